Background: an optimization exercise with open tools, aiming at small area and a short achievable clock period. Do not read the settings as production practice. RTL that was checked went through simulation tests only; none was proved equivalent to the original. Runs are listed by start time; runs that overlapped did not see each other's results, and the first one shown may already differ from the original design. Some runs may be left out. An edit can pass the tests and still lose a function that they never use. The RTL of runs 2 to 18, 21, 26 to 28, 34 and 40 to 42 was laid out without a check of its function.

===== flow/run.sh =====
#!/bin/bash
# synth_recipe.tcl (not shown) runs the flow's synth.tcl, then flattens the netlist and writes it again
# the make line also repeats each setting of config.mk as NAME=value (left out here)
make -C /OpenROAD-flow-scripts/flow DESIGN_CONFIG=/design/flow/config.mk WORK_HOME=/design/flow/orfs CLKGATE_MAP_FILE= SYNTH_SCRIPT=/design/flow/synth_recipe.tcl finish

===== flow/config.mk =====
export PLATFORM = sky130hd
export DESIGN_NAME = Microprocessor
export DESIGN_NICKNAME = Microprocessor
export VERILOG_FILES = /design/flow/design.v
export SDC_FILE = /design/flow/constraint.sdc
export NUM_CORES = 4
export LEC_CHECK = 0
export CAP_MARGIN = 20
export CORE_MARGIN = 2
export CORE_UTILIZATION = 40
export SLEW_MARGIN = 20

===== flow/constraint.sdc =====
create_clock -name core_clock -period 5.5 [get_ports {clk}]
set_input_delay 1.1000 -clock core_clock [delete_from_list [all_inputs] [get_ports {clk}]]
set_output_delay 1.1000 -clock core_clock [all_outputs]
set_load 0.01 [all_outputs]

===== flow/design.v =====
`timescale 1ns / 1ps
module ALU(
		input [7:0] operand1,
		input [7:0] operand2,
		output [7:0] result
	);
	assign result = operand1 + operand2;
endmodule
`timescale 1ns / 1ps
module Control(
		input [1:0] op,
		output reg_dst,
		output reg_write,
		output alu_src,
		output branch,
		output mem_read,
		output mem_write,
		output mem_to_reg,
		output alu_op
	);
	wire [7:0] out;
	assign {reg_dst, reg_write, alu_src, branch, mem_read, mem_write, mem_to_reg, alu_op} = out;
	assign out = op == 2'b00 ? 8'b11000001 :  
		op == 2'b01 ? 8'b01101010 :  
		op == 2'b10 ? 8'b00100100 :  
		8'b00010000;  
endmodule
`timescale 1ns / 1ps
module OpDecoder(
		input [1:0] op,
		output reg [6:0] seg
	);
	always @(op) begin
		case (op)
			2'd0: seg <= 7'b1110111;  
			2'd1: seg <= 7'b0111000;  
			2'd2: seg <= 7'b1101101;  
			2'd3: seg <= 7'b0001110;  
		endcase
	end
endmodule
`timescale 1ns / 1ps
module HexDecoder(
		input [3:0] bcd,
		output [6:0] seg
	);
	assign seg = bcd == 4'd0 ? 7'b0111111 :
		bcd == 4'd1 ? 7'b0000110 :
		bcd == 4'd2 ? 7'b1011011 :
		bcd == 4'd3 ? 7'b1001111 :
		bcd == 4'd4 ? 7'b1100110 :
		bcd == 4'd5 ? 7'b1101101 :
		bcd == 4'd6 ? 7'b1111101 :
		bcd == 4'd7 ? 7'b0000111 :
		bcd == 4'd8 ? 7'b1111111 :
		bcd == 4'd9 ? 7'b1101111 :
		bcd == 4'd10 ? 7'b1110111 :
		bcd == 4'd11 ? 7'b1111100 :
		bcd == 4'd12 ? 7'b0111001 :
		bcd == 4'd13 ? 7'b1011110 :
		bcd == 4'd14 ? 7'b1111001 :
		7'b1110001;
endmodule
`timescale 1ns / 1ps
module Registers(
		input clk,
		input reset,
		input [1:0] read_reg1,
		input [1:0] read_reg2,
		input write,
		input [1:0] write_reg,
		input [7:0] write_data,
		output [7:0] read_data1,
		output [7:0] read_data2
	);
	reg [7:0] registers[3:0];
	integer i;
	assign read_data1 = registers[read_reg1];
	assign read_data2 = registers[read_reg2];
	always @(posedge reset or posedge clk) begin
		if (reset) begin
			for (i = 0; i < 4; i = i + 1)
				registers[i] <= 0;
		end else begin
			if (write)
				registers[write_reg] <= write_data;
		end
	end
endmodule
`timescale 1ns / 1ps
module DataMemory(
		input clk,
		input reset,
		input [7:0] address,
		input write,
		input [7:0] data_inputs,
		output [7:0] data_outputs
	);
	reg [7:0] registers[31:0];
	integer i;
	assign data_outputs = registers[address[4:0]];
	always @(posedge reset or posedge clk) begin
		if (reset) begin
			for (i = 0; i < 16; i = i + 1) begin
				registers[i] <= i;
			end
			for (i = 0; i < 16; i = i + 1) begin
				registers[i + 16] <= -i;
			end
		end else begin
			if (write)
				registers[address[4:0]] <= data_inputs;
		end
	end
endmodule
`timescale 1ns / 1ps
module Microprocessor(
		input clk,
		input reset,
		input [7:0] instruction,
		output reg [7:0] pc,
		output [6:0] display_low,
		output [6:0] display_high,
		output [6:0] display_op,
		output [6:0] display_rs,
		output [6:0] display_rt,
		output [6:0] display_rd,
		output [4:0] display_pc
	);
	wire [1:0] op = instruction[7:6];
	wire [1:0] rs = instruction[5:4];
	wire [1:0] rt = instruction[3:2];
	wire [1:0] rd = instruction[1:0];
	wire [7:0] imm = {
			instruction[1],
			instruction[1],
			instruction[1],
			instruction[1],
			instruction[1],
			instruction[1],
			instruction[1],
			instruction[0]
		};
	wire reg_dst;
	wire reg_write;
	wire alu_src;
	wire branch;
	wire mem_read;
	wire mem_write;
	wire mem_to_reg;
	wire alu_op;
	wire [7:0] reg_data1;
	wire [7:0] reg_data2;
	wire [7:0] alu_result;
	wire [7:0] alu_operand2 =
		alu_src == 0
		? reg_data2
		: imm;
	wire [7:0] memory_output;
	wire [1:0] reg_write_reg =
		reg_dst == 0
		? rt
		: rd;
	wire [7:0] reg_write_data =
		mem_to_reg == 0
		? alu_result
		: memory_output;
	reg [7:0] display_write_data;
	assign display_pc = pc;
	Control control(
			.op(op),
			.reg_dst(reg_dst),
			.reg_write(reg_write),
			.alu_src(alu_src),
			.branch(branch),
			.mem_read(mem_read),
			.mem_write(mem_write),
			.mem_to_reg(mem_to_reg),
			.alu_op(alu_op)
		);
	Registers registers(
			.clk(clk),
			.reset(reset),
			.read_reg1(rs),
			.read_reg2(rt),
			.write(reg_write),
			.write_reg(reg_write_reg),
			.write_data(reg_write_data),
			.read_data1(reg_data1),
			.read_data2(reg_data2)
		);
	HexDecoder ssdecoder_high(
			.bcd(display_write_data[3:0]),
			.seg(display_low)
		);
	HexDecoder ssdecoder_low(
			.bcd(display_write_data[7:4]),
			.seg(display_high)
		);
	OpDecoder ssdecoder_op(
			.op(op),
			.seg(display_op)
		);
	HexDecoder ssdecoder_rs(
			.bcd(rs),
			.seg(display_rs)
		);
	HexDecoder ssdecoder_rt(
			.bcd(rt),
			.seg(display_rt)
		);
	HexDecoder ssdecoder_rd(
			.bcd(rd),
			.seg(display_rd)
		);
	ALU alu(
			.operand1(reg_data1),
			.operand2(alu_operand2),
			.result(alu_result)
		);
	DataMemory memory(
			.clk(clk),
			.reset(reset),
			.address(alu_result),
			.write(mem_write),
			.data_inputs(reg_data2),
			.data_outputs(memory_output)
		);
	always @(posedge reset or posedge clk) begin
		if (reset)
			pc <= 0;
		else
			pc <=
				branch == 0
				? pc + 1
				: pc + 1 + imm;
	end
	always @(posedge reset or posedge clk) begin
		if (reset)
			display_write_data <= 0;
		else
			display_write_data <= reg_write_data;
	end
endmodule

==> results.tsv, run 1 <==
stage	metric	value	unit
critical_path	worst reg2reg path endpoint	registers.registers[0][2]	
critical_path	Crit Path Category	input port to flop	
finish	Antenna Cells	0	
synth	number of synthesized flops with an enable pin	0	
detailed_routing	DR pass1 iterations	5	
finish	layout cell share with drive strength beyond 1	36.00	%
critical_path	launching element type of the critical path	input port	
finish	post-route cell area	20110	um2
sta	RSZ-0062 raised after global routing	false	
sta	share of the clock period used by the worst path	97.05	%
die	Die X-Extent	206.7	um
hold_path	number of cells on the worst hold path	2	
die	height of the chip	206.7	um
synth	Post-synth top flop	sky130_fd_sc_hd__dfrtp_1	
synth	register bit count reported by yosys	304	
global_routing	global router's overall resource usage	26.69	%
critical_path	Worst Reg2Reg Path Length in Cells	18	
critical_path	critical path fanouts, max	17	
placement	HPWL Detailed	40060	um
global_routing	maximum number of pins on one net before global-route repair	168	
critical_path	ordered cell list for the critical path	clkdlybuf4s50_1, buf_6, mux2_2, o21a_1, a21boi_0, buf_4, inv_1, ha_1, a21o_1, a211o_1, buf_4, a21oi_1, buf_4, a311oi_1, o22ai_1, nor4_2, buf_4, o41ai_1	
finish	leading cell type in the layout, fill and taps excluded	sky130_fd_sc_hd__buf_4	
critical_path	CP top delay family	compound AO/OA/AOI/OAI gates	
global_routing	vias in the first global route	13560	
global_routing	antenna violations before repair	1	
critical_path	WP buf/inv	7	
clock_network	clock network latency to the later pin of the worst-skew pair	0.57	ns
synth	Syn Std Cell Area	16440	um2
placement	area post-placement	18920	um2
sta	number of endpoints with negative hold slack in the final report	0	
synth	syn_area_per_cell	10.42	um2
global_routing	first-pass GRT wire length	85100	um
sta	setup violation total in the final timing report	0	
synth	number of instances in the synthesized netlist	1578	
sta	Max-slew headroom	24.33	%
synth	count of cell types in the netlist	86	
finish	synth-to-layout area growth	22.31	%
die	Core Rows	74	
critical_path	launch instance of the worst register-to-register path	registers.registers[3][0]	
critical_path	CP Launch Point	instruction[2]	
detailed_routing	remaining antenna violation count	0	
clock_network	number of buffers created by CTS	36	
finish	area used by multi-input combinational logic	7958	um2
finish	number of nets in the finished design	1792	
hold_path	launch instance of the worst min-delay path	memory.registers[17][0]	
critical_path	arrival time reported for the critical path endpoint	5.77	ns
die	effective utilization at floorplan	40.36	%
clock_network	cts hold-fix bufs	0	
clock_network	CTS root buffer	sky130_fd_sc_hd__clkbuf_16	
detailed_routing	Starting DRT DRC Count	1103	
critical_path	reg2reg setup slack	1.08	ns
sta	worst clock skew on the final layout	0.03128	ns
sta	Tmin final	5.338	ns
die	Top Ports	65	
die	Die Footprint	42740	um2
global_routing	total global routing overflow	0	
die	area of the core region	40740	um2
critical_path	highest-delay cell along the critical path	sky130_fd_sc_hd__clkdlybuf4s50_1	
finish	fill cell instance count of the final layout	3782	
synth	share of the yosys chip area belonging to registers	47.21	%
detailed_routing	vias per cell	5.819	
critical_path	Worst setup EP type	flop	
detailed_routing	detailed-route wire length per cell	24.07	um
critical_path	highest cell delay on the worst timing path	0.59	ns
clock_network	clock edge transition at the registers on the reported setup and hold paths	0.06	ns
synth	FFs w/ async S/R, synth	100.0	%
clock_network	maximum clock path buffer count	3	
critical_path	crit-path most repeated cell	sky130_fd_sc_hd__buf_4	
synth	number of warnings reported in the yosys synthesis log	9	
clock_network	clock tree from TritonCTS	yes	
hold_path	hold endpoint	memory.registers[17][0]	
sta	transition time at the pin with the least slew margin	1.135	ns
finish	Sequential cell area	7762	um2
placement	input/output buffers	61	
detailed_routing	final routed DRC violation total	0	
clock_network	sinks on the clock net	304	
run	reported max-cap violation count	0	
finish	highest-count cells in the layout ignoring fill and taps	sky130_fd_sc_hd__buf_4 (212), sky130_fd_sc_hd__nand2_1 (202), sky130_fd_sc_hd__mux2_2 (183)	
critical_path	data required time at the worst endpoint	5.93	ns
sta	FMAX	0.1874	GHz
detailed_routing	via count	13490	
clock_network	number of H-tree levels	2	
sta	total count of max-transition violations in the final report	0	
hold_path	Min-Delay Path Class	flop to flop	
detailed_routing	total wirelength of the detailed-routed design	55810	um
placement	Placer Congestion	0.9866	
run_status	result of the run	complete, no violations	
[area by class of cell]
type                    count  share of cell area (%)
multi-input cells        1102                   39.57
well taps                 532                   3.310
clock inverters            14                  0.6969
repair buffers            286                   12.20
inverters                  29                  0.5600
flip-flops and latches    304                   38.60
clock buffers              51                   5.059
[worst register-to-register path: stages, from the launching register on]
cell and delay, ns:
sky130_fd_sc_hd__dfrtp_1 0.39, sky130_fd_sc_hd__mux2i_1 0.10, sky130_fd_sc_hd__nand2_1 0.09, sky130_fd_sc_hd__o21ai_0 0.09
sky130_fd_sc_hd__buf_4 0.15, sky130_fd_sc_hd__o21ai_0 0.15, sky130_fd_sc_hd__ha_2 0.23, sky130_fd_sc_hd__inv_1 0.07
sky130_fd_sc_hd__fa_2 0.69, sky130_fd_sc_hd__buf_4 0.19, sky130_fd_sc_hd__nor2_1 0.06, sky130_fd_sc_hd__buf_4 0.18
sky130_fd_sc_hd__a22oi_1 0.24, sky130_fd_sc_hd__buf_4 0.15, sky130_fd_sc_hd__nor4_1 0.03, sky130_fd_sc_hd__a311o_1 0.33
sky130_fd_sc_hd__or4_1 0.46, sky130_fd_sc_hd__o31a_1 0.41, sky130_fd_sc_hd__mux2_2 0.30
[state kept, by name, summed over array words and instances (netlist names)]
signal               flops
display_write_data       8
memory.registers       256
pc                       8
registers.registers     32
[stage by stage]
stage / TNS, ns / setup WS, ns / hold WS, ns / utilization, % / std cells
6_report: 0 / 0.1624 / 0.4762 / 49.36 / 2318
4_1_cts: 0 / 0.1127 / 0.4806 / 49.28 / 2318
5_1_grt: 0 / 0.04448 / 0.4986 / 49.36 / 2318
3_5_place_dp: -12.73 / -0.4535 / 0.4700 / 46.44 / 2253
2_1_floorplan: 0 / 0.05001 / 0.4418 / - / 1580
3_3_place_gp: -12.29 / -0.3925 / 0.4595 / 46.44 / 2253
[cells in the mapped netlist, drive strengths merged, types with 10 or more instances]
| cell type | n | share of area [%] |
|---|---|---|
| nand2 | 203 | 4.7 |
| mux2 | 183 | 13 |
| dfrtp | 180 | 27 |
| o21ai | 152 | 4.6 |
| dfstp | 124 | 20 |
| nor2 | 88 | 2.1 |
| clkbuf | 81 | 1.8 |
| buf | 64 | 2.3 |
| a21oi | 48 | 1.5 |
| mux2i | 44 | 2.7 |
| nand3 | 34 | 1.0 |
| inv | 29 | 0.66 |
| nor3 | 29 | 1.1 |
| a22oi | 25 | 1.1 |
| ha | 21 | 1.6 |
| mux4 | 18 | 2.5 |
| nand4 | 17 | 0.65 |
| xnor2 | 13 | 0.69 |
| nand2b | 12 | 0.50 |
| o31ai | 12 | 0.55 |
| a211oi | 11 | 0.56 |
| a31oi | 11 | 0.42 |
| o21a | 11 | 0.50 |
| o22ai | 10 | 0.38 |
[how the worst max path moves through the flow]
| stage | endpoint | slack, ns | depth (start not counted) |
|---|---|---|---|
| global route | registers.registers[3][1] | 0.04 | 18 |
| finish | registers.registers[2][6] | 0.16 | 18 |
| global placement | registers.registers[1][2] | -0.39 | 16 |
| floorplan | registers.registers[2][2] | 0.05 | 21 |
| CTS | registers.registers[0][2] | 0.11 | 16 |
| detailed placement | registers.registers[0][2] | -0.45 | 16 |
[cell families after synthesis]
family                     share of synthesized area [%]
and+or+nand+nor                                    12.19
AOI/OAI and AO/OA                                  15.23
DFF                                                47.21
muxes                                              17.68
buffers and inverters                              4.764
adders and majority gates                          1.842
xor gates and xnor gates                           1.058
other                                            0.02281
[per-layer routing]
| layer | track usage (%) | part of all wire [%] | vias up |
|---|---|---|---|
| li1 | - | - | 6062 |
| met1 | 36.05 | 43 | 6772 |
| met2 | 42.12 | 46 | 506 |
| met3 | 3.234 | 5.5 | 149 |
| met4 | 14.29 | 5.3 | 0 |
| met5 | 0 | 0 | - |
[timing repair]
item                                    CTS  global route
endpoints found under the setup margin    0            17
gates resized for setup                   0             7
setup buffers                             0             0
Power of run 1 is not shown: the default activity estimate is doubtful for this run.
==> run 2, diff against run 1 <==
==> flow/design.v (replaced) <==
`timescale 1ns / 1ps
`timescale 1ns / 1ps
`timescale 1ns / 1ps
module OpDecoder(
		input [1:0] op,
		output reg [6:0] seg
	);
	always @(op) begin
		case (op)
			2'd0: seg <= 7'b1110111;  
			2'd1: seg <= 7'b0111000;  
			2'd2: seg <= 7'b1101101;  
			2'd3: seg <= 7'b0001110;  
		endcase
	end
endmodule
`timescale 1ns / 1ps
module HexDecoder(
		input [3:0] bcd,
		output [6:0] seg
	);
	assign seg = bcd == 4'd0 ? 7'b0111111 :
		bcd == 4'd1 ? 7'b0000110 :
		bcd == 4'd2 ? 7'b1011011 :
		bcd == 4'd3 ? 7'b1001111 :
		bcd == 4'd4 ? 7'b1100110 :
		bcd == 4'd5 ? 7'b1101101 :
		bcd == 4'd6 ? 7'b1111101 :
		bcd == 4'd7 ? 7'b0000111 :
		bcd == 4'd8 ? 7'b1111111 :
		bcd == 4'd9 ? 7'b1101111 :
		bcd == 4'd10 ? 7'b1110111 :
		bcd == 4'd11 ? 7'b1111100 :
		bcd == 4'd12 ? 7'b0111001 :
		bcd == 4'd13 ? 7'b1011110 :
		bcd == 4'd14 ? 7'b1111001 :
		7'b1110001;
endmodule
`timescale 1ns / 1ps
`timescale 1ns / 1ps
`timescale 1ns / 1ps
module Microprocessor(
		input clk,
		input reset,
		input [7:0] instruction,
		output reg [7:0] pc,
		output [6:0] display_low,
		output [6:0] display_high,
		output [6:0] display_op,
		output [6:0] display_rs,
		output [6:0] display_rt,
		output [6:0] display_rd,
		output [4:0] display_pc
	);
	wire [1:0] op = instruction[7:6];
	wire [1:0] rs = instruction[5:4];
	wire [1:0] rt = instruction[3:2];
	wire [1:0] rd = instruction[1:0];
	wire [7:0] imm = {{7{instruction[1]}}, instruction[0]};
	wire is_add   = op == 2'b00;
	wire is_load  = op == 2'b01;
	wire is_store = op == 2'b10;
	wire is_jump  = op == 2'b11;
	reg [7:0] R [0:3];
	reg [7:0] M [0:31];
	reg [7:0] disp;
	integer i;
	wire [7:0] a = R[rs];
	wire [7:0] b = R[rt];
	wire [7:0] sum = a + b;
	wire [7:0] ea = a + imm;
	wire [4:0] addr = ea[4:0];
	reg [31:0] valid;
	wire [7:0] init = addr[4] ? -{4'd0, addr[3:0]} : {4'd0, addr[3:0]};
	wire [7:0] mdata = valid[addr] ? M[addr] : init;
	wire [7:0] result = is_load ? mdata : is_store ? ea : sum;
	always @(posedge reset or posedge clk) begin
		if (reset) begin
			for (i = 0; i < 4; i = i + 1)
				R[i] <= 8'd0;
		end else if (is_add) begin
			R[rd] <= sum;
		end else if (is_load) begin
			R[rt] <= mdata;
		end
	end
	always @(posedge clk) begin
		if (is_store)
			M[addr] <= b;
	end
	always @(posedge reset or posedge clk) begin
		if (reset)
			valid <= 32'd0;
		else if (is_store)
			valid[addr] <= 1'b1;
	end
	always @(posedge reset or posedge clk) begin
		if (reset) begin
			pc <= 8'd0;
			disp <= 8'd0;
		end else begin
			pc <= pc + 8'd1 + (is_jump ? imm : 8'd0);
			disp <= result;
		end
	end
	assign display_pc = pc[4:0];
	HexDecoder d_low(.bcd(disp[3:0]), .seg(display_low));
	HexDecoder d_high(.bcd(disp[7:4]), .seg(display_high));
	HexDecoder d_rs(.bcd({2'b00, rs}), .seg(display_rs));
	HexDecoder d_rt(.bcd({2'b00, rt}), .seg(display_rt));
	HexDecoder d_rd(.bcd({2'b00, rd}), .seg(display_rd));
	OpDecoder d_op(.op(op), .seg(display_op));
endmodule
--- a/flow/config.mk
+++ b/flow/config.mk
@@ -5,7 +5,9 @@
 export SDC_FILE = /design/flow/constraint.sdc
 export NUM_CORES = 4
 export LEC_CHECK = 0
+export ABC_CLOCK_PERIOD_IN_PS = 3000
 export CAP_MARGIN = 20
 export CORE_MARGIN = 2
 export CORE_UTILIZATION = 40
+export SETUP_SLACK_MARGIN = 2.5
 export SLEW_MARGIN = 20
==> results.tsv, run 2 <==
stage	metric	value	unit	change
clock_network	clock tree from TritonCTS	yes		unchanged
synth	number of synthesized flops with an enable pin	256		was 0
critical_path	critical path fanouts, max	8		was 17
finish	highest-count cells in the layout ignoring fill and taps	sky130_fd_sc_hd__edfxtp_1 (256), sky130_fd_sc_hd__buf_4 (93), sky130_fd_sc_hd__mux4_2 (88)		was sky130_fd_sc_hd__buf_4 (212), sky130_fd_sc_hd__nand2_1 (202), sky130_fd_sc_hd__mux2_2 (183)
sta	post-route setup slack	1.472	ns	was 0.1624 ns
global_routing	first-pass GRT wire length	61890	um	was 85100 um
global_routing	antenna violations before repair	0		was 1
die	Die X-Extent	201.6	um	was 206.7 um
clock_network	sinks on the clock net	336		was 304
critical_path	Crit Path Category	input port to flop		unchanged
placement	area post-placement	17270	um2	was 18920 um2
critical_path	CP top delay family	multiplexers		was compound AO/OA/AOI/OAI gates
detailed_routing	Starting DRT DRC Count	855		was 1103
sta	RSZ-0062 raised after global routing	true		was false
finish	synth-to-layout area growth	33.21	%	was 22.31%
finish	biggest registers after layout	M: 256 flops, R: 32 flops, valid: 32 flops		was memory.registers: 256 flops, registers.registers: 32 flops
global_routing	maximum number of pins on one net before global-route repair	52		was 168
clock_network	number of buffers created by CTS	36		unchanged
synth	synth cell count leaders	sky130_fd_sc_hd__edfxtp_1 (256), sky130_fd_sc_hd__mux4_2 (87), sky130_fd_sc_hd__dfrtp_1 (80)		was sky130_fd_sc_hd__nand2_1 (202), sky130_fd_sc_hd__mux2_2 (183), sky130_fd_sc_hd__dfrtp_1 (180)
critical_path	ordered cell list for the critical path	buf_8, buf_6, mux4_2, fa_2, xor2_4, buf_12, buf_6, buf_16, buf_12, mux4_2, mux2i_1, o22a_1, o221ai_4, a21oi_4, o221ai_1		was clkdlybuf4s50_1, buf_6, mux2_2, o21a_1, a21boi_0, buf_4, inv_1, ha_1, a21o_1, a211o_1, buf_4, a21oi_1, buf_4, a311oi_1, o22ai_1, nor4_2, buf_4, o41ai_1
die	height of the chip	201.6	um	was 206.7 um
critical_path	WP buf/inv	6		was 7
sta	transition time at the pin with the least slew margin	0.9860	ns	was 1.135 ns
die	Core Rows	72		was 74
die	effective utilization at floorplan	40.50	%	was 40.36%
sta	share of the clock period used by the worst path	73.24	%	was 97.05%
detailed_routing	final routed DRC violation total	0		unchanged
global_routing	total global routing overflow	0		unchanged
synth	Yosys top cell area share	49.23	%	was 27.40%
run_status	result of the run	complete, no violations		unchanged
placement	HPWL Detailed	24480	um	was 40060 um
placement	input/output buffers	61		unchanged
clock_network	clock network latency to the later pin of the worst-skew pair	0.52	ns	was 0.57 ns
sta	worst clock skew on the final layout	0.01749	ns	was 0.03128 ns
synth	Post-synth top flop	sky130_fd_sc_hd__edfxtp_1		was sky130_fd_sc_hd__dfrtp_1
synth	library cell with the highest instance count after synthesis	sky130_fd_sc_hd__edfxtp_1		was sky130_fd_sc_hd__nand2_1
synth	number of warnings reported in the yosys synthesis log	3		was 9
finish	Largest register FFs	256		unchanged
synth	number of instances in the synthesized netlist	1021		was 1578
finish	number of nets in the finished design	1274		was 1792
global_routing	global router's overall resource usage	20.16	%	was 26.69%
finish	utilization of the core after routing	53.95	%	was 49.36%
finish	register name with the most flops	M		was memory.registers
sta	number of endpoints with negative hold slack in the final report	0		unchanged
synth	share of the yosys chip area belonging to registers	62.05	%	was 47.21%
finish	Antenna Cells	0		unchanged
sta	Total Negative Setup Slacks	0	ns	unchanged
sta	Tmin final	4.028	ns	was 5.338 ns
sta	Max-slew headroom	33.76	%	was 24.33%
critical_path	launching element type of the critical path	input port		unchanged
finish	post-route cell area	20800	um2	was 20110 um2
synth	most area-hungry cell type in the Yosys netlist	sky130_fd_sc_hd__edfxtp_1		was sky130_fd_sc_hd__dfrtp_1
critical_path	arrival time reported for the critical path endpoint	4.40	ns	was 5.77 ns
run	reported max-cap violation count	0		unchanged
placement	Placer Congestion	0.8651		was 0.9866
synth	FFs w/ async S/R, synth	23.81	%	was 100.0%
hold_path	Min-Delay Path Class	flop to flop		unchanged
clock_network	number of H-tree levels	2		unchanged
die	Top Ports	65		unchanged
finish	leading cell type in the layout, fill and taps excluded	sky130_fd_sc_hd__edfxtp_1		was sky130_fd_sc_hd__buf_4
sta	FMAX	0.2482	GHz	was 0.1874 GHz
finish	layout cell share with drive strength beyond 1	40.80	%	was 36.00%
detailed_routing	remaining antenna violation count	0		unchanged
detailed_routing	via count	9902		was 13490
clock_network	clock edge transition at the registers on the reported setup and hold paths	0.06	ns	about the same
detailed_routing	DR pass1 iterations	5		unchanged
critical_path	Worst setup EP type	flop		unchanged
sta	total count of max-transition violations in the final report	0		unchanged
detailed_routing	total wirelength of the detailed-routed design	41390	um	was 55810 um
synth	register bit count reported by yosys	336		was 304
clock_network	CTS root buffer	sky130_fd_sc_hd__clkbuf_16		unchanged
clock_network	cts hold-fix bufs	0		unchanged
global_routing	vias in the first global route	9796		was 13560
die	Die Footprint	40630	um2	was 42740 um2
detailed_routing	vias per cell	5.601		was 5.819
clock_network	maximum clock path buffer count	3		unchanged
synth	syn_area_per_cell	15.29	um2	was 10.42 um2
synth	Area contributors post-synth	sky130_fd_sc_hd__edfxtp_1 (49%), sky130_fd_sc_hd__dfrtp_1 (13%), sky130_fd_sc_hd__mux4_2 (13%), sky130_fd_sc_hd__mux2i_1 (3.0%), sky130_fd_sc_hd__ha_1 (2.6%)		was sky130_fd_sc_hd__dfrtp_1 (27%), sky130_fd_sc_hd__dfstp_2 (20%), sky130_fd_sc_hd__mux2_2 (13%), sky130_fd_sc_hd__nand2_1 (4.6%), sky130_fd_sc_hd__o21ai_0 (4.4%)
synth	Syn Std Cell Area	15610	um2	was 16440 um2
sta	setup violation total in the final timing report	0		unchanged
synth	count of cell types in the netlist	68		was 86
detailed_routing	detailed-route wire length per cell	23.41	um	was 24.07 um
critical_path	highest cell delay on the worst timing path	0.54	ns	was 0.59 ns
die	area of the core region	38560	um2	was 40740 um2
placement	dpl ws	0.09674	ns	was -0.4535 ns
critical_path	highest-delay cell along the critical path	sky130_fd_sc_hd__mux4_2		was sky130_fd_sc_hd__clkdlybuf4s50_1
critical_path	data required time at the worst endpoint	5.87	ns	was 5.93 ns
==> run 2: changes by cell type in the layout (fill, tap and decap cells not counted), moves of 54 or more <==
cell                       before  now
sky130_fd_sc_hd__dfrtp_1      180   72
sky130_fd_sc_hd__o21ai_0      142   17
sky130_fd_sc_hd__edfxtp_1       0  256
sky130_fd_sc_hd__nor2_1        85   31
sky130_fd_sc_hd__nand2_1      202   57
sky130_fd_sc_hd__dfstp_2      124    0
sky130_fd_sc_hd__mux2_2       183    1
sky130_fd_sc_hd__buf_4        212   93
sky130_fd_sc_hd__mux4_2        18   88
==> run 2: final timing paths <==
check	slack, ns	to	from	cells after the start
hold reg to reg	0.45	valid[10]	valid[10]	1
setup / recovery	1.47	R[0][7]	instruction[5]	15
setup reg to reg	1.74	R[0][7]	R[3][0]	14
hold / removal	0.45	valid[10]	valid[10]	1
max in group asynchronous	3.44	disp[3]	reset	3
min in group asynchronous	1.07	pc[4]	reset	2
==> run 2: worst reg2reg max path, stage by stage, from the launching register on <==
cell and delay, ns:
sky130_fd_sc_hd__dfrtp_1 0.40, sky130_fd_sc_hd__mux4_2 0.52, sky130_fd_sc_hd__ha_4 0.19, sky130_fd_sc_hd__fa_2 0.39, sky130_fd_sc_hd__xor2_4 0.18, sky130_fd_sc_hd__buf_12 0.17
sky130_fd_sc_hd__buf_6 0.13, sky130_fd_sc_hd__buf_16 0.14, sky130_fd_sc_hd__buf_12 0.14, sky130_fd_sc_hd__mux4_2 0.30, sky130_fd_sc_hd__mux2i_1 0.17, sky130_fd_sc_hd__o22a_1 0.31
sky130_fd_sc_hd__o221ai_4 0.17, sky130_fd_sc_hd__a21oi_4 0.25, sky130_fd_sc_hd__o221ai_1 0.14
==> run 2: kinds of logic after synthesis <==
group,after synthesis,synth area share (%)
buf+inv,101,3.261
xor+xnor,20,1.218
flops,336,62.05
compound gates,176,7.869
simple gates,208,6.138
other cells,1,0.02402
fa+ha+maj,36,3.029
mux,143,16.41
==> run 2: layout make-up <==
| class | instances | area (um2) |
|---|---|---|
| Fill cell | 3069 | 17760 |
| Clock inverter | 11 | 85.08 |
| Timing Repair Buffer | 238 | 2648 |
| Multi-Input combinational cell | 587 | 6585 |
| Sequential cell | 336 | 9699 |
| Tap cell | 518 | 648.1 |
| Clock buffer | 49 | 980.9 |
| Inverter | 29 | 155.1 |
==> run 2: routing by layer <==
layer / vias up / global-route usage, % / share of wire (%)
li1: 4392 / - / -
met1: 5164 / 27.75 / 44
met2: 281 / 33.20 / 49
met3: 65 / 3.142 / 4.6
met4: 0 / 6.119 / 2.9
met5: - / 0 / 0
==> run 2: metrics by stage <==
stage | hold WS [ns] | instances
global route | 0.4870 | 1768
floorplan | 0.4205 | 1023
global placement | 0.4382 | 1585
CTS | 0.4594 | 1731
detailed placement | 0.4456 | 1585
finish | 0.4546 | 1768
==> run 2: what timing repair did <==
action | in CTS | in global routing
resized for setup | 307 | 82
endpoints found under the setup margin | 370 | 339
pin swaps | 48 | 23
cloned | 6 | 2
buffers inserted | 80 | 35
Power of run 2 is not shown: the default activity estimate is doubtful for this run.
==> run 3, diff against run 2 <==
--- a/flow/config.mk
+++ b/flow/config.mk
@@ -5,9 +5,7 @@
 export SDC_FILE = /design/flow/constraint.sdc
 export NUM_CORES = 4
 export LEC_CHECK = 0
-export ABC_CLOCK_PERIOD_IN_PS = 3000
 export CAP_MARGIN = 20
 export CORE_MARGIN = 2
 export CORE_UTILIZATION = 40
-export SETUP_SLACK_MARGIN = 2.5
 export SLEW_MARGIN = 20
==> results.tsv, run 3 <==
stage	metric	value	unit	change
clock_network	CTS resizes	0		was 307
die	Top Ports	65		unchanged
critical_path	data required time at the worst endpoint	5.86	ns	was 5.87 ns
clock_network	maximum clock path buffer count	3		unchanged
global_routing	maximum number of pins on one net before global-route repair	46		was 52
synth	syn_area_per_cell	15.29	um2	unchanged
finish	layout cell share with drive strength beyond 1	21.10	%	was 40.80%
placement	input/output buffers	61		unchanged
clock_network	sinks on the clock net	336		unchanged
synth	fraction of the mapped netlist area in compound gates	7.869	%	unchanged
finish	Largest register FFs	256		unchanged
sta	share of the clock period used by the worst path	88.27	%	was 73.24%
sta	Total Negative Setup Slacks	0	ns	unchanged
placement	Placer Congestion	0.8660		was 0.8651
sta	RSZ-0062 raised after global routing	false		was true
sta	Max-slew headroom	40.19	%	was 33.76%
synth	Syn Std Cell Area	15610	um2	unchanged
die	height of the chip	201.6	um	unchanged
run_status	result of the run	complete, no violations		unchanged
clock_network	clock edge transition at the registers on the reported setup and hold paths	0.06	ns	about the same
finish	synth-to-layout area growth	17.07	%	was 33.21%
detailed_routing	Starting DRT DRC Count	825		was 855
clock_network	number of buffers created by CTS	37		was 36
synth	number of instances in the synthesized netlist	1021		unchanged
critical_path	Worst setup EP type	flop		unchanged
synth	Post-synth top flop	sky130_fd_sc_hd__edfxtp_1		unchanged
sta	Tmin final	4.855	ns	was 4.028 ns
synth	fraction of synthesized area in multiplexers	16.41	%	unchanged
sta	number of endpoints with negative hold slack in the final report	0		unchanged
finish	number of nets in the finished design	1161		was 1274
synth	Area contributors post-synth	sky130_fd_sc_hd__edfxtp_1 (49%), sky130_fd_sc_hd__dfrtp_1 (13%), sky130_fd_sc_hd__mux4_2 (13%), sky130_fd_sc_hd__mux2i_1 (3.0%), sky130_fd_sc_hd__ha_1 (2.6%)		unchanged
clock_network	clock network latency to the later pin of the worst-skew pair	0.52	ns	about the same
hold_path	hold endpoint	valid[18]		was valid[10]
critical_path	launching element type of the critical path	input port		unchanged
detailed_routing	DR pass1 iterations	5		unchanged
synth	Yosys top cell area share	49.23	%	unchanged
synth	most area-hungry cell type in the Yosys netlist	sky130_fd_sc_hd__edfxtp_1		unchanged
clock_network	CTS root buffer	sky130_fd_sc_hd__clkbuf_16		unchanged
synth	area fraction in and, or, nand and nor cells after synthesis	6.138	%	unchanged
finish	biggest registers after layout	M: 256 flops, R: 32 flops, valid: 32 flops		unchanged
synth	synth cell count leaders	sky130_fd_sc_hd__edfxtp_1 (256), sky130_fd_sc_hd__mux4_2 (87), sky130_fd_sc_hd__dfrtp_1 (80)		unchanged
synth	area share of fa/ha/maj cells after synthesis	3.029	%	unchanged
detailed_routing	vias per cell	5.534		was 5.601
finish	highest-count cells in the layout ignoring fill and taps	sky130_fd_sc_hd__edfxtp_1 (256), sky130_fd_sc_hd__mux4_2 (87), sky130_fd_sc_hd__dfrtp_1 (80)		was sky130_fd_sc_hd__edfxtp_1 (256), sky130_fd_sc_hd__buf_4 (93), sky130_fd_sc_hd__mux4_2 (88)
detailed_routing	detailed-route wire length per cell	22.59	um	was 23.41 um
clock_network	cts hold-fix bufs	0		unchanged
run	reported max-cap violation count	0		unchanged
sta	FMAX	0.2060	GHz	was 0.2482 GHz
global_routing	global router's overall resource usage	18.86	%	was 20.16%
die	Die X-Extent	201.6	um	unchanged
finish	leading cell type in the layout, fill and taps excluded	sky130_fd_sc_hd__edfxtp_1		unchanged
die	Core Rows	72		unchanged
sta	worst clock skew on the final layout	0.02055	ns	was 0.01749 ns
synth	number of synthesized flops with an enable pin	256		unchanged
synth	library cell with the highest instance count after synthesis	sky130_fd_sc_hd__edfxtp_1		unchanged
global_routing	antenna violations before repair	1		was 0
clock_network	number of buffers inserted to repair setup after CTS	0		was 80
global_routing	vias in the first global route	9296		was 9796
detailed_routing	remaining antenna violation count	0		unchanged
synth	Synth Area in XOR/XNOR	1.218	%	unchanged
hold_path	Min-Delay Path Class	flop to flop		unchanged
critical_path	arrival time reported for the critical path endpoint	5.22	ns	was 4.40 ns
finish	Antenna Cells	0		unchanged
global_routing	total global routing overflow	0		unchanged
critical_path	Worst Reg2Reg Path Length in Cells	10		was 14
die	Die Footprint	40630	um2	unchanged
synth	share of the yosys chip area belonging to registers	62.05	%	unchanged
global_routing	first-pass GRT wire length	57840	um	was 61890 um
critical_path	reg2reg setup slack	1.47	ns	was 1.74 ns
hold_path	number of cells on the worst hold path	1		unchanged
clock_network	clock tree from TritonCTS	yes		unchanged
die	effective utilization at floorplan	40.50	%	unchanged
sta	setup violation total in the final timing report	0		unchanged
critical_path	critical path fanouts, max	12		was 8
synth	count of cell types in the netlist	68		unchanged
detailed_routing	final routed DRC violation total	0		unchanged
detailed_routing	total wirelength of the detailed-routed design	37500	um	was 41390 um
sta	total count of max-transition violations in the final report	0		unchanged
sta	transition time at the pin with the least slew margin	0.8895	ns	was 0.9860 ns
critical_path	launch instance of the worst register-to-register path	R[3][0]		unchanged
synth	register bit count reported by yosys	336		unchanged
synth	number of warnings reported in the yosys synthesis log	3		unchanged
synth	combinational family with the most area after synthesis	multiplexers		unchanged
placement	HPWL Detailed	25490	um	was 24480 um
hold_path	launch instance of the worst min-delay path	valid[18]		was valid[10]
critical_path	worst reg2reg path endpoint	disp[4]		was R[0][7]
die	area of the core region	38560	um2	unchanged
finish	register name with the most flops	M		unchanged
critical_path	CP Launch Point	instruction[5]		unchanged
synth	FFs w/ async S/R, synth	23.81	%	unchanged
clock_network	number of H-tree levels	2		unchanged
detailed_routing	via count	9187		was 9902
critical_path	Crit Path Category	input port to flop		unchanged
==> run 3: routing by layer <==
metal	global-route usage [%]	vias to the layer above	wire (um)
met5	0	-	0
met4	6.329	0	986
met3	4.001	67	2347
met2	28.68	263	17360
met1	27.10	4716	16810
li1	-	4141	-
==> run 3: logic make-up after synthesis <==
logic type,Yosys count
other,1
multiplexers,143
AO/OA/AOI/OAI,176
buffers and inverters,101
XOR/XNOR,20
adder cells (fa/ha/maj),36
AND/OR/NAND/NOR,208
flip-flops,336
==> run 3: layout make-up <==
cell class                 count  area (um2)
clock buffer                  45        1008
fill                        3376       20280
clock inverter                21       210.2
inverter                      29       110.1
sequential                   336        9689
multi-input combinational    586        5473
tap                          518       648.1
timing repair buffer         125        1141
==> run 3: worst max path at each step <==
stage	endpoint	slack (ns)	cells past startpoint
2_1_floorplan	valid[0]	0.009	15
3_3_place_gp	disp[6]	0.10	11
3_5_place_dp	disp[6]	0.05	11
4_1_cts	disp[6]	0.59	11
5_1_grt	disp[6]	0.39	11
6_report	disp[4]	0.65	11
==> run 3: stage by stage <==
step,setup slack (ns),hold slack (ns),instances,instance area (um2),utilization [%]
global placement,0.1003,0.4312,1594,17060,44.25
CTS,0.5910,0.4498,1660,18280,47.41
global route,0.3852,0.4598,1660,18280,47.41
floorplan,0.009274,0.4205,1023,15630,-
detailed placement,0.05315,0.4374,1594,17060,44.25
finish,0.6453,0.4500,1660,18280,47.41
==> run 3: critical path, stage by stage <==
cell and delay [ns]:
sky130_fd_sc_hd__clkdlybuf4s50_1 0.55, sky130_fd_sc_hd__buf_4 0.23, sky130_fd_sc_hd__mux4_2 0.59, sky130_fd_sc_hd__fa_1 0.54, sky130_fd_sc_hd__xor2_4 0.38, sky130_fd_sc_hd__buf_4 0.30
sky130_fd_sc_hd__mux4_2 0.32, sky130_fd_sc_hd__mux2i_1 0.46, sky130_fd_sc_hd__o22ai_1 0.19, sky130_fd_sc_hd__nor3b_2 0.41, sky130_fd_sc_hd__a211oi_1 0.13
Power of run 3 is not shown: the default activity estimate is doubtful for this run.
==> run 4, diff against run 3 <==
--- a/flow/config.mk
+++ b/flow/config.mk
@@ -8,4 +8,6 @@
 export CAP_MARGIN = 20
 export CORE_MARGIN = 2
 export CORE_UTILIZATION = 40
+export SETUP_SLACK_MARGIN = 2.0
 export SLEW_MARGIN = 20
+export TNS_END_PERCENT = 0
==> results.tsv, run 4 <==
stage	metric	value	unit	change
synth	library cell with the highest instance count after synthesis	sky130_fd_sc_hd__edfxtp_1		unchanged
sta	worst clock skew on the final layout	0.01521	ns	was 0.02055 ns
critical_path	data required time at the worst endpoint	5.86	ns	about the same
synth	count of cell types in the netlist	68		unchanged
run	reported max-cap violation count	0		unchanged
sta	post-route setup slack	1.604	ns	was 0.6453 ns
sta	share of the clock period used by the worst path	70.84	%	was 88.27%
critical_path	launching element type of the critical path	input port		unchanged
synth	register bit count reported by yosys	336		unchanged
die	Die Footprint	40630	um2	unchanged
critical_path	Crit Path Category	input port to flop		unchanged
global_routing	maximum number of pins on one net before global-route repair	48		was 46
clock_network	clock edge transition at the registers on the reported setup and hold paths	0.06	ns	about the same
finish	layout cell share with drive strength beyond 1	25.11	%	was 21.10%
clock_network	CTS root buffer	sky130_fd_sc_hd__clkbuf_16		unchanged
finish	Sequential cell area	9689	um2	unchanged
finish	utilization of the core after routing	48.63	%	was 47.41%
placement	dpl ws	0.2747	ns	was 0.05315 ns
sta	Total Negative Setup Slacks	0	ns	unchanged
finish	fill cell instance count of the final layout	3355		was 3376
clock_network	number of H-tree levels	2		unchanged
clock_network	sinks on the clock net	336		unchanged
critical_path	Worst setup EP type	flop		unchanged
clock_network	clock network latency to the later pin of the worst-skew pair	0.53	ns	was 0.52 ns
critical_path	reg2reg setup slack	1.88	ns	was 1.47 ns
synth	share of the yosys chip area belonging to registers	62.05	%	unchanged
global_routing	total global routing overflow	0		unchanged
placement	input/output buffers	61		unchanged
sta	FMAX	0.2567	GHz	was 0.2060 GHz
finish	highest-count cells in the layout ignoring fill and taps	sky130_fd_sc_hd__edfxtp_1 (256), sky130_fd_sc_hd__mux4_2 (87), sky130_fd_sc_hd__dfrtp_1 (80)		unchanged
finish	leading cell type in the layout, fill and taps excluded	sky130_fd_sc_hd__edfxtp_1		unchanged
detailed_routing	vias per cell	5.606		was 5.534
finish	Antenna Cells	0		unchanged
detailed_routing	DR pass1 iterations	5		unchanged
clock_network	number of buffers created by CTS	38		was 37
synth	synth cell count leaders	sky130_fd_sc_hd__edfxtp_1 (256), sky130_fd_sc_hd__mux4_2 (87), sky130_fd_sc_hd__dfrtp_1 (80)		unchanged
die	Top Ports	65		unchanged
clock_network	cts hold-fix bufs	0		unchanged
sta	setup violation total in the final timing report	0		unchanged
finish	area used by multi-input combinational logic	5694	um2	was 5473 um2
die	height of the chip	201.6	um	unchanged
finish	synth-to-layout area growth	20.09	%	was 17.07%
finish	register name with the most flops	M		unchanged
global_routing	vias in the first global route	9595		was 9296
detailed_routing	total wirelength of the detailed-routed design	38620	um	was 37500 um
synth	number of instances in the synthesized netlist	1021		unchanged
clock_network	clock tree from TritonCTS	yes		unchanged
finish	Largest register FFs	256		unchanged
global_routing	antenna violations before repair	1		unchanged
synth	Yosys top cell area share	49.23	%	unchanged
detailed_routing	detailed-route wire length per cell	22.98	um	was 22.59 um
synth	Syn Std Cell Area	15610	um2	unchanged
die	Core Rows	72		unchanged
sta	total count of max-transition violations in the final report	0		unchanged
synth	number of warnings reported in the yosys synthesis log	3		unchanged
global_routing	first-pass GRT wire length	59600	um	was 57840 um
synth	syn_area_per_cell	15.29	um2	unchanged
synth	most area-hungry cell type in the Yosys netlist	sky130_fd_sc_hd__edfxtp_1		unchanged
sta	number of endpoints with negative hold slack in the final report	0		unchanged
critical_path	critical path fanouts, max	22		was 12
die	effective utilization at floorplan	40.50	%	unchanged
synth	Post-synth top flop	sky130_fd_sc_hd__edfxtp_1		unchanged
sta	Tmin final	3.896	ns	was 4.855 ns
hold_path	Min-Delay Path Class	flop to flop		unchanged
sta	Max-slew headroom	22.02	%	was 40.19%
synth	number of synthesized flops with an enable pin	256		unchanged
clock_network	maximum clock path buffer count	3		unchanged
detailed_routing	Starting DRT DRC Count	861		was 825
synth	FFs w/ async S/R, synth	23.81	%	unchanged
placement	HPWL Detailed	24870	um	was 25490 um
finish	number of nets in the finished design	1179		was 1161
die	area of the core region	38560	um2	unchanged
detailed_routing	remaining antenna violation count	0		unchanged
finish	biggest registers after layout	M: 256 flops, R: 32 flops, valid: 32 flops		unchanged
sta	transition time at the pin with the least slew margin	1.161	ns	was 0.8895 ns
critical_path	arrival time reported for the critical path endpoint	4.26	ns	was 5.22 ns
sta	RSZ-0062 raised after global routing	true		was false
global_routing	global router's overall resource usage	19.25	%	was 18.86%
detailed_routing	via count	9423		was 9187
detailed_routing	final routed DRC violation total	0		unchanged
placement	Placer Congestion	0.8574		was 0.8660
run_status	result of the run	complete, no violations		unchanged
synth	Area contributors post-synth	sky130_fd_sc_hd__edfxtp_1 (49%), sky130_fd_sc_hd__dfrtp_1 (13%), sky130_fd_sc_hd__mux4_2 (13%), sky130_fd_sc_hd__mux2i_1 (3.0%), sky130_fd_sc_hd__ha_1 (2.6%)		unchanged
die	Die X-Extent	201.6	um	unchanged
run 4: cell counts after synthesis:
Identical to the previous run, type by type.
run 4: routing by layer:
layer	GRT usage [%]	vias up	wire [um]	share of wire, %
met5	0	-	0	0
met4	6.014	0	882	2.3
met3	3.094	59	2115	5.5
met2	31.13	294	18730	48
met1	26.84	4865	16900	44
li1	-	4205	-	-
run 4: cell type report:
class | count | share of cell area, %
inverter | 29 | 0.6672
tap | 518 | 3.456
timing repair buffer | 141 | 7.466
clock buffer | 49 | 5.405
sequential | 336 | 51.67
multi-input combinational | 587 | 30.37
clock inverter | 21 | 0.9675
run 4: per-stage QoR:
| step | hold WS [ns] | instances | instance area (um2) |
|---|---|---|---|
| after floorplan | 0.4205 | 1023 | 15780 |
| after global placement | 0.4318 | 1595 | 17130 |
| after detailed placement | 0.4389 | 1595 | 17130 |
| after CTS | 0.4518 | 1678 | 18640 |
| after global routing | 0.4714 | 1681 | 18750 |
| final | 0.4517 | 1681 | 18750 |
run 4: repair_timing:
item	CTS	global route
setup endpoints to repair	353	318
setup buffers	10	3
gates resized for setup	46	17
pin swaps	8	2
cloned	3	0
run 4: path summary, 6_finish.rpt:
| check | start | endpoint | depth (start not counted) |
|---|---|---|---|
| worst max-delay path | instruction[5] | R[3][5] | 15 |
| worst min-delay path | valid[18] | valid[18] | 1 |
| worst max register to register | R[3][0] | R[3][5] | 14 |
| worst min register to register | valid[18] | valid[18] | 1 |
| max in group asynchronous | reset | R[2][3] | 3 |
| min in group asynchronous | reset | pc[5] | 2 |
run 4: critical path, cell delays in order:
cell                       delay [ns]
sky130_fd_sc_hd__buf_8           0.08
sky130_fd_sc_hd__mux4_2          0.54
sky130_fd_sc_hd__ha_4            0.19
sky130_fd_sc_hd__fa_2            0.41
sky130_fd_sc_hd__xor2_4          0.18
sky130_fd_sc_hd__buf_12          0.15
sky130_fd_sc_hd__buf_12          0.11
sky130_fd_sc_hd__buf_16          0.19
sky130_fd_sc_hd__mux4_2          0.31
sky130_fd_sc_hd__mux2_2          0.31
sky130_fd_sc_hd__o22ai_1         0.16
sky130_fd_sc_hd__a221oi_2        0.08
sky130_fd_sc_hd__a21oi_2         0.16
sky130_fd_sc_hd__buf_4           0.18
sky130_fd_sc_hd__a221oi_1        0.09
run 4: kinds of logic (layout without fill, tap and decap cells):
family	after synthesis	in the layout	share of synthesized area (%)
multiplexers	143	143	16.41
adder cells (fa/ha/maj)	36	36	3.029
AO/OA/AOI/OAI	176	177	7.869
buffers and inverters	101	240	3.261
AND/OR/NAND/NOR	208	208	6.138
XOR/XNOR	20	20	1.218
flip-flops	336	336	62.05
other	1	3	0.02402
Power of run 4 is not shown: the default activity estimate is doubtful for this run.
==> run 5, diff against run 4 <==
--- a/flow/config.mk
+++ b/flow/config.mk
@@ -10,4 +10,4 @@
 export CORE_UTILIZATION = 40
 export SETUP_SLACK_MARGIN = 2.0
 export SLEW_MARGIN = 20
-export TNS_END_PERCENT = 0
+export TNS_END_PERCENT = 10
==> results.tsv, run 5 <==
stage	metric	value	unit	change
clock_network	clock tree from TritonCTS	yes		unchanged
placement	input/output buffers	61		unchanged
synth	register bit count reported by yosys	336		unchanged
global_routing	antenna violations before repair	1		unchanged
global_routing	global router's overall resource usage	19.02	%	was 19.25%
sta	FMAX	0.2502	GHz	was 0.2567 GHz
finish	Antenna Cells	0		unchanged
placement	Placer Congestion	0.8903		was 0.8574
critical_path	highest-delay cell along the critical path	sky130_fd_sc_hd__mux4_2		unchanged
critical_path	launching element type of the critical path	input port		unchanged
sta	Max-slew headroom	35.29	%	was 22.02%
finish	leading cell type in the layout, fill and taps excluded	sky130_fd_sc_hd__edfxtp_1		unchanged
global_routing	total global routing overflow	0		unchanged
synth	FFs w/ async S/R, synth	23.81	%	unchanged
sta	Total Negative Setup Slacks	0	ns	unchanged
synth	Post-synth top flop	sky130_fd_sc_hd__edfxtp_1		unchanged
die	Top Ports	65		unchanged
detailed_routing	Starting DRT DRC Count	756		was 861
finish	utilization of the core after routing	50.14	%	was 48.63%
clock_network	number of buffers created by CTS	37		was 38
sta	Tmin final	3.997	ns	was 3.896 ns
die	area of the core region	38560	um2	unchanged
die	height of the chip	201.6	um	unchanged
critical_path	arrival time reported for the critical path endpoint	4.38	ns	was 4.26 ns
critical_path	critical path fanouts, max	7		was 22
placement	Cells after DPL	1599		was 1595
sta	number of endpoints with negative hold slack in the final report	0		unchanged
detailed_routing	vias per cell	5.595		was 5.606
global_routing	first-pass GRT wire length	59020	um	was 59600 um
detailed_routing	final routed DRC violation total	0		unchanged
synth	number of warnings reported in the yosys synthesis log	3		unchanged
synth	most area-hungry cell type in the Yosys netlist	sky130_fd_sc_hd__edfxtp_1		unchanged
clock_network	CTS root buffer	sky130_fd_sc_hd__clkbuf_16		unchanged
finish	synth-to-layout area growth	23.80	%	was 20.09%
critical_path	data required time at the worst endpoint	5.89	ns	was 5.86 ns
run	reported max-cap violation count	0		unchanged
finish	Final Non-Filler Cells	1706		was 1681
sta	RSZ-0062 raised after global routing	true		unchanged
hold_path	Min-Delay Path Class	flop to flop		unchanged
detailed_routing	total wirelength of the detailed-routed design	39490	um	was 38620 um
finish	layout cell share with drive strength beyond 1	29.63	%	was 25.11%
critical_path	ordered cell list for the critical path	buf_8, mux4_2, ha_4, fa_2, xor2_4, buf_12, mux4_2, mux2_4, a221o_2, buf_12, nor3_1, a211oi_1		was buf_8, mux4_2, ha_4, fa_2, xor2_4, buf_12, buf_12, buf_16, mux4_2, mux2_2, o22ai_1, a221oi_2, a21oi_2, buf_4, a221oi_1
clock_network	number of H-tree levels	2		unchanged
finish	biggest registers after layout	M: 256 flops, R: 32 flops, valid: 32 flops		unchanged
detailed_routing	remaining antenna violation count	0		unchanged
synth	Area contributors post-synth	sky130_fd_sc_hd__edfxtp_1 (49%), sky130_fd_sc_hd__dfrtp_1 (13%), sky130_fd_sc_hd__mux4_2 (13%), sky130_fd_sc_hd__mux2i_1 (3.0%), sky130_fd_sc_hd__ha_1 (2.6%)		unchanged
finish	register name with the most flops	M		unchanged
clock_network	clock edge transition at the registers on the reported setup and hold paths	0.06	ns	about the same
finish	Largest register FFs	256		unchanged
finish	fill cell instance count of the final layout	3258		was 3355
critical_path	Crit Path Category	input port to flop		unchanged
placement	HPWL Detailed	24860	um	was 24870 um
die	Core Rows	72		unchanged
sta	worst clock skew on the final layout	0.01904	ns	was 0.01521 ns
sta	transition time at the pin with the least slew margin	0.9633	ns	was 1.161 ns
die	effective utilization at floorplan	40.50	%	unchanged
critical_path	highest cell delay on the worst timing path	0.53	ns	was 0.54 ns
clock_network	maximum clock path buffer count	3		unchanged
sta	total count of max-transition violations in the final report	0		unchanged
finish	highest-count cells in the layout ignoring fill and taps	sky130_fd_sc_hd__edfxtp_1 (256), sky130_fd_sc_hd__mux4_2 (88), sky130_fd_sc_hd__buf_4 (82)		was sky130_fd_sc_hd__edfxtp_1 (256), sky130_fd_sc_hd__mux4_2 (87), sky130_fd_sc_hd__dfrtp_1 (80)
run_status	result of the run	complete, no violations		unchanged
clock_network	clock network latency to the later pin of the worst-skew pair	0.53	ns	about the same
synth	count of cell types in the netlist	68		unchanged
sta	share of the clock period used by the worst path	72.67	%	was 70.84%
critical_path	Worst setup EP type	flop		unchanged
clock_network	cts hold-fix bufs	0		unchanged
detailed_routing	via count	9545		was 9423
die	Die X-Extent	201.6	um	unchanged
clock_network	sinks on the clock net	336		unchanged
synth	share of the yosys chip area belonging to registers	62.05	%	unchanged
synth	number of instances in the synthesized netlist	1021		unchanged
die	Die Footprint	40630	um2	unchanged
global_routing	maximum number of pins on one net before global-route repair	53		was 48
detailed_routing	detailed-route wire length per cell	23.15	um	was 22.98 um
synth	Syn Std Cell Area	15610	um2	unchanged
sta	setup violation total in the final timing report	0		unchanged
synth	syn_area_per_cell	15.29	um2	unchanged
synth	Yosys top cell area share	49.23	%	unchanged
synth	number of synthesized flops with an enable pin	256		unchanged
synth	library cell with the highest instance count after synthesis	sky130_fd_sc_hd__edfxtp_1		unchanged
finish	number of nets in the finished design	1206		was 1179
global_routing	vias in the first global route	9570		was 9595
sta	hold slack	0.4511	ns	was 0.4517 ns
synth	synth cell count leaders	sky130_fd_sc_hd__edfxtp_1 (256), sky130_fd_sc_hd__mux4_2 (87), sky130_fd_sc_hd__dfrtp_1 (80)		unchanged
detailed_routing	DR pass1 iterations	6		was 5
==> run 5: cell counts after synthesis <==
No cell type changed its count.
==> run 5: logic make-up after synthesis <==
| family | count (synthesis) | synth area share [%] |
|---|---|---|
| compound gates | 176 | 7.869 |
| xor+xnor | 20 | 1.218 |
| fa+ha+maj | 36 | 3.029 |
| buf+inv | 101 | 3.261 |
| flops | 336 | 62.05 |
| mux | 143 | 16.41 |
| other cells | 1 | 0.02402 |
| simple gates | 208 | 6.138 |
==> run 5: per-stage QoR <==
step,worst slack [ns],area [um2]
after detailed placement,0.03217,17200
final,1.503,19330
after CTS,1.550,18770
after floorplan,1.208,15860
after global routing,1.441,19330
after global placement,0.1089,17200
==> run 5: per-layer routing <==
metal	global-route usage, %	vias up	wire length (um)
li1	-	4227	-
met1	27.38	4914	17340
met2	29.69	334	18650
met3	2.818	70	2377
met4	6.565	0	1130
met5	0	-	0
==> run 5: final timing paths <==
path	from	endpoint	slack, ns	depth (start not counted)
hold / removal	valid[26]	valid[26]	0.45	1
setup / recovery	instruction[5]	R[2][4]	1.50	12
min in group asynchronous	reset	pc[6]	0.99	2
hold reg to reg	valid[26]	valid[26]	0.45	1
setup reg to reg	R[3][0]	R[2][4]	1.77	11
max in group asynchronous	reset	valid[23]	3.50	3
==> run 5: area by class of cell <==
class                   instances  area, um2  area share (%)
clock inverters                19      166.4          0.8608
repair buffers                170       1748           9.042
clock buffers                  48       1018           5.269
inverters                      29      128.9          0.6667
well taps                     518      648.1           3.353
flip-flops and latches        336       9689           50.12
multi-input cells             586       5932           30.69
==> run 5: critical path, delay by kind of cell <==
family                   cells  cell delay [ns]
multiplexers                 3             1.15
adder cells (fa/ha/maj)      2             0.64
XOR/XNOR                     1             0.18
AND/OR/NAND/NOR              1             0.39
buffers and inverters        3             0.40
AO/OA/AOI/OAI                2             0.50
==> run 5: timing repair <==
action / in CTS / in global routing
cloned: 1 / 5
pin swaps: 20 / 16
resized for setup: 55 / 59
setup endpoints to repair: 353 / 343
setup buffers: 19 / 15
Power of run 5 is not shown: the default activity estimate is doubtful for this run.
==> run 6, diff against run 5 <==
--- a/flow/design.v
+++ b/flow/design.v
@@ -68,7 +68,20 @@
 	wire [7:0] a = R[rs];
 	wire [7:0] b = R[rt];
 	wire [7:0] sum = a + b;
-	wire [7:0] ea = a + imm;
+	wire [1:0] ic = instruction[1:0];
+	reg [7:0] flip;
+	integer k;
+	always @(*) begin
+		for (k = 0; k < 8; k = k + 1) begin
+			case (ic)
+				2'd0: flip[k] = 1'b0;
+				2'd1: flip[k] = &(a | ~((8'd1 << k) - 8'd1));
+				2'd2: flip[k] = (k == 0) ? 1'b0 : ~|(a & ((8'd1 << k) - 8'd2));
+				default: flip[k] = ~|(a & ((8'd1 << k) - 8'd1));
+			endcase
+		end
+	end
+	wire [7:0] ea = a ^ flip;
 	wire [4:0] addr = ea[4:0];
 	reg [31:0] valid;
 	wire [7:0] init = addr[4] ? -{4'd0, addr[3:0]} : {4'd0, addr[3:0]};
@@ -99,7 +112,7 @@
 			pc <= 8'd0;
 			disp <= 8'd0;
 		end else begin
-			pc <= pc + 8'd1 + (is_jump ? imm : 8'd0);
+			pc <= pc + (is_jump ? imm + 8'd1 : 8'd1);
 			disp <= result;
 		end
 	end
--- a/flow/config.mk
+++ b/flow/config.mk
@@ -8,6 +8,6 @@
 export CAP_MARGIN = 20
 export CORE_MARGIN = 2
 export CORE_UTILIZATION = 40
-export SETUP_SLACK_MARGIN = 2.0
+export SETUP_SLACK_MARGIN = 3.0
 export SLEW_MARGIN = 20
-export TNS_END_PERCENT = 10
+export TNS_END_PERCENT = 0
==> results.tsv, run 6 <==
stage	metric	value	unit	change
finish	Antenna Cells	0		unchanged
finish	number of nets in the finished design	1375		was 1206
synth	syn_area_per_cell	13.50	um2	was 15.29 um2
detailed_routing	DR pass1 iterations	5		was 6
clock_network	CTS root buffer	sky130_fd_sc_hd__clkbuf_16		unchanged
finish	highest-count cells in the layout ignoring fill and taps	sky130_fd_sc_hd__edfxtp_1 (256), sky130_fd_sc_hd__nand2_1 (148), sky130_fd_sc_hd__buf_4 (106)		was sky130_fd_sc_hd__edfxtp_1 (256), sky130_fd_sc_hd__mux4_2 (88), sky130_fd_sc_hd__buf_4 (82)
clock_network	cts hold-fix bufs	0		unchanged
finish	post-route cell area	19720	um2	was 19330 um2
global_routing	global router's overall resource usage	21.02	%	was 19.02%
critical_path	reg2reg setup slack	1.72	ns	was 1.77 ns
clock_network	sinks on the clock net	336		unchanged
finish	layout cell share with drive strength beyond 1	25.84	%	was 29.63%
sta	share of the clock period used by the worst path	73.51	%	was 72.67%
hold_path	Min-Delay Path Class	flop to flop		unchanged
run	reported max-cap violation count	0		unchanged
synth	number of synthesized flops with an enable pin	256		unchanged
finish	synth-to-layout area growth	24.52	%	was 23.80%
placement	HPWL Detailed	26990	um	was 24860 um
sta	transition time at the pin with the least slew margin	0.8035	ns	was 0.9633 ns
synth	Syn Std Cell Area	15840	um2	was 15610 um2
synth	share of the yosys chip area belonging to registers	61.19	%	was 62.05%
finish	fill cell instance count of the final layout	3262		was 3258
critical_path	worst reg2reg path endpoint	R[0][2]		was R[2][4]
sta	Total Negative Setup Slacks	0	ns	unchanged
global_routing	vias in the first global route	10500		was 9570
die	Die Footprint	41190	um2	was 40630 um2
global_routing	first-pass GRT wire length	65470	um	was 59020 um
critical_path	CP Launch Point	instruction[4]		was instruction[5]
synth	Area contributors post-synth	sky130_fd_sc_hd__edfxtp_1 (49%), sky130_fd_sc_hd__dfrtp_1 (13%), sky130_fd_sc_hd__mux4_2 (8.2%), sky130_fd_sc_hd__nand2_1 (3.6%), sky130_fd_sc_hd__mux2i_1 (2.7%)		was sky130_fd_sc_hd__edfxtp_1 (49%), sky130_fd_sc_hd__dfrtp_1 (13%), sky130_fd_sc_hd__mux4_2 (13%), sky130_fd_sc_hd__mux2i_1 (3.0%), sky130_fd_sc_hd__ha_1 (2.6%)
die	area of the core region	38830	um2	was 38560 um2
critical_path	launching element type of the critical path	input port		unchanged
sta	number of endpoints with negative hold slack in the final report	0		unchanged
synth	count of cell types in the netlist	70		was 68
clock_network	number of H-tree levels	2		unchanged
detailed_routing	Starting DRT DRC Count	950		was 756
synth	number of instances in the synthesized netlist	1173		was 1021
sta	FMAX	0.2473	GHz	was 0.2502 GHz
clock_network	clock edge transition at the registers on the reported setup and hold paths	0.06	ns	about the same
placement	area post-placement	17590	um2	was 17200 um2
synth	most area-hungry cell type in the Yosys netlist	sky130_fd_sc_hd__edfxtp_1		unchanged
detailed_routing	final routed DRC violation total	0		unchanged
sta	Max-slew headroom	46.43	%	was 35.29%
synth	Yosys top cell area share	48.55	%	was 49.23%
critical_path	Worst setup EP type	flop		unchanged
global_routing	maximum number of pins on one net before global-route repair	42		was 53
die	Die X-Extent	203.0	um	was 201.6 um
detailed_routing	detailed-route wire length per cell	22.72	um	was 23.15 um
placement	input/output buffers	62		was 61
detailed_routing	via count	10700		was 9545
detailed_routing	remaining antenna violation count	0		unchanged
critical_path	Worst Reg2Reg Path Length in Cells	13		was 11
synth	FFs w/ async S/R, synth	23.81	%	unchanged
critical_path	data required time at the worst endpoint	5.94	ns	was 5.89 ns
sta	RSZ-0062 raised after global routing	true		unchanged
global_routing	antenna violations before repair	0		was 1
finish	Largest register FFs	256		unchanged
die	Top Ports	65		unchanged
critical_path	launch instance of the worst register-to-register path	R[3][0]		unchanged
detailed_routing	total wirelength of the detailed-routed design	42710	um	was 39490 um
die	height of the chip	203.0	um	was 201.6 um
die	effective utilization at floorplan	40.78	%	was 40.50%
synth	register bit count reported by yosys	336		unchanged
placement	Placer Congestion	0.8858		was 0.8903
synth	synth cell count leaders	sky130_fd_sc_hd__edfxtp_1 (256), sky130_fd_sc_hd__nand2_1 (151), sky130_fd_sc_hd__dfrtp_1 (80)		was sky130_fd_sc_hd__edfxtp_1 (256), sky130_fd_sc_hd__mux4_2 (87), sky130_fd_sc_hd__dfrtp_1 (80)
critical_path	Crit Path Category	input port to flop		unchanged
clock_network	maximum clock path buffer count	3		unchanged
synth	number of warnings reported in the yosys synthesis log	3		unchanged
clock_network	number of buffers created by CTS	37		unchanged
sta	worst clock skew on the final layout	0.01176	ns	was 0.01904 ns
clock_network	clock network latency to the later pin of the worst-skew pair	0.54	ns	was 0.53 ns
clock_network	clock tree from TritonCTS	yes		unchanged
critical_path	termination of the worst setup path	R[0][2]		was R[2][4]
finish	biggest registers after layout	M: 256 flops, R: 32 flops, valid: 32 flops		unchanged
sta	total count of max-transition violations in the final report	0		unchanged
critical_path	critical path fanouts, max	29		was 7
finish	leading cell type in the layout, fill and taps excluded	sky130_fd_sc_hd__edfxtp_1		unchanged
global_routing	total global routing overflow	0		unchanged
run_status	result of the run	complete, no violations		unchanged
die	Core Rows	72		unchanged
finish	register name with the most flops	M		unchanged
sta	setup violation total in the final timing report	0		unchanged
sta	Tmin final	4.043	ns	was 3.997 ns
detailed_routing	vias per cell	5.694		was 5.595
synth	Post-synth top flop	sky130_fd_sc_hd__edfxtp_1		unchanged
critical_path	arrival time reported for the critical path endpoint	4.48	ns	was 4.38 ns
synth	library cell with the highest instance count after synthesis	sky130_fd_sc_hd__edfxtp_1		unchanged
run 6: changes by cell type after synthesis, moves of 9 or more:
cell / before / now
sky130_fd_sc_hd__nand4_1: 1 / 10
sky130_fd_sc_hd__nor3_1: 13 / 25
sky130_fd_sc_hd__a31oi_1: 2 / 12
sky130_fd_sc_hd__and3_1: 1 / 19
sky130_fd_sc_hd__nor2_1: 63 / 73
sky130_fd_sc_hd__a211oi_1: 18 / 27
sky130_fd_sc_hd__nand2_1: 65 / 151
sky130_fd_sc_hd__a31o_2: 1 / 15
sky130_fd_sc_hd__mux4_2: 87 / 58
run 6: cell type report:
class,count,area (um2),area share (%)
Clock inverter,18,110.1,0.5584
Sequential cell,336,9689,49.14
Inverter,35,171.4,0.8693
Timing Repair Buffer,199,1997,10.13
Clock buffer,50,1006,5.102
Tap cell,518,648.1,3.287
Multi-Input combinational cell,724,6096,30.92
run 6: worst min-delay path by stage:
stage,to,from,slack [ns],cells past startpoint
floorplan,valid[22],valid[22],0.43,1
global placement,valid[30],valid[30],0.45,1
detailed placement,valid[6],valid[6],0.46,1
CTS,valid[22],valid[22],0.47,1
global route,valid[22],valid[22],0.49,1
finish,valid[22],valid[22],0.47,1
run 6: cells by family after synthesis:
logic type | Yosys count | synth area share [%]
AO/OA/AOI/OAI | 223 | 10.18
XOR/XNOR | 24 | 1.375
adder cells (fa/ha/maj) | 33 | 2.639
buffers and inverters | 115 | 3.603
flip-flops | 336 | 61.19
multiplexers | 112 | 11.78
other | 1 | 0.02368
AND/OR/NAND/NOR | 329 | 9.205
run 6: critical path: stages:
cell	delay [ns]
sky130_fd_sc_hd__buf_8	0.08
sky130_fd_sc_hd__mux4_2	0.59
sky130_fd_sc_hd__buf_6	0.17
sky130_fd_sc_hd__a211o_1	0.30
sky130_fd_sc_hd__nand3_4	0.12
sky130_fd_sc_hd__nand2_8	0.11
sky130_fd_sc_hd__bufbuf_16	0.31
sky130_fd_sc_hd__clkinv_8	0.15
sky130_fd_sc_hd__nand2_1	0.08
sky130_fd_sc_hd__a31o_2	0.24
sky130_fd_sc_hd__mux4_2	0.51
sky130_fd_sc_hd__nor4_2	0.22
sky130_fd_sc_hd__a41oi_1	0.16
sky130_fd_sc_hd__a41oi_1	0.31
run 6: timing repair:
| item | CTS | global route |
|---|---|---|
| gates cloned | 8 | 0 |
| setup endpoints to repair | 546 | 387 |
| buffers inserted | 49 | 2 |
| pin swaps | 25 | 9 |
| hold endpoints to repair | 0 | 0 |
| resized for setup | 86 | 21 |
run 6: routing by layer:
| metal | global-route usage [%] | wire length [um] | vias to the layer above | part of all wire, % |
|---|---|---|---|---|
| li1 | - | - | 4807 | - |
| met1 | 29.63 | 18460 | 5404 | 43 |
| met2 | 33.28 | 20060 | 424 | 47 |
| met3 | 3.596 | 3005 | 69 | 7.0 |
| met4 | 6.804 | 1181 | 0 | 2.8 |
| met5 | 0 | 0 | - | 0 |
run 6: stage by stage:
stage | utilization (%) | std cells | hold slack, ns | setup WS [ns]
floorplan | - | 1174 | 0.4312 | 1.375
global placement | 45.30 | 1753 | 0.4498 | 0.1586
detailed placement | 45.30 | 1753 | 0.4552 | 0.09670
CTS | 50.56 | 1878 | 0.4656 | 1.481
global route | 50.78 | 1880 | 0.4902 | 1.397
finish | 50.78 | 1880 | 0.4706 | 1.457
Power of run 6 is not shown: the default activity estimate is doubtful for this run.
==> run 7, diff against run 6 <==
--- a/flow/config.mk
+++ b/flow/config.mk
@@ -8,6 +8,6 @@
 export CAP_MARGIN = 20
 export CORE_MARGIN = 2
 export CORE_UTILIZATION = 40
-export SETUP_SLACK_MARGIN = 3.0
+export SETUP_SLACK_MARGIN = 2.0
 export SLEW_MARGIN = 20
 export TNS_END_PERCENT = 0
==> results.tsv, run 7 <==
stage	metric	value	unit	change
critical_path	Worst setup EP type	flop		unchanged
clock_network	clock network latency to the later pin of the worst-skew pair	0.54	ns	about the same
synth	Area contributors post-synth	sky130_fd_sc_hd__edfxtp_1 (49%), sky130_fd_sc_hd__dfrtp_1 (13%), sky130_fd_sc_hd__mux4_2 (8.2%), sky130_fd_sc_hd__nand2_1 (3.6%), sky130_fd_sc_hd__mux2i_1 (2.7%)		unchanged
clock_network	number of buffers created by CTS	37		unchanged
critical_path	arrival time reported for the critical path endpoint	4.48	ns	about the same
finish	highest-count cells in the layout ignoring fill and taps	sky130_fd_sc_hd__edfxtp_1 (256), sky130_fd_sc_hd__nand2_1 (148), sky130_fd_sc_hd__buf_4 (106)		unchanged
critical_path	highest cell delay on the worst timing path	0.59	ns	about the same
synth	most area-hungry cell type in the Yosys netlist	sky130_fd_sc_hd__edfxtp_1		unchanged
finish	Sequential cell area	9689	um2	unchanged
sta	share of the clock period used by the worst path	73.51	%	unchanged
synth	register bit count reported by yosys	336		unchanged
critical_path	data required time at the worst endpoint	5.94	ns	about the same
clock_network	sinks on the clock net	336		unchanged
synth	FFs w/ async S/R, synth	23.81	%	unchanged
synth	library cell with the highest instance count after synthesis	sky130_fd_sc_hd__edfxtp_1		unchanged
sta	transition time at the pin with the least slew margin	0.8035	ns	unchanged
die	effective utilization at floorplan	40.78	%	unchanged
global_routing	first-pass GRT wire length	65470	um	unchanged
sta	setup violation total in the final timing report	0		unchanged
run_status	result of the run	complete, no violations		unchanged
synth	number of warnings reported in the yosys synthesis log	3		unchanged
critical_path	WP buf/inv	4		unchanged
finish	biggest registers after layout	M: 256 flops, R: 32 flops, valid: 32 flops		unchanged
finish	layout cell share with drive strength beyond 1	25.84	%	unchanged
detailed_routing	via count	10700		unchanged
global_routing	antenna violations before repair	0		unchanged
sta	number of endpoints with negative hold slack in the final report	0		unchanged
detailed_routing	total wirelength of the detailed-routed design	42710	um	unchanged
synth	number of synthesized flops with an enable pin	256		unchanged
global_routing	total global routing overflow	0		unchanged
sta	total count of max-transition violations in the final report	0		unchanged
finish	fill cell instance count of the final layout	3262		unchanged
die	Die Footprint	41190	um2	unchanged
synth	synth cell count leaders	sky130_fd_sc_hd__edfxtp_1 (256), sky130_fd_sc_hd__nand2_1 (151), sky130_fd_sc_hd__dfrtp_1 (80)		unchanged
placement	HPWL Detailed	26990	um	unchanged
global_routing	maximum number of pins on one net before global-route repair	42		unchanged
critical_path	CP top delay family	multiplexers		unchanged
detailed_routing	remaining antenna violation count	0		unchanged
critical_path	launching element type of the critical path	input port		unchanged
finish	leading cell type in the layout, fill and taps excluded	sky130_fd_sc_hd__edfxtp_1		unchanged
detailed_routing	final routed DRC violation total	0		unchanged
finish	synth-to-layout area growth	24.52	%	unchanged
run	reported max-cap violation count	0		unchanged
clock_network	number of H-tree levels	2		unchanged
synth	count of cell types in the netlist	70		unchanged
critical_path	Crit Path Category	input port to flop		unchanged
sta	FMAX	0.2473	GHz	unchanged
global_routing	vias in the first global route	10500		unchanged
finish	area used by multi-input combinational logic	6096	um2	unchanged
synth	share of the yosys chip area belonging to registers	61.19	%	unchanged
sta	Total Negative Setup Slacks	0	ns	unchanged
clock_network	CTS root buffer	sky130_fd_sc_hd__clkbuf_16		unchanged
finish	Largest register FFs	256		unchanged
die	height of the chip	203.0	um	unchanged
sta	RSZ-0062 raised after global routing	true		unchanged
die	Core Rows	72		unchanged
global_routing	global router's overall resource usage	21.02	%	unchanged
placement	Placer Congestion	0.8858		unchanged
finish	Antenna Cells	0		unchanged
detailed_routing	vias per cell	5.694		unchanged
die	Die X-Extent	203.0	um	unchanged
critical_path	critical path fanouts, max	29		unchanged
finish	register name with the most flops	M		unchanged
synth	syn_area_per_cell	13.50	um2	unchanged
hold_path	Min-Delay Path Class	flop to flop		unchanged
synth	Yosys top cell area share	48.55	%	unchanged
finish	number of nets in the finished design	1375		unchanged
detailed_routing	DR pass1 iterations	5		unchanged
detailed_routing	Starting DRT DRC Count	950		unchanged
critical_path	ordered cell list for the critical path	buf_8, mux4_2, buf_6, a211o_1, nand3_4, nand2_8, bufbuf_16, clkinv_8, nand2_1, a31o_2, mux4_2, nor4_2, a41oi_1, a41oi_1		unchanged
sta	Max-slew headroom	46.43	%	unchanged
critical_path	highest-delay cell along the critical path	sky130_fd_sc_hd__mux4_2		unchanged
sta	Tmin final	4.043	ns	unchanged
die	area of the core region	38830	um2	unchanged
synth	Post-synth top flop	sky130_fd_sc_hd__edfxtp_1		unchanged
synth	number of instances in the synthesized netlist	1173		unchanged
clock_network	clock tree from TritonCTS	yes		unchanged
clock_network	clock edge transition at the registers on the reported setup and hold paths	0.06	ns	about the same
clock_network	maximum clock path buffer count	3		unchanged
placement	input/output buffers	62		unchanged
sta	worst clock skew on the final layout	0.01176	ns	unchanged
synth	Syn Std Cell Area	15840	um2	unchanged
die	Top Ports	65		unchanged
detailed_routing	detailed-route wire length per cell	22.72	um	unchanged
-- run 7: cell counts after synthesis --
No cell type changed its count.
-- run 7: cell families (layout without fill, tap and decap cells) --
group	count (synthesis)	count (layout)	synth area share, %
flip-flops	336	336	61.19
adder cells (fa/ha/maj)	33	33	2.639
multiplexers	112	112	11.78
AND/OR/NAND/NOR	329	330	9.205
other	1	2	0.02368
buffers and inverters	115	302	3.603
XOR/XNOR	24	24	1.375
AO/OA/AOI/OAI	223	223	10.18
-- run 7: stage by stage --
step	worst slack, ns	util, %	hold WS [ns]	area (um2)	instances
6_report	1.457	50.78	0.4706	19720	1880
5_1_grt	1.397	50.78	0.4902	19720	1880
4_1_cts	1.481	50.56	0.4656	19630	1878
3_5_place_dp	0.09670	45.30	0.4552	17590	1753
3_3_place_gp	0.1586	45.30	0.4498	17590	1753
2_1_floorplan	1.375	-	0.4312	16130	1174
-- run 7: cell type report --
class                      instances  share of cell area, %
clock buffer                      50                  5.102
clock inverter                    18                 0.5584
inverter                          35                 0.8693
multi-input combinational        724                  30.92
sequential                       336                  49.14
tap                              518                  3.287
timing repair buffer             199                  10.13
-- run 7: path summary, 6_finish.rpt --
kind | startpoint | end | slack (ns) | cells after the start
setup / recovery | instruction[4] | R[0][2] | 1.46 | 14
hold / removal | valid[22] | valid[22] | 0.47 | 1
setup reg to reg | R[3][0] | R[0][2] | 1.72 | 13
hold reg to reg | valid[22] | valid[22] | 0.47 | 1
max in group asynchronous | reset | valid[16] | 3.52 | 3
min in group asynchronous | reset | R[2][1] | 1.00 | 2
-- run 7: per-layer routing --
layer / vias up / routed length (um) / share of wire, % / GRT usage (%)
li1: 4807 / - / - / -
met4: 0 / 1181 / 2.8 / 6.804
met3: 69 / 3005 / 7.0 / 3.596
met2: 424 / 20060 / 47 / 33.28
met5: - / 0 / 0 / 0
met1: 5404 / 18460 / 43 / 29.63
-- run 7: worst register-to-register path: stages (launching register included) --
cell and delay, ns:
sky130_fd_sc_hd__dfrtp_1 0.39, sky130_fd_sc_hd__mux4_2 0.58, sky130_fd_sc_hd__buf_6 0.18, sky130_fd_sc_hd__a211o_1 0.30, sky130_fd_sc_hd__nand3_4 0.12, sky130_fd_sc_hd__nand2_8 0.12
sky130_fd_sc_hd__bufbuf_16 0.31, sky130_fd_sc_hd__clkinv_8 0.15, sky130_fd_sc_hd__nand2_1 0.09, sky130_fd_sc_hd__a31o_2 0.24, sky130_fd_sc_hd__mux4_2 0.51, sky130_fd_sc_hd__nor4_2 0.23
sky130_fd_sc_hd__a41oi_1 0.16, sky130_fd_sc_hd__a41oi_1 0.31
-- run 7: what timing repair did --
item	4_1_cts	5_1_grt
hold endpoints to repair	0	0
endpoints found under the setup margin	351	340
pin swaps	25	9
cloned	8	0
resized for setup	86	21
setup buffers	49	2
hold buffers	0	0
Power of run 7 is not shown: the default activity estimate is doubtful for this run.
==> run 8, diff against run 7 <==
--- a/flow/design.v
+++ b/flow/design.v
@@ -1,4 +1,46 @@
 `timescale 1ns / 1ps
+module AddrCand(
+		input [4:0] r,
+		output [4:0] c0,
+		output [4:0] c1,
+		output [4:0] c2,
+		output [4:0] c3
+	);
+	assign c0 = r;
+	assign c1 = {r[4] ^ (&r[3:0]), r[3] ^ (&r[2:0]), r[2] ^ (&r[1:0]), r[1] ^ r[0], ~r[0]};
+	assign c3 = {r[4] ^ ~(|r[3:0]), r[3] ^ ~(|r[2:0]), r[2] ^ ~(|r[1:0]), r[1] ^ ~r[0], ~r[0]};
+	assign c2 = {r[4] ^ ~(|r[3:1]), r[3] ^ ~(|r[2:1]), r[2] ^ ~r[1], ~r[1], r[0]};
+endmodule
+module AddrSel(
+		input [15:0] sel,
+		input [79:0] cand,
+		output [4:0] addr
+	);
+	genvar j, k;
+	generate
+		for (j = 0; j < 5; j = j + 1) begin : g_bit
+			wire [15:0] col;
+			for (k = 0; k < 16; k = k + 1) begin : g_col
+				assign col[k] = cand[k * 5 + j];
+			end
+			assign addr[j] = |(sel & col);
+		end
+	endgenerate
+endmodule
+module AddrDecode(
+		input [1:0] rs,
+		input [1:0] ic,
+		output [15:0] sel
+	);
+	genvar s, c;
+	generate
+		for (s = 0; s < 4; s = s + 1) begin : g_s
+			for (c = 0; c < 4; c = c + 1) begin : g_c
+				assign sel[s * 4 + c] = (rs == s) & (ic == c);
+			end
+		end
+	endgenerate
+endmodule
 `timescale 1ns / 1ps
 `timescale 1ns / 1ps
 module OpDecoder(
@@ -37,7 +79,118 @@
 		7'b1110001;
 endmodule
 `timescale 1ns / 1ps
-`timescale 1ns / 1ps
+module RegRead(
+		input [1:0] sel,
+		input [7:0] r0,
+		input [7:0] r1,
+		input [7:0] r2,
+		input [7:0] r3,
+		output reg [7:0] data
+	);
+	always @(*) begin
+		case (sel)
+			2'd0: data = r0;
+			2'd1: data = r1;
+			2'd2: data = r2;
+			default: data = r3;
+		endcase
+	end
+endmodule
+module NextVal(
+		input ld,
+		input [7:0] ldata,
+		input sel_alt,
+		input [7:0] alt,
+		input [7:0] hold,
+		output [7:0] next
+	);
+	assign next = ld ? ldata : sel_alt ? alt : hold;
+endmodule
+`timescale 1ns / 1ps
+module MemDecode(
+		input [4:0] addr,
+		input [31:0] valid,
+		input write,
+		output [31:0] rsel,
+		output [31:0] we
+	);
+	wire [3:0] lo = 4'b0001 << addr[1:0];
+	wire [7:0] hi = 8'b00000001 << addr[4:2];
+	genvar a;
+	generate
+		for (a = 0; a < 32; a = a + 1) begin : g_sel
+			assign rsel[a] = lo[a % 4] & hi[a / 4] & valid[a];
+			assign we[a] = lo[a % 4] & hi[a / 4] & write;
+		end
+	endgenerate
+endmodule
+module MemRead(
+		input [31:0] rsel,
+		input [255:0] mem,
+		output [7:0] data,
+		output hit
+	);
+	genvar a, j;
+	generate
+		for (j = 0; j < 8; j = j + 1) begin : g_bit
+			wire [31:0] col;
+			for (a = 0; a < 32; a = a + 1) begin : g_col
+				assign col[a] = mem[a * 8 + j];
+			end
+			assign data[j] = |(rsel & col);
+		end
+	endgenerate
+	assign hit = |rsel;
+endmodule
+module MemInit(
+		input [4:0] addr,
+		output reg [7:0] value
+	);
+	always @(*) begin
+		case (addr)
+			5'd0: value = 8'h00;
+			5'd1: value = 8'h01;
+			5'd2: value = 8'h02;
+			5'd3: value = 8'h03;
+			5'd4: value = 8'h04;
+			5'd5: value = 8'h05;
+			5'd6: value = 8'h06;
+			5'd7: value = 8'h07;
+			5'd8: value = 8'h08;
+			5'd9: value = 8'h09;
+			5'd10: value = 8'h0a;
+			5'd11: value = 8'h0b;
+			5'd12: value = 8'h0c;
+			5'd13: value = 8'h0d;
+			5'd14: value = 8'h0e;
+			5'd15: value = 8'h0f;
+			5'd16: value = 8'h00;
+			5'd17: value = 8'hff;
+			5'd18: value = 8'hfe;
+			5'd19: value = 8'hfd;
+			5'd20: value = 8'hfc;
+			5'd21: value = 8'hfb;
+			5'd22: value = 8'hfa;
+			5'd23: value = 8'hf9;
+			5'd24: value = 8'hf8;
+			5'd25: value = 8'hf7;
+			5'd26: value = 8'hf6;
+			5'd27: value = 8'hf5;
+			5'd28: value = 8'hf4;
+			5'd29: value = 8'hf3;
+			5'd30: value = 8'hf2;
+			default: value = 8'hf1;
+		endcase
+	end
+endmodule
+module LoadMerge(
+		input [7:0] raw,
+		input hit,
+		input [7:0] init,
+		output [7:0] data
+	);
+	assign data = raw | (init & {8{~hit}});
+endmodule
 `timescale 1ns / 1ps
 module Microprocessor(
 		input clk,
@@ -56,6 +209,7 @@
 	wire [1:0] rs = instruction[5:4];
 	wire [1:0] rt = instruction[3:2];
 	wire [1:0] rd = instruction[1:0];
+	wire [1:0] ic = instruction[1:0];
 	wire [7:0] imm = {{7{instruction[1]}}, instruction[0]};
 	wire is_add   = op == 2'b00;
 	wire is_load  = op == 2'b01;
@@ -63,12 +217,39 @@
 	wire is_jump  = op == 2'b11;
 	reg [7:0] R [0:3];
 	reg [7:0] M [0:31];
+	reg [31:0] valid;
 	reg [7:0] disp;
-	integer i;
-	wire [7:0] a = R[rs];
-	wire [7:0] b = R[rt];
+	wire [7:0] a, b;
+	RegRead read_a(.sel(rs), .r0(R[0]), .r1(R[1]), .r2(R[2]), .r3(R[3]), .data(a));
+	RegRead read_b(.sel(rt), .r0(R[0]), .r1(R[1]), .r2(R[2]), .r3(R[3]), .data(b));
+	wire [79:0] cand;
+	genvar g;
+	generate
+		for (g = 0; g < 4; g = g + 1) begin : g_cand
+			AddrCand addr_cand(.r(R[g][4:0]),
+				.c0(cand[(g * 4 + 0) * 5 +: 5]), .c1(cand[(g * 4 + 1) * 5 +: 5]),
+				.c2(cand[(g * 4 + 2) * 5 +: 5]), .c3(cand[(g * 4 + 3) * 5 +: 5]));
+		end
+	endgenerate
+	wire [15:0] asel;
+	AddrDecode addr_dec(.rs(rs), .ic(ic), .sel(asel));
+	wire [4:0] addr;
+	AddrSel addr_sel(.sel(asel), .cand(cand), .addr(addr));
+	wire [255:0] mem_flat;
+	generate
+		for (g = 0; g < 32; g = g + 1) begin : g_flat
+			assign mem_flat[g * 8 +: 8] = M[g];
+		end
+	endgenerate
+	wire [31:0] rsel, we;
+	MemDecode mem_dec(.addr(addr), .valid(valid), .write(is_store), .rsel(rsel), .we(we));
+	wire [7:0] mraw;
+	wire hit;
+	MemRead mem_read(.rsel(rsel), .mem(mem_flat), .data(mraw), .hit(hit));
+	wire [7:0] init, mdata;
+	MemInit mem_init(.addr(addr), .value(init));
+	LoadMerge load_merge(.raw(mraw), .hit(hit), .init(init), .data(mdata));
 	wire [7:0] sum = a + b;
-	wire [1:0] ic = instruction[1:0];
 	reg [7:0] flip;
 	integer k;
 	always @(*) begin
@@ -82,30 +263,39 @@
 		end
 	end
 	wire [7:0] ea = a ^ flip;
-	wire [4:0] addr = ea[4:0];
-	reg [31:0] valid;
-	wire [7:0] init = addr[4] ? -{4'd0, addr[3:0]} : {4'd0, addr[3:0]};
-	wire [7:0] mdata = valid[addr] ? M[addr] : init;
-	wire [7:0] result = is_load ? mdata : is_store ? ea : sum;
+	wire [7:0] rnext [0:3];
+	wire [7:0] dnext;
+	generate
+		for (g = 0; g < 4; g = g + 1) begin : g_rnext
+			NextVal next_r(.ld(is_load & (rt == g)), .ldata(mdata),
+				.sel_alt(is_add & (rd == g)), .alt(sum), .hold(R[g]), .next(rnext[g]));
+		end
+	endgenerate
+	NextVal next_d(.ld(is_load), .ldata(mdata), .sel_alt(is_store), .alt(ea), .hold(sum), .next(dnext));
 	always @(posedge reset or posedge clk) begin
 		if (reset) begin
-			for (i = 0; i < 4; i = i + 1)
-				R[i] <= 8'd0;
-		end else if (is_add) begin
-			R[rd] <= sum;
-		end else if (is_load) begin
-			R[rt] <= mdata;
-		end
-	end
+			R[0] <= 8'd0;
+			R[1] <= 8'd0;
+			R[2] <= 8'd0;
+			R[3] <= 8'd0;
+		end else begin
+			R[0] <= rnext[0];
+			R[1] <= rnext[1];
+			R[2] <= rnext[2];
+			R[3] <= rnext[3];
+		end
+	end
+	integer i;
 	always @(posedge clk) begin
-		if (is_store)
-			M[addr] <= b;
+		for (i = 0; i < 32; i = i + 1)
+			if (we[i])
+				M[i] <= b;
 	end
 	always @(posedge reset or posedge clk) begin
 		if (reset)
 			valid <= 32'd0;
-		else if (is_store)
-			valid[addr] <= 1'b1;
+		else
+			valid <= valid | we;
 	end
 	always @(posedge reset or posedge clk) begin
 		if (reset) begin
@@ -113,7 +303,7 @@
 			disp <= 8'd0;
 		end else begin
 			pc <= pc + (is_jump ? imm + 8'd1 : 8'd1);
-			disp <= result;
+			disp <= dnext;
 		end
 	end
 	assign display_pc = pc[4:0];
--- a/flow/config.mk
+++ b/flow/config.mk
@@ -8,6 +8,8 @@
 export CAP_MARGIN = 20
 export CORE_MARGIN = 2
 export CORE_UTILIZATION = 40
-export SETUP_SLACK_MARGIN = 2.0
+export SETUP_SLACK_MARGIN = 2.5
 export SLEW_MARGIN = 20
+export SYNTH_HIERARCHICAL = 1
+export SYNTH_MINIMUM_KEEP_SIZE = 0
 export TNS_END_PERCENT = 0
==> results.tsv, run 8 <==
stage	metric	value	unit	change
detailed_routing	remaining antenna violation count	0		unchanged
critical_path	launching element type of the critical path	input port		unchanged
die	area of the core region	41950	um2	was 38830 um2
critical_path	Crit Path Category	input port to flop		unchanged
critical_path	highest cell delay on the worst timing path	0.59	ns	about the same
placement	input/output buffers	61		was 62
global_routing	total global routing overflow	0		unchanged
clock_network	number of buffers created by CTS	36		was 37
critical_path	crit-path most repeated cell	sky130_fd_sc_hd__buf_6		
synth	library cell with the highest instance count after synthesis	sky130_fd_sc_hd__edfxtp_1		unchanged
detailed_routing	via count	11650		was 10700
sta	setup violation total in the final timing report	0		unchanged
sta	worst clock skew on the final layout	0.02431	ns	was 0.01176 ns
sta	total count of max-transition violations in the final report	0		unchanged
synth	Post-synth top flop	sky130_fd_sc_hd__edfxtp_1		unchanged
critical_path	critical path fanouts, max	7		was 29
sta	share of the clock period used by the worst path	75.27	%	was 73.51%
synth	number of instances in the synthesized netlist	1342		was 1173
synth	FFs w/ async S/R, synth	23.81	%	unchanged
synth	share of the yosys chip area belonging to registers	56.90	%	was 61.19%
global_routing	antenna violations before repair	0		unchanged
detailed_routing	Starting DRT DRC Count	999		was 950
clock_network	maximum clock path buffer count	3		unchanged
global_routing	maximum number of pins on one net before global-route repair	44		was 42
synth	syn_area_per_cell	12.69	um2	was 13.50 um2
run	reported max-cap violation count	0		unchanged
critical_path	data required time at the worst endpoint	5.88	ns	was 5.94 ns
run_status	result of the run	complete, no violations		unchanged
synth	count of cell types in the netlist	70		unchanged
die	Top Ports	65		unchanged
sta	number of endpoints with negative hold slack in the final report	0		unchanged
critical_path	ordered cell list for the critical path	buf_8, buf_6, and4b_2, buf_6, a22o_1, a221oi_2, nand4_1, buf_12, and3b_2, and3_4, buf_6, a22oi_2, nand4_1, or4_4, a21o_4, nand2_1, o21ai_1		was buf_8, mux4_2, buf_6, a211o_1, nand3_4, nand2_8, bufbuf_16, clkinv_8, nand2_1, a31o_2, mux4_2, nor4_2, a41oi_1, a41oi_1
finish	fill cell instance count of the final layout	3655		was 3262
synth	number of warnings reported in the yosys synthesis log	14		was 3
finish	Largest register FFs	256		unchanged
clock_network	cts hold-fix bufs	0		unchanged
finish	highest-count cells in the layout ignoring fill and taps	sky130_fd_sc_hd__edfxtp_1 (256), sky130_fd_sc_hd__buf_4 (86), sky130_fd_sc_hd__a22oi_1 (81)		was sky130_fd_sc_hd__edfxtp_1 (256), sky130_fd_sc_hd__nand2_1 (148), sky130_fd_sc_hd__buf_4 (106)
detailed_routing	uppermost routed layer	met4		unchanged
clock_network	CTS root buffer	sky130_fd_sc_hd__clkbuf_16		unchanged
global_routing	first-pass GRT wire length	71620	um	was 65470 um
placement	Placer Congestion	0.9118		was 0.8858
synth	Yosys top cell area share	45.14	%	was 48.55%
clock_network	number of H-tree levels	2		unchanged
sta	Total Negative Setup Slacks	0	ns	unchanged
finish	biggest registers after layout	M: 256 flops, R: 32 flops, valid: 32 flops		unchanged
die	Core Rows	75		was 72
finish	synth-to-layout area growth	19.16	%	was 24.52%
finish	register name with the most flops	M		unchanged
sta	RSZ-0062 raised after global routing	true		unchanged
critical_path	arrival time reported for the critical path endpoint	4.52	ns	was 4.48 ns
finish	layout cell share with drive strength beyond 1	27.90	%	was 25.84%
clock_network	clock tree from TritonCTS	yes		unchanged
detailed_routing	vias per cell	5.808		was 5.694
sta	FMAX	0.2415	GHz	was 0.2473 GHz
detailed_routing	total wirelength of the detailed-routed design	46980	um	was 42710 um
detailed_routing	routed wl met2	23110	um	was 20060 um
synth	most area-hungry cell type in the Yosys netlist	sky130_fd_sc_hd__edfxtp_1		unchanged
clock_network	clock edge transition at the registers on the reported setup and hold paths	0.06	ns	about the same
critical_path	highest-delay cell along the critical path	sky130_fd_sc_hd__or4_4		was sky130_fd_sc_hd__mux4_2
finish	leading cell type in the layout, fill and taps excluded	sky130_fd_sc_hd__edfxtp_1		unchanged
synth	Area contributors post-synth	sky130_fd_sc_hd__edfxtp_1 (45%), sky130_fd_sc_hd__dfrtp_1 (12%), sky130_fd_sc_hd__a22oi_1 (5.5%), sky130_fd_sc_hd__ha_1 (3.4%), sky130_fd_sc_hd__mux2i_1 (2.8%)		was sky130_fd_sc_hd__edfxtp_1 (49%), sky130_fd_sc_hd__dfrtp_1 (13%), sky130_fd_sc_hd__mux4_2 (8.2%), sky130_fd_sc_hd__nand2_1 (3.6%), sky130_fd_sc_hd__mux2i_1 (2.7%)
detailed_routing	post-route met1 wirelength	20480	um	was 18460 um
die	Die X-Extent	210.3	um	was 203.0 um
finish	number of nets in the finished design	1496		was 1375
synth	number of synthesized flops with an enable pin	256		unchanged
sta	Tmin final	4.140	ns	was 4.043 ns
die	Die Footprint	44240	um2	was 41190 um2
global_routing	global router's overall resource usage	21.21	%	was 21.02%
critical_path	Worst setup EP type	flop		unchanged
hold_path	Min-Delay Path Class	flop to flop		unchanged
sta	transition time at the pin with the least slew margin	1.196	ns	was 0.8035 ns
synth	Syn Std Cell Area	17030	um2	was 15840 um2
detailed_routing	final routed DRC violation total	0		unchanged
detailed_routing	detailed-route wire length per cell	23.43	um	was 22.72 um
clock_network	sinks on the clock net	336		unchanged
detailed_routing	DR pass1 iterations	5		unchanged
synth	register bit count reported by yosys	336		unchanged
placement	HPWL Detailed	31510	um	was 26990 um
detailed_routing	met3 WL post-DR	2284	um	was 3005 um
die	effective utilization at floorplan	40.60	%	was 40.78%
die	height of the chip	210.3	um	was 203.0 um
finish	Antenna Cells	0		unchanged
synth	synth cell count leaders	sky130_fd_sc_hd__edfxtp_1 (256), sky130_fd_sc_hd__a22oi_1 (124), sky130_fd_sc_hd__dfrtp_1 (80)		was sky130_fd_sc_hd__edfxtp_1 (256), sky130_fd_sc_hd__nand2_1 (151), sky130_fd_sc_hd__dfrtp_1 (80)
clock_network	clock network latency to the later pin of the worst-skew pair	0.53	ns	was 0.54 ns
sta	Max-slew headroom	19.95	%	was 46.43%
global_routing	vias in the first global route	11680		was 10500
==> run 8: changes by cell type after synthesis, moves of 20 or more <==
cell                       change
sky130_fd_sc_hd__buf_4        +31
sky130_fd_sc_hd__nor2_1       -20
sky130_fd_sc_hd__o21bai_1     -31
sky130_fd_sc_hd__nand4_1      +31
sky130_fd_sc_hd__xor2_1       +24
sky130_fd_sc_hd__a22oi_1     +119
sky130_fd_sc_hd__o21ai_1      +46
sky130_fd_sc_hd__nand2_1      -73
sky130_fd_sc_hd__buf_6        +27
sky130_fd_sc_hd__mux4_2       -42
sky130_fd_sc_hd__a211oi_1     -27
sky130_fd_sc_hd__or2_2        +32
==> run 8: repair_timing <==
item                       CTS  global route
cloned                       3             1
setup endpoints to repair  373           370
buffers inserted            35             8
resized for setup          132            57
pin swaps                   40            36
==> run 8: kinds of logic (layout without fill, tap and decap cells) <==
| logic type | Yosys count | in the layout | synth area share (%) |
|---|---|---|---|
| and+or+nand+nor | 384 | 385 | 13.45 |
| DFF | 336 | 336 | 56.90 |
| AOI/OAI and AO/OA | 295 | 295 | 12.23 |
| buffers and inverters | 167 | 284 | 6.443 |
| muxes | 64 | 65 | 4.937 |
| adders and majority gates | 48 | 48 | 3.615 |
| xor gates and xnor gates | 47 | 47 | 2.417 |
| other | 1 | 6 | 0.02202 |
==> run 8: layer usage <==
layer  vias to the layer above  global-route usage [%]
met2                       359                   35.85
li1                       5296                       -
met5                         -                       0
met3                        71                   2.533
met1                      5919                   28.90
met4                         0                   6.065
==> run 8: area by class of cell <==
cell class                      count  area, um2  share of cell area [%]
Multi-Input combinational cell    846       6947                   34.23
Timing Repair Buffer              167       1541                   7.596
Tap cell                          539      674.4                   3.323
Inverter                           51      195.2                  0.9618
Clock inverter                     18      235.2                   1.159
Sequential cell                   336       9703                   47.81
Clock buffer                       48      997.2                   4.914
==> run 8: modules after synthesis, one instance, submodules excluded, excerpt <==
module	times used	cells	flops+latches	cell area, um2
AddrCand	4	28	0	219.0
AddrSel	1	45	0	394.1
Microprocessor	1	480	336	10760
RegRead	2	10	0	196.4
MemRead	1	211	0	1531
MemDecode	1	100	0	564.3
LoadMerge	1	9	0	63.81
NextVal	5	26	0	172.7
OpDecoder	1	15	0	117.6
AddrDecode	1	20	0	226.5
==> run 8: path summary, 6_finish.rpt <==
kind                                 from         to  cells after the start  slack, ns
max                        instruction[5]    R[3][1]                     17       1.36
min                             valid[12]  valid[12]                      1       0.46
max reg2reg                       R[3][0]    R[3][1]                     16       1.37
min reg2reg                     valid[12]  valid[12]                      1       0.46
max in group asynchronous           reset    R[3][1]                      3       3.38
min in group asynchronous           reset      pc[7]                      2       1.00
==> run 8: per-stage QoR <==
step                instances  hold WS (ns)  cell area, um2  utilization (%)  setup WS, ns
floorplan                1347        0.4273           17340                -         1.448
global placement         1892        0.4411           18100            43.15       0.03132
detailed placement       1892        0.4440           18100            43.15       0.03231
CTS                      1996        0.4602           20040            47.77         1.412
global route             2005        0.4695           20290            48.38         1.313
finish                   2005        0.4615           20290            48.38         1.360
==> run 8: worst max-delay path: cells and delay by family <==
kind / cells / cell delay, ns
and+or+nand+nor: 7 / 1.90
AOI/OAI and AO/OA: 5 / 0.79
buffers and inverters: 5 / 0.73
Power of run 8 is not shown: the default activity estimate is doubtful for this run.
==> run 9, diff against run 8 <==
--- a/flow/config.mk
+++ b/flow/config.mk
@@ -10,6 +10,4 @@
 export CORE_UTILIZATION = 40
 export SETUP_SLACK_MARGIN = 2.5
 export SLEW_MARGIN = 20
-export SYNTH_HIERARCHICAL = 1
-export SYNTH_MINIMUM_KEEP_SIZE = 0
 export TNS_END_PERCENT = 0
==> results.tsv, run 9 <==
stage	metric	value	unit	change
sta	number of endpoints with negative hold slack in the final report	0		unchanged
detailed_routing	vias per cell	5.953		was 5.808
detailed_routing	DR pass1 iterations	5		unchanged
detailed_routing	detailed-route wire length per cell	26.39	um	was 23.43 um
finish	Largest register FFs	256		unchanged
global_routing	first-pass GRT wire length	88790	um	was 71620 um
detailed_routing	total wirelength of the detailed-routed design	60640	um	was 46980 um
critical_path	launching element type of the critical path	input port		unchanged
sta	FMAX	0.2363	GHz	was 0.2415 GHz
global_routing	antenna violations before repair	1		was 0
placement	dpl ws	-0.1455	ns	was 0.03231 ns
sta	share of the clock period used by the worst path	76.93	%	was 75.27%
synth	FFs w/ async S/R, synth	23.81	%	unchanged
global_routing	global router's overall resource usage	27.32	%	was 21.21%
synth	share of the yosys chip area belonging to registers	56.25	%	was 56.90%
global_routing	total global routing overflow	0		unchanged
synth	count of cell types in the netlist	86		was 70
global_routing	maximum number of pins on one net before global-route repair	44		unchanged
clock_network	number of buffers created by CTS	38		was 36
global_routing	GR met1 Demand/Resource	35.29	%	was 28.90%
sta	RSZ-0062 raised after global routing	true		unchanged
critical_path	data required time at the worst endpoint	5.91	ns	was 5.88 ns
clock_network	number of H-tree levels	2		unchanged
sta	hold slack	0.4615	ns	about the same
finish	Antenna Cells	0		unchanged
global_routing	GRT Max-Usage Layer	met2		unchanged
placement	input/output buffers	62		was 61
die	Core Rows	76		was 75
synth	Area contributors post-synth	sky130_fd_sc_hd__edfxtp_1 (45%), sky130_fd_sc_hd__dfrtp_1 (12%), sky130_fd_sc_hd__ha_1 (4.1%), sky130_fd_sc_hd__a21oi_1 (2.6%), sky130_fd_sc_hd__nand2_1 (2.5%)		was sky130_fd_sc_hd__edfxtp_1 (45%), sky130_fd_sc_hd__dfrtp_1 (12%), sky130_fd_sc_hd__a22oi_1 (5.5%), sky130_fd_sc_hd__ha_1 (3.4%), sky130_fd_sc_hd__mux2i_1 (2.8%)
sta	transition time at the pin with the least slew margin	0.9465	ns	was 1.196 ns
synth	syn_area_per_cell	11.57	um2	was 12.69 um2
sta	Max-slew headroom	36.90	%	was 19.95%
die	Die Footprint	44740	um2	was 44240 um2
global_routing	vias in the first global route	13440		was 11680
die	effective utilization at floorplan	40.25	%	was 40.60%
finish	leading cell type in the layout, fill and taps excluded	sky130_fd_sc_hd__edfxtp_1		unchanged
critical_path	critical path fanouts, max	6		was 7
clock_network	clock network latency to the later pin of the worst-skew pair	0.57	ns	was 0.53 ns
clock_network	maximum clock path buffer count	3		unchanged
clock_network	clock edge transition at the registers on the reported setup and hold paths	0.06	ns	about the same
global_routing	met2 track demand over resource in global routing	44.32	%	was 35.85%
finish	layout cell share with drive strength beyond 1	29.11	%	was 27.90%
synth	register bit count reported by yosys	336		unchanged
detailed_routing	Starting DRT DRC Count	1449		was 999
detailed_routing	final routed DRC violation total	0		unchanged
placement	HPWL Detailed	41590	um	was 31510 um
hold_path	Min-Delay Path Class	flop to flop		unchanged
clock_network	sinks on the clock net	336		unchanged
synth	number of warnings reported in the yosys synthesis log	8		was 14
sta	post-route setup slack	1.269	ns	was 1.360 ns
sta	worst clock skew on the final layout	0.03700	ns	was 0.02431 ns
synth	most area-hungry cell type in the Yosys netlist	sky130_fd_sc_hd__edfxtp_1		unchanged
finish	highest-count cells in the layout ignoring fill and taps	sky130_fd_sc_hd__edfxtp_1 (256), sky130_fd_sc_hd__buf_4 (223), sky130_fd_sc_hd__nand2_1 (115)		was sky130_fd_sc_hd__edfxtp_1 (256), sky130_fd_sc_hd__buf_4 (86), sky130_fd_sc_hd__a22oi_1 (81)
sta	setup violation total in the final timing report	0		unchanged
detailed_routing	via count	13680		was 11650
synth	library cell with the highest instance count after synthesis	sky130_fd_sc_hd__edfxtp_1		unchanged
placement	Placer Congestion	0.9857		was 0.9118
die	height of the chip	211.5	um	was 210.3 um
critical_path	Worst setup EP type	flop		unchanged
sta	Tmin final	4.231	ns	was 4.140 ns
die	area of the core region	42790	um2	was 41950 um2
synth	synth cell count leaders	sky130_fd_sc_hd__edfxtp_1 (256), sky130_fd_sc_hd__nand2_1 (116), sky130_fd_sc_hd__nor2_1 (101)		was sky130_fd_sc_hd__edfxtp_1 (256), sky130_fd_sc_hd__a22oi_1 (124), sky130_fd_sc_hd__dfrtp_1 (80)
run_status	result of the run	complete, no violations		unchanged
critical_path	arrival time reported for the critical path endpoint	4.64	ns	was 4.52 ns
clock_network	clock tree from TritonCTS	yes		unchanged
finish	register name with the most flops	M		unchanged
run	reported max-cap violation count	0		unchanged
sta	Total Negative Setup Slacks	0	ns	unchanged
synth	number of synthesized flops with an enable pin	256		unchanged
critical_path	Crit Path Category	input port to flop		unchanged
sta	total count of max-transition violations in the final report	0		unchanged
detailed_routing	remaining antenna violation count	0		unchanged
clock_network	CTS root buffer	sky130_fd_sc_hd__clkbuf_16		unchanged
synth	Post-synth top flop	sky130_fd_sc_hd__edfxtp_1		unchanged
die	Die X-Extent	211.5	um	was 210.3 um
die	Top Ports	65		unchanged
global_routing	GR Util met3	5.637	%	was 2.533%
synth	Yosys top cell area share	44.63	%	was 45.14%
synth	number of instances in the synthesized netlist	1489		was 1342
finish	number of nets in the finished design	1792		was 1496
synth	Syn Std Cell Area	17230	um2	was 17030 um2
finish	biggest registers after layout	M: 256 flops, R: 32 flops, valid: 32 flops		unchanged
finish	synth-to-layout area growth	28.46	%	was 19.16%
run 9: final timing paths:
check                                     from        end  slack, ns  cells past startpoint
min in group asynchronous                reset      pc[7]       0.99                      2
worst max register to register         R[2][1]    R[1][7]       1.32                     18
worst min-delay path                 valid[30]  valid[30]       0.46                      1
max in group asynchronous                reset    R[3][0]       3.40                      3
worst max-delay path            instruction[1]    R[1][7]       1.27                     19
worst min register to register       valid[30]  valid[30]       0.46                      1
run 9: cell type report:
class	count	area, um2
clock buffer	52	1065
clock inverter	16	244.0
fill	3749	20660
inverter	53	206.4
multi-input combinational	982	7421
sequential	336	9702
tap	546	683.2
timing repair buffer	313	2806
run 9: critical path: stages:
cell,delay [ns]
sky130_fd_sc_hd__buf_4,0.14
sky130_fd_sc_hd__ha_4,0.16
sky130_fd_sc_hd__buf_4,0.14
sky130_fd_sc_hd__buf_6,0.13
sky130_fd_sc_hd__nand2b_4,0.07
sky130_fd_sc_hd__o21ai_2,0.07
sky130_fd_sc_hd__a2111oi_4,0.46
sky130_fd_sc_hd__inv_2,0.13
sky130_fd_sc_hd__ha_4,0.25
sky130_fd_sc_hd__buf_8,0.15
sky130_fd_sc_hd__and2_4,0.16
sky130_fd_sc_hd__buf_4,0.14
sky130_fd_sc_hd__a22oi_1,0.25
sky130_fd_sc_hd__nor3_1,0.13
sky130_fd_sc_hd__o21ai_1,0.19
sky130_fd_sc_hd__nand4_1,0.28
sky130_fd_sc_hd__nor4_4,0.40
sky130_fd_sc_hd__buf_6,0.18
sky130_fd_sc_hd__a31oi_1,0.08
run 9: kinds of logic (layout without fill, tap and decap cells):
group           after synthesis  after routing  share of synthesized area (%)
compound gates              351            351                          14.18
other cells                   1              2                        0.02177
fa+ha+maj                    58             58                          4.300
mux                          56             56                          4.402
buf+inv                     172            434                          4.482
flops                       336            336                          56.25
xor+xnor                     41             41                          2.085
simple gates                474            474                          14.28
run 9: timing repair:
item                                    4_1_cts  5_1_grt
endpoints found under the setup margin      371      371
hold buffers                                  0        0
gates cloned                                  3        0
pin swaps                                    41       29
resized for setup                           117       50
setup buffers                                24       17
run 9: metal layers:
| layer | routed length (um) | share of wire [%] |
|---|---|---|
| met1 | 24090 | 40 |
| met2 | 28340 | 47 |
| met3 | 5037 | 8.3 |
| met4 | 3172 | 5.2 |
| met5 | 0 | 0 |
run 9: per-stage QoR:
stage	utilization (%)	instance area (um2)	std cells
final	51.71	22130	2298
after floorplan	-	17390	1490
after detailed placement	46.23	19780	2186
after CTS	50.82	21750	2281
after global placement	46.23	19780	2186
after global routing	51.71	22130	2298
Power of run 9 is not shown: the default activity estimate is doubtful for this run.
==> run 10, diff against run 9 <==
==> flow/design.v: back to that of run 2 <==
--- a/flow/config.mk
+++ b/flow/config.mk
@@ -8,6 +8,7 @@
 export CAP_MARGIN = 20
 export CORE_MARGIN = 2
 export CORE_UTILIZATION = 40
-export SETUP_SLACK_MARGIN = 2.5
+export CTS_BUF_LIST = sky130_fd_sc_hd__clkbuf_4 sky130_fd_sc_hd__clkbuf_8
+export SETUP_SLACK_MARGIN = 2.0
 export SLEW_MARGIN = 20
 export TNS_END_PERCENT = 0
==> results.tsv, run 10 <==
stage	metric	value	unit	change
clock_network	clock network latency to the later pin of the worst-skew pair	0.64	ns	was 0.57 ns
synth	fraction of the mapped netlist area in compound gates	7.869	%	was 14.18%
synth	FFs w/ async S/R, synth	23.81	%	unchanged
finish	synth-to-layout area growth	20.06	%	was 28.46%
synth	most area-hungry cell type in the Yosys netlist	sky130_fd_sc_hd__edfxtp_1		unchanged
die	Core Rows	72		was 76
critical_path	Worst Reg2Reg Path Length in Cells	12		was 18
finish	Largest register FFs	256		unchanged
detailed_routing	total wirelength of the detailed-routed design	39020	um	was 60640 um
synth	Syn Std Cell Area	15610	um2	was 17230 um2
clock_network	clock tree from TritonCTS	yes		unchanged
run	reported max-cap violation count	0		unchanged
placement	Placer Congestion	0.8574		was 0.9857
synth	Post-synth top flop	sky130_fd_sc_hd__edfxtp_1		unchanged
global_routing	maximum number of pins on one net before global-route repair	48		was 44
sta	worst clock skew on the final layout	0.03104	ns	was 0.03700 ns
clock_network	number of buffers created by CTS	55		was 38
sta	setup violation total in the final timing report	0		unchanged
placement	input/output buffers	61		was 62
die	area of the core region	38560	um2	was 42790 um2
die	effective utilization at floorplan	40.50	%	was 40.25%
critical_path	Worst setup EP type	flop		unchanged
synth	number of synthesized flops with an enable pin	256		unchanged
sta	transition time at the pin with the least slew margin	1.143	ns	was 0.9465 ns
sta	share of the clock period used by the worst path	70.49	%	was 76.93%
sta	FMAX	0.2579	GHz	was 0.2363 GHz
critical_path	Crit Path Category	input port to flop		unchanged
finish	register name with the most flops	M		unchanged
synth	Synth Area in XOR/XNOR	1.218	%	was 2.085%
global_routing	global router's overall resource usage	19.50	%	was 27.32%
sta	Tmin final	3.877	ns	was 4.231 ns
detailed_routing	detailed-route wire length per cell	22.74	um	was 26.39 um
critical_path	arrival time reported for the critical path endpoint	4.33	ns	was 4.64 ns
die	Die X-Extent	201.6	um	was 211.5 um
global_routing	antenna violations before repair	0		was 1
clock_network	CTS root buffer	sky130_fd_sc_hd__clkbuf_8		was sky130_fd_sc_hd__clkbuf_16
sta	RSZ-0062 raised after global routing	true		unchanged
finish	layout cell share with drive strength beyond 1	27.71	%	was 29.11%
clock_network	sinks on the clock net	336		unchanged
hold_path	Min-Delay Path Class	flop to flop		unchanged
detailed_routing	remaining antenna violation count	0		unchanged
detailed_routing	final routed DRC violation total	0		unchanged
hold_path	number of cells on the worst hold path	1		unchanged
clock_network	maximum clock path buffer count	3		unchanged
critical_path	launching element type of the critical path	input port		unchanged
synth	area fraction in and, or, nand and nor cells after synthesis	6.138	%	was 14.28%
synth	register bit count reported by yosys	336		unchanged
detailed_routing	via count	9601		was 13680
critical_path	data required time at the worst endpoint	5.95	ns	was 5.91 ns
clock_network	clock edge transition at the registers on the reported setup and hold paths	0.06	ns	about the same
run_status	result of the run	complete, no violations		unchanged
synth	library cell with the highest instance count after synthesis	sky130_fd_sc_hd__edfxtp_1		unchanged
finish	biggest registers after layout	M: 256 flops, R: 32 flops, valid: 32 flops		unchanged
critical_path	crit-path most repeated cell	sky130_fd_sc_hd__mux4_2		was sky130_fd_sc_hd__buf_4
synth	synth cell count leaders	sky130_fd_sc_hd__edfxtp_1 (256), sky130_fd_sc_hd__mux4_2 (87), sky130_fd_sc_hd__dfrtp_1 (80)		was sky130_fd_sc_hd__edfxtp_1 (256), sky130_fd_sc_hd__nand2_1 (116), sky130_fd_sc_hd__nor2_1 (101)
finish	leading cell type in the layout, fill and taps excluded	sky130_fd_sc_hd__edfxtp_1		unchanged
synth	combinational family with the most area after synthesis	multiplexers		was simple AND/OR/NAND/NOR gates
finish	highest-count cells in the layout ignoring fill and taps	sky130_fd_sc_hd__edfxtp_1 (256), sky130_fd_sc_hd__mux4_2 (87), sky130_fd_sc_hd__dfrtp_1 (80)		was sky130_fd_sc_hd__edfxtp_1 (256), sky130_fd_sc_hd__buf_4 (223), sky130_fd_sc_hd__nand2_1 (115)
die	height of the chip	201.6	um	was 211.5 um
placement	HPWL Detailed	24870	um	was 41590 um
global_routing	vias in the first global route	9674		was 13440
global_routing	first-pass GRT wire length	60150	um	was 88790 um
finish	Antenna Cells	0		unchanged
synth	share of the yosys chip area belonging to registers	62.05	%	was 56.25%
synth	count of cell types in the netlist	68		was 86
finish	number of nets in the finished design	1198		was 1792
synth	Yosys top cell area share	49.23	%	was 44.63%
global_routing	total global routing overflow	0		unchanged
sta	number of endpoints with negative hold slack in the final report	0		unchanged
critical_path	critical path fanouts, max	11		was 6
critical_path	ordered cell list for the critical path	clkdlybuf4s15_2, mux4_2, ha_4, fa_2, xor2_4, buf_12, bufbuf_16, mux4_2, mux2i_2, o22a_1, o221ai_2, mux2i_4, a21oi_1		was buf_4, ha_4, buf_4, buf_6, nand2b_4, o21ai_2, a2111oi_4, inv_2, ha_4, buf_8, and2_4, buf_4, a22oi_1, nor3_1, o21ai_1, nand4_1, nor4_4, buf_6, a31oi_1
detailed_routing	DR pass1 iterations	5		unchanged
synth	Area contributors post-synth	sky130_fd_sc_hd__edfxtp_1 (49%), sky130_fd_sc_hd__dfrtp_1 (13%), sky130_fd_sc_hd__mux4_2 (13%), sky130_fd_sc_hd__mux2i_1 (3.0%), sky130_fd_sc_hd__ha_1 (2.6%)		was sky130_fd_sc_hd__edfxtp_1 (45%), sky130_fd_sc_hd__dfrtp_1 (12%), sky130_fd_sc_hd__ha_1 (4.1%), sky130_fd_sc_hd__a21oi_1 (2.6%), sky130_fd_sc_hd__nand2_1 (2.5%)
synth	area share of fa/ha/maj cells after synthesis	3.029	%	was 4.300%
synth	syn_area_per_cell	15.29	um2	was 11.57 um2
critical_path	highest cell delay on the worst timing path	0.44	ns	was 0.46 ns
synth	number of instances in the synthesized netlist	1021		was 1489
sta	Max-slew headroom	23.25	%	was 36.90%
die	Die Footprint	40630	um2	was 44740 um2
sta	total count of max-transition violations in the final report	0		unchanged
detailed_routing	Starting DRT DRC Count	877		was 1449
sta	Total Negative Setup Slacks	0	ns	unchanged
synth	number of warnings reported in the yosys synthesis log	3		was 8
detailed_routing	vias per cell	5.595		was 5.953
die	Top Ports	65		unchanged
clock_network	number of H-tree levels	2		unchanged
critical_path	highest-delay cell along the critical path	sky130_fd_sc_hd__fa_2		was sky130_fd_sc_hd__a2111oi_4
synth	fraction of synthesized area in multiplexers	16.41	%	was 4.402%
run 10: cell types whose count changed after synthesis, sizes merged, moves of 30 or more:
cell | previous run | this run
mux4 | 15 | 88
nand2 | 116 | 66
or2 | 35 | 4
nand3 | 53 | 21
a22oi | 53 | 3
a211oi | 48 | 18
nor2 | 103 | 63
clkbuf | 69 | 33
and2 | 34 | 2
a21oi | 91 | 41
run 10: final timing paths:
check / from / to / slack (ns)
max: instruction[4] / R[2][1] / 1.62
min: valid[18] / valid[18] / 0.45
max reg2reg: R[3][0] / R[2][1] / 1.80
min reg2reg: valid[18] / valid[18] / 0.45
max in group asynchronous: reset / valid[24] / 3.57
min in group asynchronous: reset / pc[5] / 0.88
run 10: routing by layer:
metal	GRT usage, %	up-vias	share of wire [%]
met5	0	-	0
met4	6.119	0	2.8
met3	4.017	72	5.7
met2	30.97	298	48
met1	27.07	4988	44
li1	-	4243	-
run 10: through the flow:
| stage | utilization (%) | hold WS [ns] | instances | cell area, um2 | setup WS [ns] |
|---|---|---|---|---|---|
| finish | 48.62 | 0.4525 | 1716 | 18750 | 1.623 |
| CTS | 48.32 | 0.4525 | 1712 | 18630 | 1.737 |
| global placement | 44.42 | 0.4318 | 1595 | 17130 | 0.2572 |
| floorplan | - | 0.4205 | 1023 | 15780 | 1.208 |
| detailed placement | 44.42 | 0.4389 | 1595 | 17130 | 0.2747 |
| global route | 48.62 | 0.4740 | 1716 | 18750 | 1.608 |
run 10: what timing repair did:
action | CTS | global route
gates resized for setup | 52 | 16
endpoints found under the setup margin | 355 | 279
cloned | 4 | 0
setup buffers | 10 | 4
pin swaps | 9 | 4
hold buffers | 0 | 0
run 10: logic make-up after synthesis:
group / Yosys count
other: 1
AOI/OAI and AO/OA: 176
xor gates and xnor gates: 20
DFF: 336
muxes: 143
buffers and inverters: 101
and+or+nand+nor: 208
adders and majority gates: 36
run 10: cell type report:
type | instances | area (um2)
Clock buffer | 65 | 838.3
Clock inverter | 38 | 320.3
Fill cell | 3318 | 19810
Inverter | 29 | 125.1
Multi-Input combinational cell | 587 | 5695
Sequential cell | 336 | 9689
Tap cell | 518 | 648.1
Timing Repair Buffer | 143 | 1431
run 10: worst max-delay path, delay by kind of cell:
family | cells | cell delay (ns)
multiplexers | 4 | 1.15
XOR/XNOR | 1 | 0.17
AO/OA/AOI/OAI | 3 | 0.53
buffers and inverters | 3 | 0.73
adder cells (fa/ha/maj) | 2 | 0.63
Power of run 10 is not shown: the default activity estimate is doubtful for this run.
==> run 11, diff against run 10 <==
--- a/flow/config.mk
+++ b/flow/config.mk
@@ -7,8 +7,7 @@
 export LEC_CHECK = 0
 export CAP_MARGIN = 20
 export CORE_MARGIN = 2
-export CORE_UTILIZATION = 40
-export CTS_BUF_LIST = sky130_fd_sc_hd__clkbuf_4 sky130_fd_sc_hd__clkbuf_8
+export CORE_UTILIZATION = 60
 export SETUP_SLACK_MARGIN = 2.0
 export SLEW_MARGIN = 20
 export TNS_END_PERCENT = 0
==> results.tsv, run 11 <==
stage	metric	value	unit	change
finish	fill cell instance count of the final layout	1641		was 3318
synth	number of synthesized flops with an enable pin	256		unchanged
clock_network	clock tree from TritonCTS	yes		unchanged
synth	count of cell types in the netlist	68		unchanged
sta	Max-slew headroom	37.04	%	was 23.25%
sta	worst clock skew on the final layout	0.01729	ns	was 0.03104 ns
critical_path	data required time at the worst endpoint	5.92	ns	was 5.95 ns
hold_path	hold endpoint	valid[26]		was valid[18]
synth	number of instances in the synthesized netlist	1021		unchanged
critical_path	arrival time reported for the critical path endpoint	4.40	ns	was 4.33 ns
finish	synth-to-layout area growth	19.10	%	was 20.06%
clock_network	clock network latency to the later pin of the worst-skew pair	0.53	ns	was 0.64 ns
detailed_routing	DR pass1 iterations	5		unchanged
critical_path	Worst setup EP type	flop		unchanged
finish	highest-count cells in the layout ignoring fill and taps	sky130_fd_sc_hd__edfxtp_1 (256), sky130_fd_sc_hd__mux4_2 (87), sky130_fd_sc_hd__dfrtp_1 (80)		unchanged
finish	layout cell share with drive strength beyond 1	26.05	%	was 27.71%
synth	library cell with the highest instance count after synthesis	sky130_fd_sc_hd__edfxtp_1		unchanged
synth	Post-synth top flop	sky130_fd_sc_hd__edfxtp_1		unchanged
detailed_routing	total wirelength of the detailed-routed design	35970	um	was 39020 um
sta	Total Negative Setup Slacks	0	ns	unchanged
die	Core Rows	59		was 72
clock_network	clock edge transition at the registers on the reported setup and hold paths	0.06	ns	about the same
run_status	result of the run	complete, no violations		unchanged
die	area of the core region	25840	um2	was 38560 um2
run	reported max-cap violation count	0		unchanged
hold_path	launch instance of the worst min-delay path	valid[26]		was valid[18]
global_routing	antenna violations before repair	0		unchanged
sta	share of the clock period used by the worst path	72.47	%	was 70.49%
finish	leading cell type in the layout, fill and taps excluded	sky130_fd_sc_hd__edfxtp_1		unchanged
hold_path	number of cells on the worst hold path	1		unchanged
die	Die Footprint	27330	um2	was 40630 um2
clock_network	number of buffers created by CTS	35		was 55
sta	setup violation total in the final timing report	0		unchanged
die	Die X-Extent	165.3	um	was 201.6 um
detailed_routing	via count	9359		was 9601
finish	number of nets in the finished design	1183		was 1198
clock_network	CTS root buffer	sky130_fd_sc_hd__clkbuf_16		was sky130_fd_sc_hd__clkbuf_8
global_routing	global router's overall resource usage	27.09	%	was 19.50%
synth	number of warnings reported in the yosys synthesis log	3		unchanged
synth	Yosys top cell area share	49.23	%	unchanged
placement	Placer Congestion	0.8834		was 0.8574
hold_path	Min-Delay Path Class	flop to flop		unchanged
die	height of the chip	165.3	um	was 201.6 um
synth	Syn Std Cell Area	15610	um2	unchanged
critical_path	Worst Reg2Reg Path Length in Cells	11		was 12
placement	input/output buffers	61		unchanged
sta	total count of max-transition violations in the final report	0		unchanged
global_routing	maximum number of pins on one net before global-route repair	55		was 48
detailed_routing	Starting DRT DRC Count	822		was 877
finish	biggest registers after layout	M: 256 flops, R: 32 flops, valid: 32 flops		unchanged
clock_network	sinks on the clock net	336		unchanged
clock_network	cts hold-fix bufs	0		unchanged
sta	transition time at the pin with the least slew margin	0.9433	ns	was 1.143 ns
clock_network	maximum clock path buffer count	3		unchanged
global_routing	total global routing overflow	0		unchanged
detailed_routing	detailed-route wire length per cell	24.01	um	was 22.74 um
detailed_routing	final routed DRC violation total	0		unchanged
placement	HPWL Detailed	23310	um	was 24870 um
synth	register bit count reported by yosys	336		unchanged
placement	area post-placement	16920	um2	was 17130 um2
synth	Area contributors post-synth	sky130_fd_sc_hd__edfxtp_1 (49%), sky130_fd_sc_hd__dfrtp_1 (13%), sky130_fd_sc_hd__mux4_2 (13%), sky130_fd_sc_hd__mux2i_1 (3.0%), sky130_fd_sc_hd__ha_1 (2.6%)		unchanged
critical_path	critical path fanouts, max	7		was 11
synth	share of the yosys chip area belonging to registers	62.05	%	unchanged
finish	Antenna Cells	0		unchanged
die	effective utilization at floorplan	60.44	%	was 40.50%
critical_path	worst reg2reg path endpoint	R[2][4]		was R[2][1]
detailed_routing	vias per cell	6.248		was 5.595
clock_network	number of H-tree levels	2		unchanged
sta	number of endpoints with negative hold slack in the final report	0		unchanged
global_routing	first-pass GRT wire length	54370	um	was 60150 um
global_routing	vias in the first global route	9117		was 9674
finish	post-route cell area	18600	um2	was 18750 um2
die	Top Ports	65		unchanged
synth	syn_area_per_cell	15.29	um2	unchanged
critical_path	launching element type of the critical path	input port		unchanged
synth	most area-hungry cell type in the Yosys netlist	sky130_fd_sc_hd__edfxtp_1		unchanged
synth	FFs w/ async S/R, synth	23.81	%	unchanged
sta	RSZ-0062 raised after global routing	true		unchanged
sta	FMAX	0.2509	GHz	was 0.2579 GHz
critical_path	Crit Path Category	input port to flop		unchanged
sta	Tmin final	3.986	ns	was 3.877 ns
critical_path	launch instance of the worst register-to-register path	R[3][0]		unchanged
synth	synth cell count leaders	sky130_fd_sc_hd__edfxtp_1 (256), sky130_fd_sc_hd__mux4_2 (87), sky130_fd_sc_hd__dfrtp_1 (80)		unchanged
finish	register name with the most flops	M		unchanged
finish	Largest register FFs	256		unchanged
critical_path	reg2reg setup slack	1.78	ns	was 1.80 ns
detailed_routing	remaining antenna violation count	0		unchanged
[run 11: changes by cell type in the layout (fill, tap and decap cells not counted), sizes merged, moves of 3 or more]
cell,delta
bufinv,-4
clkbuf,-19
buf,+7
clkdlybuf4s50,+3
dlygate4sd2,-5
clkinv,-17
[run 11: repair_timing]
item | CTS | global route
cloned | 2 | 0
endpoints found under the setup margin | 352 | 328
endpoints found under the hold margin | 0 | 0
buffers inserted | 11 | 7
resized for setup | 56 | 36
pin swaps | 11 | 11
[run 11: worst max path at each step]
stage | start | end | slack, ns | cells past startpoint
2_1_floorplan | instruction[5] | R[3][3] | 1.21 | 10
3_3_place_gp | instruction[5] | disp[4] | 0.25 | 13
3_5_place_dp | instruction[5] | R[1][1] | 0.25 | 13
4_1_cts | instruction[5] | disp[5] | 1.54 | 12
5_1_grt | instruction[5] | R[3][3] | 1.45 | 14
6_report | instruction[5] | R[2][4] | 1.51 | 12
[run 11: layout make-up]
type	instances	area [um2]	share of cell area, %
clock buffer	45	934.6	5.026
clock inverter	18	156.4	0.8410
inverter	29	121.4	0.6526
multi-input combinational	586	5827	31.33
sequential	336	9689	52.10
tap	335	419.2	2.254
timing repair buffer	149	1450	7.797
[run 11: kinds of logic (layout without fill, tap and decap cells)]
| family | after synthesis | count (layout) | synth area share (%) |
|---|---|---|---|
| DFF | 336 | 336 | 62.05 |
| and+or+nand+nor | 208 | 208 | 6.138 |
| AOI/OAI and AO/OA | 176 | 176 | 7.869 |
| muxes | 143 | 143 | 16.41 |
| buffers and inverters | 101 | 241 | 3.261 |
| adders and majority gates | 36 | 36 | 3.029 |
| xor gates and xnor gates | 20 | 20 | 1.218 |
| other | 1 | 3 | 0.02402 |
[run 11: per-layer routing]
layer	GRT usage (%)	vias to the layer above	wire, um
li1	-	4193	-
met1	39.65	4715	14980
met2	42.99	385	17210
met3	3.971	66	2593
met4	8.307	0	1189
met5	0	-	0
[run 11: per-stage QoR]
step                      std cells  worst slack [ns]  hold WS [ns]  utilization, %
after floorplan                1023             1.208        0.4205               -
after global placement         1415            0.2503        0.4334           65.48
after detailed placement       1415            0.2489        0.4432           65.48
after CTS                      1491             1.543        0.4563           71.11
after global routing           1498             1.454        0.4732           71.98
final                          1498             1.514        0.4508           71.98
[run 11: critical path, cell delays in order]
cell and delay [ns]:
sky130_fd_sc_hd__buf_8 0.08, sky130_fd_sc_hd__mux4_2 0.56, sky130_fd_sc_hd__ha_4 0.20, sky130_fd_sc_hd__fa_2 0.44
sky130_fd_sc_hd__xor2_4 0.18, sky130_fd_sc_hd__buf_6 0.14, sky130_fd_sc_hd__mux4_2 0.31, sky130_fd_sc_hd__mux2_4 0.30
sky130_fd_sc_hd__a221o_4 0.48, sky130_fd_sc_hd__nor3b_2 0.18, sky130_fd_sc_hd__buf_4 0.18, sky130_fd_sc_hd__a211oi_1 0.24
Power of run 11 is not shown: the default activity estimate is doubtful for this run.
==> run 12, diff against run 11 <==
--- a/flow/config.mk
+++ b/flow/config.mk
@@ -7,7 +7,9 @@
 export LEC_CHECK = 0
 export CAP_MARGIN = 20
 export CORE_MARGIN = 2
-export CORE_UTILIZATION = 60
+export CORE_UTILIZATION = 40
+export CTS_CLUSTER_DIAMETER = 80
+export CTS_CLUSTER_SIZE = 40
 export SETUP_SLACK_MARGIN = 2.0
 export SLEW_MARGIN = 20
 export TNS_END_PERCENT = 0
==> results.tsv, run 12 <==
stage	metric	value	unit	change
critical_path	CP top delay family	multiplexers		unchanged
finish	leading cell type in the layout, fill and taps excluded	sky130_fd_sc_hd__edfxtp_1		unchanged
critical_path	reg2reg setup slack	1.78	ns	about the same
critical_path	Worst setup EP type	flop		unchanged
global_routing	first-pass GRT wire length	58410	um	was 54370 um
critical_path	launching element type of the critical path	input port		unchanged
finish	register name with the most flops	M		unchanged
critical_path	data required time at the worst endpoint	5.91	ns	was 5.92 ns
critical_path	highest cell delay on the worst timing path	0.54	ns	was 0.56 ns
detailed_routing	remaining antenna violation count	0		unchanged
clock_network	number of H-tree levels	1		was 2
sta	setup violation total in the final timing report	0		unchanged
clock_network	cts hold-fix bufs	0		unchanged
finish	utilization of the core after routing	47.13	%	was 71.98%
critical_path	CP Launch Point	instruction[5]		unchanged
die	area of the core region	38560	um2	was 25840 um2
clock_network	clock tree from TritonCTS	yes		unchanged
finish	layout cell share with drive strength beyond 1	24.02	%	was 26.05%
synth	most area-hungry cell type in the Yosys netlist	sky130_fd_sc_hd__edfxtp_1		unchanged
detailed_routing	routed wl met2	18100	um	was 17210 um
detailed_routing	met3 WL post-DR	1934	um	was 2593 um
synth	number of warnings reported in the yosys synthesis log	3		unchanged
synth	register bit count reported by yosys	336		unchanged
sta	share of the clock period used by the worst path	72.42	%	was 72.47%
finish	synth-to-layout area growth	16.38	%	was 19.10%
critical_path	termination of the worst setup path	R[2][3]		was R[2][4]
critical_path	arrival time reported for the critical path endpoint	4.40	ns	about the same
synth	Area contributors post-synth	sky130_fd_sc_hd__edfxtp_1 (49%), sky130_fd_sc_hd__dfrtp_1 (13%), sky130_fd_sc_hd__mux4_2 (13%), sky130_fd_sc_hd__mux2i_1 (3.0%), sky130_fd_sc_hd__ha_1 (2.6%)		unchanged
synth	share of the yosys chip area belonging to registers	62.05	%	unchanged
detailed_routing	total wirelength of the detailed-routed design	37700	um	was 35970 um
clock_network	clock edge transition at the registers on the reported setup and hold paths	0.08	ns	was 0.06 ns
sta	FMAX	0.2511	GHz	was 0.2509 GHz
synth	number of instances in the synthesized netlist	1021		unchanged
detailed_routing	post-route met1 wirelength	16640	um	was 14980 um
critical_path	highest-delay cell along the critical path	sky130_fd_sc_hd__mux4_2		unchanged
die	Top Ports	65		unchanged
critical_path	crit-path most repeated cell	sky130_fd_sc_hd__mux4_2		unchanged
global_routing	vias in the first global route	9383		was 9117
synth	Post-synth top flop	sky130_fd_sc_hd__edfxtp_1		unchanged
run	reported max-cap violation count	0		unchanged
placement	input/output buffers	61		unchanged
run_status	result of the run	complete, no violations		unchanged
finish	biggest registers after layout	M: 256 flops, R: 32 flops, valid: 32 flops		unchanged
detailed_routing	via count	9286		was 9359
detailed_routing	detailed-route wire length per cell	22.91	um	was 24.01 um
synth	synth cell count leaders	sky130_fd_sc_hd__edfxtp_1 (256), sky130_fd_sc_hd__mux4_2 (87), sky130_fd_sc_hd__dfrtp_1 (80)		unchanged
finish	fill cell instance count of the final layout	3372		was 1641
synth	syn_area_per_cell	15.29	um2	unchanged
hold_path	Min-Delay Path Class	flop to flop		unchanged
global_routing	antenna violations before repair	0		unchanged
critical_path	Crit Path Category	input port to flop		unchanged
sta	number of endpoints with negative hold slack in the final report	0		unchanged
die	Die X-Extent	201.6	um	was 165.3 um
detailed_routing	Starting DRT DRC Count	883		was 822
placement	HPWL Detailed	24870	um	was 23310 um
critical_path	critical path fanouts, max	7		unchanged
die	Die Footprint	40630	um2	was 27330 um2
sta	transition time at the pin with the least slew margin	0.9009	ns	was 0.9433 ns
synth	Syn Std Cell Area	15610	um2	unchanged
detailed_routing	uppermost routed layer	met4		unchanged
finish	Largest register FFs	256		unchanged
clock_network	number of buffers created by CTS	20		was 35
sta	Tmin final	3.983	ns	was 3.986 ns
finish	Antenna Cells	0		unchanged
sta	Total Negative Setup Slacks	0	ns	unchanged
synth	library cell with the highest instance count after synthesis	sky130_fd_sc_hd__edfxtp_1		unchanged
clock_network	maximum clock path buffer count	3		unchanged
detailed_routing	final routed DRC violation total	0		unchanged
global_routing	maximum number of pins on one net before global-route repair	48		was 55
critical_path	launch instance of the worst register-to-register path	R[3][0]		unchanged
critical_path	worst reg2reg path endpoint	R[2][3]		was R[2][4]
sta	Max-slew headroom	39.72	%	was 37.04%
global_routing	total global routing overflow	0		unchanged
clock_network	sinks on the clock net	336		unchanged
die	height of the chip	201.6	um	was 165.3 um
critical_path	Worst Reg2Reg Path Length in Cells	11		unchanged
sta	worst clock skew on the final layout	0.04322	ns	was 0.01729 ns
critical_path	critical path depth	12		unchanged
synth	Yosys top cell area share	49.23	%	unchanged
detailed_routing	DR pass1 iterations	5		unchanged
synth	count of cell types in the netlist	68		unchanged
critical_path	WP buf/inv	3		unchanged
finish	number of nets in the finished design	1160		was 1183
critical_path	ordered cell list for the critical path	buf_8, mux4_2, ha_4, fa_2, xor2_4, buf_12, mux4_2, mux2_4, a221o_2, buf_4, mux2i_4, o221a_2		was buf_8, mux4_2, ha_4, fa_2, xor2_4, buf_6, mux4_2, mux2_4, a221o_4, nor3b_2, buf_4, a211oi_1
synth	FFs w/ async S/R, synth	23.81	%	unchanged
clock_network	CTS root buffer	sky130_fd_sc_hd__clkbuf_16		unchanged
synth	number of synthesized flops with an enable pin	256		unchanged
detailed_routing	vias per cell	5.642		was 6.248
die	effective utilization at floorplan	40.50	%	was 60.44%
placement	Placer Congestion	0.8574		was 0.8834
sta	total count of max-transition violations in the final report	0		unchanged
clock_network	clock network latency to the later pin of the worst-skew pair	0.55	ns	was 0.53 ns
finish	highest-count cells in the layout ignoring fill and taps	sky130_fd_sc_hd__edfxtp_1 (256), sky130_fd_sc_hd__mux4_2 (87), sky130_fd_sc_hd__dfrtp_1 (80)		unchanged
sta	RSZ-0062 raised after global routing	true		unchanged
global_routing	global router's overall resource usage	18.71	%	was 27.09%
die	Core Rows	72		was 59
run 12: cell types whose count changed in the layout (fill, tap and decap cells not counted), sizes merged:
| cell | before | now |
|---|---|---|
| dlygate4sd2 | 2 | 6 |
| clkinvlp | 3 | 7 |
| clkdlybuf4s50 | 55 | 53 |
| inv | 29 | 31 |
| a221o | 1 | 2 |
| dlymetal6s2s | 1 | 0 |
| buf | 88 | 79 |
| clkbuf | 46 | 23 |
| clkinv | 14 | 4 |
| bufinv | 1 | 0 |
run 12: through the flow:
| stage | cell area, um2 | cells | hold WS, ns | worst slack, ns |
|---|---|---|---|---|
| floorplan | 15780 | 1023 | 0.4205 | 1.208 |
| CTS | 18130 | 1642 | 0.4562 | 1.638 |
| detailed placement | 17130 | 1595 | 0.4389 | 0.2747 |
| global route | 18170 | 1646 | 0.4783 | 1.453 |
| global placement | 17130 | 1595 | 0.4318 | 0.2572 |
| finish | 18170 | 1646 | 0.4559 | 1.517 |
run 12: worst reg2reg max path: stages, from the launching register on:
cell	delay, ns
sky130_fd_sc_hd__dfrtp_1	0.40
sky130_fd_sc_hd__mux4_2	0.53
sky130_fd_sc_hd__ha_4	0.19
sky130_fd_sc_hd__fa_2	0.41
sky130_fd_sc_hd__xor2_4	0.18
sky130_fd_sc_hd__buf_12	0.15
sky130_fd_sc_hd__mux4_2	0.29
sky130_fd_sc_hd__mux2_4	0.31
sky130_fd_sc_hd__a221o_2	0.48
sky130_fd_sc_hd__buf_4	0.18
sky130_fd_sc_hd__mux2i_4	0.20
sky130_fd_sc_hd__o221a_2	0.29
run 12: logic make-up after synthesis:
kind of cell	Yosys count	synth area share, %
flip-flops	336	62.05
AND/OR/NAND/NOR	208	6.138
AO/OA/AOI/OAI	176	7.869
multiplexers	143	16.41
buffers and inverters	101	3.261
adder cells (fa/ha/maj)	36	3.029
XOR/XNOR	20	1.218
other	1	0.02402
run 12: repair_timing:
item	4_1_cts	5_1_grt
gates resized for setup	56	2
endpoints found under the setup margin	353	316
setup buffers	9	4
pin swaps	12	1
cloned	2	0
run 12: routing by layer:
metal,global-route usage [%],vias up
met5,0,-
met4,5.200,0
met3,2.413,63
met2,30.48,262
met1,26.56,4830
li1,-,4131
run 12: cell type report:
type                    count  area, um2  area share, %
multi-input cells         587       5673          31.22
inverters                  29      125.1         0.6885
well taps                 518      648.1          3.567
flip-flops and latches    336       9689          53.32
clock inverters            13      156.4         0.8606
repair buffers            140       1338          7.360
clock buffers              23      543.0          2.988
run 12: worst min path at each step:
stage	endpoint	cells past startpoint	start	slack (ns)
2_1_floorplan	valid[18]	1	valid[18]	0.42
3_3_place_gp	valid[18]	1	valid[18]	0.43
3_5_place_dp	valid[18]	1	valid[18]	0.44
4_1_cts	valid[18]	1	valid[18]	0.46
5_1_grt	valid[10]	1	valid[10]	0.48
6_report	valid[18]	1	valid[18]	0.46
Power of run 12 is not shown: the default activity estimate is doubtful for this run.
==> run 13, diff against run 12 <==
--- a/flow/config.mk
+++ b/flow/config.mk
@@ -8,8 +8,6 @@
 export CAP_MARGIN = 20
 export CORE_MARGIN = 2
 export CORE_UTILIZATION = 40
-export CTS_CLUSTER_DIAMETER = 80
-export CTS_CLUSTER_SIZE = 40
-export SETUP_SLACK_MARGIN = 2.0
+export SETUP_SLACK_MARGIN = 1.5
 export SLEW_MARGIN = 20
 export TNS_END_PERCENT = 0
==> results.tsv, run 13 <==
stage	metric	value	unit	change
run_status	result of the run	complete, no violations		unchanged
sta	Max-slew headroom	23.05	%	was 39.72%
synth	fraction of the mapped netlist area in compound gates	7.869	%	unchanged
clock_network	clock tree from TritonCTS	yes		unchanged
sta	total count of max-transition violations in the final report	0		unchanged
critical_path	data required time at the worst endpoint	5.87	ns	was 5.91 ns
critical_path	critical path fanouts, max	7		unchanged
finish	number of nets in the finished design	1176		was 1160
detailed_routing	DR pass1 iterations	5		unchanged
global_routing	vias in the first global route	9556		was 9383
detailed_routing	detailed-route wire length per cell	23.00	um	was 22.91 um
finish	leading cell type in the layout, fill and taps excluded	sky130_fd_sc_hd__edfxtp_1		unchanged
finish	Antenna Cells	0		unchanged
die	height of the chip	201.6	um	unchanged
sta	number of endpoints with negative hold slack in the final report	0		unchanged
sta	setup violation total in the final timing report	0		unchanged
sta	FMAX	0.2511	GHz	about the same
finish	synth-to-layout area growth	20.02	%	was 16.38%
finish	highest-count cells in the layout ignoring fill and taps	sky130_fd_sc_hd__edfxtp_1 (256), sky130_fd_sc_hd__mux4_2 (87), sky130_fd_sc_hd__dfrtp_1 (80)		unchanged
placement	Placer Congestion	0.8574		unchanged
detailed_routing	final routed DRC violation total	0		unchanged
synth	share of the yosys chip area belonging to registers	62.05	%	unchanged
synth	number of synthesized flops with an enable pin	256		unchanged
hold_path	Min-Delay Path Class	flop to flop		unchanged
sta	Tmin final	3.983	ns	about the same
die	Core Rows	72		unchanged
synth	Yosys top cell area share	49.23	%	unchanged
sta	share of the clock period used by the worst path	72.41	%	was 72.42%
detailed_routing	via count	9421		was 9286
critical_path	arrival time reported for the critical path endpoint	4.35	ns	was 4.40 ns
synth	most area-hungry cell type in the Yosys netlist	sky130_fd_sc_hd__edfxtp_1		unchanged
critical_path	Crit Path Category	input port to flop		unchanged
synth	number of instances in the synthesized netlist	1021		unchanged
run	reported max-cap violation count	0		unchanged
placement	HPWL Detailed	24870	um	unchanged
finish	layout cell share with drive strength beyond 1	25.43	%	was 24.02%
clock_network	clock edge transition at the registers on the reported setup and hold paths	0.06	ns	was 0.08 ns
global_routing	maximum number of pins on one net before global-route repair	48		unchanged
clock_network	CTS root buffer	sky130_fd_sc_hd__clkbuf_16		unchanged
synth	number of warnings reported in the yosys synthesis log	3		unchanged
finish	Largest register FFs	256		unchanged
clock_network	number of H-tree levels	2		was 1
sta	RSZ-0062 raised after global routing	true		unchanged
synth	syn_area_per_cell	15.29	um2	unchanged
synth	synth cell count leaders	sky130_fd_sc_hd__edfxtp_1 (256), sky130_fd_sc_hd__mux4_2 (87), sky130_fd_sc_hd__dfrtp_1 (80)		unchanged
clock_network	number of buffers created by CTS	38		was 20
critical_path	launching element type of the critical path	input port		unchanged
sta	transition time at the pin with the least slew margin	1.145	ns	was 0.9009 ns
synth	Area contributors post-synth	sky130_fd_sc_hd__edfxtp_1 (49%), sky130_fd_sc_hd__dfrtp_1 (13%), sky130_fd_sc_hd__mux4_2 (13%), sky130_fd_sc_hd__mux2i_1 (3.0%), sky130_fd_sc_hd__ha_1 (2.6%)		unchanged
sta	worst clock skew on the final layout	0.01565	ns	was 0.04322 ns
die	Top Ports	65		unchanged
synth	library cell with the highest instance count after synthesis	sky130_fd_sc_hd__edfxtp_1		unchanged
global_routing	total global routing overflow	0		unchanged
synth	Synth Area in XOR/XNOR	1.218	%	unchanged
finish	register name with the most flops	M		unchanged
detailed_routing	Starting DRT DRC Count	888		was 883
die	area of the core region	38560	um2	unchanged
detailed_routing	vias per cell	5.614		was 5.642
synth	area share of fa/ha/maj cells after synthesis	3.029	%	unchanged
die	Die Footprint	40630	um2	unchanged
detailed_routing	total wirelength of the detailed-routed design	38590	um	was 37700 um
sta	Total Negative Setup Slacks	0	ns	unchanged
placement	input/output buffers	61		unchanged
synth	count of cell types in the netlist	68		unchanged
die	Die X-Extent	201.6	um	unchanged
clock_network	clock network latency to the later pin of the worst-skew pair	0.53	ns	was 0.55 ns
synth	combinational family with the most area after synthesis	multiplexers		unchanged
critical_path	Worst setup EP type	flop		unchanged
synth	register bit count reported by yosys	336		unchanged
synth	Post-synth top flop	sky130_fd_sc_hd__edfxtp_1		unchanged
clock_network	cts hold-fix bufs	0		unchanged
finish	biggest registers after layout	M: 256 flops, R: 32 flops, valid: 32 flops		unchanged
detailed_routing	remaining antenna violation count	0		unchanged
global_routing	global router's overall resource usage	19.23	%	was 18.71%
die	effective utilization at floorplan	40.50	%	unchanged
synth	area fraction in and, or, nand and nor cells after synthesis	6.138	%	unchanged
synth	Syn Std Cell Area	15610	um2	unchanged
global_routing	first-pass GRT wire length	59530	um	was 58410 um
synth	fraction of synthesized area in multiplexers	16.41	%	unchanged
global_routing	antenna violations before repair	1		was 0
synth	FFs w/ async S/R, synth	23.81	%	unchanged
clock_network	sinks on the clock net	336		unchanged
clock_network	maximum clock path buffer count	3		unchanged
## run 13: path summary, 6_finish.rpt
kind | from | to | slack [ns] | cells past startpoint
worst max-delay path | instruction[5] | R[0][7] | 1.52 | 12
worst min-delay path | valid[18] | valid[18] | 0.45 | 1
worst max register to register | R[3][0] | R[0][7] | 1.79 | 11
worst min register to register | valid[18] | valid[18] | 0.45 | 1
max in group asynchronous | reset | R[2][3] | 3.46 | 3
min in group asynchronous | reset | pc[5] | 0.97 | 2
## run 13: timing repair
item                                    CTS  global route
gates resized for setup                  25            40
pin swaps                                 7             7
cloned                                    3             0
setup buffers                             8             2
endpoints found under the setup margin  308           103
## run 13: cell type report
cell class	instances	area (um2)
Fill cell	3346	19820
Sequential cell	336	9689
Multi-Input combinational cell	587	5724
Timing Repair Buffer	138	1359
Clock buffer	49	1013
Tap cell	518	648.1
Clock inverter	21	181.4
Inverter	29	125.1
## run 13: through the flow
step,std cells,hold WS [ns],utilization (%),cell area (um2),setup slack (ns)
3_3_place_gp,1595,0.4318,44.42,17130,0.2572
3_5_place_dp,1595,0.4389,44.42,17130,0.2747
6_report,1678,0.4517,48.60,18740,1.517
5_1_grt,1678,0.4714,48.60,18740,1.439
2_1_floorplan,1023,0.4205,-,15780,1.208
4_1_cts,1676,0.4518,48.14,18560,1.460
## run 13: layer usage
| layer | global-route usage (%) | part of all wire (%) |
|---|---|---|
| met1 | 26.76 | 43 |
| met2 | 31.19 | 48 |
| met3 | 3.077 | 6.1 |
| met4 | 5.987 | 2.6 |
| met5 | 0 | 0 |
## run 13: critical path, cell delays in order
cell	delay (ns)
sky130_fd_sc_hd__buf_8	0.08
sky130_fd_sc_hd__mux4_2	0.54
sky130_fd_sc_hd__ha_4	0.20
sky130_fd_sc_hd__fa_2	0.45
sky130_fd_sc_hd__xor2_4	0.20
sky130_fd_sc_hd__buf_12	0.16
sky130_fd_sc_hd__mux4_2	0.29
sky130_fd_sc_hd__mux2_4	0.31
sky130_fd_sc_hd__a221o_2	0.45
sky130_fd_sc_hd__buf_12	0.18
sky130_fd_sc_hd__a21oi_4	0.25
sky130_fd_sc_hd__o221ai_2	0.14
## run 13: cells by family after synthesis
kind of cell,after synthesis
DFF,336
AOI/OAI and AO/OA,176
buffers and inverters,101
xor gates and xnor gates,20
and+or+nand+nor,208
adders and majority gates,36
muxes,143
other,1
Power of run 13 is not shown: the default activity estimate is doubtful for this run.
==> run 14, diff against run 13 <==
==> flow/flow/run.sh (new file) <==
#!/bin/bash
# Standard layout, with the port buffers made of buf_1 cells instead of the
# cell buffer_ports picks by itself.
set -euo pipefail
export BUFFER_PORTS_ARGS="-buffer_cell sky130_fd_sc_hd__buf_1"
bash standard.sh > standard_make.log 2>&1
==> flow/standard.sh (new file) <==
#!/bin/bash
# synth_recipe.tcl (not shown) runs the flow's synth.tcl, then flattens the netlist and writes it again
# the make line also repeats each setting of config.mk as NAME=value (left out here)
make -C /OpenROAD-flow-scripts/flow DESIGN_CONFIG=/design/flow/config.mk WORK_HOME=/design/flow/orfs CLKGATE_MAP_FILE= SYNTH_SCRIPT=/design/flow/synth_recipe.tcl "${@:-finish}"
--- a/flow/config.mk
+++ b/flow/config.mk
@@ -8,6 +8,6 @@
 export CAP_MARGIN = 20
 export CORE_MARGIN = 2
 export CORE_UTILIZATION = 40
-export SETUP_SLACK_MARGIN = 1.5
+export SETUP_SLACK_MARGIN = 2.0
 export SLEW_MARGIN = 20
 export TNS_END_PERCENT = 0
removed: flow/run.sh
==> results.tsv, run 14 <==
stage	metric	value	unit	change
run_status	result of the run	complete, no violations		unchanged
synth	area share of fa/ha/maj cells after synthesis	3.029	%	unchanged
detailed_routing	Starting DRT DRC Count	1022		was 888
die	Core Rows	72		unchanged
synth	synth cell count leaders	sky130_fd_sc_hd__edfxtp_1 (256), sky130_fd_sc_hd__mux4_2 (87), sky130_fd_sc_hd__dfrtp_1 (80)		unchanged
finish	layout cell share with drive strength beyond 1	26.42	%	was 25.43%
placement	Cells after DPL	1585		was 1595
placement	input/output buffers	61		unchanged
finish	Antenna Cells	0		unchanged
sta	share of the clock period used by the worst path	71.34	%	was 72.41%
critical_path	worst reg2reg path endpoint	R[3][0]		was R[0][7]
synth	Synth Area in XOR/XNOR	1.218	%	unchanged
sta	FMAX	0.2549	GHz	was 0.2511 GHz
synth	fraction of synthesized area in multiplexers	16.41	%	unchanged
die	area of the core region	38560	um2	unchanged
clock_network	sinks on the clock net	336		unchanged
finish	synth-to-layout area growth	18.87	%	was 20.02%
finish	register name with the most flops	M		unchanged
detailed_routing	vias per cell	5.721		was 5.614
synth	share of the yosys chip area belonging to registers	62.05	%	unchanged
hold_path	hold endpoint	valid[18]		unchanged
critical_path	reg2reg setup slack	1.79	ns	about the same
sta	number of endpoints with negative hold slack in the final report	0		unchanged
critical_path	Crit Path Category	input port to flop		unchanged
global_routing	global router's overall resource usage	19.00	%	was 19.23%
synth	register bit count reported by yosys	336		unchanged
sta	RSZ-0062 raised after global routing	true		unchanged
detailed_routing	DR pass1 iterations	5		unchanged
synth	library cell with the highest instance count after synthesis	sky130_fd_sc_hd__edfxtp_1		unchanged
finish	Final Non-Filler Cells	1676		was 1678
detailed_routing	remaining antenna violation count	0		unchanged
clock_network	clock tree from TritonCTS	yes		unchanged
critical_path	critical path fanouts, max	8		was 7
run	reported max-cap violation count	0		unchanged
die	Die X-Extent	201.6	um	unchanged
sta	transition time at the pin with the least slew margin	0.9201	ns	was 1.145 ns
sta	Max-slew headroom	38.19	%	was 23.05%
hold_path	number of cells on the worst hold path	1		unchanged
synth	number of instances in the synthesized netlist	1021		unchanged
detailed_routing	total wirelength of the detailed-routed design	39920	um	was 38590 um
sta	Total Negative Setup Slacks	0	ns	unchanged
clock_network	clock network latency to the later pin of the worst-skew pair	0.56	ns	was 0.53 ns
global_routing	vias in the first global route	9412		was 9556
clock_network	clock edge transition at the registers on the reported setup and hold paths	0.06	ns	about the same
die	height of the chip	201.6	um	unchanged
critical_path	launch instance of the worst register-to-register path	R[3][0]		unchanged
placement	HPWL Detailed	24590	um	was 24870 um
detailed_routing	final routed DRC violation total	0		unchanged
synth	count of cell types in the netlist	68		unchanged
critical_path	arrival time reported for the critical path endpoint	4.35	ns	about the same
detailed_routing	via count	9589		was 9421
hold_path	Min-Delay Path Class	flop to flop		unchanged
critical_path	Worst setup EP type	flop		unchanged
synth	number of warnings reported in the yosys synthesis log	3		unchanged
die	effective utilization at floorplan	40.50	%	unchanged
sta	Tmin final	3.924	ns	was 3.983 ns
synth	Post-synth top flop	sky130_fd_sc_hd__edfxtp_1		unchanged
critical_path	Worst Reg2Reg Path Length in Cells	11		unchanged
synth	Syn Std Cell Area	15610	um2	unchanged
clock_network	number of H-tree levels	2		unchanged
finish	Largest register FFs	256		unchanged
finish	number of nets in the finished design	1174		was 1176
global_routing	maximum number of pins on one net before global-route repair	47		was 48
die	Die Footprint	40630	um2	unchanged
synth	Yosys top cell area share	49.23	%	unchanged
placement	Placer Congestion	0.8451		was 0.8574
sta	setup violation total in the final timing report	0		unchanged
global_routing	first-pass GRT wire length	58350	um	was 59530 um
finish	highest-count cells in the layout ignoring fill and taps	sky130_fd_sc_hd__edfxtp_1 (256), sky130_fd_sc_hd__mux4_2 (87), sky130_fd_sc_hd__dfrtp_1 (80)		unchanged
global_routing	antenna violations before repair	2		was 1
critical_path	launching element type of the critical path	input port		unchanged
finish	utilization of the core after routing	48.14	%	was 48.60%
synth	number of synthesized flops with an enable pin	256		unchanged
die	Top Ports	65		unchanged
detailed_routing	detailed-route wire length per cell	23.82	um	was 23.00 um
sta	total count of max-transition violations in the final report	0		unchanged
synth	area fraction in and, or, nand and nor cells after synthesis	6.138	%	unchanged
critical_path	data required time at the worst endpoint	5.93	ns	was 5.87 ns
synth	combinational family with the most area after synthesis	multiplexers		unchanged
synth	syn_area_per_cell	15.29	um2	unchanged
finish	leading cell type in the layout, fill and taps excluded	sky130_fd_sc_hd__edfxtp_1		unchanged
synth	most area-hungry cell type in the Yosys netlist	sky130_fd_sc_hd__edfxtp_1		unchanged
synth	FFs w/ async S/R, synth	23.81	%	unchanged
hold_path	launch instance of the worst min-delay path	valid[18]		unchanged
clock_network	CTS root buffer	sky130_fd_sc_hd__clkbuf_16		unchanged
clock_network	maximum clock path buffer count	3		unchanged
clock_network	number of buffers created by CTS	38		unchanged
synth	fraction of the mapped netlist area in compound gates	7.869	%	unchanged
finish	fill cell instance count of the final layout	3302		was 3346
global_routing	total global routing overflow	0		unchanged
sta	worst clock skew on the final layout	0.01710	ns	was 0.01565 ns
finish	biggest registers after layout	M: 256 flops, R: 32 flops, valid: 32 flops		unchanged
synth	Area contributors post-synth	sky130_fd_sc_hd__edfxtp_1 (49%), sky130_fd_sc_hd__dfrtp_1 (13%), sky130_fd_sc_hd__mux4_2 (13%), sky130_fd_sc_hd__mux2i_1 (3.0%), sky130_fd_sc_hd__ha_1 (2.6%)		unchanged
## run 14: metal layers
metal  GRT usage [%]  vias up  part of all wire, %
met5               0        -                0.058
met1           26.26     4987                   43
li1                -     4204                    -
met4           6.539        4                  2.6
met2           30.79      320                   47
met3           2.964       74                  6.9
## run 14: layout make-up
| type | count | area [um2] | area share, % |
|---|---|---|---|
| sequential | 336 | 9689 | 52.20 |
| clock buffer | 44 | 983.4 | 5.298 |
| inverter | 29 | 112.6 | 0.6067 |
| timing repair buffer | 133 | 974.7 | 5.251 |
| tap | 518 | 648.1 | 3.492 |
| multi-input combinational | 590 | 5948 | 32.05 |
| clock inverter | 26 | 205.2 | 1.105 |
## run 14: metrics by stage
step / area, um2 / worst slack, ns / hold slack (ns)
final: 18560 / 1.576 / 0.4580
after global routing: 18560 / 1.510 / 0.4833
after CTS: 18300 / 1.680 / 0.4632
after detailed placement: 16660 / 0.3572 / 0.4463
after global placement: 16660 / 0.3574 / 0.4472
after floorplan: 15780 / 1.208 / 0.4205
## run 14: worst max path at each step
stage,start,end,cells past startpoint
floorplan,instruction[5],R[3][3],10
global placement,instruction[5],R[2][3],12
detailed placement,instruction[5],R[2][3],12
CTS,instruction[5],R[3][3],11
global route,instruction[5],R[0][6],12
finish,instruction[5],R[3][0],12
## run 14: cell families after synthesis
family          Yosys count
flops                   336
mux                     143
simple gates            208
fa+ha+maj                36
compound gates          176
other cells               1
xor+xnor                 20
buf+inv                 101
## run 14: repair_timing
item	in CTS	in global routing
buffers inserted	12	2
setup endpoints to repair	330	300
resized for setup	53	32
pin swaps	9	11
hold buffers	0	0
gates cloned	3	4
## run 14: critical path: stages
cell and delay (ns):
sky130_fd_sc_hd__buf_12 0.08, sky130_fd_sc_hd__mux4_2 0.53, sky130_fd_sc_hd__ha_4 0.20, sky130_fd_sc_hd__fa_2 0.44, sky130_fd_sc_hd__xor2_4 0.20, sky130_fd_sc_hd__buf_12 0.17, sky130_fd_sc_hd__mux4_2 0.29, sky130_fd_sc_hd__mux2_4 0.32
sky130_fd_sc_hd__a221o_4 0.46, sky130_fd_sc_hd__buf_6 0.16, sky130_fd_sc_hd__mux2i_4 0.28, sky130_fd_sc_hd__o21ai_1 0.11
Power of run 14 is not shown: the default activity estimate is doubtful for this run.
==> run 15, diff against run 14 <==
==> flow/flow/run.sh (replaced) <==
#!/bin/bash
# Standard layout, with the port buffers made of buf_2 cells instead of the
# cell buffer_ports picks by itself.
set -euo pipefail
export BUFFER_PORTS_ARGS="-buffer_cell sky130_fd_sc_hd__buf_2"
bash standard.sh > standard_make.log 2>&1
==> results.tsv, run 15 <==
stage	metric	value	unit	change
run_status	result of the run	complete, no violations		unchanged
clock_network	clock edge transition at the registers on the reported setup and hold paths	0.06	ns	about the same
run	reported max-cap violation count	0		unchanged
sta	transition time at the pin with the least slew margin	0.8235	ns	was 0.9201 ns
placement	Placer Congestion	0.8460		was 0.8451
clock_network	clock tree from TritonCTS	yes		unchanged
sta	FMAX	0.2486	GHz	was 0.2549 GHz
finish	synth-to-layout area growth	18.13	%	was 18.87%
sta	share of the clock period used by the worst path	73.13	%	was 71.34%
clock_network	cts hold-fix bufs	0		unchanged
die	area of the core region	38560	um2	unchanged
global_routing	vias in the first global route	9591		was 9412
sta	total count of max-transition violations in the final report	0		unchanged
synth	share of the yosys chip area belonging to registers	62.05	%	unchanged
critical_path	critical path fanouts, max	27		was 8
detailed_routing	via count	9363		was 9589
global_routing	global router's overall resource usage	19.49	%	was 19.00%
critical_path	arrival time reported for the critical path endpoint	4.40	ns	was 4.35 ns
die	Top Ports	65		unchanged
die	Die X-Extent	201.6	um	unchanged
detailed_routing	Starting DRT DRC Count	771		was 1022
clock_network	CTS root buffer	sky130_fd_sc_hd__clkbuf_16		unchanged
synth	Area contributors post-synth	sky130_fd_sc_hd__edfxtp_1 (49%), sky130_fd_sc_hd__dfrtp_1 (13%), sky130_fd_sc_hd__mux4_2 (13%), sky130_fd_sc_hd__mux2i_1 (3.0%), sky130_fd_sc_hd__ha_1 (2.6%)		unchanged
clock_network	sinks on the clock net	336		unchanged
sta	post-route setup slack	1.478	ns	was 1.576 ns
synth	Syn Std Cell Area	15610	um2	unchanged
global_routing	first-pass GRT wire length	59560	um	was 58350 um
synth	number of warnings reported in the yosys synthesis log	3		unchanged
finish	leading cell type in the layout, fill and taps excluded	sky130_fd_sc_hd__edfxtp_1		unchanged
die	Die Footprint	40630	um2	unchanged
sta	RSZ-0062 raised after global routing	true		unchanged
sta	setup violation total in the final timing report	0		unchanged
finish	register name with the most flops	M		unchanged
synth	register bit count reported by yosys	336		unchanged
detailed_routing	final routed DRC violation total	0		unchanged
global_routing	maximum number of pins on one net before global-route repair	42		was 47
clock_network	maximum clock path buffer count	3		unchanged
sta	Total Negative Setup Slacks	0	ns	unchanged
synth	Post-synth top flop	sky130_fd_sc_hd__edfxtp_1		unchanged
synth	syn_area_per_cell	15.29	um2	unchanged
sta	Tmin final	4.022	ns	was 3.924 ns
clock_network	clock network latency to the later pin of the worst-skew pair	0.56	ns	about the same
finish	layout cell share with drive strength beyond 1	28.82	%	was 26.42%
global_routing	antenna violations before repair	4		was 2
sta	number of endpoints with negative hold slack in the final report	0		unchanged
placement	dpl ws	0.4527	ns	was 0.3572 ns
sta	worst clock skew on the final layout	0.02503	ns	was 0.01710 ns
placement	input/output buffers	61		unchanged
clock_network	number of buffers created by CTS	38		unchanged
critical_path	launching element type of the critical path	input port		unchanged
hold_path	Min-Delay Path Class	flop to flop		unchanged
placement	HPWL Detailed	24030	um	was 24590 um
finish	fill cell instance count of the final layout	3337		was 3302
finish	biggest registers after layout	M: 256 flops, R: 32 flops, valid: 32 flops		unchanged
synth	FFs w/ async S/R, synth	23.81	%	unchanged
finish	Largest register FFs	256		unchanged
synth	library cell with the highest instance count after synthesis	sky130_fd_sc_hd__edfxtp_1		unchanged
synth	number of instances in the synthesized netlist	1021		unchanged
detailed_routing	detailed-route wire length per cell	23.82	um	about the same
synth	Yosys top cell area share	49.23	%	unchanged
finish	Antenna Cells	0		unchanged
detailed_routing	remaining antenna violation count	0		unchanged
clock_network	number of H-tree levels	2		unchanged
synth	most area-hungry cell type in the Yosys netlist	sky130_fd_sc_hd__edfxtp_1		unchanged
die	effective utilization at floorplan	40.50	%	unchanged
synth	number of synthesized flops with an enable pin	256		unchanged
detailed_routing	DR pass1 iterations	7		was 5
synth	count of cell types in the netlist	68		unchanged
critical_path	Crit Path Category	input port to flop		unchanged
die	height of the chip	201.6	um	unchanged
critical_path	data required time at the worst endpoint	5.88	ns	was 5.93 ns
die	Core Rows	72		unchanged
finish	highest-count cells in the layout ignoring fill and taps	sky130_fd_sc_hd__edfxtp_1 (256), sky130_fd_sc_hd__mux4_2 (87), sky130_fd_sc_hd__dfrtp_1 (80)		unchanged
global_routing	total global routing overflow	0		unchanged
sta	Max-slew headroom	44.90	%	was 38.19%
finish	number of nets in the finished design	1169		was 1174
detailed_routing	total wirelength of the detailed-routed design	39780	um	was 39920 um
synth	synth cell count leaders	sky130_fd_sc_hd__edfxtp_1 (256), sky130_fd_sc_hd__mux4_2 (87), sky130_fd_sc_hd__dfrtp_1 (80)		unchanged
critical_path	Worst setup EP type	flop		unchanged
detailed_routing	vias per cell	5.607		was 5.721
## run 15: cell count changes in the layout (fill, tap and decap cells not counted), moves of 5 or more
cell | previous run | this run
sky130_fd_sc_hd__a211oi_1 | 9 | 16
sky130_fd_sc_hd__a211oi_2 | 9 | 2
sky130_fd_sc_hd__buf_1 | 58 | 0
sky130_fd_sc_hd__buf_2 | 1 | 59
sky130_fd_sc_hd__clkbuf_1 | 5 | 10
sky130_fd_sc_hd__clkinv_2 | 10 | 4
sky130_fd_sc_hd__mux2i_1 | 35 | 42
## run 15: cell families after synthesis
kind of cell             synth area share, %
adder cells (fa/ha/maj)                3.029
other                                0.02402
AO/OA/AOI/OAI                          7.869
flip-flops                             62.05
AND/OR/NAND/NOR                        6.138
multiplexers                           16.41
XOR/XNOR                               1.218
buffers and inverters                  3.261
## run 15: path summary, 6_finish.rpt
check	from	end	slack (ns)	cells past startpoint
hold / removal	valid[18]	valid[18]	0.46	1
max in group asynchronous	reset	R[3][2]	3.82	3
setup / recovery	instruction[5]	R[0][2]	1.48	13
setup reg to reg	R[3][0]	R[0][2]	1.56	12
hold reg to reg	valid[18]	valid[18]	0.46	1
min in group asynchronous	reset	pc[5]	0.62	2
## run 15: area by class of cell
class,instances,area (um2),area share [%]
inverter,29,118.9,0.6444
sequential,336,9689,52.53
clock inverter,20,246.5,1.336
multi-input combinational,590,5768,31.27
tap,518,648.1,3.514
clock buffer,49,1002,5.433
timing repair buffer,128,973.4,5.277
## run 15: critical path: stages
cell and delay [ns]:
sky130_fd_sc_hd__buf_12 0.08, sky130_fd_sc_hd__mux4_2 0.56, sky130_fd_sc_hd__ha_4 0.20, sky130_fd_sc_hd__fa_2 0.46, sky130_fd_sc_hd__xor2_4 0.17, sky130_fd_sc_hd__buf_12 0.16, sky130_fd_sc_hd__buf_16 0.19, sky130_fd_sc_hd__mux4_2 0.33
sky130_fd_sc_hd__mux2i_2 0.26, sky130_fd_sc_hd__o22a_1 0.21, sky130_fd_sc_hd__o221ai_1 0.18, sky130_fd_sc_hd__mux2i_2 0.34, sky130_fd_sc_hd__a21oi_1 0.14
## run 15: what timing repair did
item                                    in CTS  in global routing
endpoints found under the setup margin     330                320
pin swaps                                    8                  7
gates resized for setup                     30                 15
buffers inserted                            15                  2
gates cloned                                 4                  2
## run 15: layer usage
layer | vias up | track usage [%] | share of wire (%)
met5 | - | 0 | 0.21
li1 | 4183 | - | -
met4 | 2 | 6.618 | 2.4
met3 | 73 | 3.013 | 6.2
met2 | 322 | 31.49 | 47
met1 | 4783 | 27.06 | 44
## run 15: through the flow
stage	hold WS (ns)	util, %	instance area, um2	instances
after floorplan	0.4205	-	15780	1023
after global placement	0.4335	43.23	16670	1578
after detailed placement	0.4411	43.23	16670	1578
after CTS	0.4542	47.49	18310	1666
after global routing	0.4688	47.84	18450	1670
final	0.4574	47.84	18450	1670
Power of run 15 is not shown: the default activity estimate is doubtful for this run.
==> run 16, diff against run 15 <==
==> flow/design.v (replaced) <==
`timescale 1ns / 1ps
module BankRows(
		input [4:0] x,
		output [2:0] row0,
		output [2:0] row1,
		output [2:0] row2,
		output [2:0] row3
	);
	assign row0 = x[4:2] + {2'b00, x[1:0] == 2'd3};
	assign row1 = x[4:2];
	assign row2 = x[4:2] - {2'b00, x[1:0] == 2'd0};
	assign row3 = x[4:2] - {2'b00, ~x[1]};
endmodule
module AddImm(
		input [7:0] a,
		input [1:0] ic,
		output [7:0] y
	);
	reg [7:0] flip;
	integer k;
	always @(*) begin
		for (k = 0; k < 8; k = k + 1) begin
			case (ic)
				2'd0: flip[k] = 1'b0;
				2'd1: flip[k] = &(a | ~((8'd1 << k) - 8'd1));
				2'd2: flip[k] = (k == 0) ? 1'b0 : ~|(a & ((8'd1 << k) - 8'd2));
				default: flip[k] = ~|(a & ((8'd1 << k) - 8'd1));
			endcase
		end
	end
	assign y = a ^ flip;
endmodule
module BankSel(
		input [1:0] x,
		input [1:0] ic,
		output [1:0] bank
	);
	assign bank = x + ic;
endmodule
`timescale 1ns / 1ps
`timescale 1ns / 1ps
module OpDecoder(
		input [1:0] op,
		output reg [6:0] seg
	);
	always @(op) begin
		case (op)
			2'd0: seg <= 7'b1110111;  
			2'd1: seg <= 7'b0111000;  
			2'd2: seg <= 7'b1101101;  
			2'd3: seg <= 7'b0001110;  
		endcase
	end
endmodule
`timescale 1ns / 1ps
module HexDecoder(
		input [3:0] bcd,
		output [6:0] seg
	);
	assign seg = bcd == 4'd0 ? 7'b0111111 :
		bcd == 4'd1 ? 7'b0000110 :
		bcd == 4'd2 ? 7'b1011011 :
		bcd == 4'd3 ? 7'b1001111 :
		bcd == 4'd4 ? 7'b1100110 :
		bcd == 4'd5 ? 7'b1101101 :
		bcd == 4'd6 ? 7'b1111101 :
		bcd == 4'd7 ? 7'b0000111 :
		bcd == 4'd8 ? 7'b1111111 :
		bcd == 4'd9 ? 7'b1101111 :
		bcd == 4'd10 ? 7'b1110111 :
		bcd == 4'd11 ? 7'b1111100 :
		bcd == 4'd12 ? 7'b0111001 :
		bcd == 4'd13 ? 7'b1011110 :
		bcd == 4'd14 ? 7'b1111001 :
		7'b1110001;
endmodule
module HexDecoder2(
		input [1:0] bcd,
		output reg [6:0] seg
	);
	always @(*) begin
		case (bcd)
			2'd0: seg = 7'b0111111;
			2'd1: seg = 7'b0000110;
			2'd2: seg = 7'b1011011;
			default: seg = 7'b1001111;
		endcase
	end
endmodule
`timescale 1ns / 1ps
module Mux4 #(parameter W = 8) (
		input [1:0] sel,
		input [W-1:0] d0,
		input [W-1:0] d1,
		input [W-1:0] d2,
		input [W-1:0] d3,
		output reg [W-1:0] y
	);
	always @(*) begin
		case (sel)
			2'd0: y = d0;
			2'd1: y = d1;
			2'd2: y = d2;
			default: y = d3;
		endcase
	end
endmodule
module Mux2 #(parameter W = 8) (
		input sel,
		input [W-1:0] d0,
		input [W-1:0] d1,
		output [W-1:0] y
	);
	assign y = sel ? d1 : d0;
endmodule
module NextVal(
		input ld,
		input [7:0] ldata,
		input sel_alt,
		input [7:0] alt,
		input [7:0] hold,
		output [7:0] next
	);
	assign next = ld ? ldata : sel_alt ? alt : hold;
endmodule
`timescale 1ns / 1ps
module BankRead(
		input [2:0] row,
		input [63:0] bytes,
		input [7:0] valid,
		output [7:0] data,
		output v
	);
	wire [8:0] w [0:7];
	genvar r;
	generate
		for (r = 0; r < 8; r = r + 1) begin : g_row
			assign w[r] = {valid[r], bytes[r * 8 +: 8]};
		end
	endgenerate
	wire [8:0] lo, hi;
	Mux4 #(9) mux_lo(.sel(row[1:0]), .d0(w[0]), .d1(w[1]), .d2(w[2]), .d3(w[3]), .y(lo));
	Mux4 #(9) mux_hi(.sel(row[1:0]), .d0(w[4]), .d1(w[5]), .d2(w[6]), .d3(w[7]), .y(hi));
	Mux2 #(9) mux_row(.sel(row[2]), .d0(lo), .d1(hi), .y({v, data}));
endmodule
module MemInit(
		input [4:0] addr,
		output [7:0] value
	);
	assign value = addr[4] ? 8'd0 - {4'd0, addr[3:0]} : {4'd0, addr[3:0]};
endmodule
module LoadMerge(
		input [7:0] data,
		input v,
		input [7:0] init,
		output [7:0] y
	);
	assign y = v ? data : init;
endmodule
module BankWriteDec(
		input [2:0] row,
		input write,
		output [7:0] we
	);
	assign we = {7'd0, write} << row;
endmodule
`timescale 1ns / 1ps
module Microprocessor(
		input clk,
		input reset,
		input [7:0] instruction,
		output reg [7:0] pc,
		output [6:0] display_low,
		output [6:0] display_high,
		output [6:0] display_op,
		output [6:0] display_rs,
		output [6:0] display_rt,
		output [6:0] display_rd,
		output [4:0] display_pc
	);
	wire [1:0] op = instruction[7:6];
	wire [1:0] rs = instruction[5:4];
	wire [1:0] rt = instruction[3:2];
	wire [1:0] rd = instruction[1:0];
	wire [1:0] ic = instruction[1:0];
	wire [7:0] imm = {{7{instruction[1]}}, instruction[0]};
	wire is_add   = op == 2'b00;
	wire is_load  = op == 2'b01;
	wire is_store = op == 2'b10;
	wire is_jump  = op == 2'b11;
	reg [7:0] R [0:3];
	reg [7:0] M [0:31];
	reg [31:0] valid;
	reg [7:0] disp;
	wire [7:0] a, b;
	Mux4 #(8) read_a(.sel(rs), .d0(R[0]), .d1(R[1]), .d2(R[2]), .d3(R[3]), .y(a));
	Mux4 #(8) read_b(.sel(rt), .d0(R[0]), .d1(R[1]), .d2(R[2]), .d3(R[3]), .y(b));
	wire [7:0] sum = a + b;
	wire [7:0] ea;
	AddImm add_imm(.a(a), .ic(ic), .y(ea));
	wire [2:0] rows [0:3][0:3];
	genvar g, h;
	generate
		for (g = 0; g < 4; g = g + 1) begin : g_rows
			BankRows bank_rows(.x(R[g][4:0]), .row0(rows[g][0]), .row1(rows[g][1]),
				.row2(rows[g][2]), .row3(rows[g][3]));
		end
	endgenerate
	wire [1:0] bank;
	BankSel bank_sel(.x(a[1:0]), .ic(ic), .bank(bank));
	wire [2:0] brow [0:3];
	wire [31:0] we;
	wire [7:0] bdata [0:3];
	wire [3:0] bvalid;
	generate
		for (h = 0; h < 4; h = h + 1) begin : g_bank
			wire [2:0] row;
			Mux4 #(3) row_sel(.sel(rs), .d0(rows[0][h]), .d1(rows[1][h]), .d2(rows[2][h]),
				.d3(rows[3][h]), .y(row));
			wire [63:0] bytes;
			wire [7:0] bval;
			for (g = 0; g < 8; g = g + 1) begin : g_byte
				assign bytes[g * 8 +: 8] = M[g * 4 + h];
				assign bval[g] = valid[g * 4 + h];
			end
			BankRead bank_read(.row(row), .bytes(bytes), .valid(bval), .data(bdata[h]), .v(bvalid[h]));
			assign brow[h] = row;
			wire [7:0] bwe;
			BankWriteDec bank_we(.row(row), .write(is_store & (bank == h)), .we(bwe));
			for (g = 0; g < 8; g = g + 1) begin : g_we
				assign we[g * 4 + h] = bwe[g];
			end
		end
	endgenerate
	wire [7:0] ldata;
	wire lvalid;
	Mux4 #(9) data_sel(.sel(bank), .d0({bvalid[0], bdata[0]}), .d1({bvalid[1], bdata[1]}),
		.d2({bvalid[2], bdata[2]}), .d3({bvalid[3], bdata[3]}), .y({lvalid, ldata}));
	wire [7:0] init, mdata;
	wire [2:0] lrow;
	Mux4 #(3) lrow_sel(.sel(bank), .d0(brow[0]), .d1(brow[1]), .d2(brow[2]), .d3(brow[3]), .y(lrow));
	MemInit mem_init(.addr({lrow, bank}), .value(init));
	LoadMerge load_merge(.data(ldata), .v(lvalid), .init(init), .y(mdata));
	wire [7:0] rnext [0:3];
	wire [7:0] dnext;
	generate
		for (g = 0; g < 4; g = g + 1) begin : g_rnext
			NextVal next_r(.ld(is_load & (rt == g)), .ldata(mdata),
				.sel_alt(is_add & (rd == g)), .alt(sum), .hold(R[g]), .next(rnext[g]));
		end
	endgenerate
	NextVal next_d(.ld(is_load), .ldata(mdata), .sel_alt(is_store), .alt(ea), .hold(sum), .next(dnext));
	always @(posedge reset or posedge clk) begin
		if (reset) begin
			R[0] <= 8'd0;
			R[1] <= 8'd0;
			R[2] <= 8'd0;
			R[3] <= 8'd0;
		end else begin
			R[0] <= rnext[0];
			R[1] <= rnext[1];
			R[2] <= rnext[2];
			R[3] <= rnext[3];
		end
	end
	integer i;
	always @(posedge clk) begin
		for (i = 0; i < 32; i = i + 1)
			if (we[i])
				M[i] <= b;
	end
	always @(posedge reset or posedge clk) begin
		if (reset)
			valid <= 32'd0;
		else
			valid <= valid | we;
	end
	always @(posedge reset or posedge clk) begin
		if (reset) begin
			pc <= 8'd0;
			disp <= 8'd0;
		end else begin
			pc <= pc + (is_jump ? imm + 8'd1 : 8'd1);
			disp <= dnext;
		end
	end
	assign display_pc = pc[4:0];
	HexDecoder d_low(.bcd(disp[3:0]), .seg(display_low));
	HexDecoder d_high(.bcd(disp[7:4]), .seg(display_high));
	HexDecoder2 d_rs(.bcd(rs), .seg(display_rs));
	HexDecoder2 d_rt(.bcd(rt), .seg(display_rt));
	HexDecoder2 d_rd(.bcd(rd), .seg(display_rd));
	OpDecoder d_op(.op(op), .seg(display_op));
endmodule
==> flow/flow/run.sh (replaced) <==
#!/bin/bash
# Standard layout, with the port buffers made of buf_1 cells instead of the
# cell buffer_ports picks by itself.
set -euo pipefail
export BUFFER_PORTS_ARGS="-buffer_cell sky130_fd_sc_hd__buf_1"
bash standard.sh > standard_make.log 2>&1
--- a/flow/config.mk
+++ b/flow/config.mk
@@ -8,6 +8,10 @@
 export CAP_MARGIN = 20
 export CORE_MARGIN = 2
 export CORE_UTILIZATION = 40
+export CTS_CLUSTER_DIAMETER = 80
+export CTS_CLUSTER_SIZE = 40
 export SETUP_SLACK_MARGIN = 2.0
 export SLEW_MARGIN = 20
+export SYNTH_HIERARCHICAL = 1
+export SYNTH_MINIMUM_KEEP_SIZE = 0
 export TNS_END_PERCENT = 0
==> results.tsv, run 16 <==
stage	metric	value	unit	change
run_status	result of the run	complete, no violations		unchanged
clock_network	maximum clock path buffer count	3		unchanged
sta	transition time at the pin with the least slew margin	0.9769	ns	was 0.8235 ns
critical_path	highest cell delay on the worst timing path	0.65	ns	was 0.56 ns
synth	syn_area_per_cell	16.15	um2	was 15.29 um2
global_routing	antenna violations before repair	3		was 4
global_routing	global router's overall resource usage	18.84	%	was 19.49%
synth	Post-synth top flop	sky130_fd_sc_hd__edfxtp_1		unchanged
die	Die Footprint	44420	um2	was 40630 um2
critical_path	highest-delay cell along the critical path	sky130_fd_sc_hd__mux4_2		unchanged
synth	share of the yosys chip area belonging to registers	56.66	%	was 62.05%
detailed_routing	met3 WL post-DR	2341	um	was 2465 um
sta	hold slack	0.4666	ns	was 0.4574 ns
placement	Placer Congestion	0.7966		was 0.8460
run	reported max-cap violation count	0		unchanged
detailed_routing	detailed-route wire length per cell	24.33	um	was 23.82 um
sta	FMAX	0.2708	GHz	was 0.2486 GHz
clock_network	cts hold-fix bufs	0		unchanged
synth	number of warnings reported in the yosys synthesis log	18		was 3
hold_path	Min-Delay Path Class	flop to flop		unchanged
clock_network	clock edge transition at the registers on the reported setup and hold paths	0.10	ns	was 0.06 ns
placement	input/output buffers	61		unchanged
clock_network	number of H-tree levels	1		was 2
detailed_routing	vias per cell	5.597		was 5.607
critical_path	critical path fanouts, max	8		was 27
critical_path	arrival time reported for the critical path endpoint	4.08	ns	was 4.40 ns
finish	highest-count cells in the layout ignoring fill and taps	sky130_fd_sc_hd__edfxtp_1 (256), sky130_fd_sc_hd__mux4_2 (107), sky130_fd_sc_hd__buf_4 (65)		was sky130_fd_sc_hd__edfxtp_1 (256), sky130_fd_sc_hd__mux4_2 (87), sky130_fd_sc_hd__dfrtp_1 (80)
synth	most area-hungry cell type in the Yosys netlist	sky130_fd_sc_hd__edfxtp_1		unchanged
detailed_routing	routed wl met2	19900	um	was 18820 um
finish	number of nets in the finished design	1200		was 1169
detailed_routing	uppermost routed layer	met5		unchanged
die	effective utilization at floorplan	40.68	%	was 40.50%
clock_network	clock tree from TritonCTS	yes		unchanged
critical_path	Worst setup EP type	flop		unchanged
synth	Area contributors post-synth	sky130_fd_sc_hd__edfxtp_1 (45%), sky130_fd_sc_hd__mux4_2 (13%), sky130_fd_sc_hd__dfrtp_1 (12%), sky130_fd_sc_hd__mux2_4 (3.9%), sky130_fd_sc_hd__ha_1 (3.4%)		was sky130_fd_sc_hd__edfxtp_1 (49%), sky130_fd_sc_hd__dfrtp_1 (13%), sky130_fd_sc_hd__mux4_2 (13%), sky130_fd_sc_hd__mux2i_1 (3.0%), sky130_fd_sc_hd__ha_1 (2.6%)
sta	RSZ-0062 raised after global routing	true		unchanged
sta	worst clock skew on the final layout	0.04375	ns	was 0.02503 ns
critical_path	crit-path most repeated cell	sky130_fd_sc_hd__mux4_2		
clock_network	number of buffers created by CTS	19		was 38
die	height of the chip	210.8	um	was 201.6 um
sta	share of the clock period used by the worst path	67.15	%	was 73.13%
finish	layout cell share with drive strength beyond 1	34.11	%	was 28.82%
placement	HPWL Detailed	24850	um	was 24030 um
detailed_routing	post-route met1 wirelength	17920	um	was 17430 um
critical_path	data required time at the worst endpoint	5.89	ns	was 5.88 ns
critical_path	ordered cell list for the critical path	and2_4, ha_4, ha_4, mux4_2, mux4_2, mux2_4, mux4_2, mux2_4, nand2_1, o21ai_1		was buf_12, mux4_2, ha_4, fa_2, xor2_4, buf_12, buf_16, mux4_2, mux2i_2, o22a_1, o221ai_1, mux2i_2, a21oi_1
clock_network	clock network latency to the later pin of the worst-skew pair	0.55	ns	was 0.56 ns
synth	number of synthesized flops with an enable pin	256		unchanged
detailed_routing	remaining antenna violation count	0		unchanged
global_routing	vias in the first global route	9586		was 9591
finish	synth-to-layout area growth	11.51	%	was 18.13%
synth	Syn Std Cell Area	17100	um2	was 15610 um2
synth	number of instances in the synthesized netlist	1059		was 1021
finish	biggest registers after layout	M: 256 flops, R: 32 flops, valid: 32 flops		unchanged
detailed_routing	final routed DRC violation total	0		unchanged
synth	library cell with the highest instance count after synthesis	sky130_fd_sc_hd__edfxtp_1		unchanged
detailed_routing	total wirelength of the detailed-routed design	41230	um	was 39780 um
synth	FFs w/ async S/R, synth	23.81	%	unchanged
detailed_routing	Starting DRT DRC Count	793		was 771
global_routing	total global routing overflow	0		unchanged
die	Top Ports	65		unchanged
finish	Largest register FFs	256		unchanged
finish	leading cell type in the layout, fill and taps excluded	sky130_fd_sc_hd__edfxtp_1		unchanged
sta	Tmin final	3.693	ns	was 4.022 ns
global_routing	maximum number of pins on one net before global-route repair	45		was 42
clock_network	CTS root buffer	sky130_fd_sc_hd__clkbuf_16		unchanged
sta	Total Negative Setup Slacks	0	ns	unchanged
sta	number of endpoints with negative hold slack in the final report	0		unchanged
sta	total count of max-transition violations in the final report	0		unchanged
detailed_routing	DR pass1 iterations	5		was 7
global_routing	first-pass GRT wire length	61710	um	was 59560 um
synth	count of cell types in the netlist	66		was 68
detailed_routing	via count	9487		was 9363
die	area of the core region	42040	um2	was 38560 um2
clock_network	sinks on the clock net	336		unchanged
synth	register bit count reported by yosys	336		unchanged
synth	Yosys top cell area share	44.96	%	was 49.23%
sta	setup violation total in the final timing report	0		unchanged
critical_path	launching element type of the critical path	flop		was input port
sta	Max-slew headroom	34.87	%	was 44.90%
finish	register name with the most flops	M		unchanged
critical_path	Crit Path Category	flop to flop		was input port to flop
die	Die X-Extent	210.8	um	was 201.6 um
synth	synth cell count leaders	sky130_fd_sc_hd__edfxtp_1 (256), sky130_fd_sc_hd__mux4_2 (97), sky130_fd_sc_hd__dfrtp_1 (80)		was sky130_fd_sc_hd__edfxtp_1 (256), sky130_fd_sc_hd__mux4_2 (87), sky130_fd_sc_hd__dfrtp_1 (80)
die	Core Rows	75		was 72
## run 16: cell types whose count changed after synthesis, sizes merged, moves of 22 or more
| cell | delta |
|---|---|
| nor2 | -43 |
| mux2 | +39 |
| or2 | +31 |
| o21bai | -28 |
| a21oi | -26 |
| inv | +25 |
| mux4 | +24 |
| buf | +22 |
| o21ai | +22 |
## run 16: metal layers
layer | global-route usage (%) | up-vias
met5 | 0 | -
met4 | 4.735 | 2
met3 | 3.033 | 61
met2 | 31.28 | 282
met1 | 26.06 | 4920
li1 | - | 4222
## run 16: final timing paths
kind / to / depth (start not counted) / start / slack (ns)
worst max-delay path: R[3][1] / 10 / R[3][0] / 1.81
worst max register to register: R[3][1] / 10 / R[3][0] / 1.81
worst min-delay path: valid[6] / 1 / valid[6] / 0.47
max in group asynchronous: R[3][2] / 3 / reset / 3.66
worst min register to register: valid[6] / 1 / valid[6] / 0.47
min in group asynchronous: valid[8] / 2 / reset / 0.66
## run 16: through the flow
step | util [%] | instances | setup WS (ns) | instance area (um2)
2_1_floorplan | - | 1059 | 1.767 | 17110
3_3_place_gp | 41.74 | 1606 | 0.7031 | 17550
3_5_place_dp | 41.74 | 1606 | 0.6624 | 17550
4_1_cts | 45.06 | 1688 | 1.848 | 18940
5_1_grt | 45.35 | 1694 | 1.774 | 19070
6_report | 45.36 | 1695 | 1.807 | 19070
## run 16: what timing repair did
| action | 4_1_cts | 5_1_grt |
|---|---|---|
| setup endpoints to repair | 328 | 211 |
| gates resized for setup | 60 | 17 |
| gates cloned | 4 | 0 |
| buffers inserted | 44 | 6 |
| pin swaps | 9 | 4 |
## run 16: layout make-up
| class | instances | area, um2 |
|---|---|---|
| fillers | 3665 | 22970 |
| flip-flops and latches | 336 | 9709 |
| multi-input cells | 595 | 6843 |
| repair buffers | 136 | 892.1 |
| well taps | 539 | 674.4 |
| clock buffers | 20 | 489.2 |
| clock inverters | 14 | 254.0 |
| inverters | 54 | 203.9 |
| diodes | 1 | 2.502 |
## run 16: worst max-delay path, delay by kind of cell (launching register included)
kind,cells,cell delay [ns]
AOI/OAI and AO/OA,1,0.08
adders and majority gates,2,0.39
DFF,1,0.46
muxes,5,2.36
and+or+nand+nor,2,0.25
## run 16: cells by family (layout without fill, tap and decap cells)
| logic type | after synthesis | after routing | synth area share (%) |
|---|---|---|---|
| flip-flops | 336 | 336 | 56.66 |
| buffers and inverters | 132 | 224 | 5.041 |
| adder cells (fa/ha/maj) | 48 | 48 | 3.600 |
| other | 3 | 4 | 0.06585 |
| AO/OA/AOI/OAI | 85 | 85 | 3.000 |
| XOR/XNOR | 39 | 39 | 2.085 |
| AND/OR/NAND/NOR | 217 | 217 | 8.085 |
| multiplexers | 199 | 203 | 21.46 |
## run 16: modules after synthesis (local to each module, per instance), a selection
module	cells inside	cell area, um2
AddImm	35	247.7
Microprocessor	467	10650
HexDecoder	36	224.0
HexDecoder2	8	42.54
BankRows	21	160.2
LoadMerge	9	131.4
BankWriteDec	8	96.34
BankSel	2	36.28
OpDecoder	15	117.6
MemInit	15	106.4
NextVal	26	172.7
Power of run 16 is not shown: the default activity estimate is doubtful for this run.
==> run 17, diff against run 16 <==
--- a/flow/design.v
+++ b/flow/design.v
@@ -31,11 +31,17 @@
 	assign y = a ^ flip;
 endmodule
 module BankSel(
-		input [1:0] x,
-		input [1:0] ic,
-		output [1:0] bank
-	);
-	assign bank = x + ic;
+		input [3:0] xh,
+		input [3:0] ich,
+		output [3:0] bank
+	);
+	genvar k;
+	generate
+		for (k = 0; k < 4; k = k + 1) begin : g_k
+			assign bank[k] = (ich[0] & xh[k]) | (ich[1] & xh[(k + 3) % 4]) |
+				(ich[2] & xh[(k + 2) % 4]) | (ich[3] & xh[(k + 1) % 4]);
+		end
+	endgenerate
 endmodule
 `timescale 1ns / 1ps
 `timescale 1ns / 1ps
@@ -88,30 +94,21 @@
 	end
 endmodule
 `timescale 1ns / 1ps
-module Mux4 #(parameter W = 8) (
-		input [1:0] sel,
+module Sel4 #(parameter W = 8) (
+		input [3:0] sel,
 		input [W-1:0] d0,
 		input [W-1:0] d1,
 		input [W-1:0] d2,
 		input [W-1:0] d3,
-		output reg [W-1:0] y
-	);
-	always @(*) begin
-		case (sel)
-			2'd0: y = d0;
-			2'd1: y = d1;
-			2'd2: y = d2;
-			default: y = d3;
-		endcase
-	end
-endmodule
-module Mux2 #(parameter W = 8) (
-		input sel,
-		input [W-1:0] d0,
-		input [W-1:0] d1,
 		output [W-1:0] y
 	);
-	assign y = sel ? d1 : d0;
+	assign y = ({W{sel[0]}} & d0) | ({W{sel[1]}} & d1) | ({W{sel[2]}} & d2) | ({W{sel[3]}} & d3);
+endmodule
+module Dec2(
+		input [1:0] x,
+		output [3:0] y
+	);
+	assign y = 4'b0001 << x;
 endmodule
 module NextVal(
 		input ld,
@@ -124,29 +121,33 @@
 	assign next = ld ? ldata : sel_alt ? alt : hold;
 endmodule
 `timescale 1ns / 1ps
+module RowDec(
+		input [2:0] row,
+		output [7:0] y
+	);
+	assign y = 8'b00000001 << row;
+endmodule
 module BankRead(
-		input [2:0] row,
+		input [7:0] rsel,
 		input [63:0] bytes,
 		input [7:0] valid,
 		output [7:0] data,
 		output v
 	);
-	wire [8:0] w [0:7];
-	genvar r;
-	generate
-		for (r = 0; r < 8; r = r + 1) begin : g_row
-			assign w[r] = {valid[r], bytes[r * 8 +: 8]};
-		end
-	endgenerate
-	wire [8:0] lo, hi;
-	Mux4 #(9) mux_lo(.sel(row[1:0]), .d0(w[0]), .d1(w[1]), .d2(w[2]), .d3(w[3]), .y(lo));
-	Mux4 #(9) mux_hi(.sel(row[1:0]), .d0(w[4]), .d1(w[5]), .d2(w[6]), .d3(w[7]), .y(hi));
-	Mux2 #(9) mux_row(.sel(row[2]), .d0(lo), .d1(hi), .y({v, data}));
-endmodule
-module MemInit(
-		input [4:0] addr,
+	reg [8:0] y;
+	integer r;
+	always @(*) begin
+		y = 9'd0;
+		for (r = 0; r < 8; r = r + 1)
+			y = y | ({9{rsel[r]}} & {valid[r], bytes[r * 8 +: 8]});
+	end
+	assign {v, data} = y;
+endmodule
+module MemInit #(parameter BANK = 0) (
+		input [2:0] row,
 		output [7:0] value
 	);
+	wire [4:0] addr = {row, BANK[1:0]};
 	assign value = addr[4] ? 8'd0 - {4'd0, addr[3:0]} : {4'd0, addr[3:0]};
 endmodule
 module LoadMerge(
@@ -156,13 +157,6 @@
 		output [7:0] y
 	);
 	assign y = v ? data : init;
-endmodule
-module BankWriteDec(
-		input [2:0] row,
-		input write,
-		output [7:0] we
-	);
-	assign we = {7'd0, write} << row;
 endmodule
 `timescale 1ns / 1ps
 module Microprocessor(
@@ -192,9 +186,12 @@
 	reg [7:0] M [0:31];
 	reg [31:0] valid;
 	reg [7:0] disp;
+	wire [3:0] rs_oh, rt_oh;
+	Dec2 dec_rs(.x(rs), .y(rs_oh));
+	Dec2 dec_rt(.x(rt), .y(rt_oh));
 	wire [7:0] a, b;
-	Mux4 #(8) read_a(.sel(rs), .d0(R[0]), .d1(R[1]), .d2(R[2]), .d3(R[3]), .y(a));
-	Mux4 #(8) read_b(.sel(rt), .d0(R[0]), .d1(R[1]), .d2(R[2]), .d3(R[3]), .y(b));
+	Sel4 #(8) read_a(.sel(rs_oh), .d0(R[0]), .d1(R[1]), .d2(R[2]), .d3(R[3]), .y(a));
+	Sel4 #(8) read_b(.sel(rt_oh), .d0(R[0]), .d1(R[1]), .d2(R[2]), .d3(R[3]), .y(b));
 	wire [7:0] sum = a + b;
 	wire [7:0] ea;
 	AddImm add_imm(.a(a), .ic(ic), .y(ea));
@@ -206,46 +203,49 @@
 				.row2(rows[g][2]), .row3(rows[g][3]));
 		end
 	endgenerate
-	wire [1:0] bank;
-	BankSel bank_sel(.x(a[1:0]), .ic(ic), .bank(bank));
-	wire [2:0] brow [0:3];
+	wire [3:0] ic_oh;
+	Dec2 dec_ic(.x(ic), .y(ic_oh));
+	wire [3:0] banks [0:3];
+	generate
+		for (g = 0; g < 4; g = g + 1) begin : g_banks
+			wire [3:0] xh;
+			Dec2 dec_x(.x(R[g][1:0]), .y(xh));
+			BankSel bank_sel(.xh(xh), .ich(ic_oh), .bank(banks[g]));
+		end
+	endgenerate
+	wire [3:0] bank;
+	Sel4 #(4) bank_pick(.sel(rs_oh), .d0(banks[0]), .d1(banks[1]), .d2(banks[2]), .d3(banks[3]), .y(bank));
 	wire [31:0] we;
-	wire [7:0] bdata [0:3];
-	wire [3:0] bvalid;
+	wire [7:0] bword [0:3];
 	generate
 		for (h = 0; h < 4; h = h + 1) begin : g_bank
 			wire [2:0] row;
-			Mux4 #(3) row_sel(.sel(rs), .d0(rows[0][h]), .d1(rows[1][h]), .d2(rows[2][h]),
+			Sel4 #(3) row_sel(.sel(rs_oh), .d0(rows[0][h]), .d1(rows[1][h]), .d2(rows[2][h]),
 				.d3(rows[3][h]), .y(row));
+			wire [7:0] row_oh;
+			RowDec row_dec(.row(row), .y(row_oh));
 			wire [63:0] bytes;
 			wire [7:0] bval;
 			for (g = 0; g < 8; g = g + 1) begin : g_byte
 				assign bytes[g * 8 +: 8] = M[g * 4 + h];
 				assign bval[g] = valid[g * 4 + h];
+				assign we[g * 4 + h] = is_store & bank[h] & row_oh[g];
 			end
-			BankRead bank_read(.row(row), .bytes(bytes), .valid(bval), .data(bdata[h]), .v(bvalid[h]));
-			assign brow[h] = row;
-			wire [7:0] bwe;
-			BankWriteDec bank_we(.row(row), .write(is_store & (bank == h)), .we(bwe));
-			for (g = 0; g < 8; g = g + 1) begin : g_we
-				assign we[g * 4 + h] = bwe[g];
-			end
-		end
-	endgenerate
-	wire [7:0] ldata;
-	wire lvalid;
-	Mux4 #(9) data_sel(.sel(bank), .d0({bvalid[0], bdata[0]}), .d1({bvalid[1], bdata[1]}),
-		.d2({bvalid[2], bdata[2]}), .d3({bvalid[3], bdata[3]}), .y({lvalid, ldata}));
-	wire [7:0] init, mdata;
-	wire [2:0] lrow;
-	Mux4 #(3) lrow_sel(.sel(bank), .d0(brow[0]), .d1(brow[1]), .d2(brow[2]), .d3(brow[3]), .y(lrow));
-	MemInit mem_init(.addr({lrow, bank}), .value(init));
-	LoadMerge load_merge(.data(ldata), .v(lvalid), .init(init), .y(mdata));
+			wire [7:0] bdata, binit;
+			wire bv;
+			BankRead bank_read(.rsel(row_oh), .bytes(bytes), .valid(bval), .data(bdata), .v(bv));
+			MemInit #(h) mem_init(.row(row), .value(binit));
+			LoadMerge load_merge(.data(bdata), .v(bv), .init(binit), .y(bword[h]));
+		end
+	endgenerate
+	wire [7:0] mdata;
+	Sel4 #(8) data_sel(.sel(bank), .d0(bword[0]), .d1(bword[1]), .d2(bword[2]), .d3(bword[3]),
+		.y(mdata));
 	wire [7:0] rnext [0:3];
 	wire [7:0] dnext;
 	generate
 		for (g = 0; g < 4; g = g + 1) begin : g_rnext
-			NextVal next_r(.ld(is_load & (rt == g)), .ldata(mdata),
+			NextVal next_r(.ld(is_load & rt_oh[g]), .ldata(mdata),
 				.sel_alt(is_add & (rd == g)), .alt(sum), .hold(R[g]), .next(rnext[g]));
 		end
 	endgenerate
--- a/flow/config.mk
+++ b/flow/config.mk
@@ -8,8 +8,8 @@
 export CAP_MARGIN = 20
 export CORE_MARGIN = 2
 export CORE_UTILIZATION = 40
-export CTS_CLUSTER_DIAMETER = 80
-export CTS_CLUSTER_SIZE = 40
+export CTS_CLUSTER_DIAMETER = 60
+export CTS_CLUSTER_SIZE = 30
 export SETUP_SLACK_MARGIN = 2.0
 export SLEW_MARGIN = 20
 export SYNTH_HIERARCHICAL = 1
==> results.tsv, run 17 <==
stage	metric	value	unit	change
run_status	result of the run	complete, no violations		unchanged
finish	Final Non-Filler Cells	2041		was 1695
detailed_routing	total wirelength of the detailed-routed design	44310	um	was 41230 um
placement	input/output buffers	61		unchanged
die	Core Rows	76		was 75
sta	worst clock skew on the final layout	0.02087	ns	was 0.04375 ns
synth	Yosys top cell area share	43.92	%	was 44.96%
synth	Post-synth top flop	sky130_fd_sc_hd__edfxtp_1		unchanged
synth	number of synthesized flops with an enable pin	256		unchanged
synth	synth cell count leaders	sky130_fd_sc_hd__edfxtp_1 (256), sky130_fd_sc_hd__a22oi_1 (226), sky130_fd_sc_hd__nand2_1 (113)		was sky130_fd_sc_hd__edfxtp_1 (256), sky130_fd_sc_hd__mux4_2 (97), sky130_fd_sc_hd__dfrtp_1 (80)
clock_network	clock network latency to the later pin of the worst-skew pair	0.58	ns	was 0.55 ns
global_routing	total global routing overflow	0		unchanged
critical_path	launching element type of the critical path	flop		unchanged
critical_path	critical path fanouts, max	6		was 8
clock_network	sinks on the clock net	336		unchanged
sta	Tmin final	3.680	ns	was 3.693 ns
global_routing	global router's overall resource usage	19.57	%	was 18.84%
placement	Placer Congestion	0.8060		was 0.7966
synth	library cell with the highest instance count after synthesis	sky130_fd_sc_hd__edfxtp_1		unchanged
die	area of the core region	43170	um2	was 42040 um2
sta	share of the clock period used by the worst path	66.91	%	was 67.15%
finish	synth-to-layout area growth	10.79	%	was 11.51%
critical_path	ordered cell list for the critical path	and2_4, ha_4, ha_4, xor2_1, a22oi_2, nand2_2, nor3b_2, buf_4, a22oi_2, nand4_1, buf_4, mux2_4, a22oi_2, nand2_2, nand2_1, o21ai_1		was and2_4, ha_4, ha_4, mux4_2, mux4_2, mux2_4, mux4_2, mux2_4, nand2_1, o21ai_1
synth	Syn Std Cell Area	17500	um2	was 17100 um2
finish	register name with the most flops	M		unchanged
synth	FFs w/ async S/R, synth	23.81	%	unchanged
sta	Max-slew headroom	31.98	%	was 34.87%
finish	Antenna Cells	0		was 1
finish	Largest register FFs	256		unchanged
sta	FMAX	0.2717	GHz	was 0.2708 GHz
synth	Area contributors post-synth	sky130_fd_sc_hd__edfxtp_1 (44%), sky130_fd_sc_hd__dfrtp_1 (11%), sky130_fd_sc_hd__a22oi_1 (9.7%), sky130_fd_sc_hd__buf_6 (3.5%), sky130_fd_sc_hd__ha_1 (3.2%)		was sky130_fd_sc_hd__edfxtp_1 (45%), sky130_fd_sc_hd__mux4_2 (13%), sky130_fd_sc_hd__dfrtp_1 (12%), sky130_fd_sc_hd__mux2_4 (3.9%), sky130_fd_sc_hd__ha_1 (3.4%)
sta	transition time at the pin with the least slew margin	1.016	ns	was 0.9769 ns
critical_path	highest cell delay on the worst timing path	0.48	ns	was 0.65 ns
sta	setup violation total in the final timing report	0		unchanged
critical_path	critical path depth	16		was 10
detailed_routing	DR pass1 iterations	5		unchanged
synth	register bit count reported by yosys	336		unchanged
detailed_routing	via count	11600		was 9487
global_routing	first-pass GRT wire length	67610	um	was 61710 um
synth	most area-hungry cell type in the Yosys netlist	sky130_fd_sc_hd__edfxtp_1		unchanged
critical_path	Worst Reg2Reg Path Length in Cells	16		was 10
detailed_routing	final routed DRC violation total	0		unchanged
synth	number of instances in the synthesized netlist	1388		was 1059
detailed_routing	post-route met1 wirelength	19570	um	was 17920 um
detailed_routing	detailed-route wire length per cell	21.71	um	was 24.33 um
finish	highest-count cells in the layout ignoring fill and taps	sky130_fd_sc_hd__edfxtp_1 (256), sky130_fd_sc_hd__a22oi_1 (208), sky130_fd_sc_hd__nand2_1 (92)		was sky130_fd_sc_hd__edfxtp_1 (256), sky130_fd_sc_hd__mux4_2 (107), sky130_fd_sc_hd__buf_4 (65)
run	reported max-cap violation count	0		unchanged
critical_path	Crit Path Category	flop to flop		unchanged
synth	syn_area_per_cell	12.61	um2	was 16.15 um2
die	Die Footprint	45440	um2	was 44420 um2
synth	share of the yosys chip area belonging to registers	55.36	%	was 56.66%
die	Die X-Extent	213.2	um	was 210.8 um
detailed_routing	routed wl met2	20850	um	was 19900 um
finish	layout cell share with drive strength beyond 1	21.43	%	was 34.11%
clock_network	clock tree from TritonCTS	yes		unchanged
clock_network	number of buffers created by CTS	27		was 19
critical_path	highest-delay cell along the critical path	sky130_fd_sc_hd__dfrtp_2		was sky130_fd_sc_hd__mux4_2
finish	leading cell type in the layout, fill and taps excluded	sky130_fd_sc_hd__edfxtp_1		unchanged
synth	number of warnings reported in the yosys synthesis log	15		was 18
synth	count of cell types in the netlist	60		was 66
clock_network	clock edge transition at the registers on the reported setup and hold paths	0.09	ns	was 0.10 ns
finish	biggest registers after layout	M: 256 flops, R: 32 flops, valid: 32 flops		unchanged
critical_path	data required time at the worst endpoint	5.92	ns	was 5.89 ns
sta	RSZ-0062 raised after global routing	true		unchanged
detailed_routing	met3 WL post-DR	2272	um	was 2341 um
die	Top Ports	65		unchanged
sta	number of endpoints with negative hold slack in the final report	0		unchanged
sta	total count of max-transition violations in the final report	0		unchanged
critical_path	WP buf/inv	2		was 0
die	effective utilization at floorplan	40.54	%	was 40.68%
clock_network	CTS root buffer	sky130_fd_sc_hd__clkbuf_16		unchanged
detailed_routing	Starting DRT DRC Count	1041		was 793
finish	number of nets in the finished design	1493		was 1200
clock_network	cts hold-fix bufs	0		unchanged
sta	Total Negative Setup Slacks	0	ns	unchanged
hold_path	Min-Delay Path Class	input port to asynchronous set/reset pin		was flop to flop
critical_path	Worst setup EP type	flop		unchanged
critical_path	crit-path most repeated cell	sky130_fd_sc_hd__a22oi_2		was sky130_fd_sc_hd__mux4_2
clock_network	number of H-tree levels	1		unchanged
clock_network	maximum clock path buffer count	3		unchanged
global_routing	vias in the first global route	11250		was 9586
critical_path	CP top delay family	simple AND/OR/NAND/NOR gates		was multiplexers
global_routing	maximum number of pins on one net before global-route repair	50		was 45
placement	Cells after DPL	1949		was 1606
global_routing	antenna violations before repair	1		was 3
die	height of the chip	213.2	um	was 210.8 um
detailed_routing	remaining antenna violation count	0		unchanged
placement	HPWL Detailed	28630	um	was 24850 um
critical_path	arrival time reported for the critical path endpoint	4.10	ns	was 4.08 ns
detailed_routing	vias per cell	5.684		was 5.597
detailed_routing	uppermost routed layer	met4		was met5
run 17: layout make-up:
| cell class | count | area (um2) |
|---|---|---|
| timing repair buffer | 136 | 828.3 |
| clock buffer | 28 | 679.4 |
| inverter | 54 | 203.9 |
| fill | 3899 | 23780 |
| tap | 585 | 732.0 |
| sequential | 336 | 9704 |
| multi-input combinational | 881 | 6848 |
| clock inverter | 21 | 394.1 |
run 17: modules after synthesis, one instance, submodules excluded, excerpt:
module	times used	flops+latches	area, um2
Microprocessor	1	336	10840
BankRead	4	0	421.7
AddImm	1	0	247.7
HexDecoder	2	0	224.0
NextVal	5	0	172.7
BankRows	4	0	160.2
LoadMerge	4	0	131.4
OpDecoder	1	0	117.6
BankSel	4	0	75.07
RowDec	4	0	65.06
HexDecoder2	3	0	42.54
Dec2	7	0	26.28
run 17: repair_timing:
| item | in CTS | in global routing |
|---|---|---|
| gates cloned | 3 | 1 |
| pin swaps | 10 | 13 |
| endpoints found under the setup margin | 52 | 244 |
| gates resized for setup | 50 | 35 |
| setup buffers | 19 | 19 |
run 17: path summary, 6_finish.rpt:
path | slack [ns] | from | end
worst min-delay path | 0.42 | reset | valid[24]
max in group asynchronous | 4.25 | reset | valid[26]
worst max register to register | 1.82 | R[2][0] | R[1][0]
worst min register to register | 0.47 | valid[8] | valid[8]
min in group core_clock | 0.47 | valid[8] | valid[8]
worst max-delay path | 1.82 | R[2][0] | R[1][0]
run 17: logic make-up (layout without fill, tap and decap cells):
group,Yosys count,in the layout,share of synthesized area (%)
mux,76,76,5.290
buf+inv,176,239,7.363
xor+xnor,42,42,2.102
compound gates,340,340,14.68
fa+ha+maj,47,47,3.446
flops,336,336,55.36
other cells,8,9,0.1716
simple gates,363,367,11.59
run 17: layer usage:
layer | vias up | GRT usage (%)
met4 | 0 | 7.759
met1 | 5833 | 26.96
met3 | 87 | 2.265
met2 | 381 | 31.66
met5 | - | 0
li1 | 5301 | -
run 17: through the flow:
step	util [%]	area [um2]	setup slack, ns	hold WS, ns
floorplan	-	17530	1.931	0.4343
global placement	40.93	17670	0.4975	0.4475
detailed placement	40.93	17670	0.3976	0.4521
CTS	44.14	19060	1.950	0.4743
global route	44.91	19390	1.743	0.4341
finish	44.91	19390	1.820	0.4245
Power of run 17 is not shown: the default activity estimate is doubtful for this run.
==> run 18, diff against run 17 <==
--- a/flow/config.mk
+++ b/flow/config.mk
@@ -10,7 +10,7 @@
 export CORE_UTILIZATION = 40
 export CTS_CLUSTER_DIAMETER = 60
 export CTS_CLUSTER_SIZE = 30
-export SETUP_SLACK_MARGIN = 2.0
+export SETUP_SLACK_MARGIN = 3.0
 export SLEW_MARGIN = 20
 export SYNTH_HIERARCHICAL = 1
 export SYNTH_MINIMUM_KEEP_SIZE = 0
==> results.tsv, run 18 <==
stage	metric	value	unit	change
run_status	result of the run	complete, no violations		unchanged
die	height of the chip	213.2	um	unchanged
synth	Yosys top cell area share	43.92	%	unchanged
clock_network	clock edge transition at the registers on the reported setup and hold paths	0.09	ns	about the same
critical_path	worst reg2reg path endpoint	R[1][7]		was R[1][0]
synth	FFs w/ async S/R, synth	23.81	%	unchanged
die	Top Ports	65		unchanged
finish	highest-count cells in the layout ignoring fill and taps	sky130_fd_sc_hd__edfxtp_1 (256), sky130_fd_sc_hd__a22oi_1 (188), sky130_fd_sc_hd__nand2_1 (91)		was sky130_fd_sc_hd__edfxtp_1 (256), sky130_fd_sc_hd__a22oi_1 (208), sky130_fd_sc_hd__nand2_1 (92)
critical_path	launch instance of the worst register-to-register path	R[1][0]		was R[2][0]
synth	Area contributors post-synth	sky130_fd_sc_hd__edfxtp_1 (44%), sky130_fd_sc_hd__dfrtp_1 (11%), sky130_fd_sc_hd__a22oi_1 (9.7%), sky130_fd_sc_hd__buf_6 (3.5%), sky130_fd_sc_hd__ha_1 (3.2%)		unchanged
synth	share of the yosys chip area belonging to registers	55.36	%	unchanged
clock_network	number of buffers created by CTS	24		was 27
finish	fill cell instance count of the final layout	3923		was 3899
die	effective utilization at floorplan	40.54	%	unchanged
global_routing	total global routing overflow	0		unchanged
clock_network	maximum clock path buffer count	3		unchanged
detailed_routing	detailed-route wire length per cell	22.35	um	was 21.71 um
clock_network	clock tree from TritonCTS	yes		unchanged
synth	number of synthesized flops with an enable pin	256		unchanged
synth	library cell with the highest instance count after synthesis	sky130_fd_sc_hd__edfxtp_1		unchanged
critical_path	Crit Path Category	flop to flop		unchanged
sta	Tmin final	3.480	ns	was 3.680 ns
global_routing	maximum number of pins on one net before global-route repair	57		was 50
sta	RSZ-0062 raised after global routing	true		unchanged
sta	transition time at the pin with the least slew margin	0.8108	ns	was 1.016 ns
detailed_routing	total wirelength of the detailed-routed design	45910	um	was 44310 um
hold_path	Min-Delay Path Class	flop to flop		was input port to asynchronous set/reset pin
finish	biggest registers after layout	M: 256 flops, R: 32 flops, valid: 32 flops		unchanged
detailed_routing	Starting DRT DRC Count	1022		was 1041
detailed_routing	vias per cell	5.731		was 5.684
die	Die X-Extent	213.2	um	unchanged
hold_path	hold endpoint	valid[9]		
die	Die Footprint	45440	um2	unchanged
placement	HPWL Detailed	28570	um	was 28630 um
global_routing	global router's overall resource usage	20.01	%	was 19.57%
placement	Placer Congestion	0.8327		was 0.8060
clock_network	cts hold-fix bufs	0		unchanged
sta	setup violation total in the final timing report	0		unchanged
sta	worst clock skew on the final layout	0.02965	ns	was 0.02087 ns
finish	Largest register FFs	256		unchanged
detailed_routing	via count	11770		was 11600
clock_network	CTS root buffer	sky130_fd_sc_hd__clkbuf_16		unchanged
critical_path	launching element type of the critical path	flop		unchanged
global_routing	vias in the first global route	11400		was 11250
finish	leading cell type in the layout, fill and taps excluded	sky130_fd_sc_hd__edfxtp_1		unchanged
clock_network	sinks on the clock net	336		unchanged
global_routing	first-pass GRT wire length	69510	um	was 67610 um
critical_path	arrival time reported for the critical path endpoint	3.89	ns	was 4.10 ns
synth	number of instances in the synthesized netlist	1388		unchanged
die	Core Rows	76		unchanged
global_routing	antenna violations before repair	0		was 1
finish	layout cell share with drive strength beyond 1	23.76	%	was 21.43%
detailed_routing	remaining antenna violation count	0		unchanged
synth	Syn Std Cell Area	17500	um2	unchanged
sta	number of endpoints with negative hold slack in the final report	0		unchanged
critical_path	Worst setup EP type	flop		unchanged
synth	register bit count reported by yosys	336		unchanged
critical_path	data required time at the worst endpoint	5.91	ns	was 5.92 ns
synth	most area-hungry cell type in the Yosys netlist	sky130_fd_sc_hd__edfxtp_1		unchanged
hold_path	launch instance of the worst min-delay path	valid[9]		
clock_network	number of H-tree levels	1		unchanged
critical_path	reg2reg setup slack	2.02	ns	was 1.82 ns
detailed_routing	DR pass1 iterations	5		unchanged
synth	count of cell types in the netlist	60		unchanged
synth	number of warnings reported in the yosys synthesis log	15		unchanged
sta	total count of max-transition violations in the final report	0		unchanged
finish	synth-to-layout area growth	11.64	%	was 10.79%
die	area of the core region	43170	um2	unchanged
sta	share of the clock period used by the worst path	63.27	%	was 66.91%
finish	number of nets in the finished design	1508		was 1493
detailed_routing	final routed DRC violation total	0		unchanged
critical_path	Worst Reg2Reg Path Length in Cells	14		was 16
finish	register name with the most flops	M		unchanged
run	reported max-cap violation count	0		unchanged
placement	input/output buffers	61		unchanged
synth	Post-synth top flop	sky130_fd_sc_hd__edfxtp_1		unchanged
finish	Antenna Cells	0		unchanged
synth	synth cell count leaders	sky130_fd_sc_hd__edfxtp_1 (256), sky130_fd_sc_hd__a22oi_1 (226), sky130_fd_sc_hd__nand2_1 (113)		unchanged
sta	Max-slew headroom	45.82	%	was 31.98%
synth	syn_area_per_cell	12.61	um2	unchanged
clock_network	clock network latency to the later pin of the worst-skew pair	0.56	ns	was 0.58 ns
sta	FMAX	0.2874	GHz	was 0.2717 GHz
hold_path	number of cells on the worst hold path	1		
critical_path	critical path fanouts, max	5		was 6
sta	Total Negative Setup Slacks	0	ns	unchanged
[run 18: cells by family (layout without fill, tap and decap cells)]
| group | after synthesis | in the layout | share of synthesized area (%) |
|---|---|---|---|
| other cells | 8 | 9 | 0.1716 |
| buf+inv | 176 | 247 | 7.363 |
| xor+xnor | 42 | 42 | 2.102 |
| simple gates | 363 | 372 | 11.59 |
| flops | 336 | 336 | 55.36 |
| mux | 76 | 76 | 5.290 |
| fa+ha+maj | 47 | 47 | 3.446 |
| compound gates | 340 | 340 | 14.68 |
[run 18: cell type report]
class                           count  area (um2)  share of cell area [%]
Sequential cell                   336        9704                   49.67
Multi-Input combinational cell    886        7081                   36.24
Timing Repair Buffer              149       937.1                   4.796
Tap cell                          585       732.0                   3.746
Clock buffer                       28       646.9                   3.311
Clock inverter                     16       232.7                   1.191
Inverter                           54       205.2                   1.050
[run 18: per-layer routing]
metal / global-route usage [%] / share of wire [%]
met5: 0 / 0
met4: 6.034 / 2.4
met3: 2.397 / 5.6
met2: 33.09 / 48
met1: 27.66 / 44
[run 18: worst max-delay path: stages (launching register included)]
cell                      delay (ns)
sky130_fd_sc_hd__dfrtp_2        0.46
sky130_fd_sc_hd__and2_1         0.17
sky130_fd_sc_hd__ha_1           0.17
sky130_fd_sc_hd__ha_1           0.30
sky130_fd_sc_hd__a22oi_2        0.27
sky130_fd_sc_hd__nand2_2        0.17
sky130_fd_sc_hd__and3b_2        0.25
sky130_fd_sc_hd__buf_4          0.15
sky130_fd_sc_hd__a22oi_1        0.29
sky130_fd_sc_hd__nand4_1        0.24
sky130_fd_sc_hd__mux2_4         0.32
sky130_fd_sc_hd__a22oi_2        0.22
sky130_fd_sc_hd__nand2_2        0.14
sky130_fd_sc_hd__nand2_1        0.08
sky130_fd_sc_hd__o21ai_1        0.08
[run 18: how the worst max path moves through the flow]
| stage | from | to | slack (ns) | cells after the start |
|---|---|---|---|---|
| after detailed placement | instruction[5] | R[1][7] | 0.63 | 13 |
| after CTS | R[2][1] | R[1][5] | 2.07 | 15 |
| after floorplan | instruction[5] | disp[0] | 2.17 | 13 |
| after global placement | instruction[5] | R[0][7] | 0.64 | 13 |
| final | R[1][0] | R[1][7] | 2.02 | 14 |
| after global routing | R[2][0] | R[2][4] | 1.90 | 15 |
[run 18: per-module statistics from Yosys, one instance, submodules excluded, excerpt]
module,cell area (um2),flops+latches,cells,copies in the design
BankRead,421.7,0,53,4
NextVal,172.7,0,26,5
LoadMerge,131.4,0,9,4
OpDecoder,117.6,0,15,1
BankSel,75.07,0,12,4
RowDec,65.06,0,8,4
HexDecoder2,42.54,0,8,3
Dec2,26.28,0,4,7
[run 18: what timing repair did]
item                                    CTS  global route
endpoints found under the hold margin     0             0
resized for setup                        67            27
endpoints found under the setup margin  371           373
cloned                                    4             5
pin swaps                                30            23
buffers inserted                         42            12
[run 18: stage by stage]
stage / hold WS, ns / setup WS [ns] / area (um2) / std cells / utilization [%]
2_1_floorplan: 0.4343 / 2.166 / 17670 / 1389 / -
3_3_place_gp: 0.4487 / 0.6420 / 17800 / 1947 / 41.23
3_5_place_dp: 0.4529 / 0.6260 / 17800 / 1947 / 41.23
4_1_cts: 0.4732 / 2.072 / 19300 / 2037 / 44.72
5_1_grt: 0.4876 / 1.902 / 19540 / 2054 / 45.26
6_report: 0.4695 / 2.020 / 19540 / 2054 / 45.26
Power of run 18 is not shown: the default activity estimate is doubtful for this run.
==> run 19, diff against run 18 <==
--- a/flow/design.v
+++ b/flow/design.v
@@ -130,33 +130,16 @@
 module BankRead(
 		input [7:0] rsel,
 		input [63:0] bytes,
-		input [7:0] valid,
-		output [7:0] data,
-		output v
-	);
-	reg [8:0] y;
+		output [7:0] data
+	);
+	reg [7:0] y;
 	integer r;
 	always @(*) begin
-		y = 9'd0;
+		y = 8'd0;
 		for (r = 0; r < 8; r = r + 1)
-			y = y | ({9{rsel[r]}} & {valid[r], bytes[r * 8 +: 8]});
-	end
-	assign {v, data} = y;
-endmodule
-module MemInit #(parameter BANK = 0) (
-		input [2:0] row,
-		output [7:0] value
-	);
-	wire [4:0] addr = {row, BANK[1:0]};
-	assign value = addr[4] ? 8'd0 - {4'd0, addr[3:0]} : {4'd0, addr[3:0]};
-endmodule
-module LoadMerge(
-		input [7:0] data,
-		input v,
-		input [7:0] init,
-		output [7:0] y
-	);
-	assign y = v ? data : init;
+			y = y | ({8{rsel[r]}} & bytes[r * 8 +: 8]);
+	end
+	assign data = y;
 endmodule
 `timescale 1ns / 1ps
 module Microprocessor(
@@ -184,7 +167,6 @@
 	wire is_jump  = op == 2'b11;
 	reg [7:0] R [0:3];
 	reg [7:0] M [0:31];
-	reg [31:0] valid;
 	reg [7:0] disp;
 	wire [3:0] rs_oh, rt_oh;
 	Dec2 dec_rs(.x(rs), .y(rs_oh));
@@ -225,17 +207,11 @@
 			wire [7:0] row_oh;
 			RowDec row_dec(.row(row), .y(row_oh));
 			wire [63:0] bytes;
-			wire [7:0] bval;
 			for (g = 0; g < 8; g = g + 1) begin : g_byte
 				assign bytes[g * 8 +: 8] = M[g * 4 + h];
-				assign bval[g] = valid[g * 4 + h];
 				assign we[g * 4 + h] = is_store & bank[h] & row_oh[g];
 			end
-			wire [7:0] bdata, binit;
-			wire bv;
-			BankRead bank_read(.rsel(row_oh), .bytes(bytes), .valid(bval), .data(bdata), .v(bv));
-			MemInit #(h) mem_init(.row(row), .value(binit));
-			LoadMerge load_merge(.data(bdata), .v(bv), .init(binit), .y(bword[h]));
+			BankRead bank_read(.rsel(row_oh), .bytes(bytes), .data(bword[h]));
 		end
 	endgenerate
 	wire [7:0] mdata;
@@ -264,16 +240,17 @@
 		end
 	end
 	integer i;
-	always @(posedge clk) begin
-		for (i = 0; i < 32; i = i + 1)
-			if (we[i])
-				M[i] <= b;
-	end
 	always @(posedge reset or posedge clk) begin
-		if (reset)
-			valid <= 32'd0;
-		else
-			valid <= valid | we;
+		if (reset) begin
+			for (i = 0; i < 16; i = i + 1) begin
+				M[i] <= i;
+				M[i + 16] <= -i;
+			end
+		end else begin
+			for (i = 0; i < 32; i = i + 1)
+				if (we[i])
+					M[i] <= b;
+		end
 	end
 	always @(posedge reset or posedge clk) begin
 		if (reset) begin
==> flow/flow/run.sh (replaced) <==
#!/bin/bash
# Standard layout, with the port buffers made of buf_2 cells instead of the
# cell buffer_ports picks by itself.
set -euo pipefail
export BUFFER_PORTS_ARGS="-buffer_cell sky130_fd_sc_hd__buf_2"
bash standard.sh > standard_make.log 2>&1
==> results.tsv, run 19 <==
stage	metric	value	unit	change
finish	leading cell type in the layout, fill and taps excluded	sky130_fd_sc_hd__mux2_2		was sky130_fd_sc_hd__edfxtp_1
detailed_routing	vias per cell	5.691		was 5.731
hold_path	Min-Delay Path Class	flop to flop		unchanged
detailed_routing	remaining antenna violation count	0		unchanged
sta	FMAX	0.3250	GHz	was 0.2874 GHz
critical_path	Worst setup EP type	flop		unchanged
synth	Post-synth top flop	sky130_fd_sc_hd__dfrtp_1		was sky130_fd_sc_hd__edfxtp_1
finish	number of nets in the finished design	1617		was 1508
clock_network	number of buffers created by CTS	26		was 24
clock_network	cts hold-fix bufs	0		unchanged
detailed_routing	final routed DRC violation total	0		unchanged
sta	post-route setup slack	2.424	ns	was 2.020 ns
placement	HPWL Detailed	29610	um	was 28570 um
global_routing	first-pass GRT wire length	73400	um	was 69510 um
synth	library cell with the highest instance count after synthesis	sky130_fd_sc_hd__mux2_2		was sky130_fd_sc_hd__edfxtp_1
detailed_routing	DR pass1 iterations	5		unchanged
synth	synth cell count leaders	sky130_fd_sc_hd__mux2_2 (256), sky130_fd_sc_hd__a22oi_1 (210), sky130_fd_sc_hd__dfrtp_1 (180)		was sky130_fd_sc_hd__edfxtp_1 (256), sky130_fd_sc_hd__a22oi_1 (226), sky130_fd_sc_hd__nand2_1 (113)
synth	number of instances in the synthesized netlist	1502		was 1388
clock_network	clock edge transition at the registers on the reported setup and hold paths	0.08	ns	was 0.09 ns
sta	Total Negative Setup Slacks	0	ns	unchanged
critical_path	launching element type of the critical path	input port		was flop
synth	FFs w/ async S/R, synth	100.0	%	was 23.81%
run	reported max-cap violation count	0		unchanged
placement	Placer Congestion	0.8571		was 0.8327
sta	setup violation total in the final timing report	0		unchanged
die	Die Footprint	45070	um2	was 45440 um2
die	Top Ports	65		unchanged
sta	transition time at the pin with the least slew margin	0.8943	ns	was 0.8108 ns
finish	Largest register FFs	256		unchanged
die	effective utilization at floorplan	40.38	%	was 40.54%
critical_path	arrival time reported for the critical path endpoint	3.50	ns	was 3.89 ns
die	height of the chip	212.3	um	was 213.2 um
sta	RSZ-0062 raised after global routing	true		unchanged
synth	share of the yosys chip area belonging to registers	44.73	%	was 55.36%
critical_path	critical path fanouts, max	11		was 5
critical_path	worst reg2reg path endpoint	R[1][4]		was R[1][7]
finish	layout cell share with drive strength beyond 1	51.87	%	was 23.76%
global_routing	antenna violations before repair	1		was 0
hold_path	launch instance of the worst min-delay path	pc[7]		was valid[9]
clock_network	sinks on the clock net	304		was 336
global_routing	vias in the first global route	12330		was 11400
sta	worst clock skew on the final layout	0.02145	ns	was 0.02965 ns
clock_network	clock network latency to the later pin of the worst-skew pair	0.57	ns	was 0.56 ns
clock_network	CTS root buffer	sky130_fd_sc_hd__clkbuf_16		unchanged
clock_network	number of H-tree levels	1		unchanged
critical_path	reg2reg setup slack	2.47	ns	was 2.02 ns
synth	most area-hungry cell type in the Yosys netlist	sky130_fd_sc_hd__dfrtp_1		was sky130_fd_sc_hd__edfxtp_1
placement	input/output buffers	61		unchanged
sta	Max-slew headroom	40.38	%	was 45.82%
finish	Antenna Cells	0		unchanged
synth	number of synthesized flops with an enable pin	0		was 256
detailed_routing	detailed-route wire length per cell	21.73	um	was 22.35 um
synth	Yosys top cell area share	25.95	%	was 43.92%
sta	share of the clock period used by the worst path	55.94	%	was 63.27%
clock_network	maximum clock path buffer count	3		unchanged
die	Die X-Extent	212.3	um	was 213.2 um
detailed_routing	total wirelength of the detailed-routed design	47080	um	was 45910 um
finish	register name with the most flops	M		unchanged
placement	dpl ws	1.194	ns	was 0.6260 ns
synth	Area contributors post-synth	sky130_fd_sc_hd__dfrtp_1 (26%), sky130_fd_sc_hd__dfstp_2 (19%), sky130_fd_sc_hd__mux2_2 (17%), sky130_fd_sc_hd__a22oi_1 (9.1%), sky130_fd_sc_hd__ha_1 (3.2%)		was sky130_fd_sc_hd__edfxtp_1 (44%), sky130_fd_sc_hd__dfrtp_1 (11%), sky130_fd_sc_hd__a22oi_1 (9.7%), sky130_fd_sc_hd__buf_6 (3.5%), sky130_fd_sc_hd__ha_1 (3.2%)
synth	syn_area_per_cell	11.55	um2	was 12.61 um2
hold_path	number of cells on the worst hold path	1		unchanged
sta	Tmin final	3.076	ns	was 3.480 ns
critical_path	Crit Path Category	input port to flop		was flop to flop
global_routing	total global routing overflow	0		unchanged
detailed_routing	via count	12330		was 11770
die	area of the core region	42980	um2	was 43170 um2
sta	number of endpoints with negative hold slack in the final report	0		unchanged
die	Core Rows	76		unchanged
global_routing	global router's overall resource usage	20.84	%	was 20.01%
synth	register bit count reported by yosys	304		was 336
critical_path	data required time at the worst endpoint	5.92	ns	was 5.91 ns
detailed_routing	Starting DRT DRC Count	1012		was 1022
finish	synth-to-layout area growth	13.94	%	was 11.64%
finish	biggest registers after layout	M: 256 flops, R: 32 flops		was M: 256 flops, R: 32 flops, valid: 32 flops
global_routing	maximum number of pins on one net before global-route repair	135		was 57
sta	total count of max-transition violations in the final report	0		unchanged
synth	number of warnings reported in the yosys synthesis log	15		unchanged
clock_network	clock tree from TritonCTS	yes		unchanged
synth	count of cell types in the netlist	56		was 60
hold_path	hold endpoint	pc[7]		was valid[9]
run_status	result of the run	complete, no violations		unchanged
critical_path	launch instance of the worst register-to-register path	R[3][1]		was R[1][0]
critical_path	Worst Reg2Reg Path Length in Cells	14		unchanged
synth	Syn Std Cell Area	17360	um2	was 17500 um2
finish	highest-count cells in the layout ignoring fill and taps	sky130_fd_sc_hd__mux2_2 (256), sky130_fd_sc_hd__dfrtp_1 (165), sky130_fd_sc_hd__a22oi_1 (150)		was sky130_fd_sc_hd__edfxtp_1 (256), sky130_fd_sc_hd__a22oi_1 (188), sky130_fd_sc_hd__nand2_1 (91)
run 19: cell types whose count changed in the layout (fill, tap and decap cells not counted), sizes merged, moves of 32 or more:
cell	delta
dfrtp	+100
mux2	+223
and3	-33
or2	-32
edfxtp	-256
dfstp	+124
run 19: per-module statistics from Yosys, one instance, submodules excluded, excerpt:
module / times used / area [um2] / cells inside / flip-flops and latches
BankRead: 4 / 379.1 / 48 / 0
OpDecoder: 1 / 117.6 / 15 / 0
BankSel: 4 / 75.07 / 12 / 0
Microprocessor: 1 / 11670 / 710 / 304
AddImm: 1 / 247.7 / 35 / 0
BankRows: 4 / 160.2 / 21 / 0
NextVal: 5 / 172.7 / 26 / 0
HexDecoder2: 3 / 42.54 / 8 / 0
RowDec: 4 / 65.06 / 8 / 0
HexDecoder: 2 / 224.0 / 36 / 0
Dec2: 7 / 26.28 / 4 / 0
run 19: worst max-delay path by stage:
stage,endpoint,slack (ns),depth (start not counted),start
after detailed placement,disp[3],1.19,12,instruction[5]
after floorplan,M[0][0],0.46,1,reset
after CTS,R[3][1],2.55,13,R[2][1]
after global placement,disp[3],1.25,12,instruction[5]
final,R[1][4],2.42,12,instruction[4]
after global routing,R[3][6],2.36,14,instruction[2]
run 19: routing by layer:
| metal | up-vias | share of wire, % | global-route usage [%] |
|---|---|---|---|
| met5 | - | 0.023 | 0 |
| met4 | 2 | 2.7 | 6.390 |
| met3 | 77 | 4.4 | 2.806 |
| met2 | 278 | 47 | 33.70 |
| met1 | 6366 | 46 | 29.09 |
| li1 | 5603 | - | - |
run 19: what timing repair did:
action                                  in CTS  in global routing
resized for setup                          145                 43
setup buffers                               32                 11
cloned                                      10                  3
endpoints found under the setup margin     335                339
pin swaps                                   62                 38
run 19: critical path, stage by stage:
cell and delay, ns:
sky130_fd_sc_hd__buf_4 0.19, sky130_fd_sc_hd__nor2_4 0.07, sky130_fd_sc_hd__buf_4 0.17, sky130_fd_sc_hd__a22oi_1 0.29
sky130_fd_sc_hd__nand2_2 0.19, sky130_fd_sc_hd__and3b_2 0.32, sky130_fd_sc_hd__a22oi_1 0.24, sky130_fd_sc_hd__nand4_1 0.28
sky130_fd_sc_hd__a22oi_2 0.31, sky130_fd_sc_hd__nand2_2 0.16, sky130_fd_sc_hd__nand2_1 0.10, sky130_fd_sc_hd__o21ai_1 0.08
run 19: through the flow:
stage               utilization [%]  instance area [um2]  std cells  hold slack, ns
detailed placement            41.27                17740       2062          0.4695
floorplan                         -                17360       1502          0.4798
global placement              41.27                17740       2062          0.4486
global route                  46.01                19780       2166          0.5042
finish                        46.01                19780       2166          0.4683
CTS                           45.28                19460       2152          0.4799
run 19: cell type report:
| type | count | area, um2 |
|---|---|---|
| fill | 3924 | 23210 |
| multi-input combinational | 1039 | 9154 |
| sequential | 304 | 7781 |
| timing repair buffer | 141 | 1045 |
| tap | 585 | 732.0 |
| clock buffer | 30 | 706.9 |
| inverter | 49 | 187.7 |
| clock inverter | 18 | 168.9 |
run 19: cell families (layout without fill, tap and decap cells):
logic type	after synthesis	count (layout)	synth area share, %
other	3	3	0.06488
DFF	304	304	44.73
adders and majority gates	46	46	3.403
buffers and inverters	168	238	6.445
muxes	300	300	19.15
and+or+nand+nor	323	332	10.40
xor gates and xnor gates	37	37	1.867
AOI/OAI and AO/OA	321	321	13.94
Power of run 19 is not shown: the default activity estimate is doubtful for this run.
==> run 20, diff against run 19 <==
==> flow/flow/run.sh (replaced) <==
#!/bin/bash
# Standard layout, with the port buffers made of buf_1 cells instead of the
# cell buffer_ports picks by itself.
set -euo pipefail
export BUFFER_PORTS_ARGS="-buffer_cell sky130_fd_sc_hd__buf_1"
bash standard.sh > standard_make.log 2>&1
==> results.tsv, run 20 <==
stage	metric	value	unit	change
synth	library cell with the highest instance count after synthesis	sky130_fd_sc_hd__mux2_2		unchanged
synth	number of synthesized flops with an enable pin	0		unchanged
placement	Placer Congestion	0.8634		was 0.8571
sta	hold slack	0.4837	ns	was 0.4683 ns
detailed_routing	total wirelength of the detailed-routed design	47280	um	was 47080 um
finish	synth-to-layout area growth	14.25	%	was 13.94%
synth	syn_area_per_cell	11.55	um2	unchanged
global_routing	antenna violations before repair	0		was 1
synth	most area-hungry cell type in the Yosys netlist	sky130_fd_sc_hd__dfrtp_1		unchanged
sta	Max-slew headroom	33.91	%	was 40.38%
hold_path	launch instance of the worst min-delay path	pc[7]		unchanged
die	height of the chip	212.3	um	unchanged
synth	Area contributors post-synth	sky130_fd_sc_hd__dfrtp_1 (26%), sky130_fd_sc_hd__dfstp_2 (19%), sky130_fd_sc_hd__mux2_2 (17%), sky130_fd_sc_hd__a22oi_1 (9.1%), sky130_fd_sc_hd__ha_1 (3.2%)		unchanged
finish	Largest register FFs	256		unchanged
synth	FFs w/ async S/R, synth	100.0	%	unchanged
detailed_routing	via count	12350		was 12330
detailed_routing	vias per cell	5.671		was 5.691
finish	biggest registers after layout	M: 256 flops, R: 32 flops		unchanged
finish	fill cell instance count of the final layout	3955		was 3924
clock_network	cts hold-fix bufs	0		unchanged
critical_path	highest cell delay on the worst timing path	0.26	ns	was 0.32 ns
sta	RSZ-0062 raised after global routing	true		unchanged
synth	count of cell types in the netlist	56		unchanged
detailed_routing	detailed-route wire length per cell	21.71	um	was 21.73 um
clock_network	clock edge transition at the registers on the reported setup and hold paths	0.08	ns	about the same
sta	setup violation total in the final timing report	0		unchanged
critical_path	launch instance of the worst register-to-register path	R[2][1]		was R[3][1]
die	Top Ports	65		unchanged
finish	register name with the most flops	M		unchanged
finish	Antenna Cells	0		unchanged
finish	leading cell type in the layout, fill and taps excluded	sky130_fd_sc_hd__mux2_2		unchanged
clock_network	clock tree from TritonCTS	yes		unchanged
clock_network	maximum clock path buffer count	3		unchanged
critical_path	highest-delay cell along the critical path	sky130_fd_sc_hd__and2b_4		was sky130_fd_sc_hd__and3b_2
critical_path	ordered cell list for the critical path	buf_6, and2b_4, buf_4, a22oi_1, nand2_1, nor3b_1, buf_4, a22oi_1, nand4_1, a22oi_1, nand2_2, nand2_1, o21ai_1		was buf_4, nor2_4, buf_4, a22oi_1, nand2_2, and3b_2, a22oi_1, nand4_1, a22oi_2, nand2_2, nand2_1, o21ai_1
sta	worst clock skew on the final layout	0.03865	ns	was 0.02145 ns
global_routing	maximum number of pins on one net before global-route repair	171		was 135
hold_path	Min-Delay Path Class	flop to flop		unchanged
critical_path	Crit Path Category	input port to flop		unchanged
critical_path	critical path fanouts, max	13		was 11
sta	Total Negative Setup Slacks	0	ns	unchanged
synth	register bit count reported by yosys	304		unchanged
clock_network	CTS root buffer	sky130_fd_sc_hd__clkbuf_16		unchanged
global_routing	total global routing overflow	0		unchanged
die	effective utilization at floorplan	40.38	%	unchanged
detailed_routing	final routed DRC violation total	0		unchanged
detailed_routing	Starting DRT DRC Count	876		was 1012
critical_path	crit-path most repeated cell	sky130_fd_sc_hd__a22oi_1		
clock_network	sinks on the clock net	304		unchanged
die	Die Footprint	45070	um2	unchanged
run_status	result of the run	complete, no violations		unchanged
synth	Post-synth top flop	sky130_fd_sc_hd__dfrtp_1		unchanged
global_routing	first-pass GRT wire length	74700	um	was 73400 um
synth	Syn Std Cell Area	17360	um2	unchanged
placement	input/output buffers	61		unchanged
synth	Yosys top cell area share	25.95	%	unchanged
sta	total count of max-transition violations in the final report	0		unchanged
sta	transition time at the pin with the least slew margin	0.9914	ns	was 0.8943 ns
finish	number of nets in the finished design	1628		was 1617
sta	FMAX	0.3271	GHz	was 0.3250 GHz
run	reported max-cap violation count	0		unchanged
placement	HPWL Detailed	30010	um	was 29610 um
clock_network	number of H-tree levels	1		unchanged
detailed_routing	DR pass1 iterations	5		unchanged
critical_path	arrival time reported for the critical path endpoint	3.46	ns	was 3.50 ns
sta	Tmin final	3.057	ns	was 3.076 ns
finish	highest-count cells in the layout ignoring fill and taps	sky130_fd_sc_hd__mux2_2 (256), sky130_fd_sc_hd__a22oi_1 (165), sky130_fd_sc_hd__dfrtp_1 (163)		was sky130_fd_sc_hd__mux2_2 (256), sky130_fd_sc_hd__dfrtp_1 (165), sky130_fd_sc_hd__a22oi_1 (150)
die	area of the core region	42980	um2	unchanged
sta	share of the clock period used by the worst path	55.58	%	was 55.94%
die	Die X-Extent	212.3	um	unchanged
detailed_routing	remaining antenna violation count	0		unchanged
global_routing	vias in the first global route	12530		was 12330
synth	number of warnings reported in the yosys synthesis log	15		unchanged
synth	number of instances in the synthesized netlist	1502		unchanged
clock_network	clock network latency to the later pin of the worst-skew pair	0.58	ns	was 0.57 ns
synth	synth cell count leaders	sky130_fd_sc_hd__mux2_2 (256), sky130_fd_sc_hd__a22oi_1 (210), sky130_fd_sc_hd__dfrtp_1 (180)		unchanged
critical_path	data required time at the worst endpoint	5.91	ns	was 5.92 ns
finish	layout cell share with drive strength beyond 1	48.15	%	was 51.87%
sta	number of endpoints with negative hold slack in the final report	0		unchanged
synth	share of the yosys chip area belonging to registers	44.73	%	unchanged
critical_path	CP Launch Point	instruction[5]		was instruction[4]
critical_path	Worst setup EP type	flop		unchanged
critical_path	launching element type of the critical path	input port		unchanged
clock_network	number of buffers created by CTS	27		was 26
global_routing	global router's overall resource usage	21.28	%	was 20.84%
die	Core Rows	76		unchanged
[run 20: cell counts after synthesis]
Identical to the previous run, type by type.
[run 20: what timing repair did]
item	in CTS	in global routing
buffers inserted	45	9
setup endpoints to repair	336	339
pin swaps	61	30
gates cloned	10	0
gates resized for setup	159	31
[run 20: final timing paths]
path | to | slack, ns | cells after the start
hold reg to reg | pc[7] | 0.48 | 1
setup reg to reg | R[1][1] | 2.46 | 15
min in group asynchronous | M[3][3] | 0.71 | 3
setup / recovery | R[1][1] | 2.44 | 13
max in group asynchronous | R[0][3] | 3.56 | 4
hold / removal | pc[7] | 0.48 | 1
[run 20: through the flow]
| stage | setup slack (ns) | cell area [um2] | std cells | util [%] |
|---|---|---|---|---|
| 2_1_floorplan | 0.4582 | 17360 | 1502 | - |
| 3_3_place_gp | 1.231 | 17670 | 2064 | 41.10 |
| 3_5_place_dp | 1.146 | 17670 | 2064 | 41.10 |
| 4_1_cts | 2.533 | 19610 | 2169 | 45.62 |
| 5_1_grt | 2.308 | 19830 | 2178 | 46.13 |
| 6_report | 2.443 | 19830 | 2178 | 46.13 |
[run 20: final cells by class]
cell class / instances / area [um2] / area share, %
Multi-Input combinational cell: 1038 / 9133 / 46.06
Sequential cell: 304 / 7784 / 39.25
Timing Repair Buffer: 152 / 1062 / 5.357
Tap cell: 585 / 732.0 / 3.691
Clock buffer: 29 / 703.2 / 3.546
Clock inverter: 21 / 227.7 / 1.148
Inverter: 49 / 187.7 / 0.9465
[run 20: metal layers]
metal	global-route usage, %	share of wire [%]	vias to the layer above
met5	0	0	-
met4	7.885	3.6	0
met3	2.452	4.3	89
met2	35.16	48	332
met1	28.80	44	6311
li1	-	-	5619
[run 20: cells by family (layout without fill, tap and decap cells)]
kind of cell | count (synthesis) | count (layout) | synth area share (%)
simple gates | 323 | 331 | 10.40
compound gates | 321 | 321 | 13.94
flops | 304 | 304 | 44.73
mux | 300 | 300 | 19.15
buf+inv | 168 | 251 | 6.445
fa+ha+maj | 46 | 46 | 3.403
xor+xnor | 37 | 37 | 1.867
other cells | 3 | 3 | 0.06488
[run 20: critical path, delay by kind of cell]
| kind | cells | cell delay (ns) |
|---|---|---|
| compound gates | 4 | 0.74 |
| simple gates | 6 | 1.10 |
| buf+inv | 3 | 0.49 |
[run 20: Yosys stat by module (local to each module, per instance), a selection]
module	area [um2]	times used	flops+latches
BankRows	160.2	4	0
HexDecoder	224.0	2	0
HexDecoder2	42.54	3	0
OpDecoder	117.6	1	0
RowDec	65.06	4	0
AddImm	247.7	1	0
BankRead	379.1	4	0
Microprocessor	11670	1	304
Dec2	26.28	7	0
NextVal	172.7	5	0
Power of run 20 is not shown: the default activity estimate is doubtful for this run.
==> run 21, diff against run 20 <==
--- a/flow/design.v
+++ b/flow/design.v
@@ -1,15 +1,18 @@
 `timescale 1ns / 1ps
 module BankRows(
 		input [4:0] x,
-		output [2:0] row0,
-		output [2:0] row1,
-		output [2:0] row2,
-		output [2:0] row3
-	);
-	assign row0 = x[4:2] + {2'b00, x[1:0] == 2'd3};
-	assign row1 = x[4:2];
-	assign row2 = x[4:2] - {2'b00, x[1:0] == 2'd0};
-	assign row3 = x[4:2] - {2'b00, ~x[1]};
+		output [7:0] row0,
+		output [7:0] row1,
+		output [7:0] row2,
+		output [7:0] row3
+	);
+	wire [7:0] oh = 8'b00000001 << x[4:2];
+	wire [7:0] up = {oh[6:0], oh[7]};
+	wire [7:0] down = {oh[0], oh[7:1]};
+	assign row0 = (x[1:0] == 2'd3) ? up : oh;
+	assign row1 = oh;
+	assign row2 = (x[1:0] == 2'd0) ? down : oh;
+	assign row3 = x[1] ? oh : down;
 endmodule
 module AddImm(
 		input [7:0] a,
@@ -45,18 +48,23 @@
 endmodule
 `timescale 1ns / 1ps
 `timescale 1ns / 1ps
+module Seg2 #(parameter [3:0] TABLE = 4'b0000) (
+		input [1:0] x,
+		output y
+	);
+	assign y = TABLE[x];
+endmodule
 module OpDecoder(
 		input [1:0] op,
-		output reg [6:0] seg
-	);
-	always @(op) begin
-		case (op)
-			2'd0: seg <= 7'b1110111;  
-			2'd1: seg <= 7'b0111000;  
-			2'd2: seg <= 7'b1101101;  
-			2'd3: seg <= 7'b0001110;  
-		endcase
-	end
+		output [6:0] seg
+	);
+	Seg2 #(4'b0101) s0(.x(op), .y(seg[0]));
+	Seg2 #(4'b1001) s1(.x(op), .y(seg[1]));
+	Seg2 #(4'b1101) s2(.x(op), .y(seg[2]));
+	Seg2 #(4'b1110) s3(.x(op), .y(seg[3]));
+	Seg2 #(4'b0011) s4(.x(op), .y(seg[4]));
+	Seg2 #(4'b0111) s5(.x(op), .y(seg[5]));
+	Seg2 #(4'b0101) s6(.x(op), .y(seg[6]));
 endmodule
 `timescale 1ns / 1ps
 module HexDecoder(
@@ -177,7 +185,7 @@
 	wire [7:0] sum = a + b;
 	wire [7:0] ea;
 	AddImm add_imm(.a(a), .ic(ic), .y(ea));
-	wire [2:0] rows [0:3][0:3];
+	wire [7:0] rows [0:3][0:3];
 	genvar g, h;
 	generate
 		for (g = 0; g < 4; g = g + 1) begin : g_rows
@@ -201,11 +209,9 @@
 	wire [7:0] bword [0:3];
 	generate
 		for (h = 0; h < 4; h = h + 1) begin : g_bank
-			wire [2:0] row;
-			Sel4 #(3) row_sel(.sel(rs_oh), .d0(rows[0][h]), .d1(rows[1][h]), .d2(rows[2][h]),
-				.d3(rows[3][h]), .y(row));
 			wire [7:0] row_oh;
-			RowDec row_dec(.row(row), .y(row_oh));
+			Sel4 #(8) row_sel(.sel(rs_oh), .d0(rows[0][h]), .d1(rows[1][h]), .d2(rows[2][h]),
+				.d3(rows[3][h]), .y(row_oh));
 			wire [63:0] bytes;
 			for (g = 0; g < 8; g = g + 1) begin : g_byte
 				assign bytes[g * 8 +: 8] = M[g * 4 + h];
==> results.tsv, run 21 <==
stage	metric	value	unit	change
critical_path	launching element type of the critical path	input port		unchanged
sta	worst clock skew on the final layout	0.01485	ns	was 0.03865 ns
detailed_routing	DR pass1 iterations	5		unchanged
sta	Max-slew headroom	41.97	%	was 33.91%
die	effective utilization at floorplan	40.29	%	was 40.38%
clock_network	clock edge transition at the registers on the reported setup and hold paths	0.08	ns	about the same
clock_network	maximum clock path buffer count	3		unchanged
critical_path	worst reg2reg path endpoint	R[3][5]		was R[1][1]
finish	number of nets in the finished design	1772		was 1628
sta	transition time at the pin with the least slew margin	0.8704	ns	was 0.9914 ns
critical_path	launch instance of the worst register-to-register path	R[2][4]		was R[2][1]
hold_path	number of cells on the worst hold path	1		unchanged
finish	Antenna Cells	0		unchanged
synth	Syn Std Cell Area	18640	um2	was 17360 um2
hold_path	launch instance of the worst min-delay path	pc[7]		unchanged
finish	layout cell share with drive strength beyond 1	48.87	%	was 48.15%
detailed_routing	vias per cell	5.836		was 5.671
synth	FFs w/ async S/R, synth	100.0	%	unchanged
die	Core Rows	79		was 76
synth	most area-hungry cell type in the Yosys netlist	sky130_fd_sc_hd__dfrtp_1		unchanged
hold_path	hold endpoint	pc[7]		unchanged
detailed_routing	detailed-route wire length per cell	22.24	um	was 21.71 um
critical_path	reg2reg setup slack	2.59	ns	was 2.46 ns
critical_path	critical path fanouts, max	14		was 13
hold_path	Min-Delay Path Class	flop to flop		unchanged
placement	Cells after DPL	2230		was 2064
global_routing	antenna violations before repair	0		unchanged
critical_path	highest cell delay on the worst timing path	0.33	ns	was 0.26 ns
synth	number of synthesized flops with an enable pin	0		unchanged
critical_path	Worst setup EP type	flop		unchanged
detailed_routing	routed wl met2	24260	um	was 22670 um
critical_path	ordered cell list for the critical path	buf_12, nor2b_4, buf_4, buf_8, a22oi_2, nand2_2, buf_4, a22oi_2, nand4_1, a22oi_2, nand2_2, nand2_1, o21ai_1		was buf_6, and2b_4, buf_4, a22oi_1, nand2_1, nor3b_1, buf_4, a22oi_1, nand4_1, a22oi_1, nand2_2, nand2_1, o21ai_1
clock_network	clock tree from TritonCTS	yes		unchanged
global_routing	vias in the first global route	13600		was 12530
global_routing	maximum number of pins on one net before global-route repair	161		was 171
finish	highest-count cells in the layout ignoring fill and taps	sky130_fd_sc_hd__mux2_2 (260), sky130_fd_sc_hd__a22oi_1 (176), sky130_fd_sc_hd__dfrtp_1 (153)		was sky130_fd_sc_hd__mux2_2 (256), sky130_fd_sc_hd__a22oi_1 (165), sky130_fd_sc_hd__dfrtp_1 (163)
run	reported max-cap violation count	0		unchanged
finish	Largest register FFs	256		unchanged
placement	area post-placement	18680	um2	was 17670 um2
detailed_routing	via count	13850		was 12350
placement	input/output buffers	61		unchanged
die	Die Footprint	48340	um2	was 45070 um2
detailed_routing	final routed DRC violation total	0		unchanged
synth	number of instances in the synthesized netlist	1678		was 1502
sta	number of endpoints with negative hold slack in the final report	0		unchanged
placement	HPWL Detailed	32890	um	was 30010 um
global_routing	total global routing overflow	0		unchanged
finish	Final Non-Filler Cells	2373		was 2178
clock_network	number of H-tree levels	1		unchanged
clock_network	clock network latency to the later pin of the worst-skew pair	0.57	ns	was 0.58 ns
detailed_routing	remaining antenna violation count	0		unchanged
global_routing	first-pass GRT wire length	81630	um	was 74700 um
die	area of the core region	46260	um2	was 42980 um2
sta	share of the clock period used by the worst path	52.99	%	was 55.58%
synth	Post-synth top flop	sky130_fd_sc_hd__dfrtp_1		unchanged
synth	synth cell count leaders	sky130_fd_sc_hd__mux2_2 (260), sky130_fd_sc_hd__a22oi_1 (226), sky130_fd_sc_hd__dfrtp_1 (180)		was sky130_fd_sc_hd__mux2_2 (256), sky130_fd_sc_hd__a22oi_1 (210), sky130_fd_sc_hd__dfrtp_1 (180)
detailed_routing	uppermost routed layer	met4		unchanged
clock_network	number of buffers created by CTS	26		was 27
die	Die X-Extent	219.9	um	was 212.3 um
sta	Tmin final	2.915	ns	was 3.057 ns
finish	synth-to-layout area growth	13.53	%	was 14.25%
critical_path	Worst Reg2Reg Path Length in Cells	13		was 15
synth	library cell with the highest instance count after synthesis	sky130_fd_sc_hd__mux2_2		unchanged
synth	register bit count reported by yosys	304		unchanged
synth	count of cell types in the netlist	65		was 56
critical_path	arrival time reported for the critical path endpoint	3.33	ns	was 3.46 ns
die	Top Ports	65		unchanged
sta	FMAX	0.3431	GHz	was 0.3271 GHz
synth	Area contributors post-synth	sky130_fd_sc_hd__dfrtp_1 (24%), sky130_fd_sc_hd__dfstp_2 (17%), sky130_fd_sc_hd__mux2_2 (16%), sky130_fd_sc_hd__a22oi_1 (9.1%), sky130_fd_sc_hd__buf_6 (4.3%)		was sky130_fd_sc_hd__dfrtp_1 (26%), sky130_fd_sc_hd__dfstp_2 (19%), sky130_fd_sc_hd__mux2_2 (17%), sky130_fd_sc_hd__a22oi_1 (9.1%), sky130_fd_sc_hd__ha_1 (3.2%)
sta	total count of max-transition violations in the final report	0		unchanged
critical_path	highest-delay cell along the critical path	sky130_fd_sc_hd__a22oi_2		was sky130_fd_sc_hd__and2b_4
sta	RSZ-0062 raised after global routing	true		unchanged
detailed_routing	post-route met1 wirelength	24190	um	was 20860 um
finish	register name with the most flops	M		unchanged
synth	share of the yosys chip area belonging to registers	41.65	%	was 44.73%
synth	number of warnings reported in the yosys synthesis log	14		was 15
critical_path	Crit Path Category	input port to flop		unchanged
sta	setup violation total in the final timing report	0		unchanged
clock_network	sinks on the clock net	304		unchanged
detailed_routing	met3 WL post-DR	2786	um	was 2022 um
clock_network	CTS root buffer	sky130_fd_sc_hd__clkbuf_16		unchanged
sta	Total Negative Setup Slacks	0	ns	unchanged
global_routing	global router's overall resource usage	21.77	%	was 21.28%
detailed_routing	total wirelength of the detailed-routed design	52780	um	was 47280 um
detailed_routing	Starting DRT DRC Count	1384		was 876
synth	Yosys top cell area share	24.17	%	was 25.95%
die	height of the chip	219.9	um	was 212.3 um
synth	syn_area_per_cell	11.11	um2	was 11.55 um2
critical_path	crit-path most repeated cell	sky130_fd_sc_hd__a22oi_2		was sky130_fd_sc_hd__a22oi_1
finish	utilization of the core after routing	45.74	%	was 46.13%
finish	post-route cell area	21160	um2	was 19830 um2
critical_path	data required time at the worst endpoint	5.92	ns	was 5.91 ns
placement	Placer Congestion	0.8839		was 0.8634
run_status	result of the run	complete, no violations		unchanged
finish	leading cell type in the layout, fill and taps excluded	sky130_fd_sc_hd__mux2_2		unchanged
finish	biggest registers after layout	M: 256 flops, R: 32 flops		unchanged
[run 21: final cells by class]
type                    instances  area [um2]
inverters                      30       116.4
fillers                      4223       25100
multi-input cells            1218       10320
clock inverters                17       215.2
flip-flops and latches        304        7821
clock buffers                  31       679.4
repair buffers                166        1246
well taps                     607       759.5
[run 21: timing repair]
action                                  in CTS  in global routing
hold buffers                                 0                  0
endpoints found under the setup margin     339                339
pin swaps                                   60                 24
gates cloned                                12                  2
gates resized for setup                    225                 16
setup buffers                               56                 25
[run 21: logic make-up (layout without fill, tap and decap cells)]
group / count (synthesis) / after routing / synth area share (%)
compound gates: 377 / 377 / 15.66
buf+inv: 168 / 244 / 6.814
fa+ha+maj: 16 / 16 / 1.155
simple gates: 452 / 464 / 13.41
mux: 320 / 320 / 19.15
flops: 304 / 304 / 41.65
other cells: 3 / 3 / 0.06041
xor+xnor: 38 / 38 / 2.108
[run 21: modules after synthesis (local to each module, per instance), a selection]
module	times used	flops+latches	area, um2	cells inside
BankSel	4	0	75.07	12
HexDecoder	2	0	224.0	36
Dec2	7	0	26.28	4
AddImm	1	0	247.7	35
Microprocessor	1	304	11670	710
BankRows	4	0	397.9	56
NextVal	5	0	172.7	26
HexDecoder2	3	0	42.54	8
BankRead	4	0	379.1	48
[run 21: per-layer routing]
layer	GRT usage, %	up-vias
li1	-	6265
met5	0	-
met3	2.305	84
met4	6.264	0
met1	31.44	7113
met2	34.48	388
[run 21: worst max path at each step]
stage	start	end	slack, ns	depth (start not counted)
final	instruction[5]	R[3][6]	2.59	13
after global routing	R[2][4]	R[3][5]	2.50	13
after CTS	instruction[3]	R[1][6]	2.68	14
after detailed placement	instruction[4]	R[0][7]	1.00	12
after global placement	instruction[4]	R[1][7]	1.08	12
after floorplan	reset	M[0][0]	0.46	1
[run 21: critical path, delay by kind of cell]
family	cells	cell delay (ns)
buffers and inverters	4	0.63
AO/OA/AOI/OAI	4	0.78
AND/OR/NAND/NOR	5	0.80
[run 21: metrics by stage]
stage / hold WS (ns) / setup slack, ns
6_report: 0.4729 / 2.585
4_1_cts: 0.4786 / 2.678
3_5_place_dp: 0.4652 / 1.004
5_1_grt: 0.5068 / 2.500
3_3_place_gp: 0.4560 / 1.075
2_1_floorplan: 0.4798 / 0.4582
Power of run 21 is not shown: the default activity estimate is doubtful for this run.
==> run 22, diff against run 21 <==
--- a/flow/design.v
+++ b/flow/design.v
@@ -1,18 +1,15 @@
 `timescale 1ns / 1ps
 module BankRows(
 		input [4:0] x,
-		output [7:0] row0,
-		output [7:0] row1,
-		output [7:0] row2,
-		output [7:0] row3
-	);
-	wire [7:0] oh = 8'b00000001 << x[4:2];
-	wire [7:0] up = {oh[6:0], oh[7]};
-	wire [7:0] down = {oh[0], oh[7:1]};
-	assign row0 = (x[1:0] == 2'd3) ? up : oh;
-	assign row1 = oh;
-	assign row2 = (x[1:0] == 2'd0) ? down : oh;
-	assign row3 = x[1] ? oh : down;
+		output [2:0] row0,
+		output [2:0] row1,
+		output [2:0] row2,
+		output [2:0] row3
+	);
+	assign row0 = x[4:2] + {2'b00, x[1:0] == 2'd3};
+	assign row1 = x[4:2];
+	assign row2 = x[4:2] - {2'b00, x[1:0] == 2'd0};
+	assign row3 = x[4:2] - {2'b00, ~x[1]};
 endmodule
 module AddImm(
 		input [7:0] a,
@@ -48,23 +45,18 @@
 endmodule
 `timescale 1ns / 1ps
 `timescale 1ns / 1ps
-module Seg2 #(parameter [3:0] TABLE = 4'b0000) (
-		input [1:0] x,
-		output y
-	);
-	assign y = TABLE[x];
-endmodule
 module OpDecoder(
 		input [1:0] op,
-		output [6:0] seg
-	);
-	Seg2 #(4'b0101) s0(.x(op), .y(seg[0]));
-	Seg2 #(4'b1001) s1(.x(op), .y(seg[1]));
-	Seg2 #(4'b1101) s2(.x(op), .y(seg[2]));
-	Seg2 #(4'b1110) s3(.x(op), .y(seg[3]));
-	Seg2 #(4'b0011) s4(.x(op), .y(seg[4]));
-	Seg2 #(4'b0111) s5(.x(op), .y(seg[5]));
-	Seg2 #(4'b0101) s6(.x(op), .y(seg[6]));
+		output reg [6:0] seg
+	);
+	always @(op) begin
+		case (op)
+			2'd0: seg <= 7'b1110111;  
+			2'd1: seg <= 7'b0111000;  
+			2'd2: seg <= 7'b1101101;  
+			2'd3: seg <= 7'b0001110;  
+		endcase
+	end
 endmodule
 `timescale 1ns / 1ps
 module HexDecoder(
@@ -185,7 +177,7 @@
 	wire [7:0] sum = a + b;
 	wire [7:0] ea;
 	AddImm add_imm(.a(a), .ic(ic), .y(ea));
-	wire [7:0] rows [0:3][0:3];
+	wire [2:0] rows [0:3][0:3];
 	genvar g, h;
 	generate
 		for (g = 0; g < 4; g = g + 1) begin : g_rows
@@ -209,9 +201,11 @@
 	wire [7:0] bword [0:3];
 	generate
 		for (h = 0; h < 4; h = h + 1) begin : g_bank
+			wire [2:0] row;
+			Sel4 #(3) row_sel(.sel(rs_oh), .d0(rows[0][h]), .d1(rows[1][h]), .d2(rows[2][h]),
+				.d3(rows[3][h]), .y(row));
 			wire [7:0] row_oh;
-			Sel4 #(8) row_sel(.sel(rs_oh), .d0(rows[0][h]), .d1(rows[1][h]), .d2(rows[2][h]),
-				.d3(rows[3][h]), .y(row_oh));
+			RowDec row_dec(.row(row), .y(row_oh));
 			wire [63:0] bytes;
 			for (g = 0; g < 8; g = g + 1) begin : g_byte
 				assign bytes[g * 8 +: 8] = M[g * 4 + h];
--- a/flow/config.mk
+++ b/flow/config.mk
@@ -10,7 +10,7 @@
 export CORE_UTILIZATION = 40
 export CTS_CLUSTER_DIAMETER = 60
 export CTS_CLUSTER_SIZE = 30
-export SETUP_SLACK_MARGIN = 3.0
+export SETUP_SLACK_MARGIN = 3.5
 export SLEW_MARGIN = 20
 export SYNTH_HIERARCHICAL = 1
 export SYNTH_MINIMUM_KEEP_SIZE = 0
==> results.tsv, run 22 <==
stage	metric	value	unit	change
die	effective utilization at floorplan	40.38	%	was 40.29%
global_routing	antenna violations before repair	0		unchanged
synth	share of the yosys chip area belonging to registers	44.73	%	was 41.65%
placement	Placer Congestion	0.8634		was 0.8839
finish	Largest register FFs	256		unchanged
run_status	result of the run	complete, no violations		unchanged
finish	utilization of the core after routing	46.13	%	was 45.74%
clock_network	CTS root buffer	sky130_fd_sc_hd__clkbuf_16		unchanged
sta	FMAX	0.3271	GHz	was 0.3431 GHz
die	height of the chip	212.3	um	was 219.9 um
clock_network	sinks on the clock net	304		unchanged
critical_path	data required time at the worst endpoint	5.91	ns	was 5.92 ns
die	Die Footprint	45070	um2	was 48340 um2
clock_network	number of buffers created by CTS	27		was 26
sta	Total Negative Setup Slacks	0	ns	unchanged
placement	HPWL Detailed	30010	um	was 32890 um
sta	number of endpoints with negative hold slack in the final report	0		unchanged
clock_network	clock network latency to the later pin of the worst-skew pair	0.58	ns	was 0.57 ns
finish	register name with the most flops	M		unchanged
finish	highest-count cells in the layout ignoring fill and taps	sky130_fd_sc_hd__mux2_2 (256), sky130_fd_sc_hd__a22oi_1 (165), sky130_fd_sc_hd__dfrtp_1 (163)		was sky130_fd_sc_hd__mux2_2 (260), sky130_fd_sc_hd__a22oi_1 (176), sky130_fd_sc_hd__dfrtp_1 (153)
sta	Tmin final	3.057	ns	was 2.915 ns
global_routing	global router's overall resource usage	21.28	%	was 21.77%
global_routing	total global routing overflow	0		unchanged
run	reported max-cap violation count	0		unchanged
critical_path	Worst setup EP type	flop		unchanged
detailed_routing	final routed DRC violation total	0		unchanged
synth	syn_area_per_cell	11.55	um2	was 11.11 um2
critical_path	Crit Path Category	input port to flop		unchanged
die	Die X-Extent	212.3	um	was 219.9 um
sta	worst clock skew on the final layout	0.03865	ns	was 0.01485 ns
synth	Post-synth top flop	sky130_fd_sc_hd__dfrtp_1		unchanged
synth	library cell with the highest instance count after synthesis	sky130_fd_sc_hd__mux2_2		unchanged
sta	transition time at the pin with the least slew margin	0.9914	ns	was 0.8704 ns
synth	register bit count reported by yosys	304		unchanged
sta	setup violation total in the final timing report	0		unchanged
hold_path	Min-Delay Path Class	flop to flop		unchanged
detailed_routing	Starting DRT DRC Count	876		was 1384
die	area of the core region	42980	um2	was 46260 um2
critical_path	launching element type of the critical path	input port		unchanged
critical_path	critical path fanouts, max	13		was 14
placement	input/output buffers	61		unchanged
finish	biggest registers after layout	M: 256 flops, R: 32 flops		unchanged
finish	synth-to-layout area growth	14.25	%	was 13.53%
placement	dpl ws	1.146	ns	was 1.004 ns
die	Core Rows	76		was 79
synth	FFs w/ async S/R, synth	100.0	%	unchanged
synth	number of synthesized flops with an enable pin	0		unchanged
synth	count of cell types in the netlist	56		was 65
detailed_routing	DR pass1 iterations	5		unchanged
clock_network	cts hold-fix bufs	0		unchanged
detailed_routing	via count	12350		was 13850
sta	RSZ-0062 raised after global routing	true		unchanged
die	Top Ports	65		unchanged
sta	Max-slew headroom	33.91	%	was 41.97%
synth	most area-hungry cell type in the Yosys netlist	sky130_fd_sc_hd__dfrtp_1		unchanged
global_routing	vias in the first global route	12530		was 13600
detailed_routing	total wirelength of the detailed-routed design	47280	um	was 52780 um
synth	Syn Std Cell Area	17360	um2	was 18640 um2
sta	share of the clock period used by the worst path	55.58	%	was 52.99%
global_routing	first-pass GRT wire length	74700	um	was 81630 um
finish	leading cell type in the layout, fill and taps excluded	sky130_fd_sc_hd__mux2_2		unchanged
finish	fill cell instance count of the final layout	3955		was 4223
finish	layout cell share with drive strength beyond 1	48.15	%	was 48.87%
detailed_routing	vias per cell	5.671		was 5.836
clock_network	number of H-tree levels	1		unchanged
global_routing	maximum number of pins on one net before global-route repair	171		was 161
synth	Area contributors post-synth	sky130_fd_sc_hd__dfrtp_1 (26%), sky130_fd_sc_hd__dfstp_2 (19%), sky130_fd_sc_hd__mux2_2 (17%), sky130_fd_sc_hd__a22oi_1 (9.1%), sky130_fd_sc_hd__ha_1 (3.2%)		was sky130_fd_sc_hd__dfrtp_1 (24%), sky130_fd_sc_hd__dfstp_2 (17%), sky130_fd_sc_hd__mux2_2 (16%), sky130_fd_sc_hd__a22oi_1 (9.1%), sky130_fd_sc_hd__buf_6 (4.3%)
sta	total count of max-transition violations in the final report	0		unchanged
critical_path	arrival time reported for the critical path endpoint	3.46	ns	was 3.33 ns
finish	number of nets in the finished design	1628		was 1772
synth	synth cell count leaders	sky130_fd_sc_hd__mux2_2 (256), sky130_fd_sc_hd__a22oi_1 (210), sky130_fd_sc_hd__dfrtp_1 (180)		was sky130_fd_sc_hd__mux2_2 (260), sky130_fd_sc_hd__a22oi_1 (226), sky130_fd_sc_hd__dfrtp_1 (180)
synth	number of instances in the synthesized netlist	1502		was 1678
synth	number of warnings reported in the yosys synthesis log	15		was 14
clock_network	clock tree from TritonCTS	yes		unchanged
detailed_routing	remaining antenna violation count	0		unchanged
sta	post-route setup slack	2.443	ns	was 2.585 ns
clock_network	maximum clock path buffer count	3		unchanged
synth	Yosys top cell area share	25.95	%	was 24.17%
finish	Antenna Cells	0		unchanged
detailed_routing	detailed-route wire length per cell	21.71	um	was 22.24 um
clock_network	clock edge transition at the registers on the reported setup and hold paths	0.08	ns	about the same
[run 22: cell count changes after synthesis, moves of 16 or more]
cell,before,now
sky130_fd_sc_hd__o21ai_1,58,42
sky130_fd_sc_hd__a22oi_1,226,210
sky130_fd_sc_hd__ha_1,14,44
sky130_fd_sc_hd__a22oi_2,54,30
sky130_fd_sc_hd__nand2_1,153,112
sky130_fd_sc_hd__buf_6,71,47
sky130_fd_sc_hd__nor2_1,71,23
sky130_fd_sc_hd__inv_1,26,49
[run 22: modules after synthesis (local to each module, per instance), a selection]
module | copies in the design | flops+latches | cells inside
RowDec | 4 | 0 | 8
BankRead | 4 | 0 | 48
AddImm | 1 | 0 | 35
NextVal | 5 | 0 | 26
Microprocessor | 1 | 304 | 710
BankSel | 4 | 0 | 12
BankRows | 4 | 0 | 21
HexDecoder2 | 3 | 0 | 8
OpDecoder | 1 | 0 | 15
Dec2 | 7 | 0 | 4
HexDecoder | 2 | 0 | 36
[run 22: layer usage]
metal	share of wire, %	track usage, %	vias to the layer above
met4	3.6	7.885	0
met3	4.3	2.452	89
li1	-	-	5619
met1	44	28.80	6311
met5	0	0	-
met2	48	35.16	332
[run 22: worst max-delay path, stage by stage]
cell	delay (ns)
sky130_fd_sc_hd__buf_6	0.16
sky130_fd_sc_hd__and2b_4	0.26
sky130_fd_sc_hd__buf_4	0.15
sky130_fd_sc_hd__a22oi_1	0.20
sky130_fd_sc_hd__nand2_1	0.19
sky130_fd_sc_hd__nor3b_1	0.19
sky130_fd_sc_hd__buf_4	0.18
sky130_fd_sc_hd__a22oi_1	0.26
sky130_fd_sc_hd__nand4_1	0.21
sky130_fd_sc_hd__a22oi_1	0.21
sky130_fd_sc_hd__nand2_2	0.15
sky130_fd_sc_hd__nand2_1	0.10
sky130_fd_sc_hd__o21ai_1	0.07
[run 22: area by class of cell]
| type | instances | area, um2 | share of cell area (%) |
|---|---|---|---|
| clock buffer | 29 | 703.2 | 3.546 |
| clock inverter | 21 | 227.7 | 1.148 |
| inverter | 49 | 187.7 | 0.9465 |
| multi-input combinational | 1038 | 9133 | 46.06 |
| sequential | 304 | 7784 | 39.25 |
| tap | 585 | 732.0 | 3.691 |
| timing repair buffer | 152 | 1062 | 5.357 |
[run 22: path summary, 6_finish.rpt]
path | startpoint | end | slack [ns] | depth (start not counted)
min in group asynchronous | reset | M[3][3] | 0.71 | 3
setup / recovery | instruction[5] | R[1][1] | 2.44 | 13
hold reg to reg | pc[7] | pc[7] | 0.48 | 1
setup reg to reg | R[2][1] | R[1][1] | 2.46 | 15
hold / removal | pc[7] | pc[7] | 0.48 | 1
max in group asynchronous | reset | R[0][3] | 3.56 | 4
[run 22: repair_timing]
action                     in CTS  in global routing
pin swaps                      61                 30
cloned                         10                  0
resized for setup             159                 31
setup endpoints to repair     354                401
buffers inserted               45                  9
[run 22: cells by family after synthesis]
group                      Yosys count  synth area share (%)
AOI/OAI and AO/OA                  321                 13.94
xor gates and xnor gates            37                 1.867
adders and majority gates           46                 3.403
buffers and inverters              168                 6.445
DFF                                304                 44.73
muxes                              300                 19.15
other                                3               0.06488
and+or+nand+nor                    323                 10.40
[run 22: stage by stage]
step / hold WS, ns / cell area [um2] / std cells
finish: 0.4837 / 19830 / 2178
global route: 0.5183 / 19830 / 2178
CTS: 0.4791 / 19610 / 2169
detailed placement: 0.4660 / 17670 / 2064
global placement: 0.4566 / 17670 / 2064
floorplan: 0.4798 / 17360 / 1502
Power of run 22 is not shown: the default activity estimate is doubtful for this run.
==> run 23, diff against run 22 <==
--- a/flow/config.mk
+++ b/flow/config.mk
@@ -10,7 +10,7 @@
 export CORE_UTILIZATION = 40
 export CTS_CLUSTER_DIAMETER = 60
 export CTS_CLUSTER_SIZE = 30
-export SETUP_SLACK_MARGIN = 3.5
+export SETUP_SLACK_MARGIN = 2.5
 export SLEW_MARGIN = 20
 export SYNTH_HIERARCHICAL = 1
 export SYNTH_MINIMUM_KEEP_SIZE = 0
==> results.tsv, run 23 <==
stage	metric	value	unit	change
critical_path	highest cell delay on the worst timing path	0.42	ns	was 0.26 ns
clock_network	number of buffers created by CTS	27		unchanged
placement	Placer Congestion	0.8634		unchanged
global_routing	total global routing overflow	0		unchanged
detailed_routing	vias per cell	5.679		was 5.671
clock_network	maximum clock path buffer count	3		unchanged
synth	number of instances in the synthesized netlist	1502		unchanged
sta	post-route setup slack	2.417	ns	was 2.443 ns
critical_path	arrival time reported for the critical path endpoint	3.52	ns	was 3.46 ns
synth	Area contributors post-synth	sky130_fd_sc_hd__dfrtp_1 (26%), sky130_fd_sc_hd__dfstp_2 (19%), sky130_fd_sc_hd__mux2_2 (17%), sky130_fd_sc_hd__a22oi_1 (9.1%), sky130_fd_sc_hd__ha_1 (3.2%)		unchanged
synth	share of the yosys chip area belonging to registers	44.73	%	unchanged
detailed_routing	Starting DRT DRC Count	956		was 876
critical_path	worst reg2reg path endpoint	disp[2]		was R[1][1]
detailed_routing	total wirelength of the detailed-routed design	47440	um	was 47280 um
finish	register name with the most flops	M		unchanged
die	Top Ports	65		unchanged
critical_path	launching element type of the critical path	flop		was input port
critical_path	critical path fanouts, max	6		was 13
die	Die X-Extent	212.3	um	unchanged
finish	leading cell type in the layout, fill and taps excluded	sky130_fd_sc_hd__mux2_2		unchanged
critical_path	CP Launch Point	R[2][1]		was instruction[5]
synth	most area-hungry cell type in the Yosys netlist	sky130_fd_sc_hd__dfrtp_1		unchanged
critical_path	CP top delay family	simple AND/OR/NAND/NOR gates		unchanged
critical_path	launch instance of the worst register-to-register path	R[2][1]		unchanged
run	reported max-cap violation count	0		unchanged
sta	total count of max-transition violations in the final report	0		unchanged
detailed_routing	detailed-route wire length per cell	21.59	um	was 21.71 um
synth	syn_area_per_cell	11.55	um2	unchanged
clock_network	clock tree from TritonCTS	yes		unchanged
synth	number of synthesized flops with an enable pin	0		unchanged
sta	Tmin final	3.083	ns	was 3.057 ns
detailed_routing	via count	12480		was 12350
clock_network	clock network latency to the later pin of the worst-skew pair	0.58	ns	about the same
finish	Largest register FFs	256		unchanged
critical_path	reg2reg setup slack	2.42	ns	was 2.46 ns
critical_path	critical path depth	15		was 13
placement	input/output buffers	61		unchanged
synth	synth cell count leaders	sky130_fd_sc_hd__mux2_2 (256), sky130_fd_sc_hd__a22oi_1 (210), sky130_fd_sc_hd__dfrtp_1 (180)		unchanged
sta	FMAX	0.3244	GHz	was 0.3271 GHz
synth	register bit count reported by yosys	304		unchanged
sta	number of endpoints with negative hold slack in the final report	0		unchanged
finish	number of nets in the finished design	1647		was 1628
clock_network	clock edge transition at the registers on the reported setup and hold paths	0.08	ns	about the same
detailed_routing	remaining antenna violation count	0		unchanged
critical_path	Worst setup EP type	flop		unchanged
global_routing	global router's overall resource usage	20.63	%	was 21.28%
finish	post-route cell area	19920	um2	was 19830 um2
critical_path	termination of the worst setup path	disp[2]		was R[1][1]
sta	worst clock skew on the final layout	0.03808	ns	was 0.03865 ns
run_status	result of the run	complete, no violations		unchanged
synth	FFs w/ async S/R, synth	100.0	%	unchanged
hold_path	Min-Delay Path Class	flop to flop		unchanged
die	Die Footprint	45070	um2	unchanged
placement	area post-placement	17670	um2	unchanged
clock_network	CTS root buffer	sky130_fd_sc_hd__clkbuf_16		unchanged
global_routing	maximum number of pins on one net before global-route repair	171		unchanged
synth	library cell with the highest instance count after synthesis	sky130_fd_sc_hd__mux2_2		unchanged
die	height of the chip	212.3	um	unchanged
synth	number of warnings reported in the yosys synthesis log	15		unchanged
critical_path	Worst Reg2Reg Path Length in Cells	15		unchanged
detailed_routing	DR pass1 iterations	6		was 5
critical_path	WP buf/inv	2		was 3
clock_network	sinks on the clock net	304		unchanged
sta	Max-slew headroom	31.58	%	was 33.91%
synth	Syn Std Cell Area	17360	um2	unchanged
die	Core Rows	76		unchanged
finish	Antenna Cells	0		unchanged
synth	Post-synth top flop	sky130_fd_sc_hd__dfrtp_1		unchanged
global_routing	vias in the first global route	12250		was 12530
finish	synth-to-layout area growth	14.75	%	was 14.25%
synth	Yosys top cell area share	25.95	%	unchanged
detailed_routing	final routed DRC violation total	0		unchanged
sta	share of the clock period used by the worst path	56.05	%	was 55.58%
critical_path	highest-delay cell along the critical path	sky130_fd_sc_hd__dfrtp_2		was sky130_fd_sc_hd__and2b_4
placement	dpl ws	1.146	ns	unchanged
finish	layout cell share with drive strength beyond 1	47.95	%	was 48.15%
placement	HPWL Detailed	30010	um	unchanged
critical_path	data required time at the worst endpoint	5.94	ns	was 5.91 ns
global_routing	GR Util met3	2.216	%	was 2.452%
die	area of the core region	42980	um2	unchanged
global_routing	met2 track demand over resource in global routing	34.27	%	was 35.16%
sta	RSZ-0062 raised after global routing	true		unchanged
critical_path	Crit Path Category	flop to flop		was input port to flop
critical_path	ordered cell list for the critical path	buf_6, nor2_4, ha_4, ha_4, xor2_1, a22oi_2, nand2_2, and3b_2, buf_12, a22oi_1, nand4_1, a22oi_2, nand2_2, nand2_1, o21ai_1		was buf_6, and2b_4, buf_4, a22oi_1, nand2_1, nor3b_1, buf_4, a22oi_1, nand4_1, a22oi_1, nand2_2, nand2_1, o21ai_1
die	effective utilization at floorplan	40.38	%	unchanged
global_routing	first-pass GRT wire length	72530	um	was 74700 um
finish	biggest registers after layout	M: 256 flops, R: 32 flops		unchanged
sta	transition time at the pin with the least slew margin	1.026	ns	was 0.9914 ns
clock_network	number of H-tree levels	1		unchanged
global_routing	GRT Max-Usage Layer	met2		unchanged
sta	Total Negative Setup Slacks	0	ns	unchanged
sta	setup violation total in the final timing report	0		unchanged
global_routing	antenna violations before repair	0		unchanged
finish	highest-count cells in the layout ignoring fill and taps	sky130_fd_sc_hd__mux2_2 (256), sky130_fd_sc_hd__a22oi_1 (176), sky130_fd_sc_hd__dfrtp_1 (166)		was sky130_fd_sc_hd__mux2_2 (256), sky130_fd_sc_hd__a22oi_1 (165), sky130_fd_sc_hd__dfrtp_1 (163)
synth	count of cell types in the netlist	56		unchanged
clock_network	cts hold-fix bufs	0		unchanged
global_routing	GR met1 Demand/Resource	28.18	%	was 28.80%
-- run 23: cell counts after synthesis --
No cell type changed its count.
-- run 23: cell type report --
| type | count | area [um2] |
|---|---|---|
| Fill cell | 3968 | 23070 |
| Multi-Input combinational cell | 1039 | 9097 |
| Sequential cell | 304 | 7780 |
| Timing Repair Buffer | 170 | 1185 |
| Tap cell | 585 | 732.0 |
| Clock buffer | 29 | 703.2 |
| Clock inverter | 21 | 227.7 |
| Inverter | 49 | 190.2 |
-- run 23: through the flow --
step | instances | hold WS (ns) | util [%]
2_1_floorplan | 1502 | 0.4798 | -
3_3_place_gp | 2064 | 0.4566 | 41.10
3_5_place_dp | 2064 | 0.4660 | 41.10
4_1_cts | 2141 | 0.4791 | 44.15
5_1_grt | 2197 | 0.5183 | 46.34
6_report | 2197 | 0.4836 | 46.34
-- run 23: layer usage --
metal  share of wire [%]  vias up
met1                  44     6432
met5                   0        -
li1                    -     5672
met2                  49      304
met3                 4.5       68
met4                 2.7        0
-- run 23: logic make-up (layout without fill, tap and decap cells) --
family / count (synthesis) / in the layout / share of synthesized area (%)
simple gates: 323 / 332 / 10.40
compound gates: 321 / 321 / 13.94
flops: 304 / 304 / 44.73
mux: 300 / 300 / 19.15
buf+inv: 168 / 269 / 6.445
fa+ha+maj: 46 / 46 / 3.403
xor+xnor: 37 / 37 / 1.867
other cells: 3 / 3 / 0.06488
-- run 23: what timing repair did --
item	4_1_cts	5_1_grt
setup buffers	22	48
endpoints found under the hold margin	0	0
gates resized for setup	66	109
endpoints found under the setup margin	303	308
cloned	5	8
pin swaps	14	47
-- run 23: worst min-delay path by stage --
| stage | to | cells past startpoint | startpoint | slack (ns) |
|---|---|---|---|---|
| after detailed placement | pc[7] | 1 | pc[7] | 0.47 |
| after global placement | pc[7] | 1 | pc[7] | 0.46 |
| after CTS | pc[7] | 1 | pc[7] | 0.48 |
| final | pc[7] | 1 | pc[7] | 0.48 |
| after floorplan | M[10][6] | 1 | M[10][6] | 0.48 |
| after global routing | pc[7] | 1 | pc[7] | 0.52 |
-- run 23: modules after synthesis, one instance, submodules excluded, excerpt --
module | flip-flops and latches | cells
HexDecoder | 0 | 36
Microprocessor | 304 | 710
Dec2 | 0 | 4
OpDecoder | 0 | 15
NextVal | 0 | 26
HexDecoder2 | 0 | 8
AddImm | 0 | 35
BankRead | 0 | 48
BankRows | 0 | 21
BankSel | 0 | 12
RowDec | 0 | 8
-- run 23: worst register-to-register path, delay by kind of cell, from the launching register on --
kind                     cells  cell delay (ns)
AND/OR/NAND/NOR              6             0.94
adder cells (fa/ha/maj)      2             0.30
XOR/XNOR                     1             0.15
buffers and inverters        2             0.28
AO/OA/AOI/OAI                4             0.84
flip-flops                   1             0.42
Power of run 23 is not shown: the default activity estimate is doubtful for this run.
==> run 24, diff against run 23 <==
--- a/flow/config.mk
+++ b/flow/config.mk
@@ -7,10 +7,10 @@
 export LEC_CHECK = 0
 export CAP_MARGIN = 20
 export CORE_MARGIN = 2
-export CORE_UTILIZATION = 40
+export CORE_UTILIZATION = 55
 export CTS_CLUSTER_DIAMETER = 60
 export CTS_CLUSTER_SIZE = 30
-export SETUP_SLACK_MARGIN = 2.5
+export SETUP_SLACK_MARGIN = 3.0
 export SLEW_MARGIN = 20
 export SYNTH_HIERARCHICAL = 1
 export SYNTH_MINIMUM_KEEP_SIZE = 0
==> results.tsv, run 24 <==
stage	metric	value	unit	change
run_status	result of the run	complete, no violations		unchanged
synth	Area contributors post-synth	sky130_fd_sc_hd__dfrtp_1 (26%), sky130_fd_sc_hd__dfstp_2 (19%), sky130_fd_sc_hd__mux2_2 (17%), sky130_fd_sc_hd__a22oi_1 (9.1%), sky130_fd_sc_hd__ha_1 (3.2%)		unchanged
detailed_routing	via count	12380		was 12480
critical_path	CP top delay family	simple AND/OR/NAND/NOR gates		unchanged
synth	Syn Std Cell Area	17360	um2	unchanged
synth	number of warnings reported in the yosys synthesis log	15		unchanged
synth	library cell with the highest instance count after synthesis	sky130_fd_sc_hd__mux2_2		unchanged
sta	Total Negative Setup Slacks	0	ns	unchanged
placement	HPWL Detailed	29090	um	was 30010 um
clock_network	cts hold-fix bufs	0		unchanged
global_routing	first-pass GRT wire length	72370	um	was 72530 um
placement	Placer Congestion	0.8601		was 0.8634
die	effective utilization at floorplan	55.43	%	was 40.38%
clock_network	number of buffers created by CTS	28		was 27
die	Core Rows	65		was 76
critical_path	Worst setup EP type	flop		unchanged
finish	biggest registers after layout	M: 256 flops, R: 32 flops		unchanged
hold_path	launch instance of the worst min-delay path	pc[7]		unchanged
synth	register bit count reported by yosys	304		unchanged
critical_path	arrival time reported for the critical path endpoint	3.44	ns	was 3.52 ns
detailed_routing	final routed DRC violation total	0		unchanged
sta	worst clock skew on the final layout	0.02617	ns	was 0.03808 ns
clock_network	number of H-tree levels	1		unchanged
die	Die Footprint	32990	um2	was 45070 um2
finish	Antenna Cells	0		unchanged
critical_path	CP Launch Point	instruction[4]		was R[2][1]
synth	Yosys top cell area share	25.95	%	unchanged
die	Die X-Extent	181.6	um	was 212.3 um
critical_path	highest-delay cell along the critical path	sky130_fd_sc_hd__a22oi_2		was sky130_fd_sc_hd__dfrtp_2
critical_path	ordered cell list for the critical path	buf_6, nor2b_4, buf_6, a22oi_2, nand2_1, and3b_2, a22oi_2, nand4_1, a22oi_2, nand2_2, nand2_1, o21ai_1		was buf_6, nor2_4, ha_4, ha_4, xor2_1, a22oi_2, nand2_2, and3b_2, buf_12, a22oi_1, nand4_1, a22oi_2, nand2_2, nand2_1, o21ai_1
placement	dpl ws	1.181	ns	was 1.146 ns
global_routing	maximum number of pins on one net before global-route repair	145		was 171
global_routing	vias in the first global route	12210		was 12250
critical_path	critical path fanouts, max	11		was 6
synth	synth cell count leaders	sky130_fd_sc_hd__mux2_2 (256), sky130_fd_sc_hd__a22oi_1 (210), sky130_fd_sc_hd__dfrtp_1 (180)		unchanged
die	area of the core region	31310	um2	was 42980 um2
detailed_routing	DR pass1 iterations	5		was 6
clock_network	maximum clock path buffer count	3		unchanged
clock_network	CTS root buffer	sky130_fd_sc_hd__clkbuf_16		unchanged
finish	number of nets in the finished design	1638		was 1647
clock_network	sinks on the clock net	304		unchanged
sta	setup violation total in the final timing report	0		unchanged
finish	highest-count cells in the layout ignoring fill and taps	sky130_fd_sc_hd__mux2_2 (256), sky130_fd_sc_hd__dfrtp_1 (164), sky130_fd_sc_hd__a22oi_1 (130)		was sky130_fd_sc_hd__mux2_2 (256), sky130_fd_sc_hd__a22oi_1 (176), sky130_fd_sc_hd__dfrtp_1 (166)
run	reported max-cap violation count	0		unchanged
placement	input/output buffers	61		unchanged
global_routing	total global routing overflow	0		unchanged
sta	total count of max-transition violations in the final report	0		unchanged
sta	Max-slew headroom	44.99	%	was 31.58%
sta	RSZ-0062 raised after global routing	true		unchanged
detailed_routing	detailed-route wire length per cell	23.22	um	was 21.59 um
clock_network	clock network latency to the later pin of the worst-skew pair	0.57	ns	was 0.58 ns
synth	FFs w/ async S/R, synth	100.0	%	unchanged
global_routing	antenna violations before repair	0		unchanged
sta	post-route setup slack	2.474	ns	was 2.417 ns
finish	register name with the most flops	M		unchanged
critical_path	launch instance of the worst register-to-register path	R[2][1]		unchanged
die	height of the chip	181.6	um	was 212.3 um
finish	leading cell type in the layout, fill and taps excluded	sky130_fd_sc_hd__mux2_2		unchanged
clock_network	clock edge transition at the registers on the reported setup and hold paths	0.07	ns	was 0.08 ns
critical_path	launching element type of the critical path	input port		was flop
finish	synth-to-layout area growth	14.51	%	was 14.75%
critical_path	WP buf/inv	2		unchanged
detailed_routing	remaining antenna violation count	0		unchanged
synth	number of synthesized flops with an enable pin	0		unchanged
die	Top Ports	65		unchanged
global_routing	global router's overall resource usage	28.03	%	was 20.63%
sta	FMAX	0.3305	GHz	was 0.3244 GHz
synth	number of instances in the synthesized netlist	1502		unchanged
sta	Tmin final	3.026	ns	was 3.083 ns
critical_path	Crit Path Category	input port to flop		was flop to flop
hold_path	Min-Delay Path Class	flop to flop		unchanged
sta	share of the clock period used by the worst path	55.02	%	was 56.05%
critical_path	highest cell delay on the worst timing path	0.34	ns	was 0.42 ns
sta	number of endpoints with negative hold slack in the final report	0		unchanged
clock_network	clock tree from TritonCTS	yes		unchanged
sta	hold slack	0.4657	ns	was 0.4836 ns
synth	count of cell types in the netlist	56		unchanged
critical_path	data required time at the worst endpoint	5.92	ns	was 5.94 ns
synth	syn_area_per_cell	11.55	um2	unchanged
sta	transition time at the pin with the least slew margin	0.8234	ns	was 1.026 ns
finish	Largest register FFs	256		unchanged
detailed_routing	total wirelength of the detailed-routed design	46590	um	was 47440 um
detailed_routing	Starting DRT DRC Count	1026		was 956
detailed_routing	vias per cell	6.169		was 5.679
finish	layout cell share with drive strength beyond 1	51.00	%	was 47.95%
synth	Post-synth top flop	sky130_fd_sc_hd__dfrtp_1		unchanged
finish	utilization of the core after routing	63.47	%	was 46.34%
synth	most area-hungry cell type in the Yosys netlist	sky130_fd_sc_hd__dfrtp_1		unchanged
synth	share of the yosys chip area belonging to registers	44.73	%	unchanged
critical_path	crit-path most repeated cell	sky130_fd_sc_hd__a22oi_2		
run 24: final timing paths:
| check | slack [ns] | depth (start not counted) | to |
|---|---|---|---|
| setup / recovery | 2.47 | 12 | R[3][6] |
| hold / removal | 0.47 | 1 | pc[7] |
| setup reg to reg | 2.48 | 13 | R[3][6] |
| hold reg to reg | 0.47 | 1 | pc[7] |
| max in group asynchronous | 3.56 | 3 | M[18][0] |
| min in group asynchronous | 0.69 | 2 | M[21][2] |
run 24: cells by family after synthesis:
logic type,share of synthesized area [%]
flip-flops,44.73
AO/OA/AOI/OAI,13.94
XOR/XNOR,1.867
adder cells (fa/ha/maj),3.403
other,0.06488
multiplexers,19.15
AND/OR/NAND/NOR,10.40
buffers and inverters,6.445
run 24: worst register-to-register path, cell delays in order (launching register included):
cell                      delay (ns)
sky130_fd_sc_hd__dfrtp_2        0.41
sky130_fd_sc_hd__inv_1          0.06
sky130_fd_sc_hd__ha_1           0.19
sky130_fd_sc_hd__ha_1           0.19
sky130_fd_sc_hd__xor2_1         0.15
sky130_fd_sc_hd__a22oi_2        0.29
sky130_fd_sc_hd__nand2_4        0.12
sky130_fd_sc_hd__and3b_2        0.31
sky130_fd_sc_hd__a22oi_2        0.23
sky130_fd_sc_hd__nand4_1        0.24
sky130_fd_sc_hd__a22oi_2        0.34
sky130_fd_sc_hd__nand2_2        0.19
sky130_fd_sc_hd__nand2_1        0.11
sky130_fd_sc_hd__o21ai_1        0.07
run 24: stage by stage:
stage | cells | instance area (um2)
after detailed placement | 1880 | 17440
after global routing | 2006 | 19870
after floorplan | 1502 | 17360
after global placement | 1880 | 17440
final | 2006 | 19870
after CTS | 1996 | 19590
run 24: layout make-up:
class / instances / area (um2)
Clock buffer: 34 / 784.5
Clock inverter: 18 / 215.2
Fill cell: 2471 / 11440
Inverter: 49 / 187.7
Multi-Input combinational cell: 1039 / 9265
Sequential cell: 304 / 7782
Tap cell: 402 / 503.0
Timing Repair Buffer: 160 / 1136
run 24: timing repair:
item	4_1_cts	5_1_grt
gates cloned	12	2
pin swaps	64	43
setup buffers	52	8
gates resized for setup	181	52
endpoints found under the setup margin	339	338
run 24: metal layers:
layer	wire (um)	global-route usage (%)	vias up	part of all wire (%)
li1	-	-	5658	-
met1	21670	41.88	6331	47
met2	20940	42.99	317	45
met3	2741	4.252	69	5.9
met4	1226	6.829	0	2.6
met5	0	0	-	0
run 24: per-module statistics from Yosys, one instance, submodules excluded, excerpt:
module          cells  flip-flops and latches  copies in the design
AddImm             35                       0                     1
BankRead           48                       0                     4
BankRows           21                       0                     4
BankSel            12                       0                     4
Dec2                4                       0                     7
HexDecoder         36                       0                     2
HexDecoder2         8                       0                     3
Microprocessor    710                     304                     1
NextVal            26                       0                     5
OpDecoder          15                       0                     1
RowDec              8                       0                     4
Power of run 24 is not shown: the default activity estimate is doubtful for this run.
==> run 25, diff against run 24 <==
==> flow/flow/run.sh (replaced) <==
#!/bin/bash
# Standard layout, with the port buffers made of buf_1 cells instead of the
# cell buffer_ports picks by itself, and power recovery (downsizing of gates
# off the critical paths) after global routing.
set -euo pipefail
export BUFFER_PORTS_ARGS="-buffer_cell sky130_fd_sc_hd__buf_1"
export RECOVER_POWER=100
bash standard.sh > standard_make.log 2>&1
--- a/flow/config.mk
+++ b/flow/config.mk
@@ -7,7 +7,7 @@
 export LEC_CHECK = 0
 export CAP_MARGIN = 20
 export CORE_MARGIN = 2
-export CORE_UTILIZATION = 55
+export CORE_UTILIZATION = 40
 export CTS_CLUSTER_DIAMETER = 60
 export CTS_CLUSTER_SIZE = 30
 export SETUP_SLACK_MARGIN = 3.0
==> results.tsv, run 25 <==
stage	metric	value	unit	change
placement	input/output buffers	61		unchanged
detailed_routing	vias per cell	5.692		was 6.169
detailed_routing	total wirelength of the detailed-routed design	47260	um	was 46590 um
synth	synth cell count leaders	sky130_fd_sc_hd__mux2_2 (256), sky130_fd_sc_hd__a22oi_1 (210), sky130_fd_sc_hd__dfrtp_1 (180)		unchanged
finish	post-route cell area	19550	um2	was 19870 um2
synth	most area-hungry cell type in the Yosys netlist	sky130_fd_sc_hd__dfrtp_1		unchanged
sta	Max-slew headroom	-91.38	%	was 44.99%
finish	number of nets in the finished design	1628		was 1638
die	Top Ports	65		unchanged
finish	biggest registers after layout	M: 256 flops, R: 32 flops		unchanged
clock_network	maximum clock path buffer count	3		unchanged
clock_network	cts hold-fix bufs	0		unchanged
die	effective utilization at floorplan	40.38	%	was 55.43%
synth	FFs w/ async S/R, synth	100.0	%	unchanged
finish	synth-to-layout area growth	12.63	%	was 14.51%
placement	HPWL Detailed	30010	um	was 29090 um
sta	transition time at the pin with the least slew margin	2.871	ns	was 0.8234 ns
finish	highest-count cells in the layout ignoring fill and taps	sky130_fd_sc_hd__mux2_2 (256), sky130_fd_sc_hd__a22oi_1 (176), sky130_fd_sc_hd__dfrtp_1 (164)		was sky130_fd_sc_hd__mux2_2 (256), sky130_fd_sc_hd__dfrtp_1 (164), sky130_fd_sc_hd__a22oi_1 (130)
run_status	result of the run	finished with violations		was complete, no violations
sta	worst clock skew on the final layout	0.03886	ns	was 0.02617 ns
finish	layout cell share with drive strength beyond 1	43.44	%	was 51.00%
run_status	layout check failures	capacitance limit, slew limit		
die	Die X-Extent	212.3	um	was 181.6 um
detailed_routing	final routed DRC violation total	0		unchanged
detailed_routing	Starting DRT DRC Count	782		was 1026
global_routing	vias in the first global route	12530		was 12210
synth	count of cell types in the netlist	56		unchanged
finish	leading cell type in the layout, fill and taps excluded	sky130_fd_sc_hd__mux2_2		unchanged
sta	number of endpoints with negative hold slack in the final report	0		unchanged
sta	total count of max-transition violations in the final report	91		was 0
clock_network	clock edge transition at the registers on the reported setup and hold paths	0.08	ns	was 0.07 ns
sta	RSZ-0062 raised after global routing	true		unchanged
die	height of the chip	212.3	um	was 181.6 um
die	area of the core region	42980	um2	was 31310 um2
placement	dpl ws	1.146	ns	was 1.181 ns
sta	Total Negative Setup Slacks	0	ns	unchanged
synth	share of the yosys chip area belonging to registers	44.73	%	unchanged
synth	number of warnings reported in the yosys synthesis log	15		unchanged
synth	Yosys top cell area share	25.95	%	unchanged
critical_path	Worst setup EP type	flop		unchanged
die	Core Rows	76		was 65
clock_network	number of H-tree levels	1		unchanged
finish	Final Non-Filler Cells	2178		was 2006
global_routing	global router's overall resource usage	21.28	%	was 28.03%
critical_path	launching element type of the critical path	input port		unchanged
synth	Syn Std Cell Area	17360	um2	unchanged
global_routing	antenna violations before repair	0		unchanged
global_routing	total global routing overflow	0		unchanged
clock_network	clock network latency to the later pin of the worst-skew pair	0.58	ns	was 0.57 ns
sta	post-route setup slack	1.368	ns	was 2.474 ns
synth	Area contributors post-synth	sky130_fd_sc_hd__dfrtp_1 (26%), sky130_fd_sc_hd__dfstp_2 (19%), sky130_fd_sc_hd__mux2_2 (17%), sky130_fd_sc_hd__a22oi_1 (9.1%), sky130_fd_sc_hd__ha_1 (3.2%)		unchanged
sta	setup violation total in the final timing report	0		unchanged
detailed_routing	DR pass1 iterations	5		unchanged
detailed_routing	via count	12400		was 12380
synth	number of instances in the synthesized netlist	1502		unchanged
synth	register bit count reported by yosys	304		unchanged
synth	Post-synth top flop	sky130_fd_sc_hd__dfrtp_1		unchanged
placement	area post-placement	17670	um2	was 17440 um2
finish	Antenna Cells	0		unchanged
placement	Placer Congestion	0.8634		was 0.8601
critical_path	Worst Reg2Reg Path Length in Cells	15		was 13
finish	fill cell instance count of the final layout	4004		was 2471
sta	Tmin final	4.132	ns	was 3.026 ns
run	reported max-cap violation count	2		was 0
critical_path	Crit Path Category	input port to flop		unchanged
clock_network	clock tree from TritonCTS	yes		unchanged
hold_path	Min-Delay Path Class	flop to flop		unchanged
critical_path	arrival time reported for the critical path endpoint	4.58	ns	was 3.44 ns
detailed_routing	detailed-route wire length per cell	21.70	um	was 23.22 um
placement	Cells after DPL	2064		was 1880
global_routing	first-pass GRT wire length	74700	um	was 72370 um
global_routing	maximum number of pins on one net before global-route repair	171		was 145
critical_path	critical path fanouts, max	13		was 11
clock_network	CTS root buffer	sky130_fd_sc_hd__clkbuf_16		unchanged
detailed_routing	remaining antenna violation count	0		unchanged
synth	library cell with the highest instance count after synthesis	sky130_fd_sc_hd__mux2_2		unchanged
finish	Largest register FFs	256		unchanged
sta	FMAX	0.2420	GHz	was 0.3305 GHz
clock_network	sinks on the clock net	304		unchanged
finish	register name with the most flops	M		unchanged
synth	number of synthesized flops with an enable pin	0		unchanged
die	Die Footprint	45070	um2	was 32990 um2
hold_path	number of cells on the worst hold path	1		unchanged
sta	share of the clock period used by the worst path	75.13	%	was 55.02%
synth	syn_area_per_cell	11.55	um2	unchanged
clock_network	number of buffers created by CTS	27		was 28
critical_path	data required time at the worst endpoint	5.95	ns	was 5.92 ns
-- run 25: cell families after synthesis --
kind of cell | Yosys count | synth area share, %
flops | 304 | 44.73
fa+ha+maj | 46 | 3.403
buf+inv | 168 | 6.445
other cells | 3 | 0.06488
xor+xnor | 37 | 1.867
mux | 300 | 19.15
compound gates | 321 | 13.94
simple gates | 323 | 10.40
-- run 25: layout make-up --
cell class	instances	area (um2)	area share, %
sequential	304	7782	39.81
tap	585	732.0	3.744
clock buffer	29	703.2	3.597
inverter	49	185.2	0.9473
timing repair buffer	152	1017	5.204
clock inverter	21	227.7	1.165
multi-input combinational	1038	8900	45.53
-- run 25: worst max-delay path: stages --
cell	delay, ns
sky130_fd_sc_hd__clkbuf_1	0.34
sky130_fd_sc_hd__nor2_1	0.85
sky130_fd_sc_hd__a22oi_1	0.24
sky130_fd_sc_hd__nand2_1	0.35
sky130_fd_sc_hd__and3b_1	0.26
sky130_fd_sc_hd__buf_2	0.18
sky130_fd_sc_hd__a22oi_1	0.28
sky130_fd_sc_hd__nand4_1	0.20
sky130_fd_sc_hd__a22oi_1	0.28
sky130_fd_sc_hd__nand2_1	0.25
sky130_fd_sc_hd__nand2_1	0.15
sky130_fd_sc_hd__o21ai_1	0.07
-- run 25: final timing paths --
kind / from / to / slack [ns]
worst min register to register: pc[7] / pc[7] / 0.48
max in group asynchronous: reset / R[0][3] / 1.90
worst max register to register: R[2][1] / disp[4] / 2.26
worst max-delay path: instruction[4] / disp[4] / 1.37
worst min-delay path: pc[7] / pc[7] / 0.48
min in group asynchronous: reset / M[27][3] / 0.82
-- run 25: metrics by stage --
| step | hold WS [ns] | utilization, % |
|---|---|---|
| floorplan | 0.4798 | - |
| global placement | 0.4566 | 41.10 |
| detailed placement | 0.4660 | 41.10 |
| CTS | 0.4791 | 45.62 |
| global route | 0.5183 | 45.48 |
| finish | 0.4835 | 45.48 |
-- run 25: timing repair --
| item | 4_1_cts | 5_1_grt |
|---|---|---|
| resized for setup | 159 | 31 |
| setup endpoints to repair | 336 | 339 |
| setup buffers | 45 | 9 |
| cloned | 10 | 0 |
| pin swaps | 61 | 30 |
-- run 25: per-layer routing --
metal  vias up  GRT usage [%]  wire, um
li1       5620              -         -
met1      6341          28.80     20680
met2       347          35.16     22740
met3        90          2.452      2126
met4         0          7.885      1710
met5         -              0         0
-- run 25: Yosys stat by module, one instance, submodules excluded, excerpt --
module	cell area, um2	flip-flops and latches
NextVal	172.7	0
BankSel	75.07	0
BankRead	379.1	0
BankRows	160.2	0
AddImm	247.7	0
HexDecoder	224.0	0
RowDec	65.06	0
Dec2	26.28	0
OpDecoder	117.6	0
HexDecoder2	42.54	0
Microprocessor	11670	304
Power of run 25 is not shown: the default activity estimate is doubtful for this run.
==> run 26, diff against run 25 <==
--- a/flow/design.v
+++ b/flow/design.v
@@ -45,18 +45,23 @@
 endmodule
 `timescale 1ns / 1ps
 `timescale 1ns / 1ps
+module Seg2 #(parameter [3:0] TABLE = 4'b0000) (
+		input [1:0] x,
+		output y
+	);
+	assign y = TABLE[x];
+endmodule
 module OpDecoder(
 		input [1:0] op,
-		output reg [6:0] seg
-	);
-	always @(op) begin
-		case (op)
-			2'd0: seg <= 7'b1110111;  
-			2'd1: seg <= 7'b0111000;  
-			2'd2: seg <= 7'b1101101;  
-			2'd3: seg <= 7'b0001110;  
-		endcase
-	end
+		output [6:0] seg
+	);
+	Seg2 #(4'b0101) s0(.x(op), .y(seg[0]));
+	Seg2 #(4'b1001) s1(.x(op), .y(seg[1]));
+	Seg2 #(4'b1101) s2(.x(op), .y(seg[2]));
+	Seg2 #(4'b1110) s3(.x(op), .y(seg[3]));
+	Seg2 #(4'b0011) s4(.x(op), .y(seg[4]));
+	Seg2 #(4'b0111) s5(.x(op), .y(seg[5]));
+	Seg2 #(4'b0101) s6(.x(op), .y(seg[6]));
 endmodule
 `timescale 1ns / 1ps
 module HexDecoder(
@@ -118,7 +123,8 @@
 		input [7:0] hold,
 		output [7:0] next
 	);
-	assign next = ld ? ldata : sel_alt ? alt : hold;
+	wire keep = ~(ld | sel_alt);
+	assign next = ({8{ld}} & ldata) | ({8{sel_alt}} & alt) | ({8{keep}} & hold);
 endmodule
 `timescale 1ns / 1ps
 module RowDec(
@@ -187,16 +193,10 @@
 	endgenerate
 	wire [3:0] ic_oh;
 	Dec2 dec_ic(.x(ic), .y(ic_oh));
-	wire [3:0] banks [0:3];
-	generate
-		for (g = 0; g < 4; g = g + 1) begin : g_banks
-			wire [3:0] xh;
-			Dec2 dec_x(.x(R[g][1:0]), .y(xh));
-			BankSel bank_sel(.xh(xh), .ich(ic_oh), .bank(banks[g]));
-		end
-	endgenerate
+	wire [3:0] a_oh;
+	Dec2 dec_a(.x(a[1:0]), .y(a_oh));
 	wire [3:0] bank;
-	Sel4 #(4) bank_pick(.sel(rs_oh), .d0(banks[0]), .d1(banks[1]), .d2(banks[2]), .d3(banks[3]), .y(bank));
+	BankSel bank_sel(.xh(a_oh), .ich(ic_oh), .bank(bank));
 	wire [31:0] we;
 	wire [7:0] bword [0:3];
 	generate
==> flow/flow/run.sh (replaced) <==
#!/bin/bash
# Standard layout, with the port buffers made of buf_1 cells instead of the
# cell buffer_ports picks by itself.
set -euo pipefail
export BUFFER_PORTS_ARGS="-buffer_cell sky130_fd_sc_hd__buf_1"
bash standard.sh > standard_make.log 2>&1
==> results.tsv, run 26 <==
stage	metric	value	unit	change
run_status	result of the run	complete, no violations		was finished with violations
finish	utilization of the core after routing	44.93	%	was 45.48%
clock_network	CTS root buffer	sky130_fd_sc_hd__clkbuf_16		unchanged
global_routing	maximum number of pins on one net before global-route repair	157		was 171
run	reported max-cap violation count	0		was 2
die	Die Footprint	43700	um2	was 45070 um2
synth	share of the yosys chip area belonging to registers	46.16	%	was 44.73%
sta	number of endpoints with negative hold slack in the final report	0		unchanged
global_routing	global router's overall resource usage	20.06	%	was 21.28%
critical_path	launching element type of the critical path	input port		unchanged
sta	share of the clock period used by the worst path	59.82	%	was 75.13%
die	height of the chip	209.0	um	was 212.3 um
finish	Largest register FFs	256		unchanged
detailed_routing	DR pass1 iterations	5		unchanged
synth	count of cell types in the netlist	59		was 56
global_routing	total global routing overflow	0		unchanged
critical_path	Worst setup EP type	flop		unchanged
placement	dpl ws	1.123	ns	was 1.146 ns
sta	Max-slew headroom	42.11	%	was -91.38%
sta	RSZ-0062 raised after global routing	true		unchanged
sta	total count of max-transition violations in the final report	0		was 91
synth	Syn Std Cell Area	16820	um2	was 17360 um2
synth	Area contributors post-synth	sky130_fd_sc_hd__dfrtp_1 (27%), sky130_fd_sc_hd__dfstp_2 (19%), sky130_fd_sc_hd__mux2_2 (17%), sky130_fd_sc_hd__a22oi_1 (7.9%), sky130_fd_sc_hd__ha_1 (2.8%)		was sky130_fd_sc_hd__dfrtp_1 (26%), sky130_fd_sc_hd__dfstp_2 (19%), sky130_fd_sc_hd__mux2_2 (17%), sky130_fd_sc_hd__a22oi_1 (9.1%), sky130_fd_sc_hd__ha_1 (3.2%)
clock_network	clock tree from TritonCTS	yes		unchanged
sta	transition time at the pin with the least slew margin	0.8684	ns	was 2.871 ns
finish	highest-count cells in the layout ignoring fill and taps	sky130_fd_sc_hd__mux2_2 (256), sky130_fd_sc_hd__dfrtp_1 (173), sky130_fd_sc_hd__a22oi_1 (146)		was sky130_fd_sc_hd__mux2_2 (256), sky130_fd_sc_hd__a22oi_1 (176), sky130_fd_sc_hd__dfrtp_1 (164)
clock_network	sinks on the clock net	304		unchanged
sta	FMAX	0.3040	GHz	was 0.2420 GHz
synth	register bit count reported by yosys	304		unchanged
global_routing	vias in the first global route	11560		was 12530
sta	worst clock skew on the final layout	0.01885	ns	was 0.03886 ns
die	area of the core region	41760	um2	was 42980 um2
die	Die X-Extent	209.0	um	was 212.3 um
synth	syn_area_per_cell	12.02	um2	was 11.55 um2
finish	leading cell type in the layout, fill and taps excluded	sky130_fd_sc_hd__mux2_2		unchanged
clock_network	clock edge transition at the registers on the reported setup and hold paths	0.08	ns	about the same
sta	post-route setup slack	2.210	ns	was 1.368 ns
sta	Total Negative Setup Slacks	0	ns	unchanged
placement	input/output buffers	61		unchanged
clock_network	number of buffers created by CTS	28		was 27
finish	biggest registers after layout	M: 256 flops, R: 32 flops		unchanged
synth	library cell with the highest instance count after synthesis	sky130_fd_sc_hd__mux2_2		unchanged
clock_network	clock network latency to the later pin of the worst-skew pair	0.58	ns	about the same
detailed_routing	total wirelength of the detailed-routed design	44270	um	was 47260 um
clock_network	maximum clock path buffer count	3		unchanged
hold_path	Min-Delay Path Class	flop to flop		unchanged
sta	setup violation total in the final timing report	0		unchanged
critical_path	Crit Path Category	input port to flop		unchanged
finish	area used by multi-input combinational logic	8421	um2	was 8900 um2
die	effective utilization at floorplan	40.27	%	was 40.38%
sta	Tmin final	3.290	ns	was 4.132 ns
detailed_routing	vias per cell	5.768		was 5.692
finish	number of nets in the finished design	1485		was 1628
critical_path	critical path fanouts, max	10		was 13
synth	number of instances in the synthesized netlist	1399		was 1502
finish	register name with the most flops	M		unchanged
finish	synth-to-layout area growth	11.57	%	was 12.63%
detailed_routing	Starting DRT DRC Count	861		was 782
detailed_routing	via count	11510		was 12400
global_routing	first-pass GRT wire length	68860	um	was 74700 um
synth	Yosys top cell area share	26.78	%	was 25.95%
finish	fill cell instance count of the final layout	3792		was 4004
detailed_routing	final routed DRC violation total	0		unchanged
placement	HPWL Detailed	28410	um	was 30010 um
finish	layout cell share with drive strength beyond 1	47.49	%	was 43.44%
detailed_routing	detailed-route wire length per cell	22.18	um	was 21.70 um
synth	FFs w/ async S/R, synth	100.0	%	unchanged
clock_network	number of H-tree levels	1		unchanged
synth	synth cell count leaders	sky130_fd_sc_hd__mux2_2 (256), sky130_fd_sc_hd__dfrtp_1 (180), sky130_fd_sc_hd__a22oi_1 (178)		was sky130_fd_sc_hd__mux2_2 (256), sky130_fd_sc_hd__a22oi_1 (210), sky130_fd_sc_hd__dfrtp_1 (180)
critical_path	arrival time reported for the critical path endpoint	3.76	ns	was 4.58 ns
synth	most area-hungry cell type in the Yosys netlist	sky130_fd_sc_hd__dfrtp_1		unchanged
critical_path	data required time at the worst endpoint	5.97	ns	was 5.95 ns
synth	number of synthesized flops with an enable pin	0		unchanged
placement	Placer Congestion	0.8332		was 0.8634
finish	Sequential cell area	7771	um2	was 7782 um2
finish	Antenna Cells	0		unchanged
synth	number of warnings reported in the yosys synthesis log	14		was 15
die	Top Ports	65		unchanged
die	Core Rows	75		was 76
detailed_routing	remaining antenna violation count	0		unchanged
global_routing	antenna violations before repair	1		was 0
synth	Post-synth top flop	sky130_fd_sc_hd__dfrtp_1		unchanged
-- run 26: cell types whose count changed in the layout (fill, tap and decap cells not counted), sizes merged, moves of 3 or more --
cell    previous run  this run
mux2i             44         4
and2b             11         7
o21ai             44         5
nor2b              8         4
nand2            144        89
buf              141       119
a22o               0        40
a22oi            240       208
ha                44        38
a21o               4        43
and2              25        22
clkbuf            39        31
-- run 26: per-layer routing --
layer	vias to the layer above	GRT usage (%)	wire [um]
li1	5230	-	-
met1	5919	28.14	20060
met2	298	32.92	21100
met3	66	2.435	2112
met4	0	5.320	1003
met5	-	0	0
-- run 26: area by class of cell --
class	instances	share of cell area, %
clock buffers	29	3.808
flip-flops and latches	304	41.42
multi-input cells	934	44.88
clock inverters	23	1.467
repair buffers	121	3.894
well taps	539	3.594
inverters	46	0.9402
-- run 26: final timing paths --
kind | depth (start not counted) | from | to | slack, ns
setup / recovery | 12 | instruction[5] | R[0][5] | 2.21
hold / removal | 1 | pc[7] | pc[7] | 0.47
setup reg to reg | 14 | R[0][2] | disp[1] | 2.24
hold reg to reg | 1 | pc[7] | pc[7] | 0.47
max in group asynchronous | 3 | reset | M[8][5] | 3.65
min in group asynchronous | 2 | reset | M[1][3] | 0.59
-- run 26: kinds of logic after synthesis --
kind of cell    count (synthesis)  share of synthesized area, %
compound gates                329                         15.62
flops                         304                         46.16
simple gates                  261                         9.374
mux                           260                         17.38
buf+inv                       164                         6.354
fa+ha+maj                      40                         3.065
xor+xnor                       38                         1.979
other cells                     3                       0.06695
-- run 26: timing repair --
item	in CTS	in global routing
buffers inserted	17	8
cloned	6	0
hold endpoints to repair	0	0
gates resized for setup	78	47
hold buffers	0	0
pin swaps	27	35
endpoints found under the setup margin	341	342
-- run 26: stage by stage --
step,hold slack [ns],cell area [um2],std cells
6_report,0.4683,18760,1996
5_1_grt,0.5116,18760,1996
4_1_cts,0.4728,18490,1988
3_5_place_dp,0.4582,17080,1913
3_3_place_gp,0.4516,17080,1913
2_1_floorplan,0.4728,16820,1399
-- run 26: critical path, stage by stage --
cell and delay (ns):
sky130_fd_sc_hd__clkbuf_4 0.18, sky130_fd_sc_hd__and2b_4 0.27, sky130_fd_sc_hd__a22oi_1 0.24, sky130_fd_sc_hd__nand2_2 0.20, sky130_fd_sc_hd__nor3b_1 0.19, sky130_fd_sc_hd__buf_4 0.17, sky130_fd_sc_hd__a22oi_1 0.24, sky130_fd_sc_hd__nand4_1 0.31
sky130_fd_sc_hd__a22oi_2 0.29, sky130_fd_sc_hd__nand2_4 0.13, sky130_fd_sc_hd__a22o_1 0.27, sky130_fd_sc_hd__a21o_1 0.15
-- run 26: per-module statistics from Yosys (local to each module, per instance), excerpt --
module          cell area, um2  flops+latches  cells  times used
AddImm                   247.7              0     35           1
BankRead                 379.1              0     48           4
NextVal                  157.7              0     19           5
RowDec                   65.06              0      8           4
BankRows                 160.2              0     21           4
Dec2                     26.28              0      4           4
HexDecoder               224.0              0     36           2
BankSel                  75.07              0     12           1
Microprocessor           11670            304    710           1
HexDecoder2              42.54              0      8           3
Power of run 26 is not shown: the default activity estimate is doubtful for this run.
==> run 27, diff against run 26 <==
--- a/flow/design.v
+++ b/flow/design.v
@@ -115,6 +115,21 @@
 	);
 	assign y = 4'b0001 << x;
 endmodule
+module Nand2W #(parameter W = 8) (
+		input [W-1:0] a,
+		input [W-1:0] b,
+		output [W-1:0] y
+	);
+	assign y = ~(a & b);
+endmodule
+module Nand3W #(parameter W = 8) (
+		input [W-1:0] a,
+		input [W-1:0] b,
+		input [W-1:0] c,
+		output [W-1:0] y
+	);
+	assign y = ~(a & b & c);
+endmodule
 module NextVal(
 		input ld,
 		input [7:0] ldata,
@@ -124,7 +139,11 @@
 		output [7:0] next
 	);
 	wire keep = ~(ld | sel_alt);
-	assign next = ({8{ld}} & ldata) | ({8{sel_alt}} & alt) | ({8{keep}} & hold);
+	wire [7:0] t_ld, t_alt, t_hold;
+	Nand2W #(8) n_ld(.a({8{ld}}), .b(ldata), .y(t_ld));
+	Nand2W #(8) n_alt(.a({8{sel_alt}}), .b(alt), .y(t_alt));
+	Nand2W #(8) n_hold(.a({8{keep}}), .b(hold), .y(t_hold));
+	Nand3W #(8) n_out(.a(t_ld), .b(t_alt), .c(t_hold), .y(next));
 endmodule
 `timescale 1ns / 1ps
 module RowDec(
==> results.tsv, run 27 <==
stage	metric	value	unit	change
run	reported max-cap violation count	0		unchanged
finish	utilization of the core after routing	48.85	%	was 44.93%
die	Die X-Extent	208.3	um	was 209.0 um
finish	number of nets in the finished design	1644		was 1485
synth	most area-hungry cell type in the Yosys netlist	sky130_fd_sc_hd__dfrtp_1		unchanged
run_status	result of the run	complete, no violations		unchanged
synth	Yosys top cell area share	26.97	%	was 26.78%
synth	share of the yosys chip area belonging to registers	46.49	%	was 46.16%
finish	area used by multi-input combinational logic	9099	um2	was 8421 um2
critical_path	ordered cell list for the critical path	buf_12, nor2b_4, buf_12, a22oi_2, nand2_2, buf_4, buf_4, and3b_2, a22oi_2, nand4_1, a22oi_2, nand2_2, nand2_1, nand3_1		was clkbuf_4, and2b_4, a22oi_1, nand2_2, nor3b_1, buf_4, a22oi_1, nand4_1, a22oi_2, nand2_4, a22o_1, a21o_1
hold_path	number of cells on the worst hold path	1		unchanged
detailed_routing	final routed DRC violation total	0		unchanged
finish	Antenna Cells	0		unchanged
placement	Cells after DPL	1984		was 1913
synth	FFs w/ async S/R, synth	100.0	%	unchanged
critical_path	Worst Reg2Reg Path Length in Cells	15		was 14
critical_path	highest-delay cell along the critical path	sky130_fd_sc_hd__a22oi_2		was sky130_fd_sc_hd__nand4_1
clock_network	clock edge transition at the registers on the reported setup and hold paths	0.07	ns	was 0.08 ns
die	area of the core region	41020	um2	was 41760 um2
synth	area fraction in and, or, nand and nor cells after synthesis	13.11	%	was 9.374%
detailed_routing	detailed-route wire length per cell	21.68	um	was 22.18 um
hold_path	Min-Delay Path Class	flop to flop		unchanged
global_routing	antenna violations before repair	1		unchanged
finish	Largest register FFs	256		unchanged
synth	fraction of the mapped netlist area in compound gates	11.84	%	was 15.62%
synth	number of warnings reported in the yosys synthesis log	14		unchanged
clock_network	clock network latency to the later pin of the worst-skew pair	0.59	ns	was 0.58 ns
synth	syn_area_per_cell	11.37	um2	was 12.02 um2
critical_path	critical path fanouts, max	11		was 10
sta	Max-slew headroom	45.22	%	was 42.11%
finish	layout cell share with drive strength beyond 1	54.15	%	was 47.49%
critical_path	crit-path most repeated cell	sky130_fd_sc_hd__a22oi_2		was sky130_fd_sc_hd__a22oi_1
placement	input/output buffers	61		unchanged
sta	transition time at the pin with the least slew margin	0.8216	ns	was 0.8684 ns
critical_path	reg2reg setup slack	2.49	ns	was 2.24 ns
synth	number of synthesized flops with an enable pin	0		unchanged
synth	synth cell count leaders	sky130_fd_sc_hd__mux2_2 (256), sky130_fd_sc_hd__dfrtp_1 (180), sky130_fd_sc_hd__a22oi_1 (178)		unchanged
synth	register bit count reported by yosys	304		unchanged
clock_network	clock tree from TritonCTS	yes		unchanged
synth	count of cell types in the netlist	57		was 59
die	effective utilization at floorplan	40.71	%	was 40.27%
sta	Tmin final	3.044	ns	was 3.290 ns
critical_path	critical path depth	14		was 12
finish	highest-count cells in the layout ignoring fill and taps	sky130_fd_sc_hd__mux2_2 (256), sky130_fd_sc_hd__dfrtp_1 (167), sky130_fd_sc_hd__nand2_1 (139)		was sky130_fd_sc_hd__mux2_2 (256), sky130_fd_sc_hd__dfrtp_1 (173), sky130_fd_sc_hd__a22oi_1 (146)
critical_path	CP Launch Point	instruction[5]		unchanged
detailed_routing	vias per cell	5.784		was 5.768
clock_network	cts hold-fix bufs	0		unchanged
synth	Area contributors post-synth	sky130_fd_sc_hd__dfrtp_1 (27%), sky130_fd_sc_hd__dfstp_2 (20%), sky130_fd_sc_hd__mux2_2 (17%), sky130_fd_sc_hd__a22oi_1 (8.0%), sky130_fd_sc_hd__nand2_1 (4.0%)		was sky130_fd_sc_hd__dfrtp_1 (27%), sky130_fd_sc_hd__dfstp_2 (19%), sky130_fd_sc_hd__mux2_2 (17%), sky130_fd_sc_hd__a22oi_1 (7.9%), sky130_fd_sc_hd__ha_1 (2.8%)
clock_network	sinks on the clock net	304		unchanged
critical_path	termination of the worst setup path	R[0][6]		was R[0][5]
die	height of the chip	208.3	um	was 209.0 um
finish	post-route cell area	20040	um2	was 18760 um2
sta	Total Negative Setup Slacks	0	ns	unchanged
critical_path	data required time at the worst endpoint	5.95	ns	was 5.97 ns
synth	fraction of synthesized area in multiplexers	17.50	%	was 17.38%
synth	number of instances in the synthesized netlist	1469		was 1399
critical_path	arrival time reported for the critical path endpoint	3.49	ns	was 3.76 ns
critical_path	WP buf/inv	4		was 2
clock_network	number of buffers created by CTS	29		was 28
synth	Post-synth top flop	sky130_fd_sc_hd__dfrtp_1		unchanged
critical_path	worst reg2reg path endpoint	R[0][6]		was disp[1]
finish	register name with the most flops	M		unchanged
sta	total count of max-transition violations in the final report	0		unchanged
critical_path	Crit Path Category	input port to flop		unchanged
global_routing	total global routing overflow	0		unchanged
synth	area share of fa/ha/maj cells after synthesis	3.087	%	was 3.065%
global_routing	maximum number of pins on one net before global-route repair	142		was 157
finish	Final Non-Filler Cells	2148		was 1996
die	Top Ports	65		unchanged
detailed_routing	via count	12420		was 11510
synth	Synth Area in XOR/XNOR	1.993	%	was 1.979%
finish	leading cell type in the layout, fill and taps excluded	sky130_fd_sc_hd__mux2_2		unchanged
sta	setup violation total in the final timing report	0		unchanged
finish	synth-to-layout area growth	19.98	%	was 11.57%
global_routing	global router's overall resource usage	21.15	%	was 20.06%
finish	Sequential cell area	7779	um2	was 7771 um2
critical_path	CP top delay family	simple AND/OR/NAND/NOR gates		was compound AO/OA/AOI/OAI gates
die	Die Footprint	43400	um2	was 43700 um2
synth	library cell with the highest instance count after synthesis	sky130_fd_sc_hd__mux2_2		unchanged
detailed_routing	Starting DRT DRC Count	1158		was 861
placement	area post-placement	17030	um2	was 17080 um2
detailed_routing	total wirelength of the detailed-routed design	46580	um	was 44270 um
sta	share of the clock period used by the worst path	55.35	%	was 59.82%
clock_network	CTS root buffer	sky130_fd_sc_hd__clkbuf_16		unchanged
detailed_routing	DR pass1 iterations	5		unchanged
sta	FMAX	0.3285	GHz	was 0.3040 GHz
global_routing	vias in the first global route	12510		was 11560
finish	biggest registers after layout	M: 256 flops, R: 32 flops		unchanged
critical_path	launch instance of the worst register-to-register path	R[1][1]		was R[0][2]
finish	fill cell instance count of the final layout	3617		was 3792
sta	RSZ-0062 raised after global routing	true		unchanged
clock_network	number of H-tree levels	1		unchanged
global_routing	first-pass GRT wire length	73110	um	was 68860 um
critical_path	launching element type of the critical path	input port		unchanged
clock_network	maximum clock path buffer count	3		unchanged
placement	HPWL Detailed	28510	um	was 28410 um
sta	number of endpoints with negative hold slack in the final report	0		unchanged
synth	combinational family with the most area after synthesis	multiplexers		unchanged
synth	Syn Std Cell Area	16700	um2	was 16820 um2
sta	worst clock skew on the final layout	0.02100	ns	was 0.01885 ns
placement	Placer Congestion	0.9345		was 0.8332
die	Core Rows	74		was 75
critical_path	highest cell delay on the worst timing path	0.29	ns	was 0.31 ns
detailed_routing	remaining antenna violation count	0		unchanged
critical_path	Worst setup EP type	flop		unchanged
## run 27: cell count changes after synthesis
cell,previous run,this run
sky130_fd_sc_hd__nor2_4,5,0
sky130_fd_sc_hd__a22o_1,40,0
sky130_fd_sc_hd__buf_6,42,37
sky130_fd_sc_hd__nand2_1,57,177
sky130_fd_sc_hd__nor2_1,20,25
sky130_fd_sc_hd__a21o_1,43,3
sky130_fd_sc_hd__nand3_1,7,47
sky130_fd_sc_hd__buf_2,17,12
## run 27: routing by layer
layer | vias up | part of all wire, % | track usage [%]
met4 | 0 | 2.7 | 5.358
met2 | 381 | 47 | 34.21
met1 | 6381 | 45 | 30.12
met5 | - | 0 | 0
met3 | 89 | 5.4 | 2.596
li1 | 5572 | - | -
## run 27: how the worst min path moves through the flow
stage | slack [ns] | to | from
final | 0.47 | pc[7] | pc[7]
after global routing | 0.49 | pc[7] | pc[7]
after CTS | 0.47 | pc[7] | pc[7]
after detailed placement | 0.46 | pc[7] | pc[7]
after global placement | 0.46 | pc[7] | pc[7]
after floorplan | 0.48 | M[10][6] | M[10][6]
## run 27: worst reg2reg max path, stage by stage (launching register included)
cell                      delay (ns)
sky130_fd_sc_hd__dfrtp_2        0.45
sky130_fd_sc_hd__and2_4         0.15
sky130_fd_sc_hd__ha_1           0.18
sky130_fd_sc_hd__ha_1           0.19
sky130_fd_sc_hd__xor2_1         0.20
sky130_fd_sc_hd__a22oi_2        0.13
sky130_fd_sc_hd__buf_6          0.17
sky130_fd_sc_hd__nand2_8        0.07
sky130_fd_sc_hd__buf_4          0.10
sky130_fd_sc_hd__and3b_1        0.27
sky130_fd_sc_hd__a22oi_2        0.20
sky130_fd_sc_hd__nand4_1        0.15
sky130_fd_sc_hd__a22oi_2        0.27
sky130_fd_sc_hd__nand2_2        0.17
sky130_fd_sc_hd__nand2_1        0.10
sky130_fd_sc_hd__nand3_1        0.08
## run 27: cells by family (layout without fill, tap and decap cells)
| family | after synthesis | after routing |
|---|---|---|
| adders and majority gates | 40 | 40 |
| xor gates and xnor gates | 38 | 38 |
| buffers and inverters | 154 | 281 |
| and+or+nand+nor | 421 | 441 |
| other | 3 | 3 |
| DFF | 304 | 304 |
| muxes | 260 | 260 |
| AOI/OAI and AO/OA | 249 | 249 |
## run 27: Yosys stat by module (local to each module, per instance), a selection
module	cells inside	area [um2]	flops+latches	times used
Dec2	4	26.28	0	4
HexDecoder2	8	42.54	0	3
Microprocessor	710	11670	304	1
RowDec	8	65.06	0	4
BankRead	48	379.1	0	4
BankRows	21	160.2	0	4
NextVal	1	3.754	0	5
BankSel	12	75.07	0	1
HexDecoder	36	224.0	0	2
## run 27: timing repair
item / in CTS / in global routing
endpoints found under the setup margin: 341 / 338
endpoints found under the hold margin: 0 / 0
pin swaps: 100 / 36
setup buffers: 71 / 14
cloned: 26 / 0
gates resized for setup: 251 / 44
## run 27: layout make-up
cell class	count	share of cell area, %
tap	532	3.322
clock buffer	32	3.778
inverter	46	0.8805
clock inverter	21	1.143
timing repair buffer	182	6.638
sequential	304	38.82
multi-input combinational	1031	45.41
## run 27: through the flow
| step | hold slack, ns | worst slack [ns] |
|---|---|---|
| final | 0.4669 | 2.456 |
| after global routing | 0.4915 | 2.413 |
| after CTS | 0.4731 | 2.641 |
| after detailed placement | 0.4605 | 0.8711 |
| after global placement | 0.4580 | 0.9504 |
| after floorplan | 0.4798 | 0.4582 |
Power of run 27 is not shown: the default activity estimate is doubtful for this run.
==> run 28, diff against run 27 <==
--- a/flow/config.mk
+++ b/flow/config.mk
@@ -8,6 +8,7 @@
 export CAP_MARGIN = 20
 export CORE_MARGIN = 2
 export CORE_UTILIZATION = 40
+export CTS_BUF_LIST = sky130_fd_sc_hd__clkbuf_8
 export CTS_CLUSTER_DIAMETER = 60
 export CTS_CLUSTER_SIZE = 30
 export SETUP_SLACK_MARGIN = 3.0
==> results.tsv, run 28 <==
stage	metric	value	unit	change
global_routing	total global routing overflow	0		unchanged
critical_path	data required time at the worst endpoint	6.02	ns	was 5.95 ns
synth	number of synthesized flops with an enable pin	0		unchanged
finish	highest-count cells in the layout ignoring fill and taps	sky130_fd_sc_hd__mux2_2 (256), sky130_fd_sc_hd__dfrtp_1 (161), sky130_fd_sc_hd__nand2_1 (144)		was sky130_fd_sc_hd__mux2_2 (256), sky130_fd_sc_hd__dfrtp_1 (167), sky130_fd_sc_hd__nand2_1 (139)
synth	library cell with the highest instance count after synthesis	sky130_fd_sc_hd__mux2_2		unchanged
synth	share of the yosys chip area belonging to registers	46.49	%	unchanged
global_routing	vias in the first global route	12470		was 12510
detailed_routing	detailed-route wire length per cell	21.64	um	was 21.68 um
clock_network	CTS root buffer	sky130_fd_sc_hd__clkbuf_8		was sky130_fd_sc_hd__clkbuf_16
global_routing	GR Util met3	3.185	%	was 2.596%
sta	Max-slew headroom	45.08	%	was 45.22%
die	Die Footprint	43400	um2	unchanged
global_routing	maximum number of pins on one net before global-route repair	142		unchanged
finish	Largest register FFs	256		unchanged
global_routing	met2 track demand over resource in global routing	33.95	%	was 34.21%
die	height of the chip	208.3	um	unchanged
die	Die X-Extent	208.3	um	unchanged
detailed_routing	vias per cell	5.805		was 5.784
finish	biggest registers after layout	M: 256 flops, R: 32 flops		unchanged
placement	HPWL Detailed	28510	um	unchanged
critical_path	launching element type of the critical path	flop		was input port
synth	Post-synth top flop	sky130_fd_sc_hd__dfrtp_1		unchanged
sta	total count of max-transition violations in the final report	0		unchanged
finish	synth-to-layout area growth	18.11	%	was 19.98%
synth	Area contributors post-synth	sky130_fd_sc_hd__dfrtp_1 (27%), sky130_fd_sc_hd__dfstp_2 (20%), sky130_fd_sc_hd__mux2_2 (17%), sky130_fd_sc_hd__a22oi_1 (8.0%), sky130_fd_sc_hd__nand2_1 (4.0%)		unchanged
synth	count of cell types in the netlist	57		unchanged
detailed_routing	via count	12440		was 12420
clock_network	number of H-tree levels	1		unchanged
global_routing	GRT Max-Usage Layer	met2		unchanged
synth	Yosys top cell area share	26.97	%	unchanged
synth	synth cell count leaders	sky130_fd_sc_hd__mux2_2 (256), sky130_fd_sc_hd__dfrtp_1 (180), sky130_fd_sc_hd__a22oi_1 (178)		unchanged
clock_network	sinks on the clock net	304		unchanged
die	Top Ports	65		unchanged
synth	syn_area_per_cell	11.37	um2	unchanged
sta	Tmin final	3.003	ns	was 3.044 ns
sta	Total Negative Setup Slacks	0	ns	unchanged
sta	worst clock skew on the final layout	0.03184	ns	was 0.02100 ns
critical_path	arrival time reported for the critical path endpoint	3.52	ns	was 3.49 ns
critical_path	Crit Path Category	flop to flop		was input port to flop
clock_network	clock tree from TritonCTS	yes		unchanged
critical_path	Worst setup EP type	flop		unchanged
global_routing	global router's overall resource usage	20.83	%	was 21.15%
synth	number of instances in the synthesized netlist	1469		unchanged
detailed_routing	remaining antenna violation count	0		unchanged
finish	layout cell share with drive strength beyond 1	54.51	%	was 54.15%
detailed_routing	Starting DRT DRC Count	1249		was 1158
run	reported max-cap violation count	0		unchanged
run_status	result of the run	complete, no violations		unchanged
sta	FMAX	0.3330	GHz	was 0.3285 GHz
clock_network	number of buffers created by CTS	29		unchanged
finish	number of nets in the finished design	1637		was 1644
sta	transition time at the pin with the least slew margin	0.8179	ns	was 0.8216 ns
finish	leading cell type in the layout, fill and taps excluded	sky130_fd_sc_hd__mux2_2		unchanged
die	area of the core region	41020	um2	unchanged
clock_network	clock network latency to the later pin of the worst-skew pair	0.64	ns	was 0.59 ns
synth	Syn Std Cell Area	16700	um2	unchanged
global_routing	GR met1 Demand/Resource	29.02	%	was 30.12%
sta	setup violation total in the final timing report	0		unchanged
synth	number of warnings reported in the yosys synthesis log	14		unchanged
detailed_routing	DR pass1 iterations	6		was 5
placement	dpl ws	0.8711	ns	unchanged
global_routing	antenna violations before repair	2		was 1
finish	register name with the most flops	M		unchanged
global_routing	first-pass GRT wire length	72010	um	was 73110 um
die	effective utilization at floorplan	40.71	%	unchanged
clock_network	maximum clock path buffer count	3		unchanged
die	Core Rows	74		unchanged
critical_path	critical path fanouts, max	7		was 11
synth	most area-hungry cell type in the Yosys netlist	sky130_fd_sc_hd__dfrtp_1		unchanged
clock_network	cts hold-fix bufs	0		unchanged
detailed_routing	total wirelength of the detailed-routed design	46350	um	was 46580 um
sta	share of the clock period used by the worst path	54.60	%	was 55.35%
placement	Placer Congestion	0.9345		unchanged
detailed_routing	final routed DRC violation total	0		unchanged
sta	RSZ-0062 raised after global routing	true		unchanged
clock_network	clock edge transition at the registers on the reported setup and hold paths	0.11	ns	was 0.07 ns
sta	number of endpoints with negative hold slack in the final report	0		unchanged
synth	FFs w/ async S/R, synth	100.0	%	unchanged
hold_path	Min-Delay Path Class	input port to asynchronous set/reset pin		was flop to flop
synth	register bit count reported by yosys	304		unchanged
placement	input/output buffers	61		unchanged
sta	post-route setup slack	2.497	ns	was 2.456 ns
[run 28: through the flow]
| stage | utilization (%) | instances | area, um2 | hold WS (ns) |
|---|---|---|---|---|
| 3_3_place_gp | 41.53 | 1984 | 17030 | 0.4580 |
| 2_1_floorplan | - | 1469 | 16700 | 0.4798 |
| 6_report | 48.08 | 2142 | 19720 | 0.4531 |
| 4_1_cts | 46.57 | 2124 | 19100 | 0.4282 |
| 5_1_grt | 48.08 | 2141 | 19720 | 0.4548 |
| 3_5_place_dp | 41.53 | 1984 | 17030 | 0.4605 |
[run 28: per-layer routing]
layer	part of all wire [%]	wire, um	vias to the layer above
met3	5.9	2723	100
met4	2.8	1299	0
met1	44	20590	6369
met5	0	0	-
li1	-	-	5552
met2	47	21740	414
[run 28: worst paths after layout]
check	startpoint	to	slack, ns	cells past startpoint
max in group asynchronous	reset	R[2][3]	3.87	3
min in group core_clock	pc[7]	pc[7]	0.47	1
max	R[1][3]	R[0][6]	2.50	16
min reg2reg	pc[7]	pc[7]	0.47	1
max reg2reg	R[1][3]	R[0][6]	2.50	16
min	reset	M[4][0]	0.45	2
[run 28: area by class of cell]
cell class / instances / area, um2
fill: 3691 / 21290
clock buffer: 31 / 426.7
inverter: 46 / 176.4
multi-input combinational: 1026 / 9109
antenna: 1 / 2.502
timing repair buffer: 180 / 1324
clock inverter: 22 / 232.7
sequential: 304 / 7786
tap: 532 / 665.6
[run 28: timing repair]
action	in CTS	in global routing
setup buffers	70	13
cloned	17	4
hold endpoints to repair	0	0
resized for setup	200	98
pin swaps	85	65
setup endpoints to repair	341	340
[run 28: Yosys stat by module, one instance, submodules excluded, excerpt]
module / cells / flip-flops and latches
Dec2: 4 / 0
BankRows: 21 / 0
NextVal: 1 / 0
HexDecoder2: 8 / 0
RowDec: 8 / 0
HexDecoder: 36 / 0
Microprocessor: 710 / 304
BankRead: 48 / 0
BankSel: 12 / 0
AddImm: 35 / 0
[run 28: cells by family (layout without fill, tap and decap cells)]
| kind of cell | Yosys count | count (layout) | share of synthesized area, % |
|---|---|---|---|
| fa+ha+maj | 40 | 40 | 3.087 |
| compound gates | 249 | 249 | 11.84 |
| simple gates | 421 | 436 | 13.11 |
| buf+inv | 154 | 279 | 5.912 |
| flops | 304 | 304 | 46.49 |
| xor+xnor | 38 | 38 | 1.993 |
| mux | 260 | 260 | 17.50 |
| other cells | 3 | 4 | 0.06743 |
[run 28: critical path, cell delays in order (launching register included)]
cell and delay (ns):
sky130_fd_sc_hd__dfrtp_2 0.50, sky130_fd_sc_hd__inv_1 0.16, sky130_fd_sc_hd__ha_2 0.22, sky130_fd_sc_hd__xor2_2 0.15
sky130_fd_sc_hd__a22oi_2 0.10, sky130_fd_sc_hd__nand2_4 0.14, sky130_fd_sc_hd__buf_4 0.13, sky130_fd_sc_hd__buf_4 0.11
sky130_fd_sc_hd__nor3b_1 0.04, sky130_fd_sc_hd__buf_4 0.16, sky130_fd_sc_hd__buf_6 0.13, sky130_fd_sc_hd__a22oi_2 0.22
sky130_fd_sc_hd__nand4_1 0.20, sky130_fd_sc_hd__a22oi_2 0.25, sky130_fd_sc_hd__nand2_2 0.18, sky130_fd_sc_hd__nand2_1 0.10
sky130_fd_sc_hd__nand3_1 0.09
Power of run 28 is not shown: the default activity estimate is doubtful for this run.
==> run 29, diff against run 28 <==
--- a/flow/design.v
+++ b/flow/design.v
@@ -115,21 +115,6 @@
 	);
 	assign y = 4'b0001 << x;
 endmodule
-module Nand2W #(parameter W = 8) (
-		input [W-1:0] a,
-		input [W-1:0] b,
-		output [W-1:0] y
-	);
-	assign y = ~(a & b);
-endmodule
-module Nand3W #(parameter W = 8) (
-		input [W-1:0] a,
-		input [W-1:0] b,
-		input [W-1:0] c,
-		output [W-1:0] y
-	);
-	assign y = ~(a & b & c);
-endmodule
 module NextVal(
 		input ld,
 		input [7:0] ldata,
@@ -138,12 +123,7 @@
 		input [7:0] hold,
 		output [7:0] next
 	);
-	wire keep = ~(ld | sel_alt);
-	wire [7:0] t_ld, t_alt, t_hold;
-	Nand2W #(8) n_ld(.a({8{ld}}), .b(ldata), .y(t_ld));
-	Nand2W #(8) n_alt(.a({8{sel_alt}}), .b(alt), .y(t_alt));
-	Nand2W #(8) n_hold(.a({8{keep}}), .b(hold), .y(t_hold));
-	Nand3W #(8) n_out(.a(t_ld), .b(t_alt), .c(t_hold), .y(next));
+	assign next = ld ? ldata : sel_alt ? alt : hold;
 endmodule
 `timescale 1ns / 1ps
 module RowDec(
--- a/flow/config.mk
+++ b/flow/config.mk
@@ -8,7 +8,6 @@
 export CAP_MARGIN = 20
 export CORE_MARGIN = 2
 export CORE_UTILIZATION = 40
-export CTS_BUF_LIST = sky130_fd_sc_hd__clkbuf_8
 export CTS_CLUSTER_DIAMETER = 60
 export CTS_CLUSTER_SIZE = 30
 export SETUP_SLACK_MARGIN = 3.0
==> results.tsv, run 29 <==
stage	metric	value	unit	change
run_status	result of the run	complete, no violations		unchanged
sta	Total Negative Setup Slacks	0	ns	unchanged
finish	highest-count cells in the layout ignoring fill and taps	sky130_fd_sc_hd__mux2_2 (256), sky130_fd_sc_hd__dfrtp_1 (168), sky130_fd_sc_hd__dfstp_2 (124)		was sky130_fd_sc_hd__mux2_2 (256), sky130_fd_sc_hd__dfrtp_1 (161), sky130_fd_sc_hd__nand2_1 (144)
finish	synth-to-layout area growth	14.21	%	was 18.11%
synth	Post-synth top flop	sky130_fd_sc_hd__dfrtp_1		unchanged
sta	FMAX	0.3295	GHz	was 0.3330 GHz
synth	share of the yosys chip area belonging to registers	45.95	%	was 46.49%
clock_network	number of buffers created by CTS	27		was 29
critical_path	crit-path most repeated cell	sky130_fd_sc_hd__a22oi_2		
sta	post-route setup slack	2.465	ns	was 2.497 ns
global_routing	first-pass GRT wire length	68210	um	was 72010 um
synth	library cell with the highest instance count after synthesis	sky130_fd_sc_hd__mux2_2		unchanged
clock_network	maximum clock path buffer count	3		unchanged
critical_path	data required time at the worst endpoint	5.93	ns	was 6.02 ns
run	reported max-cap violation count	0		unchanged
detailed_routing	Starting DRT DRC Count	905		was 1249
synth	Yosys top cell area share	26.66	%	was 26.97%
placement	Placer Congestion	0.8606		was 0.9345
detailed_routing	total wirelength of the detailed-routed design	43720	um	was 46350 um
die	effective utilization at floorplan	40.36	%	was 40.71%
detailed_routing	remaining antenna violation count	0		unchanged
critical_path	Crit Path Category	input port to flop		was flop to flop
global_routing	GRT Max-Usage Layer	met2		unchanged
clock_network	clock network latency to the later pin of the worst-skew pair	0.57	ns	was 0.64 ns
global_routing	global router's overall resource usage	19.66	%	was 20.83%
die	height of the chip	209.5	um	was 208.3 um
detailed_routing	vias per cell	5.684		was 5.805
global_routing	total global routing overflow	0		unchanged
critical_path	highest cell delay on the worst timing path	0.31	ns	was 0.50 ns
die	Die Footprint	43890	um2	was 43400 um2
sta	number of endpoints with negative hold slack in the final report	0		unchanged
synth	number of warnings reported in the yosys synthesis log	14		unchanged
critical_path	WP buf/inv	3		was 5
critical_path	arrival time reported for the critical path endpoint	3.46	ns	was 3.52 ns
synth	syn_area_per_cell	11.78	um2	was 11.37 um2
detailed_routing	final routed DRC violation total	0		unchanged
finish	biggest registers after layout	M: 256 flops, R: 32 flops		unchanged
sta	Tmin final	3.035	ns	was 3.003 ns
critical_path	ordered cell list for the critical path	buf_6, nor2b_4, buf_12, a22oi_2, nand2_4, nor3b_2, clkdlybuf4s15_2, a22oi_2, nand4_1, a22oi_2, nand2_4, nand2_1, o21ai_2		was inv_1, ha_2, xor2_2, a22oi_2, nand2_4, buf_4, buf_4, nor3b_1, buf_4, buf_6, a22oi_2, nand4_1, a22oi_2, nand2_2, nand2_1, nand3_1
clock_network	cts hold-fix bufs	0		unchanged
die	Top Ports	65		unchanged
sta	worst clock skew on the final layout	0.01647	ns	was 0.03184 ns
critical_path	CP top delay family	simple AND/OR/NAND/NOR gates		unchanged
synth	most area-hungry cell type in the Yosys netlist	sky130_fd_sc_hd__dfrtp_1		unchanged
finish	Largest register FFs	256		unchanged
critical_path	critical path fanouts, max	16		was 7
finish	fill cell instance count of the final layout	3794		was 3691
critical_path	highest-delay cell along the critical path	sky130_fd_sc_hd__a22oi_2		was sky130_fd_sc_hd__dfrtp_2
global_routing	met2 track demand over resource in global routing	32.24	%	was 33.95%
placement	HPWL Detailed	27960	um	was 28510 um
synth	register bit count reported by yosys	304		unchanged
global_routing	GR Util met3	2.259	%	was 3.185%
global_routing	antenna violations before repair	0		was 2
sta	Max-slew headroom	45.44	%	was 45.08%
die	area of the core region	41850	um2	was 41020 um2
finish	post-route cell area	19290	um2	was 19720 um2
detailed_routing	detailed-route wire length per cell	21.28	um	was 21.64 um
detailed_routing	DR pass1 iterations	5		was 6
global_routing	vias in the first global route	11660		was 12470
sta	total count of max-transition violations in the final report	0		unchanged
synth	Syn Std Cell Area	16890	um2	was 16700 um2
sta	RSZ-0062 raised after global routing	true		unchanged
finish	register name with the most flops	M		unchanged
sta	setup violation total in the final timing report	0		unchanged
clock_network	sinks on the clock net	304		unchanged
sta	hold slack	0.4601	ns	was 0.4531 ns
global_routing	maximum number of pins on one net before global-route repair	198		was 142
clock_network	clock edge transition at the registers on the reported setup and hold paths	0.08	ns	was 0.11 ns
synth	FFs w/ async S/R, synth	100.0	%	unchanged
finish	leading cell type in the layout, fill and taps excluded	sky130_fd_sc_hd__mux2_2		unchanged
critical_path	launching element type of the critical path	input port		was flop
synth	count of cell types in the netlist	57		unchanged
finish	Antenna Cells	0		was 1
finish	layout cell share with drive strength beyond 1	50.46	%	was 54.51%
detailed_routing	via count	11680		was 12440
die	Core Rows	75		was 74
synth	synth cell count leaders	sky130_fd_sc_hd__mux2_2 (256), sky130_fd_sc_hd__dfrtp_1 (180), sky130_fd_sc_hd__a22oi_1 (178)		unchanged
critical_path	Worst setup EP type	flop		unchanged
placement	area post-placement	17130	um2	was 17030 um2
clock_network	CTS root buffer	sky130_fd_sc_hd__clkbuf_16		was sky130_fd_sc_hd__clkbuf_8
sta	transition time at the pin with the least slew margin	0.8125	ns	was 0.8179 ns
finish	number of nets in the finished design	1546		was 1637
placement	input/output buffers	61		unchanged
global_routing	GR met1 Demand/Resource	27.28	%	was 29.02%
placement	dpl ws	1.070	ns	was 0.8711 ns
clock_network	number of H-tree levels	1		unchanged
die	Die X-Extent	209.5	um	was 208.3 um
hold_path	Min-Delay Path Class	input port to asynchronous set/reset pin		unchanged
sta	share of the clock period used by the worst path	55.18	%	was 54.60%
clock_network	clock tree from TritonCTS	yes		unchanged
synth	number of instances in the synthesized netlist	1434		was 1469
synth	number of synthesized flops with an enable pin	0		unchanged
synth	Area contributors post-synth	sky130_fd_sc_hd__dfrtp_1 (27%), sky130_fd_sc_hd__dfstp_2 (19%), sky130_fd_sc_hd__mux2_2 (17%), sky130_fd_sc_hd__a22oi_1 (7.9%), sky130_fd_sc_hd__buf_6 (3.1%)		was sky130_fd_sc_hd__dfrtp_1 (27%), sky130_fd_sc_hd__dfstp_2 (20%), sky130_fd_sc_hd__mux2_2 (17%), sky130_fd_sc_hd__a22oi_1 (8.0%), sky130_fd_sc_hd__nand2_1 (4.0%)
-- run 29: final cells by class --
cell class / count / area [um2] / area share, %
clock buffers: 29 / 693.2 / 3.593
flip-flops and latches: 304 / 7777 / 40.31
repair buffers: 144 / 1006 / 5.214
inverters: 46 / 176.4 / 0.9145
multi-input cells: 973 / 8737 / 45.29
well taps: 539 / 674.4 / 3.496
clock inverters: 20 / 227.7 / 1.180
-- run 29: worst paths after layout --
kind | startpoint | end | slack (ns) | depth (start not counted)
hold reg to reg | pc[7] | pc[7] | 0.46 | 1
setup reg to reg | R[1][1] | R[2][4] | 2.49 | 14
setup / recovery | instruction[5] | disp[2] | 2.46 | 13
min in group core_clock | pc[7] | pc[7] | 0.46 | 1
max in group asynchronous | reset | M[30][2] | 3.73 | 4
hold / removal | reset | M[0][2] | 0.46 | 2
-- run 29: worst register-to-register path, stage by stage (launching register included) --
cell                      delay (ns)
sky130_fd_sc_hd__dfrtp_2        0.45
sky130_fd_sc_hd__and2_1         0.16
sky130_fd_sc_hd__ha_1           0.18
sky130_fd_sc_hd__ha_1           0.19
sky130_fd_sc_hd__xor2_1         0.17
sky130_fd_sc_hd__a22oi_2        0.21
sky130_fd_sc_hd__nand2_4        0.14
sky130_fd_sc_hd__buf_6          0.15
sky130_fd_sc_hd__and3b_2        0.25
sky130_fd_sc_hd__a22oi_2        0.19
sky130_fd_sc_hd__nand4_1        0.19
sky130_fd_sc_hd__a22oi_2        0.29
sky130_fd_sc_hd__nand2_4        0.14
sky130_fd_sc_hd__nand2_1        0.10
sky130_fd_sc_hd__o21ai_1        0.07
-- run 29: logic make-up after synthesis --
logic type                 after synthesis  share of synthesized area, %
AOI/OAI and AO/OA                      289                         12.89
xor gates and xnor gates                38                         1.970
adders and majority gates               40                         3.052
buffers and inverters                  164                         6.511
DFF                                    304                         45.95
muxes                                  300                         19.67
other                                    3                       0.06666
and+or+nand+nor                        296                         9.888
-- run 29: timing repair --
action	in CTS	in global routing
endpoints found under the setup margin	341	340
cloned	9	2
gates resized for setup	155	52
pin swaps	52	48
buffers inserted	35	11
-- run 29: Yosys stat by module (local to each module, per instance), excerpt --
| module | copies in the design | cell area [um2] |
|---|---|---|
| BankRows | 4 | 160.2 |
| HexDecoder | 2 | 224.0 |
| NextVal | 5 | 172.7 |
| RowDec | 4 | 65.06 |
| HexDecoder2 | 3 | 42.54 |
| BankRead | 4 | 379.1 |
| AddImm | 1 | 247.7 |
| Microprocessor | 1 | 11670 |
-- run 29: through the flow --
| stage | util, % | std cells |
|---|---|---|
| CTS | 45.25 | 2041 |
| global route | 46.10 | 2055 |
| detailed placement | 40.92 | 1948 |
| global placement | 40.92 | 1948 |
| finish | 46.10 | 2055 |
| floorplan | - | 1434 |
-- run 29: per-layer routing --
layer | vias to the layer above | wire length (um)
met5 | - | 0
met2 | 254 | 20710
met4 | 0 | 1466
met1 | 6003 | 19890
met3 | 86 | 1661
li1 | 5338 | -
Power of run 29 is not shown: the default activity estimate is doubtful for this run.
==> run 30, diff against run 29 <==
--- a/flow/config.mk
+++ b/flow/config.mk
@@ -8,6 +8,7 @@
 export CAP_MARGIN = 20
 export CORE_MARGIN = 2
 export CORE_UTILIZATION = 40
+export CTS_BUF_LIST = sky130_fd_sc_hd__clkbuf_8
 export CTS_CLUSTER_DIAMETER = 60
 export CTS_CLUSTER_SIZE = 30
 export SETUP_SLACK_MARGIN = 3.0
==> results.tsv, run 30 <==
stage	metric	value	unit	change
synth	count of cell types in the netlist	57		unchanged
detailed_routing	vias per cell	5.660		was 5.684
sta	RSZ-0062 raised after global routing	true		unchanged
finish	Largest register FFs	256		unchanged
detailed_routing	remaining antenna violation count	0		unchanged
global_routing	vias in the first global route	11470		was 11660
sta	share of the clock period used by the worst path	55.77	%	was 55.18%
sta	Max-slew headroom	43.37	%	was 45.44%
sta	total count of max-transition violations in the final report	0		unchanged
synth	number of synthesized flops with an enable pin	0		unchanged
synth	most area-hungry cell type in the Yosys netlist	sky130_fd_sc_hd__dfrtp_1		unchanged
clock_network	cts hold-fix bufs	0		unchanged
critical_path	data required time at the worst endpoint	5.96	ns	was 5.93 ns
critical_path	ordered cell list for the critical path	buf_4, nor2_1, buf_6, a22oi_1, nand2_2, nor3b_2, buf_4, buf_2, a22oi_2, nand4_1, a22oi_2, nand2_4, nand2_1, o21ai_1		was buf_6, nor2b_4, buf_12, a22oi_2, nand2_4, nor3b_2, clkdlybuf4s15_2, a22oi_2, nand4_1, a22oi_2, nand2_4, nand2_1, o21ai_2
detailed_routing	via count	11590		was 11680
critical_path	highest cell delay on the worst timing path	0.29	ns	was 0.31 ns
detailed_routing	DR pass1 iterations	5		unchanged
critical_path	highest-delay cell along the critical path	sky130_fd_sc_hd__a22oi_1		was sky130_fd_sc_hd__a22oi_2
clock_network	number of buffers created by CTS	27		unchanged
detailed_routing	total wirelength of the detailed-routed design	43340	um	was 43720 um
finish	Antenna Cells	0		unchanged
clock_network	clock network latency to the later pin of the worst-skew pair	0.62	ns	was 0.57 ns
finish	number of nets in the finished design	1538		was 1546
critical_path	WP buf/inv	4		was 3
clock_network	CTS root buffer	sky130_fd_sc_hd__clkbuf_8		was sky130_fd_sc_hd__clkbuf_16
placement	Placer Congestion	0.8606		unchanged
global_routing	total global routing overflow	0		unchanged
placement	Cells after DPL	1948		unchanged
global_routing	antenna violations before repair	0		unchanged
synth	number of instances in the synthesized netlist	1434		unchanged
critical_path	CP top delay family	simple AND/OR/NAND/NOR gates		unchanged
detailed_routing	Starting DRT DRC Count	800		was 905
clock_network	maximum clock path buffer count	3		unchanged
clock_network	clock tree from TritonCTS	yes		unchanged
die	Top Ports	65		unchanged
die	area of the core region	41850	um2	unchanged
synth	register bit count reported by yosys	304		unchanged
die	Core Rows	75		unchanged
sta	setup violation total in the final timing report	0		unchanged
synth	Post-synth top flop	sky130_fd_sc_hd__dfrtp_1		unchanged
synth	Area contributors post-synth	sky130_fd_sc_hd__dfrtp_1 (27%), sky130_fd_sc_hd__dfstp_2 (19%), sky130_fd_sc_hd__mux2_2 (17%), sky130_fd_sc_hd__a22oi_1 (7.9%), sky130_fd_sc_hd__buf_6 (3.1%)		unchanged
global_routing	global router's overall resource usage	19.45	%	was 19.66%
finish	layout cell share with drive strength beyond 1	48.81	%	was 50.46%
finish	register name with the most flops	M		unchanged
clock_network	number of H-tree levels	1		unchanged
die	Die Footprint	43890	um2	unchanged
synth	share of the yosys chip area belonging to registers	45.95	%	unchanged
critical_path	Worst setup EP type	flop		unchanged
synth	synth cell count leaders	sky130_fd_sc_hd__mux2_2 (256), sky130_fd_sc_hd__dfrtp_1 (180), sky130_fd_sc_hd__a22oi_1 (178)		unchanged
global_routing	first-pass GRT wire length	67410	um	was 68210 um
finish	highest-count cells in the layout ignoring fill and taps	sky130_fd_sc_hd__mux2_2 (256), sky130_fd_sc_hd__dfrtp_1 (166), sky130_fd_sc_hd__dfstp_2 (124), sky130_fd_sc_hd__a22oi_1 (124), sky130_fd_sc_hd__a22oi_2 (84)		was sky130_fd_sc_hd__mux2_2 (256), sky130_fd_sc_hd__dfrtp_1 (168), sky130_fd_sc_hd__dfstp_2 (124)
synth	FFs w/ async S/R, synth	100.0	%	unchanged
placement	HPWL Detailed	27960	um	unchanged
synth	library cell with the highest instance count after synthesis	sky130_fd_sc_hd__mux2_2		unchanged
sta	Total Negative Setup Slacks	0	ns	unchanged
synth	Yosys top cell area share	26.66	%	unchanged
die	Die X-Extent	209.5	um	unchanged
finish	synth-to-layout area growth	11.06	%	was 14.21%
hold_path	Min-Delay Path Class	input port to asynchronous set/reset pin		unchanged
sta	number of endpoints with negative hold slack in the final report	0		unchanged
finish	biggest registers after layout	M: 256 flops, R: 32 flops		unchanged
global_routing	maximum number of pins on one net before global-route repair	198		unchanged
critical_path	Crit Path Category	input port to flop		unchanged
run_status	result of the run	complete, no violations		unchanged
clock_network	clock edge transition at the registers on the reported setup and hold paths	0.11	ns	was 0.08 ns
finish	utilization of the core after routing	44.83	%	was 46.10%
critical_path	launching element type of the critical path	input port		unchanged
finish	leading cell type in the layout, fill and taps excluded	sky130_fd_sc_hd__mux2_2		unchanged
detailed_routing	detailed-route wire length per cell	21.17	um	was 21.28 um
synth	syn_area_per_cell	11.78	um2	unchanged
finish	Final Non-Filler Cells	2047		was 2055
sta	transition time at the pin with the least slew margin	0.8434	ns	was 0.8125 ns
die	height of the chip	209.5	um	unchanged
run	reported max-cap violation count	0		unchanged
critical_path	critical path fanouts, max	20		was 16
detailed_routing	final routed DRC violation total	0		unchanged
sta	worst clock skew on the final layout	0.02874	ns	was 0.01647 ns
sta	Tmin final	3.067	ns	was 3.035 ns
die	effective utilization at floorplan	40.36	%	unchanged
placement	input/output buffers	61		unchanged
critical_path	arrival time reported for the critical path endpoint	3.53	ns	was 3.46 ns
sta	FMAX	0.3260	GHz	was 0.3295 GHz
synth	number of warnings reported in the yosys synthesis log	14		unchanged
clock_network	sinks on the clock net	304		unchanged
synth	Syn Std Cell Area	16890	um2	unchanged
[run 30: per-module statistics from Yosys, one instance, submodules excluded, a selection]
| module | times used | cell area, um2 |
|---|---|---|
| Microprocessor | 1 | 11670 |
| BankRead | 4 | 379.1 |
| AddImm | 1 | 247.7 |
| NextVal | 5 | 172.7 |
| BankRows | 4 | 160.2 |
| BankSel | 1 | 75.07 |
| RowDec | 4 | 65.06 |
[run 30: final timing paths]
path                             to            from  slack [ns]  cells after the start
max                         R[0][4]  instruction[5]        2.43                     14
min                         M[0][2]           reset        0.40                      2
max reg2reg                 R[3][6]         R[2][0]        2.44                     15
min reg2reg                   pc[7]           pc[7]        0.47                      1
max in group asynchronous  M[26][0]           reset        3.79                      4
min in group core_clock       pc[7]           pc[7]        0.47                      1
[run 30: cell families after synthesis]
group	share of synthesized area, %
AO/OA/AOI/OAI	12.89
XOR/XNOR	1.970
flip-flops	45.95
multiplexers	19.67
buffers and inverters	6.511
adder cells (fa/ha/maj)	3.052
AND/OR/NAND/NOR	9.888
other	0.06666
[run 30: metal layers]
metal | up-vias | global-route usage (%) | part of all wire, %
li1 | 5319 | - | -
met1 | 5982 | 27.30 | 46
met2 | 215 | 32.33 | 48
met3 | 69 | 1.781 | 3.4
met4 | 0 | 5.307 | 2.7
met5 | - | 0 | 0
[run 30: final cells by class]
cell class              instances  area [um2]
fillers                      3867       23090
multi-input cells             973        8589
flip-flops and latches        304        7780
repair buffers                136       923.4
well taps                     539       674.4
clock buffers                  28       385.4
clock inverters                21       231.5
inverters                      46       176.4
[run 30: metrics by stage]
stage | hold WS [ns] | instance area, um2 | setup slack [ns]
global placement | 0.4536 | 17130 | 1.202
CTS | 0.3738 | 18640 | 2.523
global route | 0.3982 | 18760 | 2.312
floorplan | 0.4798 | 16900 | 0.4582
finish | 0.3963 | 18760 | 2.433
detailed placement | 0.4544 | 17130 | 1.070
[run 30: worst register-to-register path, stage by stage, from the launching register on]
cell and delay [ns]:
sky130_fd_sc_hd__dfrtp_2 0.43, sky130_fd_sc_hd__buf_4 0.14, sky130_fd_sc_hd__and2_4 0.13, sky130_fd_sc_hd__ha_4 0.15
sky130_fd_sc_hd__ha_4 0.15, sky130_fd_sc_hd__xor2_2 0.17, sky130_fd_sc_hd__a22oi_2 0.22, sky130_fd_sc_hd__nand2_2 0.16
sky130_fd_sc_hd__and3b_2 0.30, sky130_fd_sc_hd__buf_6 0.15, sky130_fd_sc_hd__a22oi_2 0.16, sky130_fd_sc_hd__nand4_1 0.21
sky130_fd_sc_hd__a22oi_2 0.23, sky130_fd_sc_hd__nand2_2 0.16, sky130_fd_sc_hd__nand2_1 0.10, sky130_fd_sc_hd__o21ai_1 0.07
[run 30: timing repair]
item | in CTS | in global routing
setup endpoints to repair | 341 | 341
buffers inserted | 34 | 4
hold endpoints to repair | 0 | 0
gates resized for setup | 156 | 12
cloned | 10 | 1
pin swaps | 62 | 22
Power of run 30 is not shown: the default activity estimate is doubtful for this run.
==> run 31, diff against run 30 <==
==> flow/flow/run.sh (replaced) <==
#!/bin/bash
# Standard layout, with the port buffers made of buf_1 cells instead of the
# cell buffer_ports picks by itself, and without the delay cells (they only
# help hold, which has plenty of slack here).
set -euo pipefail
export BUFFER_PORTS_ARGS="-buffer_cell sky130_fd_sc_hd__buf_1"
export DONT_USE_CELLS="sky130_fd_sc_hd__clkdlybuf4s15_1 sky130_fd_sc_hd__clkdlybuf4s15_2 sky130_fd_sc_hd__clkdlybuf4s18_1 sky130_fd_sc_hd__clkdlybuf4s18_2 sky130_fd_sc_hd__clkdlybuf4s25_1 sky130_fd_sc_hd__clkdlybuf4s25_2 sky130_fd_sc_hd__clkdlybuf4s50_1 sky130_fd_sc_hd__clkdlybuf4s50_2 sky130_fd_sc_hd__dlygate4sd1_1 sky130_fd_sc_hd__dlygate4sd2_1 sky130_fd_sc_hd__dlygate4sd3_1 sky130_fd_sc_hd__dlymetal6s2s_1 sky130_fd_sc_hd__dlymetal6s4s_1 sky130_fd_sc_hd__dlymetal6s6s_1"
bash standard.sh > standard_make.log 2>&1
--- a/flow/config.mk
+++ b/flow/config.mk
@@ -8,7 +8,6 @@
 export CAP_MARGIN = 20
 export CORE_MARGIN = 2
 export CORE_UTILIZATION = 40
-export CTS_BUF_LIST = sky130_fd_sc_hd__clkbuf_8
 export CTS_CLUSTER_DIAMETER = 60
 export CTS_CLUSTER_SIZE = 30
 export SETUP_SLACK_MARGIN = 3.0
==> results.tsv, run 31 <==
stage	metric	value	unit	change
synth	Area contributors post-synth	sky130_fd_sc_hd__dfrtp_1 (27%), sky130_fd_sc_hd__dfstp_2 (19%), sky130_fd_sc_hd__mux2_2 (17%), sky130_fd_sc_hd__a22oi_1 (7.9%), sky130_fd_sc_hd__buf_6 (3.1%)		unchanged
global_routing	antenna violations before repair	0		unchanged
sta	number of endpoints with negative hold slack in the final report	0		unchanged
placement	input/output buffers	61		unchanged
synth	library cell with the highest instance count after synthesis	sky130_fd_sc_hd__mux2_2		unchanged
critical_path	ordered cell list for the critical path	buf_6, nor2b_4, buf_12, a22oi_2, nand2_4, nor3b_2, clkdlybuf4s15_2, a22oi_2, nand4_1, a22oi_2, nand2_4, nand2_1, o21ai_2		was buf_4, nor2_1, buf_6, a22oi_1, nand2_2, nor3b_2, buf_4, buf_2, a22oi_2, nand4_1, a22oi_2, nand2_4, nand2_1, o21ai_1
finish	leading cell type in the layout, fill and taps excluded	sky130_fd_sc_hd__mux2_2		unchanged
clock_network	clock edge transition at the registers on the reported setup and hold paths	0.08	ns	was 0.11 ns
hold_path	Min-Delay Path Class	input port to asynchronous set/reset pin		unchanged
critical_path	Crit Path Category	input port to flop		unchanged
synth	syn_area_per_cell	11.78	um2	unchanged
placement	HPWL Detailed	27960	um	unchanged
sta	RSZ-0062 raised after global routing	true		unchanged
global_routing	global router's overall resource usage	19.66	%	was 19.45%
critical_path	highest-delay cell along the critical path	sky130_fd_sc_hd__a22oi_2		was sky130_fd_sc_hd__a22oi_1
clock_network	CTS root buffer	sky130_fd_sc_hd__clkbuf_16		was sky130_fd_sc_hd__clkbuf_8
critical_path	highest cell delay on the worst timing path	0.31	ns	was 0.29 ns
sta	post-route setup slack	2.465	ns	was 2.433 ns
clock_network	number of buffers created by CTS	27		unchanged
finish	fill cell instance count of the final layout	3794		was 3867
sta	Total Negative Setup Slacks	0	ns	unchanged
critical_path	launching element type of the critical path	input port		unchanged
finish	Largest register FFs	256		unchanged
clock_network	cts hold-fix bufs	0		unchanged
synth	Post-synth top flop	sky130_fd_sc_hd__dfrtp_1		unchanged
critical_path	WP buf/inv	3		was 4
sta	FMAX	0.3295	GHz	was 0.3260 GHz
global_routing	vias in the first global route	11660		was 11470
finish	Antenna Cells	0		unchanged
die	Die Footprint	43890	um2	unchanged
finish	area used by multi-input combinational logic	8737	um2	was 8589 um2
sta	worst clock skew on the final layout	0.01647	ns	was 0.02874 ns
global_routing	total global routing overflow	0		unchanged
die	Die X-Extent	209.5	um	unchanged
detailed_routing	final routed DRC violation total	0		unchanged
sta	transition time at the pin with the least slew margin	0.8125	ns	was 0.8434 ns
synth	FFs w/ async S/R, synth	100.0	%	unchanged
sta	Tmin final	3.035	ns	was 3.067 ns
finish	layout cell share with drive strength beyond 1	50.46	%	was 48.81%
run_status	result of the run	complete, no violations		unchanged
clock_network	number of H-tree levels	1		unchanged
detailed_routing	DR pass1 iterations	5		unchanged
detailed_routing	via count	11680		was 11590
synth	share of the yosys chip area belonging to registers	45.95	%	unchanged
detailed_routing	Starting DRT DRC Count	905		was 800
synth	count of cell types in the netlist	57		unchanged
die	area of the core region	41850	um2	unchanged
synth	number of synthesized flops with an enable pin	0		unchanged
detailed_routing	remaining antenna violation count	0		unchanged
placement	dpl ws	1.070	ns	unchanged
clock_network	maximum clock path buffer count	3		unchanged
synth	most area-hungry cell type in the Yosys netlist	sky130_fd_sc_hd__dfrtp_1		unchanged
finish	Sequential cell area	7777	um2	was 7780 um2
critical_path	arrival time reported for the critical path endpoint	3.46	ns	was 3.53 ns
critical_path	data required time at the worst endpoint	5.93	ns	was 5.96 ns
clock_network	clock tree from TritonCTS	yes		unchanged
synth	Syn Std Cell Area	16890	um2	unchanged
synth	Yosys top cell area share	26.66	%	unchanged
critical_path	crit-path most repeated cell	sky130_fd_sc_hd__a22oi_2		
sta	hold slack	0.4601	ns	was 0.3963 ns
sta	total count of max-transition violations in the final report	0		unchanged
synth	number of warnings reported in the yosys synthesis log	14		unchanged
critical_path	Worst setup EP type	flop		unchanged
finish	register name with the most flops	M		unchanged
critical_path	Worst Reg2Reg Path Length in Cells	14		was 15
die	Core Rows	75		unchanged
die	effective utilization at floorplan	40.36	%	unchanged
clock_network	clock network latency to the later pin of the worst-skew pair	0.57	ns	was 0.62 ns
synth	register bit count reported by yosys	304		unchanged
die	Top Ports	65		unchanged
detailed_routing	vias per cell	5.684		was 5.660
sta	setup violation total in the final timing report	0		unchanged
critical_path	CP top delay family	simple AND/OR/NAND/NOR gates		unchanged
run	reported max-cap violation count	0		unchanged
detailed_routing	total wirelength of the detailed-routed design	43720	um	was 43340 um
sta	share of the clock period used by the worst path	55.18	%	was 55.77%
finish	biggest registers after layout	M: 256 flops, R: 32 flops		unchanged
sta	Max-slew headroom	45.44	%	was 43.37%
synth	number of instances in the synthesized netlist	1434		unchanged
finish	synth-to-layout area growth	14.21	%	was 11.06%
detailed_routing	detailed-route wire length per cell	21.28	um	was 21.17 um
placement	Placer Congestion	0.8606		unchanged
finish	number of nets in the finished design	1546		was 1538
synth	synth cell count leaders	sky130_fd_sc_hd__mux2_2 (256), sky130_fd_sc_hd__dfrtp_1 (180), sky130_fd_sc_hd__a22oi_1 (178)		unchanged
die	height of the chip	209.5	um	unchanged
critical_path	critical path depth	13		was 14
global_routing	first-pass GRT wire length	68210	um	was 67410 um
finish	highest-count cells in the layout ignoring fill and taps	sky130_fd_sc_hd__mux2_2 (256), sky130_fd_sc_hd__dfrtp_1 (168), sky130_fd_sc_hd__dfstp_2 (124)		was sky130_fd_sc_hd__mux2_2 (256), sky130_fd_sc_hd__dfrtp_1 (166), sky130_fd_sc_hd__dfstp_2 (124), sky130_fd_sc_hd__a22oi_1 (124), sky130_fd_sc_hd__a22oi_2 (84)
clock_network	sinks on the clock net	304		unchanged
critical_path	critical path fanouts, max	16		was 20
global_routing	maximum number of pins on one net before global-route repair	198		unchanged
==> run 31: cell counts after synthesis <==
Identical to the previous run, type by type.
==> run 31: final cells by class <==
class                           count  share of cell area, %
Inverter                           46                 0.9145
Clock buffer                       29                  3.593
Tap cell                          539                  3.496
Multi-Input combinational cell    973                  45.29
Sequential cell                   304                  40.31
Timing Repair Buffer              144                  5.214
Clock inverter                     20                  1.180
==> run 31: cells by family (layout without fill, tap and decap cells) <==
group	count (synthesis)	in the layout	share of synthesized area [%]
compound gates	289	289	12.89
flops	304	304	45.95
buf+inv	164	239	6.511
mux	300	300	19.67
other cells	3	3	0.06666
fa+ha+maj	40	40	3.052
xor+xnor	38	38	1.970
simple gates	296	303	9.888
==> run 31: Yosys stat by module, one instance, submodules excluded, a selection <==
module | cell area [um2] | cells | flops+latches | copies in the design
RowDec | 65.06 | 8 | 0 | 4
BankRead | 379.1 | 48 | 0 | 4
BankSel | 75.07 | 12 | 0 | 1
HexDecoder | 224.0 | 36 | 0 | 2
HexDecoder2 | 42.54 | 8 | 0 | 3
BankRows | 160.2 | 21 | 0 | 4
Dec2 | 26.28 | 4 | 0 | 4
NextVal | 172.7 | 26 | 0 | 5
Microprocessor | 11670 | 710 | 304 | 1
AddImm | 247.7 | 35 | 0 | 1
==> run 31: repair_timing <==
item,in CTS,in global routing
gates resized for setup,155,52
buffers inserted,35,11
pin swaps,52,48
cloned,9,2
endpoints found under the setup margin,341,340
==> run 31: routing by layer <==
layer  wire [um]  part of all wire, %  vias up  track usage [%]
met5           0                    0        -                0
met4        1466                  3.4        0            6.383
met3        1661                  3.8       86            2.259
met2       20710                   47      254            32.24
met1       19890                   45     6003            27.28
li1            -                    -     5338                -
==> run 31: stage by stage <==
stage,cell area [um2],std cells,utilization (%)
2_1_floorplan,16900,1434,-
3_3_place_gp,17130,1948,40.92
3_5_place_dp,17130,1948,40.92
4_1_cts,18940,2041,45.25
5_1_grt,19290,2055,46.10
6_report,19290,2055,46.10
==> run 31: path summary, 6_finish.rpt <==
path,start,to,slack (ns)
max,instruction[5],disp[2],2.46
min,reset,M[0][2],0.46
max reg2reg,R[1][1],R[2][4],2.49
min reg2reg,pc[7],pc[7],0.46
max in group asynchronous,reset,M[30][2],3.73
min in group core_clock,pc[7],pc[7],0.46
Power of run 31 is not shown: the default activity estimate is doubtful for this run.
==> run 32, diff against run 31 <==
==> flow/flow/run.sh (replaced) <==
#!/bin/bash
# Standard layout, with the port buffers made of buf_1 cells instead of the
# cell buffer_ports picks by itself.
set -euo pipefail
export BUFFER_PORTS_ARGS="-buffer_cell sky130_fd_sc_hd__buf_1"
bash standard.sh > standard_make.log 2>&1
--- a/flow/config.mk
+++ b/flow/config.mk
@@ -8,8 +8,9 @@
 export CAP_MARGIN = 20
 export CORE_MARGIN = 2
 export CORE_UTILIZATION = 40
-export CTS_CLUSTER_DIAMETER = 60
-export CTS_CLUSTER_SIZE = 30
+export CTS_BUF_LIST = sky130_fd_sc_hd__clkbuf_8
+export CTS_CLUSTER_DIAMETER = 50
+export CTS_CLUSTER_SIZE = 25
 export SETUP_SLACK_MARGIN = 3.0
 export SLEW_MARGIN = 20
 export SYNTH_HIERARCHICAL = 1
==> results.tsv, run 32 <==
stage	metric	value	unit	change
die	Die X-Extent	209.5	um	unchanged
synth	most area-hungry cell type in the Yosys netlist	sky130_fd_sc_hd__dfrtp_1		unchanged
critical_path	launching element type of the critical path	flop		was input port
sta	total count of max-transition violations in the final report	0		unchanged
global_routing	global router's overall resource usage	19.70	%	was 19.66%
detailed_routing	total wirelength of the detailed-routed design	43450	um	was 43720 um
global_routing	vias in the first global route	11630		was 11660
critical_path	CP Launch Point	R[0][1]		was instruction[5]
sta	RSZ-0062 raised after global routing	true		unchanged
sta	transition time at the pin with the least slew margin	0.8322	ns	was 0.8125 ns
critical_path	worst reg2reg path endpoint	R[2][4]		unchanged
clock_network	sinks on the clock net	304		unchanged
sta	setup violation total in the final timing report	0		unchanged
global_routing	first-pass GRT wire length	68140	um	was 68210 um
finish	Antenna Cells	0		unchanged
sta	Total Negative Setup Slacks	0	ns	unchanged
finish	post-route cell area	19020	um2	was 19290 um2
hold_path	Min-Delay Path Class	input port to asynchronous set/reset pin		unchanged
placement	Cells after DPL	1948		unchanged
sta	FMAX	0.3288	GHz	was 0.3295 GHz
finish	biggest registers after layout	M: 256 flops, R: 32 flops		unchanged
clock_network	clock network latency to the later pin of the worst-skew pair	0.58	ns	was 0.57 ns
detailed_routing	vias per cell	5.684		about the same
synth	Area contributors post-synth	sky130_fd_sc_hd__dfrtp_1 (27%), sky130_fd_sc_hd__dfstp_2 (19%), sky130_fd_sc_hd__mux2_2 (17%), sky130_fd_sc_hd__a22oi_1 (7.9%), sky130_fd_sc_hd__buf_6 (3.1%)		unchanged
placement	Placer Congestion	0.8606		unchanged
die	height of the chip	209.5	um	unchanged
die	Top Ports	65		unchanged
critical_path	termination of the worst setup path	R[2][4]		was disp[2]
detailed_routing	final routed DRC violation total	0		unchanged
finish	highest-count cells in the layout ignoring fill and taps	sky130_fd_sc_hd__mux2_2 (256), sky130_fd_sc_hd__dfrtp_1 (167), sky130_fd_sc_hd__dfstp_2 (124)		was sky130_fd_sc_hd__mux2_2 (256), sky130_fd_sc_hd__dfrtp_1 (168), sky130_fd_sc_hd__dfstp_2 (124)
clock_network	clock tree from TritonCTS	yes		unchanged
critical_path	reg2reg setup slack	2.46	ns	was 2.49 ns
clock_network	number of H-tree levels	2		was 1
synth	library cell with the highest instance count after synthesis	sky130_fd_sc_hd__mux2_2		unchanged
detailed_routing	remaining antenna violation count	0		unchanged
critical_path	launch instance of the worst register-to-register path	R[0][1]		was R[1][1]
finish	leading cell type in the layout, fill and taps excluded	sky130_fd_sc_hd__mux2_2		unchanged
detailed_routing	via count	11720		was 11680
synth	Yosys top cell area share	26.66	%	unchanged
synth	register bit count reported by yosys	304		unchanged
synth	number of synthesized flops with an enable pin	0		unchanged
finish	layout cell share with drive strength beyond 1	49.84	%	was 50.46%
synth	number of instances in the synthesized netlist	1434		unchanged
clock_network	maximum clock path buffer count	3		unchanged
synth	number of warnings reported in the yosys synthesis log	14		unchanged
critical_path	Worst Reg2Reg Path Length in Cells	14		unchanged
global_routing	total global routing overflow	0		unchanged
run_status	result of the run	complete, no violations		unchanged
sta	number of endpoints with negative hold slack in the final report	0		unchanged
synth	share of the yosys chip area belonging to registers	45.95	%	unchanged
synth	Post-synth top flop	sky130_fd_sc_hd__dfrtp_1		unchanged
placement	HPWL Detailed	27960	um	unchanged
critical_path	critical path fanouts, max	7		was 16
synth	syn_area_per_cell	11.78	um2	unchanged
clock_network	CTS root buffer	sky130_fd_sc_hd__clkbuf_8		was sky130_fd_sc_hd__clkbuf_16
placement	area post-placement	17130	um2	unchanged
synth	synth cell count leaders	sky130_fd_sc_hd__mux2_2 (256), sky130_fd_sc_hd__dfrtp_1 (180), sky130_fd_sc_hd__a22oi_1 (178)		unchanged
critical_path	Crit Path Category	flop to flop		was input port to flop
synth	FFs w/ async S/R, synth	100.0	%	unchanged
clock_network	clock edge transition at the registers on the reported setup and hold paths	0.10	ns	was 0.08 ns
sta	worst clock skew on the final layout	0.02654	ns	was 0.01647 ns
sta	Max-slew headroom	44.12	%	was 45.44%
synth	Syn Std Cell Area	16890	um2	unchanged
finish	fill cell instance count of the final layout	3845		was 3794
detailed_routing	detailed-route wire length per cell	21.07	um	was 21.28 um
synth	count of cell types in the netlist	57		unchanged
sta	hold slack	0.4465	ns	was 0.4601 ns
placement	input/output buffers	61		unchanged
finish	Largest register FFs	256		unchanged
sta	share of the clock period used by the worst path	55.30	%	was 55.18%
detailed_routing	Starting DRT DRC Count	888		was 905
die	area of the core region	41850	um2	unchanged
critical_path	Worst setup EP type	flop		unchanged
global_routing	maximum number of pins on one net before global-route repair	198		unchanged
finish	number of nets in the finished design	1547		was 1546
global_routing	antenna violations before repair	0		unchanged
sta	Tmin final	3.042	ns	was 3.035 ns
die	effective utilization at floorplan	40.36	%	unchanged
finish	synth-to-layout area growth	12.59	%	was 14.21%
clock_network	number of buffers created by CTS	35		was 27
finish	register name with the most flops	M		unchanged
detailed_routing	DR pass1 iterations	5		unchanged
finish	Final Non-Filler Cells	2062		was 2055
die	Core Rows	75		unchanged
critical_path	arrival time reported for the critical path endpoint	3.46	ns	about the same
critical_path	data required time at the worst endpoint	5.92	ns	was 5.93 ns
run	reported max-cap violation count	0		unchanged
die	Die Footprint	43890	um2	unchanged
[run 32: cell counts after synthesis]
No cell type changed its count.
[run 32: repair_timing]
item,in CTS,in global routing
hold buffers,0,0
setup buffers,34,6
cloned,10,0
gates resized for setup,173,13
setup endpoints to repair,341,341
pin swaps,69,22
[run 32: per-module statistics from Yosys, one instance, submodules excluded, excerpt]
module	cells	times used
HexDecoder	36	2
Dec2	4	4
BankRows	21	4
BankSel	12	1
Microprocessor	710	1
AddImm	35	1
HexDecoder2	8	3
RowDec	8	4
NextVal	26	5
BankRead	48	4
[run 32: layout make-up]
| class | instances | area (um2) | area share (%) |
|---|---|---|---|
| Timing Repair Buffer | 136 | 918.4 | 4.829 |
| Multi-Input combinational cell | 974 | 8683 | 45.65 |
| Inverter | 46 | 176.4 | 0.9276 |
| Clock buffer | 37 | 509.2 | 2.677 |
| Sequential cell | 304 | 7779 | 40.90 |
| Clock inverter | 26 | 279.0 | 1.467 |
| Tap cell | 539 | 674.4 | 3.546 |
[run 32: how the worst min path moves through the flow]
stage / start / end / slack (ns) / cells after the start
6_report: reset / M[0][7] / 0.45 / 2
2_1_floorplan: M[10][6] / M[10][6] / 0.48 / 1
3_3_place_gp: pc[7] / pc[7] / 0.45 / 1
4_1_cts: reset / M[0][7] / 0.43 / 2
3_5_place_dp: pc[7] / pc[7] / 0.45 / 1
5_1_grt: reset / M[0][7] / 0.45 / 2
[run 32: cells by family after synthesis]
group	synth area share [%]
and+or+nand+nor	9.888
muxes	19.67
other	0.06666
DFF	45.95
xor gates and xnor gates	1.970
buffers and inverters	6.511
adders and majority gates	3.052
AOI/OAI and AO/OA	12.89
[run 32: critical path, cell delays in order, from the launching register on]
cell                      delay (ns)
sky130_fd_sc_hd__dfrtp_2        0.43
sky130_fd_sc_hd__and2_4         0.16
sky130_fd_sc_hd__ha_2           0.16
sky130_fd_sc_hd__ha_2           0.16
sky130_fd_sc_hd__xor2_1         0.17
sky130_fd_sc_hd__a22oi_2        0.23
sky130_fd_sc_hd__nand2_2        0.17
sky130_fd_sc_hd__and3b_2        0.31
sky130_fd_sc_hd__buf_6          0.15
sky130_fd_sc_hd__a22oi_2        0.14
sky130_fd_sc_hd__nand4_1        0.20
sky130_fd_sc_hd__a22oi_2        0.29
sky130_fd_sc_hd__nand2_4        0.14
sky130_fd_sc_hd__nand2_1        0.09
sky130_fd_sc_hd__o21ai_1        0.07
[run 32: layer usage]
layer | part of all wire, % | GRT usage (%) | wire [um] | vias up
met3 | 3.6 | 2.589 | 1552 | 68
li1 | - | - | - | 5357
met2 | 48 | 32.77 | 20970 | 218
met5 | 0 | 0 | 0 | -
met1 | 46 | 27.22 | 19970 | 6077
met4 | 2.2 | 5.136 | 957 | 0
[run 32: metrics by stage]
stage | setup WS, ns | utilization, %
2_1_floorplan | 0.4582 | -
3_3_place_gp | 1.202 | 40.92
3_5_place_dp | 1.070 | 40.92
4_1_cts | 2.532 | 45.11
5_1_grt | 2.357 | 45.44
6_report | 2.458 | 45.44
Power of run 32 is not shown: the default activity estimate is doubtful for this run.
==> run 33, diff against run 32 <==
==> flow/flow/run.sh (replaced) <==
#!/bin/bash
# Standard layout, with two changes:
# - the port buffers are buf_1 cells instead of the cell buffer_ports picks;
# - the delay cells are not used (they only help hold, which has plenty of
#   slack here, and the resizer otherwise picks them as slow buffers).
# The don't-use list is the platform's own list plus the delay cells.
set -euo pipefail
export BUFFER_PORTS_ARGS="-buffer_cell sky130_fd_sc_hd__buf_1"
DONT_USE="sky130_fd_sc_hd__probe_p_8 sky130_fd_sc_hd__probec_p_8 sky130_fd_sc_hd__lpflow_bleeder_1 sky130_fd_sc_hd__lpflow_clkbufkapwr_1 sky130_fd_sc_hd__lpflow_clkbufkapwr_16 sky130_fd_sc_hd__lpflow_clkbufkapwr_2 sky130_fd_sc_hd__lpflow_clkbufkapwr_4 sky130_fd_sc_hd__lpflow_clkbufkapwr_8 sky130_fd_sc_hd__lpflow_clkinvkapwr_1 sky130_fd_sc_hd__lpflow_clkinvkapwr_16 sky130_fd_sc_hd__lpflow_clkinvkapwr_2 sky130_fd_sc_hd__lpflow_clkinvkapwr_4 sky130_fd_sc_hd__lpflow_clkinvkapwr_8 sky130_fd_sc_hd__lpflow_decapkapwr_12 sky130_fd_sc_hd__lpflow_decapkapwr_3 sky130_fd_sc_hd__lpflow_decapkapwr_4 sky130_fd_sc_hd__lpflow_decapkapwr_6 sky130_fd_sc_hd__lpflow_decapkapwr_8 sky130_fd_sc_hd__lpflow_inputiso0n_1 sky130_fd_sc_hd__lpflow_inputiso0p_1 sky130_fd_sc_hd__lpflow_inputiso1n_1 sky130_fd_sc_hd__lpflow_inputiso1p_1 sky130_fd_sc_hd__lpflow_inputisolatch_1 sky130_fd_sc_hd__lpflow_isobufsrc_1 sky130_fd_sc_hd__lpflow_isobufsrc_16 sky130_fd_sc_hd__lpflow_isobufsrc_2 sky130_fd_sc_hd__lpflow_isobufsrc_4 sky130_fd_sc_hd__lpflow_isobufsrc_8 sky130_fd_sc_hd__lpflow_isobufsrckapwr_16 sky130_fd_sc_hd__lpflow_lsbuf_lh_hl_isowell_tap_1 sky130_fd_sc_hd__lpflow_lsbuf_lh_hl_isowell_tap_2 sky130_fd_sc_hd__lpflow_lsbuf_lh_hl_isowell_tap_4 sky130_fd_sc_hd__lpflow_lsbuf_lh_isowell_4 sky130_fd_sc_hd__lpflow_lsbuf_lh_isowell_tap_1 sky130_fd_sc_hd__lpflow_lsbuf_lh_isowell_tap_2 sky130_fd_sc_hd__lpflow_lsbuf_lh_isowell_tap_4 sky130_fd_sc_hd__clkdlybuf4s15_1 sky130_fd_sc_hd__clkdlybuf4s15_2 sky130_fd_sc_hd__clkdlybuf4s18_1 sky130_fd_sc_hd__clkdlybuf4s18_2 sky130_fd_sc_hd__clkdlybuf4s25_1 sky130_fd_sc_hd__clkdlybuf4s25_2 sky130_fd_sc_hd__clkdlybuf4s50_1 sky130_fd_sc_hd__clkdlybuf4s50_2 sky130_fd_sc_hd__dlygate4sd1_1 sky130_fd_sc_hd__dlygate4sd2_1 sky130_fd_sc_hd__dlygate4sd3_1 sky130_fd_sc_hd__dlymetal6s2s_1 sky130_fd_sc_hd__dlymetal6s4s_1 sky130_fd_sc_hd__dlymetal6s6s_1"
bash standard.sh "DONT_USE_CELLS=$DONT_USE" finish > standard_make.log 2>&1
--- a/flow/config.mk
+++ b/flow/config.mk
@@ -8,9 +8,8 @@
 export CAP_MARGIN = 20
 export CORE_MARGIN = 2
 export CORE_UTILIZATION = 40
-export CTS_BUF_LIST = sky130_fd_sc_hd__clkbuf_8
-export CTS_CLUSTER_DIAMETER = 50
-export CTS_CLUSTER_SIZE = 25
+export CTS_CLUSTER_DIAMETER = 60
+export CTS_CLUSTER_SIZE = 30
 export SETUP_SLACK_MARGIN = 3.0
 export SLEW_MARGIN = 20
 export SYNTH_HIERARCHICAL = 1
==> results.tsv, run 33 <==
stage	metric	value	unit	change
finish	Largest register FFs	256		unchanged
critical_path	reg2reg setup slack	2.52	ns	was 2.46 ns
die	Die X-Extent	209.3	um	was 209.5 um
detailed_routing	Starting DRT DRC Count	1029		was 888
critical_path	arrival time reported for the critical path endpoint	3.53	ns	was 3.46 ns
clock_network	clock tree from TritonCTS	yes		unchanged
die	Die Footprint	43810	um2	was 43890 um2
placement	Placer Congestion	0.9086		was 0.8606
placement	input/output buffers	61		unchanged
synth	register bit count reported by yosys	304		unchanged
clock_network	number of H-tree levels	1		was 2
finish	number of nets in the finished design	1583		was 1547
finish	leading cell type in the layout, fill and taps excluded	sky130_fd_sc_hd__mux2_2		unchanged
global_routing	vias in the first global route	12060		was 11630
sta	total count of max-transition violations in the final report	0		unchanged
sta	worst clock skew on the final layout	0.01636	ns	was 0.02654 ns
finish	biggest registers after layout	M: 256 flops, R: 32 flops		unchanged
die	area of the core region	41760	um2	was 41850 um2
sta	Tmin final	3.034	ns	was 3.042 ns
critical_path	worst reg2reg path endpoint	R[3][1]		was R[2][4]
clock_network	cts hold-fix bufs	0		unchanged
global_routing	maximum number of pins on one net before global-route repair	180		was 198
synth	library cell with the highest instance count after synthesis	sky130_fd_sc_hd__mux2_2		unchanged
die	height of the chip	209.3	um	was 209.5 um
placement	Cells after DPL	1949		was 1948
critical_path	data required time at the worst endpoint	6.00	ns	was 5.92 ns
sta	transition time at the pin with the least slew margin	1.071	ns	was 0.8322 ns
synth	most area-hungry cell type in the Yosys netlist	sky130_fd_sc_hd__dfrtp_1		unchanged
hold_path	Min-Delay Path Class	flop to flop		was input port to asynchronous set/reset pin
clock_network	clock network latency to the later pin of the worst-skew pair	0.58	ns	about the same
clock_network	maximum clock path buffer count	3		unchanged
detailed_routing	via count	11890		was 11720
detailed_routing	DR pass1 iterations	6		was 5
finish	register name with the most flops	M		unchanged
run	reported max-cap violation count	0		unchanged
synth	Area contributors post-synth	sky130_fd_sc_hd__dfrtp_1 (27%), sky130_fd_sc_hd__dfstp_2 (19%), sky130_fd_sc_hd__mux2_2 (17%), sky130_fd_sc_hd__a22oi_1 (8.5%), sky130_fd_sc_hd__buf_6 (3.5%)		was sky130_fd_sc_hd__dfrtp_1 (27%), sky130_fd_sc_hd__dfstp_2 (19%), sky130_fd_sc_hd__mux2_2 (17%), sky130_fd_sc_hd__a22oi_1 (7.9%), sky130_fd_sc_hd__buf_6 (3.1%)
synth	synth cell count leaders	sky130_fd_sc_hd__mux2_2 (256), sky130_fd_sc_hd__a22oi_1 (190), sky130_fd_sc_hd__dfrtp_1 (180)		was sky130_fd_sc_hd__mux2_2 (256), sky130_fd_sc_hd__dfrtp_1 (180), sky130_fd_sc_hd__a22oi_1 (178)
detailed_routing	vias per cell	5.676		was 5.684
placement	HPWL Detailed	28400	um	was 27960 um
sta	number of endpoints with negative hold slack in the final report	0		unchanged
clock_network	sinks on the clock net	304		unchanged
finish	fill cell instance count of the final layout	3752		was 3845
critical_path	Worst Reg2Reg Path Length in Cells	14		unchanged
finish	highest-count cells in the layout ignoring fill and taps	sky130_fd_sc_hd__mux2_2 (256), sky130_fd_sc_hd__dfrtp_1 (160), sky130_fd_sc_hd__a22oi_1 (135)		was sky130_fd_sc_hd__mux2_2 (256), sky130_fd_sc_hd__dfrtp_1 (167), sky130_fd_sc_hd__dfstp_2 (124)
sta	share of the clock period used by the worst path	55.17	%	was 55.30%
sta	setup violation total in the final timing report	0		unchanged
finish	Antenna Cells	0		unchanged
synth	FFs w/ async S/R, synth	100.0	%	unchanged
detailed_routing	total wirelength of the detailed-routed design	42810	um	was 43450 um
global_routing	antenna violations before repair	0		unchanged
sta	Max-slew headroom	28.57	%	was 44.12%
sta	Total Negative Setup Slacks	0	ns	unchanged
die	Top Ports	65		unchanged
synth	syn_area_per_cell	11.76	um2	was 11.78 um2
synth	Post-synth top flop	sky130_fd_sc_hd__dfrtp_1		unchanged
clock_network	CTS root buffer	sky130_fd_sc_hd__clkbuf_16		was sky130_fd_sc_hd__clkbuf_8
finish	layout cell share with drive strength beyond 1	47.30	%	was 49.84%
detailed_routing	remaining antenna violation count	0		unchanged
global_routing	global router's overall resource usage	19.62	%	was 19.70%
critical_path	launch instance of the worst register-to-register path	R[0][0]		was R[0][1]
synth	number of synthesized flops with an enable pin	0		unchanged
global_routing	total global routing overflow	0		unchanged
clock_network	clock edge transition at the registers on the reported setup and hold paths	0.08	ns	was 0.10 ns
clock_network	number of buffers created by CTS	29		was 35
detailed_routing	final routed DRC violation total	0		unchanged
synth	number of warnings reported in the yosys synthesis log	14		unchanged
critical_path	launching element type of the critical path	input port		was flop
synth	Syn Std Cell Area	16860	um2	was 16890 um2
global_routing	first-pass GRT wire length	68580	um	was 68140 um
hold_path	number of cells on the worst hold path	1		
critical_path	Worst setup EP type	flop		unchanged
finish	synth-to-layout area growth	14.68	%	was 12.59%
synth	Yosys top cell area share	26.71	%	was 26.66%
critical_path	Crit Path Category	input port to flop		was flop to flop
critical_path	critical path fanouts, max	8		was 7
hold_path	hold endpoint	pc[7]		
sta	RSZ-0062 raised after global routing	true		unchanged
synth	share of the yosys chip area belonging to registers	46.04	%	was 45.95%
placement	area post-placement	16970	um2	was 17130 um2
finish	Final Non-Filler Cells	2095		was 2062
die	effective utilization at floorplan	40.38	%	was 40.36%
synth	number of instances in the synthesized netlist	1434		unchanged
finish	post-route cell area	19340	um2	was 19020 um2
hold_path	launch instance of the worst min-delay path	pc[7]		
sta	FMAX	0.3296	GHz	was 0.3288 GHz
detailed_routing	detailed-route wire length per cell	20.43	um	was 21.07 um
die	Core Rows	75		unchanged
synth	count of cell types in the netlist	57		unchanged
run_status	result of the run	complete, no violations		unchanged
==> run 33: cell types whose count changed after synthesis, moves of 4 or more <==
cell,before,now
sky130_fd_sc_hd__buf_6,47,52
sky130_fd_sc_hd__a22oi_1,178,190
sky130_fd_sc_hd__a22oi_2,30,18
sky130_fd_sc_hd__buf_2,12,8
==> run 33: worst max-delay path by stage <==
| stage | from | endpoint | slack [ns] | cells after the start |
|---|---|---|---|---|
| 6_report | instruction[5] | R[0][4] | 2.47 | 13 |
| 5_1_grt | R[0][0] | R[2][6] | 2.41 | 14 |
| 4_1_cts | instruction[5] | R[0][6] | 2.58 | 14 |
| 3_5_place_dp | instruction[5] | M[19][1] | 0.91 | 10 |
| 3_3_place_gp | instruction[5] | M[19][1] | 1.0 | 10 |
| 2_1_floorplan | reset | M[0][0] | 0.46 | 1 |
==> run 33: layout make-up <==
type | instances | area, um2 | area share, %
clock buffer | 32 | 757.0 | 3.915
sequential | 304 | 7787 | 40.27
timing repair buffer | 181 | 892.1 | 4.614
tap | 539 | 674.4 | 3.488
clock inverter | 22 | 246.5 | 1.275
multi-input combinational | 971 | 8802 | 45.52
inverter | 46 | 176.4 | 0.9124
==> run 33: stage by stage <==
step	setup WS, ns	utilization (%)	hold WS (ns)
2_1_floorplan	0.4582	-	0.4798
3_3_place_gp	0.9954	40.63	0.4610
3_5_place_dp	0.9080	40.63	0.4598
4_1_cts	2.580	45.87	0.4769
5_1_grt	2.405	46.30	0.4978
6_report	2.466	46.30	0.4753
==> run 33: metal layers <==
metal / part of all wire, % / GRT usage (%)
met1: 46 / 27.61
met2: 46 / 31.08
met3: 4.5 / 2.065
met4: 3.9 / 7.980
met5: 0 / 0
==> run 33: critical path, stage by stage <==
cell and delay, ns:
sky130_fd_sc_hd__buf_12 0.12, sky130_fd_sc_hd__nor2b_4 0.14, sky130_fd_sc_hd__buf_1 0.11, sky130_fd_sc_hd__buf_2 0.17, sky130_fd_sc_hd__a22oi_1 0.22, sky130_fd_sc_hd__nand2_2 0.16, sky130_fd_sc_hd__ha_4 0.32, sky130_fd_sc_hd__a21o_1 0.13
sky130_fd_sc_hd__a21oi_2 0.06, sky130_fd_sc_hd__buf_1 0.10, sky130_fd_sc_hd__xnor2_1 0.55, sky130_fd_sc_hd__mux2i_1 0.17, sky130_fd_sc_hd__o21ai_1 0.17
==> run 33: repair_timing <==
| item | in CTS | in global routing |
|---|---|---|
| setup buffers | 73 | 14 |
| pin swaps | 82 | 30 |
| setup endpoints to repair | 341 | 338 |
| gates cloned | 4 | 1 |
| resized for setup | 240 | 27 |
| hold endpoints to repair | 0 | 0 |
==> run 33: logic make-up (layout without fill, tap and decap cells) <==
logic type      count (synthesis)  count (layout)  share of synthesized area, %
flops                         304             304                         46.04
mux                           300             300                         19.71
simple gates                  296             301                         9.929
compound gates                289             289                         12.51
buf+inv                       164             281                         6.716
fa+ha+maj                      40              40                         3.057
xor+xnor                       38              38                         1.974
other cells                     3               3                       0.06678
==> run 33: per-module statistics from Yosys (local to each module, per instance), a selection <==
module | flip-flops and latches | cell area (um2)
AddImm | 0 | 251.5
BankRead | 0 | 385.4
BankRows | 0 | 160.2
BankSel | 0 | 75.07
Dec2 | 0 | 26.28
HexDecoder | 0 | 224.0
HexDecoder2 | 0 | 42.54
Microprocessor | 304 | 11670
NextVal | 0 | 172.7
RowDec | 0 | 65.06
Power of run 33 is not shown: the default activity estimate is doubtful for this run.
==> run 34, diff against run 33 <==
--- a/flow/design.v
+++ b/flow/design.v
@@ -42,6 +42,13 @@
 				(ich[2] & xh[(k + 2) % 4]) | (ich[3] & xh[(k + 1) % 4]);
 		end
 	endgenerate
+endmodule
+module Add8(
+		input [7:0] a,
+		input [7:0] b,
+		output [7:0] y
+	);
+	assign y = a + b;
 endmodule
 `timescale 1ns / 1ps
 `timescale 1ns / 1ps
@@ -179,7 +186,8 @@
 	wire [7:0] a, b;
 	Sel4 #(8) read_a(.sel(rs_oh), .d0(R[0]), .d1(R[1]), .d2(R[2]), .d3(R[3]), .y(a));
 	Sel4 #(8) read_b(.sel(rt_oh), .d0(R[0]), .d1(R[1]), .d2(R[2]), .d3(R[3]), .y(b));
-	wire [7:0] sum = a + b;
+	wire [7:0] sum;
+	Add8 add(.a(a), .b(b), .y(sum));
 	wire [7:0] ea;
 	AddImm add_imm(.a(a), .ic(ic), .y(ea));
 	wire [2:0] rows [0:3][0:3];
==> flow/flow/run.sh (replaced) <==
#!/bin/bash
# Standard layout, with the port buffers made of buf_1 cells instead of the
# cell buffer_ports picks by itself.
set -euo pipefail
export BUFFER_PORTS_ARGS="-buffer_cell sky130_fd_sc_hd__buf_1"
bash standard.sh > standard_make.log 2>&1
==> results.tsv, run 34 <==
stage	metric	value	unit	change
run_status	result of the run	complete, no violations		unchanged
critical_path	data required time at the worst endpoint	5.97	ns	was 6.00 ns
clock_network	number of buffers created by CTS	27		was 29
sta	post-route setup slack	2.455	ns	was 2.466 ns
synth	share of the yosys chip area belonging to registers	45.81	%	was 46.04%
sta	share of the clock period used by the worst path	55.37	%	was 55.17%
sta	number of endpoints with negative hold slack in the final report	0		unchanged
critical_path	worst reg2reg path endpoint	R[2][4]		was R[3][1]
finish	fill cell instance count of the final layout	3701		was 3752
synth	combinational family with the most area after synthesis	multiplexers		unchanged
synth	area share of fa/ha/maj cells after synthesis	2.969	%	was 3.057%
sta	Total Negative Setup Slacks	0	ns	unchanged
finish	post-route cell area	19740	um2	was 19340 um2
placement	HPWL Detailed	28440	um	was 28400 um
critical_path	termination of the worst setup path	R[3][6]		was R[0][4]
synth	Area contributors post-synth	sky130_fd_sc_hd__dfrtp_1 (27%), sky130_fd_sc_hd__dfstp_2 (19%), sky130_fd_sc_hd__mux2_2 (17%), sky130_fd_sc_hd__a22oi_1 (7.9%), sky130_fd_sc_hd__buf_6 (3.1%)		was sky130_fd_sc_hd__dfrtp_1 (27%), sky130_fd_sc_hd__dfstp_2 (19%), sky130_fd_sc_hd__mux2_2 (17%), sky130_fd_sc_hd__a22oi_1 (8.5%), sky130_fd_sc_hd__buf_6 (3.5%)
critical_path	CP Launch Point	instruction[3]		was instruction[5]
global_routing	first-pass GRT wire length	68680	um	was 68580 um
sta	worst clock skew on the final layout	0.01491	ns	was 0.01636 ns
clock_network	clock tree from TritonCTS	yes		unchanged
sta	FMAX	0.3284	GHz	was 0.3296 GHz
critical_path	critical path fanouts, max	9		was 8
critical_path	ordered cell list for the critical path	buf_2, and2b_4, a22oi_1, nand2_2, ha_4, inv_1, fa_2, nor2b_4, o31a_1, o311ai_4, mux2i_1, o21ai_1		was buf_12, nor2b_4, buf_1, buf_2, a22oi_1, nand2_2, ha_4, a21o_1, a21oi_2, buf_1, xnor2_1, mux2i_1, o21ai_1
clock_network	clock edge transition at the registers on the reported setup and hold paths	0.07	ns	was 0.08 ns
synth	fraction of synthesized area in multiplexers	19.55	%	was 19.71%
detailed_routing	total wirelength of the detailed-routed design	44380	um	was 42810 um
sta	transition time at the pin with the least slew margin	0.7883	ns	was 1.071 ns
critical_path	arrival time reported for the critical path endpoint	3.51	ns	was 3.53 ns
detailed_routing	final routed DRC violation total	0		unchanged
finish	highest-count cells in the layout ignoring fill and taps	sky130_fd_sc_hd__mux2_2 (256), sky130_fd_sc_hd__dfrtp_1 (172), sky130_fd_sc_hd__dfstp_2 (124)		was sky130_fd_sc_hd__mux2_2 (256), sky130_fd_sc_hd__dfrtp_1 (160), sky130_fd_sc_hd__a22oi_1 (135)
synth	register bit count reported by yosys	304		unchanged
critical_path	Worst setup EP type	flop		unchanged
sta	Tmin final	3.045	ns	was 3.034 ns
global_routing	vias in the first global route	11880		was 12060
critical_path	critical path depth	12		was 13
placement	dpl ws	1.048	ns	was 0.9080 ns
hold_path	Min-Delay Path Class	flop to flop		unchanged
die	area of the core region	41850	um2	was 41760 um2
sta	total count of max-transition violations in the final report	0		unchanged
clock_network	number of H-tree levels	1		unchanged
critical_path	CP top delay family	compound AO/OA/AOI/OAI gates		unchanged
synth	syn_area_per_cell	11.75	um2	was 11.76 um2
synth	number of warnings reported in the yosys synthesis log	14		unchanged
placement	area post-placement	17190	um2	was 16970 um2
synth	number of instances in the synthesized netlist	1442		was 1434
clock_network	clock network latency to the later pin of the worst-skew pair	0.56	ns	was 0.58 ns
finish	utilization of the core after routing	47.17	%	was 46.30%
critical_path	reg2reg setup slack	2.49	ns	was 2.52 ns
synth	library cell with the highest instance count after synthesis	sky130_fd_sc_hd__mux2_2		unchanged
clock_network	sinks on the clock net	304		unchanged
finish	synth-to-layout area growth	16.50	%	was 14.68%
synth	Synth Area in XOR/XNOR	1.809	%	was 1.974%
synth	most area-hungry cell type in the Yosys netlist	sky130_fd_sc_hd__dfrtp_1		unchanged
synth	fraction of the mapped netlist area in compound gates	13.26	%	was 12.51%
global_routing	maximum number of pins on one net before global-route repair	133		was 180
die	effective utilization at floorplan	40.48	%	was 40.38%
global_routing	antenna violations before repair	0		unchanged
detailed_routing	remaining antenna violation count	0		unchanged
die	Die X-Extent	209.8	um	was 209.3 um
synth	number of synthesized flops with an enable pin	0		unchanged
detailed_routing	detailed-route wire length per cell	21.27	um	was 20.43 um
synth	area fraction in and, or, nand and nor cells after synthesis	9.976	%	was 9.929%
clock_network	maximum clock path buffer count	3		unchanged
die	Die Footprint	44020	um2	was 43810 um2
placement	input/output buffers	61		unchanged
finish	layout cell share with drive strength beyond 1	52.55	%	was 47.30%
detailed_routing	via count	11870		was 11890
critical_path	launching element type of the critical path	input port		unchanged
placement	Placer Congestion	0.8691		was 0.9086
critical_path	Worst Reg2Reg Path Length in Cells	15		was 14
critical_path	highest cell delay on the worst timing path	0.37	ns	was 0.55 ns
detailed_routing	vias per cell	5.688		was 5.676
global_routing	total global routing overflow	0		unchanged
critical_path	highest-delay cell along the critical path	sky130_fd_sc_hd__o311ai_4		was sky130_fd_sc_hd__xnor2_1
critical_path	Crit Path Category	input port to flop		unchanged
run	reported max-cap violation count	0		unchanged
critical_path	launch instance of the worst register-to-register path	R[0][2]		was R[0][0]
finish	Largest register FFs	256		unchanged
sta	setup violation total in the final timing report	0		unchanged
die	Top Ports	65		unchanged
finish	biggest registers after layout	M: 256 flops, R: 32 flops		unchanged
sta	RSZ-0062 raised after global routing	true		unchanged
detailed_routing	Starting DRT DRC Count	874		was 1029
critical_path	WP buf/inv	2		was 4
synth	count of cell types in the netlist	64		was 57
synth	Syn Std Cell Area	16940	um2	was 16860 um2
global_routing	global router's overall resource usage	19.82	%	was 19.62%
detailed_routing	DR pass1 iterations	5		was 6
finish	Antenna Cells	0		unchanged
finish	register name with the most flops	M		unchanged
synth	FFs w/ async S/R, synth	100.0	%	unchanged
sta	Max-slew headroom	47.45	%	was 28.57%
clock_network	CTS root buffer	sky130_fd_sc_hd__clkbuf_16		unchanged
die	height of the chip	209.8	um	was 209.3 um
synth	Post-synth top flop	sky130_fd_sc_hd__dfrtp_1		unchanged
synth	Yosys top cell area share	26.58	%	was 26.71%
synth	synth cell count leaders	sky130_fd_sc_hd__mux2_2 (256), sky130_fd_sc_hd__dfrtp_1 (180), sky130_fd_sc_hd__a22oi_1 (178)		was sky130_fd_sc_hd__mux2_2 (256), sky130_fd_sc_hd__a22oi_1 (190), sky130_fd_sc_hd__dfrtp_1 (180)
finish	number of nets in the finished design	1576		was 1583
die	Core Rows	75		unchanged
finish	leading cell type in the layout, fill and taps excluded	sky130_fd_sc_hd__mux2_2		unchanged
-- run 34: cell count changes after synthesis, sizes merged, moves of 2 or more --
| cell | delta |
|---|---|
| xnor2 | -4 |
| and3 | +3 |
| nor2b | +3 |
| o211ai | +3 |
| nand2 | +2 |
| nand3 | -2 |
| o311ai | +2 |
| or3 | +2 |
| or4 | -2 |
-- run 34: per-stage QoR --
step                instances  hold WS [ns]
floorplan                1442        0.4798
global placement         1959        0.4554
detailed placement       1959        0.4589
CTS                      2056        0.4703
global route             2086        0.5038
finish                   2086        0.4670
-- run 34: cell type report --
class                      instances  area (um2)  share of cell area [%]
clock buffer                      29       683.2                   3.461
clock inverter                    20       244.0                   1.236
inverter                          46       176.4                  0.8937
multi-input combinational        985        9100                   46.10
sequential                       304        7772                   39.37
tap                              539       674.4                   3.416
timing repair buffer             163        1090                   5.521
-- run 34: cell families after synthesis --
group / Yosys count
flops: 304
compound gates: 297
fa+ha+maj: 39
buf+inv: 164
simple gates: 301
mux: 299
xor+xnor: 35
other cells: 3
-- run 34: worst min-delay path by stage --
stage | startpoint | to | slack [ns] | depth (start not counted)
finish | pc[7] | pc[7] | 0.47 | 1
global placement | pc[7] | pc[7] | 0.46 | 1
floorplan | M[10][6] | M[10][6] | 0.48 | 1
detailed placement | pc[7] | pc[7] | 0.46 | 1
global route | pc[7] | pc[7] | 0.50 | 1
CTS | pc[7] | pc[7] | 0.47 | 1
-- run 34: Yosys stat by module, one instance, submodules excluded, excerpt --
module,cell area [um2],flops+latches
BankRows,160.2,0
HexDecoder,224.0,0
Microprocessor,11390,304
BankRead,379.1,0
BankSel,75.07,0
Dec2,26.28,0
RowDec,65.06,0
HexDecoder2,42.54,0
NextVal,172.7,0
Add8,331.6,0
-- run 34: what timing repair did --
item                                    CTS  global route
cloned                                   10             8
endpoints found under the setup margin  341           340
setup buffers                            38            22
hold buffers                              0             0
gates resized for setup                 170            96
pin swaps                                55            65
-- run 34: layer usage --
| layer | track usage (%) | wire length [um] | part of all wire, % |
|---|---|---|---|
| met1 | 27.05 | 19870 | 45 |
| met2 | 32.73 | 20800 | 47 |
| met3 | 2.858 | 2214 | 5.0 |
| met4 | 6.016 | 1493 | 3.4 |
| met5 | 0 | 0 | 0 |
Power of run 34 is not shown: the default activity estimate is doubtful for this run.
==> run 35, diff against run 34 <==
--- a/flow/design.v
+++ b/flow/design.v
@@ -42,13 +42,6 @@
 				(ich[2] & xh[(k + 2) % 4]) | (ich[3] & xh[(k + 1) % 4]);
 		end
 	endgenerate
-endmodule
-module Add8(
-		input [7:0] a,
-		input [7:0] b,
-		output [7:0] y
-	);
-	assign y = a + b;
 endmodule
 `timescale 1ns / 1ps
 `timescale 1ns / 1ps
@@ -186,8 +179,7 @@
 	wire [7:0] a, b;
 	Sel4 #(8) read_a(.sel(rs_oh), .d0(R[0]), .d1(R[1]), .d2(R[2]), .d3(R[3]), .y(a));
 	Sel4 #(8) read_b(.sel(rt_oh), .d0(R[0]), .d1(R[1]), .d2(R[2]), .d3(R[3]), .y(b));
-	wire [7:0] sum;
-	Add8 add(.a(a), .b(b), .y(sum));
+	wire [7:0] sum = a + b;
 	wire [7:0] ea;
 	AddImm add_imm(.a(a), .ic(ic), .y(ea));
 	wire [2:0] rows [0:3][0:3];
--- a/flow/config.mk
+++ b/flow/config.mk
@@ -10,6 +10,7 @@
 export CORE_UTILIZATION = 40
 export CTS_CLUSTER_DIAMETER = 60
 export CTS_CLUSTER_SIZE = 30
+export GPL_ROUTABILITY_DRIVEN = 0
 export SETUP_SLACK_MARGIN = 3.0
 export SLEW_MARGIN = 20
 export SYNTH_HIERARCHICAL = 1
==> results.tsv, run 35 <==
stage	metric	value	unit	change
finish	Final Non-Filler Cells	2055		was 2086
sta	Max-slew headroom	45.44	%	was 47.45%
die	height of the chip	209.5	um	was 209.8 um
detailed_routing	total wirelength of the detailed-routed design	43720	um	was 44380 um
global_routing	maximum number of pins on one net before global-route repair	198		was 133
die	Core Rows	75		unchanged
synth	library cell with the highest instance count after synthesis	sky130_fd_sc_hd__mux2_2		unchanged
finish	register name with the most flops	M		unchanged
finish	leading cell type in the layout, fill and taps excluded	sky130_fd_sc_hd__mux2_2		unchanged
synth	Post-synth top flop	sky130_fd_sc_hd__dfrtp_1		unchanged
placement	HPWL Detailed	27960	um	was 28440 um
clock_network	maximum clock path buffer count	3		unchanged
clock_network	CTS root buffer	sky130_fd_sc_hd__clkbuf_16		unchanged
clock_network	number of buffers created by CTS	27		unchanged
critical_path	Worst setup EP type	flop		unchanged
synth	number of warnings reported in the yosys synthesis log	14		unchanged
sta	transition time at the pin with the least slew margin	0.8125	ns	was 0.7883 ns
die	Die Footprint	43890	um2	was 44020 um2
sta	total count of max-transition violations in the final report	0		unchanged
detailed_routing	remaining antenna violation count	0		unchanged
hold_path	Min-Delay Path Class	input port to asynchronous set/reset pin		was flop to flop
die	Die X-Extent	209.5	um	was 209.8 um
global_routing	antenna violations before repair	0		unchanged
sta	hold slack	0.4601	ns	was 0.4670 ns
synth	register bit count reported by yosys	304		unchanged
sta	Total Negative Setup Slacks	0	ns	unchanged
critical_path	Crit Path Category	input port to flop		unchanged
global_routing	total global routing overflow	0		unchanged
finish	synth-to-layout area growth	14.21	%	was 16.50%
placement	Cells after DPL	1948		was 1959
clock_network	sinks on the clock net	304		unchanged
detailed_routing	Starting DRT DRC Count	905		was 874
synth	Syn Std Cell Area	16890	um2	was 16940 um2
sta	worst clock skew on the final layout	0.01647	ns	was 0.01491 ns
synth	most area-hungry cell type in the Yosys netlist	sky130_fd_sc_hd__dfrtp_1		unchanged
synth	number of synthesized flops with an enable pin	0		unchanged
finish	Largest register FFs	256		unchanged
sta	setup violation total in the final timing report	0		unchanged
clock_network	clock tree from TritonCTS	yes		unchanged
global_routing	first-pass GRT wire length	68210	um	was 68680 um
critical_path	critical path fanouts, max	16		was 9
sta	number of endpoints with negative hold slack in the final report	0		unchanged
placement	area post-placement	17130	um2	was 17190 um2
synth	count of cell types in the netlist	57		was 64
synth	share of the yosys chip area belonging to registers	45.95	%	was 45.81%
critical_path	data required time at the worst endpoint	5.93	ns	was 5.97 ns
global_routing	global router's overall resource usage	19.66	%	was 19.82%
detailed_routing	vias per cell	5.684		was 5.688
placement	input/output buffers	61		unchanged
synth	Yosys top cell area share	26.66	%	was 26.58%
detailed_routing	via count	11680		was 11870
finish	post-route cell area	19290	um2	was 19740 um2
die	effective utilization at floorplan	40.36	%	was 40.48%
sta	RSZ-0062 raised after global routing	true		unchanged
run	reported max-cap violation count	0		unchanged
detailed_routing	detailed-route wire length per cell	21.28	um	was 21.27 um
die	Top Ports	65		unchanged
critical_path	Worst Reg2Reg Path Length in Cells	14		was 15
synth	number of instances in the synthesized netlist	1434		was 1442
die	area of the core region	41850	um2	unchanged
run_status	result of the run	complete, no violations		unchanged
sta	Tmin final	3.035	ns	was 3.045 ns
global_routing	vias in the first global route	11660		was 11880
synth	FFs w/ async S/R, synth	100.0	%	unchanged
critical_path	arrival time reported for the critical path endpoint	3.46	ns	was 3.51 ns
finish	highest-count cells in the layout ignoring fill and taps	sky130_fd_sc_hd__mux2_2 (256), sky130_fd_sc_hd__dfrtp_1 (168), sky130_fd_sc_hd__dfstp_2 (124)		was sky130_fd_sc_hd__mux2_2 (256), sky130_fd_sc_hd__dfrtp_1 (172), sky130_fd_sc_hd__dfstp_2 (124)
synth	synth cell count leaders	sky130_fd_sc_hd__mux2_2 (256), sky130_fd_sc_hd__dfrtp_1 (180), sky130_fd_sc_hd__a22oi_1 (178)		unchanged
sta	share of the clock period used by the worst path	55.18	%	was 55.37%
detailed_routing	DR pass1 iterations	5		unchanged
synth	Area contributors post-synth	sky130_fd_sc_hd__dfrtp_1 (27%), sky130_fd_sc_hd__dfstp_2 (19%), sky130_fd_sc_hd__mux2_2 (17%), sky130_fd_sc_hd__a22oi_1 (7.9%), sky130_fd_sc_hd__buf_6 (3.1%)		unchanged
clock_network	cts hold-fix bufs	0		unchanged
synth	syn_area_per_cell	11.78	um2	was 11.75 um2
finish	number of nets in the finished design	1546		was 1576
finish	biggest registers after layout	M: 256 flops, R: 32 flops		unchanged
critical_path	launching element type of the critical path	input port		unchanged
finish	Antenna Cells	0		unchanged
clock_network	clock network latency to the later pin of the worst-skew pair	0.57	ns	was 0.56 ns
sta	FMAX	0.3295	GHz	was 0.3284 GHz
detailed_routing	final routed DRC violation total	0		unchanged
clock_network	number of H-tree levels	1		unchanged
finish	layout cell share with drive strength beyond 1	50.46	%	was 52.55%
clock_network	clock edge transition at the registers on the reported setup and hold paths	0.08	ns	was 0.07 ns
-- run 35: cell count changes after synthesis, moves of 3 or more --
cell | previous run | this run
sky130_fd_sc_hd__buf_2 | 8 | 12
sky130_fd_sc_hd__xnor2_1 | 10 | 14
sky130_fd_sc_hd__o211ai_1 | 3 | 0
sky130_fd_sc_hd__buf_4 | 33 | 29
-- run 35: critical path, cell delays in order --
cell and delay, ns:
sky130_fd_sc_hd__buf_6 0.12, sky130_fd_sc_hd__nor2b_4 0.16, sky130_fd_sc_hd__buf_12 0.16, sky130_fd_sc_hd__a22oi_2 0.27, sky130_fd_sc_hd__nand2_4 0.14, sky130_fd_sc_hd__nor3b_2 0.20
sky130_fd_sc_hd__clkdlybuf4s15_2 0.25, sky130_fd_sc_hd__a22oi_2 0.19, sky130_fd_sc_hd__nand4_1 0.22, sky130_fd_sc_hd__a22oi_2 0.31, sky130_fd_sc_hd__nand2_4 0.13, sky130_fd_sc_hd__nand2_1 0.11
sky130_fd_sc_hd__o21ai_2 0.07
-- run 35: timing repair --
action / CTS / global route
resized for setup: 155 / 52
buffers inserted: 35 / 11
setup endpoints to repair: 341 / 340
pin swaps: 52 / 48
cloned: 9 / 2
-- run 35: area by class of cell --
| class | instances | area, um2 |
|---|---|---|
| Sequential cell | 304 | 7777 |
| Clock inverter | 20 | 227.7 |
| Inverter | 46 | 176.4 |
| Multi-Input combinational cell | 973 | 8737 |
| Timing Repair Buffer | 144 | 1006 |
| Fill cell | 3794 | 22560 |
| Clock buffer | 29 | 693.2 |
| Tap cell | 539 | 674.4 |
-- run 35: final timing paths --
kind / end / slack [ns] / start
max: disp[2] / 2.46 / instruction[5]
max reg2reg: R[2][4] / 2.49 / R[1][1]
min: M[0][2] / 0.46 / reset
min reg2reg: pc[7] / 0.46 / pc[7]
min in group core_clock: pc[7] / 0.46 / pc[7]
max in group asynchronous: M[30][2] / 3.73 / reset
-- run 35: metrics by stage --
step / setup WS (ns) / utilization (%)
after floorplan: 0.4582 / -
after global routing: 2.362 / 46.10
after global placement: 1.202 / 40.92
final: 2.465 / 46.10
after detailed placement: 1.070 / 40.92
after CTS: 2.534 / 45.25
-- run 35: modules after synthesis, one instance, submodules excluded, excerpt --
module / cells / flops+latches / area, um2
RowDec: 8 / 0 / 65.06
NextVal: 26 / 0 / 172.7
BankRead: 48 / 0 / 379.1
BankRows: 21 / 0 / 160.2
BankSel: 12 / 0 / 75.07
Microprocessor: 710 / 304 / 11670
AddImm: 35 / 0 / 247.7
HexDecoder: 36 / 0 / 224.0
HexDecoder2: 8 / 0 / 42.54
Dec2: 4 / 0 / 26.28
-- run 35: kinds of logic (layout without fill, tap and decap cells) --
group	count (synthesis)	after routing	synth area share, %
mux	300	300	19.67
buf+inv	164	239	6.511
xor+xnor	38	38	1.970
flops	304	304	45.95
other cells	3	3	0.06666
fa+ha+maj	40	40	3.052
compound gates	289	289	12.89
simple gates	296	303	9.888
-- run 35: metal layers --
metal	vias to the layer above	track usage, %	part of all wire, %
met5	-	0	0
met4	0	6.383	3.4
met3	86	2.259	3.8
met2	254	32.24	47
met1	6003	27.28	45
li1	5338	-	-
Power of run 35 is not shown: the default activity estimate is doubtful for this run.
==> run 36, diff against run 35 <==
--- a/flow/config.mk
+++ b/flow/config.mk
@@ -10,7 +10,7 @@
 export CORE_UTILIZATION = 40
 export CTS_CLUSTER_DIAMETER = 60
 export CTS_CLUSTER_SIZE = 30
-export GPL_ROUTABILITY_DRIVEN = 0
+export PLACE_DENSITY = 0.75
 export SETUP_SLACK_MARGIN = 3.0
 export SLEW_MARGIN = 20
 export SYNTH_HIERARCHICAL = 1
==> results.tsv, run 36 <==
stage	metric	value	unit	change
critical_path	worst reg2reg path endpoint	R[3][4]		was R[2][4]
sta	share of the clock period used by the worst path	55.86	%	was 55.18%
global_routing	vias in the first global route	12160		was 11660
synth	syn_area_per_cell	11.78	um2	unchanged
clock_network	clock tree from TritonCTS	yes		unchanged
synth	number of synthesized flops with an enable pin	0		unchanged
clock_network	clock network latency to the later pin of the worst-skew pair	0.56	ns	was 0.57 ns
finish	synth-to-layout area growth	16.28	%	was 14.21%
critical_path	launching element type of the critical path	flop		was input port
die	Die X-Extent	209.5	um	unchanged
synth	share of the yosys chip area belonging to registers	45.95	%	unchanged
run_status	result of the run	complete, no violations		unchanged
finish	layout cell share with drive strength beyond 1	51.14	%	was 50.46%
clock_network	CTS root buffer	sky130_fd_sc_hd__clkbuf_16		unchanged
sta	RSZ-0062 raised after global routing	true		unchanged
synth	FFs w/ async S/R, synth	100.0	%	unchanged
hold_path	launch instance of the worst min-delay path	pc[7]		
global_routing	antenna violations before repair	0		unchanged
clock_network	sinks on the clock net	304		unchanged
detailed_routing	via count	12020		was 11680
finish	number of nets in the finished design	1567		was 1546
die	height of the chip	209.5	um	unchanged
sta	total count of max-transition violations in the final report	0		unchanged
global_routing	total global routing overflow	0		unchanged
run	reported max-cap violation count	0		unchanged
critical_path	critical path fanouts, max	7		was 16
synth	Syn Std Cell Area	16890	um2	unchanged
sta	transition time at the pin with the least slew margin	1.048	ns	was 0.8125 ns
sta	Max-slew headroom	30.13	%	was 45.44%
synth	synth cell count leaders	sky130_fd_sc_hd__mux2_2 (256), sky130_fd_sc_hd__dfrtp_1 (180), sky130_fd_sc_hd__a22oi_1 (178)		unchanged
sta	FMAX	0.3255	GHz	was 0.3295 GHz
synth	number of instances in the synthesized netlist	1434		unchanged
detailed_routing	Starting DRT DRC Count	824		was 905
die	area of the core region	41850	um2	unchanged
detailed_routing	detailed-route wire length per cell	20.47	um	was 21.28 um
synth	count of cell types in the netlist	57		unchanged
die	Die Footprint	43890	um2	unchanged
clock_network	clock edge transition at the registers on the reported setup and hold paths	0.09	ns	was 0.08 ns
synth	most area-hungry cell type in the Yosys netlist	sky130_fd_sc_hd__dfrtp_1		unchanged
detailed_routing	remaining antenna violation count	0		unchanged
synth	library cell with the highest instance count after synthesis	sky130_fd_sc_hd__mux2_2		unchanged
finish	Largest register FFs	256		unchanged
detailed_routing	total wirelength of the detailed-routed design	42460	um	was 43720 um
sta	post-route setup slack	2.428	ns	was 2.465 ns
hold_path	number of cells on the worst hold path	1		
clock_network	cts hold-fix bufs	0		unchanged
global_routing	first-pass GRT wire length	66320	um	was 68210 um
hold_path	Min-Delay Path Class	flop to flop		was input port to asynchronous set/reset pin
critical_path	Worst setup EP type	flop		unchanged
finish	register name with the most flops	M		unchanged
detailed_routing	vias per cell	5.797		was 5.684
synth	register bit count reported by yosys	304		unchanged
placement	dpl ws	1.039	ns	was 1.070 ns
sta	number of endpoints with negative hold slack in the final report	0		unchanged
synth	Post-synth top flop	sky130_fd_sc_hd__dfrtp_1		unchanged
clock_network	maximum clock path buffer count	3		unchanged
clock_network	number of H-tree levels	1		unchanged
sta	Total Negative Setup Slacks	0	ns	unchanged
critical_path	Crit Path Category	flop to flop		was input port to flop
clock_network	number of buffers created by CTS	25		was 27
global_routing	maximum number of pins on one net before global-route repair	190		was 198
critical_path	launch instance of the worst register-to-register path	R[2][2]		was R[1][1]
finish	leading cell type in the layout, fill and taps excluded	sky130_fd_sc_hd__mux2_2		unchanged
detailed_routing	DR pass1 iterations	8		was 5
sta	Tmin final	3.072	ns	was 3.035 ns
finish	highest-count cells in the layout ignoring fill and taps	sky130_fd_sc_hd__mux2_2 (256), sky130_fd_sc_hd__dfrtp_1 (168), sky130_fd_sc_hd__dfstp_2 (124)		unchanged
critical_path	arrival time reported for the critical path endpoint	3.46	ns	about the same
global_routing	global router's overall resource usage	18.62	%	was 19.66%
die	Core Rows	75		unchanged
hold_path	hold endpoint	pc[7]		
detailed_routing	final routed DRC violation total	0		unchanged
die	effective utilization at floorplan	40.36	%	unchanged
synth	number of warnings reported in the yosys synthesis log	14		unchanged
sta	worst clock skew on the final layout	0.03134	ns	was 0.01647 ns
synth	Area contributors post-synth	sky130_fd_sc_hd__dfrtp_1 (27%), sky130_fd_sc_hd__dfstp_2 (19%), sky130_fd_sc_hd__mux2_2 (17%), sky130_fd_sc_hd__a22oi_1 (7.9%), sky130_fd_sc_hd__buf_6 (3.1%)		unchanged
placement	HPWL Detailed	26830	um	was 27960 um
finish	biggest registers after layout	M: 256 flops, R: 32 flops		unchanged
placement	input/output buffers	61		unchanged
placement	Placer Congestion	0.9533		
critical_path	data required time at the worst endpoint	5.89	ns	was 5.93 ns
synth	Yosys top cell area share	26.66	%	unchanged
critical_path	reg2reg setup slack	2.43	ns	was 2.49 ns
critical_path	Worst Reg2Reg Path Length in Cells	14		unchanged
die	Top Ports	65		unchanged
sta	setup violation total in the final timing report	0		unchanged
finish	Antenna Cells	0		unchanged
==> run 36: cell types whose count changed in the layout (fill, tap and decap cells not counted), moves of 4 or more <==
cell / before / now
sky130_fd_sc_hd__nand2_4: 9 / 17
sky130_fd_sc_hd__ha_2: 2 / 6
sky130_fd_sc_hd__buf_4: 67 / 85
sky130_fd_sc_hd__buf_12: 3 / 9
sky130_fd_sc_hd__ha_1: 30 / 26
sky130_fd_sc_hd__and3b_1: 0 / 4
sky130_fd_sc_hd__inv_16: 0 / 4
sky130_fd_sc_hd__a22oi_2: 95 / 87
sky130_fd_sc_hd__clkinvlp_4: 7 / 1
sky130_fd_sc_hd__a22oi_1: 113 / 121
sky130_fd_sc_hd__nand2_2: 56 / 48
==> run 36: kinds of logic (layout without fill, tap and decap cells) <==
family	Yosys count	count (layout)	synth area share (%)
DFF	304	304	45.95
muxes	300	300	19.67
and+or+nand+nor	296	303	9.888
AOI/OAI and AO/OA	289	289	12.89
buffers and inverters	164	258	6.511
adders and majority gates	40	40	3.052
xor gates and xnor gates	38	38	1.970
other	3	3	0.06666
==> run 36: how the worst max path moves through the flow <==
stage                          to  depth (start not counted)            from
after detailed placement  R[2][6]                         13  instruction[5]
after global placement    R[2][6]                         13  instruction[5]
final                     R[3][4]                         14         R[2][2]
after floorplan           M[0][0]                          1           reset
after CTS                 R[3][4]                         13  instruction[5]
after global routing      R[1][3]                         11  instruction[5]
==> run 36: Yosys stat by module, one instance, submodules excluded, a selection <==
module | times used | flops+latches | cells inside | area (um2)
AddImm | 1 | 0 | 35 | 247.7
BankRead | 4 | 0 | 48 | 379.1
BankRows | 4 | 0 | 21 | 160.2
BankSel | 1 | 0 | 12 | 75.07
Dec2 | 4 | 0 | 4 | 26.28
HexDecoder | 2 | 0 | 36 | 224.0
HexDecoder2 | 3 | 0 | 8 | 42.54
Microprocessor | 1 | 304 | 710 | 11670
NextVal | 5 | 0 | 26 | 172.7
RowDec | 4 | 0 | 8 | 65.06
==> run 36: area by class of cell <==
class / instances / area (um2)
fillers: 3558 / 22210
multi-input cells: 973 / 8792
flip-flops and latches: 304 / 7777
repair buffers: 167 / 1271
well taps: 539 / 674.4
clock buffers: 26 / 639.4
clock inverters: 19 / 311.5
inverters: 46 / 176.4
==> run 36: timing repair <==
item / 4_1_cts / 5_1_grt
setup buffers: 48 / 23
cloned: 9 / 4
setup endpoints to repair: 342 / 340
pin swaps: 80 / 47
resized for setup: 190 / 45
==> run 36: per-stage QoR <==
step                      hold WS (ns)  instances  cell area [um2]  utilization (%)
after floorplan                 0.4798       1434            16900                -
after global routing            0.5141       2074            19640            46.93
after CTS                       0.4801       2047            19190            45.84
final                           0.4845       2074            19640            46.93
after global placement          0.4578       1945            17100            40.86
after detailed placement        0.4559       1945            17100            40.86
==> run 36: critical path, cell delays in order, from the launching register on <==
cell,delay [ns]
sky130_fd_sc_hd__dfrtp_2,0.45
sky130_fd_sc_hd__buf_4,0.15
sky130_fd_sc_hd__ha_2,0.17
sky130_fd_sc_hd__ha_2,0.17
sky130_fd_sc_hd__xor2_1,0.27
sky130_fd_sc_hd__a22oi_2,0.15
sky130_fd_sc_hd__nand2_4,0.15
sky130_fd_sc_hd__buf_4,0.14
sky130_fd_sc_hd__and3b_2,0.26
sky130_fd_sc_hd__a22oi_2,0.22
sky130_fd_sc_hd__nand4_1,0.19
sky130_fd_sc_hd__a22oi_2,0.25
sky130_fd_sc_hd__nand2_2,0.17
sky130_fd_sc_hd__nand2_1,0.11
sky130_fd_sc_hd__o21ai_1,0.09
==> run 36: per-layer routing <==
metal	up-vias	track usage (%)	wire [um]
met1	6145	23.98	17570
met4	0	7.508	1759
met5	-	0	0
met2	377	31.41	20820
met3	116	2.993	2307
li1	5385	-	-
Power of run 36 is not shown: the default activity estimate is doubtful for this run.
==> run 37, diff against run 36 <==
==> flow/config.mk (replaced) <==
export PLATFORM = sky130hd
export DESIGN_NAME = Microprocessor
export DESIGN_NICKNAME = Microprocessor
export VERILOG_FILES = /design/flow/design.v
export SDC_FILE = /design/flow/constraint.sdc
export NUM_CORES = 4
export LEC_CHECK = 0
export CAP_MARGIN = 10
export CORE_MARGIN = 2
export CORE_UTILIZATION = 40
export CTS_CLUSTER_DIAMETER = 60
export CTS_CLUSTER_SIZE = 30
export SETUP_SLACK_MARGIN = 3.0
export SLEW_MARGIN = 10
export SYNTH_HIERARCHICAL = 1
export SYNTH_MINIMUM_KEEP_SIZE = 0
export TNS_END_PERCENT = 0
==> results.tsv, run 37 <==
stage	metric	value	unit	change
clock_network	clock network latency to the later pin of the worst-skew pair	0.57	ns	was 0.56 ns
sta	share of the clock period used by the worst path	55.17	%	was 55.86%
clock_network	cts hold-fix bufs	0		unchanged
sta	setup violation total in the final timing report	0		unchanged
global_routing	first-pass GRT wire length	68210	um	was 66320 um
finish	fill cell instance count of the final layout	3795		was 3558
finish	biggest registers after layout	M: 256 flops, R: 32 flops		unchanged
critical_path	critical path fanouts, max	8		was 7
synth	count of cell types in the netlist	57		unchanged
placement	HPWL Detailed	27960	um	was 26830 um
finish	highest-count cells in the layout ignoring fill and taps	sky130_fd_sc_hd__mux2_2 (256), sky130_fd_sc_hd__dfrtp_1 (168), sky130_fd_sc_hd__dfstp_2 (124)		unchanged
synth	register bit count reported by yosys	304		unchanged
clock_network	clock edge transition at the registers on the reported setup and hold paths	0.08	ns	was 0.09 ns
global_routing	total global routing overflow	0		unchanged
synth	fraction of synthesized area in multiplexers	19.67	%	unchanged
detailed_routing	Starting DRT DRC Count	984		was 824
sta	worst clock skew on the final layout	0.01649	ns	was 0.03134 ns
finish	number of nets in the finished design	1545		was 1567
critical_path	highest-delay cell along the critical path	sky130_fd_sc_hd__fa_2		was sky130_fd_sc_hd__dfrtp_2
synth	synth cell count leaders	sky130_fd_sc_hd__mux2_2 (256), sky130_fd_sc_hd__dfrtp_1 (180), sky130_fd_sc_hd__a22oi_1 (178)		unchanged
synth	library cell with the highest instance count after synthesis	sky130_fd_sc_hd__mux2_2		unchanged
critical_path	crit-path most repeated cell	sky130_fd_sc_hd__a21oi_2		was sky130_fd_sc_hd__a22oi_2
die	Die Footprint	43890	um2	unchanged
sta	Max-slew headroom	24.36	%	was 30.13%
synth	area share of fa/ha/maj cells after synthesis	3.052	%	unchanged
synth	most area-hungry cell type in the Yosys netlist	sky130_fd_sc_hd__dfrtp_1		unchanged
critical_path	Worst setup EP type	flop		unchanged
synth	FFs w/ async S/R, synth	100.0	%	unchanged
clock_network	number of H-tree levels	1		unchanged
die	effective utilization at floorplan	40.36	%	unchanged
finish	Final Non-Filler Cells	2055		was 2074
synth	number of instances in the synthesized netlist	1434		unchanged
clock_network	maximum clock path buffer count	3		unchanged
synth	syn_area_per_cell	11.78	um2	unchanged
critical_path	arrival time reported for the critical path endpoint	3.51	ns	was 3.46 ns
global_routing	maximum number of pins on one net before global-route repair	198		was 190
detailed_routing	total wirelength of the detailed-routed design	43790	um	was 42460 um
sta	Tmin final	3.034	ns	was 3.072 ns
die	Top Ports	65		unchanged
synth	Synth Area in XOR/XNOR	1.970	%	unchanged
placement	area post-placement	17130	um2	was 17100 um2
critical_path	launch instance of the worst register-to-register path	R[1][1]		was R[2][2]
sta	RSZ-0062 raised after global routing	true		unchanged
global_routing	antenna violations before repair	0		unchanged
synth	number of warnings reported in the yosys synthesis log	14		unchanged
detailed_routing	remaining antenna violation count	0		unchanged
sta	transition time at the pin with the least slew margin	1.135	ns	was 1.048 ns
synth	fraction of the mapped netlist area in compound gates	12.89	%	unchanged
detailed_routing	via count	11700		was 12020
finish	utilization of the core after routing	46.04	%	was 46.93%
clock_network	number of buffers created by CTS	27		was 25
clock_network	sinks on the clock net	304		unchanged
finish	synth-to-layout area growth	14.06	%	was 16.28%
synth	number of synthesized flops with an enable pin	0		unchanged
critical_path	ordered cell list for the critical path	buf_8, nor2b_4, buf_6, a22oi_2, nand2_2, buf_12, fa_2, a21o_1, a21oi_2, o21bai_2, a21oi_2, xnor2_2, mux2i_1, o21ai_1		was buf_4, ha_2, ha_2, xor2_1, a22oi_2, nand2_4, buf_4, and3b_2, a22oi_2, nand4_1, a22oi_2, nand2_2, nand2_1, o21ai_1
critical_path	Worst Reg2Reg Path Length in Cells	14		unchanged
synth	area fraction in and, or, nand and nor cells after synthesis	9.888	%	unchanged
synth	Area contributors post-synth	sky130_fd_sc_hd__dfrtp_1 (27%), sky130_fd_sc_hd__dfstp_2 (19%), sky130_fd_sc_hd__mux2_2 (17%), sky130_fd_sc_hd__a22oi_1 (7.9%), sky130_fd_sc_hd__buf_6 (3.1%)		unchanged
sta	total count of max-transition violations in the final report	0		unchanged
clock_network	CTS root buffer	sky130_fd_sc_hd__clkbuf_16		unchanged
finish	Largest register FFs	256		unchanged
critical_path	highest cell delay on the worst timing path	0.39	ns	was 0.45 ns
global_routing	global router's overall resource usage	19.66	%	was 18.62%
sta	Total Negative Setup Slacks	0	ns	unchanged
critical_path	data required time at the worst endpoint	5.98	ns	was 5.89 ns
critical_path	worst reg2reg path endpoint	R[3][3]		was R[3][4]
detailed_routing	vias per cell	5.694		was 5.797
finish	register name with the most flops	M		unchanged
hold_path	Min-Delay Path Class	input port to asynchronous set/reset pin		was flop to flop
placement	input/output buffers	61		unchanged
run_status	result of the run	complete, no violations		unchanged
finish	post-route cell area	19270	um2	was 19640 um2
critical_path	Crit Path Category	input port to flop		was flop to flop
synth	Syn Std Cell Area	16890	um2	unchanged
placement	Placer Congestion	0.8606		was 0.9533
die	height of the chip	209.5	um	unchanged
global_routing	vias in the first global route	11660		was 12160
detailed_routing	final routed DRC violation total	0		unchanged
synth	Yosys top cell area share	26.66	%	unchanged
clock_network	clock tree from TritonCTS	yes		unchanged
synth	Post-synth top flop	sky130_fd_sc_hd__dfrtp_1		unchanged
placement	Cells after DPL	1948		was 1945
sta	number of endpoints with negative hold slack in the final report	0		unchanged
critical_path	launching element type of the critical path	input port		was flop
sta	FMAX	0.3295	GHz	was 0.3255 GHz
finish	leading cell type in the layout, fill and taps excluded	sky130_fd_sc_hd__mux2_2		unchanged
detailed_routing	detailed-route wire length per cell	21.31	um	was 20.47 um
critical_path	reg2reg setup slack	2.47	ns	was 2.43 ns
synth	share of the yosys chip area belonging to registers	45.95	%	unchanged
die	Core Rows	75		unchanged
synth	combinational family with the most area after synthesis	multiplexers		unchanged
die	Die X-Extent	209.5	um	unchanged
detailed_routing	DR pass1 iterations	5		was 8
die	area of the core region	41850	um2	unchanged
run	reported max-cap violation count	0		unchanged
finish	layout cell share with drive strength beyond 1	50.43	%	was 51.14%
[run 37: cell types whose count changed in the layout (fill, tap and decap cells not counted), moves of 6 or more]
cell	previous run	this run
sky130_fd_sc_hd__buf_4	85	67
sky130_fd_sc_hd__a22oi_1	121	113
sky130_fd_sc_hd__a22oi_2	87	95
sky130_fd_sc_hd__nand2_2	48	56
sky130_fd_sc_hd__nand2_4	17	9
sky130_fd_sc_hd__buf_12	9	3
sky130_fd_sc_hd__clkinvlp_4	1	7
[run 37: per-module statistics from Yosys (local to each module, per instance), a selection]
module | copies in the design | cells inside | area [um2] | flip-flops and latches
HexDecoder | 2 | 36 | 224.0 | 0
BankRows | 4 | 21 | 160.2 | 0
Dec2 | 4 | 4 | 26.28 | 0
BankSel | 1 | 12 | 75.07 | 0
NextVal | 5 | 26 | 172.7 | 0
Microprocessor | 1 | 710 | 11670 | 304
RowDec | 4 | 8 | 65.06 | 0
[run 37: cell type report]
type | count | area (um2) | share of cell area (%)
Multi-Input combinational cell | 973 | 8737 | 45.35
Sequential cell | 304 | 7777 | 40.37
Timing Repair Buffer | 143 | 978.4 | 5.078
Clock buffer | 29 | 693.2 | 3.598
Tap cell | 539 | 674.4 | 3.500
Clock inverter | 20 | 227.7 | 1.182
Inverter | 46 | 176.4 | 0.9156
Antenna cell | 1 | 2.502 | 0.01299
[run 37: repair_timing]
item                       CTS  global route
buffers inserted            35            11
pin swaps                   52            48
resized for setup          155            52
cloned                       9             2
setup endpoints to repair  341           340
[run 37: layer usage]
metal	wire length, um	track usage (%)	vias to the layer above
met5	0	0	-
met2	20460	32.24	266
li1	-	-	5342
met1	20010	27.28	6004
met3	1790	2.259	90
met4	1528	6.383	0
[run 37: worst max path at each step]
| stage | to | startpoint | cells after the start | slack (ns) |
|---|---|---|---|---|
| floorplan | M[0][0] | reset | 1 | 0.46 |
| global placement | M[1][7] | instruction[5] | 10 | 1.20 |
| detailed placement | M[6][7] | instruction[4] | 10 | 1.07 |
| CTS | R[0][6] | instruction[3] | 14 | 2.53 |
| global route | disp[6] | instruction[3] | 14 | 2.36 |
| finish | disp[6] | instruction[3] | 14 | 2.47 |
[run 37: critical path, delay by kind of cell]
family	cells	cell delay, ns
xor+xnor	1	0.18
compound gates	6	1.06
mux	1	0.14
simple gates	2	0.24
fa+ha+maj	1	0.39
buf+inv	3	0.39
[run 37: cells by family (layout without fill, tap and decap cells)]
family | Yosys count | after routing
multiplexers | 300 | 300
XOR/XNOR | 38 | 38
flip-flops | 304 | 304
adder cells (fa/ha/maj) | 40 | 40
AO/OA/AOI/OAI | 289 | 289
other | 3 | 4
buffers and inverters | 164 | 238
AND/OR/NAND/NOR | 296 | 303
[run 37: stage by stage]
step / hold slack, ns / setup slack (ns)
floorplan: 0.4798 / 0.4582
global placement: 0.4536 / 1.202
detailed placement: 0.4544 / 1.070
CTS: 0.4485 / 2.534
global route: 0.4740 / 2.362
finish: 0.4607 / 2.466
Power of run 37 is not shown: the default activity estimate is doubtful for this run.
==> run 38, diff against run 37 <==
==> flow/flow/run.sh (replaced) <==
#!/bin/bash
# Standard layout, with two changes:
# - the port buffers are buf_1 cells instead of the cell buffer_ports picks;
# - timing repair may resize a gate to a cell of another width
#   (MATCH_CELL_FOOTPRINT=0); the platform sets 1, which keeps each resized
#   gate to cells of its own width.
set -euo pipefail
export BUFFER_PORTS_ARGS="-buffer_cell sky130_fd_sc_hd__buf_1"
bash standard.sh MATCH_CELL_FOOTPRINT=0 finish > standard_make.log 2>&1
--- a/flow/config.mk
+++ b/flow/config.mk
@@ -5,13 +5,13 @@
 export SDC_FILE = /design/flow/constraint.sdc
 export NUM_CORES = 4
 export LEC_CHECK = 0
-export CAP_MARGIN = 10
+export CAP_MARGIN = 20
 export CORE_MARGIN = 2
 export CORE_UTILIZATION = 40
 export CTS_CLUSTER_DIAMETER = 60
 export CTS_CLUSTER_SIZE = 30
 export SETUP_SLACK_MARGIN = 3.0
-export SLEW_MARGIN = 10
+export SLEW_MARGIN = 20
 export SYNTH_HIERARCHICAL = 1
 export SYNTH_MINIMUM_KEEP_SIZE = 0
 export TNS_END_PERCENT = 0
==> results.tsv, run 38 <==
stage	metric	value	unit	change
detailed_routing	final routed DRC violation total	0		unchanged
clock_network	number of buffers created by CTS	27		unchanged
finish	register name with the most flops	M		unchanged
die	effective utilization at floorplan	40.36	%	unchanged
finish	highest-count cells in the layout ignoring fill and taps	sky130_fd_sc_hd__mux2_2 (256), sky130_fd_sc_hd__dfrtp_1 (167), sky130_fd_sc_hd__dfstp_2 (124)		was sky130_fd_sc_hd__mux2_2 (256), sky130_fd_sc_hd__dfrtp_1 (168), sky130_fd_sc_hd__dfstp_2 (124)
sta	worst clock skew on the final layout	0.01959	ns	was 0.01649 ns
synth	number of warnings reported in the yosys synthesis log	14		unchanged
critical_path	data required time at the worst endpoint	5.91	ns	was 5.98 ns
global_routing	first-pass GRT wire length	68510	um	was 68210 um
synth	number of instances in the synthesized netlist	1434		unchanged
critical_path	Crit Path Category	flop to flop		was input port to flop
synth	syn_area_per_cell	11.78	um2	unchanged
sta	number of endpoints with negative hold slack in the final report	0		unchanged
synth	count of cell types in the netlist	57		unchanged
finish	leading cell type in the layout, fill and taps excluded	sky130_fd_sc_hd__mux2_2		unchanged
sta	FMAX	0.3312	GHz	was 0.3295 GHz
placement	HPWL Detailed	27960	um	unchanged
clock_network	maximum clock path buffer count	3		unchanged
sta	total count of max-transition violations in the final report	0		unchanged
detailed_routing	vias per cell	5.701		was 5.694
finish	post-route cell area	19430	um2	was 19270 um2
sta	Total Negative Setup Slacks	0	ns	unchanged
detailed_routing	detailed-route wire length per cell	21.31	um	about the same
synth	Yosys top cell area share	26.66	%	unchanged
clock_network	clock edge transition at the registers on the reported setup and hold paths	0.08	ns	about the same
finish	Antenna Cells	0		was 1
clock_network	CTS root buffer	sky130_fd_sc_hd__clkbuf_16		unchanged
synth	register bit count reported by yosys	304		unchanged
die	Top Ports	65		unchanged
global_routing	antenna violations before repair	0		unchanged
global_routing	total global routing overflow	0		unchanged
detailed_routing	remaining antenna violation count	0		unchanged
hold_path	Min-Delay Path Class	input port to asynchronous set/reset pin		unchanged
die	height of the chip	209.5	um	unchanged
sta	setup violation total in the final timing report	0		unchanged
detailed_routing	via count	11810		was 11700
synth	synth cell count leaders	sky130_fd_sc_hd__mux2_2 (256), sky130_fd_sc_hd__dfrtp_1 (180), sky130_fd_sc_hd__a22oi_1 (178)		unchanged
synth	FFs w/ async S/R, synth	100.0	%	unchanged
clock_network	sinks on the clock net	304		unchanged
clock_network	number of H-tree levels	1		unchanged
critical_path	critical path fanouts, max	6		was 8
die	Core Rows	75		unchanged
critical_path	launching element type of the critical path	flop		was input port
synth	library cell with the highest instance count after synthesis	sky130_fd_sc_hd__mux2_2		unchanged
placement	input/output buffers	61		unchanged
global_routing	maximum number of pins on one net before global-route repair	198		unchanged
detailed_routing	Starting DRT DRC Count	862		was 984
placement	Cells after DPL	1948		unchanged
clock_network	clock tree from TritonCTS	yes		unchanged
finish	Final Non-Filler Cells	2072		was 2055
synth	most area-hungry cell type in the Yosys netlist	sky130_fd_sc_hd__dfrtp_1		unchanged
critical_path	CP Launch Point	R[1][0]		was instruction[3]
synth	number of synthesized flops with an enable pin	0		unchanged
finish	Largest register FFs	256		unchanged
synth	Syn Std Cell Area	16890	um2	unchanged
critical_path	launch instance of the worst register-to-register path	R[1][0]		was R[1][1]
detailed_routing	total wirelength of the detailed-routed design	44160	um	was 43790 um
sta	transition time at the pin with the least slew margin	0.8402	ns	was 1.135 ns
critical_path	Worst setup EP type	flop		unchanged
run	reported max-cap violation count	0		unchanged
die	area of the core region	41850	um2	unchanged
placement	area post-placement	17130	um2	unchanged
clock_network	clock network latency to the later pin of the worst-skew pair	0.57	ns	about the same
synth	share of the yosys chip area belonging to registers	45.95	%	unchanged
finish	number of nets in the finished design	1563		was 1545
placement	Placer Congestion	0.8606		unchanged
sta	RSZ-0062 raised after global routing	true		unchanged
die	Die Footprint	43890	um2	unchanged
synth	Post-synth top flop	sky130_fd_sc_hd__dfrtp_1		unchanged
die	Die X-Extent	209.5	um	unchanged
finish	layout cell share with drive strength beyond 1	51.34	%	was 50.43%
clock_network	cts hold-fix bufs	0		unchanged
finish	synth-to-layout area growth	15.01	%	was 14.06%
detailed_routing	DR pass1 iterations	5		unchanged
global_routing	vias in the first global route	11700		was 11660
synth	Area contributors post-synth	sky130_fd_sc_hd__dfrtp_1 (27%), sky130_fd_sc_hd__dfstp_2 (19%), sky130_fd_sc_hd__mux2_2 (17%), sky130_fd_sc_hd__a22oi_1 (7.9%), sky130_fd_sc_hd__buf_6 (3.1%)		unchanged
global_routing	global router's overall resource usage	19.74	%	was 19.66%
finish	biggest registers after layout	M: 256 flops, R: 32 flops		unchanged
sta	Max-slew headroom	43.58	%	was 24.36%
sta	share of the clock period used by the worst path	54.90	%	was 55.17%
run_status	result of the run	complete, no violations		unchanged
sta	Tmin final	3.019	ns	was 3.034 ns
critical_path	arrival time reported for the critical path endpoint	3.43	ns	was 3.51 ns
run 38: through the flow:
step	setup slack, ns	hold WS, ns	utilization (%)
6_report	2.481	0.4635	46.42
5_1_grt	2.425	0.4742	46.42
4_1_cts	2.546	0.4485	45.49
3_5_place_dp	1.070	0.4544	40.92
3_3_place_gp	1.202	0.4536	40.92
2_1_floorplan	0.4582	0.4798	-
run 38: area by class of cell:
type	count	area, um2
Multi-Input combinational cell	975	8773
Clock inverter	20	227.7
Clock buffer	29	693.2
Fill cell	3786	22430
Timing Repair Buffer	159	1104
Inverter	46	176.4
Tap cell	539	674.4
Sequential cell	304	7779
run 38: what timing repair did:
action                                  in CTS  in global routing
pin swaps                                   64                 45
setup buffers                               35                 26
resized for setup                          188                 34
endpoints found under the setup margin     341                339
gates cloned                                11                  2
run 38: path summary, 6_finish.rpt:
path                       cells past startpoint  endpoint  slack (ns)
min                                            2   M[0][2]        0.46
max in group asynchronous                      4  M[10][1]        3.74
max                                           13   R[2][4]        2.48
min in group core_clock                        1     pc[7]        0.46
max reg2reg                                   13   R[2][4]        2.48
min reg2reg                                    1     pc[7]        0.46
run 38: critical path: stages (launching register included):
cell                      delay [ns]
sky130_fd_sc_hd__dfrtp_2        0.45
sky130_fd_sc_hd__and2_4         0.17
sky130_fd_sc_hd__ha_1           0.18
sky130_fd_sc_hd__ha_2           0.26
sky130_fd_sc_hd__a22oi_2        0.24
sky130_fd_sc_hd__nand2_2        0.16
sky130_fd_sc_hd__buf_4          0.17
sky130_fd_sc_hd__and3b_2        0.25
sky130_fd_sc_hd__a22oi_2        0.19
sky130_fd_sc_hd__nand4_1        0.20
sky130_fd_sc_hd__a22oi_2        0.30
sky130_fd_sc_hd__nand2_4        0.13
sky130_fd_sc_hd__nand2_1        0.09
sky130_fd_sc_hd__o21ai_1        0.07
run 38: modules after synthesis (local to each module, per instance), excerpt:
module          area, um2  flops+latches  cells
AddImm              247.7              0     35
BankRead            379.1              0     48
BankRows            160.2              0     21
BankSel             75.07              0     12
Dec2                26.28              0      4
HexDecoder          224.0              0     36
HexDecoder2         42.54              0      8
Microprocessor      11670            304    710
NextVal             172.7              0     26
RowDec              65.06              0      8
run 38: cell families after synthesis:
group | synth area share [%]
DFF | 45.95
muxes | 19.67
and+or+nand+nor | 9.888
AOI/OAI and AO/OA | 12.89
buffers and inverters | 6.511
adders and majority gates | 3.052
xor gates and xnor gates | 1.970
other | 0.06666
run 38: per-layer routing:
metal	vias up	share of wire, %	global-route usage, %
li1	5374	-	-
met1	6096	45	27.26
met2	254	48	32.68
met3	89	3.7	2.185
met4	0	3.1	6.187
met5	-	0	0
Power of run 38 is not shown: the default activity estimate is doubtful for this run.
==> run 39, diff against run 38 <==
==> flow/flow/run.sh (replaced) <==
#!/bin/bash
# Standard layout, with the port buffers made of buf_1 cells instead of the
# cell buffer_ports picks by itself.
set -euo pipefail
export BUFFER_PORTS_ARGS="-buffer_cell sky130_fd_sc_hd__buf_1"
bash standard.sh > standard_make.log 2>&1
--- a/flow/config.mk
+++ b/flow/config.mk
@@ -14,4 +14,4 @@
 export SLEW_MARGIN = 20
 export SYNTH_HIERARCHICAL = 1
 export SYNTH_MINIMUM_KEEP_SIZE = 0
-export TNS_END_PERCENT = 0
+export TNS_END_PERCENT = 2
==> results.tsv, run 39 <==
stage	metric	value	unit	change
clock_network	number of buffers created by CTS	27		unchanged
detailed_routing	Starting DRT DRC Count	858		was 862
critical_path	crit-path most repeated cell	sky130_fd_sc_hd__a21oi_2		was sky130_fd_sc_hd__a22oi_2
clock_network	CTS root buffer	sky130_fd_sc_hd__clkbuf_16		unchanged
clock_network	clock tree from TritonCTS	yes		unchanged
sta	Tmin final	3.010	ns	was 3.019 ns
finish	leading cell type in the layout, fill and taps excluded	sky130_fd_sc_hd__mux2_2		unchanged
critical_path	CP top delay family	compound AO/OA/AOI/OAI gates		was simple AND/OR/NAND/NOR gates
detailed_routing	DR pass1 iterations	5		unchanged
clock_network	clock edge transition at the registers on the reported setup and hold paths	0.08	ns	about the same
synth	register bit count reported by yosys	304		unchanged
global_routing	antenna violations before repair	0		unchanged
global_routing	vias in the first global route	11660		was 11700
sta	Max-slew headroom	43.98	%	was 43.58%
finish	Largest register FFs	256		unchanged
die	Die X-Extent	209.5	um	unchanged
detailed_routing	via count	11790		was 11810
finish	utilization of the core after routing	46.58	%	was 46.42%
global_routing	first-pass GRT wire length	68490	um	was 68510 um
synth	Post-synth top flop	sky130_fd_sc_hd__dfrtp_1		unchanged
clock_network	number of H-tree levels	1		unchanged
finish	register name with the most flops	M		unchanged
finish	biggest registers after layout	M: 256 flops, R: 32 flops		unchanged
die	Core Rows	75		unchanged
die	Top Ports	65		unchanged
synth	most area-hungry cell type in the Yosys netlist	sky130_fd_sc_hd__dfrtp_1		unchanged
detailed_routing	vias per cell	5.704		was 5.701
die	Die Footprint	43890	um2	unchanged
critical_path	arrival time reported for the critical path endpoint	3.49	ns	was 3.43 ns
placement	HPWL Detailed	27960	um	unchanged
hold_path	Min-Delay Path Class	input port to asynchronous set/reset pin		unchanged
die	effective utilization at floorplan	40.36	%	unchanged
critical_path	Worst setup EP type	flop		unchanged
placement	Placer Congestion	0.8606		unchanged
clock_network	clock network latency to the later pin of the worst-skew pair	0.57	ns	about the same
critical_path	critical path fanouts, max	8		was 6
finish	layout cell share with drive strength beyond 1	51.67	%	was 51.34%
synth	count of cell types in the netlist	57		unchanged
sta	FMAX	0.3323	GHz	was 0.3312 GHz
run	reported max-cap violation count	0		unchanged
finish	highest-count cells in the layout ignoring fill and taps	sky130_fd_sc_hd__mux2_2 (256), sky130_fd_sc_hd__dfrtp_1 (168), sky130_fd_sc_hd__dfstp_2 (124)		was sky130_fd_sc_hd__mux2_2 (256), sky130_fd_sc_hd__dfrtp_1 (167), sky130_fd_sc_hd__dfstp_2 (124)
clock_network	maximum clock path buffer count	3		unchanged
synth	synth cell count leaders	sky130_fd_sc_hd__mux2_2 (256), sky130_fd_sc_hd__dfrtp_1 (180), sky130_fd_sc_hd__a22oi_1 (178)		unchanged
synth	Syn Std Cell Area	16890	um2	unchanged
placement	input/output buffers	61		unchanged
critical_path	highest cell delay on the worst timing path	0.39	ns	was 0.45 ns
finish	synth-to-layout area growth	15.40	%	was 15.01%
critical_path	critical path depth	14		was 13
synth	number of synthesized flops with an enable pin	0		unchanged
critical_path	launching element type of the critical path	input port		was flop
global_routing	maximum number of pins on one net before global-route repair	198		unchanged
sta	total count of max-transition violations in the final report	0		unchanged
global_routing	total global routing overflow	0		unchanged
die	height of the chip	209.5	um	unchanged
sta	worst clock skew on the final layout	0.01795	ns	was 0.01959 ns
global_routing	global router's overall resource usage	19.73	%	was 19.74%
detailed_routing	final routed DRC violation total	0		unchanged
detailed_routing	remaining antenna violation count	0		unchanged
critical_path	data required time at the worst endpoint	5.98	ns	was 5.91 ns
critical_path	Crit Path Category	input port to flop		was flop to flop
detailed_routing	detailed-route wire length per cell	21.35	um	was 21.31 um
synth	library cell with the highest instance count after synthesis	sky130_fd_sc_hd__mux2_2		unchanged
detailed_routing	total wirelength of the detailed-routed design	44100	um	was 44160 um
synth	share of the yosys chip area belonging to registers	45.95	%	unchanged
finish	Antenna Cells	0		unchanged
synth	Yosys top cell area share	26.66	%	unchanged
finish	fill cell instance count of the final layout	3789		was 3786
critical_path	highest-delay cell along the critical path	sky130_fd_sc_hd__fa_2		was sky130_fd_sc_hd__dfrtp_2
sta	number of endpoints with negative hold slack in the final report	0		unchanged
run_status	result of the run	complete, no violations		unchanged
sta	RSZ-0062 raised after global routing	true		unchanged
die	area of the core region	41850	um2	unchanged
synth	FFs w/ async S/R, synth	100.0	%	unchanged
critical_path	WP buf/inv	3		was 1
clock_network	sinks on the clock net	304		unchanged
synth	Area contributors post-synth	sky130_fd_sc_hd__dfrtp_1 (27%), sky130_fd_sc_hd__dfstp_2 (19%), sky130_fd_sc_hd__mux2_2 (17%), sky130_fd_sc_hd__a22oi_1 (7.9%), sky130_fd_sc_hd__buf_6 (3.1%)		unchanged
synth	number of instances in the synthesized netlist	1434		unchanged
synth	syn_area_per_cell	11.78	um2	unchanged
sta	setup violation total in the final timing report	0		unchanged
sta	share of the clock period used by the worst path	54.72	%	was 54.90%
clock_network	cts hold-fix bufs	0		unchanged
finish	number of nets in the finished design	1557		was 1563
sta	transition time at the pin with the least slew margin	0.8343	ns	was 0.8402 ns
sta	Total Negative Setup Slacks	0	ns	unchanged
synth	number of warnings reported in the yosys synthesis log	14		unchanged
critical_path	ordered cell list for the critical path	buf_8, nor2b_4, buf_6, a22oi_2, nand2_2, buf_12, fa_2, a21o_1, a21oi_2, o21bai_2, a21oi_2, xnor2_2, mux2i_1, o21ai_1		was and2_4, ha_1, ha_2, a22oi_2, nand2_2, buf_4, and3b_2, a22oi_2, nand4_1, a22oi_2, nand2_4, nand2_1, o21ai_1
critical_path	Worst Reg2Reg Path Length in Cells	13		unchanged
## run 39: worst paths after layout
kind / from / end / slack, ns
min in group core_clock: pc[7] / pc[7] / 0.46
min: reset / M[0][2] / 0.46
max reg2reg: R[0][0] / R[2][4] / 2.50
min reg2reg: pc[7] / pc[7] / 0.46
max in group asynchronous: reset / M[30][2] / 3.72
max: instruction[3] / disp[6] / 2.49
## run 39: Yosys stat by module (local to each module, per instance), a selection
module / cell area, um2 / cells inside / flops+latches
Dec2: 26.28 / 4 / 0
HexDecoder: 224.0 / 36 / 0
RowDec: 65.06 / 8 / 0
BankRead: 379.1 / 48 / 0
NextVal: 172.7 / 26 / 0
BankRows: 160.2 / 21 / 0
Microprocessor: 11670 / 710 / 304
AddImm: 247.7 / 35 / 0
BankSel: 75.07 / 12 / 0
HexDecoder2: 42.54 / 8 / 0
## run 39: layout make-up
class                           count  area, um2  share of cell area [%]
Clock buffer                       29      693.2                   3.556
Clock inverter                     20      227.7                   1.168
Inverter                           46      176.4                  0.9050
Multi-Input combinational cell    974       8861                   45.46
Sequential cell                   304       7777                   39.90
Tap cell                          539      674.4                   3.460
Timing Repair Buffer              154       1084                   5.558
## run 39: metal layers
layer	up-vias	wire length, um	global-route usage, %
met4	0	1385	6.187
met5	-	0	0
met1	6069	20130	27.23
met2	272	20920	32.56
li1	5364	-	-
met3	80	1669	2.334
## run 39: repair_timing
action | CTS | global route
cloned | 9 | 2
pin swaps | 54 | 47
resized for setup | 165 | 66
setup endpoints to repair | 341 | 340
setup buffers | 39 | 18
## run 39: kinds of logic (layout without fill, tap and decap cells)
logic type | count (synthesis) | after routing | synth area share (%)
other cells | 3 | 3 | 0.06666
buf+inv | 164 | 249 | 6.511
simple gates | 296 | 304 | 9.888
flops | 304 | 304 | 45.95
xor+xnor | 38 | 38 | 1.970
fa+ha+maj | 40 | 40 | 3.052
mux | 300 | 300 | 19.67
compound gates | 289 | 289 | 12.89
## run 39: per-stage QoR
stage | worst slack (ns) | instance area (um2) | hold slack (ns) | std cells
2_1_floorplan | 0.4582 | 16900 | 0.4798 | 1434
3_3_place_gp | 1.202 | 17130 | 0.4536 | 1948
3_5_place_dp | 1.070 | 17130 | 0.4544 | 1948
4_1_cts | 2.534 | 19030 | 0.4485 | 2045
5_1_grt | 2.362 | 19490 | 0.4742 | 2066
6_report | 2.490 | 19490 | 0.4625 | 2066
Power of run 39 is not shown: the default activity estimate is doubtful for this run.
==> run 40, diff against run 39 <==
--- a/flow/design.v
+++ b/flow/design.v
@@ -42,6 +42,46 @@
 				(ich[2] & xh[(k + 2) % 4]) | (ich[3] & xh[(k + 1) % 4]);
 		end
 	endgenerate
+endmodule
+module Add8(
+		input [7:0] a,
+		input [7:0] b,
+		output [7:0] y
+	);
+	wire [7:0] g = a & b;
+	wire [7:0] p = a ^ b;
+	wire [7:0] g1, p1;
+	wire [7:0] g2, p2;
+	wire [7:0] g3;
+	genvar i;
+	generate
+		for (i = 0; i < 8; i = i + 1) begin : g_l1
+			if (i % 2 == 1) begin : g_m
+				assign g1[i] = g[i] | (p[i] & g[i - 1]);
+				assign p1[i] = p[i] & p[i - 1];
+			end else begin : g_k
+				assign g1[i] = g[i];
+				assign p1[i] = p[i];
+			end
+		end
+		for (i = 0; i < 8; i = i + 1) begin : g_l2
+			if (i % 4 >= 2) begin : g_m
+				assign g2[i] = g1[i] | (p1[i] & g1[(i / 4) * 4 + 1]);
+				assign p2[i] = p1[i] & p1[(i / 4) * 4 + 1];
+			end else begin : g_k
+				assign g2[i] = g1[i];
+				assign p2[i] = p1[i];
+			end
+		end
+		for (i = 0; i < 8; i = i + 1) begin : g_l3
+			if (i >= 4) begin : g_m
+				assign g3[i] = g2[i] | (p2[i] & g2[3]);
+			end else begin : g_k
+				assign g3[i] = g2[i];
+			end
+		end
+	endgenerate
+	assign y = p ^ {g3[6:0], 1'b0};
 endmodule
 `timescale 1ns / 1ps
 `timescale 1ns / 1ps
@@ -179,7 +219,8 @@
 	wire [7:0] a, b;
 	Sel4 #(8) read_a(.sel(rs_oh), .d0(R[0]), .d1(R[1]), .d2(R[2]), .d3(R[3]), .y(a));
 	Sel4 #(8) read_b(.sel(rt_oh), .d0(R[0]), .d1(R[1]), .d2(R[2]), .d3(R[3]), .y(b));
-	wire [7:0] sum = a + b;
+	wire [7:0] sum;
+	Add8 add(.a(a), .b(b), .y(sum));
 	wire [7:0] ea;
 	AddImm add_imm(.a(a), .ic(ic), .y(ea));
 	wire [2:0] rows [0:3][0:3];
--- a/flow/config.mk
+++ b/flow/config.mk
@@ -14,4 +14,4 @@
 export SLEW_MARGIN = 20
 export SYNTH_HIERARCHICAL = 1
 export SYNTH_MINIMUM_KEEP_SIZE = 0
-export TNS_END_PERCENT = 2
+export TNS_END_PERCENT = 0
==> results.tsv, run 40 <==
stage	metric	value	unit	change
clock_network	clock edge transition at the registers on the reported setup and hold paths	0.08	ns	about the same
synth	syn_area_per_cell	11.81	um2	was 11.78 um2
synth	Yosys top cell area share	26.70	%	was 26.66%
hold_path	number of cells on the worst hold path	1		
clock_network	clock tree from TritonCTS	yes		unchanged
synth	number of instances in the synthesized netlist	1428		was 1434
critical_path	launch instance of the worst register-to-register path	R[0][1]		was R[0][0]
synth	synth cell count leaders	sky130_fd_sc_hd__mux2_2 (256), sky130_fd_sc_hd__dfrtp_1 (180), sky130_fd_sc_hd__a22oi_1 (178)		unchanged
sta	setup violation total in the final timing report	0		unchanged
critical_path	WP buf/inv	3		unchanged
clock_network	sinks on the clock net	304		unchanged
synth	most area-hungry cell type in the Yosys netlist	sky130_fd_sc_hd__dfrtp_1		unchanged
sta	post-route setup slack	2.382	ns	was 2.490 ns
die	Core Rows	75		unchanged
finish	fill cell instance count of the final layout	3765		was 3789
detailed_routing	final routed DRC violation total	0		unchanged
finish	biggest registers after layout	M: 256 flops, R: 32 flops		unchanged
detailed_routing	vias per cell	5.672		was 5.704
finish	register name with the most flops	M		unchanged
critical_path	Crit Path Category	input port to flop		unchanged
finish	layout cell share with drive strength beyond 1	50.30	%	was 51.67%
global_routing	antenna violations before repair	0		unchanged
die	Die X-Extent	209.4	um	was 209.5 um
sta	Tmin final	3.118	ns	was 3.010 ns
critical_path	data required time at the worst endpoint	5.99	ns	was 5.98 ns
synth	library cell with the highest instance count after synthesis	sky130_fd_sc_hd__mux2_2		unchanged
synth	share of the yosys chip area belonging to registers	46.01	%	was 45.95%
global_routing	maximum number of pins on one net before global-route repair	168		was 198
critical_path	highest-delay cell along the critical path	sky130_fd_sc_hd__fa_2		unchanged
die	Die Footprint	43830	um2	was 43890 um2
detailed_routing	via count	11590		was 11790
clock_network	clock network latency to the later pin of the worst-skew pair	0.57	ns	about the same
global_routing	first-pass GRT wire length	66870	um	was 68490 um
detailed_routing	remaining antenna violation count	0		unchanged
synth	register bit count reported by yosys	304		unchanged
detailed_routing	DR pass1 iterations	6		was 5
critical_path	CP top delay family	adder cells		was compound AO/OA/AOI/OAI gates
die	area of the core region	41760	um2	was 41850 um2
clock_network	number of H-tree levels	1		unchanged
critical_path	critical path depth	13		was 14
critical_path	Worst Reg2Reg Path Length in Cells	14		was 13
synth	Area contributors post-synth	sky130_fd_sc_hd__dfrtp_1 (27%), sky130_fd_sc_hd__dfstp_2 (19%), sky130_fd_sc_hd__mux2_2 (17%), sky130_fd_sc_hd__a22oi_1 (7.9%), sky130_fd_sc_hd__buf_6 (3.1%)		unchanged
synth	FFs w/ async S/R, synth	100.0	%	unchanged
run_status	result of the run	complete, no violations		unchanged
finish	utilization of the core after routing	45.82	%	was 46.58%
sta	share of the clock period used by the worst path	56.69	%	was 54.72%
clock_network	number of buffers created by CTS	27		unchanged
hold_path	Min-Delay Path Class	flop to flop		was input port to asynchronous set/reset pin
synth	count of cell types in the netlist	58		was 57
sta	Total Negative Setup Slacks	0	ns	unchanged
global_routing	vias in the first global route	11350		was 11660
critical_path	CP Launch Point	instruction[5]		was instruction[3]
detailed_routing	detailed-route wire length per cell	21.55	um	was 21.35 um
sta	transition time at the pin with the least slew margin	0.9238	ns	was 0.8343 ns
placement	Placer Congestion	0.8560		was 0.8606
finish	number of nets in the finished design	1534		was 1557
sta	total count of max-transition violations in the final report	0		unchanged
sta	FMAX	0.3207	GHz	was 0.3323 GHz
synth	Syn Std Cell Area	16870	um2	was 16890 um2
sta	worst clock skew on the final layout	0.01799	ns	was 0.01795 ns
die	Top Ports	65		unchanged
hold_path	launch instance of the worst min-delay path	pc[7]		
placement	input/output buffers	61		unchanged
synth	number of synthesized flops with an enable pin	0		unchanged
finish	highest-count cells in the layout ignoring fill and taps	sky130_fd_sc_hd__mux2_2 (256), sky130_fd_sc_hd__dfrtp_1 (168), sky130_fd_sc_hd__dfstp_2 (124)		unchanged
critical_path	crit-path most repeated cell	sky130_fd_sc_hd__fa_2		was sky130_fd_sc_hd__a21oi_2
finish	leading cell type in the layout, fill and taps excluded	sky130_fd_sc_hd__mux2_2		unchanged
sta	hold slack	0.4749	ns	was 0.4625 ns
critical_path	ordered cell list for the critical path	buf_8, nor2b_4, buf_6, a22oi_2, nand2_2, ha_4, fa_2, a21o_4, a21oi_4, fa_2, inv_4, mux2i_1, o21ai_1		was buf_8, nor2b_4, buf_6, a22oi_2, nand2_2, buf_12, fa_2, a21o_1, a21oi_2, o21bai_2, a21oi_2, xnor2_2, mux2i_1, o21ai_1
critical_path	Worst setup EP type	flop		unchanged
synth	number of warnings reported in the yosys synthesis log	14		unchanged
detailed_routing	total wirelength of the detailed-routed design	44060	um	was 44100 um
sta	Max-slew headroom	38.41	%	was 43.98%
sta	number of endpoints with negative hold slack in the final report	0		unchanged
die	effective utilization at floorplan	40.40	%	was 40.36%
critical_path	critical path fanouts, max	12		was 8
critical_path	arrival time reported for the critical path endpoint	3.61	ns	was 3.49 ns
placement	HPWL Detailed	28300	um	was 27960 um
critical_path	launching element type of the critical path	input port		unchanged
die	height of the chip	209.4	um	was 209.5 um
run	reported max-cap violation count	0		unchanged
sta	RSZ-0062 raised after global routing	true		unchanged
placement	dpl ws	1.052	ns	was 1.070 ns
critical_path	highest cell delay on the worst timing path	0.47	ns	was 0.39 ns
clock_network	maximum clock path buffer count	3		unchanged
synth	Post-synth top flop	sky130_fd_sc_hd__dfrtp_1		unchanged
finish	Largest register FFs	256		unchanged
finish	Antenna Cells	0		unchanged
detailed_routing	Starting DRT DRC Count	855		was 858
global_routing	global router's overall resource usage	19.30	%	was 19.73%
global_routing	total global routing overflow	0		unchanged
finish	synth-to-layout area growth	13.42	%	was 15.40%
clock_network	CTS root buffer	sky130_fd_sc_hd__clkbuf_16		unchanged
run 40: cell count changes after synthesis, moves of 3 or more:
cell,previous run,this run
sky130_fd_sc_hd__a21oi_1,18,15
sky130_fd_sc_hd__xnor2_1,14,11
sky130_fd_sc_hd__buf_2,12,8
sky130_fd_sc_hd__buf_4,29,33
run 40: per-module statistics from Yosys (local to each module, per instance), excerpt:
module / cell area [um2] / times used / cells inside / flip-flops and latches
HexDecoder: 224.0 / 2 / 36 / 0
BankRead: 379.1 / 4 / 48 / 0
RowDec: 65.06 / 4 / 8 / 0
BankSel: 75.07 / 1 / 12 / 0
AddImm: 247.7 / 1 / 35 / 0
HexDecoder2: 42.54 / 3 / 8 / 0
run 40: kinds of logic (layout without fill, tap and decap cells):
family	after synthesis	count (layout)	share of synthesized area, %
simple gates	294	301	9.746
flops	304	304	46.01
other cells	3	3	0.06675
xor+xnor	36	36	1.869
fa+ha+maj	40	40	3.145
buf+inv	166	236	6.623
compound gates	286	286	12.90
mux	299	299	19.64
run 40: worst paths after layout:
kind / to / slack (ns)
worst min register to register: pc[7] / 0.47
worst max-delay path: disp[4] / 2.38
max in group asynchronous: M[2][4] / 3.48
worst max register to register: R[0][3] / 2.41
min in group asynchronous: M[4][7] / 0.66
worst min-delay path: pc[7] / 0.47
run 40: per-stage QoR:
step / cell area, um2 / instances
floorplan: 16870 / 1428
detailed placement: 17110 / 1944
global placement: 17110 / 1944
finish: 19130 / 2044
CTS: 18230 / 1998
global route: 19130 / 2044
run 40: final cells by class:
cell class                 instances  area (um2)  area share, %
timing repair buffer             138       899.6          4.702
tap                              539       674.4          3.525
clock buffer                      29       693.2          3.623
clock inverter                    21       224.0          1.171
multi-input combinational        965        8678          45.36
sequential                       304        7777          40.65
inverter                          48       186.4         0.9744
run 40: repair_timing:
action	CTS	global route
hold buffers	0	0
pin swaps	6	69
endpoints found under the hold margin	0	0
setup endpoints to repair	341	341
buffers inserted	2	36
gates resized for setup	61	140
cloned	2	10
run 40: per-layer routing:
layer	up-vias	global-route usage (%)	share of wire, %
li1	5309	-	-
met1	5916	27.51	46
met2	287	30.61	47
met3	82	2.259	4.4
met4	0	6.527	3.0
met5	-	0	0
Power of run 40 is not shown: the default activity estimate is doubtful for this run.
==> run 41, diff against run 40 <==
--- a/flow/design.v
+++ b/flow/design.v
@@ -42,46 +42,6 @@
 				(ich[2] & xh[(k + 2) % 4]) | (ich[3] & xh[(k + 1) % 4]);
 		end
 	endgenerate
-endmodule
-module Add8(
-		input [7:0] a,
-		input [7:0] b,
-		output [7:0] y
-	);
-	wire [7:0] g = a & b;
-	wire [7:0] p = a ^ b;
-	wire [7:0] g1, p1;
-	wire [7:0] g2, p2;
-	wire [7:0] g3;
-	genvar i;
-	generate
-		for (i = 0; i < 8; i = i + 1) begin : g_l1
-			if (i % 2 == 1) begin : g_m
-				assign g1[i] = g[i] | (p[i] & g[i - 1]);
-				assign p1[i] = p[i] & p[i - 1];
-			end else begin : g_k
-				assign g1[i] = g[i];
-				assign p1[i] = p[i];
-			end
-		end
-		for (i = 0; i < 8; i = i + 1) begin : g_l2
-			if (i % 4 >= 2) begin : g_m
-				assign g2[i] = g1[i] | (p1[i] & g1[(i / 4) * 4 + 1]);
-				assign p2[i] = p1[i] & p1[(i / 4) * 4 + 1];
-			end else begin : g_k
-				assign g2[i] = g1[i];
-				assign p2[i] = p1[i];
-			end
-		end
-		for (i = 0; i < 8; i = i + 1) begin : g_l3
-			if (i >= 4) begin : g_m
-				assign g3[i] = g2[i] | (p2[i] & g2[3]);
-			end else begin : g_k
-				assign g3[i] = g2[i];
-			end
-		end
-	endgenerate
-	assign y = p ^ {g3[6:0], 1'b0};
 endmodule
 `timescale 1ns / 1ps
 `timescale 1ns / 1ps
@@ -148,6 +108,23 @@
 		output [W-1:0] y
 	);
 	assign y = ({W{sel[0]}} & d0) | ({W{sel[1]}} & d1) | ({W{sel[2]}} & d2) | ({W{sel[3]}} & d3);
+endmodule
+module Mux4 #(parameter W = 8) (
+		input [1:0] sel,
+		input [W-1:0] d0,
+		input [W-1:0] d1,
+		input [W-1:0] d2,
+		input [W-1:0] d3,
+		output reg [W-1:0] y
+	);
+	always @(*) begin
+		case (sel)
+			2'd0: y = d0;
+			2'd1: y = d1;
+			2'd2: y = d2;
+			default: y = d3;
+		endcase
+	end
 endmodule
 module Dec2(
 		input [1:0] x,
@@ -217,10 +194,9 @@
 	Dec2 dec_rs(.x(rs), .y(rs_oh));
 	Dec2 dec_rt(.x(rt), .y(rt_oh));
 	wire [7:0] a, b;
-	Sel4 #(8) read_a(.sel(rs_oh), .d0(R[0]), .d1(R[1]), .d2(R[2]), .d3(R[3]), .y(a));
-	Sel4 #(8) read_b(.sel(rt_oh), .d0(R[0]), .d1(R[1]), .d2(R[2]), .d3(R[3]), .y(b));
-	wire [7:0] sum;
-	Add8 add(.a(a), .b(b), .y(sum));
+	Mux4 #(8) read_a(.sel(rs), .d0(R[0]), .d1(R[1]), .d2(R[2]), .d3(R[3]), .y(a));
+	Mux4 #(8) read_b(.sel(rt), .d0(R[0]), .d1(R[1]), .d2(R[2]), .d3(R[3]), .y(b));
+	wire [7:0] sum = a + b;
 	wire [7:0] ea;
 	AddImm add_imm(.a(a), .ic(ic), .y(ea));
 	wire [2:0] rows [0:3][0:3];
@@ -242,7 +218,7 @@
 	generate
 		for (h = 0; h < 4; h = h + 1) begin : g_bank
 			wire [2:0] row;
-			Sel4 #(3) row_sel(.sel(rs_oh), .d0(rows[0][h]), .d1(rows[1][h]), .d2(rows[2][h]),
+			Mux4 #(3) row_sel(.sel(rs), .d0(rows[0][h]), .d1(rows[1][h]), .d2(rows[2][h]),
 				.d3(rows[3][h]), .y(row));
 			wire [7:0] row_oh;
 			RowDec row_dec(.row(row), .y(row_oh));
==> results.tsv, run 41 <==
stage	metric	value	unit	change
sta	RSZ-0062 raised after global routing	true		unchanged
synth	synth cell count leaders	sky130_fd_sc_hd__mux2_2 (256), sky130_fd_sc_hd__dfrtp_1 (180), sky130_fd_sc_hd__a22oi_1 (134)		was sky130_fd_sc_hd__mux2_2 (256), sky130_fd_sc_hd__dfrtp_1 (180), sky130_fd_sc_hd__a22oi_1 (178)
detailed_routing	detailed-route wire length per cell	24.31	um	was 21.55 um
synth	Post-synth top flop	sky130_fd_sc_hd__dfrtp_1		unchanged
critical_path	termination of the worst setup path	R[1][3]		was disp[4]
finish	fill cell instance count of the final layout	3819		was 3765
synth	Synth Area in XOR/XNOR	1.969	%	was 1.869%
finish	biggest registers after layout	M: 256 flops, R: 32 flops		unchanged
critical_path	WP buf/inv	0		was 3
global_routing	global router's overall resource usage	21.88	%	was 19.30%
sta	hold slack	0.4687	ns	was 0.4749 ns
finish	Sequential cell area	7779	um2	was 7777 um2
global_routing	total global routing overflow	0		unchanged
detailed_routing	remaining antenna violation count	0		unchanged
clock_network	sinks on the clock net	304		unchanged
finish	layout cell share with drive strength beyond 1	48.58	%	was 50.30%
synth	most area-hungry cell type in the Yosys netlist	sky130_fd_sc_hd__dfrtp_1		unchanged
clock_network	maximum clock path buffer count	3		unchanged
synth	Syn Std Cell Area	16900	um2	was 16870 um2
synth	library cell with the highest instance count after synthesis	sky130_fd_sc_hd__mux2_2		unchanged
critical_path	critical path fanouts, max	7		was 12
die	area of the core region	41850	um2	was 41760 um2
critical_path	Crit Path Category	flop to flop		was input port to flop
sta	Max-slew headroom	28.66	%	was 38.41%
synth	area share of fa/ha/maj cells after synthesis	3.050	%	was 3.145%
clock_network	clock network latency to the later pin of the worst-skew pair	0.56	ns	was 0.57 ns
synth	register bit count reported by yosys	304		unchanged
sta	number of endpoints with negative hold slack in the final report	0		unchanged
clock_network	clock edge transition at the registers on the reported setup and hold paths	0.08	ns	about the same
placement	HPWL Detailed	28020	um	was 28300 um
detailed_routing	final routed DRC violation total	0		unchanged
critical_path	ordered cell list for the critical path	and2_1, ha_1, ha_1, xor2_1, mux4_2, and3b_2, a22oi_2, nand4_1, a22oi_2, nand2_4, nand2_1, o21ai_1		was buf_8, nor2b_4, buf_6, a22oi_2, nand2_2, ha_4, fa_2, a21o_4, a21oi_4, fa_2, inv_4, mux2i_1, o21ai_1
sta	total count of max-transition violations in the final report	0		unchanged
global_routing	antenna violations before repair	0		unchanged
synth	area fraction in and, or, nand and nor cells after synthesis	9.107	%	was 9.746%
critical_path	arrival time reported for the critical path endpoint	3.70	ns	was 3.61 ns
synth	count of cell types in the netlist	60		was 58
synth	number of instances in the synthesized netlist	1370		was 1428
die	height of the chip	209.5	um	was 209.4 um
die	effective utilization at floorplan	40.38	%	was 40.40%
die	Die Footprint	43910	um2	was 43830 um2
sta	Tmin final	3.289	ns	was 3.118 ns
finish	Antenna Cells	0		unchanged
hold_path	Min-Delay Path Class	flop to flop		unchanged
run	reported max-cap violation count	0		unchanged
detailed_routing	Starting DRT DRC Count	929		was 855
finish	register name with the most flops	M		unchanged
critical_path	launch instance of the worst register-to-register path	R[2][1]		was R[0][1]
run_status	result of the run	complete, no violations		unchanged
placement	Cells after DPL	1879		was 1944
critical_path	CP top delay family	simple AND/OR/NAND/NOR gates		was adder cells
synth	Yosys top cell area share	26.65	%	was 26.70%
global_routing	maximum number of pins on one net before global-route repair	133		was 168
placement	Placer Congestion	0.8377		was 0.8560
critical_path	worst reg2reg path endpoint	R[1][3]		was R[0][3]
detailed_routing	total wirelength of the detailed-routed design	48090	um	was 44060 um
critical_path	Worst setup EP type	flop		unchanged
die	Die X-Extent	209.5	um	was 209.4 um
die	Core Rows	75		unchanged
synth	syn_area_per_cell	12.33	um2	was 11.81 um2
finish	Largest register FFs	256		unchanged
synth	share of the yosys chip area belonging to registers	45.94	%	was 46.01%
clock_network	number of buffers created by CTS	23		was 27
sta	Total Negative Setup Slacks	0	ns	unchanged
sta	FMAX	0.3041	GHz	was 0.3207 GHz
synth	combinational family with the most area after synthesis	multiplexers		unchanged
detailed_routing	vias per cell	5.910		was 5.672
finish	synth-to-layout area growth	12.00	%	was 13.42%
sta	worst clock skew on the final layout	0.01918	ns	was 0.01799 ns
sta	setup violation total in the final timing report	0		unchanged
critical_path	data required time at the worst endpoint	5.91	ns	was 5.99 ns
detailed_routing	via count	11690		was 11590
critical_path	highest cell delay on the worst timing path	0.60	ns	was 0.47 ns
critical_path	launching element type of the critical path	flop		was input port
synth	FFs w/ async S/R, synth	100.0	%	unchanged
synth	Area contributors post-synth	sky130_fd_sc_hd__dfrtp_1 (27%), sky130_fd_sc_hd__dfstp_2 (19%), sky130_fd_sc_hd__mux2_2 (17%), sky130_fd_sc_hd__a22oi_1 (6.0%), sky130_fd_sc_hd__ha_1 (2.8%)		was sky130_fd_sc_hd__dfrtp_1 (27%), sky130_fd_sc_hd__dfstp_2 (19%), sky130_fd_sc_hd__mux2_2 (17%), sky130_fd_sc_hd__a22oi_1 (7.9%), sky130_fd_sc_hd__buf_6 (3.1%)
critical_path	critical path depth	12		was 13
sta	transition time at the pin with the least slew margin	1.070	ns	was 0.9238 ns
finish	Final Non-Filler Cells	1978		was 2044
synth	number of synthesized flops with an enable pin	0		unchanged
clock_network	number of H-tree levels	1		unchanged
critical_path	Worst Reg2Reg Path Length in Cells	12		was 14
die	Top Ports	65		unchanged
finish	number of nets in the finished design	1473		was 1534
synth	fraction of the mapped netlist area in compound gates	10.04	%	was 12.90%
detailed_routing	DR pass1 iterations	5		was 6
finish	highest-count cells in the layout ignoring fill and taps	sky130_fd_sc_hd__mux2_2 (256), sky130_fd_sc_hd__dfrtp_1 (167), sky130_fd_sc_hd__dfstp_2 (124)		was sky130_fd_sc_hd__mux2_2 (256), sky130_fd_sc_hd__dfrtp_1 (168), sky130_fd_sc_hd__dfstp_2 (124)
sta	share of the clock period used by the worst path	59.80	%	was 56.69%
finish	leading cell type in the layout, fill and taps excluded	sky130_fd_sc_hd__mux2_2		unchanged
critical_path	CP Launch Point	R[2][1]		was instruction[5]
clock_network	CTS root buffer	sky130_fd_sc_hd__clkbuf_16		unchanged
global_routing	vias in the first global route	11710		was 11350
finish	area used by multi-input combinational logic	8574	um2	was 8678 um2
critical_path	highest-delay cell along the critical path	sky130_fd_sc_hd__mux4_2		was sky130_fd_sc_hd__fa_2
critical_path	reg2reg setup slack	2.21	ns	was 2.41 ns
synth	number of warnings reported in the yosys synthesis log	16		was 14
placement	input/output buffers	61		unchanged
global_routing	first-pass GRT wire length	73690	um	was 66870 um
clock_network	clock tree from TritonCTS	yes		unchanged
synth	fraction of synthesized area in multiplexers	23.66	%	was 19.64%
run 41: cell types whose count changed after synthesis, moves of 4 or more:
cell	before	now
sky130_fd_sc_hd__buf_4	33	29
sky130_fd_sc_hd__buf_6	47	41
sky130_fd_sc_hd__mux4_2	0	16
sky130_fd_sc_hd__a22oi_2	30	18
sky130_fd_sc_hd__a22oi_1	178	134
sky130_fd_sc_hd__buf_2	8	12
sky130_fd_sc_hd__nand2_1	98	69
sky130_fd_sc_hd__mux4_1	0	12
run 41: cell families after synthesis:
family          Yosys count
flops                   304
xor+xnor                 38
simple gates            264
buf+inv                 160
other cells               3
fa+ha+maj                40
mux                     328
compound gates          233
run 41: per-module statistics from Yosys, one instance, submodules excluded, excerpt:
module,cell area [um2],cells,copies in the design
AddImm,247.7,35,1
BankRead,379.1,48,4
Dec2,26.28,4,3
HexDecoder,224.0,36,2
HexDecoder2,42.54,8,3
NextVal,172.7,26,5
RowDec,65.06,8,4
run 41: worst min-delay path by stage:
stage                           to      from  cells past startpoint  slack (ns)
after floorplan           M[10][6]  M[10][6]                      1        0.48
after global placement       pc[7]     pc[7]                      1        0.46
after detailed placement     pc[7]     pc[7]                      1        0.46
after CTS                    pc[7]     pc[7]                      1        0.47
after global routing         pc[7]     pc[7]                      1        0.50
final                        pc[7]     pc[7]                      1        0.47
run 41: final cells by class:
class	instances	share of cell area [%]
Inverter	46	0.9321
Timing Repair Buffer	133	4.773
Clock inverter	18	1.289
Tap cell	539	3.563
Sequential cell	304	41.10
Clock buffer	23	3.041
Multi-Input combinational cell	915	45.30
run 41: metal layers:
layer  vias up  part of all wire, %  GRT usage [%]
met2       451                   45          34.11
met1      5998                   44          30.64
met4         0                  3.8          8.315
met3       106                  7.3          3.726
met5         -                    0              0
li1       5135                    -              -
run 41: timing repair:
| action | CTS | global route |
|---|---|---|
| resized for setup | 94 | 32 |
| gates cloned | 10 | 1 |
| setup buffers | 40 | 7 |
| pin swaps | 24 | 24 |
| hold buffers | 0 | 0 |
| endpoints found under the setup margin | 341 | 341 |
run 41: stage by stage:
stage	area [um2]	setup WS, ns	utilization [%]
finish	18930	2.211	45.22
global route	18930	2.151	45.22
CTS	18730	2.324	44.76
detailed placement	17130	0.9757	40.94
global placement	17120	0.9166	40.91
floorplan	16900	0.4582	-
Power of run 41 is not shown: the default activity estimate is doubtful for this run.
==> run 42, diff against run 41 <==
--- a/flow/config.mk
+++ b/flow/config.mk
@@ -8,8 +8,9 @@
 export CAP_MARGIN = 20
 export CORE_MARGIN = 2
 export CORE_UTILIZATION = 40
-export CTS_CLUSTER_DIAMETER = 60
-export CTS_CLUSTER_SIZE = 30
+export CTS_BUF_LIST = sky130_fd_sc_hd__clkbuf_8
+export CTS_CLUSTER_DIAMETER = 50
+export CTS_CLUSTER_SIZE = 25
 export SETUP_SLACK_MARGIN = 3.0
 export SLEW_MARGIN = 20
 export SYNTH_HIERARCHICAL = 1
==> results.tsv, run 42 <==
stage	metric	value	unit	change
critical_path	launch instance of the worst register-to-register path	R[3][0]		was R[2][1]
finish	number of nets in the finished design	1493		was 1473
critical_path	Worst Reg2Reg Path Length in Cells	13		was 12
synth	Syn Std Cell Area	16900	um2	unchanged
detailed_routing	final routed DRC violation total	0		unchanged
die	Die X-Extent	209.5	um	unchanged
finish	biggest registers after layout	M: 256 flops, R: 32 flops		unchanged
run_status	result of the run	complete, no violations		unchanged
global_routing	total global routing overflow	0		unchanged
hold_path	Min-Delay Path Class	flop to flop		unchanged
detailed_routing	Starting DRT DRC Count	1101		was 929
critical_path	data required time at the worst endpoint	5.91	ns	about the same
critical_path	worst reg2reg path endpoint	R[2][6]		was R[1][3]
global_routing	met2 track demand over resource in global routing	34.82	%	was 34.11%
sta	Total Negative Setup Slacks	0	ns	unchanged
finish	Largest register FFs	256		unchanged
clock_network	CTS root buffer	sky130_fd_sc_hd__clkbuf_8		was sky130_fd_sc_hd__clkbuf_16
clock_network	cts hold-fix bufs	0		unchanged
critical_path	Worst setup EP type	flop		unchanged
finish	synth-to-layout area growth	13.87	%	was 12.00%
sta	total count of max-transition violations in the final report	0		unchanged
detailed_routing	remaining antenna violation count	0		unchanged
clock_network	number of buffers created by CTS	34		was 23
clock_network	clock edge transition at the registers on the reported setup and hold paths	0.07	ns	was 0.08 ns
sta	FMAX	0.3084	GHz	was 0.3041 GHz
die	Top Ports	65		unchanged
hold_path	hold endpoint	pc[7]		unchanged
critical_path	reg2reg setup slack	2.26	ns	was 2.21 ns
clock_network	number of H-tree levels	2		was 1
sta	Max-slew headroom	29.71	%	was 28.66%
global_routing	GR met1 Demand/Resource	30.20	%	was 30.64%
hold_path	launch instance of the worst min-delay path	pc[7]		unchanged
synth	Yosys top cell area share	26.65	%	unchanged
synth	syn_area_per_cell	12.33	um2	unchanged
synth	library cell with the highest instance count after synthesis	sky130_fd_sc_hd__mux2_2		unchanged
detailed_routing	vias per cell	5.851		was 5.910
synth	register bit count reported by yosys	304		unchanged
finish	Final Non-Filler Cells	2008		was 1978
critical_path	ordered cell list for the critical path	nor2_2, ha_2, ha_2, xor2_1, mux4_2, and3b_2, buf_6, a22oi_2, nand4_1, a22oi_2, nand2_4, nand2_2, o21ai_1		was and2_1, ha_1, ha_1, xor2_1, mux4_2, and3b_2, a22oi_2, nand4_1, a22oi_2, nand2_4, nand2_1, o21ai_1
clock_network	maximum clock path buffer count	3		unchanged
critical_path	highest cell delay on the worst timing path	0.62	ns	was 0.60 ns
placement	input/output buffers	61		unchanged
synth	Area contributors post-synth	sky130_fd_sc_hd__dfrtp_1 (27%), sky130_fd_sc_hd__dfstp_2 (19%), sky130_fd_sc_hd__mux2_2 (17%), sky130_fd_sc_hd__a22oi_1 (6.0%), sky130_fd_sc_hd__ha_1 (2.8%)		unchanged
finish	fill cell instance count of the final layout	3776		was 3819
critical_path	Crit Path Category	flop to flop		unchanged
global_routing	global router's overall resource usage	21.96	%	was 21.88%
detailed_routing	detailed-route wire length per cell	24.05	um	was 24.31 um
placement	area post-placement	17130	um2	unchanged
placement	Cells after DPL	1879		unchanged
clock_network	clock tree from TritonCTS	yes		unchanged
global_routing	vias in the first global route	11810		was 11710
synth	count of cell types in the netlist	60		unchanged
synth	number of instances in the synthesized netlist	1370		unchanged
clock_network	clock network latency to the later pin of the worst-skew pair	0.58	ns	was 0.56 ns
global_routing	first-pass GRT wire length	73800	um	was 73690 um
finish	layout cell share with drive strength beyond 1	52.18	%	was 48.58%
synth	synth cell count leaders	sky130_fd_sc_hd__mux2_2 (256), sky130_fd_sc_hd__dfrtp_1 (180), sky130_fd_sc_hd__a22oi_1 (134)		unchanged
synth	number of warnings reported in the yosys synthesis log	16		unchanged
die	Core Rows	75		unchanged
die	area of the core region	41850	um2	unchanged
die	Die Footprint	43910	um2	unchanged
global_routing	GRT Max-Usage Layer	met2		unchanged
run	reported max-cap violation count	0		unchanged
sta	Tmin final	3.242	ns	was 3.289 ns
synth	number of synthesized flops with an enable pin	0		unchanged
sta	worst clock skew on the final layout	0.02904	ns	was 0.01918 ns
sta	share of the clock period used by the worst path	58.95	%	was 59.80%
finish	register name with the most flops	M		unchanged
finish	highest-count cells in the layout ignoring fill and taps	sky130_fd_sc_hd__mux2_2 (256), sky130_fd_sc_hd__dfrtp_1 (167), sky130_fd_sc_hd__dfstp_2 (124)		unchanged
finish	leading cell type in the layout, fill and taps excluded	sky130_fd_sc_hd__mux2_2		unchanged
critical_path	highest-delay cell along the critical path	sky130_fd_sc_hd__mux4_2		unchanged
critical_path	critical path fanouts, max	8		was 7
global_routing	antenna violations before repair	0		unchanged
detailed_routing	DR pass1 iterations	5		unchanged
placement	HPWL Detailed	28020	um	unchanged
placement	Placer Congestion	0.8377		unchanged
synth	Post-synth top flop	sky130_fd_sc_hd__dfrtp_1		unchanged
sta	setup violation total in the final timing report	0		unchanged
hold_path	number of cells on the worst hold path	1		unchanged
sta	RSZ-0062 raised after global routing	true		unchanged
critical_path	arrival time reported for the critical path endpoint	3.65	ns	was 3.70 ns
global_routing	maximum number of pins on one net before global-route repair	133		unchanged
detailed_routing	via count	11750		was 11690
die	effective utilization at floorplan	40.38	%	unchanged
critical_path	launching element type of the critical path	flop		unchanged
synth	most area-hungry cell type in the Yosys netlist	sky130_fd_sc_hd__dfrtp_1		unchanged
clock_network	sinks on the clock net	304		unchanged
synth	FFs w/ async S/R, synth	100.0	%	unchanged
sta	transition time at the pin with the least slew margin	1.054	ns	was 1.070 ns
synth	share of the yosys chip area belonging to registers	45.94	%	unchanged
global_routing	GR Util met3	4.773	%	was 3.726%
sta	number of endpoints with negative hold slack in the final report	0		unchanged
finish	post-route cell area	19240	um2	was 18930 um2
die	height of the chip	209.5	um	unchanged
detailed_routing	total wirelength of the detailed-routed design	48290	um	was 48090 um
==> run 42: area by class of cell <==
type                    instances  area, um2  share of cell area [%]
repair buffers                142      984.7                   5.117
flip-flops and latches        304       7779                   40.43
clock inverters                25      366.6                   1.905
multi-input cells             915       8763                   45.54
diodes                          1      2.502                 0.01300
clock buffers                  36      495.5                   2.575
well taps                     539      674.4                   3.505
inverters                      46      176.4                  0.9168
==> run 42: worst max-delay path: cells and delay by family, from the launching register on <==
family | cells | cell delay (ns)
buffers and inverters | 1 | 0.16
flip-flops | 1 | 0.45
XOR/XNOR | 1 | 0.14
adder cells (fa/ha/maj) | 2 | 0.34
multiplexers | 1 | 0.62
AND/OR/NAND/NOR | 5 | 0.81
AO/OA/AOI/OAI | 3 | 0.56
==> run 42: metrics by stage <==
stage | setup slack [ns] | hold slack, ns | utilization, %
finish | 2.258 | 0.4685 | 45.98
global route | 2.189 | 0.5049 | 45.97
CTS | 2.330 | 0.4730 | 44.93
detailed placement | 0.9757 | 0.4616 | 40.94
global placement | 0.9166 | 0.4569 | 40.91
floorplan | 0.4582 | 0.4798 | -
==> run 42: logic make-up after synthesis <==
group	after synthesis	share of synthesized area (%)
AO/OA/AOI/OAI	233	10.04
XOR/XNOR	38	1.969
adder cells (fa/ha/maj)	40	3.051
buffers and inverters	160	6.168
flip-flops	304	45.94
multiplexers	328	23.66
other	3	0.06663
AND/OR/NAND/NOR	264	9.107
==> run 42: what timing repair did <==
action                                  CTS  global route
hold endpoints to repair                  0             0
pin swaps                                33            46
endpoints found under the setup margin  341           342
gates cloned                             10             3
gates resized for setup                  95            84
buffers inserted                         42            12
==> run 42: per-module statistics from Yosys (local to each module, per instance), excerpt <==
| module | cells | cell area, um2 | copies in the design | flops+latches |
|---|---|---|---|---|
| NextVal | 26 | 172.7 | 5 | 0 |
| AddImm | 35 | 247.7 | 1 | 0 |
| Microprocessor | 710 | 11670 | 1 | 304 |
| BankSel | 12 | 75.07 | 1 | 0 |
| HexDecoder | 36 | 224.0 | 2 | 0 |
| RowDec | 8 | 65.06 | 4 | 0 |
| BankRead | 48 | 379.1 | 4 | 0 |
| Dec2 | 4 | 26.28 | 3 | 0 |
| HexDecoder2 | 8 | 42.54 | 3 | 0 |
| BankRows | 21 | 160.2 | 4 | 0 |
==> run 42: worst max-delay path by stage <==
stage / startpoint / end / slack, ns / cells after the start
final: R[3][0] / R[2][6] / 2.26 / 13
after global routing: R[3][1] / R[1][6] / 2.19 / 12
after CTS: R[1][0] / R[0][7] / 2.33 / 13
after detailed placement: instruction[2] / R[2][6] / 0.98 / 12
after global placement: instruction[4] / disp[1] / 0.92 / 9
after floorplan: reset / M[0][0] / 0.46 / 1
==> run 42: per-layer routing <==
metal  up-vias  part of all wire (%)
li1       5172                     -
met1      6039                    43
met2       441                    46
met3        97                   8.1
met4         0                   3.3
met5         -                     0
Power of run 42 is not shown: the default activity estimate is doubtful for this run.
==> run 43, diff against run 42 <==
--- a/flow/design.v
+++ b/flow/design.v
@@ -108,23 +108,6 @@
 		output [W-1:0] y
 	);
 	assign y = ({W{sel[0]}} & d0) | ({W{sel[1]}} & d1) | ({W{sel[2]}} & d2) | ({W{sel[3]}} & d3);
-endmodule
-module Mux4 #(parameter W = 8) (
-		input [1:0] sel,
-		input [W-1:0] d0,
-		input [W-1:0] d1,
-		input [W-1:0] d2,
-		input [W-1:0] d3,
-		output reg [W-1:0] y
-	);
-	always @(*) begin
-		case (sel)
-			2'd0: y = d0;
-			2'd1: y = d1;
-			2'd2: y = d2;
-			default: y = d3;
-		endcase
-	end
 endmodule
 module Dec2(
 		input [1:0] x,
@@ -194,8 +177,8 @@
 	Dec2 dec_rs(.x(rs), .y(rs_oh));
 	Dec2 dec_rt(.x(rt), .y(rt_oh));
 	wire [7:0] a, b;
-	Mux4 #(8) read_a(.sel(rs), .d0(R[0]), .d1(R[1]), .d2(R[2]), .d3(R[3]), .y(a));
-	Mux4 #(8) read_b(.sel(rt), .d0(R[0]), .d1(R[1]), .d2(R[2]), .d3(R[3]), .y(b));
+	Sel4 #(8) read_a(.sel(rs_oh), .d0(R[0]), .d1(R[1]), .d2(R[2]), .d3(R[3]), .y(a));
+	Sel4 #(8) read_b(.sel(rt_oh), .d0(R[0]), .d1(R[1]), .d2(R[2]), .d3(R[3]), .y(b));
 	wire [7:0] sum = a + b;
 	wire [7:0] ea;
 	AddImm add_imm(.a(a), .ic(ic), .y(ea));
@@ -218,7 +201,7 @@
 	generate
 		for (h = 0; h < 4; h = h + 1) begin : g_bank
 			wire [2:0] row;
-			Mux4 #(3) row_sel(.sel(rs), .d0(rows[0][h]), .d1(rows[1][h]), .d2(rows[2][h]),
+			Sel4 #(3) row_sel(.sel(rs_oh), .d0(rows[0][h]), .d1(rows[1][h]), .d2(rows[2][h]),
 				.d3(rows[3][h]), .y(row));
 			wire [7:0] row_oh;
 			RowDec row_dec(.row(row), .y(row_oh));
==> flow/run.sh (new file) <==
#!/bin/bash
# synth_recipe.tcl (not shown) runs the flow's synth.tcl, then flattens the netlist and writes it again
# the make line also repeats each setting of config.mk as NAME=value (left out here)
make -C /OpenROAD-flow-scripts/flow DESIGN_CONFIG=/design/flow/config.mk WORK_HOME=/design/flow/orfs CLKGATE_MAP_FILE= SYNTH_SCRIPT=/design/flow/synth_recipe.tcl finish
--- a/flow/config.mk
+++ b/flow/config.mk
@@ -8,9 +8,8 @@
 export CAP_MARGIN = 20
 export CORE_MARGIN = 2
 export CORE_UTILIZATION = 40
-export CTS_BUF_LIST = sky130_fd_sc_hd__clkbuf_8
-export CTS_CLUSTER_DIAMETER = 50
-export CTS_CLUSTER_SIZE = 25
+export CTS_CLUSTER_DIAMETER = 60
+export CTS_CLUSTER_SIZE = 30
 export SETUP_SLACK_MARGIN = 3.0
 export SLEW_MARGIN = 20
 export SYNTH_HIERARCHICAL = 1
removed: flow/flow/run.sh
removed: flow/standard.sh
==> results.tsv, run 43 <==
stage	metric	value	unit	change
synth	library cell with the highest instance count after synthesis	sky130_fd_sc_hd__mux2_2		unchanged
die	Core Rows	75		unchanged
synth	fraction of synthesized area in multiplexers	19.67	%	was 23.66%
hold_path	Min-Delay Path Class	flop to flop		unchanged
critical_path	data required time at the worst endpoint	5.93	ns	was 5.91 ns
run_status	result of the run	complete, no violations		unchanged
synth	fraction of the mapped netlist area in compound gates	12.89	%	was 10.04%
synth	number of synthesized flops with an enable pin	0		unchanged
synth	count of cell types in the netlist	57		was 60
synth	most area-hungry cell type in the Yosys netlist	sky130_fd_sc_hd__dfrtp_1		unchanged
sta	Total Negative Setup Slacks	0	ns	unchanged
synth	Post-synth top flop	sky130_fd_sc_hd__dfrtp_1		unchanged
detailed_routing	remaining antenna violation count	0		unchanged
synth	area share of fa/ha/maj cells after synthesis	3.052	%	was 3.050%
synth	Syn Std Cell Area	16890	um2	was 16900 um2
die	area of the core region	41850	um2	unchanged
synth	share of the yosys chip area belonging to registers	45.95	%	was 45.94%
die	height of the chip	209.5	um	about the same
clock_network	number of buffers created by CTS	28		was 34
sta	Tmin final	3.038	ns	was 3.242 ns
finish	area used by multi-input combinational logic	8569	um2	was 8763 um2
synth	synth cell count leaders	sky130_fd_sc_hd__mux2_2 (256), sky130_fd_sc_hd__dfrtp_1 (180), sky130_fd_sc_hd__a22oi_1 (178)		was sky130_fd_sc_hd__mux2_2 (256), sky130_fd_sc_hd__dfrtp_1 (180), sky130_fd_sc_hd__a22oi_1 (134)
critical_path	Crit Path Category	flop to flop		unchanged
global_routing	total global routing overflow	0		unchanged
synth	number of instances in the synthesized netlist	1434		was 1370
detailed_routing	DR pass1 iterations	5		unchanged
finish	highest-count cells in the layout ignoring fill and taps	sky130_fd_sc_hd__mux2_2 (256), sky130_fd_sc_hd__dfrtp_1 (159), sky130_fd_sc_hd__a22oi_1 (134)		was sky130_fd_sc_hd__mux2_2 (256), sky130_fd_sc_hd__dfrtp_1 (167), sky130_fd_sc_hd__dfstp_2 (124)
sta	post-route setup slack	2.462	ns	was 2.258 ns
finish	Largest register FFs	256		unchanged
placement	HPWL Detailed	28340	um	was 28020 um
critical_path	launching element type of the critical path	flop		unchanged
sta	number of endpoints with negative hold slack in the final report	0		unchanged
synth	Area contributors post-synth	sky130_fd_sc_hd__dfrtp_1 (27%), sky130_fd_sc_hd__dfstp_2 (19%), sky130_fd_sc_hd__mux2_2 (17%), sky130_fd_sc_hd__a22oi_1 (7.9%), sky130_fd_sc_hd__buf_6 (3.1%)		was sky130_fd_sc_hd__dfrtp_1 (27%), sky130_fd_sc_hd__dfstp_2 (19%), sky130_fd_sc_hd__mux2_2 (17%), sky130_fd_sc_hd__a22oi_1 (6.0%), sky130_fd_sc_hd__ha_1 (2.8%)
critical_path	arrival time reported for the critical path endpoint	3.47	ns	was 3.65 ns
placement	Placer Congestion	0.8822		was 0.8377
finish	number of nets in the finished design	1548		was 1493
finish	post-route cell area	19500	um2	was 19240 um2
clock_network	clock network latency to the later pin of the worst-skew pair	0.59	ns	was 0.58 ns
placement	dpl ws	0.6983	ns	was 0.9757 ns
clock_network	maximum clock path buffer count	3		unchanged
synth	number of warnings reported in the yosys synthesis log	14		was 16
finish	Antenna Cells	0		was 1
sta	RSZ-0062 raised after global routing	true		unchanged
finish	biggest registers after layout	M: 256 flops, R: 32 flops		unchanged
finish	fill cell instance count of the final layout	3772		was 3776
detailed_routing	Starting DRT DRC Count	740		was 1101
synth	register bit count reported by yosys	304		unchanged
finish	leading cell type in the layout, fill and taps excluded	sky130_fd_sc_hd__mux2_2		unchanged
clock_network	CTS root buffer	sky130_fd_sc_hd__clkbuf_16		was sky130_fd_sc_hd__clkbuf_8
global_routing	first-pass GRT wire length	69900	um	was 73800 um
run	reported max-cap violation count	0		unchanged
placement	area post-placement	17510	um2	was 17130 um2
synth	combinational family with the most area after synthesis	multiplexers		unchanged
clock_network	sinks on the clock net	304		unchanged
finish	Sequential cell area	7789	um2	was 7779 um2
sta	Max-slew headroom	42.40	%	was 29.71%
detailed_routing	total wirelength of the detailed-routed design	44600	um	was 48290 um
clock_network	clock edge transition at the registers on the reported setup and hold paths	0.08	ns	was 0.07 ns
synth	FFs w/ async S/R, synth	100.0	%	unchanged
critical_path	critical path fanouts, max	6		was 8
synth	syn_area_per_cell	11.78	um2	was 12.33 um2
detailed_routing	via count	11780		was 11750
sta	share of the clock period used by the worst path	55.24	%	was 58.95%
sta	transition time at the pin with the least slew margin	0.8622	ns	was 1.054 ns
synth	Synth Area in XOR/XNOR	1.970	%	was 1.969%
clock_network	cts hold-fix bufs	0		unchanged
placement	input/output buffers	61		unchanged
detailed_routing	detailed-route wire length per cell	21.66	um	was 24.05 um
finish	layout cell share with drive strength beyond 1	49.67	%	was 52.18%
global_routing	vias in the first global route	11930		was 11810
global_routing	maximum number of pins on one net before global-route repair	99		was 133
synth	Yosys top cell area share	26.66	%	was 26.65%
die	Top Ports	65		unchanged
finish	synth-to-layout area growth	15.44	%	was 13.87%
synth	area fraction in and, or, nand and nor cells after synthesis	9.888	%	was 9.107%
die	effective utilization at floorplan	40.36	%	was 40.38%
die	Die Footprint	43890	um2	was 43910 um2
finish	register name with the most flops	M		unchanged
detailed_routing	vias per cell	5.720		was 5.851
clock_network	clock tree from TritonCTS	yes		unchanged
global_routing	global router's overall resource usage	20.11	%	was 21.96%
sta	FMAX	0.3291	GHz	was 0.3084 GHz
sta	total count of max-transition violations in the final report	0		unchanged
sta	worst clock skew on the final layout	0.03821	ns	was 0.02904 ns
critical_path	Worst setup EP type	flop		unchanged
clock_network	number of H-tree levels	1		was 2
global_routing	antenna violations before repair	0		unchanged
die	Die X-Extent	209.5	um	about the same
sta	setup violation total in the final timing report	0		unchanged
detailed_routing	final routed DRC violation total	0		unchanged
## run 43: repair_timing
action / CTS / global route
pin swaps: 43 / 33
resized for setup: 214 / 31
setup buffers: 44 / 10
setup endpoints to repair: 355 / 349
gates cloned: 5 / 1
## run 43: layout make-up
class,count,share of cell area [%]
Inverter,46,0.9047
Tap cell,539,3.458
Clock buffer,31,3.811
Timing Repair Buffer,148,6.699
Sequential cell,304,39.94
Multi-Input combinational cell,970,43.95
Clock inverter,21,1.238
## run 43: through the flow
stage | hold slack, ns | std cells | utilization [%]
after detailed placement | 0.4676 | 1947 | 41.84
after global placement | 0.4594 | 1947 | 41.84
after global routing | 0.4945 | 2059 | 46.59
after floorplan | 0.4798 | 1434 | -
final | 0.4805 | 2059 | 46.59
after CTS | 0.4888 | 2048 | 46.01
## run 43: path summary, 6_finish.rpt
check                        start       end  slack [ns]  cells after the start
min                          pc[7]     pc[7]        0.48                      1
min reg2reg                  pc[7]     pc[7]        0.48                      1
min in group asynchronous    reset   M[4][7]        1.03                      2
max in group asynchronous    reset  M[26][7]        3.42                      3
max                        R[0][0]   R[1][0]        2.46                     13
max reg2reg                R[0][0]   R[1][0]        2.46                     13
## run 43: per-layer routing
layer / up-vias / routed length, um / global-route usage (%) / share of wire, %
met5: - / 0 / 0 / 0
met4: 0 / 1460 / 7.141 / 3.3
met3: 87 / 1967 / 2.259 / 4.4
met2: 299 / 21180 / 33.03 / 47
met1: 6053 / 19990 / 27.66 / 45
li1: 5339 / - / - / -
## run 43: per-module statistics from Yosys (local to each module, per instance), excerpt
module / cells / times used / area [um2] / flip-flops and latches
BankSel: 12 / 1 / 75.07 / 0
BankRead: 48 / 4 / 379.1 / 0
HexDecoder: 36 / 2 / 224.0 / 0
AddImm: 35 / 1 / 247.7 / 0
Microprocessor: 710 / 1 / 11670 / 304
Dec2: 4 / 4 / 26.28 / 0
NextVal: 26 / 5 / 172.7 / 0
HexDecoder2: 8 / 3 / 42.54 / 0
BankRows: 21 / 4 / 160.2 / 0
## run 43: cells by family after synthesis
| family | count (synthesis) |
|---|---|
| other | 3 |
| adder cells (fa/ha/maj) | 40 |
| AO/OA/AOI/OAI | 289 |
| multiplexers | 300 |
| buffers and inverters | 164 |
| flip-flops | 304 |
| XOR/XNOR | 38 |
| AND/OR/NAND/NOR | 296 |
## run 43: worst max-delay path, stage by stage, from the launching register on
cell	delay, ns
sky130_fd_sc_hd__dfrtp_2	0.47
sky130_fd_sc_hd__and2_4	0.17
sky130_fd_sc_hd__ha_4	0.16
sky130_fd_sc_hd__ha_4	0.15
sky130_fd_sc_hd__xor2_1	0.16
sky130_fd_sc_hd__a22oi_2	0.31
sky130_fd_sc_hd__nand2_2	0.17
sky130_fd_sc_hd__and3b_2	0.30
sky130_fd_sc_hd__a22oi_2	0.20
sky130_fd_sc_hd__nand4_1	0.24
sky130_fd_sc_hd__a22oi_2	0.25
sky130_fd_sc_hd__nand2_2	0.14
sky130_fd_sc_hd__nand2_1	0.09
sky130_fd_sc_hd__o21ai_1	0.07
Power of run 43 is not shown: the default activity estimate is doubtful for this run.

==> what the ideal ports hide <==
Ports are ideal in the flow. The routed layouts listed here were re-timed in OpenROAD.
Step 1 (the two cells are an assumption about what drives the block):
set clk [get_ports {clk}]
set_driving_cell -lib_cell sky130_fd_sc_hd__clkbuf_16 $clk
set_driving_cell -lib_cell sky130_fd_sc_hd__buf_2 [delete_from_list [all_inputs] $clk]
Step 2 adds t to the input delays and takes it off the output delays; t is the mean of the earliest and latest rising clock arrival at the registers after step 1. Input paths then give back, and output paths get back, about the clock's delay inside the block.
Three values: ideal ports, drivers, drivers and shift; two values: the first two.
run	shift t [ns]	setup slack, ns	worst data-port slew with drivers (ns)
run 1	0.607	0.162 / 0.186 / -0.421	0.04
run 2	0.570	1.472 / 1.470 / 0.900	0.06
run 3	0.570	0.645 / 0.675 / 0.105	0.04
run 4	0.571	1.604 / 1.601 / 1.030	0.05
run 5	0.575	1.503 / 1.503 / 0.928	0.05
run 6	0.585	1.457 / 1.457 / 0.872	0.05
run 7	0.585	1.457 / 1.457 / 0.872	0.05
run 8	0.574	1.360 / 1.370 / 0.796	0.06
run 9	0.603	1.269 / 1.285 / 0.683	0.05
run 10	0.667	1.623 / 1.626 / 0.959	0.05
run 11	0.575	1.514 / 1.512 / 0.937	0.05
run 12	0.580	1.517 / 1.512 / 0.933	0.05
run 13	0.571	1.517 / 1.515 / 0.945	0.05
run 14	0.602	1.576 / 1.565 / 0.963	0.06
run 15	0.599	1.478 / 1.465 / 0.866	0.06
run 16	0.587	1.807 / 1.807 / 1.289	0.05
run 17	0.624	1.820 / 1.820 / 1.313	0.03
run 18	0.609	2.020 / 2.020 / 1.447	0.03
run 19	0.619	2.424 / 2.453 / 1.834	0.05
run 20	0.617	2.443 / 2.457 / 1.840	0.06
run 21	0.619	2.585 / 2.568 / 1.949	0.11
run 22	0.617	2.443 / 2.457 / 1.840	0.06
run 23	0.617	2.417 / 2.395 / 1.838	0.04
run 24	0.608	2.474 / 2.468 / 1.860	0.06
run 25	0.618	1.368 / 1.401 / 0.783	0.04
run 26	0.631	2.210 / 2.235 / 1.614	0.03
run 27	0.629	2.456 / 2.442 / 1.813	0.07
run 28	0.684	2.497 / 2.497 / 1.834	0.05
run 29	0.615	2.465 / 2.488 / 1.876	0.05
run 30	0.657	2.433 / 2.439 / 1.803	0.04
run 31	0.615	2.465 / 2.488 / 1.876	0.05
run 32	0.617	2.458 / 2.458 / 1.872	0.04
run 33	0.623	2.466 / 2.461 / 1.839	0.07
run 34	0.607	2.455 / 2.486 / 1.880	0.03
run 35	0.615	2.465 / 2.488 / 1.876	0.05
run 36	0.593	2.428 / 2.386 / 1.793	0.12
run 37	0.613	2.466 / 2.471 / 1.868	0.05
run 38	0.613	2.481 / 2.481 / 1.919	0.06
run 39	0.614	2.490 / 2.501 / 1.892	0.05
run 40	0.613	2.382 / 2.395 / 1.783	0.05
run 41	0.601	2.211 / 2.211 / 1.664	0.10
run 42	0.612	2.258 / 2.258 / 1.696	0.10
run 43	0.625	2.462 / 2.462 / 1.878	0.06
With both steps, setup timing fails in run 1, where it was met with ideal ports. For run 10, which loses most, drivers alone change the setup slack by +0.003 ns; drivers and shift together by -0.664 ns.
